This design comes from an exercise in tuning for small area, a short achievable clock period and few clock cycles on the open sky130 flow, not from production work.
RTL that was checked went through simulation tests only; none was proved equivalent to the original.
Runs are listed by start time; runs that overlapped did not see each other's results, and the first one shown may already differ from the original design.
Not every run is shown, and edits may drop behaviour that the tests do not exercise.
Function not checked in runs 5, 6, 13, 20, 24, 33 and 40: the RTL went through the layout flow alone.
Power figures rest on the tool's default switching activity, not on a simulated workload.

[flow/run.sh]
#!/bin/bash
# synth_recipe.tcl (not shown) runs the flow's synth.tcl, then flattens the netlist and writes it again
# the make line also repeats each setting of config.mk as NAME=value (left out here)
make -C /OpenROAD-flow-scripts/flow DESIGN_CONFIG=/design/flow/config.mk WORK_HOME=/design/flow/orfs CLKGATE_MAP_FILE= SYNTH_SCRIPT=/design/flow/synth_recipe.tcl finish
[flow/constraint.sdc]
create_clock -name core_clock -period 7.0 [get_ports {clk}]
set_input_delay 1.4000 -clock core_clock [delete_from_list [all_inputs] [get_ports {clk}]]
set_output_delay 1.4000 -clock core_clock [all_outputs]
set_load 0.01 [all_outputs]
[flow/config.mk]
export PLATFORM = sky130hd
export DESIGN_NAME = MFE
export DESIGN_NICKNAME = MFE
export VERILOG_FILES = /design/flow/design.v
export SDC_FILE = /design/flow/constraint.sdc
export NUM_CORES = 4
export LEC_CHECK = 0
export CAP_MARGIN = 20
export CORE_MARGIN = 2
export CORE_UTILIZATION = 40
export SLEW_MARGIN = 20
[flow/design.v]
module MFE(clk, reset, ready, busy, iaddr, idata, data_rd, addr, data_wr, wen);
input              clk, reset;
input              ready;
output reg         busy;
output reg  [13:0] iaddr;   
input       [ 7:0] idata;                          
input       [ 7:0] data_rd;                        
output reg  [13:0] addr;
output reg  [ 7:0] data_wr;
output reg         wen;
reg         [ 7:0] mat [8:0];
reg         [ 3:0] mat_rd_idx;                     
reg  signed [ 7:0] x_center;                        
reg  signed [ 7:0] y_center;                       
wire signed [ 1:0] dx = mat_rd_idx / 4'd3 - 4'd1;  
wire signed [ 1:0] dy = mat_rd_idx % 4'd3 - 4'd1;  
wire signed [ 7:0] x  = x_center + dx;
wire signed [ 7:0] y  = y_center + dy;
reg         [ 7:0] mat_for_sort [8:0];
reg         [ 3:0] sort_idx;
reg         [ 7:0] sort_a;
reg         [ 7:0] sort_b;
reg         [ 7:0] sort_c;
reg         [ 7:0] sort_s0;
reg         [ 7:0] sort_s1;
reg         [ 7:0] sort_s2;
parameter S_IDLE   =  0;
parameter S_RD_REQ =  1;
parameter S_RD_RES =  2;
parameter S_SORT_R =  3;
parameter S_SORT_C =  4;
parameter S_SORT_D =  5;
parameter S_SORT_E =  6;
parameter S_WR     =  7;
reg [2:0] state;
reg [2:0] n_state;
integer i;
task sort_2;
    input  [7:0] a, b;
    output [7:0] s0, s1;
    begin
        if (a < b) begin
            s0 = a;
            s1 = b;
        end
        else begin
            s0 = b;
            s1 = a;
        end
    end
endtask
task sort_3;
    input  [7:0] a, b, c;
    output [7:0] s0, s1, s2;
    begin
        if (a <= c && b <= c) begin
            s2 = c;
            sort_2(a, b, s0, s1);
        end
        else begin
            if (a <= b) begin  
                s2 = b;
                sort_2(a, c, s0, s1);
            end
            else begin
                s2 = a;
                sort_2(b, c, s0, s1);
            end
        end
    end
endtask
always @(posedge clk or posedge reset) begin
    if (reset)
        state <= S_IDLE;
    else
        state <= n_state;
end
always @(posedge clk or posedge reset) begin
    if (reset) begin
        busy <= 0;
        wen  <= 0;
    end
    else begin
        case (state)
            S_IDLE: begin
                busy <= 0;
                wen  <= 0;
            end
            S_RD_REQ: begin
                busy <= 1;
                wen  <= 0;
            end
            S_WR: begin
                wen  <= 1;
            end
            default: begin
            end
        endcase
    end
end
always @(posedge clk) begin
    case (state)
        S_IDLE: begin
            iaddr      <= 0;
            addr       <= 0;
            x_center   <= 0;
            y_center   <= 0;
            mat_rd_idx <= 0;
        end
        S_RD_REQ: begin
            if (!(x < 0 || x >= 128 || y < 0 || y >= 128)) begin
                iaddr <= (y << 7) | x;
            end
        end
        S_RD_RES: begin
            for (i = 0; i < 9-1; i = i + 1) begin
                mat[i]          <= mat[i+1];
                mat_for_sort[i] <= mat[i+1];
            end
            if (x < 0 || x >= 128 || y < 0 || y >= 128) begin
                mat[8]          <= 0;
                mat_for_sort[8] <= 0;
            end
            else begin
                mat[8]          <= idata;
                mat_for_sort[8] <= idata;
            end
            if (mat_rd_idx == 8) begin
                mat_rd_idx <= 6;
                sort_idx   <= 0;
            end
            else begin
                mat_rd_idx <= mat_rd_idx + 4'd1;
            end
        end
        S_SORT_R: begin
            case (sort_idx)
                0: begin
                    sort_a <= mat_for_sort[0];
                    sort_b <= mat_for_sort[1];
                    sort_c <= mat_for_sort[2];
                    sort_idx <= 1;
                end
                1: begin
                    mat_for_sort[0] <= sort_s0;
                    mat_for_sort[1] <= sort_s1;
                    mat_for_sort[2] <= sort_s2;
                    sort_a <= mat_for_sort[3];
                    sort_b <= mat_for_sort[4];
                    sort_c <= mat_for_sort[5];
                    sort_idx <= 2;
                end
                2: begin
                    mat_for_sort[3] <= sort_s0;
                    mat_for_sort[4] <= sort_s1;
                    mat_for_sort[5] <= sort_s2;
                    sort_a <= mat_for_sort[6];
                    sort_b <= mat_for_sort[7];
                    sort_c <= mat_for_sort[8];
                    sort_idx <= 3;
                end
                3: begin
                    mat_for_sort[6] <= sort_s0;
                    mat_for_sort[7] <= sort_s1;
                    mat_for_sort[8] <= sort_s2;
                    sort_idx <= 4;
                end
                default: begin
                end
            endcase
        end
        S_SORT_C: begin
            case (sort_idx)
                4: begin
                    sort_a <= mat_for_sort[0];
                    sort_b <= mat_for_sort[3];
                    sort_c <= mat_for_sort[6];
                    sort_idx <= 5;
                end
                5: begin
                    mat_for_sort[0] <= sort_s0;
                    mat_for_sort[3] <= sort_s1;
                    mat_for_sort[6] <= sort_s2;
                    sort_a <= mat_for_sort[1];
                    sort_b <= mat_for_sort[4];
                    sort_c <= mat_for_sort[7];
                    sort_idx <= 6;
                end
                6: begin
                    mat_for_sort[1] <= sort_s0;
                    mat_for_sort[4] <= sort_s1;
                    mat_for_sort[7] <= sort_s2;
                    sort_a <= mat_for_sort[2];
                    sort_b <= mat_for_sort[5];
                    sort_c <= mat_for_sort[8];
                    sort_idx <= 7;
                end
                7: begin
                    mat_for_sort[2] <= sort_s0;
                    mat_for_sort[5] <= sort_s1;
                    mat_for_sort[8] <= sort_s2;
                    sort_idx <= 8;
                end
                default: begin
                end
            endcase
        end
        S_SORT_D: begin
            case (sort_idx)
                8: begin
                    sort_a <= mat_for_sort[2];
                    sort_b <= mat_for_sort[4];
                    sort_c <= mat_for_sort[6];
                    sort_idx <= 9;
                end
                9: begin
                    mat_for_sort[2] <= sort_s0;
                    mat_for_sort[4] <= sort_s1;
                    mat_for_sort[6] <= sort_s2;
                    sort_idx <= 0;
                end
                default: begin
                end
            endcase
        end
        S_SORT_E: begin
            sort_3(sort_a, sort_b, sort_c, sort_s0, sort_s1, sort_s2);
        end
        S_WR: begin
            addr    <= (y_center << 7) | x_center;
            data_wr <= mat_for_sort[4];
            if (x_center == 127) begin
                x_center   <= 0;
                y_center   <= y_center + 8'd1;
                mat_rd_idx <= 0;
            end
            else begin
                x_center   <= x_center + 8'd1;
            end
        end
        default: begin
        end
    endcase
end
always @(*) begin
    n_state = S_IDLE;
    case (state)
        S_IDLE: begin
            if (ready)
                n_state = S_RD_REQ;
            else
                n_state = S_IDLE;
        end
        S_RD_REQ: begin
            n_state = S_RD_RES;
        end
        S_RD_RES: begin
            if (mat_rd_idx == 8)
                n_state = S_SORT_R;
            else
                n_state = S_RD_REQ;
        end
        S_SORT_R: begin
            if (sort_idx == 3)
                n_state = S_SORT_C;
            else
                n_state = S_SORT_E;
        end
        S_SORT_C: begin
            if (sort_idx == 7)
                n_state = S_SORT_D;
            else
                n_state = S_SORT_E;
        end
        S_SORT_D: begin
            if (sort_idx == 9)
                n_state = S_WR;
            else
                n_state = S_SORT_E;
        end
        S_SORT_E: begin
            if (sort_idx <= 3)
                n_state = S_SORT_R;
            else if (sort_idx <= 7)
                n_state = S_SORT_C;
            else
                n_state = S_SORT_D;
        end
        S_WR: begin
            if (x_center == 127 && y_center == 127)
                n_state = S_IDLE;
            else
                n_state = S_RD_REQ;
        end
        default: begin
        end
    endcase
end
endmodule
==> flow_summary.toml, run 1 <==
[cts]
clockBufferDepth = 3
cts_resized = 0
cts-hold-fix-buffers = 0
root_buffer = "clkbuf_16"
cts-buffers-inserted = 27
clk_pin_slew_ns = 0.06
numClockSinks = 249
htreeDepth = 1
cts_tree = "yes"
post-cts-setup-buffers = 0
clk_latency_ns = 0.54

[layout]
fillers = 2856
final_common_cell = "edfxtp_1"
multiInputGateArea_um2 = 5164
diodes = 0
syn2layout_area_growth_pct = 14.59
regArea_um2 = 7452
nets = 1202
drive_above_1_share_pct = 9.731
final_cell_mix = "244 x edfxtp_1, 121 x nand2_1, 92 x nor2_1"

[logic_synthesis]
synth.distinct_cells = 62
syn_nets = 1164
synth_area_per_cell_um2 = 11.84
ys_dominant_reg_cell = "edfxtp_1"
yosysTopAreaCell = "edfxtp_1"
synth_top_area_share_pct = 56.61
async_flop_share_pct = 2.008
synth_cells = 1093
synth-seq-cells = 249
ys_seq_area_share_pct = 57.58
syn_area_um2 = 12940
yosys_warnings = 3
synthTopCellsByArea = "edfxtp_1 57%, a221o_1 4.9%, ha_1 4.8%"
synth_edf_count = 244

[setup_path]
critPathMaxStageDelay_ns = 0.50
path_depth = 21
path_cells = "nor2b_2, inv_1, ha_1, and2b_1, a221o_1, inv_1, ha_1, or3b_1, a21oi_1, inv_1, ha_1, a21o_1, a21oi_1, o21bai_1, or3_1, a31oi_1, xnor2_1, buf_4, nand2_1, a211oi_2, buf_4"
cp-end-kind = "flip-flop"
r2r-start = "mat_rd_idx[2]"
ff2ff_setup_slack_ns = 1.03
path_max_fanout = 14
startpoint = "mat_rd_idx[2]"
cp.required_ns = 7.24
startpoint_type = "flip-flop"
arrival_ns = 6.20
endpoint = "iaddr[4]"
worstSetupPathType = "flip-flop to flip-flop"
cp_num_buf_inv = 5
crit_slowest_cell = "edfxtp_1"
path_delay_family = "compound AO/OA/AOI/OAI gates"
reg2reg_depth = 21
r2r_end = "iaddr[4]"

[global_routing]
grt_pass1_wl_um = 54560
overflow = 0
grtUsageMet1_pct = 30.63
first_global_vias = 9065
met2_usage_pct = 31.73
antenna_found_initial = 1
grt-busiest-layer = "met2"
grt_start_max_net_pins = 72
use_met3_pct = 4.774
grt_usage_pct = 21.34

[detailed_routing]
first_iter_violations = 1101
dr_total_vias = 9519
first_pass_iters = 7
postRouteAntennaNets = 0
viasPerCell = 6.129
routed_wl_um = 36220
drc = 0
routedWlPerCell_um = 23.32

[run]
drv_cap = 0

[floorplanning]
die_h_um = 183.9
die-area_um2 = 33810
ios = 57
chipWidth_um = 183.9
rows = 65
coreArea_um2 = 31720
initial_core_util_pct = 40.80

[timing]
setup_viol = 0
rsz0062_at_grt = "false"
worst_slew_pin_slew_ns = 1.243
skew_ns = 0.01020
finalCritPeriodShare_pct = 85.23
period_minus_slack_ns = 5.966
max_freq_ghz = 0.1676
finalWorstSetupSlack_ns = 1.034
slew_violations = 0
maxSlewHeadroom_pct = 16.56
hold_violations = 0
finalSetupTns_ns = 0

[place]
portBuffers = 48
place_hpwl_um = 23400
post-place-ws_ns = 1.066
routabilityCongestion = 0.8379

[min_path]
min_path_type = "flip-flop to flip-flop"

[run_status]
status = "no timing/DRC/antenna violations"
-- worst reg2reg max path, cell delays in order, from the launching register on --
cell and delay, ns:
edfxtp_1 0.50, nor2b_2 0.32, inv_1 0.11, ha_1 0.27, and2b_1 0.20, a221o_1 0.14, inv_1 0.05, ha_1 0.17
or3b_1 0.41, a21oi_1 0.48, inv_1 0.27, ha_1 0.34, a21o_1 0.16, a21oi_1 0.23, o21bai_1 0.13, or3_1 0.32
a31oi_1 0.21, xnor2_1 0.45, buf_4 0.31, nand2_1 0.08, a211oi_2 0.27, buf_4 0.25
-- worst min path at each step --
stage,startpoint,end,cells after the start
2_1_floorplan,mat[5][0],mat[4][0],0
3_3_place_gp,mat[5][2],mat[4][2],0
3_5_place_dp,mat[5][7],mat[4][7],0
4_1_cts,mat[5][3],mat[4][3],0
5_1_grt,mat[5][3],mat[4][3],0
6_report,mat[5][7],mat[4][7],0
-- synthesized netlist by cell type (3+ instances only) --
cell	count
nand3_1	15
nor4_1	3
a211oi_1	9
nand4_1	6
a222oi_1	6
xnor2_1	14
nor3_1	3
nand3b_1	3
a22oi_1	9
nor2_1	95
o21a_1	5
clkbuf_1	53
and3_1	45
a221o_1	63
dfrtp_1	5
a221oi_1	20
a311oi_1	8
or3_1	10
nand2b_1	6
edfxtp_1	244
nor2b_1	7
ha_1	50
xor2_1	10
o21bai_1	3
a21oi_1	67
nand2_1	122
buf_1	6
a31oi_1	11
o21ai_1	5
inv_1	33
mux2i_1	17
a22o_1	15
xnor2_2	3
a32oi_1	8
o22ai_1	10
mux2_4	8
a21o_1	11
mux2_2	11
and2_1	11
o21ai_0	36
-- cell families (layout without fill, tap and decap cells) --
logic type / count (synthesis) / in the layout / share of synthesized area (%)
AND/OR/NAND/NOR: 336 / 336 / 12.06
AO/OA/AOI/OAI: 295 / 295 / 16.94
flip-flops: 249 / 249 / 57.58
buffers and inverters: 97 / 155 / 2.958
adder cells (fa/ha/maj): 52 / 52 / 5.143
multiplexers: 36 / 36 / 3.200
XOR/XNOR: 28 / 28 / 2.127
-- flip-flops by register name (all words and copies together), names as in the netlist, 4 cells and up --
signal,flops
sort_s0,8
iaddr,14
y_center,8
addr,14
sort_s1,8
mat,64
mat_rd_idx,4
sort_s2,8
x_center,8
sort_idx,4
sort_c,8
mat_for_sort,72
sort_b,8
data_wr,8
sort_a,8
-- per-stage QoR --
step	std cells	hold slack, ns	cell area, µm²	util (%)
final	1553	0.4435	14830	46.76
after detailed placement	1504	0.4333	13900	43.83
after CTS	1553	0.4495	14830	46.75
after global placement	1504	0.4270	13900	43.81
after floorplan	1093	0.4204	12940	-
after global routing	1553	0.4587	14830	46.76
-- layout make-up --
type	instances	share of cell area (%)
multi-input cells	747	34.82
well taps	402	3.392
inverters	35	0.8859
clock inverters	19	1.620
clock buffers	30	4.632
repair buffers	71	4.404
flip-flops and latches	249	50.25
-- metal layers --
metal,part of all wire (%),up-vias,routed length [µm]
li1,-,4310,-
met1,43,4653,15510
met2,44,469,15860
met3,10,87,3713
met4,3.1,0,1131
met5,0,-,0
Testbench counts, summed over its fixed seeds: cycles 3,158,040.
Power of run 1 is not shown: the default activity estimate is doubtful for this run.
==> run 2, diff against run 1 <==
==> flow/design.v (replaced) <==
module MFE(clk, reset, ready, busy, iaddr, idata, data_rd, addr, data_wr, wen);
input              clk, reset;
input              ready;
output reg         busy;
output reg  [13:0] iaddr;
input       [ 7:0] idata;
input       [ 7:0] data_rd;
output reg  [13:0] addr;
output reg  [ 7:0] data_wr;
output reg         wen;
reg        run;         
reg  [1:0] ph;          
reg  [2:0] v;           
reg        first;       
reg        done_rd;     
wire [6:0] rrow = iaddr[13:7];
wire [6:0] rcol = iaddr[6:0];
wire       pix_ok = !((ph == 2'd0 && rrow == 7'd127) || (ph == 2'd2 && rrow == 7'd0));
reg  [7:0] r0, r1, r2;                
reg  [7:0] c0l, c0m, c0h;             
reg  [7:0] c1l, c1m, c1h;             
reg  [7:0] c2l, c2m, c2h;             
reg  [7:0] L, M, H;
reg        hz;                        
reg        s_c0;                      
reg        s_lmh;                     
reg        col0_r, col1_r;            
reg        cm_new, cm_old;            
wire       mnew = cm_new, mold = cm_old;
wire ab = r2 > r1, ac = r2 > r0, bc = r1 > r0;
wire [7:0] s_lo = ab ? (bc ? r0 : r1) : (ac ? r0 : r2);
wire [7:0] s_hi = ab ? (ac ? r2 : r0) : (bc ? r1 : r0);
wire [7:0] s_md = ab ? (bc ? r1 : (ac ? r0 : r2)) : (ac ? r2 : (bc ? r0 : r1));
wire l_ab = (c2l > c1l) & ~mold;
wire l_ac = ((c2l > c0l) | mnew) & ~mold;
wire l_bc = (c1l > c0l) | mnew;
wire [7:0] l_max = l_ab ? (l_ac ? c2l : c0l) : (l_bc ? c1l : c0l);
wire m_ab = (c2m > c1m) & ~mold;
wire m_ac = ((c2m > c0m) | mnew) & ~mold;
wire m_bc = (c1m > c0m) | mnew;
wire [7:0] m_med = m_ab ? (m_bc ? c1m : (m_ac ? c0m : c2m)) : (m_ac ? c2m : (m_bc ? c0m : c1m));
wire h_ab = c2h > c1h, h_ac = c2h > c0h, h_bc = c1h > c0h;
wire [7:0] h_min = h_ab ? (h_bc ? c0h : c1h) : (h_ac ? c0h : c2h);
wire f_ab = L > M;
wire f_ac = (L > H) | hz;
wire f_bc = (M > H) | hz;
wire [7:0] f_med = f_ab ? (f_bc ? M : (f_ac ? H : L)) : (f_ac ? L : (f_bc ? H : M));
always @(posedge clk) begin
    r0 <= pix_ok ? idata : 8'd0;
    r1 <= r0;
    r2 <= r1;
    c0l <= s_lo; c0m <= s_md; c0h <= s_hi;
    if (s_c0) begin
        c1l <= c0l; c1m <= c0m; c1h <= c0h;
        c2l <= c1l; c2m <= c1m; c2h <= c1h;
    end
    L <= l_max; M <= m_med; H <= h_min;
    hz <= mnew | mold;
    data_wr <= f_med;
end
reg s_r;
always @(posedge clk or posedge reset) begin
    if (reset) begin
        run     <= 1'b0;
        busy    <= 1'b0;
        wen     <= 1'b0;
        ph      <= 2'd0;
        s_r     <= 1'b0;
        s_c0    <= 1'b0;
        s_lmh   <= 1'b0;
        first   <= 1'b0;
        done_rd <= 1'b0;
    end else begin
        s_r   <= run && ph == 2'd2;
        s_c0  <= s_r;
        s_lmh <= s_c0 && !first;
        wen   <= s_lmh;
        if (s_c0) first <= 1'b0;
        if (!busy) begin
            if (ready) begin
                busy  <= 1'b1;
                run   <= 1'b1;
                ph    <= 2'd1;
                first <= 1'b1;
                done_rd <= 1'b0;
            end
        end else begin
            if (run) begin
                ph <= (ph == 2'd2) ? 2'd0 : ph + 2'd1;
                if (ph == 2'd2 && done_rd) run <= 1'b0;
                if (ph == 2'd2 && rcol == 7'd127 && rrow == 7'd0) done_rd <= 1'b1;
            end
            if (wen && addr == 14'd16383) busy <= 1'b0;
        end
    end
end
always @(posedge clk) begin
    col0_r <= rcol == 7'd0;
    col1_r <= rcol == 7'd1;
    if (s_r) begin
        cm_new <= col0_r;
        cm_old <= col1_r;
    end
end
always @(posedge clk) begin
    if (!busy) begin
        iaddr <= 14'd16256;
        addr  <= 14'd0;
        if (ready) iaddr <= 14'd16256 + 14'd128;
    end else begin
        if (ph == 2'd2) iaddr <= iaddr + 14'd16129;    
        else            iaddr <= iaddr + 14'd128;      
        if (wen) addr <= addr + 14'd1;
    end
end
endmodule
==> flow_summary.toml, run 2 <==
[timing]
maxSlewHeadroom_pct = 28.70
finalSetupTns_ns = 0
finalCritPeriodShare_pct = 42.78
worst_slew_pin_slew_ns = 1.067
hold_violations = 0
skew_ns = 0.01096
slew_violations = 0
setup_viol = 0
finalWorstSetupSlack_ns = 4.006
period_minus_slack_ns = 2.994
rsz0062_at_grt = "false"
max_freq_ghz = 0.3340

[setup_path]
crit_slowest_cell = "nor2b_1"
path_max_fanout = 9
worstSetupPathType = "flip-flop to flip-flop"
critPathMaxStageDelay_ns = 0.86
arrival_ns = 3.31
startpoint_type = "flip-flop"
cp.required_ns = 7.31
cpMostUsedCell = "nor2b_1"
r2r-start = "H[1]"
startpoint = "H[1]"
cp-end-kind = "flip-flop"
path_cells = "inv_1, ha_1, nor2b_1, o211ai_1, a21oi_1, o22ai_1, buf_4, nor2b_1, mux2i_1, mux2_2"

[detailed_routing]
dr_total_vias = 6610
first_pass_iters = 6
routed_wl_um = 19660
viasPerCell = 5.201
first_iter_violations = 345
drc = 0
routedWlPerCell_um = 15.47
postRouteAntennaNets = 0

[cts]
cts_tree = "yes"
clk_latency_ns = 0.43
htreeDepth = 4
post-cts-setup-buffers = 0
cts_resized = 0
clockBufferDepth = 2
numClockSinks = 171
cts-hold-fix-buffers = 0
clk_pin_slew_ns = 0.07
root_buffer = "clkbuf_16"
cts-buffers-inserted = 17

[place]
post-place-ws_ns = 4.041
portBuffers = 48
place_hpwl_um = 14760
dp_cells = 1239
routabilityCongestion = 0.8349

[logic_synthesis]
synth-seq-cells = 171
ys_dominant_reg_cell = "dfxtp_1"
synth_area_per_cell_um2 = 10.59
yosysTopAreaCell = "dfxtp_1"
synth_edf_count = 57
ys_seq_area_share_pct = 42.95
syn_nets = 1035
synthTopCellsByArea = "dfxtp_1 22%, edfxtp_1 18%, ha_1 17%"
synth.distinct_cells = 72
synthMostInstantiatedCell = "ha_1"
yosys_warnings = 1
synth_top_area_share_pct = 22.11
async_flop_share_pct = 5.848
synth_cells = 889
syn_area_um2 = 9415
yosys-top-cells-count = "127 x ha_1, 104 x dfxtp_1, 94 x inv_1, 57 x edfxtp_1, 46 x a21oi_1"

[global_routing]
first_global_vias = 6399
antenna_found_initial = 1
grt_usage_pct = 16.60
overflow = 0
grt_start_max_net_pins = 50
grt_pass1_wl_um = 32410

[power]
p_comb_share_pct = 33.1
p_per_area_nw_per_um2 = 325.8
pwr-share-seq_pct = 39.4
p_switching_uw = 1171
p_int_uw = 2347
swShare_pct = 33.29
clock_power_share_pct = 27.5
p_leak_uw = 0.004644
ir_worst_vdd_v = 0.0001970

[floorplanning]
coreArea_um2 = 23260
rows = 56
ios = 57
die_h_um = 157.4
chipWidth_um = 157.4
die-area_um2 = 24780
initial_core_util_pct = 40.47

[layout]
nets = 1085
syn2layout_area_growth_pct = 14.67
final_common_cell = "ha_1"
instances_no_fill = 1271
diodes = 0
drive_above_1_share_pct = 7.878
fillers = 2192
reg_top3 = "addr (14), iaddr (14)"
final_cell_mix = "127 x ha_1, 104 x dfxtp_1, 94 x inv_1"

[run_status]
status = "no timing/DRC/antenna violations"

[min_path]
min_from = "s_lmh"
min_path_type = "flip-flop to flip-flop"

[run]
drv_cap = 0
[run 2: final cells by class]
class                           count  area, µm²  share of cell area (%)
Tap cell                          319      399.1                   3.697
Sequential cell                   171       4048                   37.49
Clock inverter                     12      150.1                   1.391
Clock buffer                       20      456.7                   4.230
Multi-Input combinational cell    605       4895                   45.34
Inverter                           94      352.8                   3.268
Timing Repair Buffer               50      495.5                   4.589
[run 2: cell families after synthesis]
kind of cell	share of synthesized area, %
adder cells (fa/ha/maj)	16.88
multiplexers	5.356
AO/OA/AOI/OAI	15.44
buffers and inverters	5.063
flip-flops	42.95
AND/OR/NAND/NOR	12.27
XOR/XNOR	2.047
[run 2: final timing paths]
check                        endpoint  slack [ns]  cells after the start
max reg2reg                data_wr[0]        4.01                     10
min in group asynchronous         s_r        1.24                      2
max                        data_wr[0]        4.01                     10
max in group asynchronous        s_c0        5.44                      2
min                               wen        0.36                      0
min reg2reg                       wen        0.36                      0
[run 2: power by group through the flow]
stage	combinational, µW	sequential, µW	clock, µW
4_1_cts	1170	1390	988
3_3_place_gp	1140	1400	0
2_1_floorplan	835	1370	0
3_5_place_dp	1160	1410	0
5_1_grt	1310	1410	1030
6_report	1160	1380	969
[run 2: per-layer routing]
metal | wire length [µm] | up-vias | track usage (%) | part of all wire, %
met5 | 0 | - | 0 | 0
met4 | 306 | 0 | 4.892 | 1.6
met3 | 682 | 18 | 3.139 | 3.5
met2 | 8600 | 125 | 25.91 | 44
met1 | 10070 | 3100 | 23.35 | 51
li1 | - | 3367 | - | -
[run 2: through the flow]
| stage | instance area, µm² | total power, µW | hold WS [ns] | util [%] |
|---|---|---|---|---|
| floorplan | 9415 | 2208 | 0.3312 | - |
| global placement | 10190 | 2548 | 0.3334 | 43.79 |
| detailed placement | 10190 | 2568 | 0.3569 | 43.79 |
| CTS | 10790 | 3544 | 0.3642 | 46.40 |
| global route | 10800 | 3748 | 0.3635 | 46.41 |
| finish | 10800 | 3518 | 0.3607 | 46.41 |
[run 2: critical path: cells and delay by family (launching register included)]
family          cells  cell delay (ns)
flops               1             0.34
simple gates        2             0.99
compound gates      3             0.41
mux                 2             0.51
fa+ha+maj           1             0.30
buf+inv             2             0.33
Testbench counts for the RTL of run 2, summed over its fixed seeds: cycles 393,280.
==> run 3, diff against run 2 <==
==> flow/design.v (replaced) <==
module MFE(clk, reset, ready, busy, iaddr, idata, data_rd, addr, data_wr, wen);
input              clk, reset;
input              ready;
output reg         busy;
output reg  [13:0] iaddr;
input       [ 7:0] idata;
input       [ 7:0] data_rd;
output reg  [13:0] addr;
output reg  [ 7:0] data_wr;
output reg         wen;
reg  [1:0] ph;
reg  [1:0] pcnt;        
wire [6:0] rrow = iaddr[13:7];
wire [6:0] rcol = iaddr[6:0];
wire       p_first  = (ph == 2'd1);
wire       p_second = (ph == 2'd2);
wire       p_third  = (ph == 2'd0);
wire       pix_ok = !((p_third && rrow == 7'd127) || (p_second && rrow == 7'd0));
wire       zcol = (rcol == 7'd2) && !p_second;
reg  [7:0] r0;
reg  [7:0] q0, q1, q2;                 
wire       ce0 = (r0 < q0) | p_first;
wire       ce1 = (r0 < q1) | !p_third;
always @(posedge clk) begin
    r0 <= pix_ok ? idata : 8'd0;
    q0 <= ce0 ? r0 : q0;
    q1 <= ce0 ? q0 : (ce1 ? r0 : q1);
    q2 <= ce1 ? q1 : r0;
end
reg  [23:0] P, Q;
always @(posedge clk) begin
    Q <= P;
    P <= p_first ? {q2, q1, q0} : Q;
end
wire [7:0] vl = zcol ? 8'd0 : Q[ 7: 0];
wire [7:0] vm = zcol ? 8'd0 : Q[15: 8];
wire [7:0] vh = zcol ? 8'd0 : Q[23:16];
reg  [7:0] L, H, mn, mx;
wire gtL = vl > L;
wire ltH = vh < H;
wire gtm = vm > mn;
wire ltx = vm < mx;
always @(posedge clk) begin
    if (p_first | gtL) L <= vl;
    if (p_first | ltH) H <= vh;
    if (p_first) begin
        mn <= vm;
        mx <= vm;
    end else if (p_second) begin
        if (!gtm) mn <= vm;
        if (!ltx) mx <= vm;
    end else begin
        if (gtm) mn <= ltx ? vm : mx;
    end
end
wire f_ab = L > mn, f_ac = L > H, f_bc = mn > H;
wire [7:0] f_med = f_ab ? (f_bc ? mn : (f_ac ? H : L)) : (f_ac ? L : (f_bc ? H : mn));
always @(posedge clk) begin
    if (p_first) data_wr <= f_med;
end
always @(posedge clk or posedge reset) begin
    if (reset) begin
        busy <= 1'b0;
        wen  <= 1'b0;
        ph   <= 2'd0;
        pcnt <= 2'd0;
    end else begin
        wen <= busy && p_first && pcnt == 2'd3 && !(wen && addr == 14'd16383);
        if (!busy) begin
            ph   <= 2'd0;
            pcnt <= 2'd0;
            if (ready) begin
                busy <= 1'b1;
                ph   <= 2'd1;
            end
        end else begin
            ph <= p_second ? 2'd0 : ph + 2'd1;
            if (p_first && pcnt != 2'd3) pcnt <= pcnt + 2'd1;
            if (wen && addr == 14'd16383) busy <= 1'b0;
        end
    end
end
always @(posedge clk) begin
    if (!busy) begin
        iaddr <= ready ? 14'd16256 + 14'd128 : 14'd16256;
    end else begin
        iaddr <= iaddr + (p_second ? 14'd16129 : 14'd128);
    end
    addr <= iaddr - 14'd3;
end
endmodule
==> flow_summary.toml, run 3 <==
[timing]
worst_slew_pin_slew_ns = 0.9951
finalSetupTns_ns = 0
maxSlewHeadroom_pct = 33.66
period_minus_slack_ns = 4.641
slew_violations = 0
max_freq_ghz = 0.2155
rsz0062_at_grt = "false"
skew_ns = 0.006982
hold_violations = 0
setup_viol = 0
finalCritPeriodShare_pct = 66.30

[floorplanning]
chipWidth_um = 138.4
rows = 49
coreArea_um2 = 17840
die_h_um = 138.4
ios = 57
die-area_um2 = 19160
initial_core_util_pct = 40.51

[layout]
drive_above_1_share_pct = 11.17
nets = 785
final_common_cell = "dfxtp_1"
reg_top3 = "P (24), Q (24)"
diodes = 0
syn2layout_area_growth_pct = 17.99
final_cell_mix = "92 x dfxtp_1, 81 x ha_1, 61 x inv_1"

[cts]
clk_latency_ns = 0.42
clk_pin_slew_ns = 0.06
numClockSinks = 154
clockBufferDepth = 2
cts_tree = "yes"
post-cts-setup-buffers = 0
cts_resized = 0
cts-buffers-inserted = 17
htreeDepth = 4
root_buffer = "clkbuf_16"
cts-hold-fix-buffers = 0

[logic_synthesis]
async_flop_share_pct = 3.896
synthXorXnorAreaFrac_pct = 3.029
ys_dominant_reg_cell = "dfxtp_1"
yosys-top-cells-count = "92 x dfxtp_1, 81 x ha_1, 61 x inv_1, 56 x edfxtp_1, 40 x mux2_2"
yosysTopAreaCell = "dfxtp_1"
ys_seq_area_share_pct = 50.82
synth_top_family_by_area = "adder cells"
syn_area_um2 = 7228
synth.distinct_cells = 57
synth-simple-area-share_pct = 10.35
synth_mux_area_share_pct = 6.647
synth_cells = 629
synth_compound_area_share_pct = 11.18
synth_fa_ha_area_share_pct = 14.02
synth_edf_count = 56
synthTopCellsByArea = "dfxtp_1 25%, edfxtp_1 23%, ha_1 14%"
yosys_warnings = 1
synth_top_area_share_pct = 25.48
synth-seq-cells = 154
synthMostInstantiatedCell = "dfxtp_1"
synth_area_per_cell_um2 = 11.49
syn_nets = 729

[setup_path]
ff2ff_setup_slack_ns = 2.36
path_max_fanout = 23
cp.required_ns = 7.04
cp_num_buf_inv = 1
cp-end-kind = "flip-flop"
crit_slowest_cell = "mux2i_1"
startpoint_type = "flip-flop"
path_delay_family = "simple AND/OR/NAND/NOR gates"
critPathMaxStageDelay_ns = 0.77
arrival_ns = 4.68
worstSetupPathType = "flip-flop to flip-flop"
path_cells = "inv_1, ha_1, nor3b_1, nand2_1, and2_1, ha_1, a211oi_1, o21ai_0, a31o_2, o21ai_0, mux2i_1"

[detailed_routing]
first_pass_iters = 5
postRouteAntennaNets = 0
viasPerCell = 5.172
routed_wl_um = 14900
drc = 0
dr_total_vias = 4794
first_iter_violations = 329
routedWlPerCell_um = 16.07

[global_routing]
first_global_vias = 4823
grt_start_max_net_pins = 39
antenna_found_initial = 0
overflow = 0
met2_usage_pct = 26.50
grt_pass1_wl_um = 24520
grt-busiest-layer = "met2"
grt_usage_pct = 16.04
use_met3_pct = 3.672
grtUsageMet1_pct = 20.17

[place]
place_hpwl_um = 11310
portBuffers = 48
routabilityCongestion = 0.8958

[run]
drv_cap = 0

[min_path]
min_path_type = "flip-flop to flip-flop"

[run_status]
status = "no timing/DRC/antenna violations"
-- run 3: kinds of logic after synthesis --
| family | count (synthesis) |
|---|---|
| DFF | 154 |
| AOI/OAI and AO/OA | 117 |
| and+or+nand+nor | 136 |
| muxes | 43 |
| xor gates and xnor gates | 25 |
| adders and majority gates | 81 |
| buffers and inverters | 73 |
-- run 3: metrics by stage --
| stage | setup WS [ns] | util [%] | cell area [µm²] | std cells | hold slack, ns |
|---|---|---|---|---|---|
| floorplan | 3.585 | - | 7228 | 629 | 0.3096 |
| global placement | 2.640 | 44.54 | 7946 | 895 | 0.3097 |
| detailed placement | 2.450 | 44.54 | 7946 | 895 | 0.3121 |
| CTS | 2.431 | 47.80 | 8528 | 927 | 0.3246 |
| global route | 2.086 | 47.80 | 8528 | 927 | 0.3262 |
| finish | 2.359 | 47.80 | 8528 | 927 | 0.3241 |
-- run 3: path summary, 6_finish.rpt --
path	endpoint	start	cells past startpoint
worst max-delay path	mn[1]	ph[0]	11
worst min-delay path	Q[4]	P[4]	0
worst max register to register	mn[1]	ph[0]	11
worst min register to register	Q[4]	P[4]	0
max in group asynchronous	pcnt[0]	reset	2
min in group asynchronous	ph[1]	reset	2
-- run 3: area by class of cell --
class	count	area, µm²
inverter	61	229.0
tap	229	286.5
fill	1571	9313
sequential	154	3674
timing repair buffer	49	488.0
clock buffer	23	499.2
clock inverter	9	82.58
multi-input combinational	402	3269
-- run 3: per-layer routing --
| layer | vias to the layer above | wire length, µm |
|---|---|---|
| met1 | 2269 | 6755 |
| met4 | 0 | 391 |
| met3 | 28 | 601 |
| met2 | 117 | 7152 |
| met5 | - | 0 |
| li1 | 2380 | - |
-- run 3: worst register-to-register path, cell delays in order, from the launching register on --
cell      delay [ns]
dfrtp_1         0.37
inv_1           0.09
ha_1            0.39
nor3b_1         0.53
nand2_1         0.49
and2_1          0.40
ha_1            0.35
a211oi_1        0.28
o21ai_0         0.15
a31o_2          0.23
o21ai_0         0.22
mux2i_1         0.77
Testbench counts for the RTL of run 3, summed over its fixed seeds: cycles 393,296.
Power of run 3 is not shown: the default activity estimate is doubtful for this run.
==> run 4, diff against run 3 <==
--- a/flow/config.mk
+++ b/flow/config.mk
@@ -8,4 +8,5 @@
 export CAP_MARGIN = 20
 export CORE_MARGIN = 2
 export CORE_UTILIZATION = 40
+export SETUP_SLACK_MARGIN = 4.5
 export SLEW_MARGIN = 20
==> flow_summary.toml, run 4 <==
[cts]
cts-hold-fix-buffers = 0
cts-buffers-inserted = 17
htreeDepth = 4
clk_latency_ns = 0.42
root_buffer = "clkbuf_16"
clk_pin_slew_ns = 0.06
cts_tree = "yes"
clockBufferDepth = 2
numClockSinks = 154

[floorplanning]
rows = 49
ios = 57
chipWidth_um = 138.4
die_h_um = 138.4
coreArea_um2 = 17840
die-area_um2 = 19160
initial_core_util_pct = 40.51

[setup_path]
arrival_ns = 3.06
cp-end-kind = "flip-flop"
path_max_fanout = 7
critPathMaxStageDelay_ns = 0.37
startpoint_type = "flip-flop"
reg2reg_depth = 13
path_cells = "inv_2, ha_4, nor3b_4, nand2_4, and2_4, ha_4, a21o_1, a21o_1, a21oi_2, a211oi_2, a41oi_4, buf_12, mux2_4"
cp.required_ns = 7.17
crit_slowest_cell = "dfrtp_1"
worstSetupPathType = "flip-flop to flip-flop"

[timing]
max_freq_ghz = 0.3464
finalCritPeriodShare_pct = 41.24
worst_slew_pin_slew_ns = 0.5387
finalSetupTns_ns = 0
rsz0062_at_grt = "true"
skew_ns = 0.01188
hold_violations = 0
setup_viol = 0
slew_violations = 0
period_minus_slack_ns = 2.887
finalWorstSetupSlack_ns = 4.113
maxSlewHeadroom_pct = 64.01

[place]
place_hpwl_um = 11300
routabilityCongestion = 0.9230
portBuffers = 48
post-place-ws_ns = 3.334

[global_routing]
first_global_vias = 5110
antenna_found_initial = 0
grt_start_max_net_pins = 39
grt-busiest-layer = "met2"
grt_pass1_wl_um = 25870
met2_usage_pct = 29.49
grtUsageMet1_pct = 20.67
use_met3_pct = 3.741
overflow = 0
grt_usage_pct = 17.02

[logic_synthesis]
yosysTopAreaCell = "dfxtp_1"
ys_seq_area_share_pct = 50.82
synth_edf_count = 56
synth_top_area_share_pct = 25.48
async_flop_share_pct = 3.896
syn_area_um2 = 7228
synthMostInstantiatedCell = "dfxtp_1"
syn_nets = 729
synth_cells = 629
ys_dominant_reg_cell = "dfxtp_1"
synthTopCellsByArea = "dfxtp_1 25%, edfxtp_1 23%, ha_1 14%"
synth.distinct_cells = 57
synth_area_per_cell_um2 = 11.49
yosys-top-cells-count = "92 x dfxtp_1, 81 x ha_1, 61 x inv_1, 56 x edfxtp_1, 40 x mux2_2"
synth-seq-cells = 154
yosys_warnings = 1

[detailed_routing]
routedWlPerCell_um = 16.44
viasPerCell = 5.181
first_pass_iters = 7
first_iter_violations = 310
postRouteAntennaNets = 0
routed_wl_um = 15930
drc = 0
dr_total_vias = 5020

[run_status]
status = "no timing/DRC/antenna violations"

[layout]
reg_top3 = "P (24), Q (24)"
final_common_cell = "dfxtp_1"
drive_above_1_share_pct = 25.95
diodes = 0
fillers = 1546
nets = 827
syn2layout_area_growth_pct = 27.21
final_cell_mix = "79 x dfxtp_1, 71 x ha_1, 56 x edfxtp_1"

[run]
drv_cap = 0

[min_path]
min_path_type = "flip-flop to flip-flop"
min_path_cells = 0
-- run 4: cell count changes in the layout (fill, tap and decap cells not counted), moves of 8 or more --
cell             delta
and2_1              -8
buf_4              +34
clkdlybuf4s15_1    +12
clkdlybuf4s50_1    -38
dfxtp_1            -13
dfxtp_4            +11
dlygate4sd2_1      +18
ha_1               -10
mux2_2              -8
mux2_4              +8
-- run 4: per-layer routing --
| metal | up-vias | share of wire (%) |
|---|---|---|
| met5 | - | 0 |
| met4 | 0 | 1.9 |
| met3 | 27 | 3.4 |
| met2 | 127 | 50 |
| met1 | 2399 | 45 |
| li1 | 2467 | - |
-- run 4: logic make-up (layout without fill, tap and decap cells) --
logic type | after synthesis | after routing | synth area share (%)
DFF | 154 | 154 | 50.82
and+or+nand+nor | 136 | 137 | 10.35
AOI/OAI and AO/OA | 117 | 117 | 11.18
adders and majority gates | 81 | 81 | 14.02
buffers and inverters | 73 | 183 | 3.947
muxes | 43 | 43 | 6.647
xor gates and xnor gates | 25 | 25 | 3.029
-- run 4: area by class of cell --
class / count / area (µm²) / area share [%]
timing repair buffer: 90 / 777.0 / 8.450
tap: 229 / 286.5 / 3.116
inverter: 61 / 232.7 / 2.531
clock buffer: 21 / 450.4 / 4.899
clock inverter: 11 / 121.4 / 1.320
sequential: 154 / 3719 / 40.44
multi-input combinational: 403 / 3608 / 39.24
-- run 4: final timing paths --
path,start,endpoint,slack (ns)
worst max-delay path,ph[0],mn[4],4.11
worst min-delay path,P[22],Q[22],0.32
worst max register to register,ph[0],mn[4],4.11
worst min register to register,P[22],Q[22],0.32
max in group asynchronous,reset,busy,5.60
min in group asynchronous,reset,ph[0],1.20
-- run 4: worst max-delay path: cells and delay by family (launching register included) --
family | cells | cell delay [ns]
adder cells (fa/ha/maj) | 2 | 0.39
multiplexers | 1 | 0.29
AND/OR/NAND/NOR | 3 | 0.54
flip-flops | 1 | 0.37
AO/OA/AOI/OAI | 5 | 0.83
buffers and inverters | 2 | 0.22
-- run 4: through the flow --
| step | cells | hold slack (ns) | instance area, µm² | util, % |
|---|---|---|---|---|
| detailed placement | 895 | 0.3121 | 8050 | 45.12 |
| finish | 969 | 0.3227 | 9195 | 51.54 |
| global route | 969 | 0.3283 | 9195 | 51.54 |
| global placement | 895 | 0.3099 | 8050 | 45.12 |
| floorplan | 629 | 0.3096 | 7342 | - |
| CTS | 950 | 0.3242 | 9021 | 50.56 |
-- run 4: timing repair --
item,CTS,global route
pin swaps,15,9
endpoints found under the setup margin,103,79
resized for setup,122,32
gates cloned,1,0
setup buffers,22,19
Power of run 4 is not shown: the default activity estimate is doubtful for this run.
==> run 5, diff against run 4 <==
==> flow/design.v (replaced) <==
module MFE(clk, reset, ready, busy, iaddr, idata, data_rd, addr, data_wr, wen);
input              clk, reset;
input              ready;
output reg         busy;
output reg  [13:0] iaddr;
input       [ 7:0] idata;
input       [ 7:0] data_rd;
output reg  [13:0] addr;
output reg  [ 7:0] data_wr;
output reg         wen;
function gt8;
    input [7:0] a, b;
    reg g;
    integer i;
    begin
        g = 1'b0;
        for (i = 0; i < 8; i = i + 1)
            g = (a[i] & ~b[i]) | ((a[i] | ~b[i]) & g);
        gt8 = g;
    end
endfunction
reg        p_first, p_second, p_third;
reg  [1:0] pcnt;        
reg        zcol;        
wire [6:0] rrow = iaddr[13:7];
wire [6:0] rcol = iaddr[6:0];
wire       pix_ok = !((p_third && rrow == 7'd127) || (p_second && rrow == 7'd0));
reg  [7:0] r0;
reg  [7:0] q0, q1, q2;                 
wire       ce0 = gt8(q0, r0) | p_first;
wire       ce1 = gt8(q1, r0) | !p_third;
always @(posedge clk) begin
    r0 <= pix_ok ? idata : 8'd0;
    q0 <= ce0 ? r0 : q0;
    q1 <= ce0 ? q0 : (ce1 ? r0 : q1);
    q2 <= ce1 ? q1 : r0;
end
reg  [23:0] P, Q;
always @(posedge clk) begin
    Q <= P;
    P <= p_first ? {q2, q1, q0} : Q;
end
wire [7:0] ql = Q[ 7: 0];
wire [7:0] qm = Q[15: 8];
wire [7:0] qh = Q[23:16];
wire [7:0] vl = zcol ? 8'd0 : ql;
wire [7:0] vm = zcol ? 8'd0 : qm;
wire [7:0] vh = zcol ? 8'd0 : qh;
reg  [7:0] L, H, mn, mx;
wire gtL = gt8(ql, L) & ~zcol;
wire ltH = gt8(H, qh) | zcol;
wire gtm = gt8(qm, mn) & ~zcol;
wire ltx = gt8(mx, qm) | zcol;
always @(posedge clk) begin
    if (p_first | gtL) L <= vl;
    if (p_first | ltH) H <= vh;
    if (p_first) begin
        mn <= vm;
        mx <= vm;
    end else if (p_second) begin
        if (!gtm) mn <= vm;
        if (!ltx) mx <= vm;
    end else begin
        if (gtm) mn <= ltx ? vm : mx;
    end
end
wire f_ab = gt8(L, mn), f_ac = gt8(L, H), f_bc = gt8(mn, H);
wire [7:0] f_med = f_ab ? (f_bc ? mn : (f_ac ? H : L)) : (f_ac ? L : (f_bc ? H : mn));
always @(posedge clk) begin
    if (p_first) data_wr <= f_med;
end
always @(posedge clk or posedge reset) begin
    if (reset) begin
        busy     <= 1'b0;
        wen      <= 1'b0;
        p_first  <= 1'b0;
        p_second <= 1'b0;
        p_third  <= 1'b1;
        pcnt     <= 2'd0;
    end else begin
        wen <= busy && p_first && pcnt == 2'd3;
        if (!busy) begin
            pcnt <= 2'd0;
            if (ready) begin
                busy     <= 1'b1;
                p_first  <= 1'b1;
                p_third  <= 1'b0;
            end
        end else begin
            p_first  <= p_third;
            p_second <= p_first;
            p_third  <= p_second;
            if (p_first && pcnt != 2'd3) pcnt <= pcnt + 2'd1;
            if (wen && addr == 14'd16383) begin
                busy     <= 1'b0;
                p_first  <= 1'b0;
                p_second <= 1'b0;
                p_third  <= 1'b1;
            end
        end
    end
end
always @(posedge clk) begin
    zcol <= (p_second && rcol == 7'd1) || (p_third && rcol == 7'd2);
    if (!busy) begin
        iaddr <= ready ? 14'd16256 + 14'd128 : 14'd16256;
    end else begin
        iaddr <= iaddr + (p_second ? 14'd16129 : 14'd128);
    end
    addr <= iaddr - 14'd3;
end
endmodule
--- a/flow/config.mk
+++ b/flow/config.mk
@@ -5,6 +5,7 @@
 export SDC_FILE = /design/flow/constraint.sdc
 export NUM_CORES = 4
 export LEC_CHECK = 0
+export ABC_CLOCK_PERIOD_IN_PS = 2500
 export CAP_MARGIN = 20
 export CORE_MARGIN = 2
 export CORE_UTILIZATION = 40
==> flow_summary.toml, run 5 <==
[run_status]
status = "no timing/DRC/antenna violations"

[floorplanning]
coreArea_um2 = 16520
rows = 47
ios = 57
die-area_um2 = 17870
chipWidth_um = 133.7
die_h_um = 133.7
initial_core_util_pct = 40.71

[logic_synthesis]
ys_dominant_reg_cell = "dfxtp_1"
yosysTopAreaCell = "dfxtp_1"
synthTopCellsByArea = "dfxtp_1 28%, edfxtp_1 25%, mux2_2 4.2%"
synth-seq-cells = 156
syn_nets = 649
syn_area_um2 = 6726
async_flop_share_pct = 4.487
synthMostInstantiatedCell = "dfxtp_1"
synth_compound_area_share_pct = 12.57
synth_area_per_cell_um2 = 10.88
ys_seq_area_share_pct = 55.30
yosys_warnings = 1
yosys-top-cells-count = "93 x dfxtp_1, 56 x edfxtp_1, 55 x inv_1, 39 x nand2_1, 32 x nor2_1"
synth_fa_ha_area_share_pct = 6.585
synth_edf_count = 56
synth_top_family_by_area = "simple AND/OR/NAND/NOR gates"
synth_cells = 618
synth_top_area_share_pct = 27.68
synth-simple-area-share_pct = 14.04
synth.distinct_cells = 65
synth_mux_area_share_pct = 4.334
synthXorXnorAreaFrac_pct = 3.125

[cts]
root_buffer = "clkbuf_16"
clockBufferDepth = 2
htreeDepth = 4
clk_pin_slew_ns = 0.06
cts_tree = "yes"
cts-buffers-inserted = 17
numClockSinks = 156
cts-hold-fix-buffers = 0
clk_latency_ns = 0.42

[detailed_routing]
viasPerCell = 5.181
dr_total_vias = 4803
routedWlPerCell_um = 15.95
postRouteAntennaNets = 0
routed_wl_um = 14790
dr_wl_met3_um = 429
first_iter_violations = 214
drc = 0
met1_length_um = 6949
first_pass_iters = 5
top_layer_used = "met4"
wl_met2_um = 7144

[setup_path]
arrival_ns = 2.99
startpoint = "mx[0]"
worstSetupPathType = "flip-flop to flip-flop"
cp-end-kind = "flip-flop"
startpoint_type = "flip-flop"
crit_slowest_cell = "edfxtp_1"
r2r-start = "mx[0]"
path_cells = "nor2b_4, maj3_2, a221oi_2, o31ai_2, maj3_2, maj3_2, nor4_4, buf_6, mux2_4"
path_delay_family = "adder cells"
cp_num_buf_inv = 1
cp.required_ns = 7.17
path_max_fanout = 7
cpMostUsedCell = "maj3_2"
critPathMaxStageDelay_ns = 0.39

[timing]
hold_violations = 0
rsz0062_at_grt = "true"
skew_ns = 0.008564
finalSetupTns_ns = 0
setup_viol = 0
finalWorstSetupSlack_ns = 4.175
fin_hold_ws_ns = 0.3226
period_minus_slack_ns = 2.825
finalCritPeriodShare_pct = 40.35
max_freq_ghz = 0.3540
slew_violations = 0
maxSlewHeadroom_pct = 50.25
worst_slew_pin_slew_ns = 0.7394

[place]
place_hpwl_um = 10260
post-place-ws_ns = 3.867
routabilityCongestion = 0.8011
portBuffers = 48
place_area_um2 = 7520

[layout]
fillers = 1447
reg_top3 = "P (24), Q (24)"
syn2layout_area_growth_pct = 28.11
final_cell_mix = "78 x dfxtp_1, 56 x edfxtp_1, 53 x inv_1"
drive_above_1_share_pct = 24.89
stdcell_area_um2 = 8617
final_common_cell = "dfxtp_1"
diodes = 0
nets = 725

[global_routing]
first_global_vias = 4774
overflow = 0
grt_start_max_net_pins = 58
grt_usage_pct = 17.13
grt_pass1_wl_um = 23960
antenna_found_initial = 0

[min_path]
min_from = "P[3]"
min_path_type = "flip-flop to flip-flop"

[run]
drv_cap = 0
run 5: cell types whose count changed in the layout (fill, tap and decap cells not counted), sizes merged, moves of 14 or more:
cell / delta
mux2: -15
nor2: +21
a21oi: -14
buf: -19
nor2b: +24
ha: -69
and2: -20
maj3: +29
run 5: layer usage:
layer | global-route usage, % | vias to the layer above
li1 | - | 2366
met1 | 22.26 | 2320
met2 | 28.15 | 95
met3 | 3.767 | 22
met4 | 6.265 | 0
met5 | 0 | -
run 5: final cells by class:
type	count	area (µm²)	area share, %
Clock inverter	14	150.1	1.742
Multi-Input combinational cell	390	3099	35.97
Inverter	55	206.4	2.396
Timing Repair Buffer	74	679.4	7.884
Sequential cell	156	3777	43.84
Tap cell	220	275.3	3.194
Clock buffer	18	429.2	4.980
run 5: through the flow:
| stage | instances | utilization [%] |
|---|---|---|
| 3_3_place_gp | 871 | 45.51 |
| 3_5_place_dp | 871 | 45.51 |
| 5_1_grt | 927 | 52.15 |
| 2_1_floorplan | 618 | - |
| 4_1_cts | 923 | 51.36 |
| 6_report | 927 | 52.15 |
run 5: repair_timing:
action	in CTS	in global routing
resized for setup	125	46
pin swaps	24	28
cloned	0	0
setup buffers	20	4
endpoints found under the setup margin	114	78
run 5: kinds of logic after synthesis:
logic type | count (synthesis)
buf+inv | 72
fa+ha+maj | 41
compound gates | 122
mux | 26
flops | 156
simple gates | 177
xor+xnor | 24
run 5: final timing paths:
kind	slack, ns	end	cells after the start
min in group asynchronous	1.25	p_first	2
worst min-delay path	0.32	Q[3]	0
max in group asynchronous	5.47	p_third	2
worst max-delay path	4.18	mn[0]	9
worst max register to register	4.18	mn[0]	9
worst min register to register	0.32	Q[3]	0
Power of run 5 is not shown: the default activity estimate is doubtful for this run.
==> run 6, diff against run 5 <==
--- a/flow/config.mk
+++ b/flow/config.mk
@@ -5,7 +5,6 @@
 export SDC_FILE = /design/flow/constraint.sdc
 export NUM_CORES = 4
 export LEC_CHECK = 0
-export ABC_CLOCK_PERIOD_IN_PS = 2500
 export CAP_MARGIN = 20
 export CORE_MARGIN = 2
 export CORE_UTILIZATION = 40
==> flow_summary.toml, run 6 <==
[run_status]
status = "no timing/DRC/antenna violations"

[detailed_routing]
dr_total_vias = 4803
routed_wl_um = 14790
first_iter_violations = 214
postRouteAntennaNets = 0
viasPerCell = 5.181
first_pass_iters = 5
routedWlPerCell_um = 15.95
drc = 0

[global_routing]
overflow = 0
antenna_found_initial = 0
grt_start_max_net_pins = 58
grt_pass1_wl_um = 23960
grt_usage_pct = 17.13
first_global_vias = 4774

[floorplanning]
coreArea_um2 = 16520
die-area_um2 = 17870
ios = 57
die_h_um = 133.7
chipWidth_um = 133.7
initial_core_util_pct = 40.71
rows = 47

[min_path]
min_from = "P[3]"
min_path_type = "flip-flop to flip-flop"

[place]
place_hpwl_um = 10260
portBuffers = 48
routabilityCongestion = 0.8011
place_area_um2 = 7520

[timing]
slew_violations = 0
worst_slew_pin_slew_ns = 0.7394
rsz0062_at_grt = "true"
maxSlewHeadroom_pct = 50.25
finalCritPeriodShare_pct = 40.35
finalSetupTns_ns = 0
hold_violations = 0
skew_ns = 0.008564
setup_viol = 0
period_minus_slack_ns = 2.825
max_freq_ghz = 0.3540
fin_hold_ws_ns = 0.3226

[setup_path]
path_max_fanout = 7
r2r-start = "mx[0]"
crit_slowest_cell = "edfxtp_1"
cp-end-kind = "flip-flop"
startpoint = "mx[0]"
startpoint_type = "flip-flop"
arrival_ns = 2.99
critPathMaxStageDelay_ns = 0.39
cpMostUsedCell = "maj3_2"
worstSetupPathType = "flip-flop to flip-flop"
cp.required_ns = 7.17
path_cells = "nor2b_4, maj3_2, a221oi_2, o31ai_2, maj3_2, maj3_2, nor4_4, buf_6, mux2_4"

[layout]
final_common_cell = "dfxtp_1"
syn2layout_area_growth_pct = 28.11
nets = 725
diodes = 0
drive_above_1_share_pct = 24.89
final_cell_mix = "78 x dfxtp_1, 56 x edfxtp_1, 53 x inv_1"
stdcell_area_um2 = 8617
reg_top3 = "P (24), Q (24)"

[cts]
cts_tree = "yes"
numClockSinks = 156
cts-buffers-inserted = 17
htreeDepth = 4
clk_pin_slew_ns = 0.06
clk_latency_ns = 0.42
root_buffer = "clkbuf_16"
clockBufferDepth = 2

[logic_synthesis]
ys_seq_area_share_pct = 55.30
synth-seq-cells = 156
synth_area_per_cell_um2 = 10.88
syn_area_um2 = 6726
synth.distinct_cells = 65
synth_top_area_share_pct = 27.68
synthMostInstantiatedCell = "dfxtp_1"
synthTopCellsByArea = "dfxtp_1 28%, edfxtp_1 25%, mux2_2 4.2%"
synth_cells = 618
synth_edf_count = 56
yosysTopAreaCell = "dfxtp_1"
yosys_warnings = 1
syn_nets = 649
ys_dominant_reg_cell = "dfxtp_1"
yosys-top-cells-count = "93 x dfxtp_1, 56 x edfxtp_1, 55 x inv_1, 39 x nand2_1, 32 x nor2_1"
async_flop_share_pct = 4.487

[run]
drv_cap = 0
## run 6: cell counts after synthesis
Identical to the previous run, type by type.
## run 6: worst max-delay path, delay by kind of cell, from the launching register on
family	cells	cell delay, ns
compound gates	2	0.35
mux	1	0.31
flops	1	0.39
fa+ha+maj	3	0.96
buf+inv	1	0.19
simple gates	2	0.37
## run 6: area by class of cell
cell class | instances | area, µm²
fill | 1447 | 7908
sequential | 156 | 3777
multi-input combinational | 390 | 3099
timing repair buffer | 74 | 679.4
clock buffer | 18 | 429.2
tap | 220 | 275.3
inverter | 55 | 206.4
clock inverter | 14 | 150.1
## run 6: worst paths after layout
kind | endpoint | slack (ns) | depth (start not counted)
worst max-delay path | mn[0] | 4.18 | 9
worst min-delay path | Q[3] | 0.32 | 0
worst max register to register | mn[0] | 4.18 | 9
worst min register to register | Q[3] | 0.32 | 0
max in group asynchronous | p_third | 5.47 | 2
min in group asynchronous | p_first | 1.25 | 2
## run 6: logic make-up (layout without fill, tap and decap cells)
logic type / Yosys count / in the layout / synth area share (%)
buf+inv: 72 / 161 / 4.036
simple gates: 177 / 177 / 14.04
fa+ha+maj: 41 / 41 / 6.585
mux: 26 / 26 / 4.334
flops: 156 / 156 / 55.30
xor+xnor: 24 / 24 / 3.125
compound gates: 122 / 122 / 12.57
## run 6: stage by stage
| stage | util, % | worst slack [ns] | instances |
|---|---|---|---|
| after floorplan | - | 4.307 | 618 |
| after global placement | 45.51 | 3.948 | 871 |
| after detailed placement | 45.51 | 3.867 | 871 |
| after CTS | 51.36 | 4.149 | 923 |
| after global routing | 52.15 | 4.074 | 927 |
| final | 52.15 | 4.175 | 927 |
## run 6: timing repair
action | CTS | global route
pin swaps | 24 | 28
gates resized for setup | 125 | 46
setup endpoints to repair | 114 | 78
hold buffers | 0 | 0
setup buffers | 20 | 4
gates cloned | 0 | 0
## run 6: layer usage
metal | vias up | wire [µm] | global-route usage, %
li1 | 2366 | - | -
met1 | 2320 | 6949 | 22.26
met4 | 0 | 263 | 6.265
met2 | 95 | 7144 | 28.15
met5 | - | 0 | 0
met3 | 22 | 429 | 3.767
Power of run 6 is not shown: the default activity estimate is doubtful for this run.
==> run 7, diff against run 6 <==
--- a/flow/design.v
+++ b/flow/design.v
@@ -10,13 +10,22 @@
 output reg         wen;
 function gt8;
     input [7:0] a, b;
-    reg g;
+    reg [7:0] g1, e1;
+    reg [3:0] g2, e2;
+    reg [1:0] g3, e3;
     integer i;
     begin
-        g = 1'b0;
-        for (i = 0; i < 8; i = i + 1)
-            g = (a[i] & ~b[i]) | ((a[i] | ~b[i]) & g);
-        gt8 = g;
+        g1 = a & ~b;
+        e1 = a | ~b;
+        for (i = 0; i < 4; i = i + 1) begin
+            g2[i] = g1[2*i+1] | (e1[2*i+1] & g1[2*i]);
+            e2[i] = g1[2*i+1] | (e1[2*i+1] & e1[2*i]);
+        end
+        for (i = 0; i < 2; i = i + 1) begin
+            g3[i] = g2[2*i+1] | (e2[2*i+1] & g2[2*i]);
+            e3[i] = g2[2*i+1] | (e2[2*i+1] & e2[2*i]);
+        end
+        gt8 = g3[1] | (e3[1] & g3[0]);
     end
 endfunction
 reg        p_first, p_second, p_third;
==> flow_summary.toml, run 7 <==
[logic_synthesis]
yosysTopAreaCell = "dfxtp_1"
async_flop_share_pct = 4.487
syn_area_um2 = 6740
synth.distinct_cells = 62
synth_top_area_share_pct = 27.62
ys_seq_area_share_pct = 55.19
yosys-top-cells-count = "93 x dfxtp_1, 56 x edfxtp_1, 53 x inv_1, 34 x nor2b_1, 28 x nor2_1"
synth-seq-cells = 156
synth_area_per_cell_um2 = 11.33
synth_cells = 595
yosys_warnings = 1
synthTopCellsByArea = "dfxtp_1 28%, edfxtp_1 25%, mux2_2 3.7%"
ys_dominant_reg_cell = "dfxtp_1"
synth_edf_count = 56
synthMostInstantiatedCell = "dfxtp_1"
syn_nets = 626

[setup_path]
cp_num_buf_inv = 0
cp-end-kind = "flip-flop"
worstSetupPathType = "flip-flop to flip-flop"
arrival_ns = 2.61
cpMostUsedCell = "maj3_2"
path_cells = "nor2b_1, maj3_2, maj3_2, maj3_2, maj3_2, a221oi_4, o21ai_4"
path_max_fanout = 8
critPathMaxStageDelay_ns = 0.35
crit_slowest_cell = "maj3_2"
cp.required_ns = 7.14
startpoint_type = "flip-flop"
path_delay_family = "adder cells"

[layout]
syn2layout_area_growth_pct = 26.23
regArea_um2 = 3762
multiInputGateArea_um2 = 2939
final_common_cell = "dfxtp_1"
reg_top3 = "P (24), Q (24)"
fillers = 1470
final_cell_mix = "79 x dfxtp_1, 56 x edfxtp_1, 53 x inv_1"
diodes = 0
nets = 708
drive_above_1_share_pct = 22.17

[global_routing]
grt_pass1_wl_um = 23430
first_global_vias = 4640
grt_usage_pct = 16.75
overflow = 0
antenna_found_initial = 0
grt_start_max_net_pins = 48

[run]
drv_cap = 0

[floorplanning]
coreArea_um2 = 16520
ios = 57
die_h_um = 133.8
chipWidth_um = 133.8
die-area_um2 = 17910
initial_core_util_pct = 40.79
rows = 47

[cts]
htreeDepth = 4
cts-hold-fix-buffers = 0
clockBufferDepth = 2
cts_tree = "yes"
numClockSinks = 156
clk_latency_ns = 0.42
cts-buffers-inserted = 17
clk_pin_slew_ns = 0.06
root_buffer = "clkbuf_16"

[detailed_routing]
routed_wl_um = 14410
first_pass_iters = 7
first_iter_violations = 309
viasPerCell = 5.055
drc = 0
postRouteAntennaNets = 0
dr_total_vias = 4600
routedWlPerCell_um = 15.83

[place]
routabilityCongestion = 0.8473
place_hpwl_um = 10070
portBuffers = 48

[timing]
period_minus_slack_ns = 2.466
finalCritPeriodShare_pct = 35.23
hold_violations = 0
slew_violations = 0
rsz0062_at_grt = "true"
maxSlewHeadroom_pct = 54.64
finalSetupTns_ns = 0
worst_slew_pin_slew_ns = 0.6741
skew_ns = 0.01415
setup_viol = 0
max_freq_ghz = 0.4055

[run_status]
status = "no timing/DRC/antenna violations"

[min_path]
min_path_type = "flip-flop to flip-flop"
run 7: final cells by class:
type / count / share of cell area (%)
clock buffer: 23 / 6.500
clock inverter: 9 / 1.309
inverter: 53 / 2.338
multi-input combinational: 371 / 34.54
sequential: 156 / 44.22
tap: 220 / 3.235
timing repair buffer: 78 / 7.853
run 7: cells by family (layout without fill, tap and decap cells):
| logic type | Yosys count | after routing | share of synthesized area [%] |
|---|---|---|---|
| AOI/OAI and AO/OA | 104 | 104 | 11.55 |
| xor gates and xnor gates | 27 | 27 | 3.508 |
| adders and majority gates | 40 | 40 | 6.627 |
| buffers and inverters | 68 | 163 | 3.805 |
| DFF | 156 | 156 | 55.19 |
| muxes | 39 | 39 | 6.460 |
| and+or+nand+nor | 161 | 161 | 12.86 |
run 7: routing by layer:
metal	vias to the layer above	track usage [%]	part of all wire (%)
met4	0	7.270	0.85
met2	74	27.09	49
met5	-	0	0
met3	8	3.628	2.3
met1	2220	21.72	48
li1	2298	-	-
run 7: worst paths after layout:
check	slack [ns]	endpoint	depth (start not counted)	from
setup / recovery	4.53	L[6]	7	Q[0]
setup reg to reg	4.53	L[6]	7	Q[0]
hold / removal	0.31	Q[21]	0	P[21]
max in group asynchronous	5.47	p_third	2	reset
min in group asynchronous	1.26	pcnt[1]	2	reset
hold reg to reg	0.31	Q[21]	0	P[21]
run 7: metrics by stage:
step / setup slack, ns / cell area (µm²) / instances / util, % / hold WS, ns
floorplan: 4.530 / 6748 / 595 / - / 0.3096
global placement: 3.990 / 7461 / 850 / 45.15 / 0.3097
detailed placement: 3.942 / 7461 / 850 / 45.15 / 0.3121
CTS: 4.384 / 8307 / 894 / 50.27 / 0.3200
global route: 4.417 / 8508 / 910 / 51.49 / 0.3209
finish: 4.534 / 8508 / 910 / 51.49 / 0.3110
run 7: repair_timing:
item / in CTS / in global routing
setup endpoints to repair: 89 / 55
buffers inserted: 12 / 16
gates resized for setup: 86 / 33
pin swaps: 5 / 19
Testbench counts for the RTL of run 7, summed over its fixed seeds: cycles 393,296.
Power of run 7 is not shown: the default activity estimate is doubtful for this run.
==> run 8, diff against run 7 <==
--- a/flow/config.mk
+++ b/flow/config.mk
@@ -8,5 +8,5 @@
 export CAP_MARGIN = 20
 export CORE_MARGIN = 2
 export CORE_UTILIZATION = 40
-export SETUP_SLACK_MARGIN = 4.5
+export SETUP_SLACK_MARGIN = 4.8
 export SLEW_MARGIN = 20
==> flow_summary.toml, run 8 <==
[detailed_routing]
viasPerCell = 5.100
postRouteAntennaNets = 0
first_iter_violations = 233
routed_wl_um = 15920
wl_met2_um = 7877
met1_length_um = 7267
first_pass_iters = 5
drc = 0
dr_wl_met3_um = 569
top_layer_used = "met4"
dr_total_vias = 4835
routedWlPerCell_um = 16.79

[min_path]
min_from = "P[7]"
min_path_type = "flip-flop to flip-flop"
holdPathEnd = "Q[7]"
min_path_cells = 0

[cts]
numClockSinks = 156
clk_pin_slew_ns = 0.06
cts_tree = "yes"
htreeDepth = 4
clk_latency_ns = 0.42
clockBufferDepth = 2
root_buffer = "clkbuf_16"
cts-buffers-inserted = 17

[logic_synthesis]
ys_seq_area_share_pct = 55.19
synthTopCellsByArea = "dfxtp_1 28%, edfxtp_1 25%, mux2_2 3.7%"
syn_area_um2 = 6740
synthMostInstantiatedCell = "dfxtp_1"
synth_top_area_share_pct = 27.62
synth-seq-cells = 156
synth_edf_count = 56
ys_dominant_reg_cell = "dfxtp_1"
synth_cells = 595
synth_area_per_cell_um2 = 11.33
synth.distinct_cells = 62
yosys_warnings = 1
yosys-top-cells-count = "93 x dfxtp_1, 56 x edfxtp_1, 53 x inv_1, 34 x nor2b_1, 28 x nor2_1"
async_flop_share_pct = 4.487
yosysTopAreaCell = "dfxtp_1"
syn_nets = 626

[global_routing]
overflow = 0
antenna_found_initial = 0
first_global_vias = 4910
grt_start_max_net_pins = 33
grt_usage_pct = 18.30
grt_pass1_wl_um = 25690

[layout]
final_common_cell = "dfxtp_1"
fillers = 1413
syn2layout_area_growth_pct = 33.27
multiInputGateArea_um2 = 3063
regArea_um2 = 3804
stdcell_area_um2 = 8982
diodes = 0
final_cell_mix = "61 x dfxtp_1, 59 x buf_4, 56 x edfxtp_1"
drive_above_1_share_pct = 37.50
nets = 746
reg_top3 = "P (24), Q (24)"

[timing]
skew_ns = 0.007642
maxSlewHeadroom_pct = 54.97
setup_viol = 0
finalSetupTns_ns = 0
worst_slew_pin_slew_ns = 0.6692
rsz0062_at_grt = "true"
finalCritPeriodShare_pct = 35.00
period_minus_slack_ns = 2.450
slew_violations = 0
max_freq_ghz = 0.4082
fin_hold_ws_ns = 0.3231
hold_violations = 0

[place]
place_hpwl_um = 10400
routabilityCongestion = 0.8125
portBuffers = 48
place_area_um2 = 7516

[floorplanning]
coreArea_um2 = 16520
rows = 47
die-area_um2 = 17910
chipWidth_um = 133.8
initial_core_util_pct = 40.79
die_h_um = 133.8
ios = 57

[setup_path]
cp-end-kind = "flip-flop"
arrival_ns = 2.59
worstSetupPathType = "flip-flop to flip-flop"
reg2reg_depth = 7
r2r_end = "data_wr[4]"
r2r-start = "mn[0]"
ff2ff_setup_slack_ns = 4.55
path_max_fanout = 7
startpoint_type = "flip-flop"
cp.required_ns = 7.14

[run_status]
status = "no timing/DRC/antenna violations"

[run]
drv_cap = 0
run 8: changes by cell type in the layout (fill, tap and decap cells not counted), sizes merged:
cell	change
buf	+76
dlygate4sd2	-18
clkdlybuf4s15	-14
inv	-4
clkbuf	-2
bufinv	-1
clkinv	+1
run 8: through the flow:
stage / util [%] / instances / setup WS [ns]
after floorplan: - / 595 / 4.750
after global placement: 45.48 / 851 / 4.133
after detailed placement: 45.48 / 851 / 4.120
after CTS: 53.11 / 931 / 4.547
after global routing: 54.36 / 948 / 4.479
final: 54.36 / 948 / 4.550
run 8: cell type report:
type | instances | area share (%)
Sequential cell | 156 | 42.35
Multi-Input combinational cell | 371 | 34.10
Timing Repair Buffer | 116 | 11.60
Clock buffer | 27 | 6.073
Tap cell | 220 | 3.064
Inverter | 53 | 2.257
Clock inverter | 5 | 0.5572
run 8: critical path, stage by stage, from the launching register on:
cell and delay (ns):
edfxtp_1 0.42, nand2b_4 0.16, maj3_2 0.34, o2111ai_4 0.22, a222oi_1 0.15, nor2_2 0.29
mux2i_4 0.42, a222oi_1 0.16
run 8: how the worst max path moves through the flow:
stage | from | end | slack [ns] | cells after the start
after floorplan | r0[0] | q1[0] | 4.75 | 7
after global placement | busy | busy | 4.13 | 1
after detailed placement | busy | busy | 4.12 | 1
after CTS | busy | busy | 4.55 | 1
after global routing | L[0] | L[5] | 4.48 | 7
final | mn[0] | data_wr[4] | 4.55 | 7
run 8: repair_timing:
| item | 4_1_cts | 5_1_grt |
|---|---|---|
| endpoints found under the setup margin | 113 | 108 |
| hold buffers | 0 | 0 |
| pin swaps | 26 | 22 |
| buffers inserted | 48 | 17 |
| resized for setup | 274 | 21 |
run 8: metal layers:
metal  track usage, %  vias up
li1                 -     2360
met1            23.62     2351
met2            30.88      105
met3            3.893       19
met4            5.615        0
met5                0        -
run 8: cells by family (layout without fill, tap and decap cells):
logic type | Yosys count | count (layout) | share of synthesized area, %
AO/OA/AOI/OAI | 104 | 104 | 11.55
flip-flops | 156 | 156 | 55.19
buffers and inverters | 68 | 201 | 3.805
adder cells (fa/ha/maj) | 40 | 40 | 6.627
AND/OR/NAND/NOR | 161 | 161 | 12.86
XOR/XNOR | 27 | 27 | 3.508
multiplexers | 39 | 39 | 6.460
Power of run 8 is not shown: the default activity estimate is doubtful for this run.
==> run 9, diff against run 8 <==
--- a/flow/config.mk
+++ b/flow/config.mk
@@ -8,5 +8,8 @@
 export CAP_MARGIN = 20
 export CORE_MARGIN = 2
 export CORE_UTILIZATION = 40
-export SETUP_SLACK_MARGIN = 4.8
+export CTS_BUF_LIST = sky130_fd_sc_hd__clkbuf_4 sky130_fd_sc_hd__clkbuf_8
+export CTS_CLUSTER_DIAMETER = 150
+export CTS_CLUSTER_SIZE = 40
+export SETUP_SLACK_MARGIN = 4.5
 export SLEW_MARGIN = 20
==> flow_summary.toml, run 9 <==
[cts]
clk_latency_ns = 0.45
cts-hold-fix-buffers = 0
clk_pin_slew_ns = 0.08
htreeDepth = 4
numClockSinks = 156
cts-buffers-inserted = 17
clockBufferDepth = 2
cts_tree = "yes"
root_buffer = "clkbuf_8"

[layout]
diodes = 0
syn2layout_area_growth_pct = 25.00
drive_above_1_share_pct = 26.81
final_common_cell = "dfxtp_1"
nets = 723
reg_top3 = "P (24), Q (24)"
final_cell_mix = "77 x dfxtp_1, 56 x edfxtp_1, 53 x inv_1"
stdcell_area_um2 = 8426

[timing]
rsz0062_at_grt = "true"
maxSlewHeadroom_pct = 51.63
max_freq_ghz = 0.4040
setup_viol = 0
period_minus_slack_ns = 2.475
finalSetupTns_ns = 0
slew_violations = 0
hold_violations = 0
worst_slew_pin_slew_ns = 0.7189
skew_ns = 0.009300
finalCritPeriodShare_pct = 35.36

[global_routing]
overflow = 0
antenna_found_initial = 0
grt_pass1_wl_um = 23600
grt_usage_pct = 17.00
grt_start_max_net_pins = 48
first_global_vias = 4677

[run]
drv_cap = 0

[setup_path]
arrival_ns = 1.08
cp_num_buf_inv = 1
path_delay_family = "flip-flops"
worstSetupPathType = "flip-flop to primary output"
path_cells = "clkbuf_2"
startpoint_type = "flip-flop"
cp.required_ns = 5.60
path_max_fanout = 2
critPathMaxStageDelay_ns = 0.49
crit_slowest_cell = "dfrtp_4"
cp-end-kind = "primary output"

[detailed_routing]
viasPerCell = 5.039
first_pass_iters = 5
postRouteAntennaNets = 0
routed_wl_um = 14640
first_iter_violations = 278
dr_total_vias = 4661
routedWlPerCell_um = 15.83
drc = 0

[logic_synthesis]
synth-seq-cells = 156
yosys_warnings = 1
ys_dominant_reg_cell = "dfxtp_1"
yosysTopAreaCell = "dfxtp_1"
synth_edf_count = 56
synthTopCellsByArea = "dfxtp_1 28%, edfxtp_1 25%, mux2_2 3.7%"
yosys-top-cells-count = "93 x dfxtp_1, 56 x edfxtp_1, 53 x inv_1, 34 x nor2b_1, 28 x nor2_1"
async_flop_share_pct = 4.487
synth.distinct_cells = 62
synth_top_area_share_pct = 27.62
ys_seq_area_share_pct = 55.19
synth_cells = 595
syn_nets = 626
synthMostInstantiatedCell = "dfxtp_1"
synth_area_per_cell_um2 = 11.33
syn_area_um2 = 6740

[place]
routabilityCongestion = 0.8473
place_hpwl_um = 10070
place_area_um2 = 7461
portBuffers = 48

[floorplanning]
rows = 47
initial_core_util_pct = 40.79
die_h_um = 133.8
die-area_um2 = 17910
ios = 57
coreArea_um2 = 16520
chipWidth_um = 133.8

[min_path]
min_path_type = "flip-flop to flip-flop"

[run_status]
status = "no timing/DRC/antenna violations"
run 9: cell families after synthesis:
family | share of synthesized area, %
AOI/OAI and AO/OA | 11.55
xor gates and xnor gates | 3.508
adders and majority gates | 6.627
buffers and inverters | 3.805
DFF | 55.19
muxes | 6.460
and+or+nand+nor | 12.86
run 9: final timing paths:
check / startpoint / to / slack [ns] / cells after the start
min reg2reg: P[20] / Q[20] / 0.32 / 0
max: busy / busy / 4.52 / 1
min: P[20] / Q[20] / 0.32 / 0
min in group asynchronous: reset / pcnt[1] / 1.21 / 2
max in group asynchronous: reset / p_third / 5.51 / 2
max reg2reg: mn[7] / data_wr[4] / 4.53 / 8
run 9: through the flow:
| stage | hold WS (ns) | cells | setup WS [ns] | utilization [%] |
|---|---|---|---|---|
| after floorplan | 0.3096 | 595 | 4.530 | - |
| after global placement | 0.3097 | 850 | 3.990 | 45.15 |
| after detailed placement | 0.3121 | 850 | 3.942 | 45.15 |
| after CTS | 0.3251 | 902 | 4.333 | 49.80 |
| after global routing | 0.3279 | 925 | 4.408 | 50.99 |
| final | 0.3214 | 925 | 4.525 | 50.99 |
run 9: repair_timing:
item / 4_1_cts / 5_1_grt
pin swaps: 5 / 16
setup endpoints to repair: 89 / 68
setup buffers: 20 / 23
resized for setup: 121 / 42
run 9: metal layers:
| layer | global-route usage, % | up-vias | share of wire, % |
|---|---|---|---|
| li1 | - | 2321 | - |
| met4 | 6.797 | 0 | 1.7 |
| met2 | 27.83 | 88 | 49 |
| met5 | 0 | - | 0 |
| met3 | 4.308 | 17 | 3.0 |
| met1 | 21.59 | 2235 | 47 |
run 9: final cells by class:
type / count / area (µm²)
clock inverter: 13 / 231.5
fill: 1476 / 8099
inverter: 53 / 198.9
timing repair buffer: 93 / 765.7
tap: 220 / 275.3
multi-input combinational: 371 / 2915
sequential: 156 / 3777
clock buffer: 19 / 261.5
Power of run 9 is not shown: the default activity estimate is doubtful for this run.
==> run 10, diff against run 9 <==
--- a/flow/config.mk
+++ b/flow/config.mk
@@ -7,9 +7,8 @@
 export LEC_CHECK = 0
 export CAP_MARGIN = 20
 export CORE_MARGIN = 2
-export CORE_UTILIZATION = 40
+export CORE_UTILIZATION = 65
 export CTS_BUF_LIST = sky130_fd_sc_hd__clkbuf_4 sky130_fd_sc_hd__clkbuf_8
-export CTS_CLUSTER_DIAMETER = 150
-export CTS_CLUSTER_SIZE = 40
+export PLACE_DENSITY = 0.75
 export SETUP_SLACK_MARGIN = 4.5
 export SLEW_MARGIN = 20
==> flow_summary.toml, run 10 <==
[logic_synthesis]
synth_edf_count = 56
syn_area_um2 = 6740
async_flop_share_pct = 4.487
synth_top_area_share_pct = 27.62
synth_area_per_cell_um2 = 11.33
ys_dominant_reg_cell = "dfxtp_1"
synth-seq-cells = 156
synth.distinct_cells = 62
synthTopCellsByArea = "dfxtp_1 28%, edfxtp_1 25%, mux2_2 3.7%"
yosysTopAreaCell = "dfxtp_1"
ys_seq_area_share_pct = 55.19
yosys-top-cells-count = "93 x dfxtp_1, 56 x edfxtp_1, 53 x inv_1, 34 x nor2b_1, 28 x nor2_1"
yosys_warnings = 1
syn_nets = 626
synthMostInstantiatedCell = "dfxtp_1"
synth_cells = 595

[detailed_routing]
first_iter_violations = 264
routed_wl_um = 14790
dr_total_vias = 4858
first_pass_iters = 5
routedWlPerCell_um = 17.84
postRouteAntennaNets = 0
viasPerCell = 5.860
drc = 0

[timing]
max_freq_ghz = 0.3985
slew_violations = 0
period_minus_slack_ns = 2.509
finalSetupTns_ns = 0
maxSlewHeadroom_pct = 43.55
hold_violations = 0
worst_slew_pin_slew_ns = 0.8428
finalCritPeriodShare_pct = 35.85
skew_ns = 0.009450
rsz0062_at_grt = "true"
setup_viol = 0

[cts]
clk_latency_ns = 0.44
numClockSinks = 156
cts_tree = "yes"
htreeDepth = 4
clk_pin_slew_ns = 0.09
clockBufferDepth = 2
cts-buffers-inserted = 17
root_buffer = "clkbuf_8"

[run]
drv_cap = 0

[setup_path]
cp-end-kind = "flip-flop"
reg2reg_depth = 9
cp.required_ns = 7.24
crit_slowest_cell = "a222oi_1"
arrival_ns = 2.75
critPathMaxStageDelay_ns = 0.49
path_depth = 9
cp_num_buf_inv = 2
path_delay_family = "compound AO/OA/AOI/OAI gates"
worstSetupPathType = "flip-flop to flip-flop"
startpoint_type = "flip-flop"
path_cells = "nor2b_1, maj3_2, o211ai_2, a222oi_1, buf_4, or3_4, o41ai_4, buf_4, a222oi_1"
path_max_fanout = 6

[run_status]
status = "no timing/DRC/antenna violations"

[layout]
nets = 711
diodes = 0
syn2layout_area_growth_pct = 21.09
final_common_cell = "dfxtp_1"
final_cell_mix = "79 x dfxtp_1, 56 x edfxtp_1, 52 x inv_1"
reg_top3 = "P (24), Q (24)"
stdcell_area_um2 = 8162
fillers = 632
drive_above_1_share_pct = 23.81

[global_routing]
antenna_found_initial = 0
overflow = 0
first_global_vias = 4736
grt_usage_pct = 26.36
grt_pass1_wl_um = 22970
grt_start_max_net_pins = 51

[place]
place_area_um2 = 7356
place_hpwl_um = 9715
portBuffers = 48
routabilityCongestion = 0.8747

[floorplanning]
initial_core_util_pct = 66.18
ios = 57
die_h_um = 105.8
coreArea_um2 = 10180
rows = 37
chipWidth_um = 105.8
die-area_um2 = 11200

[min_path]
min_path_type = "flip-flop to flip-flop"
min_path_cells = 0
==> run 10: metrics by stage <==
| step | cells | utilization, % | hold WS, ns | setup slack [ns] |
|---|---|---|---|---|
| floorplan | 595 | - | 0.3096 | 4.530 |
| global placement | 766 | 72.22 | 0.3096 | 4.046 |
| detailed placement | 766 | 72.22 | 0.3132 | 4.034 |
| CTS | 811 | 78.21 | 0.3288 | 4.377 |
| global route | 829 | 80.14 | 0.3392 | 4.423 |
| finish | 829 | 80.14 | 0.3267 | 4.491 |
==> run 10: cells by family (layout without fill, tap and decap cells) <==
group / Yosys count / after routing / synth area share [%]
AND/OR/NAND/NOR: 161 / 161 / 12.86
flip-flops: 156 / 156 / 55.19
adder cells (fa/ha/maj): 40 / 40 / 6.627
buffers and inverters: 68 / 166 / 3.805
XOR/XNOR: 27 / 27 / 3.508
AO/OA/AOI/OAI: 104 / 104 / 11.55
multiplexers: 39 / 39 / 6.460
==> run 10: final timing paths <==
check / to / startpoint / slack, ns
setup / recovery: data_wr[1] / mn[4] / 4.49
hold / removal: Q[19] / P[19] / 0.33
setup reg to reg: data_wr[1] / mn[4] / 4.49
hold reg to reg: Q[19] / P[19] / 0.33
max in group asynchronous: p_third / reset / 5.54
min in group asynchronous: pcnt[0] / reset / 1.19
==> run 10: layer usage <==
| metal | global-route usage (%) | part of all wire [%] |
|---|---|---|
| met3 | 6.370 | 6.2 |
| met2 | 41.01 | 47 |
| met4 | 11.09 | 2.4 |
| met5 | 0 | 0 |
| met1 | 35.52 | 44 |
==> run 10: repair_timing <==
| item | in CTS | in global routing |
|---|---|---|
| setup endpoints to repair | 89 | 72 |
| resized for setup | 103 | 40 |
| setup buffers | 13 | 18 |
| endpoints found under the hold margin | 0 | 0 |
| pin swaps | 4 | 25 |
| hold buffers | 0 | 0 |
==> run 10: final cells by class <==
cell class                 count  area (µm²)  area share (%)
sequential                   156        3775           46.25
clock buffer                  17       234.0           2.867
timing repair buffer          81       705.7           8.646
multi-input combinational    371        2909           35.64
tap                          136       170.2           2.085
clock inverter                15       168.9           2.070
inverter                      53       198.9           2.438
Power of run 10 is not shown: the default activity estimate is doubtful for this run.
==> run 11, diff against run 10 <==
--- a/flow/design.v
+++ b/flow/design.v
@@ -31,6 +31,7 @@
 reg        p_first, p_second, p_third;
 reg  [1:0] pcnt;        
 reg        zcol;        
+reg        znew;        
 wire [6:0] rrow = iaddr[13:7];
 wire [6:0] rcol = iaddr[6:0];
 wire       pix_ok = !((p_third && rrow == 7'd127) || (p_second && rrow == 7'd0));
@@ -53,30 +54,24 @@
 wire [7:0] qm = Q[15: 8];
 wire [7:0] qh = Q[23:16];
 wire [7:0] vl = zcol ? 8'd0 : ql;
-wire [7:0] vm = zcol ? 8'd0 : qm;
 wire [7:0] vh = zcol ? 8'd0 : qh;
-reg  [7:0] L, H, mn, mx;
+reg  [7:0] L, H, M;
 wire gtL = gt8(ql, L) & ~zcol;
 wire ltH = gt8(H, qh) | zcol;
-wire gtm = gt8(qm, mn) & ~zcol;
-wire ltx = gt8(mx, qm) | zcol;
+wire [7:0] ma = qm, mb = P[15:8], mc = q1;
+wire m_ab = gt8(ma, mb) & ~zcol;
+wire m_ac = (gt8(ma, mc) | znew) & ~zcol;
+wire m_bc = gt8(mb, mc) | znew;
+wire [7:0] m_med = m_ab ? (m_bc ? mb : (m_ac ? mc : ma)) : (m_ac ? ma : (m_bc ? mc : mb));
 always @(posedge clk) begin
     if (p_first | gtL) L <= vl;
     if (p_first | ltH) H <= vh;
-    if (p_first) begin
-        mn <= vm;
-        mx <= vm;
-    end else if (p_second) begin
-        if (!gtm) mn <= vm;
-        if (!ltx) mx <= vm;
-    end else begin
-        if (gtm) mn <= ltx ? vm : mx;
-    end
+    if (p_first) M <= m_med;
 end
-wire f_ab = gt8(L, mn), f_ac = gt8(L, H), f_bc = gt8(mn, H);
-wire [7:0] f_med = f_ab ? (f_bc ? mn : (f_ac ? H : L)) : (f_ac ? L : (f_bc ? H : mn));
+wire f_ab = gt8(L, M), f_ac = gt8(L, H), f_bc = gt8(M, H);
+wire [7:0] f_med = f_ab ? (f_bc ? M : (f_ac ? H : L)) : (f_ac ? L : (f_bc ? H : M));
 always @(posedge clk) begin
-    if (p_first) data_wr <= f_med;
+    data_wr <= f_med;
 end
 always @(posedge clk or posedge reset) begin
     if (reset) begin
@@ -111,11 +106,9 @@
 end
 always @(posedge clk) begin
     zcol <= (p_second && rcol == 7'd1) || (p_third && rcol == 7'd2);
-    if (!busy) begin
-        iaddr <= ready ? 14'd16256 + 14'd128 : 14'd16256;
-    end else begin
-        iaddr <= iaddr + (p_second ? 14'd16129 : 14'd128);
-    end
+    znew <= rcol == 7'd1;
+    if (!busy && !ready) iaddr <= 14'd16256;
+    else                 iaddr <= iaddr + (p_second ? 14'd16129 : 14'd128);
     addr <= iaddr - 14'd3;
 end
 endmodule
--- a/flow/config.mk
+++ b/flow/config.mk
@@ -7,8 +7,7 @@
 export LEC_CHECK = 0
 export CAP_MARGIN = 20
 export CORE_MARGIN = 2
-export CORE_UTILIZATION = 65
+export CORE_UTILIZATION = 40
 export CTS_BUF_LIST = sky130_fd_sc_hd__clkbuf_4 sky130_fd_sc_hd__clkbuf_8
-export PLACE_DENSITY = 0.75
 export SETUP_SLACK_MARGIN = 4.5
 export SLEW_MARGIN = 20
==> flow_summary.toml, run 11 <==
[timing]
setup_viol = 0
slew_violations = 0
max_freq_ghz = 0.3012
finalSetupTns_ns = 0
maxSlewHeadroom_pct = 45.99
period_minus_slack_ns = 3.320
fin_hold_ws_ns = 0.3234
rsz0062_at_grt = "true"
worst_slew_pin_slew_ns = 0.8028
hold_violations = 0
finalCritPeriodShare_pct = 47.43
skew_ns = 0.01305

[detailed_routing]
routedWlPerCell_um = 15.94
dr_wl_met3_um = 628
postRouteAntennaNets = 0
first_pass_iters = 4
routed_wl_um = 15540
wl_met2_um = 7596
first_iter_violations = 270
dr_total_vias = 5047
met1_length_um = 7045
top_layer_used = "met5"
drc = 0
viasPerCell = 5.176

[logic_synthesis]
synth_top_area_share_pct = 30.95
yosysTopAreaCell = "dfxtp_1"
synthTopCellsByArea = "dfxtp_1 31%, edfxtp_1 18%, maj3_1 3.3%"
async_flop_share_pct = 4.698
synthMostInstantiatedCell = "dfxtp_1"
synth_compound_area_share_pct = 14.75
synthXorXnorAreaFrac_pct = 3.053
synth_cells = 635
synth-seq-cells = 149
synth_edf_count = 40
synth_fa_ha_area_share_pct = 6.808
syn_nets = 666
yosys-top-cells-count = "102 x dfxtp_1, 56 x inv_1, 44 x nor2_1, 40 x edfxtp_1, 35 x nand2_1"
synth_area_per_cell_um2 = 10.39
synth_top_family_by_area = "compound AO/OA/AOI/OAI gates"
synth_mux_area_share_pct = 5.689
synth.distinct_cells = 66
yosys_warnings = 1
ys_seq_area_share_pct = 51.83
synth-simple-area-share_pct = 13.65
syn_area_um2 = 6598
ys_dominant_reg_cell = "dfxtp_1"

[setup_path]
cp_num_buf_inv = 0
r2r-start = "H[0]"
path_max_fanout = 8
cp-end-kind = "flip-flop"
r2r_end = "H[4]"
startpoint_type = "flip-flop"
path_cells = "nor2b_4, maj3_2, maj3_2, maj3_2, maj3_2, maj3_2, maj3_2, maj3_2, or3_4"
ff2ff_setup_slack_ns = 3.68
critPathMaxStageDelay_ns = 0.41
arrival_ns = 3.52
crit_slowest_cell = "or3_4"
path_delay_family = "adder cells"
cp.required_ns = 7.20
worstSetupPathType = "flip-flop to flip-flop"
reg2reg_depth = 9
startpoint = "H[0]"
cpMostUsedCell = "maj3_2"

[floorplanning]
rows = 46
ios = 57
die-area_um2 = 17540
initial_core_util_pct = 41.23
chipWidth_um = 132.4
die_h_um = 132.4
coreArea_um2 = 16000

[cts]
numClockSinks = 149
clockBufferDepth = 2
htreeDepth = 4
cts_tree = "yes"
cts-buffers-inserted = 17
root_buffer = "clkbuf_8"
clk_pin_slew_ns = 0.08
clk_latency_ns = 0.46

[place]
routabilityCongestion = 0.8758
place_hpwl_um = 10340
portBuffers = 48
place_area_um2 = 7401

[layout]
utilization_pct = 54.25
nets = 777
final_cell_mix = "86 x dfxtp_1, 55 x inv_1, 45 x buf_4"
reg_top3 = "P (24), Q (24)"
final_common_cell = "dfxtp_1"
stdcell_area_um2 = 8680
drive_above_1_share_pct = 31.09
syn2layout_area_growth_pct = 31.56
diodes = 0

[global_routing]
grt_start_max_net_pins = 53
overflow = 0
first_global_vias = 4904
antenna_found_initial = 1
grt_usage_pct = 17.62
grt_pass1_wl_um = 24390

[run]
drv_cap = 0

[min_path]
holdPathEnd = "Q[7]"
min_from = "P[7]"
min_path_cells = 0
min_path_type = "flip-flop to flip-flop"

[run_status]
status = "no timing/DRC/antenna violations"
## run 11: final cells by class
cell class,count,area [µm²]
Clock buffer,21,276.5
Tap cell,216,270.3
Fill cell,1434,7321
Multi-Input combinational cell,413,3321
Timing Repair Buffer,107,993.5
Clock inverter,11,126.4
Sequential cell,149,3475
Inverter,58,217.7
## run 11: worst register-to-register path, stage by stage (launching register included)
cell	delay, ns
edfxtp_1	0.39
nor2b_4	0.14
maj3_2	0.29
maj3_2	0.32
maj3_2	0.32
maj3_2	0.29
maj3_2	0.29
maj3_2	0.30
maj3_2	0.30
or3_4	0.41
## run 11: through the flow
step	worst slack, ns	std cells
finish	3.680	975
CTS	3.658	950
detailed placement	3.592	884
global route	3.592	975
global placement	3.628	884
floorplan	3.805	635
## run 11: what timing repair did
item                       in CTS  in global routing
gates cloned                    1                  0
resized for setup             134                 52
pin swaps                      14                 21
buffers inserted               33                 25
setup endpoints to repair      97                 74
hold buffers                    0                  0
## run 11: kinds of logic after synthesis
group	count (synthesis)
AOI/OAI and AO/OA	135
xor gates and xnor gates	23
adders and majority gates	41
buffers and inverters	74
DFF	149
muxes	35
and+or+nand+nor	178
## run 11: how the worst max path moves through the flow
| stage | cells after the start | end | slack, ns |
|---|---|---|---|
| after floorplan | 9 | H[0] | 3.80 |
| after global placement | 9 | H[2] | 3.63 |
| after detailed placement | 9 | H[2] | 3.59 |
| after CTS | 9 | H[4] | 3.66 |
| after global routing | 9 | H[4] | 3.59 |
| final | 9 | H[4] | 3.68 |
## run 11: metal layers
metal | up-vias | GRT usage, %
li1 | 2507 | -
met1 | 2416 | 22.27
met2 | 97 | 28.90
met3 | 25 | 4.291
met4 | 2 | 7.348
met5 | - | 0
Testbench counts for the RTL of run 11, summed over its fixed seeds: cycles 393,296.
Power of run 11 is not shown: the default activity estimate is doubtful for this run.
==> run 12, diff against run 11 <==
==> flow/flow/run.sh (new file) <==
#!/bin/bash
# The standard layout, with plain buffers (buf_2) on the ports instead of the
# default delay-cell choice.
set -euo pipefail
bash standard.sh BUFFER_PORTS_ARGS="-buffer_cell sky130_fd_sc_hd__buf_2" finish > standard.log 2>&1
==> flow/standard.sh (new file) <==
#!/bin/bash
# synth_recipe.tcl (not shown) runs the flow's synth.tcl, then flattens the netlist and writes it again
# the make line also repeats each setting of config.mk as NAME=value (left out here)
make -C /OpenROAD-flow-scripts/flow DESIGN_CONFIG=/design/flow/config.mk WORK_HOME=/design/flow/orfs CLKGATE_MAP_FILE= SYNTH_SCRIPT=/design/flow/synth_recipe.tcl "${@:-finish}"
removed: flow/run.sh
==> flow_summary.toml, run 12 <==
[detailed_routing]
viasPerCell = 5.138
dr_total_vias = 4912
routed_wl_um = 14710
drc = 0
routedWlPerCell_um = 15.38
first_pass_iters = 5
first_iter_violations = 268
postRouteAntennaNets = 0

[global_routing]
grt_pass1_wl_um = 23900
overflow = 0
grt_start_max_net_pins = 54
grt_usage_pct = 17.08
first_global_vias = 4733
antenna_found_initial = 0

[floorplanning]
initial_core_util_pct = 41.23
coreArea_um2 = 16000
die-area_um2 = 17540
rows = 46
chipWidth_um = 132.4
die_h_um = 132.4
ios = 57

[timing]
fin_hold_ws_ns = 0.3239
worst_slew_pin_slew_ns = 1.015
finalCritPeriodShare_pct = 47.35
slew_violations = 0
max_freq_ghz = 0.3017
rsz0062_at_grt = "true"
finalWorstSetupSlack_ns = 3.686
maxSlewHeadroom_pct = 32.27
finalSetupTns_ns = 0
setup_viol = 0
skew_ns = 0.01821
period_minus_slack_ns = 3.314
hold_violations = 0

[logic_synthesis]
yosysTopAreaCell = "dfxtp_1"
syn_area_um2 = 6598
synth-seq-cells = 149
synthMostInstantiatedCell = "dfxtp_1"
async_flop_share_pct = 4.698
synth_top_area_share_pct = 30.95
synth_cells = 635
synth.distinct_cells = 66
ys_dominant_reg_cell = "dfxtp_1"
syn_nets = 666
yosys_warnings = 1
synth_area_per_cell_um2 = 10.39
synthTopCellsByArea = "dfxtp_1 31%, edfxtp_1 18%, maj3_1 3.3%"
yosys-top-cells-count = "102 x dfxtp_1, 56 x inv_1, 44 x nor2_1, 40 x edfxtp_1, 35 x nand2_1"
synth_edf_count = 40
ys_seq_area_share_pct = 51.83

[place]
routabilityCongestion = 0.8819
place_hpwl_um = 10210
post-place-ws_ns = 3.613
portBuffers = 48

[setup_path]
path_cells = "nor2b_4, maj3_2, maj3_2, maj3_2, maj3_2, maj3_2, maj3_2, maj3_2, or3_4"
r2r_end = "H[7]"
ff2ff_setup_slack_ns = 3.69
reg2reg_depth = 9
crit_slowest_cell = "or3_4"
worstSetupPathType = "flip-flop to flip-flop"
startpoint_type = "flip-flop"
arrival_ns = 3.49
critPathMaxStageDelay_ns = 0.41
r2r-start = "H[0]"
cp.required_ns = 7.18
cpMostUsedCell = "maj3_2"
path_max_fanout = 8
cp-end-kind = "flip-flop"

[cts]
clk_latency_ns = 0.45
htreeDepth = 4
numClockSinks = 149
cts-buffers-inserted = 17
clk_pin_slew_ns = 0.08
root_buffer = "clkbuf_8"
cts_tree = "yes"
clockBufferDepth = 2

[min_path]
min_path_type = "flip-flop to flip-flop"
min_path_cells = 0
min_from = "P[5]"
holdPathEnd = "Q[5]"

[layout]
drive_above_1_share_pct = 32.70
syn2layout_area_growth_pct = 25.24
nets = 758
diodes = 0
fillers = 1459
regArea_um2 = 3441
multiInputGateArea_um2 = 3328
final_common_cell = "dfxtp_1"
reg_top3 = "P (24), Q (24)"
final_cell_mix = "89 x dfxtp_1, 55 x inv_1, 48 x buf_2"

[run_status]
status = "no timing/DRC/antenna violations"

[run]
drv_cap = 0
==> run 12: cells by family (layout without fill, tap and decap cells) <==
family / after synthesis / after routing / synth area share (%)
AND/OR/NAND/NOR: 178 / 179 / 13.65
flip-flops: 149 / 149 / 51.83
AO/OA/AOI/OAI: 135 / 136 / 14.75
buffers and inverters: 74 / 177 / 4.210
adder cells (fa/ha/maj): 41 / 41 / 6.808
multiplexers: 35 / 35 / 5.689
XOR/XNOR: 23 / 23 / 3.053
==> run 12: how the worst max path moves through the flow <==
| stage | start | end | cells past startpoint |
|---|---|---|---|
| after CTS | H[0] | H[6] | 9 |
| after global placement | H[0] | H[1] | 9 |
| after global routing | H[0] | H[7] | 9 |
| after floorplan | H[0] | H[0] | 9 |
| final | H[0] | H[7] | 9 |
| after detailed placement | H[0] | H[2] | 9 |
==> run 12: per-layer routing <==
metal  global-route usage (%)  vias up  routed length, µm
li1                         -     2474                  -
met4                    7.646        0                308
met5                        0        -                  0
met1                    22.69     2320               6875
met2                    27.37       91               7061
met3                    2.950       27                460
==> run 12: cell type report <==
type	count	share of cell area [%]
Clock buffer	20	3.180
Clock inverter	12	1.560
Inverter	58	2.635
Multi-Input combinational cell	414	40.28
Sequential cell	149	41.64
Tap cell	216	3.271
Timing Repair Buffer	87	7.435
==> run 12: what timing repair did <==
item | 4_1_cts | 5_1_grt
hold buffers | 0 | 0
buffers inserted | 22 | 16
pin swaps | 18 | 25
gates cloned | 2 | 0
hold endpoints to repair | 0 | 0
gates resized for setup | 52 | 42
setup endpoints to repair | 72 | 62
==> run 12: critical path: cells and delay by family (launching register included) <==
kind / cells / cell delay, ns
adder cells (fa/ha/maj): 7 / 2.13
flip-flops: 1 / 0.39
AND/OR/NAND/NOR: 2 / 0.54
==> run 12: metrics by stage <==
| step | cell area, µm² | std cells | utilization (%) |
|---|---|---|---|
| 2_1_floorplan | 6703 | 635 | - |
| 3_3_place_gp | 7161 | 884 | 44.75 |
| 3_5_place_dp | 7161 | 884 | 44.75 |
| 4_1_cts | 7941 | 940 | 49.63 |
| 5_1_grt | 8263 | 956 | 51.64 |
| 6_report | 8263 | 956 | 51.64 |
Power of run 12 is not shown: the default activity estimate is doubtful for this run.
==> run 13, diff against run 12 <==
--- a/flow/design.v
+++ b/flow/design.v
@@ -10,22 +10,8 @@
 output reg         wen;
 function gt8;
     input [7:0] a, b;
-    reg [7:0] g1, e1;
-    reg [3:0] g2, e2;
-    reg [1:0] g3, e3;
-    integer i;
     begin
-        g1 = a & ~b;
-        e1 = a | ~b;
-        for (i = 0; i < 4; i = i + 1) begin
-            g2[i] = g1[2*i+1] | (e1[2*i+1] & g1[2*i]);
-            e2[i] = g1[2*i+1] | (e1[2*i+1] & e1[2*i]);
-        end
-        for (i = 0; i < 2; i = i + 1) begin
-            g3[i] = g2[2*i+1] | (e2[2*i+1] & g2[2*i]);
-            e3[i] = g2[2*i+1] | (e2[2*i+1] & e2[2*i]);
-        end
-        gt8 = g3[1] | (e3[1] & g3[0]);
+        gt8 = a > b;
     end
 endfunction
 reg        p_first, p_second, p_third;
==> flow/run.sh (new file) <==
#!/bin/bash
# synth_recipe.tcl (not shown) runs the flow's synth.tcl, then flattens the netlist and writes it again
# the make line also repeats each setting of config.mk as NAME=value (left out here)
make -C /OpenROAD-flow-scripts/flow DESIGN_CONFIG=/design/flow/config.mk WORK_HOME=/design/flow/orfs CLKGATE_MAP_FILE= SYNTH_SCRIPT=/design/flow/synth_recipe.tcl finish
removed: flow/flow/run.sh
removed: flow/standard.sh
==> flow_summary.toml, run 13 <==
[run_status]
status = "no timing/DRC/antenna violations"

[place]
place_hpwl_um = 11800
place_area_um2 = 8006
routabilityCongestion = 0.8399
portBuffers = 48

[timing]
hold_violations = 0
maxSlewHeadroom_pct = 55.04
setup_viol = 0
fin_hold_ws_ns = 0.3275
max_freq_ghz = 0.4069
slew_violations = 0
worst_slew_pin_slew_ns = 0.6682
skew_ns = 0.01208
finalCritPeriodShare_pct = 35.11
rsz0062_at_grt = "true"
period_minus_slack_ns = 2.458
finalSetupTns_ns = 0

[cts]
numClockSinks = 149
cts_tree = "yes"
clockBufferDepth = 2
cts-hold-fix-buffers = 0
cts-buffers-inserted = 17
clk_pin_slew_ns = 0.08
clk_latency_ns = 0.44
htreeDepth = 4
root_buffer = "clkbuf_8"

[detailed_routing]
viasPerCell = 5.185
first_pass_iters = 4
routedWlPerCell_um = 16.22
dr_total_vias = 5226
drc = 0
first_iter_violations = 248
postRouteAntennaNets = 0
routed_wl_um = 16350

[global_routing]
first_global_vias = 5299
overflow = 0
antenna_found_initial = 0
grt_pass1_wl_um = 26340
grt_usage_pct = 17.10
grt_start_max_net_pins = 48

[setup_path]
path_max_fanout = 2
crit_slowest_cell = "dfxtp_1"
startpoint_type = "flip-flop"
cp-end-kind = "primary output"
critPathMaxStageDelay_ns = 0.37
path_depth = 1
worstSetupPathType = "flip-flop to primary output"
cp_num_buf_inv = 1
path_cells = "clkdlybuf4s15_1"
reg2reg_depth = 10
cp.required_ns = 5.60
path_delay_family = "flip-flops"
arrival_ns = 1.06

[layout]
diodes = 0
stdcell_area_um2 = 8825
reg_top3 = "P (24), Q (24)"
final_cell_mix = "91 x ha_1, 79 x dfxtp_1, 64 x inv_1"
fillers = 1645
syn2layout_area_growth_pct = 21.08
nets = 877
drive_above_1_share_pct = 22.21
final_common_cell = "ha_1"

[logic_synthesis]
synth_cells = 679
yosys_warnings = 1
async_flop_share_pct = 4.698
yosys-top-cells-count = "102 x dfxtp_1, 92 x ha_1, 68 x inv_1, 44 x nor2_1, 40 x edfxtp_1"
synth_edf_count = 40
synth_top_area_share_pct = 28.02
synth-seq-cells = 149
syn_area_um2 = 7288
synthMostInstantiatedCell = "dfxtp_1"
syn_nets = 790
ys_dominant_reg_cell = "dfxtp_1"
ys_seq_area_share_pct = 46.92
synth.distinct_cells = 59
synth_area_per_cell_um2 = 10.73
yosysTopAreaCell = "dfxtp_1"
synthTopCellsByArea = "dfxtp_1 28%, edfxtp_1 16%, ha_1 16%"

[run]
drv_cap = 0

[floorplanning]
ios = 57
coreArea_um2 = 17900
rows = 49
initial_core_util_pct = 40.71
die-area_um2 = 19320
die_h_um = 139.0
chipWidth_um = 139.0

[min_path]
min_path_cells = 0
min_path_type = "flip-flop to flip-flop"
run 13: cell families after synthesis:
logic type	after synthesis	synth area share (%)
XOR/XNOR	25	3.004
flip-flops	149	46.92
buffers and inverters	80	4.275
adder cells (fa/ha/maj)	92	15.79
multiplexers	39	6.026
AO/OA/AOI/OAI	126	11.71
AND/OR/NAND/NOR	168	12.27
run 13: worst paths after layout:
kind,start,endpoint,slack (ns)
max in group asynchronous,reset,p_third,5.56
min in group asynchronous,reset,p_second,1.18
hold reg to reg,P[22],Q[22],0.33
setup / recovery,addr[7],addr[7],4.54
hold / removal,P[22],Q[22],0.33
setup reg to reg,q1[3],M[0],4.55
run 13: metal layers:
metal	vias up	wire length (µm)	track usage [%]
met4	0	457	7.656
met1	2491	7458	21.52
met2	113	7727	28.29
met5	-	0	0
met3	33	706	3.695
li1	2589	-	-
run 13: cell type report:
type | count | area [µm²] | area share (%)
multi-input combinational | 450 | 3722 | 42.18
sequential | 149 | 3486 | 39.50
timing repair buffer | 80 | 705.7 | 7.997
tap | 229 | 286.5 | 3.247
clock buffer | 21 | 270.3 | 3.063
inverter | 68 | 255.2 | 2.892
clock inverter | 11 | 98.84 | 1.120
run 13: through the flow:
stage	worst slack, ns	cells	utilization (%)
finish	4.542	1008	49.29
global route	4.441	1008	49.29
CTS	4.431	990	47.87
detailed placement	4.052	945	44.72
global placement	4.091	945	44.72
floorplan	4.712	679	-
run 13: what timing repair did:
action / 4_1_cts / 5_1_grt
hold endpoints to repair: 0 / 0
pin swaps: 1 / 14
buffers inserted: 13 / 18
setup endpoints to repair: 70 / 55
resized for setup: 109 / 50
Power of run 13 is not shown: the default activity estimate is doubtful for this run.
==> run 14, diff against run 13 <==
--- a/flow/design.v
+++ b/flow/design.v
@@ -10,8 +10,22 @@
 output reg         wen;
 function gt8;
     input [7:0] a, b;
+    reg [7:0] g1, e1;
+    reg [3:0] g2, e2;
+    reg [1:0] g3, e3;
+    integer i;
     begin
-        gt8 = a > b;
+        g1 = a & ~b;
+        e1 = a | ~b;
+        for (i = 0; i < 4; i = i + 1) begin
+            g2[i] = g1[2*i+1] | (e1[2*i+1] & g1[2*i]);
+            e2[i] = g1[2*i+1] | (e1[2*i+1] & e1[2*i]);
+        end
+        for (i = 0; i < 2; i = i + 1) begin
+            g3[i] = g2[2*i+1] | (e2[2*i+1] & g2[2*i]);
+            e3[i] = g2[2*i+1] | (e2[2*i+1] & e2[2*i]);
+        end
+        gt8 = g3[1] | (e3[1] & g3[0]);
     end
 endfunction
 reg        p_first, p_second, p_third;
--- a/flow/config.mk
+++ b/flow/config.mk
@@ -5,6 +5,7 @@
 export SDC_FILE = /design/flow/constraint.sdc
 export NUM_CORES = 4
 export LEC_CHECK = 0
+export ABC_AREA = 1
 export CAP_MARGIN = 20
 export CORE_MARGIN = 2
 export CORE_UTILIZATION = 40
==> flow_summary.toml, run 14 <==
[logic_synthesis]
ys_dominant_reg_cell = "dfxtp_1"
synthMostInstantiatedCell = "nand2_1"
yosysTopAreaCell = "dfxtp_1"
synth_cells = 1017
synth_edf_count = 40
yosys_warnings = 1
async_flop_share_pct = 4.698
ys_seq_area_share_pct = 45.71
synth_area_per_cell_um2 = 7.356
syn_area_um2 = 7481
synthTopCellsByArea = "dfxtp_1 27%, edfxtp_1 16%, nand2_1 16%"
synth-seq-cells = 149
synth_top_area_share_pct = 27.30
synth.distinct_cells = 46
yosys-top-cells-count = "316 x nand2_1, 134 x inv_1, 102 x dfxtp_1, 89 x nand3_1, 73 x o21ai_0"
syn_nets = 1048

[layout]
final_common_cell = "nand2_1"
drive_above_1_share_pct = 10.44
final_cell_mix = "316 x nand2_1, 134 x inv_1, 89 x nand3_1"
fillers = 1870
instances_no_fill = 1327
nets = 1110
syn2layout_area_growth_pct = 16.74
reg_top3 = "P (24), Q (24)"

[setup_path]
worstSetupPathType = "flip-flop to primary output"
cp-end-kind = "primary output"
arrival_ns = 1.10
crit_slowest_cell = "dfrtp_2"
cp_num_buf_inv = 1
startpoint_type = "flip-flop"
path_cells = "clkdlybuf4s15_1"
path_delay_family = "flip-flops"
path_max_fanout = 2
critPathMaxStageDelay_ns = 0.43
cp.required_ns = 5.60

[floorplanning]
die-area_um2 = 19810
chipWidth_um = 140.8
ios = 57
die_h_um = 140.8
coreArea_um2 = 18520
initial_core_util_pct = 40.40
rows = 50

[global_routing]
grt_pass1_wl_um = 29930
grt_usage_pct = 19.06
first_global_vias = 6053
overflow = 0
antenna_found_initial = 1
grt_start_max_net_pins = 61

[cts]
cts_tree = "yes"
cts-buffers-inserted = 17
clk_latency_ns = 0.45
clockBufferDepth = 2
cts-hold-fix-buffers = 0
htreeDepth = 4
clk_pin_slew_ns = 0.09
numClockSinks = 149
root_buffer = "clkbuf_8"

[timing]
rsz0062_at_grt = "true"
slew_violations = 0
hold_violations = 0
setup_viol = 0
skew_ns = 0.01312
maxSlewHeadroom_pct = 56.90
finalCritPeriodShare_pct = 35.78
max_freq_ghz = 0.3993
finalSetupTns_ns = 0
fin_hold_ws_ns = 0.3280
worst_slew_pin_slew_ns = 0.6447
period_minus_slack_ns = 2.505
finalWorstSetupSlack_ns = 4.495

[detailed_routing]
routed_wl_um = 18390
drc = 0
postRouteAntennaNets = 0
dr_total_vias = 6625
first_iter_violations = 428
first_pass_iters = 5
routedWlPerCell_um = 13.86
viasPerCell = 4.992

[min_path]
min_path_type = "flip-flop to flip-flop"

[place]
post-place-ws_ns = 4.189
routabilityCongestion = 0.8863
dp_cells = 1279
place_hpwl_um = 13190
portBuffers = 48

[run_status]
status = "no timing/DRC/antenna violations"

[run]
drv_cap = 0
## run 14: stage by stage
stage / utilization [%] / instance area, µm²
after floorplan: - / 7481
after global placement: 43.98 / 8144
after detailed placement: 43.98 / 8144
after CTS: 46.68 / 8643
after global routing: 47.15 / 8731
final: 47.16 / 8733
## run 14: logic make-up (layout without fill, tap and decap cells)
family	Yosys count	in the layout	share of synthesized area, %
buffers and inverters	168	243	9.015
xor gates and xnor gates	14	14	1.639
and+or+nand+nor	528	528	30.26
other	0	1	0
DFF	149	149	45.71
adders and majority gates	12	12	2.007
AOI/OAI and AO/OA	146	146	11.37
## run 14: layout make-up
type / instances / area (µm²) / share of cell area, %
flip-flops and latches: 149 / 3473 / 39.77
multi-input cells: 700 / 3395 / 38.87
repair buffers: 65 / 576.8 / 6.605
inverters: 146 / 548.0 / 6.275
well taps: 234 / 292.8 / 3.352
clock buffers: 19 / 249.0 / 2.851
clock inverters: 13 / 196.4 / 2.249
diodes: 1 / 2.502 / 0.02865
## run 14: path summary, 6_finish.rpt
kind	depth (start not counted)	endpoint	from	slack, ns
worst max register to register	8	q1[3]	r0[7]	4.69
min in group asynchronous	2	pcnt[0]	reset	1.19
max in group asynchronous	2	p_third	reset	5.54
worst min-delay path	0	Q[21]	P[21]	0.33
worst min register to register	0	Q[21]	P[21]	0.33
worst max-delay path	1	busy	busy	4.50
## run 14: routing by layer
metal / vias to the layer above / share of wire, % / track usage [%]
li1: 3439 / - / -
met1: 3009 / 47 / 25.40
met2: 149 / 47 / 31.32
met3: 28 / 4.5 / 3.397
met4: 0 / 1.6 / 6.632
met5: - / 0 / 0
## run 14: timing repair
| item | CTS | global route |
|---|---|---|
| gates resized for setup | 96 | 22 |
| setup buffers | 3 | 12 |
| endpoints found under the setup margin | 46 | 35 |
Testbench counts for the RTL of run 14, summed over its fixed seeds: cycles 393,296.
Power of run 14 is not shown: the default activity estimate is doubtful for this run.
==> run 15, diff against run 14 <==
--- a/flow/design.v
+++ b/flow/design.v
@@ -31,7 +31,6 @@
 reg        p_first, p_second, p_third;
 reg  [1:0] pcnt;        
 reg        zcol;        
-reg        znew;        
 wire [6:0] rrow = iaddr[13:7];
 wire [6:0] rcol = iaddr[6:0];
 wire       pix_ok = !((p_third && rrow == 7'd127) || (p_second && rrow == 7'd0));
@@ -54,24 +53,30 @@
 wire [7:0] qm = Q[15: 8];
 wire [7:0] qh = Q[23:16];
 wire [7:0] vl = zcol ? 8'd0 : ql;
+wire [7:0] vm = zcol ? 8'd0 : qm;
 wire [7:0] vh = zcol ? 8'd0 : qh;
-reg  [7:0] L, H, M;
+reg  [7:0] L, H, mn, mx;
 wire gtL = gt8(ql, L) & ~zcol;
 wire ltH = gt8(H, qh) | zcol;
-wire [7:0] ma = qm, mb = P[15:8], mc = q1;
-wire m_ab = gt8(ma, mb) & ~zcol;
-wire m_ac = (gt8(ma, mc) | znew) & ~zcol;
-wire m_bc = gt8(mb, mc) | znew;
-wire [7:0] m_med = m_ab ? (m_bc ? mb : (m_ac ? mc : ma)) : (m_ac ? ma : (m_bc ? mc : mb));
+wire gtm = gt8(qm, mn) & ~zcol;
+wire ltx = gt8(mx, qm) | zcol;
 always @(posedge clk) begin
     if (p_first | gtL) L <= vl;
     if (p_first | ltH) H <= vh;
-    if (p_first) M <= m_med;
+    if (p_first) begin
+        mn <= vm;
+        mx <= vm;
+    end else if (p_second) begin
+        if (!gtm) mn <= vm;
+        if (!ltx) mx <= vm;
+    end else begin
+        if (gtm) mn <= ltx ? vm : mx;
+    end
 end
-wire f_ab = gt8(L, M), f_ac = gt8(L, H), f_bc = gt8(M, H);
-wire [7:0] f_med = f_ab ? (f_bc ? M : (f_ac ? H : L)) : (f_ac ? L : (f_bc ? H : M));
+wire f_ab = gt8(L, mn), f_ac = gt8(L, H), f_bc = gt8(mn, H);
+wire [7:0] f_med = f_ab ? (f_bc ? mn : (f_ac ? H : L)) : (f_ac ? L : (f_bc ? H : mn));
 always @(posedge clk) begin
-    data_wr <= f_med;
+    if (p_first) data_wr <= f_med;
 end
 always @(posedge clk or posedge reset) begin
     if (reset) begin
@@ -106,9 +111,11 @@
 end
 always @(posedge clk) begin
     zcol <= (p_second && rcol == 7'd1) || (p_third && rcol == 7'd2);
-    znew <= rcol == 7'd1;
-    if (!busy && !ready) iaddr <= 14'd16256;
-    else                 iaddr <= iaddr + (p_second ? 14'd16129 : 14'd128);
+    if (!busy) begin
+        iaddr <= ready ? 14'd16256 + 14'd128 : 14'd16256;
+    end else begin
+        iaddr <= iaddr + (p_second ? 14'd16129 : 14'd128);
+    end
     addr <= iaddr - 14'd3;
 end
 endmodule
--- a/flow/config.mk
+++ b/flow/config.mk
@@ -5,7 +5,6 @@
 export SDC_FILE = /design/flow/constraint.sdc
 export NUM_CORES = 4
 export LEC_CHECK = 0
-export ABC_AREA = 1
 export CAP_MARGIN = 20
 export CORE_MARGIN = 2
 export CORE_UTILIZATION = 40
==> flow_summary.toml, run 15 <==
[timing]
setup_viol = 0
finalSetupTns_ns = 0
rsz0062_at_grt = "true"
worst_slew_pin_slew_ns = 0.7189
slew_violations = 0
hold_violations = 0
period_minus_slack_ns = 2.475
maxSlewHeadroom_pct = 51.63
max_freq_ghz = 0.4040
skew_ns = 0.009300
fin_hold_ws_ns = 0.3214
finalCritPeriodShare_pct = 35.36

[floorplanning]
initial_core_util_pct = 40.79
ios = 57
chipWidth_um = 133.8
rows = 47
coreArea_um2 = 16520
die-area_um2 = 17910
die_h_um = 133.8

[logic_synthesis]
synthMostInstantiatedCell = "dfxtp_1"
synth_area_per_cell_um2 = 11.33
synth_top_area_share_pct = 27.62
synth.distinct_cells = 62
syn_area_um2 = 6740
yosys_warnings = 1
ys_seq_area_share_pct = 55.19
synthTopCellsByArea = "dfxtp_1 28%, edfxtp_1 25%, mux2_2 3.7%"
yosys-top-cells-count = "93 x dfxtp_1, 56 x edfxtp_1, 53 x inv_1, 34 x nor2b_1, 28 x nor2_1"
synth_cells = 595
syn_nets = 626
synth_edf_count = 56
synth-seq-cells = 156
async_flop_share_pct = 4.487
yosysTopAreaCell = "dfxtp_1"
ys_dominant_reg_cell = "dfxtp_1"

[global_routing]
grt_pass1_wl_um = 23600
grt_usage_pct = 17.00
antenna_found_initial = 0
first_global_vias = 4677
grt_start_max_net_pins = 48
overflow = 0

[detailed_routing]
dr_total_vias = 4661
first_iter_violations = 278
viasPerCell = 5.039
routedWlPerCell_um = 15.83
postRouteAntennaNets = 0
routed_wl_um = 14640
drc = 0
first_pass_iters = 5

[setup_path]
r2r-start = "mn[7]"
r2r_end = "data_wr[4]"
arrival_ns = 1.08
cp.required_ns = 5.60
crit_slowest_cell = "dfrtp_4"
path_delay_family = "flip-flops"
path_cells = "clkbuf_2"
path_max_fanout = 2
cp-end-kind = "primary output"
ff2ff_setup_slack_ns = 4.53
startpoint_type = "flip-flop"
worstSetupPathType = "flip-flop to primary output"
reg2reg_depth = 8
critPathMaxStageDelay_ns = 0.49
cp_num_buf_inv = 1
path_depth = 1

[min_path]
min_path_type = "flip-flop to flip-flop"
min_path_cells = 0
holdPathEnd = "Q[20]"
min_from = "P[20]"

[layout]
nets = 723
final_common_cell = "dfxtp_1"
reg_top3 = "P (24), Q (24)"
drive_above_1_share_pct = 26.81
final_cell_mix = "77 x dfxtp_1, 56 x edfxtp_1, 53 x inv_1"
syn2layout_area_growth_pct = 25.00
diodes = 0

[run]
drv_cap = 0

[cts]
htreeDepth = 4
clk_latency_ns = 0.45
root_buffer = "clkbuf_8"
clockBufferDepth = 2
cts-buffers-inserted = 17
clk_pin_slew_ns = 0.08
cts_tree = "yes"
numClockSinks = 156

[place]
routabilityCongestion = 0.8473
portBuffers = 48
place_hpwl_um = 10070

[run_status]
status = "no timing/DRC/antenna violations"
-- run 15: cell types whose count changed after synthesis, moves of 16 or more --
cell      before  now
and2_1         0   18
o21ai_0       73   19
mux2_2         0   22
nor2b_1        0   34
nand3_1       89    9
nand2b_1       0   18
nor2_1        68   28
inv_1        134   53
nand2_1      316   23
edfxtp_1      40   56
nand4_1       29    7
a21oi_1       31   15
-- run 15: cell type report --
cell class / count / area (µm²)
clock buffer: 19 / 261.5
clock inverter: 13 / 231.5
fill: 1476 / 8099
inverter: 53 / 198.9
multi-input combinational: 371 / 2915
sequential: 156 / 3777
tap: 220 / 275.3
timing repair buffer: 93 / 765.7
-- run 15: kinds of logic after synthesis --
kind of cell | Yosys count | synth area share [%]
buffers and inverters | 68 | 3.805
and+or+nand+nor | 161 | 12.86
adders and majority gates | 40 | 6.627
muxes | 39 | 6.460
AOI/OAI and AO/OA | 104 | 11.55
xor gates and xnor gates | 27 | 3.508
DFF | 156 | 55.19
-- run 15: how the worst max path moves through the flow --
stage | start | end | slack [ns]
4_1_cts | busy | busy | 4.33
3_5_place_dp | Q[16] | H[0] | 3.94
2_1_floorplan | Q[16] | H[0] | 4.53
3_3_place_gp | Q[16] | H[0] | 3.99
6_report | busy | busy | 4.52
5_1_grt | mn[7] | data_wr[4] | 4.41
-- run 15: what timing repair did --
action / in CTS / in global routing
hold buffers: 0 / 0
buffers inserted: 20 / 23
gates resized for setup: 121 / 42
endpoints found under the setup margin: 89 / 68
gates cloned: 0 / 0
pin swaps: 5 / 16
-- run 15: through the flow --
step | cells | utilization (%) | setup slack, ns | cell area [µm²]
6_report | 925 | 50.99 | 4.525 | 8426
5_1_grt | 925 | 50.99 | 4.408 | 8426
4_1_cts | 902 | 49.80 | 4.333 | 8229
3_5_place_dp | 850 | 45.15 | 3.942 | 7461
3_3_place_gp | 850 | 45.15 | 3.990 | 7461
2_1_floorplan | 595 | - | 4.530 | 6748
-- run 15: metal layers --
layer | part of all wire [%] | track usage, %
met5 | 0 | 0
met4 | 1.7 | 6.797
met3 | 3.0 | 4.308
met2 | 49 | 27.83
met1 | 47 | 21.59
Testbench counts for the RTL of run 15, summed over its fixed seeds: cycles 393,296.
Power of run 15 is not shown: the default activity estimate is doubtful for this run.
==> run 16, diff against run 15 <==
==> flow/flow/run.sh (new file) <==
#!/bin/bash
# The standard layout (standard.sh, all ORFS steps), with two changes:
#  - the ports get plain buf_2 buffers instead of the default delay-cell choice;
#  - clock tree synthesis uses no dummy loads.
set -euo pipefail
bash standard.sh \
  BUFFER_PORTS_ARGS="-buffer_cell sky130_fd_sc_hd__buf_2" \
  CTS_ARGS="-sink_clustering_enable -repair_clock_nets -dont_use_dummy_load -buf_list {sky130_fd_sc_hd__clkbuf_4 sky130_fd_sc_hd__clkbuf_8}" \
  finish > standard.log 2>&1
==> flow/standard.sh (new file) <==
#!/bin/bash
# synth_recipe.tcl (not shown) runs the flow's synth.tcl, then flattens the netlist and writes it again
# the make line also repeats each setting of config.mk as NAME=value (left out here)
make -C /OpenROAD-flow-scripts/flow DESIGN_CONFIG=/design/flow/config.mk WORK_HOME=/design/flow/orfs CLKGATE_MAP_FILE= SYNTH_SCRIPT=/design/flow/synth_recipe.tcl "${@:-finish}"
removed: flow/run.sh
==> flow_summary.toml, run 16 <==
[run_status]
status = "no timing/DRC/antenna violations"

[cts]
cts-hold-fix-buffers = 0
clockBufferDepth = 2
clk_pin_slew_ns = 0.08
cts-buffers-inserted = 17
root_buffer = "clkbuf_8"
cts_tree = "yes"
htreeDepth = 4
numClockSinks = 156
clk_latency_ns = 0.44

[setup_path]
critPathMaxStageDelay_ns = 0.50
cp.required_ns = 5.60
crit_slowest_cell = "dfrtp_4"
path_cells = "buf_6"
cp_num_buf_inv = 1
path_max_fanout = 2
cp-end-kind = "primary output"
worstSetupPathType = "flip-flop to primary output"
ff2ff_setup_slack_ns = 4.55
path_delay_family = "flip-flops"
startpoint_type = "flip-flop"
arrival_ns = 1.08

[floorplanning]
chipWidth_um = 133.8
die-area_um2 = 17910
die_h_um = 133.8
coreArea_um2 = 16520
ios = 57
initial_core_util_pct = 40.79
rows = 47

[timing]
maxSlewHeadroom_pct = 54.05
finalSetupTns_ns = 0
worst_slew_pin_slew_ns = 0.6830
finalCritPeriodShare_pct = 35.38
period_minus_slack_ns = 2.477
hold_violations = 0
rsz0062_at_grt = "true"
max_freq_ghz = 0.4037
setup_viol = 0
skew_ns = 0.01994
slew_violations = 0

[layout]
drive_above_1_share_pct = 25.19
reg_top3 = "P (24), Q (24)"
fillers = 1524
final_common_cell = "dfxtp_1"
nets = 700
final_cell_mix = "81 x dfxtp_1, 56 x edfxtp_1, 53 x inv_1"
syn2layout_area_growth_pct = 15.30
diodes = 0

[logic_synthesis]
syn_nets = 626
synth_area_per_cell_um2 = 11.33
yosys-top-cells-count = "93 x dfxtp_1, 56 x edfxtp_1, 53 x inv_1, 34 x nor2b_1, 28 x nor2_1"
yosysTopAreaCell = "dfxtp_1"
synthMostInstantiatedCell = "dfxtp_1"
synth-seq-cells = 156
synth_cells = 595
ys_dominant_reg_cell = "dfxtp_1"
synth_top_area_share_pct = 27.62
synthTopCellsByArea = "dfxtp_1 28%, edfxtp_1 25%, mux2_2 3.7%"
syn_area_um2 = 6740
ys_seq_area_share_pct = 55.19
synth_edf_count = 56
yosys_warnings = 1
async_flop_share_pct = 4.487
synth.distinct_cells = 62

[run]
drv_cap = 0

[place]
routabilityCongestion = 0.8057
place_hpwl_um = 9910
portBuffers = 48

[detailed_routing]
viasPerCell = 5.076
routed_wl_um = 13710
first_iter_violations = 245
postRouteAntennaNets = 0
first_pass_iters = 5
routedWlPerCell_um = 15.45
drc = 0
dr_total_vias = 4502

[global_routing]
overflow = 0
antenna_found_initial = 0
first_global_vias = 4558
grt_pass1_wl_um = 22750
grt_usage_pct = 16.30
grt_start_max_net_pins = 51

[min_path]
min_path_type = "flip-flop to flip-flop"
-- run 16: final timing paths --
path | startpoint | end | cells past startpoint
min in group asynchronous | reset | p_first | 2
min | P[13] | Q[13] | 0
max reg2reg | L[0] | L[0] | 7
min reg2reg | P[13] | Q[13] | 0
max in group asynchronous | reset | p_third | 2
max | busy | busy | 1
-- run 16: logic make-up after synthesis --
kind of cell | synth area share, %
mux | 6.460
simple gates | 12.86
xor+xnor | 3.508
buf+inv | 3.805
fa+ha+maj | 6.627
compound gates | 11.55
flops | 55.19
-- run 16: metal layers --
| layer | routed length (µm) | part of all wire (%) | track usage (%) |
|---|---|---|---|
| met2 | 6621 | 48 | 26.50 |
| met4 | 210 | 1.5 | 6.501 |
| met3 | 386 | 2.8 | 4.308 |
| met1 | 6487 | 47 | 20.75 |
| met5 | 0 | 0 | 0 |
-- run 16: metrics by stage --
step | instance area [µm²] | cells | hold WS [ns] | util (%) | worst slack, ns
final | 7771 | 887 | 0.3193 | 47.03 | 4.523
after global routing | 7771 | 887 | 0.3270 | 47.03 | 4.438
after CTS | 7615 | 876 | 0.3195 | 46.08 | 4.485
after detailed placement | 7214 | 849 | 0.3121 | 43.66 | 4.027
after global placement | 7214 | 849 | 0.3095 | 43.66 | 4.025
after floorplan | 6748 | 595 | 0.3096 | - | 4.530
-- run 16: what timing repair did --
action                     in CTS  in global routing
setup endpoints to repair      62                 42
pin swaps                       4                 11
setup buffers                  10                 11
resized for setup              25                 17
-- run 16: area by class of cell --
type / count / area, µm² / area share, %
clock buffers: 17 / 234.0 / 3.011
well taps: 220 / 275.3 / 3.542
inverters: 53 / 198.9 / 2.560
repair buffers: 70 / 424.2 / 5.458
multi-input cells: 371 / 2893 / 37.22
flip-flops and latches: 156 / 3746 / 48.20
Power of run 16 is not shown: the default activity estimate is doubtful for this run.
==> run 17, diff against run 16 <==
==> flow/flow/run.sh (replaced) <==
#!/bin/bash
# The standard layout (standard.sh, all ORFS steps), with two changes:
#  - the ports get plain buf_2 buffers instead of the default delay-cell choice;
#  - clock tree synthesis uses no dummy loads.
set -euo pipefail
bash standard.sh \
  BUFFER_PORTS_ARGS="-buffer_cell sky130_fd_sc_hd__buf_2" \
  CTS_ARGS="-sink_clustering_enable -repair_clock_nets -dont_use_dummy_load -buf_list {sky130_fd_sc_hd__clkbuf_4}" \
  finish > standard.log 2>&1
==> flow_summary.toml, run 17 <==
[run_status]
status = "no timing/DRC/antenna violations"

[cts]
cts_tree = "yes"
root_buffer = "clkbuf_4"
htreeDepth = 4
clk_latency_ns = 0.55
numClockSinks = 156
cts-buffers-inserted = 17
clockBufferDepth = 2
clk_pin_slew_ns = 0.12
cts-hold-fix-buffers = 0

[min_path]
min_from = "P[13]"
min_path_type = "flip-flop to flip-flop"

[logic_synthesis]
async_flop_share_pct = 4.487
synth_top_area_share_pct = 27.62
synth-seq-cells = 156
syn_nets = 626
synthTopCellsByArea = "dfxtp_1 28%, edfxtp_1 25%, mux2_2 3.7%"
synthMostInstantiatedCell = "dfxtp_1"
yosys_warnings = 1
ys_seq_area_share_pct = 55.19
yosysTopAreaCell = "dfxtp_1"
ys_dominant_reg_cell = "dfxtp_1"
synth_cells = 595
synth_area_per_cell_um2 = 11.33
yosys-top-cells-count = "93 x dfxtp_1, 56 x edfxtp_1, 53 x inv_1, 34 x nor2b_1, 28 x nor2_1"
synth_edf_count = 56
syn_area_um2 = 6740
synth.distinct_cells = 62

[timing]
rsz0062_at_grt = "true"
finalSetupTns_ns = 0
finalCritPeriodShare_pct = 37.13
worst_slew_pin_slew_ns = 0.6682
setup_viol = 0
max_freq_ghz = 0.3847
maxSlewHeadroom_pct = 55.04
slew_violations = 0
period_minus_slack_ns = 2.599
hold_violations = 0
skew_ns = 0.03200

[setup_path]
cp.required_ns = 5.60
cp-end-kind = "primary output"
worstSetupPathType = "flip-flop to primary output"
path_max_fanout = 2
crit_slowest_cell = "dfrtp_4"
arrival_ns = 1.20
path_delay_family = "flip-flops"
cp_num_buf_inv = 1
startpoint_type = "flip-flop"
path_cells = "buf_6"
startpoint = "busy"
r2r-start = "Q[0]"
critPathMaxStageDelay_ns = 0.52

[global_routing]
grt_usage_pct = 16.51
overflow = 0
grt_pass1_wl_um = 23140
first_global_vias = 4652
antenna_found_initial = 0
grt_start_max_net_pins = 51

[layout]
final_common_cell = "dfxtp_1"
reg_top3 = "P (24), Q (24)"
final_cell_mix = "79 x dfxtp_1, 56 x edfxtp_1, 53 x inv_1"
diodes = 0
drive_above_1_share_pct = 27.31
utilization_pct = 47.39
syn2layout_area_growth_pct = 16.19
nets = 714

[detailed_routing]
dr_total_vias = 4590
routedWlPerCell_um = 15.60
drc = 0
postRouteAntennaNets = 0
first_iter_violations = 210
routed_wl_um = 14060
first_pass_iters = 6
viasPerCell = 5.094

[floorplanning]
ios = 57
rows = 47
chipWidth_um = 133.8
die-area_um2 = 17910
initial_core_util_pct = 40.79
coreArea_um2 = 16520
die_h_um = 133.8

[place]
routabilityCongestion = 0.8057
portBuffers = 48
place_hpwl_um = 9910

[run]
drv_cap = 0
-- run 17: metal layers --
| metal | share of wire (%) | up-vias | track usage (%) |
|---|---|---|---|
| met4 | 1.8 | 0 | 5.496 |
| met5 | 0 | - | 0 |
| met1 | 47 | 2211 | 21.04 |
| met2 | 48 | 70 | 27.66 |
| met3 | 3.0 | 19 | 3.930 |
| li1 | - | 2290 | - |
-- run 17: per-stage QoR --
step	setup slack [ns]	cell area (µm²)	hold slack, ns	cells
global route	4.338	7831	0.3184	901
CTS	4.357	7652	0.3155	888
global placement	4.025	7214	0.3095	849
floorplan	4.530	6748	0.3096	595
finish	4.401	7831	0.3116	901
detailed placement	4.027	7214	0.3121	849
-- run 17: cells by family after synthesis --
logic type                 count (synthesis)  share of synthesized area (%)
xor gates and xnor gates                  27                          3.508
DFF                                      156                          55.19
muxes                                     39                          6.460
AOI/OAI and AO/OA                        104                          11.55
adders and majority gates                 40                          6.627
buffers and inverters                     68                          3.805
and+or+nand+nor                          161                          12.86
-- run 17: path summary, 6_finish.rpt --
path	slack [ns]	cells after the start	to
max	4.40	1	busy
min	0.31	0	Q[13]
max reg2reg	4.53	7	L[0]
min reg2reg	0.31	0	Q[13]
max in group asynchronous	5.95	2	p_second
min in group asynchronous	0.77	2	p_first
-- run 17: worst reg2reg max path, stage by stage, from the launching register on --
cell      delay (ns)
dfxtp_1         0.35
nor2b_1         0.14
maj3_2          0.31
maj3_2          0.31
maj3_2          0.32
maj3_2          0.34
a221oi_4        0.27
o21ai_4         0.14
-- run 17: layout make-up --
class                   instances  area, µm²
clock buffers                  17      127.6
inverters                      53      198.9
multi-input cells             371       2897
repair buffers                 84      554.3
fillers                      1521       8693
flip-flops and latches        156       3779
well taps                     220      275.3
-- run 17: what timing repair did --
item	CTS	global route
endpoints found under the setup margin	71	59
resized for setup	43	16
setup buffers	22	13
pin swaps	4	12
Power of run 17 is not shown: the default activity estimate is doubtful for this run.
==> run 18, diff against run 17 <==
--- a/flow/flow/run.sh
+++ b/flow/flow/run.sh
@@ -5,5 +5,5 @@
 set -euo pipefail
 bash standard.sh \
   BUFFER_PORTS_ARGS="-buffer_cell sky130_fd_sc_hd__buf_2" \
-  CTS_ARGS="-sink_clustering_enable -repair_clock_nets -dont_use_dummy_load -buf_list {sky130_fd_sc_hd__clkbuf_4}" \
+  CTS_ARGS="-sink_clustering_enable -repair_clock_nets -dont_use_dummy_load -buf_list {sky130_fd_sc_hd__clkbuf_8} -sink_clustering_size 40 -sink_clustering_max_diameter 200" \
   finish > standard.log 2>&1
==> flow_summary.toml, run 18 <==
[run_status]
status = "no timing/DRC/antenna violations"

[floorplanning]
chipWidth_um = 133.8
coreArea_um2 = 16520
ios = 57
rows = 47
initial_core_util_pct = 40.79
die_h_um = 133.8
die-area_um2 = 17910

[setup_path]
worstSetupPathType = "flip-flop to primary output"
path_max_fanout = 2
startpoint_type = "flip-flop"
r2r_end = "L[0]"
path_delay_family = "flip-flops"
cp_num_buf_inv = 1
endpoint = "busy"
r2r-start = "L[0]"
path_depth = 1
arrival_ns = 1.08
critPathMaxStageDelay_ns = 0.50
ff2ff_setup_slack_ns = 4.55
cp.required_ns = 5.60
startpoint = "busy"
path_cells = "buf_6"
crit_slowest_cell = "dfrtp_4"
cp-end-kind = "primary output"
reg2reg_depth = 7

[layout]
drive_above_1_share_pct = 25.19
final_common_cell = "dfxtp_1"
final_cell_mix = "81 x dfxtp_1, 56 x edfxtp_1, 53 x inv_1"
reg_top3 = "P (24), Q (24)"
syn2layout_area_growth_pct = 15.30
diodes = 0
fillers = 1524
nets = 700
stdcell_area_um2 = 7771

[logic_synthesis]
yosys-top-cells-count = "93 x dfxtp_1, 56 x edfxtp_1, 53 x inv_1, 34 x nor2b_1, 28 x nor2_1"
synth_area_per_cell_um2 = 11.33
syn_area_um2 = 6740
synth_cells = 595
yosys_warnings = 1
ys_seq_area_share_pct = 55.19
synth_edf_count = 56
synth_top_area_share_pct = 27.62
ys_dominant_reg_cell = "dfxtp_1"
yosysTopAreaCell = "dfxtp_1"
synthMostInstantiatedCell = "dfxtp_1"
synth.distinct_cells = 62
synthTopCellsByArea = "dfxtp_1 28%, edfxtp_1 25%, mux2_2 3.7%"
syn_nets = 626
synth-seq-cells = 156
async_flop_share_pct = 4.487

[timing]
skew_ns = 0.01994
max_freq_ghz = 0.4037
hold_violations = 0
finalCritPeriodShare_pct = 35.38
finalSetupTns_ns = 0
setup_viol = 0
worst_slew_pin_slew_ns = 0.6830
period_minus_slack_ns = 2.477
rsz0062_at_grt = "true"
maxSlewHeadroom_pct = 54.05
slew_violations = 0

[place]
place_hpwl_um = 9910
place_area_um2 = 7214
portBuffers = 48
routabilityCongestion = 0.8057

[detailed_routing]
routed_wl_um = 13710
first_pass_iters = 5
drc = 0
dr_total_vias = 4502
routedWlPerCell_um = 15.45
postRouteAntennaNets = 0
first_iter_violations = 245
viasPerCell = 5.076

[global_routing]
antenna_found_initial = 0
grt_pass1_wl_um = 22750
grt_usage_pct = 16.30
first_global_vias = 4558
overflow = 0
grt_start_max_net_pins = 51

[cts]
cts_tree = "yes"
numClockSinks = 156
clk_latency_ns = 0.44
root_buffer = "clkbuf_8"
clk_pin_slew_ns = 0.08
htreeDepth = 4
cts-hold-fix-buffers = 0
clockBufferDepth = 2
cts-buffers-inserted = 17

[run]
drv_cap = 0

[min_path]
min_from = "P[13]"
min_path_type = "flip-flop to flip-flop"
==> run 18: cell counts after synthesis <==
Identical to the previous run, type by type.
==> run 18: kinds of logic after synthesis <==
group,after synthesis,synth area share [%]
adders and majority gates,40,6.627
muxes,39,6.460
buffers and inverters,68,3.805
DFF,156,55.19
and+or+nand+nor,161,12.86
AOI/OAI and AO/OA,104,11.55
xor gates and xnor gates,27,3.508
==> run 18: how the worst min path moves through the flow <==
stage	end	cells past startpoint
after floorplan	Q[0]	0
after global placement	Q[12]	0
after detailed placement	Q[11]	0
after CTS	Q[13]	0
after global routing	Q[13]	0
final	Q[13]	0
==> run 18: metrics by stage <==
| stage | util (%) | worst slack, ns | hold slack [ns] | std cells |
|---|---|---|---|---|
| global route | 47.03 | 4.438 | 0.3270 | 887 |
| floorplan | - | 4.530 | 0.3096 | 595 |
| global placement | 43.66 | 4.025 | 0.3095 | 849 |
| CTS | 46.08 | 4.485 | 0.3195 | 876 |
| detailed placement | 43.66 | 4.027 | 0.3121 | 849 |
| finish | 47.03 | 4.523 | 0.3193 | 887 |
==> run 18: timing repair <==
item | in CTS | in global routing
gates resized for setup | 25 | 17
gates cloned | 0 | 0
setup endpoints to repair | 62 | 42
pin swaps | 4 | 11
setup buffers | 10 | 11
==> run 18: routing by layer <==
layer,share of wire [%],vias to the layer above,GRT usage [%]
met2,48,74,26.50
met1,47,2155,20.75
met5,0,-,0
li1,-,2254,-
met4,1.5,0,6.501
met3,2.8,19,4.308
==> run 18: final cells by class <==
| class | instances | area [µm²] | share of cell area [%] |
|---|---|---|---|
| Tap cell | 220 | 275.3 | 3.542 |
| Multi-Input combinational cell | 371 | 2893 | 37.22 |
| Timing Repair Buffer | 70 | 424.2 | 5.458 |
| Clock buffer | 17 | 234.0 | 3.011 |
| Inverter | 53 | 198.9 | 2.560 |
| Sequential cell | 156 | 3746 | 48.20 |
Power of run 18 is not shown: the default activity estimate is doubtful for this run.
==> run 19, diff against run 18 <==
--- a/flow/design.v
+++ b/flow/design.v
@@ -31,6 +31,7 @@
 reg        p_first, p_second, p_third;
 reg  [1:0] pcnt;        
 reg        zcol;        
+reg        znew;        
 wire [6:0] rrow = iaddr[13:7];
 wire [6:0] rcol = iaddr[6:0];
 wire       pix_ok = !((p_third && rrow == 7'd127) || (p_second && rrow == 7'd0));
@@ -53,30 +54,24 @@
 wire [7:0] qm = Q[15: 8];
 wire [7:0] qh = Q[23:16];
 wire [7:0] vl = zcol ? 8'd0 : ql;
-wire [7:0] vm = zcol ? 8'd0 : qm;
 wire [7:0] vh = zcol ? 8'd0 : qh;
-reg  [7:0] L, H, mn, mx;
+reg  [7:0] L, H, M;
 wire gtL = gt8(ql, L) & ~zcol;
 wire ltH = gt8(H, qh) | zcol;
-wire gtm = gt8(qm, mn) & ~zcol;
-wire ltx = gt8(mx, qm) | zcol;
+wire [7:0] ma = qm, mb = P[15:8], mc = q1;
+wire m_ab = gt8(ma, mb) & ~zcol;
+wire m_ac = (gt8(ma, mc) | znew) & ~zcol;
+wire m_bc = gt8(mb, mc) | znew;
+wire [7:0] m_med = m_ab ? (m_bc ? mb : (m_ac ? mc : ma)) : (m_ac ? ma : (m_bc ? mc : mb));
 always @(posedge clk) begin
     if (p_first | gtL) L <= vl;
     if (p_first | ltH) H <= vh;
-    if (p_first) begin
-        mn <= vm;
-        mx <= vm;
-    end else if (p_second) begin
-        if (!gtm) mn <= vm;
-        if (!ltx) mx <= vm;
-    end else begin
-        if (gtm) mn <= ltx ? vm : mx;
-    end
+    if (p_first) M <= m_med;
 end
-wire f_ab = gt8(L, mn), f_ac = gt8(L, H), f_bc = gt8(mn, H);
-wire [7:0] f_med = f_ab ? (f_bc ? mn : (f_ac ? H : L)) : (f_ac ? L : (f_bc ? H : mn));
+wire f_ab = gt8(L, M), f_ac = gt8(L, H), f_bc = gt8(M, H);
+wire [7:0] f_med = f_ab ? (f_bc ? M : (f_ac ? H : L)) : (f_ac ? L : (f_bc ? H : M));
 always @(posedge clk) begin
-    if (p_first) data_wr <= f_med;
+    data_wr <= f_med;
 end
 always @(posedge clk or posedge reset) begin
     if (reset) begin
@@ -111,11 +106,9 @@
 end
 always @(posedge clk) begin
     zcol <= (p_second && rcol == 7'd1) || (p_third && rcol == 7'd2);
-    if (!busy) begin
-        iaddr <= ready ? 14'd16256 + 14'd128 : 14'd16256;
-    end else begin
-        iaddr <= iaddr + (p_second ? 14'd16129 : 14'd128);
-    end
+    znew <= rcol == 7'd1;
+    if (!busy && !ready) iaddr <= 14'd16256;
+    else                 iaddr <= iaddr + (p_second ? 14'd16129 : 14'd128);
     addr <= iaddr - 14'd3;
 end
 endmodule
==> flow/flow/run.sh (replaced) <==
#!/bin/bash
# The standard layout (standard.sh, all ORFS steps), with two changes:
#  - the ports get plain buf_2 buffers instead of the default delay-cell choice;
#  - clock tree synthesis uses no dummy loads.
set -euo pipefail
bash standard.sh \
  BUFFER_PORTS_ARGS="-buffer_cell sky130_fd_sc_hd__buf_2" \
  CTS_ARGS="-sink_clustering_enable -repair_clock_nets -dont_use_dummy_load -buf_list {sky130_fd_sc_hd__clkbuf_4 sky130_fd_sc_hd__clkbuf_8}" \
  finish > standard.log 2>&1
==> flow_summary.toml, run 19 <==
[detailed_routing]
routed_wl_um = 14760
drc = 0
wl_met2_um = 7151
postRouteAntennaNets = 0
dr_wl_met3_um = 473
top_layer_used = "met4"
routedWlPerCell_um = 15.64
met1_length_um = 6817
first_iter_violations = 291
dr_total_vias = 4940
viasPerCell = 5.233
first_pass_iters = 5

[setup_path]
startpoint_type = "flip-flop"
cp.required_ns = 7.16
cpMostUsedCell = "maj3_2"
cp_num_buf_inv = 0
path_max_fanout = 8
arrival_ns = 3.49
crit_slowest_cell = "or3_4"
path_delay_family = "adder cells"
cp-end-kind = "flip-flop"
path_cells = "nor2b_4, maj3_2, maj3_2, maj3_2, maj3_2, maj3_2, maj3_2, maj3_2, or3_4"
critPathMaxStageDelay_ns = 0.41
worstSetupPathType = "flip-flop to flip-flop"

[logic_synthesis]
ys_seq_area_share_pct = 51.83
synth_cells = 635
async_flop_share_pct = 4.698
synthMostInstantiatedCell = "dfxtp_1"
yosys-top-cells-count = "102 x dfxtp_1, 56 x inv_1, 44 x nor2_1, 40 x edfxtp_1, 35 x nand2_1"
synth_top_area_share_pct = 30.95
synth-seq-cells = 149
syn_nets = 666
ys_dominant_reg_cell = "dfxtp_1"
yosysTopAreaCell = "dfxtp_1"
yosys_warnings = 1
synth.distinct_cells = 66
synth_area_per_cell_um2 = 10.39
syn_area_um2 = 6598
synth_edf_count = 40
synthTopCellsByArea = "dfxtp_1 31%, edfxtp_1 18%, maj3_1 3.3%"

[min_path]
min_path_type = "flip-flop to flip-flop"

[timing]
hold_violations = 0
finalSetupTns_ns = 0
setup_viol = 0
rsz0062_at_grt = "true"
skew_ns = 0.02861
worst_slew_pin_slew_ns = 1.046
finalCritPeriodShare_pct = 47.52
max_freq_ghz = 0.3006
fin_hold_ws_ns = 0.3183
finalWorstSetupSlack_ns = 3.673
slew_violations = 0
period_minus_slack_ns = 3.327
maxSlewHeadroom_pct = 30.19

[floorplanning]
chipWidth_um = 132.4
ios = 57
initial_core_util_pct = 41.23
die-area_um2 = 17540
rows = 46
die_h_um = 132.4
coreArea_um2 = 16000

[cts]
clk_latency_ns = 0.44
root_buffer = "clkbuf_8"
cts-hold-fix-buffers = 0
clockBufferDepth = 2
clk_pin_slew_ns = 0.08
cts_tree = "yes"
htreeDepth = 4
numClockSinks = 149
cts-buffers-inserted = 17

[place]
post-place-ws_ns = 3.613
routabilityCongestion = 0.8819
place_hpwl_um = 10210
portBuffers = 48

[run]
drv_cap = 0

[global_routing]
antenna_found_initial = 0
grt_start_max_net_pins = 54
overflow = 0
grt_pass1_wl_um = 23890
first_global_vias = 4739
grt_usage_pct = 17.13

[layout]
final_common_cell = "dfxtp_1"
fillers = 1474
reg_top3 = "P (24), Q (24)"
utilization_pct = 50.79
nets = 761
drive_above_1_share_pct = 31.46
syn2layout_area_growth_pct = 23.17
diodes = 0
final_cell_mix = "89 x dfxtp_1, 55 x inv_1, 48 x buf_2"

[run_status]
status = "no timing/DRC/antenna violations"
run 19: worst reg2reg max path, stage by stage (launching register included):
cell and delay [ns]:
edfxtp_1 0.38, nor2b_4 0.13, maj3_2 0.29, maj3_2 0.32
maj3_2 0.33, maj3_2 0.30, maj3_2 0.30, maj3_2 0.30
maj3_2 0.29, or3_4 0.41
run 19: kinds of logic after synthesis:
kind of cell / count (synthesis) / share of synthesized area, %
fa+ha+maj: 41 / 6.808
mux: 35 / 5.689
buf+inv: 74 / 4.210
flops: 149 / 51.83
compound gates: 135 / 14.75
simple gates: 178 / 13.65
xor+xnor: 23 / 3.053
run 19: through the flow:
step / std cells / instance area (µm²)
after floorplan: 635 / 6703
after global placement: 884 / 7161
after detailed placement: 884 / 7161
after CTS: 927 / 7830
after global routing: 944 / 8127
final: 944 / 8127
run 19: layer usage:
layer | up-vias | track usage, %
met1 | 2340 | 22.59
met3 | 28 | 3.180
met4 | 0 | 7.228
met2 | 111 | 27.69
li1 | 2461 | -
met5 | - | 0
run 19: what timing repair did:
item                                    in CTS  in global routing
setup buffers                               24                 17
gates resized for setup                     56                 34
gates cloned                                 2                  0
endpoints found under the setup margin      72                 61
pin swaps                                   19                 19
run 19: layout make-up:
| type | instances | area (µm²) | area share [%] |
|---|---|---|---|
| tap | 216 | 270.3 | 3.326 |
| timing repair buffer | 90 | 638.1 | 7.852 |
| multi-input combinational | 414 | 3326 | 40.92 |
| clock buffer | 17 | 234.0 | 2.879 |
| sequential | 149 | 3441 | 42.34 |
| inverter | 58 | 217.7 | 2.679 |
run 19: path summary, 6_finish.rpt:
check,end,start,slack (ns),cells after the start
setup reg to reg,H[7],H[0],3.67,9
max in group asynchronous,p_third,reset,5.86,2
hold / removal,Q[2],P[2],0.32,0
min in group asynchronous,pcnt[1],reset,0.87,2
setup / recovery,H[7],H[0],3.67,9
hold reg to reg,Q[2],P[2],0.32,0
Testbench counts for the RTL of run 19, summed over its fixed seeds: cycles 393,296.
Power of run 19 is not shown: the default activity estimate is doubtful for this run.
==> run 20, diff against run 19 <==
--- a/flow/design.v
+++ b/flow/design.v
@@ -31,7 +31,6 @@
 reg        p_first, p_second, p_third;
 reg  [1:0] pcnt;        
 reg        zcol;        
-reg        znew;        
 wire [6:0] rrow = iaddr[13:7];
 wire [6:0] rcol = iaddr[6:0];
 wire       pix_ok = !((p_third && rrow == 7'd127) || (p_second && rrow == 7'd0));
@@ -54,22 +53,28 @@
 wire [7:0] qm = Q[15: 8];
 wire [7:0] qh = Q[23:16];
 wire [7:0] vl = zcol ? 8'd0 : ql;
+wire [7:0] vm = zcol ? 8'd0 : qm;
 wire [7:0] vh = zcol ? 8'd0 : qh;
-reg  [7:0] L, H, M;
+reg  [7:0] L, H, mn, mx;
 wire gtL = gt8(ql, L) & ~zcol;
 wire ltH = gt8(H, qh) | zcol;
-wire [7:0] ma = qm, mb = P[15:8], mc = q1;
-wire m_ab = gt8(ma, mb) & ~zcol;
-wire m_ac = (gt8(ma, mc) | znew) & ~zcol;
-wire m_bc = gt8(mb, mc) | znew;
-wire [7:0] m_med = m_ab ? (m_bc ? mb : (m_ac ? mc : ma)) : (m_ac ? ma : (m_bc ? mc : mb));
+wire gtm = gt8(qm, mn) & ~zcol;
+wire ltx = gt8(mx, qm) | zcol;
 always @(posedge clk) begin
     if (p_first | gtL) L <= vl;
     if (p_first | ltH) H <= vh;
-    if (p_first) M <= m_med;
+    if (p_first) begin
+        mn <= vm;
+        mx <= vm;
+    end else if (p_second) begin
+        if (!gtm) mn <= vm;
+        if (!ltx) mx <= vm;
+    end else begin
+        if (gtm) mn <= ltx ? vm : mx;
+    end
 end
-wire f_ab = gt8(L, M), f_ac = gt8(L, H), f_bc = gt8(M, H);
-wire [7:0] f_med = f_ab ? (f_bc ? M : (f_ac ? H : L)) : (f_ac ? L : (f_bc ? H : M));
+wire f_ab = gt8(L, mn), f_ac = gt8(L, H), f_bc = gt8(mn, H);
+wire [7:0] f_med = f_ab ? (f_bc ? mn : (f_ac ? H : L)) : (f_ac ? L : (f_bc ? H : mn));
 always @(posedge clk) begin
     data_wr <= f_med;
 end
@@ -106,7 +111,6 @@
 end
 always @(posedge clk) begin
     zcol <= (p_second && rcol == 7'd1) || (p_third && rcol == 7'd2);
-    znew <= rcol == 7'd1;
     if (!busy && !ready) iaddr <= 14'd16256;
     else                 iaddr <= iaddr + (p_second ? 14'd16129 : 14'd128);
     addr <= iaddr - 14'd3;
==> flow_summary.toml, run 20 <==
[logic_synthesis]
ys_dominant_reg_cell = "dfxtp_1"
yosysTopAreaCell = "dfxtp_1"
synth_top_area_share_pct = 30.06
syn_area_um2 = 6726
synth_area_per_cell_um2 = 10.11
synth-seq-cells = 156
synth_edf_count = 48
synth.distinct_cells = 61
synthMostInstantiatedCell = "dfxtp_1"
synth_compound_area_share_pct = 12.24
ys_seq_area_share_pct = 54.11
async_flop_share_pct = 4.487
synth-simple-area-share_pct = 14.62
yosys-top-cells-count = "101 x dfxtp_1, 75 x inv_1, 49 x nor2_1, 48 x edfxtp_1, 47 x nand2_1"
synth_cells = 665
yosys_warnings = 1
syn_nets = 696
synth_mux_area_share_pct = 4.018
synthTopCellsByArea = "dfxtp_1 30%, edfxtp_1 21%, inv_1 4.2%"
synthXorXnorAreaFrac_pct = 3.385
synth_fa_ha_area_share_pct = 6.176
synth_top_family_by_area = "simple AND/OR/NAND/NOR gates"

[place]
portBuffers = 48
post-place-ws_ns = 4.185
place_area_um2 = 7201
routabilityCongestion = 0.8910
place_hpwl_um = 10470

[floorplanning]
ios = 57
initial_core_util_pct = 40.71
chipWidth_um = 133.7
coreArea_um2 = 16520
die_h_um = 133.7
die-area_um2 = 17870
rows = 47

[timing]
skew_ns = 0.02665
slew_violations = 0
finalSetupTns_ns = 0
worst_slew_pin_slew_ns = 0.9121
finalCritPeriodShare_pct = 36.82
rsz0062_at_grt = "true"
setup_viol = 0
maxSlewHeadroom_pct = 38.97
hold_violations = 0
finalWorstSetupSlack_ns = 4.423
period_minus_slack_ns = 2.577
max_freq_ghz = 0.3880

[layout]
final_common_cell = "dfxtp_1"
syn2layout_area_growth_pct = 16.59
drive_above_1_share_pct = 22.99
diodes = 0
final_cell_mix = "86 x dfxtp_1, 74 x inv_1, 49 x nor2_1"
stdcell_area_um2 = 7843
nets = 768
reg_top3 = "P (24), Q (24)"
fillers = 1537

[global_routing]
overflow = 0
grt_pass1_wl_um = 23630
antenna_found_initial = 0
grt_start_max_net_pins = 46
grt_usage_pct = 16.84
first_global_vias = 4790

[cts]
cts-buffers-inserted = 17
clk_latency_ns = 0.45
numClockSinks = 156
clockBufferDepth = 2
clk_pin_slew_ns = 0.07
root_buffer = "clkbuf_8"
cts-hold-fix-buffers = 0
htreeDepth = 4
cts_tree = "yes"

[run]
drv_cap = 0

[detailed_routing]
first_pass_iters = 5
routed_wl_um = 14620
drc = 0
first_iter_violations = 344
routedWlPerCell_um = 15.30
viasPerCell = 5.156
postRouteAntennaNets = 0
dr_total_vias = 4924

[setup_path]
cp-end-kind = "flip-flop"
arrival_ns = 2.75
path_max_fanout = 6
startpoint_type = "flip-flop"
cp.required_ns = 7.18
cpMostUsedCell = "maj3_2"
worstSetupPathType = "flip-flop to flip-flop"
path_cells = "nand2b_4, maj3_2, maj3_2, maj3_2, maj3_2, o31a_4, mux2_4"
crit_slowest_cell = "o31a_4"
critPathMaxStageDelay_ns = 0.34
ff2ff_setup_slack_ns = 4.42

[run_status]
status = "no timing/DRC/antenna violations"

[min_path]
min_path_type = "flip-flop to flip-flop"
-- run 20: through the flow --
| step | util [%] | instances | hold slack (ns) |
|---|---|---|---|
| after CTS | 46.30 | 947 | 0.3148 |
| final | 47.46 | 955 | 0.3141 |
| after global routing | 47.46 | 955 | 0.3204 |
| after floorplan | - | 665 | 0.3096 |
| after global placement | 43.58 | 916 | 0.3102 |
| after detailed placement | 43.58 | 916 | 0.3121 |
-- run 20: kinds of logic (layout without fill, tap and decap cells) --
family | after synthesis | in the layout
AND/OR/NAND/NOR | 199 | 199
AO/OA/AOI/OAI | 126 | 126
adder cells (fa/ha/maj) | 38 | 38
multiplexers | 25 | 25
XOR/XNOR | 26 | 26
flip-flops | 156 | 156
buffers and inverters | 95 | 165
-- run 20: repair_timing --
item | in CTS | in global routing
gates resized for setup | 33 | 24
pin swaps | 8 | 11
buffers inserted | 14 | 7
setup endpoints to repair | 80 | 71
gates cloned | 0 | 1
-- run 20: cell type report --
type	instances	area [µm²]	share of cell area (%)
multi-input cells	414	2908	37.08
clock buffers	17	234.0	2.983
flip-flops and latches	156	3666	46.75
inverters	75	285.3	3.638
well taps	220	275.3	3.510
repair buffers	73	474.2	6.047
-- run 20: metal layers --
layer	vias to the layer above	share of wire, %	GRT usage [%]
met5	-	0	0
met4	0	1.4	6.028
met3	16	3.5	3.691
met2	118	48	27.98
met1	2354	47	21.67
li1	2436	-	-
-- run 20: critical path: cells and delay by family (launching register included) --
kind | cells | cell delay [ns]
flops | 1 | 0.32
mux | 1 | 0.31
compound gates | 1 | 0.34
fa+ha+maj | 4 | 1.23
simple gates | 1 | 0.13
-- run 20: path summary, 6_finish.rpt --
| check | startpoint | endpoint | cells past startpoint |
|---|---|---|---|
| max reg2reg | r0[0] | q1[0] | 7 |
| min reg2reg | P[23] | Q[23] | 0 |
| max | r0[0] | q1[0] | 7 |
| min | P[23] | Q[23] | 0 |
| max in group asynchronous | reset | p_third | 2 |
| min in group asynchronous | reset | pcnt[0] | 2 |
Power of run 20 is not shown: the default activity estimate is doubtful for this run.
==> run 21, diff against run 20 <==
--- a/flow/design.v
+++ b/flow/design.v
@@ -76,7 +76,7 @@
 wire f_ab = gt8(L, mn), f_ac = gt8(L, H), f_bc = gt8(mn, H);
 wire [7:0] f_med = f_ab ? (f_bc ? mn : (f_ac ? H : L)) : (f_ac ? L : (f_bc ? H : mn));
 always @(posedge clk) begin
-    data_wr <= f_med;
+    if (p_first) data_wr <= f_med;
 end
 always @(posedge clk or posedge reset) begin
     if (reset) begin
@@ -111,8 +111,11 @@
 end
 always @(posedge clk) begin
     zcol <= (p_second && rcol == 7'd1) || (p_third && rcol == 7'd2);
-    if (!busy && !ready) iaddr <= 14'd16256;
-    else                 iaddr <= iaddr + (p_second ? 14'd16129 : 14'd128);
+    if (!busy) begin
+        iaddr <= ready ? 14'd16256 + 14'd128 : 14'd16256;
+    end else begin
+        iaddr <= iaddr + (p_second ? 14'd16129 : 14'd128);
+    end
     addr <= iaddr - 14'd3;
 end
 endmodule
--- a/flow/config.mk
+++ b/flow/config.mk
@@ -9,5 +9,5 @@
 export CORE_MARGIN = 2
 export CORE_UTILIZATION = 40
 export CTS_BUF_LIST = sky130_fd_sc_hd__clkbuf_4 sky130_fd_sc_hd__clkbuf_8
-export SETUP_SLACK_MARGIN = 4.5
+export SETUP_SLACK_MARGIN = 4.4
 export SLEW_MARGIN = 20
==> flow_summary.toml, run 21 <==
[floorplanning]
rows = 47
die-area_um2 = 17910
die_h_um = 133.8
coreArea_um2 = 16520
chipWidth_um = 133.8
initial_core_util_pct = 40.79
ios = 57

[logic_synthesis]
syn_area_um2 = 6740
synth.distinct_cells = 62
syn_nets = 626
ys_dominant_reg_cell = "dfxtp_1"
yosysTopAreaCell = "dfxtp_1"
synth_edf_count = 56
synth_top_area_share_pct = 27.62
synth_area_per_cell_um2 = 11.33
synth-seq-cells = 156
synthMostInstantiatedCell = "dfxtp_1"
async_flop_share_pct = 4.487
synth_cells = 595
yosys_warnings = 1
synthTopCellsByArea = "dfxtp_1 28%, edfxtp_1 25%, mux2_2 3.7%"
yosys-top-cells-count = "93 x dfxtp_1, 56 x edfxtp_1, 53 x inv_1, 34 x nor2b_1, 28 x nor2_1"
ys_seq_area_share_pct = 55.19

[cts]
root_buffer = "clkbuf_8"
cts-buffers-inserted = 17
clk_latency_ns = 0.45
cts-hold-fix-buffers = 0
clockBufferDepth = 2
cts_tree = "yes"
htreeDepth = 4
numClockSinks = 156
clk_pin_slew_ns = 0.07

[detailed_routing]
first_iter_violations = 226
drc = 0
first_pass_iters = 6
routed_wl_um = 13860
postRouteAntennaNets = 0
viasPerCell = 5.130
dr_total_vias = 4550
routedWlPerCell_um = 15.63

[setup_path]
startpoint_type = "flip-flop"
arrival_ns = 2.63
path_max_fanout = 8
path_delay_family = "adder cells"
cp-end-kind = "flip-flop"
path_cells = "nand2b_1, maj3_2, maj3_2, maj3_1, a221oi_2, a211oi_1, nor2_4"
crit_slowest_cell = "maj3_1"
worstSetupPathType = "flip-flop to flip-flop"
cp.required_ns = 7.11
critPathMaxStageDelay_ns = 0.37
cpMostUsedCell = "maj3_2"
cp_num_buf_inv = 0

[timing]
slew_violations = 0
period_minus_slack_ns = 2.521
setup_viol = 0
rsz0062_at_grt = "false"
worst_slew_pin_slew_ns = 0.7337
max_freq_ghz = 0.3966
skew_ns = 0.02649
finalSetupTns_ns = 0
finalCritPeriodShare_pct = 36.02
maxSlewHeadroom_pct = 50.86
hold_violations = 0

[place]
place_hpwl_um = 10010
routabilityCongestion = 0.8206
portBuffers = 48

[layout]
final_cell_mix = "88 x dfxtp_1, 56 x edfxtp_1, 53 x inv_1"
final_common_cell = "dfxtp_1"
reg_top3 = "P (24), Q (24)"
syn2layout_area_growth_pct = 13.96
nets = 700
fillers = 1528
diodes = 0
drive_above_1_share_pct = 22.79

[min_path]
min_path_type = "flip-flop to flip-flop"

[global_routing]
grt_usage_pct = 16.02
grt_pass1_wl_um = 22270
overflow = 0
first_global_vias = 4497
grt_start_max_net_pins = 33
antenna_found_initial = 0

[run]
drv_cap = 0

[run_status]
status = "no timing/DRC/antenna violations"
==> run 21: cell count changes after synthesis, sizes merged, moves of 9 or more <==
cell / delta
nor2b: +19
a21o: +9
a21oi: -18
nor2: -20
o21ai: -9
mux2: +20
inv: -22
nand2: -24
nand3: -13
a221oi: -9
==> run 21: through the flow <==
step	setup slack (ns)	instances	area [µm²]	hold slack [ns]	utilization (%)
final	4.479	887	7681	0.3183	46.48
after global routing	4.388	887	7681	0.3199	46.48
after CTS	4.409	874	7532	0.3194	45.58
after detailed placement	4.024	851	7221	0.3121	43.70
after global placement	4.031	851	7221	0.3099	43.70
after floorplan	4.490	595	6740	0.3096	-
==> run 21: final timing paths <==
check                      slack [ns]  cells after the start  endpoint   from
min reg2reg                      0.32                      0      Q[2]   P[2]
max in group asynchronous        5.86                      2   p_third  reset
max reg2reg                      4.48                      7      H[1]  Q[16]
min in group asynchronous        0.87                      2   pcnt[1]  reset
max                              4.48                      7      H[1]  Q[16]
min                              0.32                      0      Q[2]   P[2]
==> run 21: timing repair <==
item / in CTS / in global routing
setup endpoints to repair: 36 / 36
setup buffers: 6 / 13
endpoints found under the hold margin: 0 / 0
pin swaps: 3 / 4
gates resized for setup: 9 / 12
==> run 21: logic make-up after synthesis <==
logic type,Yosys count,synth area share (%)
adders and majority gates,40,6.627
buffers and inverters,68,3.805
AOI/OAI and AO/OA,104,11.55
DFF,156,55.19
muxes,39,6.460
and+or+nand+nor,161,12.86
xor gates and xnor gates,27,3.508
==> run 21: layout make-up <==
type / count / area, µm² / area share (%)
clock buffer: 17 / 234.0 / 3.046
inverter: 53 / 198.9 / 2.590
multi-input combinational: 371 / 2835 / 36.91
sequential: 156 / 3732 / 48.59
tap: 220 / 275.3 / 3.584
timing repair buffer: 70 / 405.4 / 5.278
==> run 21: layer usage <==
layer / routed length (µm) / part of all wire [%] / GRT usage (%) / vias up
met1: 6449 / 47 / 20.34 / 2185
met5: 0 / 0 / 0 / -
li1: - / - / - / 2250
met3: 506 / 3.6 / 3.704 / 18
met2: 6689 / 48 / 26.30 / 97
met4: 218 / 1.6 / 6.797 / 0
Testbench counts for the RTL of run 21, summed over its fixed seeds: cycles 393,296.
Power of run 21 is not shown: the default activity estimate is doubtful for this run.
==> run 22, diff against run 21 <==
--- a/flow/config.mk
+++ b/flow/config.mk
@@ -9,5 +9,5 @@
 export CORE_MARGIN = 2
 export CORE_UTILIZATION = 40
 export CTS_BUF_LIST = sky130_fd_sc_hd__clkbuf_4 sky130_fd_sc_hd__clkbuf_8
-export SETUP_SLACK_MARGIN = 4.4
+export SETUP_SLACK_MARGIN = 4.6
 export SLEW_MARGIN = 20
==> flow_summary.toml, run 22 <==
[logic_synthesis]
async_flop_share_pct = 4.487
syn_area_um2 = 6740
ys_dominant_reg_cell = "dfxtp_1"
synth_cells = 595
syn_nets = 626
synth_fa_ha_area_share_pct = 6.627
yosysTopAreaCell = "dfxtp_1"
ys_seq_area_share_pct = 55.19
synth-seq-cells = 156
synth_top_family_by_area = "simple AND/OR/NAND/NOR gates"
synth_compound_area_share_pct = 11.55
synth_edf_count = 56
synth.distinct_cells = 62
synthXorXnorAreaFrac_pct = 3.508
synthTopCellsByArea = "dfxtp_1 28%, edfxtp_1 25%, mux2_2 3.7%"
synthMostInstantiatedCell = "dfxtp_1"
synth-simple-area-share_pct = 12.86
yosys-top-cells-count = "93 x dfxtp_1, 56 x edfxtp_1, 53 x inv_1, 34 x nor2b_1, 28 x nor2_1"
synth_mux_area_share_pct = 6.460
yosys_warnings = 1
synth_top_area_share_pct = 27.62
synth_area_per_cell_um2 = 11.33

[setup_path]
path_delay_family = "flip-flops"
path_max_fanout = 7
worstSetupPathType = "flip-flop to primary output"
critPathMaxStageDelay_ns = 0.52
path_depth = 1
arrival_ns = 1.09
cp.required_ns = 5.60
cp_num_buf_inv = 1
crit_slowest_cell = "dfrtp_4"
r2r_end = "L[5]"
r2r-start = "L[0]"
path_cells = "buf_6"
reg2reg_depth = 7
cp-end-kind = "primary output"
ff2ff_setup_slack_ns = 4.55
startpoint_type = "flip-flop"

[timing]
finalSetupTns_ns = 0
setup_viol = 0
slew_violations = 0
worst_slew_pin_slew_ns = 0.6419
skew_ns = 0.03174
hold_violations = 0
finalCritPeriodShare_pct = 35.63
period_minus_slack_ns = 2.494
maxSlewHeadroom_pct = 56.81
max_freq_ghz = 0.4009
rsz0062_at_grt = "true"

[floorplanning]
ios = 57
die-area_um2 = 17910
chipWidth_um = 133.8
coreArea_um2 = 16520
die_h_um = 133.8
rows = 47
initial_core_util_pct = 40.79

[global_routing]
grt_pass1_wl_um = 23130
antenna_found_initial = 0
grt_start_max_net_pins = 51
first_global_vias = 4620
grt_usage_pct = 16.50
overflow = 0

[layout]
final_cell_mix = "77 x dfxtp_1, 56 x edfxtp_1, 51 x inv_1"
reg_top3 = "P (24), Q (24)"
final_common_cell = "dfxtp_1"
drive_above_1_share_pct = 29.01
syn2layout_area_growth_pct = 19.10
diodes = 0
nets = 719

[detailed_routing]
dr_total_vias = 4636
viasPerCell = 5.117
routed_wl_um = 14220
routedWlPerCell_um = 15.69
postRouteAntennaNets = 0
first_iter_violations = 230
first_pass_iters = 4
drc = 0

[cts]
cts-hold-fix-buffers = 0
root_buffer = "clkbuf_8"
htreeDepth = 4
clockBufferDepth = 2
cts-buffers-inserted = 17
clk_pin_slew_ns = 0.08
numClockSinks = 156
clk_latency_ns = 0.45
cts_tree = "yes"

[min_path]
min_path_cells = 0
min_from = "P[21]"
min_path_type = "flip-flop to flip-flop"
holdPathEnd = "Q[21]"

[place]
place_hpwl_um = 10000
routabilityCongestion = 0.8195
portBuffers = 48

[run_status]
status = "no timing/DRC/antenna violations"

[run]
drv_cap = 0
==> run 22: how the worst max path moves through the flow <==
stage | slack (ns) | from | to
after global routing | 4.46 | busy | busy
after floorplan | 4.66 | L[0] | L[0]
final | 4.51 | busy | busy
after detailed placement | 4.19 | H[1] | H[1]
after CTS | 4.40 | busy | busy
after global placement | 4.21 | Q[16] | H[0]
==> run 22: layout make-up <==
cell class                 instances  area, µm²
fill                            1529       8497
sequential                       156       3781
multi-input combinational        371       2943
timing repair buffer              89      595.6
tap                              220      275.3
clock buffer                      17      234.0
inverter                          53      198.9
==> run 22: timing repair <==
item,CTS,global route
endpoints found under the setup margin,71,64
setup buffers,20,20
gates cloned,0,0
gates resized for setup,44,24
pin swaps,10,20
==> run 22: per-layer routing <==
layer	vias up	GRT usage (%)	share of wire [%]
met1	2243	21.29	46
li1	2292	-	-
met4	0	5.910	1.3
met5	-	0	0
met3	19	4.460	3.3
met2	82	26.72	49
==> run 22: cells by family (layout without fill, tap and decap cells) <==
| group | after synthesis | after routing |
|---|---|---|
| simple gates | 161 | 161 |
| mux | 39 | 39 |
| buf+inv | 68 | 159 |
| fa+ha+maj | 40 | 40 |
| xor+xnor | 27 | 27 |
| compound gates | 104 | 104 |
| flops | 156 | 156 |
==> run 22: metrics by stage <==
step | utilization, % | setup WS, ns | area (µm²) | cells | hold slack, ns
after global routing | 48.58 | 4.461 | 8028 | 906 | 0.3220
after CTS | 47.08 | 4.404 | 7780 | 886 | 0.3216
after floorplan | - | 4.657 | 6750 | 595 | 0.3096
final | 48.58 | 4.506 | 8028 | 906 | 0.3171
after detailed placement | 43.67 | 4.194 | 7217 | 849 | 0.3121
after global placement | 43.67 | 4.210 | 7217 | 849 | 0.3100
==> run 22: worst register-to-register path: stages (launching register included) <==
cell and delay (ns):
edfxtp_1 0.38, nor2b_1 0.06, maj3_2 0.31, maj3_2 0.31
maj3_2 0.32, maj3_2 0.33, a221oi_4 0.30, o21ai_4 0.16
Power of run 22 is not shown: the default activity estimate is doubtful for this run.
==> run 23, diff against run 22 <==
--- a/flow/design.v
+++ b/flow/design.v
@@ -31,6 +31,7 @@
 reg        p_first, p_second, p_third;
 reg  [1:0] pcnt;        
 reg        zcol;        
+reg        znew;        
 wire [6:0] rrow = iaddr[13:7];
 wire [6:0] rcol = iaddr[6:0];
 wire       pix_ok = !((p_third && rrow == 7'd127) || (p_second && rrow == 7'd0));
@@ -53,30 +54,24 @@
 wire [7:0] qm = Q[15: 8];
 wire [7:0] qh = Q[23:16];
 wire [7:0] vl = zcol ? 8'd0 : ql;
-wire [7:0] vm = zcol ? 8'd0 : qm;
 wire [7:0] vh = zcol ? 8'd0 : qh;
-reg  [7:0] L, H, mn, mx;
+reg  [7:0] L, H, M;
 wire gtL = gt8(ql, L) & ~zcol;
 wire ltH = gt8(H, qh) | zcol;
-wire gtm = gt8(qm, mn) & ~zcol;
-wire ltx = gt8(mx, qm) | zcol;
+wire [7:0] ma = qm, mb = P[15:8], mc = q1;
+wire m_ab = gt8(ma, mb) & ~zcol;
+wire m_ac = (gt8(ma, mc) | znew) & ~zcol;
+wire m_bc = gt8(mb, mc) | znew;
+wire [7:0] m_med = m_ab ? (m_bc ? mb : (m_ac ? mc : ma)) : (m_ac ? ma : (m_bc ? mc : mb));
 always @(posedge clk) begin
     if (p_first | gtL) L <= vl;
     if (p_first | ltH) H <= vh;
-    if (p_first) begin
-        mn <= vm;
-        mx <= vm;
-    end else if (p_second) begin
-        if (!gtm) mn <= vm;
-        if (!ltx) mx <= vm;
-    end else begin
-        if (gtm) mn <= ltx ? vm : mx;
-    end
+    if (p_first) M <= m_med;
 end
-wire f_ab = gt8(L, mn), f_ac = gt8(L, H), f_bc = gt8(mn, H);
-wire [7:0] f_med = f_ab ? (f_bc ? mn : (f_ac ? H : L)) : (f_ac ? L : (f_bc ? H : mn));
+wire f_ab = gt8(L, M), f_ac = gt8(L, H), f_bc = gt8(M, H);
+wire [7:0] f_med = f_ab ? (f_bc ? M : (f_ac ? H : L)) : (f_ac ? L : (f_bc ? H : M));
 always @(posedge clk) begin
-    if (p_first) data_wr <= f_med;
+    data_wr <= f_med;
 end
 always @(posedge clk or posedge reset) begin
     if (reset) begin
@@ -111,11 +106,9 @@
 end
 always @(posedge clk) begin
     zcol <= (p_second && rcol == 7'd1) || (p_third && rcol == 7'd2);
-    if (!busy) begin
-        iaddr <= ready ? 14'd16256 + 14'd128 : 14'd16256;
-    end else begin
-        iaddr <= iaddr + (p_second ? 14'd16129 : 14'd128);
-    end
+    znew <= rcol == 7'd1;
+    if (!busy && !ready) iaddr <= 14'd16256;
+    else                 iaddr <= iaddr + (p_second ? 14'd16129 : 14'd128);
     addr <= iaddr - 14'd3;
 end
 endmodule
--- a/flow/config.mk
+++ b/flow/config.mk
@@ -5,9 +5,10 @@
 export SDC_FILE = /design/flow/constraint.sdc
 export NUM_CORES = 4
 export LEC_CHECK = 0
+export ABC_AREA = 1
 export CAP_MARGIN = 20
 export CORE_MARGIN = 2
 export CORE_UTILIZATION = 40
 export CTS_BUF_LIST = sky130_fd_sc_hd__clkbuf_4 sky130_fd_sc_hd__clkbuf_8
-export SETUP_SLACK_MARGIN = 4.6
+export SETUP_SLACK_MARGIN = 4.5
 export SLEW_MARGIN = 20
==> flow_summary.toml, run 23 <==
[min_path]
min_path_type = "flip-flop to flip-flop"

[logic_synthesis]
ys_seq_area_share_pct = 45.71
ys_dominant_reg_cell = "dfxtp_1"
synth_top_area_share_pct = 27.30
yosys-top-cells-count = "316 x nand2_1, 134 x inv_1, 102 x dfxtp_1, 89 x nand3_1, 73 x o21ai_0"
synth_cells = 1017
synth_fa_ha_area_share_pct = 2.007
async_flop_share_pct = 4.698
synth_top_family_by_area = "simple AND/OR/NAND/NOR gates"
synth.distinct_cells = 46
yosysTopAreaCell = "dfxtp_1"
synth-seq-cells = 149
synth_compound_area_share_pct = 11.37
syn_nets = 1048
synthXorXnorAreaFrac_pct = 1.639
synth_area_per_cell_um2 = 7.356
synth_edf_count = 40
synth-simple-area-share_pct = 30.26
syn_area_um2 = 7481
synth_mux_area_share_pct = 0
synthMostInstantiatedCell = "nand2_1"
synthTopCellsByArea = "dfxtp_1 27%, edfxtp_1 16%, nand2_1 16%"
yosys_warnings = 1

[timing]
maxSlewHeadroom_pct = 52.19
period_minus_slack_ns = 2.440
finalCritPeriodShare_pct = 34.85
fin_hold_ws_ns = 0.3081
skew_ns = 0.02911
finalSetupTns_ns = 0
worst_slew_pin_slew_ns = 0.7124
finalWorstSetupSlack_ns = 4.560
setup_viol = 0
max_freq_ghz = 0.4099
hold_violations = 0
slew_violations = 0
rsz0062_at_grt = "false"

[detailed_routing]
routedWlPerCell_um = 13.60
routed_wl_um = 17660
drc = 0
postRouteAntennaNets = 0
viasPerCell = 5.011
dr_total_vias = 6504
first_iter_violations = 527
first_pass_iters = 5

[place]
portBuffers = 48
post-place-ws_ns = 4.280
routabilityCongestion = 0.8513
place_hpwl_um = 13010

[global_routing]
first_global_vias = 5854
grt_pass1_wl_um = 29270
grt_start_max_net_pins = 61
antenna_found_initial = 0
overflow = 0
grt_usage_pct = 18.42

[setup_path]
path_delay_family = "flip-flops"
startpoint_type = "flip-flop"
cp_num_buf_inv = 1
critPathMaxStageDelay_ns = 0.43
path_cells = "buf_2"
worstSetupPathType = "flip-flop to primary output"
crit_slowest_cell = "dfxtp_1"
cp-end-kind = "primary output"
cp.required_ns = 5.60
arrival_ns = 1.04
path_max_fanout = 5

[floorplanning]
chipWidth_um = 140.8
coreArea_um2 = 18520
die-area_um2 = 19810
rows = 50
initial_core_util_pct = 40.40
die_h_um = 140.8
ios = 57

[layout]
final_common_cell = "nand2_1"
reg_top3 = "P (24), Q (24)"
syn2layout_area_growth_pct = 9.416
diodes = 0
final_cell_mix = "316 x nand2_1, 134 x inv_1, 93 x dfxtp_1"
nets = 1097
drive_above_1_share_pct = 10.43
utilization_pct = 44.20

[cts]
clk_latency_ns = 0.44
cts-hold-fix-buffers = 0
clockBufferDepth = 2
cts_tree = "yes"
clk_pin_slew_ns = 0.09
cts-buffers-inserted = 17
root_buffer = "clkbuf_8"
numClockSinks = 149
htreeDepth = 4

[run_status]
status = "no timing/DRC/antenna violations"

[run]
drv_cap = 0
[run 23: cell count changes in the layout (fill, tap and decap cells not counted), sizes merged, moves of 37 or more]
cell	change
nand3	+83
nor2	+39
o21ai	+59
nand2	+301
inv	+90
buf	-37
[run 23: worst paths after layout]
check | start | end | slack, ns | depth (start not counted)
max | iaddr[10] | iaddr[10] | 4.56 | 1
min | P[21] | Q[21] | 0.31 | 0
max reg2reg | r0[7] | q1[2] | 4.70 | 8
min reg2reg | P[21] | Q[21] | 0.31 | 0
max in group asynchronous | reset | p_third | 5.82 | 2
min in group asynchronous | reset | wen | 0.90 | 2
[run 23: logic make-up (layout without fill, tap and decap cells)]
kind of cell               Yosys count  after routing
buffers and inverters              168            215
adders and majority gates           12             12
and+or+nand+nor                    528            528
AOI/OAI and AO/OA                  146            146
xor gates and xnor gates            14             14
DFF                                149            149
[run 23: layout make-up]
type / count / area [µm²]
Fill cell: 1881 / 10330
Tap cell: 234 / 292.8
Multi-Input combinational cell: 700 / 3405
Inverter: 146 / 548.0
Clock buffer: 17 / 234.0
Timing Repair Buffer: 52 / 270.3
Sequential cell: 149 / 3436
[run 23: timing repair]
item	in CTS	in global routing
gates resized for setup	9	5
setup endpoints to repair	24	11
pin swaps	0	0
setup buffers	0	3
endpoints found under the hold margin	0	0
[run 23: layer usage]
layer  vias to the layer above  global-route usage [%]  share of wire, %
li1                       3388                       -                 -
met1                      2942                   25.84                49
met2                       161                   29.65                46
met3                        13                   3.397               4.6
met4                         0                   4.368              0.71
met5                         -                       0                 0
[run 23: per-stage QoR]
| step | instances | instance area [µm²] |
|---|---|---|
| after CTS | 1295 | 8143 |
| after floorplan | 1017 | 7481 |
| after global placement | 1278 | 7896 |
| after detailed placement | 1278 | 7896 |
| final | 1298 | 8185 |
| after global routing | 1298 | 8185 |
Testbench counts for the RTL of run 23, summed over its fixed seeds: cycles 393,296.
Power of run 23 is not shown: the default activity estimate is doubtful for this run.
==> run 24, diff against run 23 <==
--- a/flow/design.v
+++ b/flow/design.v
@@ -31,7 +31,6 @@
 reg        p_first, p_second, p_third;
 reg  [1:0] pcnt;        
 reg        zcol;        
-reg        znew;        
 wire [6:0] rrow = iaddr[13:7];
 wire [6:0] rcol = iaddr[6:0];
 wire       pix_ok = !((p_third && rrow == 7'd127) || (p_second && rrow == 7'd0));
@@ -54,39 +53,50 @@
 wire [7:0] qm = Q[15: 8];
 wire [7:0] qh = Q[23:16];
 wire [7:0] vl = zcol ? 8'd0 : ql;
+wire [7:0] vm = zcol ? 8'd0 : qm;
 wire [7:0] vh = zcol ? 8'd0 : qh;
-reg  [7:0] L, H, M;
+reg  [7:0] L, H, mn, mx;
 wire gtL = gt8(ql, L) & ~zcol;
 wire ltH = gt8(H, qh) | zcol;
-wire [7:0] ma = qm, mb = P[15:8], mc = q1;
-wire m_ab = gt8(ma, mb) & ~zcol;
-wire m_ac = (gt8(ma, mc) | znew) & ~zcol;
-wire m_bc = gt8(mb, mc) | znew;
-wire [7:0] m_med = m_ab ? (m_bc ? mb : (m_ac ? mc : ma)) : (m_ac ? ma : (m_bc ? mc : mb));
+wire gtm = gt8(qm, mn) & ~zcol;
+wire ltx = gt8(mx, qm) | zcol;
 always @(posedge clk) begin
     if (p_first | gtL) L <= vl;
     if (p_first | ltH) H <= vh;
-    if (p_first) M <= m_med;
+    if (p_first) begin
+        mn <= vm;
+        mx <= vm;
+    end else if (p_second) begin
+        if (!gtm) mn <= vm;
+        if (!ltx) mx <= vm;
+    end else begin
+        if (gtm) mn <= ltx ? vm : mx;
+    end
 end
-wire f_ab = gt8(L, M), f_ac = gt8(L, H), f_bc = gt8(M, H);
-wire [7:0] f_med = f_ab ? (f_bc ? M : (f_ac ? H : L)) : (f_ac ? L : (f_bc ? H : M));
+wire f_ab = gt8(L, mn), f_ac = gt8(L, H), f_bc = gt8(mn, H);
+wire [7:0] f_med = f_ab ? (f_bc ? mn : (f_ac ? H : L)) : (f_ac ? L : (f_bc ? H : mn));
 always @(posedge clk) begin
-    data_wr <= f_med;
+    if (p_first) data_wr <= f_med;
 end
+reg        act, wr;
 always @(posedge clk or posedge reset) begin
     if (reset) begin
         busy     <= 1'b0;
+        act      <= 1'b0;
         wen      <= 1'b0;
+        wr       <= 1'b0;
         p_first  <= 1'b0;
         p_second <= 1'b0;
         p_third  <= 1'b1;
         pcnt     <= 2'd0;
     end else begin
-        wen <= busy && p_first && pcnt == 2'd3;
-        if (!busy) begin
+        wen <= act && p_first && pcnt == 2'd3;
+        wr  <= act && p_first && pcnt == 2'd3;
+        if (!act) begin
             pcnt <= 2'd0;
             if (ready) begin
                 busy     <= 1'b1;
+                act      <= 1'b1;
                 p_first  <= 1'b1;
                 p_third  <= 1'b0;
             end
@@ -95,8 +105,9 @@
             p_second <= p_first;
             p_third  <= p_second;
             if (p_first && pcnt != 2'd3) pcnt <= pcnt + 2'd1;
-            if (wen && addr == 14'd16383) begin
+            if (wr && addr == 14'd16383) begin
                 busy     <= 1'b0;
+                act      <= 1'b0;
                 p_first  <= 1'b0;
                 p_second <= 1'b0;
                 p_third  <= 1'b1;
@@ -106,9 +117,11 @@
 end
 always @(posedge clk) begin
     zcol <= (p_second && rcol == 7'd1) || (p_third && rcol == 7'd2);
-    znew <= rcol == 7'd1;
-    if (!busy && !ready) iaddr <= 14'd16256;
-    else                 iaddr <= iaddr + (p_second ? 14'd16129 : 14'd128);
+    if (!act) begin
+        iaddr <= ready ? 14'd16256 + 14'd128 : 14'd16256;
+    end else begin
+        iaddr <= iaddr + (p_second ? 14'd16129 : 14'd128);
+    end
     addr <= iaddr - 14'd3;
 end
 endmodule
--- a/flow/config.mk
+++ b/flow/config.mk
@@ -5,7 +5,6 @@
 export SDC_FILE = /design/flow/constraint.sdc
 export NUM_CORES = 4
 export LEC_CHECK = 0
-export ABC_AREA = 1
 export CAP_MARGIN = 20
 export CORE_MARGIN = 2
 export CORE_UTILIZATION = 40
==> flow_summary.toml, run 24 <==
[run_status]
status = "no timing/DRC/antenna violations"

[layout]
utilization_pct = 48.44
nets = 693
syn2layout_area_growth_pct = 19.10
instances_no_fill = 880
final_common_cell = "dfxtp_1"
reg_top3 = "P (24), Q (24)"
final_cell_mix = "76 x dfxtp_1, 56 x edfxtp_1, 48 x buf_2"
drive_above_1_share_pct = 34.24
diodes = 0

[cts]
clk_latency_ns = 0.44
htreeDepth = 4
numClockSinks = 157
cts_tree = "yes"
root_buffer = "clkbuf_8"
clk_pin_slew_ns = 0.07
cts-hold-fix-buffers = 0
cts-buffers-inserted = 17
clockBufferDepth = 2

[logic_synthesis]
synth.distinct_cells = 58
synth_cells = 586
yosys_warnings = 1
synthTopCellsByArea = "dfxtp_1 28%, edfxtp_1 25%, mux2_2 4.7%"
yosys-top-cells-count = "93 x dfxtp_1, 56 x edfxtp_1, 45 x inv_1, 39 x nor2b_1, 33 x nor2_1"
yosysTopAreaCell = "dfxtp_1"
synth-seq-cells = 157
synth_top_area_share_pct = 27.70
ys_dominant_reg_cell = "dfxtp_1"
ys_seq_area_share_pct = 55.71
synthMostInstantiatedCell = "dfxtp_1"
synth_area_per_cell_um2 = 11.47
synth_edf_count = 56
async_flop_share_pct = 5.096
syn_area_um2 = 6721
syn_nets = 617

[timing]
rsz0062_at_grt = "true"
hold_violations = 0
setup_viol = 0
finalCritPeriodShare_pct = 37.81
period_minus_slack_ns = 2.647
worst_slew_pin_slew_ns = 0.8503
fin_hold_ws_ns = 0.3167
max_freq_ghz = 0.3778
slew_violations = 0
maxSlewHeadroom_pct = 42.79
finalSetupTns_ns = 0
skew_ns = 0.02727

[place]
place_hpwl_um = 9791
portBuffers = 48
routabilityCongestion = 0.8908
dp_cells = 840

[setup_path]
worstSetupPathType = "flip-flop to flip-flop"
reg2reg_depth = 9
cp.required_ns = 7.17
r2r-start = "q0[0]"
ff2ff_setup_slack_ns = 4.35
startpoint_type = "flip-flop"
path_max_fanout = 8
arrival_ns = 2.81
cp-end-kind = "flip-flop"
startpoint = "q0[0]"
r2r_end = "q1[3]"
endpoint = "q1[3]"

[global_routing]
antenna_found_initial = 0
grt_usage_pct = 16.30
grt_start_max_net_pins = 30
grt_pass1_wl_um = 22830
first_global_vias = 4510
overflow = 0

[detailed_routing]
viasPerCell = 5.116
routedWlPerCell_um = 15.98
dr_total_vias = 4502
routed_wl_um = 14060
drc = 0
first_pass_iters = 4
first_iter_violations = 244
postRouteAntennaNets = 0

[floorplanning]
die-area_um2 = 17860
rows = 47
initial_core_util_pct = 40.68
die_h_um = 133.6
coreArea_um2 = 16520
ios = 57
chipWidth_um = 133.6

[run]
drv_cap = 0

[min_path]
min_path_type = "flip-flop to flip-flop"
## run 24: what timing repair did
action,in CTS,in global routing
resized for setup,61,47
pin swaps,19,18
hold endpoints to repair,0,0
buffers inserted,15,8
endpoints found under the setup margin,86,84
## run 24: cells by family after synthesis
| family | after synthesis | share of synthesized area [%] |
|---|---|---|
| flip-flops | 157 | 55.71 |
| AO/OA/AOI/OAI | 92 | 9.773 |
| AND/OR/NAND/NOR | 166 | 13.57 |
| adder cells (fa/ha/maj) | 41 | 6.739 |
| buffers and inverters | 60 | 3.369 |
| XOR/XNOR | 27 | 3.518 |
| multiplexers | 43 | 7.316 |
## run 24: how the worst min path moves through the flow
stage / start / to / slack, ns / cells past startpoint
floorplan: P[0] / Q[0] / 0.31 / 0
global placement: P[18] / Q[18] / 0.31 / 0
detailed placement: P[12] / Q[12] / 0.31 / 0
CTS: P[6] / Q[6] / 0.32 / 0
global route: P[6] / Q[6] / 0.32 / 0
finish: P[6] / Q[6] / 0.32 / 0
## run 24: metrics by stage
stage               cell area, µm²  setup WS (ns)
floorplan                     6733          4.459
global placement              7198          4.206
detailed placement            7198          4.013
CTS                           7766          4.383
global route                  8005          4.277
finish                        8005          4.353
## run 24: layout make-up
type / count / area, µm²
timing repair buffer: 72 / 447.9
clock buffer: 17 / 234.0
tap: 220 / 275.3
sequential: 157 / 3776
multi-input combinational: 369 / 3103
fill: 1486 / 8519
inverter: 45 / 168.9
## run 24: per-layer routing
layer  vias to the layer above  wire [µm]  GRT usage [%]
met2                        93       6747          27.12
met1                      2175       6531          20.92
met3                        16        519          3.843
li1                       2218          -              -
met4                         0        265          5.496
met5                         -          0              0
## run 24: worst max-delay path, stage by stage (launching register included)
cell and delay, ns:
edfxtp_1 0.41, nor2b_4 0.15, maj3_2 0.30, maj3_2 0.31
maj3_2 0.30, o211ai_1 0.08, nand2_1 0.11, a211oi_4 0.25
buf_12 0.17, mux2_1 0.31
Power of run 24 is not shown: the default activity estimate is doubtful for this run.
==> run 25, diff against run 24 <==
--- a/flow/design.v
+++ b/flow/design.v
@@ -78,25 +78,20 @@
 always @(posedge clk) begin
     if (p_first) data_wr <= f_med;
 end
-reg        act, wr;
 always @(posedge clk or posedge reset) begin
     if (reset) begin
         busy     <= 1'b0;
-        act      <= 1'b0;
         wen      <= 1'b0;
-        wr       <= 1'b0;
         p_first  <= 1'b0;
         p_second <= 1'b0;
         p_third  <= 1'b1;
         pcnt     <= 2'd0;
     end else begin
-        wen <= act && p_first && pcnt == 2'd3;
-        wr  <= act && p_first && pcnt == 2'd3;
-        if (!act) begin
+        wen <= busy && p_first && pcnt == 2'd3;
+        if (!busy) begin
             pcnt <= 2'd0;
             if (ready) begin
                 busy     <= 1'b1;
-                act      <= 1'b1;
                 p_first  <= 1'b1;
                 p_third  <= 1'b0;
             end
@@ -105,9 +100,8 @@
             p_second <= p_first;
             p_third  <= p_second;
             if (p_first && pcnt != 2'd3) pcnt <= pcnt + 2'd1;
-            if (wr && addr == 14'd16383) begin
+            if (wen && addr == 14'd16383) begin
                 busy     <= 1'b0;
-                act      <= 1'b0;
                 p_first  <= 1'b0;
                 p_second <= 1'b0;
                 p_third  <= 1'b1;
@@ -117,7 +111,7 @@
 end
 always @(posedge clk) begin
     zcol <= (p_second && rcol == 7'd1) || (p_third && rcol == 7'd2);
-    if (!act) begin
+    if (!busy) begin
         iaddr <= ready ? 14'd16256 + 14'd128 : 14'd16256;
     end else begin
         iaddr <= iaddr + (p_second ? 14'd16129 : 14'd128);
--- a/flow/config.mk
+++ b/flow/config.mk
@@ -11,3 +11,4 @@
 export CTS_BUF_LIST = sky130_fd_sc_hd__clkbuf_4 sky130_fd_sc_hd__clkbuf_8
 export SETUP_SLACK_MARGIN = 4.5
 export SLEW_MARGIN = 20
+export TNS_END_PERCENT = 5
==> flow_summary.toml, run 25 <==
[layout]
final_cell_mix = "92 x dfxtp_1, 56 x edfxtp_1, 53 x inv_1"
stdcell_area_um2 = 7731
reg_top3 = "P (24), Q (24)"
drive_above_1_share_pct = 22.95
diodes = 0
syn2layout_area_growth_pct = 14.70
utilization_pct = 46.79
nets = 704
fillers = 1521
final_common_cell = "dfxtp_1"

[setup_path]
cp_num_buf_inv = 1
crit_slowest_cell = "dfxtp_1"
critPathMaxStageDelay_ns = 0.51
worstSetupPathType = "flip-flop to primary output"
path_cells = "buf_2"
startpoint_type = "flip-flop"
path_depth = 1
path_delay_family = "flip-flops"
cp-end-kind = "primary output"
cp.required_ns = 5.60
arrival_ns = 1.13
reg2reg_depth = 8
path_max_fanout = 8

[logic_synthesis]
async_flop_share_pct = 4.487
syn_area_um2 = 6740
synth_edf_count = 56
synth_fa_ha_area_share_pct = 6.627
yosys-top-cells-count = "93 x dfxtp_1, 56 x edfxtp_1, 53 x inv_1, 34 x nor2b_1, 28 x nor2_1"
syn_nets = 626
synth_compound_area_share_pct = 11.55
ys_seq_area_share_pct = 55.19
synth-simple-area-share_pct = 12.86
yosysTopAreaCell = "dfxtp_1"
synth_top_family_by_area = "simple AND/OR/NAND/NOR gates"
synthXorXnorAreaFrac_pct = 3.508
synth_area_per_cell_um2 = 11.33
synth_top_area_share_pct = 27.62
synthTopCellsByArea = "dfxtp_1 28%, edfxtp_1 25%, mux2_2 3.7%"
synth.distinct_cells = 62
synth_mux_area_share_pct = 6.460
synth-seq-cells = 156
ys_dominant_reg_cell = "dfxtp_1"
yosys_warnings = 1
synthMostInstantiatedCell = "dfxtp_1"
synth_cells = 595

[floorplanning]
die_h_um = 133.8
ios = 57
initial_core_util_pct = 40.79
chipWidth_um = 133.8
rows = 47
coreArea_um2 = 16520
die-area_um2 = 17910

[timing]
finalCritPeriodShare_pct = 36.18
period_minus_slack_ns = 2.533
rsz0062_at_grt = "true"
setup_viol = 0
max_freq_ghz = 0.3948
finalSetupTns_ns = 0
skew_ns = 0.01786
hold_violations = 0
slew_violations = 0
maxSlewHeadroom_pct = 54.90
worst_slew_pin_slew_ns = 0.6704

[min_path]
min_path_cells = 0
min_path_type = "flip-flop to flip-flop"

[global_routing]
overflow = 0
antenna_found_initial = 0
use_met3_pct = 4.308
grt_pass1_wl_um = 22520
grt_start_max_net_pins = 51
grtUsageMet1_pct = 20.62
grt_usage_pct = 16.15
grt-busiest-layer = "met2"
met2_usage_pct = 26.15
first_global_vias = 4521

[cts]
root_buffer = "clkbuf_8"
clk_latency_ns = 0.44
numClockSinks = 156
htreeDepth = 4
cts-hold-fix-buffers = 0
cts_tree = "yes"
clk_pin_slew_ns = 0.07
clockBufferDepth = 2
cts-buffers-inserted = 17

[detailed_routing]
first_iter_violations = 250
routed_wl_um = 13750
drc = 0
viasPerCell = 5.136
first_pass_iters = 4
dr_total_vias = 4576
postRouteAntennaNets = 0
routedWlPerCell_um = 15.44

[place]
portBuffers = 48
place_area_um2 = 7214
routabilityCongestion = 0.8057
place_hpwl_um = 9910

[run]
drv_cap = 0

[run_status]
status = "no timing/DRC/antenna violations"
## run 25: cell families after synthesis
| family | count (synthesis) |
|---|---|
| AOI/OAI and AO/OA | 104 |
| xor gates and xnor gates | 27 |
| adders and majority gates | 40 |
| buffers and inverters | 68 |
| DFF | 156 |
| muxes | 39 |
| and+or+nand+nor | 161 |
## run 25: layer usage
layer	part of all wire (%)	routed length, µm	vias up
met5	0	0	-
met4	1.7	240	0
met3	3.1	426	23
met2	48	6586	88
met1	47	6501	2201
li1	-	-	2264
## run 25: timing repair
item,4_1_cts,5_1_grt
setup buffers,4,21
gates cloned,0,0
gates resized for setup,7,11
pin swaps,1,8
setup endpoints to repair,62,67
## run 25: path summary, 6_finish.rpt
| check | from | end | slack (ns) |
|---|---|---|---|
| setup / recovery | iaddr[7] | iaddr[7] | 4.47 |
| hold / removal | P[13] | Q[13] | 0.32 |
| setup reg to reg | mn[4] | data_wr[3] | 4.49 |
| hold reg to reg | P[13] | Q[13] | 0.32 |
| max in group asynchronous | reset | p_third | 5.82 |
| min in group asynchronous | reset | p_first | 0.90 |
## run 25: cell type report
type                            instances  area (µm²)  area share, %
Timing Repair Buffer                   74       447.9          5.794
Tap cell                              220       275.3          3.560
Multi-Input combinational cell        371        2845          36.80
Inverter                               53       198.9          2.573
Sequential cell                       156        3730          48.24
Clock buffer                           17       234.0          3.026
## run 25: stage by stage
stage / hold WS (ns) / cells / setup WS [ns]
global placement: 0.3095 / 849 / 4.025
global route: 0.3270 / 891 / 4.356
finish: 0.3191 / 891 / 4.467
floorplan: 0.3096 / 595 / 4.530
CTS: 0.3195 / 870 / 4.391
detailed placement: 0.3121 / 849 / 4.027
Testbench counts for the RTL of run 25, summed over its fixed seeds: cycles 393,296.
Power of run 25 is not shown: the default activity estimate is doubtful for this run.
==> run 26, diff against run 25 <==
==> flow/flow/run.sh (replaced) <==
#!/bin/bash
# The standard layout (standard.sh, all ORFS steps), with three changes:
#  - Yosys's ABC maps with flow/abc_speed.script (the classic delay-targeted
#    mapper) in place of ORFS's abc_speed.script; ORFS's scripts are otherwise
#    used unchanged, from a copy in this folder;
#  - the ports get plain buf_2 buffers instead of the default delay-cell choice;
#  - clock tree synthesis uses no dummy loads.
set -euo pipefail
here=$(pwd)
rm -rf "$here/orfs_scripts"
cp -r "$FLOW_HOME/scripts" "$here/orfs_scripts"
cp "$here/flow/abc_speed.script" "$here/orfs_scripts/abc_speed.script"
bash standard.sh \
  SCRIPTS_DIR="$here/orfs_scripts" \
  BUFFER_PORTS_ARGS="-buffer_cell sky130_fd_sc_hd__buf_2" \
  CTS_ARGS="-sink_clustering_enable -repair_clock_nets -dont_use_dummy_load -buf_list {sky130_fd_sc_hd__clkbuf_4 sky130_fd_sc_hd__clkbuf_8}" \
  finish > standard.log 2>&1
==> flow/flow/abc_speed.script (new file) <==
strash
dch
map -D 1300
topo
buffer -c
upsize -c -D 1300
dnsize -c -D 1300
--- a/flow/config.mk
+++ b/flow/config.mk
@@ -11,4 +11,3 @@
 export CTS_BUF_LIST = sky130_fd_sc_hd__clkbuf_4 sky130_fd_sc_hd__clkbuf_8
 export SETUP_SLACK_MARGIN = 4.5
 export SLEW_MARGIN = 20
-export TNS_END_PERCENT = 5
==> flow_summary.toml, run 26 <==
[power]
p_total_uw = 2012
ir_worst_vdd_v = 0.0001290
p_leak_uw = 0.003362
p_per_area_nw_per_um2 = 265.0

[setup_path]
path_delay_family = "flip-flops"
worstSetupPathType = "flip-flop to primary output"
crit_slowest_cell = "dfxtp_2"
cp_num_buf_inv = 1
path_cells = "buf_2"
startpoint_type = "flip-flop"
critPathMaxStageDelay_ns = 0.42
path_max_fanout = 8
arrival_ns = 1.03
cp.required_ns = 5.60
cp-end-kind = "primary output"

[global_routing]
overflow = 0
first_global_vias = 4814
grt_pass1_wl_um = 23830
grt_start_max_net_pins = 40
grt_usage_pct = 16.84
antenna_found_initial = 0

[floorplanning]
die-area_um2 = 17960
chipWidth_um = 134
rows = 47
coreArea_um2 = 16520
ios = 57
die_h_um = 134
initial_core_util_pct = 40.91

[cts]
cts-hold-fix-buffers = 0
root_buffer = "clkbuf_8"
numClockSinks = 156
clockBufferDepth = 2
cts_tree = "yes"
cts-buffers-inserted = 17
clk_latency_ns = 0.44
clk_pin_slew_ns = 0.08
htreeDepth = 4

[timing]
skew_ns = 0.01929
hold_violations = 0
finalSetupTns_ns = 0
finalCritPeriodShare_pct = 34.65
slew_violations = 0
rsz0062_at_grt = "true"
period_minus_slack_ns = 2.425
maxSlewHeadroom_pct = 34.92
max_freq_ghz = 0.4123
setup_viol = 0
worst_slew_pin_slew_ns = 0.9748

[logic_synthesis]
synth.distinct_cells = 51
syn_area_um2 = 6760
synth_top_area_share_pct = 27.54
yosys_warnings = 1
ys_dominant_reg_cell = "dfxtp_1"
syn_nets = 781
yosys-top-cells-count = "103 x inv_1, 93 x dfxtp_1, 90 x o21ai_0, 89 x nand2_1, 86 x nor2_1"
async_flop_share_pct = 4.487
synth_edf_count = 56
synth-seq-cells = 156
synthMostInstantiatedCell = "inv_1"
synth_cells = 750
yosysTopAreaCell = "dfxtp_1"
ys_seq_area_share_pct = 55.02
synth_area_per_cell_um2 = 9.014
synthTopCellsByArea = "dfxtp_1 28%, edfxtp_1 25%, o21ai_0 6.7%"

[detailed_routing]
viasPerCell = 5.027
drc = 0
postRouteAntennaNets = 0
routed_wl_um = 14430
routedWlPerCell_um = 14.02
first_pass_iters = 4
dr_total_vias = 5173
first_iter_violations = 347

[place]
portBuffers = 48
place_hpwl_um = 10330
routabilityCongestion = 0.8570

[layout]
reg_top3 = "P (24), Q (24)"
syn2layout_area_growth_pct = 12.31
fillers = 1633
nets = 842
drive_above_1_share_pct = 15.20
final_common_cell = "inv_1"
final_cell_mix = "103 x inv_1, 89 x nand2_1, 89 x o21ai_0"
diodes = 0

[run_status]
status = "no timing/DRC/antenna violations"

[min_path]
min_path_type = "flip-flop to flip-flop"

[run]
drv_cap = 0
run 26: layer usage:
layer  global-route usage (%)  share of wire [%]  vias to the layer above
met3                    4.006                4.5                       19
met5                        0                  0                        -
met4                    6.324                2.0                        0
li1                         -                  -                     2662
met2                    26.10                 45                      112
met1                    22.96                 48                     2380
run 26: final cells by class:
class | instances | area (µm²) | area share (%)
flip-flops and latches | 156 | 3737 | 49.23
well taps | 220 | 275.3 | 3.626
repair buffers | 67 | 382.9 | 5.043
multi-input cells | 465 | 2572 | 33.88
inverters | 104 | 390.4 | 5.142
clock buffers | 17 | 234.0 | 3.082
run 26: repair_timing:
item	4_1_cts	5_1_grt
hold endpoints to repair	0	0
buffers inserted	1	15
setup endpoints to repair	25	26
gates cloned	1	1
pin swaps	1	4
resized for setup	10	9
run 26: where the power goes:
group | internal, µW | switching, µW | total [µW]
Combinational | 153 | 243 | 396
Clock | 214 | 279 | 493
Sequential | 1060 | 61.4 | 1120
run 26: final timing paths:
path | from | end | slack [ns] | cells past startpoint
setup / recovery | iaddr[3] | iaddr[3] | 4.57 | 1
hold / removal | P[3] | Q[3] | 0.31 | 0
setup reg to reg | mn[7] | mn[5] | 4.67 | 9
hold reg to reg | P[3] | Q[3] | 0.31 | 0
max in group asynchronous | reset | p_third | 5.86 | 2
min in group asynchronous | reset | p_second | 0.87 | 2
run 26: logic make-up (layout without fill, tap and decap cells):
logic type / after synthesis / in the layout / share of synthesized area, %
AOI/OAI and AO/OA: 218 / 220 / 19.34
xor gates and xnor gates: 19 / 19 / 2.462
adders and majority gates: 12 / 12 / 2.221
buffers and inverters: 131 / 188 / 7.866
DFF: 156 / 156 / 55.03
muxes: 3 / 3 / 0.4997
and+or+nand+nor: 211 / 211 / 12.59
run 26: through the flow:
step                      std cells  hold slack, ns  util (%)  instance area [µm²]  setup WS (ns)
after global routing           1029          0.3189     45.95                 7592          4.477
after detailed placement        994          0.3121     43.32                 7158          4.435
final                          1029          0.3076     45.95                 7592          4.575
after global placement          994          0.3097     43.32                 7158          4.416
after floorplan                 750          0.3096         -                 6760          4.589
after CTS                      1013          0.3070     44.97                 7431          4.502
==> run 27, diff against run 26 <==
--- a/flow/design.v
+++ b/flow/design.v
@@ -31,6 +31,7 @@
 reg        p_first, p_second, p_third;
 reg  [1:0] pcnt;        
 reg        zcol;        
+reg        znew;        
 wire [6:0] rrow = iaddr[13:7];
 wire [6:0] rcol = iaddr[6:0];
 wire       pix_ok = !((p_third && rrow == 7'd127) || (p_second && rrow == 7'd0));
@@ -53,30 +54,24 @@
 wire [7:0] qm = Q[15: 8];
 wire [7:0] qh = Q[23:16];
 wire [7:0] vl = zcol ? 8'd0 : ql;
-wire [7:0] vm = zcol ? 8'd0 : qm;
 wire [7:0] vh = zcol ? 8'd0 : qh;
-reg  [7:0] L, H, mn, mx;
+reg  [7:0] L, H, M;
 wire gtL = gt8(ql, L) & ~zcol;
 wire ltH = gt8(H, qh) | zcol;
-wire gtm = gt8(qm, mn) & ~zcol;
-wire ltx = gt8(mx, qm) | zcol;
+wire [7:0] ma = qm, mb = P[15:8], mc = q1;
+wire m_ab = gt8(ma, mb) & ~zcol;
+wire m_ac = (gt8(ma, mc) | znew) & ~zcol;
+wire m_bc = gt8(mb, mc) | znew;
+wire [7:0] m_med = m_ab ? (m_bc ? mb : (m_ac ? mc : ma)) : (m_ac ? ma : (m_bc ? mc : mb));
 always @(posedge clk) begin
     if (p_first | gtL) L <= vl;
     if (p_first | ltH) H <= vh;
-    if (p_first) begin
-        mn <= vm;
-        mx <= vm;
-    end else if (p_second) begin
-        if (!gtm) mn <= vm;
-        if (!ltx) mx <= vm;
-    end else begin
-        if (gtm) mn <= ltx ? vm : mx;
-    end
+    if (p_first) M <= m_med;
 end
-wire f_ab = gt8(L, mn), f_ac = gt8(L, H), f_bc = gt8(mn, H);
-wire [7:0] f_med = f_ab ? (f_bc ? mn : (f_ac ? H : L)) : (f_ac ? L : (f_bc ? H : mn));
+wire f_ab = gt8(L, M), f_ac = gt8(L, H), f_bc = gt8(M, H);
+wire [7:0] f_med = f_ab ? (f_bc ? M : (f_ac ? H : L)) : (f_ac ? L : (f_bc ? H : M));
 always @(posedge clk) begin
-    if (p_first) data_wr <= f_med;
+    data_wr <= f_med;
 end
 always @(posedge clk or posedge reset) begin
     if (reset) begin
@@ -111,11 +106,9 @@
 end
 always @(posedge clk) begin
     zcol <= (p_second && rcol == 7'd1) || (p_third && rcol == 7'd2);
-    if (!busy) begin
-        iaddr <= ready ? 14'd16256 + 14'd128 : 14'd16256;
-    end else begin
-        iaddr <= iaddr + (p_second ? 14'd16129 : 14'd128);
-    end
+    znew <= rcol == 7'd1;
+    if (!busy && !ready) iaddr <= 14'd16256;
+    else                 iaddr <= iaddr + (p_second ? 14'd16129 : 14'd128);
     addr <= iaddr - 14'd3;
 end
 endmodule
==> flow_summary.toml, run 27 <==
[setup_path]
path_cells = "buf_2"
cp.required_ns = 5.60
path_delay_family = "flip-flops"
path_max_fanout = 5
worstSetupPathType = "flip-flop to primary output"
critPathMaxStageDelay_ns = 0.43
cp_num_buf_inv = 1
crit_slowest_cell = "dfxtp_1"
arrival_ns = 1.04
cp-end-kind = "primary output"
startpoint_type = "flip-flop"

[logic_synthesis]
syn_area_um2 = 6726
synthTopCellsByArea = "dfxtp_1 30%, edfxtp_1 18%, nand2_1 6.4%"
synth-seq-cells = 149
ys_seq_area_share_pct = 50.84
yosys_warnings = 1
synth_edf_count = 40
synth_area_per_cell_um2 = 8.398
yosys-top-cells-count = "115 x nand2_1, 102 x dfxtp_1, 87 x inv_1, 79 x nor2_1, 73 x a21oi_1"
ys_dominant_reg_cell = "dfxtp_1"
syn_nets = 832
async_flop_share_pct = 4.698
yosysTopAreaCell = "dfxtp_1"
synth.distinct_cells = 51
synth_top_area_share_pct = 30.36
synth_cells = 801
synthMostInstantiatedCell = "nand2_1"

[global_routing]
first_global_vias = 4965
grt_start_max_net_pins = 63
overflow = 0
grt-busiest-layer = "met2"
use_met3_pct = 4.262
met2_usage_pct = 25.92
grtUsageMet1_pct = 23.96
grt_pass1_wl_um = 24150
grt_usage_pct = 17.19
antenna_found_initial = 0

[timing]
worst_slew_pin_slew_ns = 0.9943
slew_violations = 0
finalSetupTns_ns = 0
setup_viol = 0
period_minus_slack_ns = 2.437
max_freq_ghz = 0.4103
maxSlewHeadroom_pct = 33.62
hold_violations = 0
rsz0062_at_grt = "true"
finalCritPeriodShare_pct = 34.82
skew_ns = 0.02782

[floorplanning]
die-area_um2 = 17870
chipWidth_um = 133.7
initial_core_util_pct = 40.71
coreArea_um2 = 16520
die_h_um = 133.7
ios = 57
rows = 47

[detailed_routing]
drc = 0
dr_total_vias = 5452
routed_wl_um = 14730
postRouteAntennaNets = 0
first_iter_violations = 345
viasPerCell = 5.110
first_pass_iters = 5
routedWlPerCell_um = 13.80

[cts]
clk_pin_slew_ns = 0.06
root_buffer = "clkbuf_8"
clk_latency_ns = 0.46
htreeDepth = 4
clockBufferDepth = 2
cts-buffers-inserted = 17
numClockSinks = 149
cts_tree = "yes"

[place]
routabilityCongestion = 0.8680
portBuffers = 48
place_hpwl_um = 10720

[layout]
regArea_um2 = 3436
diodes = 0
multiInputGateArea_um2 = 2800
fillers = 1624
reg_top3 = "P (24), Q (24)"
final_cell_mix = "115 x nand2_1, 92 x dfxtp_1, 87 x inv_1"
final_common_cell = "nand2_1"
drive_above_1_share_pct = 14.40
syn2layout_area_growth_pct = 11.03
nets = 880

[min_path]
min_path_type = "flip-flop to flip-flop"

[run_status]
status = "no timing/DRC/antenna violations"

[run]
drv_cap = 0
==> run 27: cells by family (layout without fill, tap and decap cells) <==
| logic type | count (synthesis) | count (layout) | share of synthesized area [%] |
|---|---|---|---|
| simple gates | 229 | 229 | 13.73 |
| flops | 149 | 149 | 50.84 |
| fa+ha+maj | 13 | 13 | 2.381 |
| buf+inv | 135 | 181 | 8.166 |
| compound gates | 262 | 262 | 23.20 |
| xor+xnor | 13 | 13 | 1.693 |
==> run 27: final timing paths <==
check	from	end	slack, ns	cells past startpoint
hold / removal	P[3]	Q[3]	0.32	0
max in group asynchronous	reset	p_third	5.86	2
setup reg to reg	H[1]	H[4]	4.60	6
hold reg to reg	P[3]	Q[3]	0.32	0
setup / recovery	iaddr[12]	iaddr[12]	4.56	1
min in group asynchronous	reset	pcnt[1]	0.88	2
==> run 27: layout make-up <==
type | instances | share of cell area [%]
flip-flops and latches | 149 | 46.00
multi-input cells | 517 | 37.49
inverters | 108 | 5.663
repair buffers | 56 | 4.021
well taps | 220 | 3.686
clock buffers | 17 | 3.133
==> run 27: worst register-to-register path, delay by kind of cell, from the launching register on <==
family / cells / cell delay [ns]
DFF: 1 / 0.45
buffers and inverters: 1 / 0.08
AOI/OAI and AO/OA: 5 / 1.50
==> run 27: through the flow <==
| stage | area, µm² | hold slack, ns | utilization [%] | std cells | setup slack [ns] |
|---|---|---|---|---|---|
| 2_1_floorplan | 6726 | 0.3096 | - | 801 | 4.703 |
| 5_1_grt | 7468 | 0.3262 | 45.20 | 1067 | 4.451 |
| 6_report | 7468 | 0.3221 | 45.20 | 1067 | 4.563 |
| 4_1_cts | 7443 | 0.3216 | 45.04 | 1067 | 4.526 |
| 3_3_place_gp | 7152 | 0.3098 | 43.28 | 1046 | 4.345 |
| 3_5_place_dp | 7157 | 0.3121 | 43.31 | 1046 | 4.354 |
==> run 27: per-layer routing <==
metal / share of wire, % / up-vias
met5: 0 / -
met4: 2.1 / 0
met3: 4.0 / 19
met2: 44 / 119
met1: 50 / 2487
li1: - / 2827
==> run 27: repair_timing <==
item	CTS	global route
hold buffers	0	0
setup buffers	4	0
cloned	0	0
hold endpoints to repair	0	0
gates resized for setup	13	6
endpoints found under the setup margin	21	18
pin swaps	1	1
Testbench counts for the RTL of run 27, summed over its fixed seeds: cycles 393,296.
Power of run 27 is not shown: the default activity estimate is doubtful for this run.
==> run 28, diff against run 27 <==
==> flow/flow/abc_speed.script (replaced) <==
strash
dch
map -D 1000
topo
buffer -c
upsize -c -D 1000
dnsize -c -D 1000
==> flow_summary.toml, run 28 <==
[run_status]
status = "no timing/DRC/antenna violations"

[layout]
fillers = 1673
multiInputGateArea_um2 = 2915
instances_no_fill = 1081
final_common_cell = "nand2_1"
syn2layout_area_growth_pct = 9.885
final_cell_mix = "142 x nand2_1, 96 x inv_1, 93 x dfxtp_1"
reg_top3 = "P (24), Q (24)"
regArea_um2 = 3435
utilization_pct = 45.14
drive_above_1_share_pct = 12.78
nets = 894
diodes = 0

[floorplanning]
initial_core_util_pct = 41.08
die-area_um2 = 18210
rows = 47
die_h_um = 135.0
chipWidth_um = 135.0
ios = 57
coreArea_um2 = 16700

[setup_path]
cp_num_buf_inv = 1
startpoint_type = "flip-flop"
path_max_fanout = 6
worstSetupPathType = "flip-flop to primary output"
cp-end-kind = "primary output"
r2r-start = "q1[7]"
path_cells = "buf_2"
path_delay_family = "flip-flops"
critPathMaxStageDelay_ns = 0.43
cp.required_ns = 5.60
startpoint = "iaddr[6]"
crit_slowest_cell = "dfxtp_1"
arrival_ns = 1.05

[timing]
finalSetupTns_ns = 0
worst_slew_pin_slew_ns = 0.7240
period_minus_slack_ns = 2.448
max_freq_ghz = 0.4084
finalCritPeriodShare_pct = 34.98
slew_violations = 0
maxSlewHeadroom_pct = 51.73
setup_viol = 0
skew_ns = 0.03526
hold_violations = 0
fin_hold_ws_ns = 0.3244
rsz0062_at_grt = "false"

[logic_synthesis]
syn_nets = 849
async_flop_share_pct = 4.698
synthMostInstantiatedCell = "nand2_1"
synth_cells = 818
ys_dominant_reg_cell = "dfxtp_1"
synth_area_per_cell_um2 = 8.387
syn_area_um2 = 6860
synth.distinct_cells = 50
yosys-top-cells-count = "142 x nand2_1, 102 x dfxtp_1, 96 x inv_1, 71 x o21ai_0, 67 x nor2_1"
ys_seq_area_share_pct = 49.84
yosysTopAreaCell = "dfxtp_1"
synth_top_area_share_pct = 29.76
synthTopCellsByArea = "dfxtp_1 30%, edfxtp_1 18%, nand2_1 7.8%"
synth_edf_count = 40
synth-seq-cells = 149
yosys_warnings = 1

[cts]
cts_tree = "yes"
htreeDepth = 4
cts-buffers-inserted = 17
clk_pin_slew_ns = 0.08
clockBufferDepth = 2
cts-hold-fix-buffers = 0
root_buffer = "clkbuf_8"
clk_latency_ns = 0.46
numClockSinks = 149

[detailed_routing]
dr_total_vias = 5593
postRouteAntennaNets = 0
first_iter_violations = 413
viasPerCell = 5.174
drc = 0
routed_wl_um = 15200
first_pass_iters = 5
routedWlPerCell_um = 14.06

[global_routing]
first_global_vias = 4996
grt_usage_pct = 17.39
grt_pass1_wl_um = 25000
antenna_found_initial = 0
grt_start_max_net_pins = 63
overflow = 0

[place]
routabilityCongestion = 0.9021
portBuffers = 48
place_hpwl_um = 10990
dp_cells = 1062

[min_path]
min_from = "P[23]"
min_path_type = "flip-flop to flip-flop"

[run]
drv_cap = 0
-- run 28: logic make-up (layout without fill, tap and decap cells) --
| kind of cell | after synthesis | after routing | synth area share [%] |
|---|---|---|---|
| adder cells (fa/ha/maj) | 12 | 12 | 2.189 |
| AO/OA/AOI/OAI | 263 | 264 | 23.33 |
| buffers and inverters | 135 | 177 | 8.317 |
| XOR/XNOR | 12 | 12 | 1.532 |
| flip-flops | 149 | 149 | 49.84 |
| AND/OR/NAND/NOR | 247 | 247 | 14.79 |
-- run 28: area by class of cell --
class                           count  share of cell area, %
Sequential cell                   149                  45.56
Inverter                          107                  5.328
Tap cell                          220                  3.651
Clock buffer                       17                  3.104
Multi-Input combinational cell    535                  38.67
Timing Repair Buffer               53                  3.685
-- run 28: metrics by stage --
| step | instance area [µm²] | setup WS [ns] |
|---|---|---|
| 2_1_floorplan | 6860 | 4.646 |
| 3_3_place_gp | 7246 | 4.514 |
| 3_5_place_dp | 7246 | 4.449 |
| 4_1_cts | 7498 | 4.515 |
| 5_1_grt | 7538 | 4.495 |
| 6_report | 7538 | 4.552 |
-- run 28: worst paths after layout --
check,end,slack (ns),cells past startpoint
max in group asynchronous,p_third,5.86,2
min,Q[23],0.32,0
min in group asynchronous,wen,0.87,2
min reg2reg,Q[23],0.32,0
max,iaddr[6],4.55,1
max reg2reg,M[6],4.74,9
-- run 28: repair_timing --
action / CTS / global route
endpoints found under the setup margin: 17 / 27
setup buffers: 1 / 0
gates resized for setup: 10 / 6
pin swaps: 0 / 1
gates cloned: 0 / 1
-- run 28: per-layer routing --
layer	vias to the layer above	GRT usage [%]	routed length (µm)
met5	-	0	0
met4	0	5.208	204
met3	17	4.317	586
met2	106	26.14	6741
met1	2573	24.76	7665
li1	2897	-	-
Power of run 28 is not shown: the default activity estimate is doubtful for this run.
==> run 29, diff against run 28 <==
==> flow/flow/abc_speed.script (replaced) <==
strash
dch
map -D 1600
topo
buffer -c
upsize -c -D 1600
dnsize -c -D 1600
==> flow_summary.toml, run 29 <==
[global_routing]
overflow = 0
antenna_found_initial = 0
grt_start_max_net_pins = 52
grt_pass1_wl_um = 24740
grt_usage_pct = 17.73
first_global_vias = 4933

[min_path]
min_path_type = "flip-flop to flip-flop"

[logic_synthesis]
yosys_warnings = 1
syn_nets = 824
synth_edf_count = 40
synthTopCellsByArea = "dfxtp_1 31%, edfxtp_1 18%, o21ai_0 6.5%"
synthMostInstantiatedCell = "inv_1"
synth_cells = 793
yosys-top-cells-count = "111 x inv_1, 102 x dfxtp_1, 94 x nand2_1, 89 x nor2_1, 87 x o21ai_0"
yosysTopAreaCell = "dfxtp_1"
syn_area_um2 = 6689
synth-seq-cells = 149
synth_top_area_share_pct = 30.53
synth.distinct_cells = 45
ys_seq_area_share_pct = 51.12
ys_dominant_reg_cell = "dfxtp_1"
async_flop_share_pct = 4.698
synth_area_per_cell_um2 = 8.435

[layout]
fillers = 1651
reg_top3 = "P (24), Q (24)"
nets = 884
syn2layout_area_growth_pct = 13.28
utilization_pct = 46.02
drive_above_1_share_pct = 14.34
final_common_cell = "inv_1"
final_cell_mix = "109 x inv_1, 93 x nand2_1, 91 x dfxtp_1"
diodes = 0

[timing]
rsz0062_at_grt = "true"
period_minus_slack_ns = 2.453
setup_viol = 0
maxSlewHeadroom_pct = 41.70
finalCritPeriodShare_pct = 35.04
hold_violations = 0
max_freq_ghz = 0.4077
finalSetupTns_ns = 0
skew_ns = 0.02867
fin_hold_ws_ns = 0.3220
worst_slew_pin_slew_ns = 0.8733
slew_violations = 0

[setup_path]
path_delay_family = "flip-flops"
path_cells = "buf_2"
path_max_fanout = 5
critPathMaxStageDelay_ns = 0.44
arrival_ns = 1.05
worstSetupPathType = "flip-flop to primary output"
startpoint_type = "flip-flop"
cp.required_ns = 5.60
crit_slowest_cell = "dfxtp_1"
cp_num_buf_inv = 1
cp-end-kind = "primary output"

[detailed_routing]
drc = 0
routed_wl_um = 15450
dr_total_vias = 5566
postRouteAntennaNets = 0
viasPerCell = 5.197
routedWlPerCell_um = 14.42
first_iter_violations = 251
first_pass_iters = 7

[place]
portBuffers = 48
routabilityCongestion = 0.8423
place_hpwl_um = 10810

[cts]
cts-hold-fix-buffers = 0
clockBufferDepth = 2
root_buffer = "clkbuf_8"
htreeDepth = 4
cts_tree = "yes"
cts-buffers-inserted = 17
numClockSinks = 149
clk_pin_slew_ns = 0.07
clk_latency_ns = 0.45

[floorplanning]
rows = 47
coreArea_um2 = 16470
die_h_um = 133.3
ios = 57
initial_core_util_pct = 40.62
die-area_um2 = 17770
chipWidth_um = 133.3

[run]
drv_cap = 0

[run_status]
status = "no timing/DRC/antenna violations"
## run 29: cell types whose count changed in the layout (fill, tap and decap cells not counted), moves of 4 or more
cell / change
o211ai_1: -4
nand2_1: -49
inv_1: +13
nor2_1: +22
buf_4: +12
inv_2: -8
o21ai_0: +17
o21a_1: -4
a32oi_1: -6
o21ai_1: -35
a21oi_1: +18
## run 29: logic make-up (layout without fill, tap and decap cells)
kind of cell               Yosys count  after routing  share of synthesized area (%)
AOI/OAI and AO/OA                  262            264                          23.46
DFF                                149            149                          51.12
buffers and inverters              142            198                          8.474
xor gates and xnor gates            12             12                          1.571
adders and majority gates           14             14                          2.544
and+or+nand+nor                    214            214                          12.83
## run 29: layout make-up
cell class,count,area [µm²],share of cell area [%]
flip-flops and latches,149,3437,45.36
multi-input cells,504,2799,36.94
inverters,113,427.9,5.647
repair buffers,68,404.1,5.334
well taps,220,275.3,3.633
clock buffers,17,234.0,3.088
## run 29: layer usage
layer	part of all wire (%)	global-route usage [%]	up-vias	routed length, µm
li1	-	-	2842	-
met1	47	23.29	2575	7202
met2	47	28.52	125	7234
met3	4.4	3.729	24	676
met4	2.2	7.388	0	334
met5	0	0	-	0
## run 29: path summary, 6_finish.rpt
kind                                start         to  slack [ns]  cells past startpoint
worst max-delay path            iaddr[13]  iaddr[13]        4.55                      1
worst min-delay path                 P[6]       Q[6]        0.32                      0
worst max register to register      q1[2]       M[7]        4.61                      9
worst min register to register       P[6]       Q[6]        0.32                      0
max in group asynchronous           reset    p_third        5.85                      2
min in group asynchronous           reset    pcnt[1]        0.88                      2
## run 29: repair_timing
item / CTS / global route
cloned: 1 / 2
setup buffers: 0 / 13
gates resized for setup: 12 / 13
endpoints found under the setup margin: 19 / 22
pin swaps: 1 / 4
## run 29: through the flow
stage | cells | setup WS (ns) | instance area (µm²)
detailed placement | 1038 | 4.291 | 7113
global placement | 1038 | 4.265 | 7113
global route | 1071 | 4.435 | 7577
finish | 1071 | 4.547 | 7577
floorplan | 793 | 4.703 | 6689
CTS | 1056 | 4.447 | 7388
Power of run 29 is not shown: the default activity estimate is doubtful for this run.
==> run 30, diff against run 29 <==
==> flow/flow/abc_speed.script (replaced) <==
strash
dch
map -D 1300
topo
buffer -c
upsize -c -D 1300
dnsize -c -D 1300
--- a/flow/config.mk
+++ b/flow/config.mk
@@ -9,5 +9,5 @@
 export CORE_MARGIN = 2
 export CORE_UTILIZATION = 40
 export CTS_BUF_LIST = sky130_fd_sc_hd__clkbuf_4 sky130_fd_sc_hd__clkbuf_8
-export SETUP_SLACK_MARGIN = 4.5
+export SETUP_SLACK_MARGIN = 4.6
 export SLEW_MARGIN = 20
==> flow_summary.toml, run 30 <==
[setup_path]
cp-end-kind = "primary output"
ff2ff_setup_slack_ns = 4.71
cp.required_ns = 5.60
path_cells = "buf_2"
worstSetupPathType = "flip-flop to primary output"
crit_slowest_cell = "dfrtp_1"
arrival_ns = 1.03
cp_num_buf_inv = 1
path_delay_family = "flip-flops"
critPathMaxStageDelay_ns = 0.43
startpoint_type = "flip-flop"
path_max_fanout = 2

[detailed_routing]
first_iter_violations = 339
drc = 0
postRouteAntennaNets = 0
routed_wl_um = 15120
dr_total_vias = 5558
routedWlPerCell_um = 13.90
first_pass_iters = 5
viasPerCell = 5.108

[timing]
worst_slew_pin_slew_ns = 1.075
slew_violations = 0
finalSetupTns_ns = 0
max_freq_ghz = 0.4116
period_minus_slack_ns = 2.430
setup_viol = 0
maxSlewHeadroom_pct = 28.24
rsz0062_at_grt = "true"
finalCritPeriodShare_pct = 34.71
hold_violations = 0
skew_ns = 0.02538

[floorplanning]
die-area_um2 = 17870
initial_core_util_pct = 40.71
die_h_um = 133.7
coreArea_um2 = 16520
rows = 47
ios = 57
chipWidth_um = 133.7

[logic_synthesis]
async_flop_share_pct = 4.698
yosys-top-cells-count = "115 x nand2_1, 102 x dfxtp_1, 87 x inv_1, 79 x nor2_1, 73 x a21oi_1"
synth-seq-cells = 149
synth_edf_count = 40
synth_area_per_cell_um2 = 8.398
ys_seq_area_share_pct = 50.84
synthTopCellsByArea = "dfxtp_1 30%, edfxtp_1 18%, nand2_1 6.4%"
synth_top_area_share_pct = 30.36
synth_cells = 801
synthMostInstantiatedCell = "nand2_1"
synth.distinct_cells = 51
syn_area_um2 = 6726
yosys_warnings = 1
ys_dominant_reg_cell = "dfxtp_1"
yosysTopAreaCell = "dfxtp_1"
syn_nets = 832

[layout]
reg_top3 = "P (24), Q (24)"
stdcell_area_um2 = 7736
final_cell_mix = "115 x nand2_1, 87 x inv_1, 86 x dfxtp_1"
syn2layout_area_growth_pct = 15.01
drive_above_1_share_pct = 17.63
diodes = 0
nets = 901
utilization_pct = 46.82
final_common_cell = "nand2_1"

[global_routing]
antenna_found_initial = 0
met2_usage_pct = 26.15
grt-busiest-layer = "met2"
grt_pass1_wl_um = 24340
grt_usage_pct = 17.32
first_global_vias = 4998
overflow = 0
grt_start_max_net_pins = 63
use_met3_pct = 4.262
grtUsageMet1_pct = 24.13

[cts]
numClockSinks = 149
cts-hold-fix-buffers = 0
clk_pin_slew_ns = 0.07
clockBufferDepth = 2
root_buffer = "clkbuf_8"
cts_tree = "yes"
cts-buffers-inserted = 17
clk_latency_ns = 0.45
htreeDepth = 4

[place]
place_area_um2 = 7157
place_hpwl_um = 10720
routabilityCongestion = 0.8680
portBuffers = 48

[run]
drv_cap = 0

[min_path]
min_path_type = "flip-flop to flip-flop"

[run_status]
status = "no timing/DRC/antenna violations"
## run 30: cell types whose count changed after synthesis, moves of 5 or more
| cell | previous run | this run |
|---|---|---|
| inv_2 | 2 | 18 |
| buf_2 | 2 | 13 |
| nand2_1 | 94 | 115 |
| nor2_1 | 89 | 79 |
| clkbuf_1 | 21 | 11 |
| a22oi_1 | 15 | 27 |
| inv_1 | 111 | 87 |
| o211ai_1 | 15 | 10 |
| o21ai_1 | 6 | 41 |
| a32oi_1 | 8 | 0 |
| o21ai_0 | 87 | 61 |
| a21oi_1 | 81 | 73 |
## run 30: final timing paths
path,cells past startpoint,startpoint,end
setup / recovery,1,wen,wen
hold / removal,0,P[2],Q[2]
setup reg to reg,10,p_second,iaddr[12]
hold reg to reg,0,P[2],Q[2]
max in group asynchronous,2,reset,p_third
min in group asynchronous,2,reset,pcnt[1]
## run 30: logic make-up after synthesis
group	after synthesis	synth area share (%)
compound gates	262	23.20
xor+xnor	13	1.693
fa+ha+maj	13	2.381
buf+inv	135	8.166
flops	149	50.84
simple gates	229	13.73
## run 30: final cells by class
class,instances,area (µm²)
Sequential cell,149,3476
Clock buffer,17,234.0
Timing Repair Buffer,76,462.9
Fill cell,1606,8788
Tap cell,220,275.3
Inverter,108,425.4
Multi-Input combinational cell,518,2863
## run 30: what timing repair did
item / in CTS / in global routing
setup buffers: 6 / 18
gates resized for setup: 29 / 20
cloned: 0 / 1
pin swaps: 1 / 1
hold endpoints to repair: 0 / 0
endpoints found under the setup margin: 39 / 43
## run 30: stage by stage
stage / setup slack (ns) / std cells / hold slack [ns]
floorplan: 4.703 / 801 / 0.3096
global placement: 4.345 / 1046 / 0.3098
detailed placement: 4.354 / 1046 / 0.3121
CTS: 4.547 / 1069 / 0.3216
global route: 4.521 / 1088 / 0.3266
finish: 4.570 / 1088 / 0.3240
## run 30: per-layer routing
layer | share of wire, % | wire (µm)
met1 | 50 | 7507
met5 | 0 | 0
met2 | 44 | 6727
met3 | 3.9 | 591
met4 | 1.9 | 293
Power of run 30 is not shown: the default activity estimate is doubtful for this run.
==> run 31, diff against run 30 <==
--- a/flow/config.mk
+++ b/flow/config.mk
@@ -9,5 +9,5 @@
 export CORE_MARGIN = 2
 export CORE_UTILIZATION = 40
 export CTS_BUF_LIST = sky130_fd_sc_hd__clkbuf_4 sky130_fd_sc_hd__clkbuf_8
-export SETUP_SLACK_MARGIN = 4.6
+export SETUP_SLACK_MARGIN = 4.7
 export SLEW_MARGIN = 20
==> flow_summary.toml, run 31 <==
[run_status]
status = "no timing/DRC/antenna violations"

[logic_synthesis]
synth_top_family_by_area = "compound AO/OA/AOI/OAI gates"
synth_cells = 801
yosysTopAreaCell = "dfxtp_1"
synth_edf_count = 40
synth_area_per_cell_um2 = 8.398
synth_mux_area_share_pct = 0
synth_fa_ha_area_share_pct = 2.381
syn_area_um2 = 6726
synth_compound_area_share_pct = 23.20
synth-simple-area-share_pct = 13.73
syn_nets = 832
synthXorXnorAreaFrac_pct = 1.693
synth_top_area_share_pct = 30.36
yosys-top-cells-count = "115 x nand2_1, 102 x dfxtp_1, 87 x inv_1, 79 x nor2_1, 73 x a21oi_1"
async_flop_share_pct = 4.698
synthTopCellsByArea = "dfxtp_1 30%, edfxtp_1 18%, nand2_1 6.4%"
yosys_warnings = 1
synthMostInstantiatedCell = "nand2_1"
ys_seq_area_share_pct = 50.84
synth.distinct_cells = 51
synth-seq-cells = 149
ys_dominant_reg_cell = "dfxtp_1"

[layout]
nets = 917
reg_top3 = "P (24), Q (24)"
stdcell_area_um2 = 8170
utilization_pct = 49.44
drive_above_1_share_pct = 21.83
fillers = 1573
diodes = 0
final_common_cell = "nand2_1"
syn2layout_area_growth_pct = 21.47
final_cell_mix = "114 x nand2_1, 85 x inv_1, 79 x nor2_1"

[cts]
clk_latency_ns = 0.46
numClockSinks = 149
clockBufferDepth = 2
cts_tree = "yes"
clk_pin_slew_ns = 0.07
root_buffer = "clkbuf_8"
htreeDepth = 4
cts-buffers-inserted = 17

[floorplanning]
die_h_um = 133.7
die-area_um2 = 17870
ios = 57
coreArea_um2 = 16520
rows = 47
chipWidth_um = 133.7
initial_core_util_pct = 40.71

[setup_path]
critPathMaxStageDelay_ns = 0.42
worstSetupPathType = "flip-flop to primary output"
path_cells = "buf_2"
cp-end-kind = "primary output"
path_delay_family = "flip-flops"
arrival_ns = 1.02
startpoint_type = "flip-flop"
crit_slowest_cell = "dfrtp_1"
cp_num_buf_inv = 1
path_max_fanout = 2
cp.required_ns = 5.60

[global_routing]
antenna_found_initial = 0
grt_start_max_net_pins = 63
overflow = 0
grt_pass1_wl_um = 25390
grt_usage_pct = 18.10
first_global_vias = 5136

[timing]
period_minus_slack_ns = 2.420
max_freq_ghz = 0.4132
finalSetupTns_ns = 0
skew_ns = 0.02532
hold_violations = 0
worst_slew_pin_slew_ns = 1.029
slew_violations = 0
rsz0062_at_grt = "true"
setup_viol = 0
maxSlewHeadroom_pct = 31.31
finalCritPeriodShare_pct = 34.57

[run]
drv_cap = 0

[place]
place_hpwl_um = 10720
place_area_um2 = 7157
portBuffers = 48
routabilityCongestion = 0.8680

[detailed_routing]
dr_total_vias = 5720
viasPerCell = 5.181
first_iter_violations = 339
postRouteAntennaNets = 0
routedWlPerCell_um = 14.68
routed_wl_um = 16210
drc = 0
first_pass_iters = 5

[min_path]
min_path_type = "flip-flop to flip-flop"
[run 31: cell families after synthesis]
logic type / count (synthesis)
flip-flops: 149
adder cells (fa/ha/maj): 13
AND/OR/NAND/NOR: 229
AO/OA/AOI/OAI: 262
XOR/XNOR: 13
buffers and inverters: 135
[run 31: timing repair]
item | CTS | global route
setup buffers | 20 | 18
hold buffers | 0 | 0
pin swaps | 1 | 11
resized for setup | 76 | 35
setup endpoints to repair | 69 | 76
gates cloned | 0 | 3
[run 31: routing by layer]
layer  track usage (%)  up-vias  share of wire, %
li1                  -     2923                 -
met1             24.90     2636                49
met2             27.61      141                45
met3             4.718       20               4.1
met4             6.442        0               2.0
met5                 0        -                 0
[run 31: final timing paths]
| check | from | endpoint | slack [ns] | cells after the start |
|---|---|---|---|---|
| max | wen | wen | 4.58 | 1 |
| min | P[3] | Q[3] | 0.32 | 0 |
| max reg2reg | iaddr[0] | iaddr[12] | 4.65 | 11 |
| min reg2reg | P[3] | Q[3] | 0.32 | 0 |
| max in group asynchronous | reset | p_third | 5.85 | 2 |
| min in group asynchronous | reset | p_second | 0.88 | 2 |
[run 31: layout make-up]
cell class | instances | area, µm² | share of cell area [%]
Sequential cell | 149 | 3492 | 42.74
Tap cell | 220 | 275.3 | 3.369
Inverter | 108 | 437.9 | 5.360
Multi-Input combinational cell | 519 | 2943 | 36.02
Clock buffer | 17 | 234.0 | 2.864
Timing Repair Buffer | 91 | 788.3 | 9.648
[run 31: metrics by stage]
stage | instances | setup WS [ns] | hold WS (ns)
6_report | 1104 | 4.580 | 0.3229
5_1_grt | 1104 | 4.465 | 0.3262
4_1_cts | 1083 | 4.547 | 0.3216
3_5_place_dp | 1046 | 4.354 | 0.3121
3_3_place_gp | 1046 | 4.345 | 0.3098
2_1_floorplan | 801 | 4.703 | 0.3096
Power of run 31 is not shown: the default activity estimate is doubtful for this run.
==> run 32, diff against run 31 <==
--- a/flow/design.v
+++ b/flow/design.v
@@ -73,20 +73,26 @@
 always @(posedge clk) begin
     data_wr <= f_med;
 end
+reg        act;
+reg        last;        
 always @(posedge clk or posedge reset) begin
     if (reset) begin
         busy     <= 1'b0;
+        act      <= 1'b0;
         wen      <= 1'b0;
+        last     <= 1'b0;
         p_first  <= 1'b0;
         p_second <= 1'b0;
         p_third  <= 1'b1;
         pcnt     <= 2'd0;
     end else begin
-        wen <= busy && p_first && pcnt == 2'd3;
-        if (!busy) begin
+        wen <= act && p_first && pcnt == 2'd3;
+        last <= act && p_first && pcnt == 2'd3 && iaddr == 14'd2;
+        if (!act) begin
             pcnt <= 2'd0;
             if (ready) begin
                 busy     <= 1'b1;
+                act      <= 1'b1;
                 p_first  <= 1'b1;
                 p_third  <= 1'b0;
             end
@@ -95,8 +101,9 @@
             p_second <= p_first;
             p_third  <= p_second;
             if (p_first && pcnt != 2'd3) pcnt <= pcnt + 2'd1;
-            if (wen && addr == 14'd16383) begin
+            if (last) begin
                 busy     <= 1'b0;
+                act      <= 1'b0;
                 p_first  <= 1'b0;
                 p_second <= 1'b0;
                 p_third  <= 1'b1;
@@ -107,7 +114,7 @@
 always @(posedge clk) begin
     zcol <= (p_second && rcol == 7'd1) || (p_third && rcol == 7'd2);
     znew <= rcol == 7'd1;
-    if (!busy && !ready) iaddr <= 14'd16256;
+    if (!act && !ready) iaddr <= 14'd16256;
     else                 iaddr <= iaddr + (p_second ? 14'd16129 : 14'd128);
     addr <= iaddr - 14'd3;
 end
--- a/flow/config.mk
+++ b/flow/config.mk
@@ -9,5 +9,5 @@
 export CORE_MARGIN = 2
 export CORE_UTILIZATION = 40
 export CTS_BUF_LIST = sky130_fd_sc_hd__clkbuf_4 sky130_fd_sc_hd__clkbuf_8
-export SETUP_SLACK_MARGIN = 4.7
+export SETUP_SLACK_MARGIN = 4.5
 export SLEW_MARGIN = 20
==> flow_summary.toml, run 32 <==
[run_status]
status = "no timing/DRC/antenna violations"

[timing]
max_freq_ghz = 0.4126
rsz0062_at_grt = "false"
period_minus_slack_ns = 2.424
finalCritPeriodShare_pct = 34.63
skew_ns = 0.03056
slew_violations = 0
setup_viol = 0
hold_violations = 0
maxSlewHeadroom_pct = 40.09
worst_slew_pin_slew_ns = 0.8972
finalSetupTns_ns = 0

[logic_synthesis]
async_flop_share_pct = 5.960
ys_seq_area_share_pct = 51.49
yosysTopAreaCell = "dfxtp_1"
syn_area_um2 = 6739
synth_area_per_cell_um2 = 8.662
yosys-top-cells-count = "102 x dfxtp_1, 94 x inv_1, 92 x nand2_1, 82 x o21ai_0, 81 x nor2_1"
synth_cells = 778
synth-seq-cells = 151
synthTopCellsByArea = "dfxtp_1 30%, edfxtp_1 18%, o21ai_0 6.1%"
ys_dominant_reg_cell = "dfxtp_1"
synth.distinct_cells = 54
syn_nets = 809
yosys_warnings = 1
synthMostInstantiatedCell = "dfxtp_1"
synth_edf_count = 40
synth_top_area_share_pct = 30.30

[global_routing]
grt_usage_pct = 16.71
grt_pass1_wl_um = 23890
antenna_found_initial = 0
first_global_vias = 4822
grt_start_max_net_pins = 60
overflow = 0

[cts]
cts_tree = "yes"
clk_latency_ns = 0.45
cts-buffers-inserted = 17
htreeDepth = 4
clockBufferDepth = 2
numClockSinks = 151
clk_pin_slew_ns = 0.08
root_buffer = "clkbuf_8"
cts-hold-fix-buffers = 0

[place]
routabilityCongestion = 0.8011
place_hpwl_um = 10160
portBuffers = 48

[layout]
final_common_cell = "inv_1"
final_cell_mix = "94 x inv_1, 92 x nand2_1, 91 x dfxtp_1"
diodes = 0
syn2layout_area_growth_pct = 10.73
drive_above_1_share_pct = 14.34
reg_top3 = "P (24), Q (24)"
nets = 856

[setup_path]
path_cells = "buf_2"
startpoint_type = "flip-flop"
path_max_fanout = 8
cp_num_buf_inv = 1
r2r-start = "Q[9]"
critPathMaxStageDelay_ns = 0.42
worstSetupPathType = "flip-flop to primary output"
cp.required_ns = 5.60
crit_slowest_cell = "dfxtp_2"
cp-end-kind = "primary output"
startpoint = "iaddr[1]"
arrival_ns = 1.02
path_delay_family = "flip-flops"

[detailed_routing]
routedWlPerCell_um = 13.80
dr_total_vias = 5349
postRouteAntennaNets = 0
viasPerCell = 5.128
drc = 0
routed_wl_um = 14400
first_iter_violations = 373
first_pass_iters = 5

[floorplanning]
die_h_um = 133.8
rows = 47
chipWidth_um = 133.8
coreArea_um2 = 16520
ios = 57
initial_core_util_pct = 40.78
die-area_um2 = 17900

[run]
drv_cap = 0

[min_path]
min_path_type = "flip-flop to flip-flop"
min_from = "P[6]"
## run 32: cell count changes in the layout (fill, tap and decap cells not counted), sizes merged, moves of 4 or more
| cell | before | now |
|---|---|---|
| nand4 | 7 | 3 |
| o22ai | 18 | 27 |
| a32oi | 0 | 7 |
| buf | 90 | 55 |
| o32a | 0 | 7 |
| a21oi | 73 | 62 |
| o21ai | 106 | 111 |
| a22oi | 27 | 10 |
| nor3 | 8 | 4 |
| nand2 | 115 | 94 |
## run 32: path summary, 6_finish.rpt
kind / to / slack, ns / cells past startpoint
worst max-delay path: iaddr[1] / 4.58 / 1
worst min-delay path: Q[6] / 0.31 / 0
worst max register to register: M[0] / 4.67 / 10
worst min register to register: Q[6] / 0.31 / 0
max in group asynchronous: p_third / 5.78 / 2
min in group asynchronous: act / 0.91 / 2
## run 32: what timing repair did
item	4_1_cts	5_1_grt
buffers inserted	0	0
gates resized for setup	5	13
hold endpoints to repair	0	0
cloned	0	0
setup endpoints to repair	5	24
## run 32: layout make-up
| cell class | count | area [µm²] |
|---|---|---|
| Fill cell | 1633 | 9062 |
| Sequential cell | 151 | 3485 |
| Multi-Input combinational cell | 497 | 2786 |
| Inverter | 103 | 389.1 |
| Timing Repair Buffer | 55 | 292.8 |
| Tap cell | 220 | 275.3 |
| Clock buffer | 17 | 234.0 |
## run 32: routing by layer
metal	track usage, %	routed length, µm	share of wire (%)
met1	24.16	7446	52
met2	24.50	6299	44
met3	3.968	535	3.7
met4	5.733	114	0.79
met5	0	0	0
## run 32: stage by stage
stage / area [µm²] / util (%) / hold WS, ns / worst slack [ns] / cells
2_1_floorplan: 6739 / - / 0.3096 / 4.687 / 778
3_3_place_gp: 7172 / 43.40 / 0.3098 / 4.500 / 1026
3_5_place_dp: 7177 / 43.43 / 0.3121 / 4.529 / 1026
4_1_cts: 7417 / 44.89 / 0.3146 / 4.502 / 1043
5_1_grt: 7462 / 45.16 / 0.3290 / 4.506 / 1043
6_report: 7462 / 45.16 / 0.3150 / 4.576 / 1043
## run 32: kinds of logic (layout without fill, tap and decap cells)
logic type	count (synthesis)	in the layout	synth area share [%]
xor+xnor	12	12	1.560
flops	151	151	51.49
compound gates	263	263	23.91
fa+ha+maj	14	14	2.544
buf+inv	130	175	7.891
simple gates	208	208	12.61
Testbench counts for the RTL of run 32, summed over its fixed seeds: cycles 393,296.
Power of run 32 is not shown: the default activity estimate is doubtful for this run.
==> run 33, diff against run 32 <==
--- a/flow/design.v
+++ b/flow/design.v
@@ -87,7 +87,7 @@
         pcnt     <= 2'd0;
     end else begin
         wen <= act && p_first && pcnt == 2'd3;
-        last <= act && p_first && pcnt == 2'd3 && iaddr == 14'd2;
+        last <= act && p_first && pcnt == 2'd3 && addr == 14'd16255;
         if (!act) begin
             pcnt <= 2'd0;
             if (ready) begin
==> flow_summary.toml, run 33 <==
[logic_synthesis]
synth_edf_count = 40
synthMostInstantiatedCell = "nand2_1"
synthTopCellsByArea = "dfxtp_1 30%, edfxtp_1 18%, o21ai_0 6.8%"
synth_area_per_cell_um2 = 8.515
synth.distinct_cells = 46
syn_nets = 823
ys_seq_area_share_pct = 51.45
yosys-top-cells-count = "116 x nand2_1, 107 x inv_1, 102 x dfxtp_1, 92 x o21ai_0, 73 x nor2_1"
syn_area_um2 = 6744
async_flop_share_pct = 5.960
synth_top_area_share_pct = 30.28
synth-seq-cells = 151
yosysTopAreaCell = "dfxtp_1"
synth_cells = 792
ys_dominant_reg_cell = "dfxtp_1"
yosys_warnings = 1

[detailed_routing]
routed_wl_um = 14480
first_iter_violations = 359
dr_total_vias = 5358
first_pass_iters = 5
viasPerCell = 5.045
postRouteAntennaNets = 0
routedWlPerCell_um = 13.63
drc = 0

[min_path]
min_path_type = "flip-flop to flip-flop"
min_path_cells = 0

[cts]
cts-buffers-inserted = 17
numClockSinks = 151
clockBufferDepth = 2
htreeDepth = 4
clk_latency_ns = 0.43
root_buffer = "clkbuf_8"
clk_pin_slew_ns = 0.08
cts_tree = "yes"

[floorplanning]
coreArea_um2 = 16520
die-area_um2 = 17910
initial_core_util_pct = 40.81
chipWidth_um = 133.8
ios = 57
die_h_um = 133.8
rows = 47

[timing]
skew_ns = 0.01999
period_minus_slack_ns = 2.425
maxSlewHeadroom_pct = 44.77
rsz0062_at_grt = "false"
max_freq_ghz = 0.4123
setup_viol = 0
worst_slew_pin_slew_ns = 0.8284
finalCritPeriodShare_pct = 34.65
finalSetupTns_ns = 0
slew_violations = 0
hold_violations = 0

[setup_path]
reg2reg_depth = 10
arrival_ns = 1.03
cp_num_buf_inv = 1
startpoint_type = "flip-flop"
path_max_fanout = 6
cp-end-kind = "primary output"
worstSetupPathType = "flip-flop to primary output"
path_depth = 1
crit_slowest_cell = "dfxtp_1"
critPathMaxStageDelay_ns = 0.43
path_cells = "buf_2"
path_delay_family = "flip-flops"
cp.required_ns = 5.60

[global_routing]
antenna_found_initial = 0
grt_usage_pct = 16.55
grt_start_max_net_pins = 57
overflow = 0
first_global_vias = 4822
grt_pass1_wl_um = 23700

[layout]
drive_above_1_share_pct = 13.66
reg_top3 = "P (24), Q (24)"
regArea_um2 = 3485
diodes = 0
syn2layout_area_growth_pct = 11.65
nets = 875
final_common_cell = "nand2_1"
multiInputGateArea_um2 = 2814
fillers = 1626
final_cell_mix = "114 x nand2_1, 107 x inv_1, 92 x dfxtp_1"
stdcell_area_um2 = 7530

[run]
drv_cap = 0

[place]
place_area_um2 = 7188
routabilityCongestion = 0.8686
place_hpwl_um = 10450
portBuffers = 48

[run_status]
status = "no timing/DRC/antenna violations"
-- run 33: final timing paths --
kind,slack [ns],startpoint,endpoint
max,4.57,iaddr[0],iaddr[0]
min,0.32,P[7],Q[7]
max reg2reg,4.71,Q[9],M[0]
min reg2reg,0.32,P[7],Q[7]
max in group asynchronous,5.79,reset,p_third
min in group asynchronous,0.91,reset,busy
-- run 33: timing repair --
action / in CTS / in global routing
setup buffers: 0 / 3
setup endpoints to repair: 21 / 32
endpoints found under the hold margin: 0 / 0
hold buffers: 0 / 0
resized for setup: 7 / 16
-- run 33: layer usage --
metal / share of wire, % / up-vias / routed length (µm) / GRT usage, %
met5: 0 / - / 0 / 0
met3: 4.2 / 15 / 609 / 3.855
met1: 52 / 2425 / 7599 / 24.89
met2: 42 / 104 / 6068 / 23.45
met4: 1.4 / 0 / 200 / 5.201
li1: - / 2814 / - / -
-- run 33: metrics by stage --
| step | cells | hold WS (ns) | setup slack [ns] | utilization, % |
|---|---|---|---|---|
| after floorplan | 792 | 0.3096 | 4.708 | - |
| after global placement | 1042 | 0.3096 | 4.216 | 43.50 |
| after detailed placement | 1042 | 0.3121 | 4.230 | 43.50 |
| after CTS | 1059 | 0.3214 | 4.502 | 44.97 |
| after global routing | 1062 | 0.3205 | 4.503 | 45.57 |
| final | 1062 | 0.3154 | 4.575 | 45.57 |
-- run 33: cells by family after synthesis --
kind of cell	after synthesis	synth area share (%)
fa+ha+maj	14	2.542
simple gates	222	13.15
xor+xnor	14	1.818
buf+inv	135	7.922
flops	151	51.45
compound gates	256	23.12
-- run 33: cell type report --
cell class / count / area share (%)
tap: 220 / 3.656
sequential: 151 / 46.28
timing repair buffer: 57 / 4.055
clock buffer: 17 / 3.107
inverter: 111 / 5.533
multi-input combinational: 506 / 37.37
Power of run 33 is not shown: the default activity estimate is doubtful for this run.
==> run 34, diff against run 33 <==
--- a/flow/design.v
+++ b/flow/design.v
@@ -87,7 +87,7 @@
         pcnt     <= 2'd0;
     end else begin
         wen <= act && p_first && pcnt == 2'd3;
-        last <= act && p_first && pcnt == 2'd3 && addr == 14'd16255;
+        last <= act && p_first && pcnt == 2'd3 && iaddr == 14'd2;
         if (!act) begin
             pcnt <= 2'd0;
             if (ready) begin
@@ -114,7 +114,7 @@
 always @(posedge clk) begin
     zcol <= (p_second && rcol == 7'd1) || (p_third && rcol == 7'd2);
     znew <= rcol == 7'd1;
-    if (!act && !ready) iaddr <= 14'd16256;
+    if ((!act && !ready) || last) iaddr <= 14'd16256;
     else                 iaddr <= iaddr + (p_second ? 14'd16129 : 14'd128);
     addr <= iaddr - 14'd3;
 end
==> flow_summary.toml, run 34 <==
[cts]
htreeDepth = 4
clk_pin_slew_ns = 0.07
clk_latency_ns = 0.46
cts-buffers-inserted = 17
cts_tree = "yes"
clockBufferDepth = 2
root_buffer = "clkbuf_8"
numClockSinks = 151

[setup_path]
path_max_fanout = 6
worstSetupPathType = "flip-flop to primary output"
path_delay_family = "flip-flops"
startpoint_type = "flip-flop"
cp.required_ns = 5.60
path_cells = "buf_2"
r2r-start = "q0[2]"
startpoint = "iaddr[4]"
crit_slowest_cell = "dfxtp_1"
cp_num_buf_inv = 1
cp-end-kind = "primary output"
ff2ff_setup_slack_ns = 4.63
arrival_ns = 1.04
critPathMaxStageDelay_ns = 0.44

[logic_synthesis]
syn_area_um2 = 6705
synth_area_per_cell_um2 = 8.574
synth-seq-cells = 151
synth_cells = 782
async_flop_share_pct = 5.960
yosys-top-cells-count = "103 x nand2_1, 102 x dfxtp_1, 90 x a21oi_1, 84 x inv_1, 77 x nor2_1"
synth_edf_count = 40
syn_nets = 813
synthTopCellsByArea = "dfxtp_1 30%, edfxtp_1 18%, a21oi_1 6.7%"
synth.distinct_cells = 53
synth_top_area_share_pct = 30.45
ys_dominant_reg_cell = "dfxtp_1"
ys_seq_area_share_pct = 51.74
synthMostInstantiatedCell = "nand2_1"
yosysTopAreaCell = "dfxtp_1"
yosys_warnings = 1

[layout]
drive_above_1_share_pct = 15.39
multiInputGateArea_um2 = 2785
nets = 871
syn2layout_area_growth_pct = 11.74
fillers = 1684
final_cell_mix = "103 x nand2_1, 93 x dfxtp_1, 90 x a21oi_1"
reg_top3 = "P (24), Q (24)"
final_common_cell = "nand2_1"
regArea_um2 = 3482
diodes = 0

[timing]
worst_slew_pin_slew_ns = 0.7240
skew_ns = 0.02527
maxSlewHeadroom_pct = 51.73
rsz0062_at_grt = "true"
slew_violations = 0
setup_viol = 0
period_minus_slack_ns = 2.444
max_freq_ghz = 0.4091
finalSetupTns_ns = 0
finalCritPeriodShare_pct = 34.92
hold_violations = 0

[global_routing]
grt_pass1_wl_um = 23310
overflow = 0
antenna_found_initial = 0
first_global_vias = 4859
grt_usage_pct = 16.39
grt_start_max_net_pins = 60

[place]
portBuffers = 48
place_hpwl_um = 10300
routabilityCongestion = 0.8623

[min_path]
min_from = "P[23]"
min_path_type = "flip-flop to flip-flop"

[detailed_routing]
routed_wl_um = 14310
drc = 0
first_pass_iters = 5
postRouteAntennaNets = 0
first_iter_violations = 364
viasPerCell = 5.106
routedWlPerCell_um = 13.52
dr_total_vias = 5402

[floorplanning]
initial_core_util_pct = 40.72
chipWidth_um = 133.5
die-area_um2 = 17810
rows = 47
die_h_um = 133.5
ios = 57
coreArea_um2 = 16470

[run_status]
status = "no timing/DRC/antenna violations"

[run]
drv_cap = 0
## run 34: logic make-up after synthesis
kind of cell / synth area share [%]
adder cells (fa/ha/maj): 2.407
XOR/XNOR: 1.698
AO/OA/AOI/OAI: 23.96
buffers and inverters: 7.408
AND/OR/NAND/NOR: 12.78
flip-flops: 51.74
## run 34: final timing paths
check,endpoint,cells past startpoint
max reg2reg,q1[4],7
max in group asynchronous,p_third,2
max,iaddr[4],1
min,Q[23],0
min in group asynchronous,act,2
min reg2reg,Q[23],0
## run 34: layout make-up
class / count / share of cell area (%)
clock buffer: 17 / 3.123
timing repair buffer: 60 / 4.409
tap: 220 / 3.674
sequential: 151 / 46.48
multi-input combinational: 508 / 37.17
inverter: 102 / 5.144
## run 34: routing by layer
metal  vias up  GRT usage (%)  part of all wire (%)
met5         -              0                     0
met4         0          4.787                   1.3
met3        11          4.072                   3.7
met2       120          25.23                    44
met1      2459          22.91                    51
li1       2812              -                     -
## run 34: repair_timing
action,in CTS,in global routing
hold buffers,0,0
hold endpoints to repair,0,0
gates resized for setup,11,5
setup endpoints to repair,24,15
pin swaps,1,1
buffers inserted,1,3
## run 34: stage by stage
| stage | hold WS (ns) | utilization [%] | area (µm²) | setup slack, ns | std cells |
|---|---|---|---|---|---|
| finish | 0.3244 | 45.50 | 7492 | 4.556 | 1058 |
| detailed placement | 0.3121 | 43.54 | 7169 | 4.292 | 1037 |
| global placement | 0.3100 | 43.54 | 7169 | 4.315 | 1037 |
| global route | 0.3344 | 45.50 | 7492 | 4.489 | 1058 |
| floorplan | 0.3096 | - | 6705 | 4.739 | 782 |
| CTS | 0.3294 | 45.21 | 7443 | 4.503 | 1055 |
Testbench counts for the RTL of run 34, summed over its fixed seeds: cycles 393,296.
Power of run 34 is not shown: the default activity estimate is doubtful for this run.
==> run 35, diff against run 34 <==
--- a/flow/flow/run.sh
+++ b/flow/flow/run.sh
@@ -13,5 +13,5 @@
 bash standard.sh \
   SCRIPTS_DIR="$here/orfs_scripts" \
   BUFFER_PORTS_ARGS="-buffer_cell sky130_fd_sc_hd__buf_2" \
-  CTS_ARGS="-sink_clustering_enable -repair_clock_nets -dont_use_dummy_load -buf_list {sky130_fd_sc_hd__clkbuf_4 sky130_fd_sc_hd__clkbuf_8}" \
+  CTS_ARGS="-repair_clock_nets -dont_use_dummy_load -buf_list {sky130_fd_sc_hd__clkbuf_8}" \
   finish > standard.log 2>&1
==> flow_summary.toml, run 35 <==
[layout]
syn2layout_area_growth_pct = 11.74
instances_no_fill = 1058
final_common_cell = "nand2_1"
final_cell_mix = "103 x nand2_1, 93 x dfxtp_1, 90 x a21oi_1"
diodes = 0
nets = 871
drive_above_1_share_pct = 15.39
utilization_pct = 45.50
stdcell_area_um2 = 7492
reg_top3 = "P (24), Q (24)"

[cts]
root_buffer = "clkbuf_8"
clk_latency_ns = 0.46
htreeDepth = 4
numClockSinks = 151
cts_tree = "yes"
clockBufferDepth = 2
cts-buffers-inserted = 17
clk_pin_slew_ns = 0.07

[min_path]
min_path_type = "flip-flop to flip-flop"
holdPathEnd = "Q[23]"
min_from = "P[23]"
min_path_cells = 0

[detailed_routing]
routedWlPerCell_um = 13.52
first_pass_iters = 5
postRouteAntennaNets = 0
dr_total_vias = 5402
drc = 0
viasPerCell = 5.106
routed_wl_um = 14310
first_iter_violations = 364

[timing]
finalCritPeriodShare_pct = 34.92
hold_violations = 0
maxSlewHeadroom_pct = 51.73
skew_ns = 0.02527
worst_slew_pin_slew_ns = 0.7240
max_freq_ghz = 0.4091
setup_viol = 0
period_minus_slack_ns = 2.444
finalSetupTns_ns = 0
rsz0062_at_grt = "true"
slew_violations = 0

[setup_path]
arrival_ns = 1.04
r2r_end = "q1[4]"
crit_slowest_cell = "dfxtp_1"
ff2ff_setup_slack_ns = 4.63
path_max_fanout = 6
reg2reg_depth = 7
startpoint_type = "flip-flop"
cp_num_buf_inv = 1
path_delay_family = "flip-flops"
critPathMaxStageDelay_ns = 0.44
worstSetupPathType = "flip-flop to primary output"
r2r-start = "q0[2]"
path_cells = "buf_2"
cp-end-kind = "primary output"
cp.required_ns = 5.60

[global_routing]
grt_pass1_wl_um = 23310
grt-busiest-layer = "met2"
first_global_vias = 4859
grt_start_max_net_pins = 60
antenna_found_initial = 0
grtUsageMet1_pct = 22.91
use_met3_pct = 4.072
overflow = 0
grt_usage_pct = 16.39
met2_usage_pct = 25.23

[logic_synthesis]
synth_area_per_cell_um2 = 8.574
synthTopCellsByArea = "dfxtp_1 30%, edfxtp_1 18%, a21oi_1 6.7%"
async_flop_share_pct = 5.960
synth_edf_count = 40
yosys_warnings = 1
synth.distinct_cells = 53
syn_area_um2 = 6705
synth_top_area_share_pct = 30.45
ys_dominant_reg_cell = "dfxtp_1"
yosysTopAreaCell = "dfxtp_1"
syn_nets = 813
synthMostInstantiatedCell = "nand2_1"
yosys-top-cells-count = "103 x nand2_1, 102 x dfxtp_1, 90 x a21oi_1, 84 x inv_1, 77 x nor2_1"
synth_cells = 782
synth-seq-cells = 151
ys_seq_area_share_pct = 51.74

[floorplanning]
ios = 57
initial_core_util_pct = 40.72
die_h_um = 133.5
chipWidth_um = 133.5
rows = 47
coreArea_um2 = 16470
die-area_um2 = 17810

[place]
routabilityCongestion = 0.8623
dp_cells = 1037
place_area_um2 = 7169
portBuffers = 48
place_hpwl_um = 10300

[run]
drv_cap = 0

[run_status]
status = "no timing/DRC/antenna violations"
-- run 35: cell counts in the layout (fill, tap and decap cells not counted) --
Identical to the previous run, type by type.
-- run 35: how the worst max path moves through the flow --
stage,from,to,slack [ns],cells after the start
CTS,iaddr[9],iaddr[9],4.50,1
finish,iaddr[4],iaddr[4],4.56,1
global placement,ready,iaddr[9],4.32,6
global route,p_second,iaddr[12],4.49,11
floorplan,H[2],H[0],4.74,6
detailed placement,ready,iaddr[13],4.29,6
-- run 35: kinds of logic after synthesis --
logic type	synth area share (%)
buffers and inverters	7.408
AO/OA/AOI/OAI	23.96
flip-flops	51.74
XOR/XNOR	1.698
adder cells (fa/ha/maj)	2.407
AND/OR/NAND/NOR	12.78
-- run 35: area by class of cell --
| type | count | area (µm²) |
|---|---|---|
| well taps | 220 | 275.3 |
| flip-flops and latches | 151 | 3482 |
| repair buffers | 60 | 330.3 |
| clock buffers | 17 | 234.0 |
| multi-input cells | 508 | 2785 |
| fillers | 1684 | 8974 |
| inverters | 102 | 385.4 |
-- run 35: per-layer routing --
metal / routed length (µm) / up-vias
met1: 7332 / 2459
li1: - / 2812
met5: 0 / -
met4: 182 / 0
met3: 524 / 11
met2: 6269 / 120
-- run 35: through the flow --
stage               hold slack (ns)  worst slack [ns]
global route                 0.3344             4.489
CTS                          0.3294             4.503
global placement             0.3100             4.315
finish                       0.3244             4.556
floorplan                    0.3096             4.739
detailed placement           0.3121             4.292
-- run 35: worst reg2reg max path: cells and delay by family (launching register included) --
family | cells | cell delay (ns)
AO/OA/AOI/OAI | 4 | 0.79
flip-flops | 1 | 0.46
adder cells (fa/ha/maj) | 1 | 0.33
AND/OR/NAND/NOR | 1 | 0.30
buffers and inverters | 1 | 0.23
-- run 35: what timing repair did --
| item | in CTS | in global routing |
|---|---|---|
| endpoints found under the setup margin | 24 | 15 |
| endpoints found under the hold margin | 0 | 0 |
| gates resized for setup | 11 | 5 |
| buffers inserted | 1 | 3 |
| pin swaps | 1 | 1 |
| hold buffers | 0 | 0 |
Power of run 35 is not shown: the default activity estimate is doubtful for this run.
==> run 36, diff against run 35 <==
--- a/flow/flow/run.sh
+++ b/flow/flow/run.sh
@@ -13,5 +13,5 @@
 bash standard.sh \
   SCRIPTS_DIR="$here/orfs_scripts" \
   BUFFER_PORTS_ARGS="-buffer_cell sky130_fd_sc_hd__buf_2" \
-  CTS_ARGS="-repair_clock_nets -dont_use_dummy_load -buf_list {sky130_fd_sc_hd__clkbuf_8}" \
+  CTS_ARGS="-sink_clustering_enable -sink_clustering_size 40 -sink_clustering_max_diameter 300 -sink_clustering_levels 1 -repair_clock_nets -dont_use_dummy_load -buf_list {sky130_fd_sc_hd__clkbuf_8}" \
   finish > standard.log 2>&1
==> flow_summary.toml, run 36 <==
[run_status]
status = "no timing/DRC/antenna violations"

[logic_synthesis]
synthXorXnorAreaFrac_pct = 1.698
synth.distinct_cells = 53
syn_nets = 813
synth_mux_area_share_pct = 0
synth_fa_ha_area_share_pct = 2.407
synth-simple-area-share_pct = 12.78
yosys_warnings = 1
synth-seq-cells = 151
ys_dominant_reg_cell = "dfxtp_1"
synth_cells = 782
synth_compound_area_share_pct = 23.96
synth_top_area_share_pct = 30.45
yosys-top-cells-count = "103 x nand2_1, 102 x dfxtp_1, 90 x a21oi_1, 84 x inv_1, 77 x nor2_1"
yosysTopAreaCell = "dfxtp_1"
synthTopCellsByArea = "dfxtp_1 30%, edfxtp_1 18%, a21oi_1 6.7%"
synth_edf_count = 40
syn_area_um2 = 6705
synth_top_family_by_area = "compound AO/OA/AOI/OAI gates"
synth_area_per_cell_um2 = 8.574
synthMostInstantiatedCell = "nand2_1"
async_flop_share_pct = 5.960
ys_seq_area_share_pct = 51.74

[setup_path]
path_delay_family = "flip-flops"
crit_slowest_cell = "dfxtp_1"
startpoint = "iaddr[4]"
cp-end-kind = "primary output"
r2r-start = "q0[2]"
path_depth = 1
endpoint = "iaddr[4]"
reg2reg_depth = 7
cp_num_buf_inv = 1
arrival_ns = 1.04
startpoint_type = "flip-flop"
worstSetupPathType = "flip-flop to primary output"
path_max_fanout = 6
cp.required_ns = 5.60
path_cells = "buf_2"
ff2ff_setup_slack_ns = 4.63
r2r_end = "q1[4]"
critPathMaxStageDelay_ns = 0.44

[cts]
root_buffer = "clkbuf_8"
clk_latency_ns = 0.46
cts_tree = "yes"
cts-buffers-inserted = 17
numClockSinks = 151
clockBufferDepth = 2
cts-hold-fix-buffers = 0
htreeDepth = 4
clk_pin_slew_ns = 0.07

[timing]
skew_ns = 0.02527
finalCritPeriodShare_pct = 34.92
setup_viol = 0
finalWorstSetupSlack_ns = 4.556
period_minus_slack_ns = 2.444
maxSlewHeadroom_pct = 51.73
slew_violations = 0
finalSetupTns_ns = 0
worst_slew_pin_slew_ns = 0.7240
hold_violations = 0
max_freq_ghz = 0.4091
fin_hold_ws_ns = 0.3244
rsz0062_at_grt = "true"

[floorplanning]
coreArea_um2 = 16470
chipWidth_um = 133.5
ios = 57
rows = 47
die-area_um2 = 17810
initial_core_util_pct = 40.72
die_h_um = 133.5

[min_path]
min_path_type = "flip-flop to flip-flop"

[place]
place_area_um2 = 7169
place_hpwl_um = 10300
routabilityCongestion = 0.8623
post-place-ws_ns = 4.292
portBuffers = 48

[layout]
nets = 871
stdcell_area_um2 = 7492
drive_above_1_share_pct = 15.39
fillers = 1684
diodes = 0
final_cell_mix = "103 x nand2_1, 93 x dfxtp_1, 90 x a21oi_1"
syn2layout_area_growth_pct = 11.74
reg_top3 = "P (24), Q (24)"
final_common_cell = "nand2_1"

[global_routing]
grt_start_max_net_pins = 60
antenna_found_initial = 0
first_global_vias = 4859
overflow = 0
grt_usage_pct = 16.39
grt_pass1_wl_um = 23310

[run]
drv_cap = 0

[detailed_routing]
viasPerCell = 5.106
routed_wl_um = 14310
dr_total_vias = 5402
first_pass_iters = 5
first_iter_violations = 364
postRouteAntennaNets = 0
drc = 0
routedWlPerCell_um = 13.52
[run 36: how the worst min path moves through the flow]
stage | start | end | slack (ns) | cells past startpoint
detailed placement | P[17] | Q[17] | 0.31 | 0
global route | P[6] | Q[6] | 0.33 | 0
CTS | P[7] | Q[7] | 0.33 | 0
floorplan | P[0] | Q[0] | 0.31 | 0
global placement | P[3] | Q[3] | 0.31 | 0
finish | P[23] | Q[23] | 0.32 | 0
[run 36: final cells by class]
type,instances,area [µm²],area share [%]
tap,220,275.3,3.674
clock buffer,17,234.0,3.123
sequential,151,3482,46.48
timing repair buffer,60,330.3,4.409
multi-input combinational,508,2785,37.17
inverter,102,385.4,5.144
[run 36: kinds of logic (layout without fill, tap and decap cells)]
logic type,Yosys count,in the layout
adder cells (fa/ha/maj),13,13
AO/OA/AOI/OAI,270,270
buffers and inverters,123,179
XOR/XNOR,13,13
AND/OR/NAND/NOR,212,212
flip-flops,151,151
[run 36: per-stage QoR]
step                      instances  utilization, %
after global placement         1037           43.54
after floorplan                 782               -
after CTS                      1055           45.21
final                          1058           45.50
after global routing           1058           45.50
after detailed placement       1037           43.54
[run 36: worst reg2reg max path: cells and delay by family (launching register included)]
| family | cells | cell delay (ns) |
|---|---|---|
| flops | 1 | 0.46 |
| compound gates | 4 | 0.79 |
| simple gates | 1 | 0.30 |
| fa+ha+maj | 1 | 0.33 |
| buf+inv | 1 | 0.23 |
[run 36: metal layers]
layer	vias up	track usage, %	wire [µm]
li1	2812	-	-
met1	2459	22.91	7332
met2	120	25.23	6269
met3	11	4.072	524
met4	0	4.787	182
met5	-	0	0
[run 36: repair_timing]
action                                 CTS  global route
setup buffers                            1             3
gates cloned                             0             0
setup endpoints to repair               24            15
gates resized for setup                 11             5
pin swaps                                1             1
endpoints found under the hold margin    0             0
Power of run 36 is not shown: the default activity estimate is doubtful for this run.
==> run 37, diff against run 36 <==
--- a/flow/flow/run.sh
+++ b/flow/flow/run.sh
@@ -13,5 +13,5 @@
 bash standard.sh \
   SCRIPTS_DIR="$here/orfs_scripts" \
   BUFFER_PORTS_ARGS="-buffer_cell sky130_fd_sc_hd__buf_2" \
-  CTS_ARGS="-sink_clustering_enable -sink_clustering_size 40 -sink_clustering_max_diameter 300 -sink_clustering_levels 1 -repair_clock_nets -dont_use_dummy_load -buf_list {sky130_fd_sc_hd__clkbuf_8}" \
+  CTS_ARGS="-sink_clustering_enable -repair_clock_nets -dont_use_dummy_load -buf_list {sky130_fd_sc_hd__clkbuf_4 sky130_fd_sc_hd__clkbuf_8}" \
   finish > standard.log 2>&1
--- a/flow/config.mk
+++ b/flow/config.mk
@@ -7,7 +7,8 @@
 export LEC_CHECK = 0
 export CAP_MARGIN = 20
 export CORE_MARGIN = 2
-export CORE_UTILIZATION = 40
+export CORE_UTILIZATION = 70
 export CTS_BUF_LIST = sky130_fd_sc_hd__clkbuf_4 sky130_fd_sc_hd__clkbuf_8
+export PLACE_DENSITY = 0.8
 export SETUP_SLACK_MARGIN = 4.5
 export SLEW_MARGIN = 20
==> flow_summary.toml, run 37 <==
[run_status]
status = "no timing/DRC/antenna violations"

[timing]
maxSlewHeadroom_pct = 50.54
finalSetupTns_ns = 0
slew_violations = 0
skew_ns = 0.04123
finalCritPeriodShare_pct = 34.87
setup_viol = 0
period_minus_slack_ns = 2.441
rsz0062_at_grt = "true"
hold_violations = 0
max_freq_ghz = 0.4097
worst_slew_pin_slew_ns = 0.7419

[place]
place_hpwl_um = 10570
portBuffers = 48
routabilityCongestion = 0.9080

[cts]
htreeDepth = 4
numClockSinks = 151
clk_latency_ns = 0.44
clockBufferDepth = 2
cts_tree = "yes"
root_buffer = "clkbuf_8"
clk_pin_slew_ns = 0.10
cts-hold-fix-buffers = 0
cts-buffers-inserted = 17

[logic_synthesis]
synth_edf_count = 40
syn_nets = 813
ys_dominant_reg_cell = "dfxtp_1"
yosysTopAreaCell = "dfxtp_1"
synthTopCellsByArea = "dfxtp_1 30%, edfxtp_1 18%, a21oi_1 6.7%"
synthMostInstantiatedCell = "nand2_1"
synth_top_area_share_pct = 30.45
synth_area_per_cell_um2 = 8.574
async_flop_share_pct = 5.960
synth_cells = 782
synth-seq-cells = 151
yosys_warnings = 1
yosys-top-cells-count = "103 x nand2_1, 102 x dfxtp_1, 90 x a21oi_1, 84 x inv_1, 77 x nor2_1"
syn_area_um2 = 6705
ys_seq_area_share_pct = 51.74
synth.distinct_cells = 53

[layout]
final_cell_mix = "103 x nand2_1, 94 x dfxtp_1, 90 x a21oi_1"
final_common_cell = "nand2_1"
diodes = 0
multiInputGateArea_um2 = 2784
syn2layout_area_growth_pct = 10.51
nets = 876
reg_top3 = "P (24), Q (24)"
fillers = 679
regArea_um2 = 3481
drive_above_1_share_pct = 15.78

[global_routing]
antenna_found_initial = 0
grt_start_max_net_pins = 60
first_global_vias = 5141
grt_pass1_wl_um = 24220
overflow = 0
grt_usage_pct = 29.68

[min_path]
min_path_type = "flip-flop to flip-flop"

[detailed_routing]
drc = 0
first_pass_iters = 4
postRouteAntennaNets = 0
routedWlPerCell_um = 15.38
routed_wl_um = 14950
dr_total_vias = 5783
first_iter_violations = 419
viasPerCell = 5.950

[setup_path]
path_max_fanout = 6
startpoint_type = "flip-flop"
cp_num_buf_inv = 1
arrival_ns = 1.04
critPathMaxStageDelay_ns = 0.45
ff2ff_setup_slack_ns = 4.67
cp.required_ns = 5.60
path_cells = "buf_2"
cp-end-kind = "primary output"
worstSetupPathType = "flip-flop to primary output"
path_delay_family = "flip-flops"
crit_slowest_cell = "dfxtp_1"

[floorplanning]
initial_core_util_pct = 72.22
coreArea_um2 = 9284
rows = 35
ios = 57
die_h_um = 101.9
die-area_um2 = 10380
chipWidth_um = 101.9

[run]
drv_cap = 0
[run 37: area by class of cell]
type	count	share of cell area, %
tap	129	2.178
clock buffer	17	3.158
multi-input combinational	509	37.57
inverter	102	5.201
sequential	151	46.98
timing repair buffer	64	4.914
[run 37: metrics by stage]
stage / hold slack [ns] / util, % / setup WS, ns / cell area, µm² / cells
finish: 0.3047 / 79.81 / 4.559 / 7410 / 972
detailed placement: 0.3121 / 75.88 / 4.227 / 7044 / 944
CTS: 0.2997 / 78.63 / 4.500 / 7300 / 961
global placement: 0.3100 / 75.75 / 4.160 / 7033 / 943
floorplan: 0.3096 / - / 4.739 / 6705 / 782
global route: 0.3011 / 79.81 / 4.481 / 7410 / 972
[run 37: cell families after synthesis]
family	after synthesis	share of synthesized area, %
AND/OR/NAND/NOR	212	12.78
adder cells (fa/ha/maj)	13	2.407
flip-flops	151	51.74
AO/OA/AOI/OAI	270	23.96
buffers and inverters	123	7.408
XOR/XNOR	13	1.698
[run 37: path summary, 6_finish.rpt]
check,startpoint,to,cells past startpoint
setup / recovery,iaddr[7],iaddr[7],1
hold / removal,P[1],Q[1],0
setup reg to reg,q1[7],M[2],10
hold reg to reg,P[1],Q[1],0
max in group asynchronous,reset,p_third,2
min in group asynchronous,reset,busy,2
[run 37: timing repair]
item | in CTS | in global routing
gates cloned | 0 | 1
resized for setup | 7 | 8
setup buffers | 0 | 10
hold endpoints to repair | 0 | 0
pin swaps | 0 | 3
endpoints found under the setup margin | 25 | 29
[run 37: per-layer routing]
layer	vias to the layer above	global-route usage [%]	wire (µm)	share of wire, %
met5	-	0	0	0
met4	0	10.87	278	1.9
met3	38	5.609	1134	7.6
met2	251	44.99	6953	46
met1	2672	42.92	6587	44
li1	2822	-	-	-
Power of run 37 is not shown: the default activity estimate is doubtful for this run.
==> run 38, diff against run 37 <==
--- a/flow/config.mk
+++ b/flow/config.mk
@@ -7,8 +7,8 @@
 export LEC_CHECK = 0
 export CAP_MARGIN = 20
 export CORE_MARGIN = 2
-export CORE_UTILIZATION = 70
+export CORE_UTILIZATION = 55
 export CTS_BUF_LIST = sky130_fd_sc_hd__clkbuf_4 sky130_fd_sc_hd__clkbuf_8
-export PLACE_DENSITY = 0.8
+export PLACE_DENSITY = 0.65
 export SETUP_SLACK_MARGIN = 4.5
 export SLEW_MARGIN = 20
==> flow_summary.toml, run 38 <==
[run_status]
status = "no timing/DRC/antenna violations"

[logic_synthesis]
async_flop_share_pct = 5.960
synth-simple-area-share_pct = 12.78
ys_seq_area_share_pct = 51.74
synthXorXnorAreaFrac_pct = 1.698
synth-seq-cells = 151
syn_nets = 813
yosys_warnings = 1
synth_cells = 782
syn_area_um2 = 6705
synth_area_per_cell_um2 = 8.574
ys_dominant_reg_cell = "dfxtp_1"
synthTopCellsByArea = "dfxtp_1 30%, edfxtp_1 18%, a21oi_1 6.7%"
yosysTopAreaCell = "dfxtp_1"
synth_top_family_by_area = "compound AO/OA/AOI/OAI gates"
synth.distinct_cells = 53
synth_top_area_share_pct = 30.45
yosys-top-cells-count = "103 x nand2_1, 102 x dfxtp_1, 90 x a21oi_1, 84 x inv_1, 77 x nor2_1"
synth_compound_area_share_pct = 23.96
synth_mux_area_share_pct = 0
synthMostInstantiatedCell = "nand2_1"
synth_edf_count = 40
synth_fa_ha_area_share_pct = 2.407

[setup_path]
worstSetupPathType = "flip-flop to primary output"
startpoint_type = "flip-flop"
path_max_fanout = 6
critPathMaxStageDelay_ns = 0.42
arrival_ns = 1.02
cp-end-kind = "primary output"
path_delay_family = "flip-flops"
crit_slowest_cell = "dfxtp_1"
cp_num_buf_inv = 1
path_cells = "buf_2"
cp.required_ns = 5.60

[global_routing]
antenna_found_initial = 0
grt_pass1_wl_um = 25670
grt-busiest-layer = "met2"
grt_start_max_net_pins = 60
met2_usage_pct = 40.59
use_met3_pct = 5.347
overflow = 0
grt_usage_pct = 25.18
grtUsageMet1_pct = 33.73
first_global_vias = 5267

[place]
place_hpwl_um = 10980
portBuffers = 48
post-place-ws_ns = 4.234
routabilityCongestion = 0.8606

[detailed_routing]
routed_wl_um = 15360
first_pass_iters = 5
postRouteAntennaNets = 0
routedWlPerCell_um = 15.62
dr_total_vias = 5589
drc = 0
viasPerCell = 5.686
first_iter_violations = 488

[layout]
nets = 869
drive_above_1_share_pct = 15.43
final_common_cell = "nand2_1"
reg_top3 = "P (24), Q (24)"
final_cell_mix = "103 x nand2_1, 92 x dfxtp_1, 90 x a21oi_1"
fillers = 1045
diodes = 0
syn2layout_area_growth_pct = 10.58
regArea_um2 = 3483
multiInputGateArea_um2 = 2800

[floorplanning]
chipWidth_um = 114.4
die-area_um2 = 13090
die_h_um = 114.4
coreArea_um2 = 11960
rows = 40
initial_core_util_pct = 56.06
ios = 57

[cts]
clk_latency_ns = 0.44
clockBufferDepth = 2
cts_tree = "yes"
root_buffer = "clkbuf_8"
numClockSinks = 151
cts-buffers-inserted = 17
clk_pin_slew_ns = 0.07
htreeDepth = 4

[timing]
max_freq_ghz = 0.4127
finalWorstSetupSlack_ns = 4.577
period_minus_slack_ns = 2.423
finalSetupTns_ns = 0
slew_violations = 0
skew_ns = 0.01528
hold_violations = 0
rsz0062_at_grt = "false"
maxSlewHeadroom_pct = 31.43
finalCritPeriodShare_pct = 34.61
worst_slew_pin_slew_ns = 1.020
setup_viol = 0

[run]
drv_cap = 0

[min_path]
min_path_type = "flip-flop to flip-flop"
## run 38: kinds of logic (layout without fill, tap and decap cells)
kind of cell,Yosys count,after routing
adders and majority gates,13,13
AOI/OAI and AO/OA,270,271
DFF,151,151
buffers and inverters,123,176
and+or+nand+nor,212,212
xor gates and xnor gates,13,13
## run 38: worst paths after layout
kind	slack (ns)	depth (start not counted)	end	from
max	4.58	1	iaddr[4]	iaddr[4]
min	0.32	0	Q[0]	P[0]
max reg2reg	4.62	11	L[0]	L[2]
min reg2reg	0.32	0	Q[0]	P[0]
max in group asynchronous	5.80	2	p_third	reset
min in group asynchronous	0.90	2	pcnt[1]	reset
## run 38: routing by layer
metal  share of wire (%)  up-vias  wire length (µm)
met5                   0        -                 0
met4                 2.0        0               306
met3                 4.5       26               696
met2                  47      169              7267
met1                  46     2586              7085
li1                    -     2808                 -
## run 38: what timing repair did
action                                  CTS  global route
buffers inserted                          1             4
hold buffers                              0             0
endpoints found under the setup margin   33            17
pin swaps                                 1             2
gates resized for setup                  14             5
gates cloned                              0             1
## run 38: layout make-up
type | count | area share (%)
sequential | 151 | 46.98
multi-input combinational | 509 | 37.77
inverter | 102 | 5.197
timing repair buffer | 57 | 4.421
clock buffer | 17 | 3.156
tap | 147 | 2.481
## run 38: through the flow
stage / instances / hold WS (ns) / utilization (%) / instance area, µm²
CTS: 978 / 0.3220 / 61.42 / 7347
floorplan: 782 / 0.3096 / - / 6705
global placement: 959 / 0.3098 / 58.86 / 7041
global route: 983 / 0.3287 / 61.99 / 7415
detailed placement: 960 / 0.3121 / 58.99 / 7056
finish: 983 / 0.3209 / 61.99 / 7415
Power of run 38 is not shown: the default activity estimate is doubtful for this run.
==> run 39, diff against run 38 <==
--- a/flow/design.v
+++ b/flow/design.v
@@ -32,9 +32,10 @@
 reg  [1:0] pcnt;        
 reg        zcol;        
 reg        znew;        
+reg        act;         
 wire [6:0] rrow = iaddr[13:7];
 wire [6:0] rcol = iaddr[6:0];
-wire       pix_ok = !((p_third && rrow == 7'd127) || (p_second && rrow == 7'd0));
+wire       pix_ok = act && !((p_third && rrow == 7'd127) || (p_second && rrow == 7'd0));
 reg  [7:0] r0;
 reg  [7:0] q0, q1, q2;                 
 wire       ce0 = gt8(q0, r0) | p_first;
@@ -73,7 +74,6 @@
 always @(posedge clk) begin
     data_wr <= f_med;
 end
-reg        act;
 reg        last;        
 always @(posedge clk or posedge reset) begin
     if (reset) begin
@@ -114,8 +114,8 @@
 always @(posedge clk) begin
     zcol <= (p_second && rcol == 7'd1) || (p_third && rcol == 7'd2);
     znew <= rcol == 7'd1;
-    if ((!act && !ready) || last) iaddr <= 14'd16256;
-    else                 iaddr <= iaddr + (p_second ? 14'd16129 : 14'd128);
+    if (!act) iaddr <= ready ? 14'd0 : 14'd16256;
+    else      iaddr <= iaddr + (p_second ? 14'd16129 : 14'd128);
     addr <= iaddr - 14'd3;
 end
 endmodule
--- a/flow/config.mk
+++ b/flow/config.mk
@@ -7,8 +7,7 @@
 export LEC_CHECK = 0
 export CAP_MARGIN = 20
 export CORE_MARGIN = 2
-export CORE_UTILIZATION = 55
+export CORE_UTILIZATION = 40
 export CTS_BUF_LIST = sky130_fd_sc_hd__clkbuf_4 sky130_fd_sc_hd__clkbuf_8
-export PLACE_DENSITY = 0.65
 export SETUP_SLACK_MARGIN = 4.5
 export SLEW_MARGIN = 20
==> flow_summary.toml, run 39 <==
[logic_synthesis]
synth-seq-cells = 151
synth_cells = 771
syn_area_um2 = 6709
async_flop_share_pct = 5.960
synth_area_per_cell_um2 = 8.702
yosysTopAreaCell = "dfxtp_1"
synth_edf_count = 40
synthMostInstantiatedCell = "dfxtp_1"
ys_seq_area_share_pct = 51.72
synth_top_area_share_pct = 30.44
yosys-top-cells-count = "102 x dfxtp_1, 99 x inv_1, 97 x o21ai_0, 81 x nand2_1, 78 x nor2_1"
synthTopCellsByArea = "dfxtp_1 30%, edfxtp_1 18%, o21ai_0 7.2%"
yosys_warnings = 1
ys_dominant_reg_cell = "dfxtp_1"
syn_nets = 802
synth.distinct_cells = 50

[layout]
reg_top3 = "P (24), Q (24)"
fillers = 1662
instances_no_fill = 1037
drive_above_1_share_pct = 13.71
final_cell_mix = "97 x o21ai_0, 97 x inv_1, 93 x dfxtp_1"
stdcell_area_um2 = 7518
regArea_um2 = 3485
diodes = 0
multiInputGateArea_um2 = 2805
syn2layout_area_growth_pct = 12.07
nets = 850

[floorplanning]
die_h_um = 133.5
rows = 47
coreArea_um2 = 16470
ios = 57
chipWidth_um = 133.5
die-area_um2 = 17820
initial_core_util_pct = 40.74

[global_routing]
grt_usage_pct = 17.94
first_global_vias = 5170
grt_start_max_net_pins = 60
antenna_found_initial = 0
overflow = 0
grt_pass1_wl_um = 25230

[detailed_routing]
drc = 0
routedWlPerCell_um = 15.11
first_iter_violations = 283
viasPerCell = 5.240
first_pass_iters = 5
postRouteAntennaNets = 0
dr_total_vias = 5434
routed_wl_um = 15670

[cts]
root_buffer = "clkbuf_8"
numClockSinks = 151
clk_latency_ns = 0.45
cts-hold-fix-buffers = 0
clockBufferDepth = 2
cts_tree = "yes"
clk_pin_slew_ns = 0.07
cts-buffers-inserted = 17
htreeDepth = 4

[place]
place_area_um2 = 7106
post-place-ws_ns = 4.147
portBuffers = 48
routabilityCongestion = 0.8170
place_hpwl_um = 10920
dp_cells = 1013

[timing]
period_minus_slack_ns = 2.442
maxSlewHeadroom_pct = 44.11
max_freq_ghz = 0.4095
finalSetupTns_ns = 0
worst_slew_pin_slew_ns = 0.8373
finalCritPeriodShare_pct = 34.88
slew_violations = 0
hold_violations = 0
skew_ns = 0.02727
rsz0062_at_grt = "true"
setup_viol = 0
finalWorstSetupSlack_ns = 4.558

[setup_path]
crit_slowest_cell = "dfxtp_1"
path_max_fanout = 5
path_delay_family = "flip-flops"
path_cells = "buf_2"
critPathMaxStageDelay_ns = 0.43
cp_num_buf_inv = 1
worstSetupPathType = "flip-flop to primary output"
cp.required_ns = 5.60
startpoint_type = "flip-flop"
cp-end-kind = "primary output"
arrival_ns = 1.04

[run_status]
status = "no timing/DRC/antenna violations"

[min_path]
min_path_type = "flip-flop to flip-flop"

[run]
drv_cap = 0
run 39: cell types whose count changed after synthesis, moves of 8 or more:
| cell | previous run | this run |
|---|---|---|
| inv_1 | 84 | 99 |
| a221oi_1 | 0 | 11 |
| a21oi_1 | 90 | 65 |
| xor2_1 | 9 | 17 |
| nand2_1 | 103 | 81 |
| o21ai_0 | 74 | 97 |
| a32oi_1 | 9 | 0 |
| inv_2 | 17 | 6 |
| o21ai_1 | 26 | 15 |
run 39: path summary, 6_finish.rpt:
check                      startpoint  cells after the start  slack (ns)         to
setup / recovery            iaddr[12]                      1        4.56  iaddr[12]
hold / removal                   P[4]                      0        0.31       Q[4]
setup reg to reg                q0[1]                      8        4.64      q1[7]
hold reg to reg                  P[4]                      0        0.31       Q[4]
max in group asynchronous       reset                      2        5.79    p_third
min in group asynchronous       reset                      2        0.89       busy
run 39: timing repair:
action                     CTS  global route
setup buffers                0             5
cloned                       1             1
resized for setup           11            18
setup endpoints to repair   30            34
pin swaps                    1             3
run 39: layout make-up:
class / instances / area share [%]
inverter: 105 / 5.309
sequential: 151 / 46.35
timing repair buffer: 57 / 4.260
clock buffer: 17 / 3.112
multi-input combinational: 487 / 37.31
tap: 220 / 3.661
run 39: cell families after synthesis:
group / count (synthesis) / share of synthesized area (%)
flip-flops: 151 / 51.72
buffers and inverters: 135 / 8.094
XOR/XNOR: 19 / 2.480
adder cells (fa/ha/maj): 12 / 2.238
AND/OR/NAND/NOR: 186 / 11.10
AO/OA/AOI/OAI: 268 / 24.38
run 39: metrics by stage:
stage / utilization [%] / hold slack, ns
2_1_floorplan: - / 0.3096
3_3_place_gp: 43.15 / 0.3098
3_5_place_dp: 43.15 / 0.3121
4_1_cts: 44.85 / 0.3115
5_1_grt: 45.66 / 0.3212
6_report: 45.66 / 0.3079
run 39: metal layers:
layer  wire [µm]  track usage (%)  share of wire, %  vias up
li1            -                -                 -     2762
met1        6894            21.88                44     2536
met2        7824            30.81                50      117
met3         720            5.099               4.6       19
met4         232            5.496               1.5        0
met5           0                0                 0        -
Testbench counts for the RTL of run 39, summed over its fixed seeds: cycles 393,296.
Power of run 39 is not shown: the default activity estimate is doubtful for this run.
==> run 40, diff against run 39 <==
--- a/flow/design.v
+++ b/flow/design.v
@@ -87,7 +87,7 @@
         pcnt     <= 2'd0;
     end else begin
         wen <= act && p_first && pcnt == 2'd3;
-        last <= act && p_first && pcnt == 2'd3 && iaddr == 14'd2;
+        last <= act && p_first && pcnt == 2'd3 && addr == 14'd16255;
         if (!act) begin
             pcnt <= 2'd0;
             if (ready) begin
@@ -111,11 +111,12 @@
         end
     end
 end
+wire [13:0] iaddr_next = !act ? (ready ? 14'd0 : 14'd16256)
+                              : iaddr + (p_second ? 14'd16129 : 14'd128);
 always @(posedge clk) begin
     zcol <= (p_second && rcol == 7'd1) || (p_third && rcol == 7'd2);
     znew <= rcol == 7'd1;
-    if (!act) iaddr <= ready ? 14'd0 : 14'd16256;
-    else      iaddr <= iaddr + (p_second ? 14'd16129 : 14'd128);
-    addr <= iaddr - 14'd3;
+    iaddr <= iaddr_next;
+    addr <= iaddr_next - 14'd131;
 end
 endmodule
==> flow_summary.toml, run 40 <==
[layout]
final_common_cell = "inv_1"
reg_top3 = "P (24), Q (24)"
final_cell_mix = "107 x inv_1, 101 x dfxtp_1, 95 x nand2_1"
drive_above_1_share_pct = 17.30
syn2layout_area_growth_pct = 13.36
nets = 904
diodes = 0

[floorplanning]
chipWidth_um = 136.0
die-area_um2 = 18490
rows = 48
die_h_um = 136.0
coreArea_um2 = 17180
ios = 57
initial_core_util_pct = 40.56

[global_routing]
overflow = 0
grt_start_max_net_pins = 60
met2_usage_pct = 26.15
antenna_found_initial = 0
grt-busiest-layer = "met2"
use_met3_pct = 3.356
first_global_vias = 5071
grtUsageMet1_pct = 24.51
grt_pass1_wl_um = 24960
grt_usage_pct = 17.21

[timing]
period_minus_slack_ns = 2.448
finalSetupTns_ns = 0
worst_slew_pin_slew_ns = 0.7484
fin_hold_ws_ns = 0.3033
finalCritPeriodShare_pct = 34.97
slew_violations = 0
rsz0062_at_grt = "true"
hold_violations = 0
setup_viol = 0
maxSlewHeadroom_pct = 49.77
max_freq_ghz = 0.4085
skew_ns = 0.03534

[logic_synthesis]
synth.distinct_cells = 58
ys_seq_area_share_pct = 49.80
yosys_warnings = 1
syn_area_um2 = 6967
yosysTopAreaCell = "dfxtp_1"
synth_edf_count = 40
synth-seq-cells = 151
synth_top_area_share_pct = 29.31
async_flop_share_pct = 5.960
syn_nets = 847
synth_area_per_cell_um2 = 8.517
synthTopCellsByArea = "dfxtp_1 29%, edfxtp_1 17%, o21ai_0 6.0%"
yosys-top-cells-count = "110 x inv_1, 102 x dfxtp_1, 98 x nand2_1, 84 x o21ai_0, 82 x a21oi_1"
synthMostInstantiatedCell = "inv_1"
synth_cells = 818
ys_dominant_reg_cell = "dfxtp_1"

[setup_path]
cp-end-kind = "primary output"
startpoint_type = "flip-flop"
critPathMaxStageDelay_ns = 0.44
arrival_ns = 1.05
path_delay_family = "flip-flops"
crit_slowest_cell = "dfxtp_1"
cp_num_buf_inv = 1
worstSetupPathType = "flip-flop to primary output"
cp.required_ns = 5.60
path_max_fanout = 4
path_cells = "buf_2"

[detailed_routing]
drc = 0
first_pass_iters = 6
postRouteAntennaNets = 0
dr_total_vias = 5635
routedWlPerCell_um = 13.89
routed_wl_um = 15250
viasPerCell = 5.132
first_iter_violations = 363

[run_status]
status = "no timing/DRC/antenna violations"

[min_path]
min_path_type = "flip-flop to flip-flop"

[cts]
root_buffer = "clkbuf_8"
clk_latency_ns = 0.44
clk_pin_slew_ns = 0.08
numClockSinks = 151
cts-buffers-inserted = 17
clockBufferDepth = 2
htreeDepth = 4
cts_tree = "yes"

[place]
place_hpwl_um = 10980
portBuffers = 48
routabilityCongestion = 0.8352

[run]
drv_cap = 0
==> run 40: area by class of cell <==
class	count	area [µm²]
multi-input combinational	521	3080
inverter	117	442.9
tap	225	281.5
clock buffer	17	234.0
sequential	151	3472
fill	1725	9279
timing repair buffer	67	386.6
==> run 40: cells by family (layout without fill, tap and decap cells) <==
logic type	after synthesis	count (layout)	synth area share (%)
xor gates and xnor gates	15	15	1.994
buffers and inverters	148	201	8.782
and+or+nand+nor	219	220	13.70
AOI/OAI and AO/OA	274	275	23.76
adders and majority gates	11	11	1.958
DFF	151	151	49.80
==> run 40: path summary, 6_finish.rpt <==
path / from / to / slack [ns] / cells past startpoint
min in group asynchronous: reset / pcnt[0] / 0.94 / 2
max reg2reg: p_second / addr[13] / 4.63 / 12
max in group asynchronous: reset / p_third / 5.70 / 2
min reg2reg: P[3] / Q[3] / 0.30 / 0
min: P[3] / Q[3] / 0.30 / 0
max: iaddr[10] / iaddr[10] / 4.55 / 1
==> run 40: metrics by stage <==
stage               instance area [µm²]  utilization (%)  worst slack, ns  std cells
CTS                                7665            44.62            4.506       1086
global route                       7898            45.98            4.472       1098
global placement                   7360            42.85            4.125       1065
detailed placement                 7360            42.85            4.128       1065
finish                             7898            45.98            4.552       1098
floorplan                          6967                -            4.590        818
==> run 40: metal layers <==
metal / part of all wire, % / wire [µm]
met5: 0 / 0
met4: 1.0 / 156
met3: 3.9 / 598
met2: 45 / 6894
met1: 50 / 7602
==> run 40: timing repair <==
item / 4_1_cts / 5_1_grt
gates resized for setup: 8 / 27
pin swaps: 1 / 14
setup buffers: 3 / 11
hold buffers: 0 / 0
endpoints found under the setup margin: 27 / 21
cloned: 1 / 1
Power of run 40 is not shown: the default activity estimate is doubtful for this run.

separate check: timing with driven ports:
The flow's constraints put no driver on any port. The routed layouts listed below were extracted and timed again, unchanged, in two steps. Step 1, drivers: a clkbuf_16 drives clk and a buf_2 each remaining input, both assumed. Step 2 times the ports against the registers' clock, not the clock port: input delays grow and output delays shrink by t, the midpoint of the rising clock arrivals with the driver on. Three values: ideal, step 1, step 2; two values: the first two.
run	t (ns)	setup WS [ns]	clock arrival spread, ns	worst register clock-pin slew, ns
run 1	0.589	1.034 / 1.034 / 1.034	0.013 / 0.013	0.07 / 0.07
run 2	0.467	4.006 / 4.006 / 4.006	0.014 / 0.014	0.07 / 0.07
run 3	0.457	2.359 / 2.359 / 2.359	0.008 / 0.008	0.06 / 0.06
run 4	0.461	4.113 / 4.113 / 4.113	0.012 / 0.012	0.06 / 0.06
run 5	0.459	4.175 / 4.175 / 4.175	0.008 / 0.009	0.06 / 0.06
run 6	0.459	4.175 / 4.175 / 4.175	0.008 / 0.009	0.06 / 0.06
run 7	0.458	4.534 / 4.493 / 4.386	0.015 / 0.015	0.06 / 0.06
run 8	0.457	4.550 / 4.525 / 4.546	0.009 / 0.010	0.06 / 0.06
run 9	0.487	4.525 / 4.485 / 4.421	0.010 / 0.010	0.09 / 0.09
run 10	0.468	4.491 / 4.491 / 4.476	0.010 / 0.010	0.09 / 0.09
run 11	0.487	3.680 / 3.680 / 3.680	0.013 / 0.013	0.08 / 0.08
run 12	0.477	3.686 / 3.686 / 3.686	0.021 / 0.021	0.09 / 0.09
run 13	0.475	4.542 / 4.502 / 4.452	0.014 / 0.014	0.08 / 0.08
run 14	0.478	4.495 / 4.459 / 4.206	0.013 / 0.013	0.09 / 0.09
run 15	0.487	4.525 / 4.485 / 4.421	0.010 / 0.010	0.09 / 0.09
run 16	0.473	4.523 / 4.486 / 4.545	0.020 / 0.020	0.08 / 0.08
run 17	0.571	4.401 / 4.364 / 4.530	0.032 / 0.032	0.12 / 0.12
run 18	0.473	4.523 / 4.486 / 4.545	0.020 / 0.020	0.08 / 0.08
run 19	0.464	3.673 / 3.673 / 3.673	0.034 / 0.033	0.08 / 0.08
run 20	0.472	4.423 / 4.423 / 4.423	0.028 / 0.027	0.09 / 0.09
run 21	0.478	4.479 / 4.462 / 4.479	0.027 / 0.026	0.08 / 0.08
run 22	0.469	4.506 / 4.468 / 4.550	0.032 / 0.032	0.08 / 0.08
run 23	0.467	4.560 / 4.522 / 4.525	0.035 / 0.035	0.09 / 0.09
run 24	0.462	4.353 / 4.353 / 4.353	0.029 / 0.029	0.09 / 0.09
run 25	0.471	4.467 / 4.430 / 4.493	0.018 / 0.018	0.08 / 0.08
run 26	0.471	4.575 / 4.537 / 4.672	0.020 / 0.019	0.08 / 0.08
run 27	0.478	4.563 / 4.526 / 4.597	0.038 / 0.038	0.09 / 0.09
run 28	0.480	4.552 / 4.511 / 4.743	0.036 / 0.035	0.08 / 0.08
run 29	0.475	4.547 / 4.508 / 4.342	0.031 / 0.031	0.08 / 0.08
run 30	0.472	4.570 / 4.533 / 4.715	0.038 / 0.038	0.09 / 0.09
run 31	0.480	4.580 / 4.543 / 4.652	0.034 / 0.035	0.09 / 0.09
run 32	0.472	4.576 / 4.537 / 4.670	0.031 / 0.032	0.09 / 0.09
run 33	0.460	4.575 / 4.537 / 4.700	0.020 / 0.020	0.08 / 0.08
run 34	0.479	4.556 / 4.519 / 4.260	0.029 / 0.029	0.09 / 0.09
run 35	0.479	4.556 / 4.519 / 4.260	0.029 / 0.029	0.09 / 0.09
run 36	0.479	4.556 / 4.519 / 4.260	0.029 / 0.029	0.09 / 0.09
run 37	0.451	4.559 / 4.525 / 4.223	0.041 / 0.041	0.10 / 0.10
run 38	0.465	4.577 / 4.540 / 4.305	0.016 / 0.016	0.08 / 0.08
run 39	0.476	4.558 / 4.519 / 4.641	0.032 / 0.031	0.09 / 0.09
run 40	0.465	4.552 / 4.514 / 4.366	0.035 / 0.036	0.09 / 0.09
After both steps setup and hold are still met in every run listed. The setup slack of run 37, which loses most, moves by -0.034 ns with the drivers and by -0.336 ns with both steps.
